From an optimization exercise on the open Yosys and OpenROAD flow, aimed at small area and a short achievable clock period; shortcuts taken in it are not production practice.
Where RTL was checked, it was by simulation tests only, not by an equivalence proof against the original.
Runs are listed by start time; runs that overlapped did not see each other's results, and the first one shown may already differ from the original design.
The series may have gaps, and a smaller design here may also do less where the tests do not look.
Only the layout flow was run in runs 1 to 5, 7, 9, 11, 13 to 15, 23, 24, 28 to 31, 33 and 34; the RTL was not checked for function there.
Power is estimated from default activity; no workload was simulated.

[flow/run.sh]
#!/bin/bash
# synth_recipe.tcl (not shown) runs the flow's synth.tcl, then flattens the netlist and writes it again
# the make line also repeats each setting of config.mk as NAME=value (left out here)
make -C /OpenROAD-flow-scripts/flow DESIGN_CONFIG=/design/flow/config.mk WORK_HOME=/design/flow/orfs CLKGATE_MAP_FILE= SYNTH_SCRIPT=/design/flow/synth_recipe.tcl finish
[flow/config.mk]
export PLATFORM = sky130hd
export DESIGN_NAME = FIR_Top
export DESIGN_NICKNAME = FIR_Top
export VERILOG_FILES = /design/flow/design.v
export SDC_FILE = /design/flow/constraint.sdc
export NUM_CORES = 4
export LEC_CHECK = 0
export CAP_MARGIN = 20
export CORE_MARGIN = 2
export CORE_UTILIZATION = 40
export SLEW_MARGIN = 20
[flow/constraint.sdc]
create_clock -name core_clock -period 9.5 [get_ports {clk}]
set_input_delay 1.9000 -clock core_clock [delete_from_list [all_inputs] [get_ports {clk}]]
set_output_delay 1.9000 -clock core_clock [all_outputs]
set_load 0.01 [all_outputs]
[flow/design.v]
`timescale 1ns/1ps
module half_adder(input a,b,output sum,carry);
  assign sum = a ^ b;
  assign carry = a & b;
endmodule
`timescale 1ns/1ps
module full_adder( output sum,carry, input a,b,c);
  wire w1, w2, w3;
  half_adder HA1(.a(a), .b(b), .sum(w1), .carry(w2));
  half_adder HA2(.a(w1), .b(c), .sum(sum), .carry(w3));
  or or1(carry, w2, w3);
endmodule
`timescale 1ns/1ps
module RCA_16bit(output cout, output [15:0] sum, input [15:0] a, b);
    wire [14:0] c;
    full_adder F0(.a(a[0]), .b(b[0]), .c(1'b0), .sum(sum[0]), .carry(c[0]));
    full_adder F1(.a(a[1]), .b(b[1]), .c(c[0]), .sum(sum[1]), .carry(c[1]));
    full_adder F2(.a(a[2]), .b(b[2]), .c(c[1]), .sum(sum[2]), .carry(c[2]));
    full_adder F3(.a(a[3]), .b(b[3]), .c(c[2]), .sum(sum[3]), .carry(c[3]));
    full_adder F4(.a(a[4]), .b(b[4]), .c(c[3]), .sum(sum[4]), .carry(c[4]));
    full_adder F5(.a(a[5]), .b(b[5]), .c(c[4]), .sum(sum[5]), .carry(c[5]));
    full_adder F6(.a(a[6]), .b(b[6]), .c(c[5]), .sum(sum[6]), .carry(c[6]));
    full_adder F7(.a(a[7]), .b(b[7]), .c(c[6]), .sum(sum[7]), .carry(c[7]));
    full_adder F8(.a(a[8]), .b(b[8]), .c(c[7]), .sum(sum[8]), .carry(c[8]));
    full_adder F9(.a(a[9]), .b(b[9]), .c(c[8]), .sum(sum[9]), .carry(c[9]));
    full_adder F10(.a(a[10]), .b(b[10]), .c(c[9]), .sum(sum[10]), .carry(c[10]));
    full_adder F11(.a(a[11]), .b(b[11]), .c(c[10]), .sum(sum[11]), .carry(c[11]));
    full_adder F12(.a(a[12]), .b(b[12]), .c(c[11]), .sum(sum[12]), .carry(c[12]));
    full_adder F13(.a(a[13]), .b(b[13]), .c(c[12]), .sum(sum[13]), .carry(c[13]));
    full_adder F14(.a(a[14]), .b(b[14]), .c(c[13]), .sum(sum[14]), .carry(c[14]));
    full_adder F15(.a(a[15]), .b(b[15]), .c(c[14]), .sum(sum[15]), .carry(cout));
endmodule
`timescale 1ns/1ps
module d_ff(input clk,input [15:0]d,output reg [15:0]q);
  always@(posedge clk)
      q<=d;       
endmodule         
`timescale 1ns / 1ps
module Braun_Multiplier(
    input [7:0] a, b,
    output [15:0] p
);
    wire [15:0] sum_0, sum_1, sum_2, sum_3, sum_4, sum_5, sum_6, sum_7;
    wire [7:0] partial_product[7:0];
    genvar i, j;
    generate
        for (i = 0; i < 8; i = i + 1) begin
            for (j = 0; j < 8; j = j + 1) begin
                assign partial_product[i][j] = a[i] & b[j];   
            end
        end
    endgenerate
    assign sum_0 = {8'b0, partial_product[0]};
    assign sum_1 = {partial_product[1], 1'b0} + sum_0;
    assign sum_2 = {partial_product[2], 2'b0} + sum_1;
    assign sum_3 = {partial_product[3], 3'b0} + sum_2;
    assign sum_4 = {partial_product[4], 4'b0} + sum_3;
    assign sum_5 = {partial_product[5], 5'b0} + sum_4;
    assign sum_6 = {partial_product[6], 6'b0} + sum_5;
    assign sum_7 = {partial_product[7], 7'b0} + sum_6;
    assign p = sum_7;
endmodule
`timescale 1ns / 1ps
module FIR_Top(input clk, input [7:0]Xin, H0,H1,H2,output reg [15:0]Yout);
wire [15:0] M0,M1,M2,add_out1,add_out2;
wire [15:0] Q1,Q2;
Braun_Multiplier BM1(.a(Xin), .b(H2), .p(M2));
Braun_Multiplier BM2(.a(Xin), .b(H1), .p(M1));
Braun_Multiplier BM3(.a(Xin), .b(H0), .p(M0));
RCA_16bit RCA1(.sum(add_out1), .a(Q1), .b(M1));
RCA_16bit RCA2(.sum(add_out2), .a(Q2), .b(M0));
d_ff DFF1(.clk(clk), .d(M2), .q(Q1));
d_ff DFF2(.clk(clk), .d(add_out1), .q(Q2));
always@ (posedge clk)
Yout <= add_out2;
endmodule
==> results of run 1 <==
[flip-flops by register name (all words and copies together) (netlist names)]
signal,count
DFF1.q,16
Yout,16
DFF2.q,16
[through the flow]
stage          TNS [ns]  worst slack [ns]
5_1_grt         -0.0147           -0.0147
6_report              0             0.272
3_5_place_dp      -3.16            -0.845
4_1_cts         -0.0299           -0.0299
2_1_floorplan         0            0.0315
3_3_place_gp      -2.52            -0.735
[critical path: stages]
cell           delay (ns)
dlygate4sd2_1        0.29
and2_1               0.18
ha_1                 0.30
o21ai_1              0.13
nor2_1               0.06
o21ai_1              0.20
nor2b_4              0.20
xor2_2               0.16
fa_1                 0.45
fa_1                 0.49
inv_1                0.05
fa_1                 0.47
ha_1                 0.30
ha_1                 0.23
fa_1                 0.48
inv_1                0.06
fa_2                 0.39
fa_2                 0.38
fa_2                 0.37
fa_2                 0.38
fa_2                 0.38
fa_2                 0.37
fa_2                 0.37
fa_1                 0.41
xor2_1               0.16
xnor2_1              0.18
xnor2_1              0.09
[synthesized netlist by cell type]
master / n
a2111oi_4: 2
a211oi_1: 5
a21o_1: 12
a21o_2: 3
a21oi_1: 24
a221o_1: 2
a41o_1: 1
and2_1: 106
and2_2: 1
and3_1: 5
and3_4: 2
clkbuf_1: 16
dfxtp_1: 48
fa_1: 130
ha_1: 104
inv_1: 177
nand2_1: 90
nand3_1: 6
nor2_1: 12
nor2b_1: 4
nor3_1: 6
nor3b_1: 3
o2111ai_1: 1
o211ai_1: 1
o21a_1: 3
o21ai_0: 12
o21ai_1: 2
o21bai_1: 9
xnor2_1: 24
xor2_1: 23
[repair_timing]
item	CTS	global route
hold endpoints to repair	0	0
pin swaps	2	12
endpoints found under the setup margin	4	3
resized for setup	14	29
[per-layer routing]
layer | GRT usage | wire (um) | vias up
met5 | 0 | 0 | -
met4 | 0.0422 | 214 | 0
met3 | 0.0235 | 414 | 11
met2 | 0.302 | 8150 | 64
met1 | 0.221 | 7250 | 2743
li1 | - | - | 2736
[cell type report]
class | count | share of cell area
clock buffer | 7 | 0.0166
tap | 260 | 0.0353
multi-input combinational | 593 | 0.668
timing repair buffer | 106 | 0.103
inverter | 177 | 0.0722
sequential | 48 | 0.104
[cells by family (layout without fill, tap and decap cells)]
family,Yosys count,after routing,synth area share
and+or+nand+nor,235,235,0.157
adders and majority gates,234,234,0.504
buffers and inverters,193,290,0.0935
AOI/OAI and AO/OA,77,77,0.0691
DFF,48,48,0.124
xor gates and xnor gates,47,47,0.0531
[path summary, 6_finish.rpt]
| path | to | slack (ns) | cells after the start |
|---|---|---|---|
| worst min-delay path | Yout[0] | 0.45 | 1 |
| worst min register to register | Yout[0] | 0.45 | 1 |
| worst max-delay path | Yout[15] | 0.27 | 27 |
| worst max register to register | Yout[15] | 2.84 | 19 |
[where the power goes]
part | internal, mW | switching (mW) | total, mW
combinational | 0.775 | 0.857 | 1.63
sequential | 0.333 | 0.0303 | 0.363
clock | 0.111 | 0.0817 | 0.193
==> notes.md, run 1 <==
* Status: timing/DRC/antenna clean
* Critical R2R Launch: DFF2.q[0]
* WHS at 0.449 ns
* Clock transition at the registers of the reported paths at 0.07 ns
* Fill cells at 1803
* Area Overhead vs Synth at 18.8%
* Longest Clk Path Bufs at 2
* Synthesized instance count at 834
* Largest net degree at the start of global routing at 25
* Crit-path max FO at 3
* Max_cap viols at 0
* Final core occ at 0.489
* Worst hold path type: register to register
* Vias in the first global route at 5871
* Worst Path Required at 9.69 ns
* Cells after DPL at 1184
* Most frequent cells in the layout: 177 x inv_1, 114 x fa_1, 102 x and2_1
* Tmin final at 9.23 ns
* Die W at 143 um
* CTS tree: yes
* Hold path startpoint: DFF2.q[0]
* H-Tree Depth at 2
* Yosys warnings at 3
* Worst Setup End Kind: register
* Core Box Area at 0.0188 mm^2
* # rows at 50
* Critical path class: input port to register
* Final WL at 16000 um
* Top-area cell type share of the netlist area at 0.336
* Commonest non-fill, non-tap cell in the layout: inv_1
* Most area-consuming cells after synthesis: fa_1 34%, ha_1 17%, dfxtp_1 12%
* Crit path launch: H0[3]
* I/O Pins at 49
* Worst EP arrival at 9.42 ns
* Unique masters post-synth at 30
* VDD IR max at 105 uV
* Slew Limit Fails at 0
* Syn Area/Cell at 9.29 um^2
* Initial core utilization at 0.412
* Seq. cell area at 961 um^2
* #FFs+latches synth at 48
* Vias after detailed routing at 5554
* Clk_skew at 0.00735 ns
* Worst slew pin tran at 0.372 ns
* Critical path startpoint category: input port
* Gr usage total at 0.171
* Fmax at 108 MHz
* Largest area contributor in the netlist: fa_1
* Placed cell area at 0.00899 mm^2
* Final Cycle Share at 0.971
* Headroom to the max-slew limit at 0.752
* Die H at 143 um
* Hold buffers post-CTS at 0
* First-pass DRT Iterations at 4
* Total congestion overflow at 0
* Global-route wire length before repair at 27700 um
* DR iter-0 viols at 136
* Post-route insts no fill at 1191
* Full die area at 0.0205 mm^2
* Routed WL per cell at 13.5 um
* Ant diodes at 0
* Sequential area share after synthesis at 0.124
* Pwr Total at 2.19 mW
* DRC at 0
* Pwr Density at 238 mW/mm^2
* Nets@finish at 1198
* Clock Sinks at 48
* Vias/cell at 4.66
* Finished Cell Area at 0.00921 mm^2
* Footprint of the multi-input gates at 0.00615 mm^2
* Post-DP HPWL at 13500 um
* Final Hold Viols at 0
* Port Buffers at 48
* Antenna violations before repair at 0
* TritonCTS Buffers at 5
* Layout cells sized above 1 at 0.113
* Worst-Skew Late Latency at 0.30 ns
* Endpoints failing setup at 0
* Netlist area before placement at 0.00775 mm^2
* Post-route ant nets at 0
* Root Driver: clkbuf_16
* Final RePlAce weighted congestion at 0.806
* Post-CTS Setup Repair Bufs at 0
* P_leak at 4.81 nW
==> run 2: changes to the inputs <==
--- a/flow/design.v
+++ b/flow/design.v
@@ -60,17 +60,659 @@
     assign sum_7 = {partial_product[7], 7'b0} + sum_6;
     assign p = sum_7;
 endmodule
-`timescale 1ns / 1ps
-module FIR_Top(input clk, input [7:0]Xin, H0,H1,H2,output reg [15:0]Yout);
-wire [15:0] M0,M1,M2,add_out1,add_out2;
-wire [15:0] Q1,Q2;
-Braun_Multiplier BM1(.a(Xin), .b(H2), .p(M2));
-Braun_Multiplier BM2(.a(Xin), .b(H1), .p(M1));
-Braun_Multiplier BM3(.a(Xin), .b(H0), .p(M0));
-RCA_16bit RCA1(.sum(add_out1), .a(Q1), .b(M1));
-RCA_16bit RCA2(.sum(add_out2), .a(Q2), .b(M0));
-d_ff DFF1(.clk(clk), .d(M2), .q(Q1));
-d_ff DFF2(.clk(clk), .d(add_out1), .q(Q2));
-always@ (posedge clk)
-Yout <= add_out2;
+module FIR_Top(input clk, input [7:0] Xin, H0, H1, H2, output reg [15:0] Yout);
+  reg [15:0] Q1;
+  reg [15:0] Q2;
+  wire p1 = Xin[0] ^ Xin[1];
+  wire g2 = Xin[0] & Xin[1];
+  wire p3 = Xin[1] ^ Xin[2];
+  wire g4 = Xin[1] & Xin[2];
+  wire p5 = Xin[2] ^ Xin[3];
+  wire g6 = Xin[2] & Xin[3];
+  wire p7 = Xin[3] ^ Xin[4];
+  wire g8 = Xin[3] & Xin[4];
+  wire p9 = Xin[4] ^ Xin[5];
+  wire g10 = Xin[4] & Xin[5];
+  wire p11 = Xin[5] ^ Xin[6];
+  wire g12 = Xin[5] & Xin[6];
+  wire p13 = Xin[6] ^ Xin[7];
+  wire g14 = Xin[6] & Xin[7];
+  wire G15 = g2 | (p1 & 1'b0);
+  wire P16 = p1 & Xin[0];
+  wire G17 = g6 | (p5 & g4);
+  wire P18 = p5 & p3;
+  wire G19 = g10 | (p9 & g8);
+  wire P20 = p9 & p7;
+  wire G21 = g14 | (p13 & g12);
+  wire P22 = p13 & p11;
+  wire G23 = 1'b0 | (1'b0 & 1'b0);
+  wire P24 = 1'b0 & Xin[7];
+  wire G25 = g4 | (p3 & G15);
+  wire P26 = p3 & P16;
+  wire G27 = G17 | (P18 & G15);
+  wire P28 = P18 & P16;
+  wire G29 = g12 | (p11 & G19);
+  wire P30 = p11 & P20;
+  wire G31 = G21 | (P22 & G19);
+  wire P32 = P22 & P20;
+  wire G33 = g8 | (p7 & G27);
+  wire P34 = p7 & P28;
+  wire G35 = G19 | (P20 & G27);
+  wire P36 = P20 & P28;
+  wire G37 = G29 | (P30 & G27);
+  wire P38 = P30 & P28;
+  wire G39 = G31 | (P32 & G27);
+  wire P40 = P32 & P28;
+  wire G41 = 1'b0 | (Xin[7] & G39);
+  wire P42 = Xin[7] & P40;
+  wire G43 = G23 | (P24 & G39);
+  wire P44 = P24 & P40;
+  wire y45 = p3 ^ G15;
+  wire y46 = p5 ^ G25;
+  wire y47 = p7 ^ G27;
+  wire y48 = p9 ^ G33;
+  wire y49 = p11 ^ G35;
+  wire y50 = p13 ^ G37;
+  wire y51 = Xin[7] ^ G39;
+  wire y52 = 1'b0 ^ G41;
+  wire [9:0] T0 = {y52, y51, y50, y49, y48, y47, y46, y45, p1, Xin[0]};
+  wire e53 = H2[0] & ~H2[1];
+  wire e54 = ~H2[0] & H2[1];
+  wire e55 = H2[0] & H2[1];
+  wire r56 = (H2[0] & Xin[0]);
+  wire r57 = (e53 & Xin[1]) | (e54 & Xin[0]) | (e55 & T0[1]);
+  wire r58 = (e53 & Xin[2]) | (e54 & Xin[1]) | (e55 & T0[2]);
+  wire r59 = (e53 & Xin[3]) | (e54 & Xin[2]) | (e55 & T0[3]);
+  wire r60 = (e53 & Xin[4]) | (e54 & Xin[3]) | (e55 & T0[4]);
+  wire r61 = (e53 & Xin[5]) | (e54 & Xin[4]) | (e55 & T0[5]);
+  wire r62 = (e53 & Xin[6]) | (e54 & Xin[5]) | (e55 & T0[6]);
+  wire r63 = (e53 & Xin[7]) | (e54 & Xin[6]) | (e55 & T0[7]);
+  wire r64 = (e54 & Xin[7]) | (e55 & T0[8]);
+  wire r65 = (e55 & T0[9]);
+  wire e66 = H2[2] & ~H2[3];
+  wire e67 = ~H2[2] & H2[3];
+  wire e68 = H2[2] & H2[3];
+  wire r69 = (H2[2] & Xin[0]);
+  wire r70 = (e66 & Xin[1]) | (e67 & Xin[0]) | (e68 & T0[1]);
+  wire r71 = (e66 & Xin[2]) | (e67 & Xin[1]) | (e68 & T0[2]);
+  wire r72 = (e66 & Xin[3]) | (e67 & Xin[2]) | (e68 & T0[3]);
+  wire r73 = (e66 & Xin[4]) | (e67 & Xin[3]) | (e68 & T0[4]);
+  wire r74 = (e66 & Xin[5]) | (e67 & Xin[4]) | (e68 & T0[5]);
+  wire r75 = (e66 & Xin[6]) | (e67 & Xin[5]) | (e68 & T0[6]);
+  wire r76 = (e66 & Xin[7]) | (e67 & Xin[6]) | (e68 & T0[7]);
+  wire r77 = (e67 & Xin[7]) | (e68 & T0[8]);
+  wire r78 = (e68 & T0[9]);
+  wire e79 = H2[4] & ~H2[5];
+  wire e80 = ~H2[4] & H2[5];
+  wire e81 = H2[4] & H2[5];
+  wire r82 = (H2[4] & Xin[0]);
+  wire r83 = (e79 & Xin[1]) | (e80 & Xin[0]) | (e81 & T0[1]);
+  wire r84 = (e79 & Xin[2]) | (e80 & Xin[1]) | (e81 & T0[2]);
+  wire r85 = (e79 & Xin[3]) | (e80 & Xin[2]) | (e81 & T0[3]);
+  wire r86 = (e79 & Xin[4]) | (e80 & Xin[3]) | (e81 & T0[4]);
+  wire r87 = (e79 & Xin[5]) | (e80 & Xin[4]) | (e81 & T0[5]);
+  wire r88 = (e79 & Xin[6]) | (e80 & Xin[5]) | (e81 & T0[6]);
+  wire r89 = (e79 & Xin[7]) | (e80 & Xin[6]) | (e81 & T0[7]);
+  wire r90 = (e80 & Xin[7]) | (e81 & T0[8]);
+  wire r91 = (e81 & T0[9]);
+  wire e92 = H2[6] & ~H2[7];
+  wire e93 = ~H2[6] & H2[7];
+  wire e94 = H2[6] & H2[7];
+  wire r95 = (H2[6] & Xin[0]);
+  wire r96 = (e92 & Xin[1]) | (e93 & Xin[0]) | (e94 & T0[1]);
+  wire r97 = (e92 & Xin[2]) | (e93 & Xin[1]) | (e94 & T0[2]);
+  wire r98 = (e92 & Xin[3]) | (e93 & Xin[2]) | (e94 & T0[3]);
+  wire r99 = (e92 & Xin[4]) | (e93 & Xin[3]) | (e94 & T0[4]);
+  wire r100 = (e92 & Xin[5]) | (e93 & Xin[4]) | (e94 & T0[5]);
+  wire r101 = (e92 & Xin[6]) | (e93 & Xin[5]) | (e94 & T0[6]);
+  wire r102 = (e92 & Xin[7]) | (e93 & Xin[6]) | (e94 & T0[7]);
+  wire r103 = (e93 & Xin[7]) | (e94 & T0[8]);
+  wire r104 = (e94 & T0[9]);
+  wire s105 = r82 ^ r60 ^ r71;
+  wire c106 = (r82 & r60) | (r71 & (r82 ^ r60));
+  wire s107 = r61 ^ r72 ^ r83;
+  wire c108 = (r61 & r72) | (r83 & (r61 ^ r72));
+  wire s109 = r95 ^ r62 ^ r73;
+  wire c110 = (r95 & r62) | (r73 & (r95 ^ r62));
+  wire s111 = r84 ^ c108 ^ s109;
+  wire c112 = (r84 & c108) | (s109 & (r84 ^ c108));
+  wire s113 = r63 ^ r74 ^ r85;
+  wire c114 = (r63 & r74) | (r85 & (r63 ^ r74));
+  wire s115 = r96 ^ c110 ^ s113;
+  wire c116 = (r96 & c110) | (s113 & (r96 ^ c110));
+  wire s117 = r64 ^ r75 ^ r86;
+  wire c118 = (r64 & r75) | (r86 & (r64 ^ r75));
+  wire s119 = r97 ^ c114 ^ s117;
+  wire c120 = (r97 & c114) | (s117 & (r97 ^ c114));
+  wire s121 = r65 ^ r76 ^ r87;
+  wire c122 = (r65 & r76) | (r87 & (r65 ^ r76));
+  wire s123 = r98 ^ c118 ^ s121;
+  wire c124 = (r98 & c118) | (s121 & (r98 ^ c118));
+  wire s125 = r77 ^ r88 ^ r99;
+  wire c126 = (r77 & r88) | (r99 & (r77 ^ r88));
+  wire s127 = c122 ^ s125 ^ c124;
+  wire c128 = (c122 & s125) | (c124 & (c122 ^ s125));
+  wire s129 = r78 ^ r89 ^ r100;
+  wire c130 = (r78 & r89) | (r100 & (r78 ^ r89));
+  wire s131 = c126 ^ s129 ^ c128;
+  wire c132 = (c126 & s129) | (c128 & (c126 ^ s129));
+  wire s133 = r90 ^ r101 ^ c130;
+  wire c134 = (r90 & r101) | (c130 & (r90 ^ r101));
+  wire s135 = r91 ^ r102 ^ c134;
+  wire c136 = (r91 & r102) | (c134 & (r91 ^ r102));
+  wire p137 = r58 ^ r69;
+  wire g138 = r58 & r69;
+  wire p139 = r59 ^ r70;
+  wire g140 = r59 & r70;
+  wire p141 = c106 ^ s107;
+  wire g142 = c106 & s107;
+  wire p143 = c112 ^ s115;
+  wire g144 = c112 & s115;
+  wire p145 = c116 ^ s119;
+  wire g146 = c116 & s119;
+  wire p147 = c120 ^ s123;
+  wire g148 = c120 & s123;
+  wire p149 = c132 ^ s133;
+  wire g150 = c132 & s133;
+  wire p151 = r103 ^ c136;
+  wire g152 = r103 & c136;
+  wire G153 = 1'b0 | (r57 & 1'b0);
+  wire P154 = r57 & r56;
+  wire G155 = g140 | (p139 & g138);
+  wire P156 = p139 & p137;
+  wire G157 = g142 | (p141 & 1'b0);
+  wire P158 = p141 & s105;
+  wire G159 = g144 | (p143 & 1'b0);
+  wire P160 = p143 & s111;
+  wire G161 = g148 | (p147 & g146);
+  wire P162 = p147 & p145;
+  wire G163 = 1'b0 | (s131 & 1'b0);
+  wire P164 = s131 & s127;
+  wire G165 = 1'b0 | (s135 & g150);
+  wire P166 = s135 & p149;
+  wire G167 = 1'b0 | (r104 & g152);
+  wire P168 = r104 & p151;
+  wire G169 = g138 | (p137 & G153);
+  wire P170 = p137 & P154;
+  wire G171 = G155 | (P156 & G153);
+  wire P172 = P156 & P154;
+  wire G173 = 1'b0 | (s111 & G157);
+  wire P174 = s111 & P158;
+  wire G175 = G159 | (P160 & G157);
+  wire P176 = P160 & P158;
+  wire G177 = 1'b0 | (s127 & G161);
+  wire P178 = s127 & P162;
+  wire G179 = G163 | (P164 & G161);
+  wire P180 = P164 & P162;
+  wire G181 = g152 | (p151 & G165);
+  wire P182 = p151 & P166;
+  wire G183 = G167 | (P168 & G165);
+  wire P184 = P168 & P166;
+  wire G185 = 1'b0 | (s105 & G171);
+  wire P186 = s105 & P172;
+  wire G187 = G157 | (P158 & G171);
+  wire P188 = P158 & P172;
+  wire G189 = G173 | (P174 & G171);
+  wire P190 = P174 & P172;
+  wire G191 = G175 | (P176 & G171);
+  wire P192 = P176 & P172;
+  wire G193 = g150 | (p149 & G179);
+  wire P194 = p149 & P180;
+  wire G195 = G165 | (P166 & G179);
+  wire P196 = P166 & P180;
+  wire G197 = G181 | (P182 & G179);
+  wire P198 = P182 & P180;
+  wire G199 = G183 | (P184 & G179);
+  wire P200 = P184 & P180;
+  wire G201 = g146 | (p145 & G191);
+  wire P202 = p145 & P192;
+  wire G203 = G161 | (P162 & G191);
+  wire P204 = P162 & P192;
+  wire G205 = G177 | (P178 & G191);
+  wire P206 = P178 & P192;
+  wire G207 = G179 | (P180 & G191);
+  wire P208 = P180 & P192;
+  wire G209 = G193 | (P194 & G191);
+  wire P210 = P194 & P192;
+  wire G211 = G195 | (P196 & G191);
+  wire P212 = P196 & P192;
+  wire G213 = G197 | (P198 & G191);
+  wire P214 = P198 & P192;
+  wire G215 = G199 | (P200 & G191);
+  wire P216 = P200 & P192;
+  wire y217 = p137 ^ G153;
+  wire y218 = p139 ^ G169;
+  wire y219 = s105 ^ G171;
+  wire y220 = p141 ^ G185;
+  wire y221 = s111 ^ G187;
+  wire y222 = p143 ^ G189;
+  wire y223 = p145 ^ G191;
+  wire y224 = p147 ^ G201;
+  wire y225 = s127 ^ G203;
+  wire y226 = s131 ^ G205;
+  wire y227 = p149 ^ G207;
+  wire y228 = s135 ^ G209;
+  wire y229 = p151 ^ G211;
+  wire y230 = r104 ^ G213;
+  wire e231 = H1[0] & ~H1[1];
+  wire e232 = ~H1[0] & H1[1];
+  wire e233 = H1[0] & H1[1];
+  wire r234 = (H1[0] & Xin[0]);
+  wire r235 = (e231 & Xin[1]) | (e232 & Xin[0]) | (e233 & T0[1]);
+  wire r236 = (e231 & Xin[2]) | (e232 & Xin[1]) | (e233 & T0[2]);
+  wire r237 = (e231 & Xin[3]) | (e232 & Xin[2]) | (e233 & T0[3]);
+  wire r238 = (e231 & Xin[4]) | (e232 & Xin[3]) | (e233 & T0[4]);
+  wire r239 = (e231 & Xin[5]) | (e232 & Xin[4]) | (e233 & T0[5]);
+  wire r240 = (e231 & Xin[6]) | (e232 & Xin[5]) | (e233 & T0[6]);
+  wire r241 = (e231 & Xin[7]) | (e232 & Xin[6]) | (e233 & T0[7]);
+  wire r242 = (e232 & Xin[7]) | (e233 & T0[8]);
+  wire r243 = (e233 & T0[9]);
+  wire e244 = H1[2] & ~H1[3];
+  wire e245 = ~H1[2] & H1[3];
+  wire e246 = H1[2] & H1[3];
+  wire r247 = (H1[2] & Xin[0]);
+  wire r248 = (e244 & Xin[1]) | (e245 & Xin[0]) | (e246 & T0[1]);
+  wire r249 = (e244 & Xin[2]) | (e245 & Xin[1]) | (e246 & T0[2]);
+  wire r250 = (e244 & Xin[3]) | (e245 & Xin[2]) | (e246 & T0[3]);
+  wire r251 = (e244 & Xin[4]) | (e245 & Xin[3]) | (e246 & T0[4]);
+  wire r252 = (e244 & Xin[5]) | (e245 & Xin[4]) | (e246 & T0[5]);
+  wire r253 = (e244 & Xin[6]) | (e245 & Xin[5]) | (e246 & T0[6]);
+  wire r254 = (e244 & Xin[7]) | (e245 & Xin[6]) | (e246 & T0[7]);
+  wire r255 = (e245 & Xin[7]) | (e246 & T0[8]);
+  wire r256 = (e246 & T0[9]);
+  wire e257 = H1[4] & ~H1[5];
+  wire e258 = ~H1[4] & H1[5];
+  wire e259 = H1[4] & H1[5];
+  wire r260 = (H1[4] & Xin[0]);
+  wire r261 = (e257 & Xin[1]) | (e258 & Xin[0]) | (e259 & T0[1]);
+  wire r262 = (e257 & Xin[2]) | (e258 & Xin[1]) | (e259 & T0[2]);
+  wire r263 = (e257 & Xin[3]) | (e258 & Xin[2]) | (e259 & T0[3]);
+  wire r264 = (e257 & Xin[4]) | (e258 & Xin[3]) | (e259 & T0[4]);
+  wire r265 = (e257 & Xin[5]) | (e258 & Xin[4]) | (e259 & T0[5]);
+  wire r266 = (e257 & Xin[6]) | (e258 & Xin[5]) | (e259 & T0[6]);
+  wire r267 = (e257 & Xin[7]) | (e258 & Xin[6]) | (e259 & T0[7]);
+  wire r268 = (e258 & Xin[7]) | (e259 & T0[8]);
+  wire r269 = (e259 & T0[9]);
+  wire e270 = H1[6] & ~H1[7];
+  wire e271 = ~H1[6] & H1[7];
+  wire e272 = H1[6] & H1[7];
+  wire r273 = (H1[6] & Xin[0]);
+  wire r274 = (e270 & Xin[1]) | (e271 & Xin[0]) | (e272 & T0[1]);
+  wire r275 = (e270 & Xin[2]) | (e271 & Xin[1]) | (e272 & T0[2]);
+  wire r276 = (e270 & Xin[3]) | (e271 & Xin[2]) | (e272 & T0[3]);
+  wire r277 = (e270 & Xin[4]) | (e271 & Xin[3]) | (e272 & T0[4]);
+  wire r278 = (e270 & Xin[5]) | (e271 & Xin[4]) | (e272 & T0[5]);
+  wire r279 = (e270 & Xin[6]) | (e271 & Xin[5]) | (e272 & T0[6]);
+  wire r280 = (e270 & Xin[7]) | (e271 & Xin[6]) | (e272 & T0[7]);
+  wire r281 = (e271 & Xin[7]) | (e272 & T0[8]);
+  wire r282 = (e272 & T0[9]);
+  wire s283 = Q1[2] ^ r247 ^ r236;
+  wire c284 = (Q1[2] & r247) | (r236 & (Q1[2] ^ r247));
+  wire s285 = Q1[3] ^ r237 ^ r248;
+  wire c286 = (Q1[3] & r237) | (r248 & (Q1[3] ^ r237));
+  wire s287 = Q1[4] ^ r260 ^ r238;
+  wire c288 = (Q1[4] & r260) | (r238 & (Q1[4] ^ r260));
+  wire s289 = r249 ^ c286 ^ s287;
+  wire c290 = (r249 & c286) | (s287 & (r249 ^ c286));
+  wire s291 = Q1[5] ^ r239 ^ r250;
+  wire c292 = (Q1[5] & r239) | (r250 & (Q1[5] ^ r239));
+  wire s293 = r261 ^ c288 ^ s291;
+  wire c294 = (r261 & c288) | (s291 & (r261 ^ c288));
+  wire s295 = Q1[6] ^ r273 ^ r240;
+  wire c296 = (Q1[6] & r273) | (r240 & (Q1[6] ^ r273));
+  wire s297 = r251 ^ r262 ^ c292;
+  wire c298 = (r251 & r262) | (c292 & (r251 ^ r262));
+  wire s299 = s295 ^ c294 ^ s297;
+  wire c300 = (s295 & c294) | (s297 & (s295 ^ c294));
+  wire s301 = Q1[7] ^ r241 ^ r252;
+  wire c302 = (Q1[7] & r241) | (r252 & (Q1[7] ^ r241));
+  wire s303 = r263 ^ r274 ^ c296;
+  wire c304 = (r263 & r274) | (c296 & (r263 ^ r274));
+  wire s305 = s301 ^ c298 ^ s303;
+  wire c306 = (s301 & c298) | (s303 & (s301 ^ c298));
+  wire s307 = Q1[8] ^ r242 ^ r253;
+  wire c308 = (Q1[8] & r242) | (r253 & (Q1[8] ^ r242));
+  wire s309 = r264 ^ r275 ^ c302;
+  wire c310 = (r264 & r275) | (c302 & (r264 ^ r275));
+  wire s311 = s307 ^ c304 ^ s309;
+  wire c312 = (s307 & c304) | (s309 & (s307 ^ c304));
+  wire s313 = Q1[9] ^ r243 ^ r254;
+  wire c314 = (Q1[9] & r243) | (r254 & (Q1[9] ^ r243));
+  wire s315 = r265 ^ r276 ^ c308;
+  wire c316 = (r265 & r276) | (c308 & (r265 ^ r276));
+  wire s317 = s313 ^ c310 ^ s315;
+  wire c318 = (s313 & c310) | (s315 & (s313 ^ c310));
+  wire s319 = Q1[10] ^ r255 ^ r266;
+  wire c320 = (Q1[10] & r255) | (r266 & (Q1[10] ^ r255));
+  wire s321 = r277 ^ c314 ^ s319;
+  wire c322 = (r277 & c314) | (s319 & (r277 ^ c314));
+  wire s323 = c316 ^ s321 ^ c318;
+  wire c324 = (c316 & s321) | (c318 & (c316 ^ s321));
+  wire s325 = Q1[11] ^ r256 ^ r267;
+  wire c326 = (Q1[11] & r256) | (r267 & (Q1[11] ^ r256));
+  wire s327 = r278 ^ c320 ^ s325;
+  wire c328 = (r278 & c320) | (s325 & (r278 ^ c320));
+  wire s329 = c322 ^ s327 ^ c324;
+  wire c330 = (c322 & s327) | (c324 & (c322 ^ s327));
+  wire s331 = Q1[12] ^ r268 ^ r279;
+  wire c332 = (Q1[12] & r268) | (r279 & (Q1[12] ^ r268));
+  wire s333 = c326 ^ s331 ^ c328;
+  wire c334 = (c326 & s331) | (c328 & (c326 ^ s331));
+  wire s335 = Q1[13] ^ r269 ^ r280;
+  wire c336 = (Q1[13] & r269) | (r280 & (Q1[13] ^ r269));
+  wire s337 = c332 ^ s335 ^ c334;
+  wire c338 = (c332 & s335) | (c334 & (c332 ^ s335));
+  wire s339 = Q1[14] ^ r281 ^ c336;
+  wire c340 = (Q1[14] & r281) | (c336 & (Q1[14] ^ r281));
+  wire s341 = Q1[15] ^ r282 ^ c340;
+  wire p342 = r234 ^ Q1[0];
+  wire g343 = r234 & Q1[0];
+  wire p344 = r235 ^ Q1[1];
+  wire g345 = r235 & Q1[1];
+  wire p346 = c284 ^ s285;
+  wire g347 = c284 & s285;
+  wire p348 = c290 ^ s293;
+  wire g349 = c290 & s293;
+  wire p350 = c300 ^ s305;
+  wire g351 = c300 & s305;
+  wire p352 = c306 ^ s311;
+  wire g353 = c306 & s311;
+  wire p354 = c312 ^ s317;
+  wire g355 = c312 & s317;
+  wire p356 = c330 ^ s333;
+  wire g357 = c330 & s333;
+  wire p358 = c338 ^ s339;
+  wire g359 = c338 & s339;
+  wire G360 = g345 | (p344 & g343);
+  wire P361 = p344 & p342;
+  wire G362 = g347 | (p346 & 1'b0);
+  wire P363 = p346 & s283;
+  wire G364 = g349 | (p348 & 1'b0);
+  wire P365 = p348 & s289;
+  wire G366 = g351 | (p350 & 1'b0);
+  wire P367 = p350 & s299;
+  wire G368 = g355 | (p354 & g353);
+  wire P369 = p354 & p352;
+  wire G370 = 1'b0 | (s329 & 1'b0);
+  wire P371 = s329 & s323;
+  wire G372 = 1'b0 | (s337 & g357);
+  wire P373 = s337 & p356;
+  wire G374 = 1'b0 | (s341 & g359);
+  wire P375 = s341 & p358;
+  wire G376 = 1'b0 | (s283 & G360);
+  wire P377 = s283 & P361;
+  wire G378 = G362 | (P363 & G360);
+  wire P379 = P363 & P361;
+  wire G380 = 1'b0 | (s299 & G364);
+  wire P381 = s299 & P365;
+  wire G382 = G366 | (P367 & G364);
+  wire P383 = P367 & P365;
+  wire G384 = 1'b0 | (s323 & G368);
+  wire P385 = s323 & P369;
+  wire G386 = G370 | (P371 & G368);
+  wire P387 = P371 & P369;
+  wire G388 = g359 | (p358 & G372);
+  wire P389 = p358 & P373;
+  wire G390 = G374 | (P375 & G372);
+  wire P391 = P375 & P373;
+  wire G392 = 1'b0 | (s289 & G378);
+  wire P393 = s289 & P379;
+  wire G394 = G364 | (P365 & G378);
+  wire P395 = P365 & P379;
+  wire G396 = G380 | (P381 & G378);
+  wire P397 = P381 & P379;
+  wire G398 = G382 | (P383 & G378);
+  wire P399 = P383 & P379;
+  wire G400 = g357 | (p356 & G386);
+  wire P401 = p356 & P387;
+  wire G402 = G372 | (P373 & G386);
+  wire P403 = P373 & P387;
+  wire G404 = G388 | (P389 & G386);
+  wire P405 = P389 & P387;
+  wire G406 = G390 | (P391 & G386);
+  wire P407 = P391 & P387;
+  wire G408 = g353 | (p352 & G398);
+  wire P409 = p352 & P399;
+  wire G410 = G368 | (P369 & G398);
+  wire P411 = P369 & P399;
+  wire G412 = G384 | (P385 & G398);
+  wire P413 = P385 & P399;
+  wire G414 = G386 | (P387 & G398);
+  wire P415 = P387 & P399;
+  wire G416 = G400 | (P401 & G398);
+  wire P417 = P401 & P399;
+  wire G418 = G402 | (P403 & G398);
+  wire P419 = P403 & P399;
+  wire G420 = G404 | (P405 & G398);
+  wire P421 = P405 & P399;
+  wire G422 = G406 | (P407 & G398);
+  wire P423 = P407 & P399;
+  wire y424 = p344 ^ g343;
+  wire y425 = s283 ^ G360;
+  wire y426 = p346 ^ G376;
+  wire y427 = s289 ^ G378;
+  wire y428 = p348 ^ G392;
+  wire y429 = s299 ^ G394;
+  wire y430 = p350 ^ G396;
+  wire y431 = p352 ^ G398;
+  wire y432 = p354 ^ G408;
+  wire y433 = s323 ^ G410;
+  wire y434 = s329 ^ G412;
+  wire y435 = p356 ^ G414;
+  wire y436 = s337 ^ G416;
+  wire y437 = p358 ^ G418;
+  wire y438 = s341 ^ G420;
+  wire e439 = H0[0] & ~H0[1];
+  wire e440 = ~H0[0] & H0[1];
+  wire e441 = H0[0] & H0[1];
+  wire r442 = (H0[0] & Xin[0]);
+  wire r443 = (e439 & Xin[1]) | (e440 & Xin[0]) | (e441 & T0[1]);
+  wire r444 = (e439 & Xin[2]) | (e440 & Xin[1]) | (e441 & T0[2]);
+  wire r445 = (e439 & Xin[3]) | (e440 & Xin[2]) | (e441 & T0[3]);
+  wire r446 = (e439 & Xin[4]) | (e440 & Xin[3]) | (e441 & T0[4]);
+  wire r447 = (e439 & Xin[5]) | (e440 & Xin[4]) | (e441 & T0[5]);
+  wire r448 = (e439 & Xin[6]) | (e440 & Xin[5]) | (e441 & T0[6]);
+  wire r449 = (e439 & Xin[7]) | (e440 & Xin[6]) | (e441 & T0[7]);
+  wire r450 = (e440 & Xin[7]) | (e441 & T0[8]);
+  wire r451 = (e441 & T0[9]);
+  wire e452 = H0[2] & ~H0[3];
+  wire e453 = ~H0[2] & H0[3];
+  wire e454 = H0[2] & H0[3];
+  wire r455 = (H0[2] & Xin[0]);
+  wire r456 = (e452 & Xin[1]) | (e453 & Xin[0]) | (e454 & T0[1]);
+  wire r457 = (e452 & Xin[2]) | (e453 & Xin[1]) | (e454 & T0[2]);
+  wire r458 = (e452 & Xin[3]) | (e453 & Xin[2]) | (e454 & T0[3]);
+  wire r459 = (e452 & Xin[4]) | (e453 & Xin[3]) | (e454 & T0[4]);
+  wire r460 = (e452 & Xin[5]) | (e453 & Xin[4]) | (e454 & T0[5]);
+  wire r461 = (e452 & Xin[6]) | (e453 & Xin[5]) | (e454 & T0[6]);
+  wire r462 = (e452 & Xin[7]) | (e453 & Xin[6]) | (e454 & T0[7]);
+  wire r463 = (e453 & Xin[7]) | (e454 & T0[8]);
+  wire r464 = (e454 & T0[9]);
+  wire e465 = H0[4] & ~H0[5];
+  wire e466 = ~H0[4] & H0[5];
+  wire e467 = H0[4] & H0[5];
+  wire r468 = (H0[4] & Xin[0]);
+  wire r469 = (e465 & Xin[1]) | (e466 & Xin[0]) | (e467 & T0[1]);
+  wire r470 = (e465 & Xin[2]) | (e466 & Xin[1]) | (e467 & T0[2]);
+  wire r471 = (e465 & Xin[3]) | (e466 & Xin[2]) | (e467 & T0[3]);
+  wire r472 = (e465 & Xin[4]) | (e466 & Xin[3]) | (e467 & T0[4]);
+  wire r473 = (e465 & Xin[5]) | (e466 & Xin[4]) | (e467 & T0[5]);
+  wire r474 = (e465 & Xin[6]) | (e466 & Xin[5]) | (e467 & T0[6]);
+  wire r475 = (e465 & Xin[7]) | (e466 & Xin[6]) | (e467 & T0[7]);
+  wire r476 = (e466 & Xin[7]) | (e467 & T0[8]);
+  wire r477 = (e467 & T0[9]);
+  wire e478 = H0[6] & ~H0[7];
+  wire e479 = ~H0[6] & H0[7];
+  wire e480 = H0[6] & H0[7];
+  wire r481 = (H0[6] & Xin[0]);
+  wire r482 = (e478 & Xin[1]) | (e479 & Xin[0]) | (e480 & T0[1]);
+  wire r483 = (e478 & Xin[2]) | (e479 & Xin[1]) | (e480 & T0[2]);
+  wire r484 = (e478 & Xin[3]) | (e479 & Xin[2]) | (e480 & T0[3]);
+  wire r485 = (e478 & Xin[4]) | (e479 & Xin[3]) | (e480 & T0[4]);
+  wire r486 = (e478 & Xin[5]) | (e479 & Xin[4]) | (e480 & T0[5]);
+  wire r487 = (e478 & Xin[6]) | (e479 & Xin[5]) | (e480 & T0[6]);
+  wire r488 = (e478 & Xin[7]) | (e479 & Xin[6]) | (e480 & T0[7]);
+  wire r489 = (e479 & Xin[7]) | (e480 & T0[8]);
+  wire r490 = (e480 & T0[9]);
+  wire s491 = Q2[2] ^ r455 ^ r444;
+  wire c492 = (Q2[2] & r455) | (r444 & (Q2[2] ^ r455));
+  wire s493 = Q2[3] ^ r445 ^ r456;
+  wire c494 = (Q2[3] & r445) | (r456 & (Q2[3] ^ r445));
+  wire s495 = Q2[4] ^ r468 ^ r446;
+  wire c496 = (Q2[4] & r468) | (r446 & (Q2[4] ^ r468));
+  wire s497 = r457 ^ c494 ^ s495;
+  wire c498 = (r457 & c494) | (s495 & (r457 ^ c494));
+  wire s499 = Q2[5] ^ r447 ^ r458;
+  wire c500 = (Q2[5] & r447) | (r458 & (Q2[5] ^ r447));
+  wire s501 = r469 ^ c496 ^ s499;
+  wire c502 = (r469 & c496) | (s499 & (r469 ^ c496));
+  wire s503 = Q2[6] ^ r481 ^ r448;
+  wire c504 = (Q2[6] & r481) | (r448 & (Q2[6] ^ r481));
+  wire s505 = r459 ^ r470 ^ c500;
+  wire c506 = (r459 & r470) | (c500 & (r459 ^ r470));
+  wire s507 = s503 ^ c502 ^ s505;
+  wire c508 = (s503 & c502) | (s505 & (s503 ^ c502));
+  wire s509 = Q2[7] ^ r449 ^ r460;
+  wire c510 = (Q2[7] & r449) | (r460 & (Q2[7] ^ r449));
+  wire s511 = r471 ^ r482 ^ c504;
+  wire c512 = (r471 & r482) | (c504 & (r471 ^ r482));
+  wire s513 = s509 ^ c506 ^ s511;
+  wire c514 = (s509 & c506) | (s511 & (s509 ^ c506));
+  wire s515 = Q2[8] ^ r450 ^ r461;
+  wire c516 = (Q2[8] & r450) | (r461 & (Q2[8] ^ r450));
+  wire s517 = r472 ^ r483 ^ c510;
+  wire c518 = (r472 & r483) | (c510 & (r472 ^ r483));
+  wire s519 = s515 ^ c512 ^ s517;
+  wire c520 = (s515 & c512) | (s517 & (s515 ^ c512));
+  wire s521 = Q2[9] ^ r451 ^ r462;
+  wire c522 = (Q2[9] & r451) | (r462 & (Q2[9] ^ r451));
+  wire s523 = r473 ^ r484 ^ c516;
+  wire c524 = (r473 & r484) | (c516 & (r473 ^ r484));
+  wire s525 = s521 ^ c518 ^ s523;
+  wire c526 = (s521 & c518) | (s523 & (s521 ^ c518));
+  wire s527 = Q2[10] ^ r463 ^ r474;
+  wire c528 = (Q2[10] & r463) | (r474 & (Q2[10] ^ r463));
+  wire s529 = r485 ^ c522 ^ s527;
+  wire c530 = (r485 & c522) | (s527 & (r485 ^ c522));
+  wire s531 = c524 ^ s529 ^ c526;
+  wire c532 = (c524 & s529) | (c526 & (c524 ^ s529));
+  wire s533 = Q2[11] ^ r464 ^ r475;
+  wire c534 = (Q2[11] & r464) | (r475 & (Q2[11] ^ r464));
+  wire s535 = r486 ^ c528 ^ s533;
+  wire c536 = (r486 & c528) | (s533 & (r486 ^ c528));
+  wire s537 = c530 ^ s535 ^ c532;
+  wire c538 = (c530 & s535) | (c532 & (c530 ^ s535));
+  wire s539 = Q2[12] ^ r476 ^ r487;
+  wire c540 = (Q2[12] & r476) | (r487 & (Q2[12] ^ r476));
+  wire s541 = c534 ^ s539 ^ c536;
+  wire c542 = (c534 & s539) | (c536 & (c534 ^ s539));
+  wire s543 = Q2[13] ^ r477 ^ r488;
+  wire c544 = (Q2[13] & r477) | (r488 & (Q2[13] ^ r477));
+  wire s545 = c540 ^ s543 ^ c542;
+  wire c546 = (c540 & s543) | (c542 & (c540 ^ s543));
+  wire s547 = Q2[14] ^ r489 ^ c544;
+  wire c548 = (Q2[14] & r489) | (c544 & (Q2[14] ^ r489));
+  wire s549 = Q2[15] ^ r490 ^ c548;
+  wire p550 = r442 ^ Q2[0];
+  wire g551 = r442 & Q2[0];
+  wire p552 = r443 ^ Q2[1];
+  wire g553 = r443 & Q2[1];
+  wire p554 = c492 ^ s493;
+  wire g555 = c492 & s493;
+  wire p556 = c498 ^ s501;
+  wire g557 = c498 & s501;
+  wire p558 = c508 ^ s513;
+  wire g559 = c508 & s513;
+  wire p560 = c514 ^ s519;
+  wire g561 = c514 & s519;
+  wire p562 = c520 ^ s525;
+  wire g563 = c520 & s525;
+  wire p564 = c538 ^ s541;
+  wire g565 = c538 & s541;
+  wire p566 = c546 ^ s547;
+  wire g567 = c546 & s547;
+  wire G568 = g553 | (p552 & g551);
+  wire P569 = p552 & p550;
+  wire G570 = g555 | (p554 & 1'b0);
+  wire P571 = p554 & s491;
+  wire G572 = g557 | (p556 & 1'b0);
+  wire P573 = p556 & s497;
+  wire G574 = g559 | (p558 & 1'b0);
+  wire P575 = p558 & s507;
+  wire G576 = g563 | (p562 & g561);
+  wire P577 = p562 & p560;
+  wire G578 = 1'b0 | (s537 & 1'b0);
+  wire P579 = s537 & s531;
+  wire G580 = 1'b0 | (s545 & g565);
+  wire P581 = s545 & p564;
+  wire G582 = 1'b0 | (s549 & g567);
+  wire P583 = s549 & p566;
+  wire G584 = 1'b0 | (s491 & G568);
+  wire P585 = s491 & P569;
+  wire G586 = G570 | (P571 & G568);
+  wire P587 = P571 & P569;
+  wire G588 = 1'b0 | (s507 & G572);
+  wire P589 = s507 & P573;
+  wire G590 = G574 | (P575 & G572);
+  wire P591 = P575 & P573;
+  wire G592 = 1'b0 | (s531 & G576);
+  wire P593 = s531 & P577;
+  wire G594 = G578 | (P579 & G576);
+  wire P595 = P579 & P577;
+  wire G596 = g567 | (p566 & G580);
+  wire P597 = p566 & P581;
+  wire G598 = G582 | (P583 & G580);
+  wire P599 = P583 & P581;
+  wire G600 = 1'b0 | (s497 & G586);
+  wire P601 = s497 & P587;
+  wire G602 = G572 | (P573 & G586);
+  wire P603 = P573 & P587;
+  wire G604 = G588 | (P589 & G586);
+  wire P605 = P589 & P587;
+  wire G606 = G590 | (P591 & G586);
+  wire P607 = P591 & P587;
+  wire G608 = g565 | (p564 & G594);
+  wire P609 = p564 & P595;
+  wire G610 = G580 | (P581 & G594);
+  wire P611 = P581 & P595;
+  wire G612 = G596 | (P597 & G594);
+  wire P613 = P597 & P595;
+  wire G614 = G598 | (P599 & G594);
+  wire P615 = P599 & P595;
+  wire G616 = g561 | (p560 & G606);
+  wire P617 = p560 & P607;
+  wire G618 = G576 | (P577 & G606);
+  wire P619 = P577 & P607;
+  wire G620 = G592 | (P593 & G606);
+  wire P621 = P593 & P607;
+  wire G622 = G594 | (P595 & G606);
+  wire P623 = P595 & P607;
+  wire G624 = G608 | (P609 & G606);
+  wire P625 = P609 & P607;
+  wire G626 = G610 | (P611 & G606);
+  wire P627 = P611 & P607;
+  wire G628 = G612 | (P613 & G606);
+  wire P629 = P613 & P607;
+  wire G630 = G614 | (P615 & G606);
+  wire P631 = P615 & P607;
+  wire y632 = p552 ^ g551;
+  wire y633 = s491 ^ G568;
+  wire y634 = p554 ^ G584;
+  wire y635 = s497 ^ G586;
+  wire y636 = p556 ^ G600;
+  wire y637 = s507 ^ G602;
+  wire y638 = p558 ^ G604;
+  wire y639 = p560 ^ G606;
+  wire y640 = p562 ^ G616;
+  wire y641 = s531 ^ G618;
+  wire y642 = s537 ^ G620;
+  wire y643 = p564 ^ G622;
+  wire y644 = s545 ^ G624;
+  wire y645 = p566 ^ G626;
+  wire y646 = s549 ^ G628;
+  always @(posedge clk) begin
+    Q1 <= {y230, y229, y228, y227, y226, y225, y224, y223, y222, y221, y220, y219, y218, y217, r57, r56};
+    Q2 <= {y438, y437, y436, y435, y434, y433, y432, y431, y430, y429, y428, y427, y426, y425, y424, p342};
+    Yout <= {y646, y645, y644, y643, y642, y641, y640, y639, y638, y637, y636, y635, y634, y633, y632, p550};
+  end
 endmodule
==> run 2 against run 1 <==
Clock skew barely moved; register-to-register slack better by 3.2 ns; worst setup slack gained 1.8 ns.
==> notes.md, run 2 <==
* Placed cell area at 0.00705 mm^2 (was 0.00899 mm^2)
* Top Registers: Q1 (16), Q2 (16), Yout (16) (was DFF1.q (16), DFF2.q (16), Yout (16))
* Area Overhead vs Synth at 11.5% (was 18.8%)
* Post-CTS Setup Repair Bufs at 0 (unchanged)
* Die H at 131 um (was 143 um)
* VDD IR max at 141 uV (was 105 uV)
* Longest Clk Path Bufs at 2 (unchanged)
* Synthesized instance count at 752 (was 834)
* Ant diodes at 0 (unchanged)
* Syn Area/Cell at 8.60 um^2 (was 9.29 um^2)
* Sequential share of power at 0.163 (was 0.166)
* Crit-path max FO at 25 (was 3)
* Port Buffers at 48 (unchanged)
* Post-route ant nets at 0 (unchanged)
* Post-DP HPWL at 12600 um (was 13500 um)
* Netlist area before placement at 0.00647 mm^2 (was 0.00775 mm^2)
* Critical path startpoint category: input port (unchanged)
* # rows at 46 (was 50)
* NetSw at 1.01 mW (was 0.969 mW)
* Int Power at 1.22 mW (about the same)
* Worst Setup End Kind: register (unchanged)
* Ys async rst share at 0 (unchanged)
* Worst EP arrival at 7.64 ns (was 9.42 ns)
* WHS at 0.475 ns (was 0.449 ns)
* DRC at 0 (unchanged)
* Initial core utilization at 0.409 (was 0.412)
* Layout cells sized above 1 at 0.0837 (was 0.113)
* Most frequent cells in the layout: 93 x inv_1, 82 x fa_1, 74 x nand2_1 (was 177 x inv_1, 114 x fa_1, 102 x and2_1)
* Nets@finish at 903 (was 1198)
* Fill cells at 1551 (was 1803)
* Core Box Area at 0.0158 mm^2 (was 0.0188 mm^2)
* Routed WL per cell at 17.3 um (was 13.5 um)
* Top-count cell post-synth: inv_1 (unchanged)
* RSZ-0062 raised after global routing: no
* CTS tree: yes (unchanged)
* First-pass DRT Iterations at 5 (was 4)
* Headroom to the max-slew limit at 0.343 (was 0.752)
* Slew Limit Fails at 0 (unchanged)
* Sw frac at 0.453 (was 0.443)
* H-Tree Depth at 2 (unchanged)
* Top-area cell type share of the netlist area at 0.254 (was 0.336)
* Critical path class: input port to register (unchanged)
* Die W at 131 um (was 143 um)
* Final RePlAce weighted congestion at 0.847 (was 0.806)
* Commonest non-fill, non-tap cell in the layout: inv_1 (unchanged)
* CTS resizes at 0 (was 14)
* #FFs+latches synth at 48 (unchanged)
* Root Driver: clkbuf_16 (unchanged)
* Fmax at 134 MHz (was 108 MHz)
* Antenna violations before repair at 0 (unchanged)
* Most used DFF post-synth: dfxtp_1 (unchanged)
* Gr usage total at 0.197 (was 0.171)
* Worst slew pin tran at 0.978 ns (was 0.372 ns)
* Yosys warnings at 1 (was 3)
* Sum of negative setup slack at 0 ns (unchanged)
* Final Cycle Share at 0.785 (was 0.971)
* Final Hold Viols at 0 (unchanged)
* Clock transition at the registers of the reported paths at 0.07 ns (about the same)
* Largest area contributor in the netlist: fa_1 (unchanged)
* Clock Sinks at 48 (unchanged)
* Commonest cells in the synthesized netlist: 93 x inv_1, 82 x fa_1, 74 x nand2_1 (was 177 x inv_1, 130 x fa_1, 106 x and2_1)
* Comb power frac at 0.744 (was 0.746)
* Pwr Density at 309 mW/mm^2 (was 238 mW/mm^2)
* Tmin final at 7.46 ns (was 9.23 ns)
* TritonCTS Buffers at 5 (unchanged)
* P_leak at 3.21 nW (was 4.81 nW)
* Global-route wire length before repair at 27900 um (was 27700 um)
* Worst hold path type: register to register (unchanged)
* Sequential area share after synthesis at 0.149 (was 0.124)
* DR iter-0 viols at 343 (was 136)
* Worst Path Required at 9.68 ns (was 9.69 ns)
* Max_cap viols at 0 (unchanged)
* Finished Cell Area at 0.00721 mm^2 (was 0.00921 mm^2)
* Full die area at 0.0172 mm^2 (was 0.0205 mm^2)
* Number of synthesized flops with an enable pin at 0 (unchanged)
* Vias after detailed routing at 5441 (was 5554)
* Hold buffers post-CTS at 0 (unchanged)
* Vias in the first global route at 5699 (was 5871)
* Endpoints failing setup at 0 (unchanged)
* Status: timing/DRC/antenna clean (unchanged)
* Total congestion overflow at 0 (unchanged)
* I/O Pins at 49 (unchanged)
* Unique masters post-synth at 47 (was 30)
* Vias/cell at 5.62 (was 4.66)
* Worst-Skew Late Latency at 0.30 ns (about the same)
* Most area-consuming cells after synthesis: fa_1 25%, dfxtp_1 15%, ha_1 7.0% (was fa_1 34%, ha_1 17%, dfxtp_1 12%)
* Clk_skew at 0.00695 ns (was 0.00735 ns)
* Largest net degree at the start of global routing at 28 (was 25)
* Final WL at 16800 um (was 16000 um)
* Clk pwr share at 0.093 (was 0.088)
## run 2: final timing paths
check	from	cells after the start	to	slack [ns]
worst min-delay path	Q2[0]	1	Yout[0]	0.48
worst min register to register	Q2[0]	1	Yout[0]	0.48
worst max-delay path	Xin[0]	19	Q1[14]	2.04
worst max register to register	Q1[6]	10	Q2[14]	6.00
## run 2: kinds of logic after synthesis
logic type / synth area share
and+or+nand+nor: 0.129
AOI/OAI and AO/OA: 0.185
adders and majority gates: 0.323
muxes: 0.0748
buffers and inverters: 0.0919
DFF: 0.149
xor gates and xnor gates: 0.0474
## run 2: area by class of cell
type / instances / area [um^2] / share of cell area
Multi-Input combinational cell: 546 / 4910 / 0.681
Sequential cell: 48 / 961 / 0.133
Clock buffer: 6 / 129 / 0.0179
Timing Repair Buffer: 58 / 556 / 0.0770
Clock inverter: 2 / 35.0 / 0.00486
Tap cell: 216 / 270 / 0.0375
Inverter: 93 / 349 / 0.0484
## run 2: routing by layer
layer  vias to the layer above  part of all wire  wire (um)  track usage
li1                       2523                 -          -            -
met1                      2671              0.41       6950        0.231
met2                       202              0.51       8540        0.365
met3                        45             0.050        841       0.0243
met4                         0             0.028        471       0.0761
met5                         -                 0          0            0
## run 2: power groups by stage
| stage | Combinational (mW) | Sequential, mW | Clock [mW] |
|---|---|---|---|
| finish | 1.66 | 0.363 | 0.206 |
| global route | 1.91 | 0.373 | 0.218 |
| CTS | 1.68 | 0.366 | 0.211 |
| detailed placement | 1.67 | 0.371 | 0 |
| global placement | 1.61 | 0.369 | 0 |
| floorplan | 1.26 | 0.380 | 0 |
## run 2: per-stage QoR
stage                     power [mW]  cells  setup WS (ns)  utilization
after floorplan                 1.64    752           2.98            -
after global placement          1.98    961           1.97        0.445
after detailed placement        2.04    961           1.82        0.445
after CTS                       2.26    969           2.13        0.456
after global routing            2.51    969           1.73        0.456
final                           2.23    969           2.04        0.456
## run 2: worst max-delay path: stages
cell,delay [ns]
clkdlybuf4s50_1,0.45
buf_4,0.30
ha_1,0.25
a21o_1,0.17
a21oi_1,0.09
fa_1,0.38
xnor2_1,0.79
nand2_1,0.09
o21ai_0,0.12
a22oi_1,0.13
fa_1,0.47
fa_1,0.40
fa_1,0.39
fa_1,0.49
nand4bb_1,0.21
a2111o_1,0.42
a21boi_0,0.28
o21ai_0,0.14
xnor2_1,0.14
==> run 3: too many edits to list; what changed since run 2 <==
flow/design.v: 718 -> 853 lines; modules unchanged: 5
  FIR_Top: edited, 656 -> 791 lines, not shown
==> run 3 against run 2 <==
Cell area rose by 8.2%; global-route usage shrank 3.2 points; hold slack got worse by 0.0032 ns; sequential share of layout area is 1.0 points lower; non-clock buffer count fell by 8; cell count increased by 1.7%; clock skew up 0.0019 ns; critical endpoint is now Yout[14].
==> notes.md, run 3 <==
* Die W at 135 um (was 131 um)
* Status: timing/DRC/antenna clean (unchanged)
* Layout cells sized above 1 at 0.0171 (was 0.0837)
* Synth Area in Compound Gates at 0.0368 (was 0.185)
* Netlist area before placement at 0.00690 mm^2 (was 0.00647 mm^2)
* Synth Area in Adders at 0.505 (was 0.323)
* Ys async rst share at 0 (unchanged)
* Commonest non-fill, non-tap cell in the layout: inv_1 (unchanged)
* Hold buffers post-CTS at 0 (unchanged)
* R2r endpoint: Yout[14] (was Q2[14])
* Clock Sinks at 48 (unchanged)
* Port Buffers at 48 (unchanged)
* Worst Setup End Kind: register (unchanged)
* Clk_skew at 0.00888 ns (was 0.00695 ns)
* Number of synthesized flops with an enable pin at 0 (unchanged)
* Total congestion overflow at 0 (unchanged)
* Final WL at 13600 um (was 16800 um)
* Synthesized instance count at 719 (was 752)
* Sequential area share after synthesis at 0.139 (was 0.149)
* Worst Path Required at 9.69 ns (was 9.68 ns)
* Gr usage total at 0.165 (was 0.197)
* Synth Area in XOR/XNOR at 0.0368 (was 0.0474)
* Final core occ at 0.458 (was 0.456)
* Final Cycle Share at 0.780 (was 0.785)
* Worst-Skew Late Latency at 0.29 ns (was 0.30 ns)
* Register-to-Register Path Depth at 14 (was 10)
* DRC at 0 (unchanged)
* I/O Pins at 49 (unchanged)
* Worst EP arrival at 7.60 ns (was 7.64 ns)
* Initial core utilization at 0.405 (was 0.409)
* Most frequent cells in the layout: 162 x inv_1, 154 x fa_1, 116 x and2_1 (was 93 x inv_1, 82 x fa_1, 74 x nand2_1)
* Root Driver: clkbuf_16 (unchanged)
* Full die area at 0.0183 mm^2 (was 0.0172 mm^2)
* Yosys warnings at 1 (unchanged)
* RSZ-0062 raised after global routing: no (unchanged)
* Vias in the first global route at 5255 (was 5699)
* Worst Setup EP: Yout[14] (was Q1[14])
* DR iter-0 viols at 121 (was 343)
* Largest area contributor in the netlist: fa_1 (unchanged)
* Worst slew pin tran at 1.05 ns (was 0.978 ns)
* Antenna violations before repair at 0 (unchanged)
* Crit path launch: Xin[1] (was Xin[0])
* Critical path class: input port to register (unchanged)
* Syn Area/Cell at 9.60 um^2 (was 8.60 um^2)
* Final RePlAce weighted congestion at 0.828 (was 0.847)
* Global-route wire length before repair at 24300 um (was 27900 um)
* Fmax at 135 MHz (was 134 MHz)
* Clock transition at the registers of the reported paths at 0.07 ns (about the same)
* Post-route ant nets at 0 (unchanged)
* First-pass DRT Iterations at 4 (was 5)
* Critical path startpoint category: input port (unchanged)
* Post-CTS Setup Repair Bufs at 0 (unchanged)
* Endpoints failing setup at 0 (unchanged)
* Area share of and/or/nand/nor cells after synthesis at 0.184 (was 0.129)
* Top-count cell post-synth: inv_1 (unchanged)
* Commonest cells in the synthesized netlist: 162 x inv_1, 154 x fa_1, 116 x and2_1 (was 93 x inv_1, 82 x fa_1, 74 x nand2_1)
* Mux share of post-synthesis cell area at 0.00145 (was 0.0748)
* Final Hold Viols at 0 (unchanged)
* H-Tree Depth at 2 (unchanged)
* Worst hold path type: register to register (unchanged)
* Max_cap viols at 0 (unchanged)
* Largest net degree at the start of global routing at 25 (was 28)
* Top-area cell type share of the netlist area at 0.447 (was 0.254)
* Core Box Area at 0.0171 mm^2 (was 0.0158 mm^2)
* Area Overhead vs Synth at 13.1% (was 11.5%)
* Post-DP HPWL at 10900 um (was 12600 um)
* # rows at 48 (was 46)
* Tmin final at 7.41 ns (was 7.46 ns)
* Headroom to the max-slew limit at 0.298 (was 0.343)
* Vias/cell at 4.75 (was 5.62)
* CTS tree: yes (unchanged)
* TritonCTS Buffers at 5 (unchanged)
* Unique masters post-synth at 40 (was 47)
* CTS resizes at 0 (unchanged)
* Critical R2R Launch: Q2[2] (was Q1[6])
* Sum of negative setup slack at 0 ns (unchanged)
* Worst reg2reg setup slack at 4.53 ns (was 6.00 ns)
* Top Registers: Q1 (16), Q2 (16), Yout (16) (unchanged)
* Longest Clk Path Bufs at 2 (unchanged)
* Ant diodes at 0 (unchanged)
* Routed WL per cell at 13.8 um (was 17.3 um)
* #FFs+latches synth at 48 (unchanged)
* Crit-path max FO at 24 (was 25)
* Largest family of logic cells by synthesized area: adder cells (unchanged)
* Most used DFF post-synth: dfxtp_1 (unchanged)
* Die H at 135 um (was 131 um)
* Nets@finish at 979 (was 903)
* Slew Limit Fails at 0 (unchanged)
* Most area-consuming cells after synthesis: fa_1 45%, dfxtp_1 14%, and2_1 11% (was fa_1 25%, dfxtp_1 15%, ha_1 7.0%)
* Vias after detailed routing at 4683 (was 5441)
## run 3: cell types whose count changed after synthesis, moves of 27 or more
cell | previous run | this run
a21oi_1 | 33 | 6
mux2_2 | 35 | 0
a22oi_1 | 44 | 0
fa_1 | 82 | 154
clkbuf_1 | 64 | 16
inv_1 | 93 | 162
and2_1 | 8 | 116
## run 3: area by class of cell
class	count	area [um^2]
clock buffers	5	125
clock inverters	2	60.1
fillers	1662	9250
inverters	162	608
multi-input cells	493	5270
flip-flops and latches	48	961
well taps	225	282
repair buffers	50	495
## run 3: kinds of logic after synthesis
group	count (synthesis)
AOI/OAI and AO/OA	36
xor gates and xnor gates	29
adders and majority gates	186
buffers and inverters	178
DFF	48
muxes	1
and+or+nand+nor	241
## run 3: per-stage QoR
step | hold slack [ns] | area (um^2) | setup WS [ns] | std cells
6_report | 0.472 | 7800 | 2.09 | 985
3_5_place_dp | 0.465 | 7620 | 1.76 | 978
2_1_floorplan | 0.432 | 6900 | 2.92 | 719
4_1_cts | 0.482 | 7800 | 2.07 | 985
3_3_place_gp | 0.448 | 7620 | 1.87 | 978
5_1_grt | 0.508 | 7800 | 1.73 | 985
## run 3: worst min-delay path by stage
stage | startpoint | end | slack [ns] | cells past startpoint
after floorplan | Q1[0] | Q2[0] | 0.43 | 1
after global placement | Q2[0] | Yout[0] | 0.45 | 1
after detailed placement | Q2[0] | Yout[0] | 0.46 | 1
after CTS | Q2[0] | Yout[0] | 0.48 | 1
after global routing | Q2[0] | Yout[0] | 0.51 | 1
final | Q2[0] | Yout[0] | 0.47 | 1
## run 3: worst max-delay path: stages
cell	delay [ns]
clkdlybuf4s50_1	1.04
nand2_1	0.15
fa_1	0.49
fa_1	0.40
fa_1	0.44
fa_1	0.41
fa_1	0.41
fa_1	0.41
fa_1	0.37
inv_1	0.09
fa_1	0.44
nor4bb_1	0.18
a41o_1	0.27
or4b_1	0.46
o311ai_0	0.10
## run 3: layer usage
layer,track usage,vias up,share of wire
met3,0.0195,14,0.027
met4,0.0353,0,0.011
met1,0.195,2407,0.43
li1,-,2195,-
met2,0.320,67,0.53
met5,0,-,0
Power of run 3 is not shown: the default activity estimate is doubtful for this run.
## Run 4: large edit since run 3, in outline
flow/design.v: 853 -> 899 lines; modules unchanged: 5
  FIR_Top: edited, 791 -> 837 lines, not shown
--- a/flow/config.mk
+++ b/flow/config.mk
@@ -8,4 +8,5 @@
 export CAP_MARGIN = 20
 export CORE_MARGIN = 2
 export CORE_UTILIZATION = 40
+export SETUP_SLACK_MARGIN = 3.5
 export SLEW_MARGIN = 20
==> run 4 against run 3 <==
Still clean; critical path depth did not move; via count up 10%; clock skew fell by 0.0049 ns; area after synthesis is 5.0% higher; die area increased by 4.9%; first-iteration DRC count rose by 80%; sequential share of layout area decreased by 0.79 points; worst setup slack improved by 1.6 ns; largest cell class unchanged; highest routed layer unchanged.
==> notes.md, run 4 <==
* Status: timing/DRC/antenna clean (unchanged)
* Headroom to the max-slew limit at 0.670 (was 0.298)
* # rows at 49 (was 48)
* Most used cell, CP: fa_1 (unchanged)
* Crit-path max FO at 8 (was 24)
* Core Box Area at 0.0179 mm^2 (was 0.0171 mm^2)
* Post-DP HPWL at 11600 um (was 10900 um)
* Total congestion overflow at 0 (unchanged)
* Layout cells sized above 1 at 0.0369 (was 0.0171)
* Fmax at 172 MHz (was 135 MHz)
* Initial core utilization at 0.405 (about the same)
* First-pass DRT Iterations at 4 (unchanged)
* Die H at 139 um (was 135 um)
* Sequential area share after synthesis at 0.133 (was 0.139)
* Top-count cell post-synth: inv_1 (unchanged)
* Fill cells at 1778 (was 1662)
* Port Buffers at 48 (unchanged)
* Worst Path Required at 9.70 ns (was 9.69 ns)
* TritonCTS Buffers at 5 (unchanged)
* Largest area contributor in the netlist: fa_1 (unchanged)
* Sum of negative setup slack at 0 ns (unchanged)
* Final RePlAce weighted congestion at 0.800 (was 0.828)
* Slew Limit Fails at 0 (unchanged)
* Hold buffers post-CTS at 0 (unchanged)
* Number of synthesized flops with an enable pin at 0 (unchanged)
* Post-route ant nets at 0 (unchanged)
* Root Driver: clkbuf_16 (unchanged)
* Worst slew pin tran at 0.495 ns (was 1.05 ns)
* Worst-Skew Late Latency at 0.31 ns (was 0.29 ns)
* Critical path startpoint category: input port (unchanged)
* Clk_skew at 0.00400 ns (was 0.00888 ns)
* H-Tree Depth at 2 (unchanged)
* Crit path cell chain: clkdlybuf4s50_1, and2_1, ha_1, inv_1, fa_1, fa_1, fa_1, inv_1, ha_1, nor2_1, nor4b_1, a221oi_2, nor2_1, a31o_1, a22o_1 (was clkdlybuf4s50_1, nand2_1, fa_1, fa_1, fa_1, fa_1, fa_1, fa_1, fa_1, inv_1, fa_1, nor4bb_1, a41o_1, or4b_1, o311ai_0)
* Final Hold Viols at 0 (unchanged)
* Vias after detailed routing at 5166 (was 4683)
* DR iter-0 viols at 218 (was 121)
* Most frequent cells in the layout: 184 x inv_1, 142 x fa_1, 121 x nand2_1 (was 162 x inv_1, 154 x fa_1, 116 x and2_1)
* Worst Setup End Kind: register (unchanged)
* Worst hold path type: register to register (unchanged)
* RSZ-0062 raised after global routing: no (unchanged)
* Antenna violations before repair at 0 (unchanged)
* Footprint of the multi-input gates at 0.00554 mm^2 (was 0.00527 mm^2)
* DRC at 0 (unchanged)
* Final Cycle Share at 0.611 (was 0.780)
* Area Overhead vs Synth at 15.1% (was 13.1%)
* Yosys warnings at 1 (unchanged)
* Worst reg2reg setup slack at 5.54 ns (was 4.53 ns)
* CTS tree: yes (unchanged)
* Critical path class: input port to register (unchanged)
* Longest Clk Path Bufs at 2 (unchanged)
* Vias/cell at 4.83 (was 4.75)
* Commonest non-fill, non-tap cell in the layout: inv_1 (unchanged)
* Die W at 139 um (was 135 um)
* Worst EP arrival at 6.01 ns (was 7.60 ns)
* Netlist area before placement at 0.00725 mm^2 (was 0.00690 mm^2)
* Ant diodes at 0 (unchanged)
* Largest net degree at the start of global routing at 25 (unchanged)
* #FFs+latches synth at 48 (unchanged)
* Most area-consuming cells after synthesis: fa_1 39%, dfxtp_1 13%, ha_1 11% (was fa_1 45%, dfxtp_1 14%, and2_1 11%)
* Gr usage total at 0.169 (was 0.165)
* Vias in the first global route at 5533 (was 5255)
* Clock Sinks at 48 (unchanged)
* I/O Pins at 49 (unchanged)
* Top-area cell type share of the netlist area at 0.392 (was 0.447)
* Final WL at 15300 um (was 13600 um)
* Global-route wire length before repair at 26400 um (was 24300 um)
* Nets@finish at 1082 (was 979)
* Tmin final at 5.81 ns (was 7.41 ns)
* Syn Area/Cell at 9.12 um^2 (was 9.60 um^2)
* Routed WL per cell at 14.3 um (was 13.8 um)
* Ys async rst share at 0 (unchanged)
* Critical-path top delay cell: clkdlybuf4s50_1 (unchanged)
* Seq. cell area at 961 um^2 (unchanged)
* Clock transition at the registers of the reported paths at 0.07 ns (about the same)
* Full die area at 0.0192 mm^2 (was 0.0183 mm^2)
* Commonest cells in the synthesized netlist: 184 x inv_1, 142 x fa_1, 121 x nand2_1 (was 162 x inv_1, 154 x fa_1, 116 x and2_1)
* Synthesized instance count at 795 (was 719)
* Max_cap viols at 0 (unchanged)
* Top Registers: Q1 (16), Q2 (16), Yout (16) (unchanged)
* Unique masters post-synth at 42 (was 40)
* Critical Path Max Stage Delay at 0.55 ns (was 1.04 ns)
* Endpoints failing setup at 0 (unchanged)
* Most used DFF post-synth: dfxtp_1 (unchanged)
## run 4: cell types whose count changed after synthesis, moves of 3 or more
cell | before | now
ha_1 | 32 | 65
clkbuf_1 | 16 | 20
o21bai_1 | 2 | 5
inv_1 | 162 | 184
a21oi_1 | 6 | 25
and2_1 | 116 | 85
a21o_1 | 2 | 7
fa_1 | 154 | 142
a211oi_1 | 4 | 0
nand2_1 | 84 | 121
## run 4: final cells by class
class / instances / area share
clock buffers: 5 / 0.0150
clock inverters: 1 / 0.00360
inverters: 184 / 0.0828
multi-input cells: 543 / 0.664
flip-flops and latches: 48 / 0.115
well taps: 229 / 0.0343
repair buffers: 60 / 0.0855
## run 4: critical path: cells and delay by family
kind | cells | cell delay [ns]
adder cells (fa/ha/maj) | 5 | 1.98
AO/OA/AOI/OAI | 3 | 0.75
AND/OR/NAND/NOR | 4 | 0.70
buffers and inverters | 3 | 0.67
## run 4: what timing repair did
| action | 4_1_cts | 5_1_grt |
|---|---|---|
| cloned | 0 | 4 |
| pin swaps | 2 | 2 |
| resized for setup | 17 | 34 |
| setup endpoints to repair | 22 | 10 |
| endpoints found under the hold margin | 0 | 0 |
| setup buffers | 1 | 2 |
## run 4: layer usage
layer,global-route usage,wire [um],up-vias
li1,-,-,2463
met1,0.231,6850,2598
met2,0.289,7590,95
met3,0.0218,640,10
met4,0.0362,165,0
met5,0,0,-
## run 4: logic make-up (layout without fill, tap and decap cells)
kind of cell,after synthesis,in the layout,share of synthesized area
simple gates,246,246,0.165
fa+ha+maj,207,207,0.504
buf+inv,204,250,0.106
compound gates,62,62,0.0583
flops,48,48,0.133
xor+xnor,28,28,0.0338
## run 4: final timing paths
| kind | startpoint | endpoint | cells after the start |
|---|---|---|---|
| max | H1[1] | Q2[15] | 15 |
| max reg2reg | Q1[8] | Q2[15] | 13 |
| min | Q2[0] | Yout[0] | 1 |
| min reg2reg | Q2[0] | Yout[0] | 1 |
## run 4: stage by stage
stage | utilization | worst slack [ns] | hold slack, ns | instance area, um^2 | cells
floorplan | - | 3.76 | 0.432 | 7250 | 795
global placement | 0.446 | 2.68 | 0.447 | 7980 | 1057
detailed placement | 0.446 | 2.56 | 0.450 | 7980 | 1057
CTS | 0.456 | 3.50 | 0.465 | 8160 | 1064
global route | 0.466 | 3.48 | 0.487 | 8340 | 1070
finish | 0.466 | 3.69 | 0.463 | 8340 | 1070
Power of run 4 is not shown: the default activity estimate is doubtful for this run.
==> run 5: changes to the inputs <==
==> flow/design.v (replaced) <==
`timescale 1ns/1ps
module half_adder(input a,b,output sum,carry);
  assign sum = a ^ b;
  assign carry = a & b;
endmodule
`timescale 1ns/1ps
module full_adder( output sum,carry, input a,b,c);
  wire w1, w2, w3;
  half_adder HA1(.a(a), .b(b), .sum(w1), .carry(w2));
  half_adder HA2(.a(w1), .b(c), .sum(sum), .carry(w3));
  or or1(carry, w2, w3);
endmodule
`timescale 1ns/1ps
module RCA_16bit(output cout, output [15:0] sum, input [15:0] a, b);
    wire [14:0] c;
    full_adder F0(.a(a[0]), .b(b[0]), .c(1'b0), .sum(sum[0]), .carry(c[0]));
    full_adder F1(.a(a[1]), .b(b[1]), .c(c[0]), .sum(sum[1]), .carry(c[1]));
    full_adder F2(.a(a[2]), .b(b[2]), .c(c[1]), .sum(sum[2]), .carry(c[2]));
    full_adder F3(.a(a[3]), .b(b[3]), .c(c[2]), .sum(sum[3]), .carry(c[3]));
    full_adder F4(.a(a[4]), .b(b[4]), .c(c[3]), .sum(sum[4]), .carry(c[4]));
    full_adder F5(.a(a[5]), .b(b[5]), .c(c[4]), .sum(sum[5]), .carry(c[5]));
    full_adder F6(.a(a[6]), .b(b[6]), .c(c[5]), .sum(sum[6]), .carry(c[6]));
    full_adder F7(.a(a[7]), .b(b[7]), .c(c[6]), .sum(sum[7]), .carry(c[7]));
    full_adder F8(.a(a[8]), .b(b[8]), .c(c[7]), .sum(sum[8]), .carry(c[8]));
    full_adder F9(.a(a[9]), .b(b[9]), .c(c[8]), .sum(sum[9]), .carry(c[9]));
    full_adder F10(.a(a[10]), .b(b[10]), .c(c[9]), .sum(sum[10]), .carry(c[10]));
    full_adder F11(.a(a[11]), .b(b[11]), .c(c[10]), .sum(sum[11]), .carry(c[11]));
    full_adder F12(.a(a[12]), .b(b[12]), .c(c[11]), .sum(sum[12]), .carry(c[12]));
    full_adder F13(.a(a[13]), .b(b[13]), .c(c[12]), .sum(sum[13]), .carry(c[13]));
    full_adder F14(.a(a[14]), .b(b[14]), .c(c[13]), .sum(sum[14]), .carry(c[14]));
    full_adder F15(.a(a[15]), .b(b[15]), .c(c[14]), .sum(sum[15]), .carry(cout));
endmodule
`timescale 1ns/1ps
module d_ff(input clk,input [15:0]d,output reg [15:0]q);
  always@(posedge clk)
      q<=d;       
endmodule         
`timescale 1ns / 1ps
module Braun_Multiplier(
    input [7:0] a, b,
    output [15:0] p
);
    wire [15:0] sum_0, sum_1, sum_2, sum_3, sum_4, sum_5, sum_6, sum_7;
    wire [7:0] partial_product[7:0];
    genvar i, j;
    generate
        for (i = 0; i < 8; i = i + 1) begin
            for (j = 0; j < 8; j = j + 1) begin
                assign partial_product[i][j] = a[i] & b[j];   
            end
        end
    endgenerate
    assign sum_0 = {8'b0, partial_product[0]};
    assign sum_1 = {partial_product[1], 1'b0} + sum_0;
    assign sum_2 = {partial_product[2], 2'b0} + sum_1;
    assign sum_3 = {partial_product[3], 3'b0} + sum_2;
    assign sum_4 = {partial_product[4], 4'b0} + sum_3;
    assign sum_5 = {partial_product[5], 5'b0} + sum_4;
    assign sum_6 = {partial_product[6], 6'b0} + sum_5;
    assign sum_7 = {partial_product[7], 7'b0} + sum_6;
    assign p = sum_7;
endmodule
module FIR_Top(input clk, input [7:0] Xin, H0, H1, H2, output reg [15:0] Yout);
  reg [7:0] X1;
  reg [7:0] X2;
  reg [7:0] H11;
  reg [7:0] H21;
  reg [7:0] H22;
  wire a1 = Xin[0] & H0[0];
  wire a2 = Xin[0] & H0[1];
  wire a3 = Xin[0] & H0[2];
  wire a4 = Xin[0] & H0[3];
  wire a5 = Xin[0] & H0[4];
  wire a6 = Xin[0] & H0[5];
  wire a7 = Xin[0] & H0[6];
  wire a8 = Xin[0] & H0[7];
  wire a9 = Xin[1] & H0[0];
  wire a10 = Xin[1] & H0[1];
  wire a11 = Xin[1] & H0[2];
  wire a12 = Xin[1] & H0[3];
  wire a13 = Xin[1] & H0[4];
  wire a14 = Xin[1] & H0[5];
  wire a15 = Xin[1] & H0[6];
  wire a16 = Xin[1] & H0[7];
  wire a17 = Xin[2] & H0[0];
  wire a18 = Xin[2] & H0[1];
  wire a19 = Xin[2] & H0[2];
  wire a20 = Xin[2] & H0[3];
  wire a21 = Xin[2] & H0[4];
  wire a22 = Xin[2] & H0[5];
  wire a23 = Xin[2] & H0[6];
  wire a24 = Xin[2] & H0[7];
  wire a25 = Xin[3] & H0[0];
  wire a26 = Xin[3] & H0[1];
  wire a27 = Xin[3] & H0[2];
  wire a28 = Xin[3] & H0[3];
  wire a29 = Xin[3] & H0[4];
  wire a30 = Xin[3] & H0[5];
  wire a31 = Xin[3] & H0[6];
  wire a32 = Xin[3] & H0[7];
  wire a33 = Xin[4] & H0[0];
  wire a34 = Xin[4] & H0[1];
  wire a35 = Xin[4] & H0[2];
  wire a36 = Xin[4] & H0[3];
  wire a37 = Xin[4] & H0[4];
  wire a38 = Xin[4] & H0[5];
  wire a39 = Xin[4] & H0[6];
  wire a40 = Xin[4] & H0[7];
  wire a41 = Xin[5] & H0[0];
  wire a42 = Xin[5] & H0[1];
  wire a43 = Xin[5] & H0[2];
  wire a44 = Xin[5] & H0[3];
  wire a45 = Xin[5] & H0[4];
  wire a46 = Xin[5] & H0[5];
  wire a47 = Xin[5] & H0[6];
  wire a48 = Xin[5] & H0[7];
  wire a49 = Xin[6] & H0[0];
  wire a50 = Xin[6] & H0[1];
  wire a51 = Xin[6] & H0[2];
  wire a52 = Xin[6] & H0[3];
  wire a53 = Xin[6] & H0[4];
  wire a54 = Xin[6] & H0[5];
  wire a55 = Xin[6] & H0[6];
  wire a56 = Xin[6] & H0[7];
  wire a57 = Xin[7] & H0[0];
  wire a58 = Xin[7] & H0[1];
  wire a59 = Xin[7] & H0[2];
  wire a60 = Xin[7] & H0[3];
  wire a61 = Xin[7] & H0[4];
  wire a62 = Xin[7] & H0[5];
  wire a63 = Xin[7] & H0[6];
  wire a64 = Xin[7] & H0[7];
  wire a65 = X1[0] & H11[0];
  wire a66 = X1[0] & H11[1];
  wire a67 = X1[0] & H11[2];
  wire a68 = X1[0] & H11[3];
  wire a69 = X1[0] & H11[4];
  wire a70 = X1[0] & H11[5];
  wire a71 = X1[0] & H11[6];
  wire a72 = X1[0] & H11[7];
  wire a73 = X1[1] & H11[0];
  wire a74 = X1[1] & H11[1];
  wire a75 = X1[1] & H11[2];
  wire a76 = X1[1] & H11[3];
  wire a77 = X1[1] & H11[4];
  wire a78 = X1[1] & H11[5];
  wire a79 = X1[1] & H11[6];
  wire a80 = X1[1] & H11[7];
  wire a81 = X1[2] & H11[0];
  wire a82 = X1[2] & H11[1];
  wire a83 = X1[2] & H11[2];
  wire a84 = X1[2] & H11[3];
  wire a85 = X1[2] & H11[4];
  wire a86 = X1[2] & H11[5];
  wire a87 = X1[2] & H11[6];
  wire a88 = X1[2] & H11[7];
  wire a89 = X1[3] & H11[0];
  wire a90 = X1[3] & H11[1];
  wire a91 = X1[3] & H11[2];
  wire a92 = X1[3] & H11[3];
  wire a93 = X1[3] & H11[4];
  wire a94 = X1[3] & H11[5];
  wire a95 = X1[3] & H11[6];
  wire a96 = X1[3] & H11[7];
  wire a97 = X1[4] & H11[0];
  wire a98 = X1[4] & H11[1];
  wire a99 = X1[4] & H11[2];
  wire a100 = X1[4] & H11[3];
  wire a101 = X1[4] & H11[4];
  wire a102 = X1[4] & H11[5];
  wire a103 = X1[4] & H11[6];
  wire a104 = X1[4] & H11[7];
  wire a105 = X1[5] & H11[0];
  wire a106 = X1[5] & H11[1];
  wire a107 = X1[5] & H11[2];
  wire a108 = X1[5] & H11[3];
  wire a109 = X1[5] & H11[4];
  wire a110 = X1[5] & H11[5];
  wire a111 = X1[5] & H11[6];
  wire a112 = X1[5] & H11[7];
  wire a113 = X1[6] & H11[0];
  wire a114 = X1[6] & H11[1];
  wire a115 = X1[6] & H11[2];
  wire a116 = X1[6] & H11[3];
  wire a117 = X1[6] & H11[4];
  wire a118 = X1[6] & H11[5];
  wire a119 = X1[6] & H11[6];
  wire a120 = X1[6] & H11[7];
  wire a121 = X1[7] & H11[0];
  wire a122 = X1[7] & H11[1];
  wire a123 = X1[7] & H11[2];
  wire a124 = X1[7] & H11[3];
  wire a125 = X1[7] & H11[4];
  wire a126 = X1[7] & H11[5];
  wire a127 = X1[7] & H11[6];
  wire a128 = X1[7] & H11[7];
  wire a129 = X2[0] & H22[0];
  wire a130 = X2[0] & H22[1];
  wire a131 = X2[0] & H22[2];
  wire a132 = X2[0] & H22[3];
  wire a133 = X2[0] & H22[4];
  wire a134 = X2[0] & H22[5];
  wire a135 = X2[0] & H22[6];
  wire a136 = X2[0] & H22[7];
  wire a137 = X2[1] & H22[0];
  wire a138 = X2[1] & H22[1];
  wire a139 = X2[1] & H22[2];
  wire a140 = X2[1] & H22[3];
  wire a141 = X2[1] & H22[4];
  wire a142 = X2[1] & H22[5];
  wire a143 = X2[1] & H22[6];
  wire a144 = X2[1] & H22[7];
  wire a145 = X2[2] & H22[0];
  wire a146 = X2[2] & H22[1];
  wire a147 = X2[2] & H22[2];
  wire a148 = X2[2] & H22[3];
  wire a149 = X2[2] & H22[4];
  wire a150 = X2[2] & H22[5];
  wire a151 = X2[2] & H22[6];
  wire a152 = X2[2] & H22[7];
  wire a153 = X2[3] & H22[0];
  wire a154 = X2[3] & H22[1];
  wire a155 = X2[3] & H22[2];
  wire a156 = X2[3] & H22[3];
  wire a157 = X2[3] & H22[4];
  wire a158 = X2[3] & H22[5];
  wire a159 = X2[3] & H22[6];
  wire a160 = X2[3] & H22[7];
  wire a161 = X2[4] & H22[0];
  wire a162 = X2[4] & H22[1];
  wire a163 = X2[4] & H22[2];
  wire a164 = X2[4] & H22[3];
  wire a165 = X2[4] & H22[4];
  wire a166 = X2[4] & H22[5];
  wire a167 = X2[4] & H22[6];
  wire a168 = X2[4] & H22[7];
  wire a169 = X2[5] & H22[0];
  wire a170 = X2[5] & H22[1];
  wire a171 = X2[5] & H22[2];
  wire a172 = X2[5] & H22[3];
  wire a173 = X2[5] & H22[4];
  wire a174 = X2[5] & H22[5];
  wire a175 = X2[5] & H22[6];
  wire a176 = X2[5] & H22[7];
  wire a177 = X2[6] & H22[0];
  wire a178 = X2[6] & H22[1];
  wire a179 = X2[6] & H22[2];
  wire a180 = X2[6] & H22[3];
  wire a181 = X2[6] & H22[4];
  wire a182 = X2[6] & H22[5];
  wire a183 = X2[6] & H22[6];
  wire a184 = X2[6] & H22[7];
  wire a185 = X2[7] & H22[0];
  wire a186 = X2[7] & H22[1];
  wire a187 = X2[7] & H22[2];
  wire a188 = X2[7] & H22[3];
  wire a189 = X2[7] & H22[4];
  wire a190 = X2[7] & H22[5];
  wire a191 = X2[7] & H22[6];
  wire a192 = X2[7] & H22[7];
  wire s193 = a71 ^ a78 ^ a85;
  wire c194 = (a71 & a78) | (a85 & (a71 ^ a78));
  wire s195 = a72 ^ a79 ^ a86;
  wire c196 = (a72 & a79) | (a86 & (a72 ^ a79));
  wire s197 = a93 ^ a100 ^ a107;
  wire c198 = (a93 & a100) | (a107 & (a93 ^ a100));
  wire s199 = a114 ^ a121 ^ a136;
  wire c200 = (a114 & a121) | (a136 & (a114 ^ a121));
  wire s201 = a80 ^ a87 ^ a94;
  wire c202 = (a80 & a87) | (a94 & (a80 ^ a87));
  wire s203 = a101 ^ a108 ^ a115;
  wire c204 = (a101 & a108) | (a115 & (a101 ^ a108));
  wire s205 = a122 ^ a144;
  wire c206 = a122 & a144;
  wire s207 = a88 ^ a95 ^ a102;
  wire c208 = (a88 & a95) | (a102 & (a88 ^ a95));
  wire s209 = a69 ^ a76 ^ a83;
  wire c210 = (a69 & a76) | (a83 & (a69 ^ a76));
  wire s211 = a70 ^ a77 ^ a84;
  wire c212 = (a70 & a77) | (a84 & (a70 ^ a77));
  wire s213 = a91 ^ a98 ^ a105;
  wire c214 = (a91 & a98) | (a105 & (a91 ^ a98));
  wire s215 = a134 ^ a141 ^ a148;
  wire c216 = (a134 & a141) | (a148 & (a134 ^ a141));
  wire s217 = a92 ^ a99 ^ a106;
  wire c218 = (a92 & a99) | (a106 & (a92 ^ a99));
  wire s219 = a113 ^ a135 ^ a142;
  wire c220 = (a113 & a135) | (a142 & (a113 ^ a135));
  wire s221 = a149 ^ a156 ^ a163;
  wire c222 = (a149 & a156) | (a163 & (a149 ^ a156));
  wire s223 = a170 ^ a177 ^ s193;
  wire c224 = (a170 & a177) | (s193 & (a170 ^ a177));
  wire s225 = a7 ^ a14;
  wire c226 = a7 & a14;
  wire s227 = a143 ^ a150 ^ a157;
  wire c228 = (a143 & a150) | (a157 & (a143 ^ a150));
  wire s229 = a164 ^ a171 ^ a178;
  wire c230 = (a164 & a171) | (a178 & (a164 ^ a171));
  wire s231 = a185 ^ c194 ^ s195;
  wire c232 = (a185 & c194) | (s195 & (a185 ^ c194));
  wire s233 = s197 ^ s199 ^ a8;
  wire c234 = (s197 & s199) | (a8 & (s197 ^ s199));
  wire s235 = a15 ^ a22 ^ a29;
  wire c236 = (a15 & a22) | (a29 & (a15 ^ a22));
  wire s237 = a36 ^ a43;
  wire c238 = a36 & a43;
  wire s239 = a151 ^ a158 ^ a165;
  wire c240 = (a151 & a158) | (a165 & (a151 ^ a158));
  wire s241 = a172 ^ a179 ^ a186;
  wire c242 = (a172 & a179) | (a186 & (a172 ^ a179));
  wire s243 = s205 ^ c196 ^ c198;
  wire c244 = (s205 & c196) | (c198 & (s205 ^ c196));
  wire s245 = c200 ^ s201 ^ s203;
  wire c246 = (c200 & s201) | (s203 & (c200 ^ s201));
  wire s247 = a16 ^ a23 ^ a30;
  wire c248 = (a16 & a23) | (a30 & (a16 ^ a23));
  wire s249 = a37 ^ a44 ^ a51;
  wire c250 = (a37 & a44) | (a51 & (a37 ^ a44));
  wire s251 = a109 ^ a116 ^ a123;
  wire c252 = (a109 & a116) | (a123 & (a109 ^ a116));
  wire s253 = a152 ^ a159 ^ a166;
  wire c254 = (a152 & a159) | (a166 & (a152 ^ a159));
  wire s255 = a173 ^ a180 ^ a187;
  wire c256 = (a173 & a180) | (a187 & (a173 ^ a180));
  wire s257 = c206 ^ c202 ^ c204;
  wire c258 = (c206 & c202) | (c204 & (c206 ^ c202));
  wire s259 = s207 ^ a24 ^ a31;
  wire c260 = (s207 & a24) | (a31 & (s207 ^ a24));
  wire s261 = a38 ^ a45 ^ a52;
  wire c262 = (a38 & a45) | (a52 & (a38 ^ a45));
  wire s263 = a96 ^ a103 ^ a110;
  wire c264 = (a96 & a103) | (a110 & (a96 ^ a103));
  wire s265 = a117 ^ a124 ^ a160;
  wire c266 = (a117 & a124) | (a160 & (a117 ^ a124));
  wire s267 = a167 ^ a174 ^ a181;
  wire c268 = (a167 & a174) | (a181 & (a167 ^ a174));
  wire s269 = a188 ^ c208 ^ a32;
  wire c270 = (a188 & c208) | (a32 & (a188 ^ c208));
  wire s271 = a39 ^ a46;
  wire c272 = a39 & a46;
  wire s273 = a104 ^ a111 ^ a118;
  wire c274 = (a104 & a111) | (a118 & (a104 ^ a111));
  wire s275 = a125 ^ a168 ^ a175;
  wire c276 = (a125 & a168) | (a175 & (a125 ^ a168));
  wire s277 = a68 ^ a75 ^ a82;
  wire c278 = (a68 & a75) | (a82 & (a68 ^ a75));
  wire s279 = a89 ^ a132;
  wire c280 = a89 & a132;
  wire s281 = a90 ^ a97 ^ a133;
  wire c282 = (a90 & a97) | (a133 & (a90 ^ a97));
  wire s283 = a140 ^ a147 ^ a154;
  wire c284 = (a140 & a147) | (a154 & (a140 ^ a147));
  wire s285 = a161 ^ s209 ^ a5;
  wire c286 = (a161 & s209) | (a5 & (a161 ^ s209));
  wire s287 = a155 ^ a162 ^ a169;
  wire c288 = (a155 & a162) | (a169 & (a155 ^ a162));
  wire s289 = c210 ^ s211 ^ s213;
  wire c290 = (c210 & s211) | (s213 & (c210 ^ s211));
  wire s291 = s215 ^ a6 ^ a13;
  wire c292 = (s215 & a6) | (a13 & (s215 ^ a6));
  wire s293 = a20 ^ a27;
  wire c294 = a20 & a27;
  wire s295 = c212 ^ c214 ^ c216;
  wire c296 = (c212 & c214) | (c216 & (c212 ^ c214));
  wire s297 = s217 ^ s219 ^ s221;
  wire c298 = (s217 & s219) | (s221 & (s217 ^ s219));
  wire s299 = s223 ^ a21 ^ a28;
  wire c300 = (s223 & a21) | (a28 & (s223 ^ a21));
  wire s301 = a35 ^ a42 ^ a49;
  wire c302 = (a35 & a42) | (a49 & (a35 ^ a42));
  wire s303 = c218 ^ c220 ^ c222;
  wire c304 = (c218 & c220) | (c222 & (c218 ^ c220));
  wire s305 = s227 ^ s229 ^ c224;
  wire c306 = (s227 & s229) | (c224 & (s227 ^ s229));
  wire s307 = s231 ^ a50 ^ a57;
  wire c308 = (s231 & a50) | (a57 & (s231 ^ a50));
  wire s309 = c226 ^ s237 ^ s233;
  wire c310 = (c226 & s237) | (s233 & (c226 ^ s237));
  wire s311 = c228 ^ c230 ^ s239;
  wire c312 = (c228 & c230) | (s239 & (c228 ^ c230));
  wire s313 = s241 ^ c232 ^ s243;
  wire c314 = (s241 & c232) | (s243 & (s241 ^ c232));
  wire s315 = s245 ^ a58 ^ c238;
  wire c316 = (s245 & a58) | (c238 & (s245 ^ a58));
  wire s317 = c234 ^ c236 ^ s247;
  wire c318 = (c234 & c236) | (s247 & (c234 ^ c236));
  wire s319 = c240 ^ c242 ^ s251;
  wire c320 = (c240 & c242) | (s251 & (c240 ^ c242));
  wire s321 = s253 ^ s255 ^ c244;
  wire c322 = (s253 & s255) | (c244 & (s253 ^ s255));
  wire s323 = c246 ^ s257 ^ a59;
  wire c324 = (c246 & s257) | (a59 & (c246 ^ s257));
  wire s325 = c248 ^ c250 ^ s259;
  wire c326 = (c248 & c250) | (s259 & (c248 ^ c250));
  wire s327 = c252 ^ c254 ^ c256;
  wire c328 = (c252 & c254) | (c256 & (c252 ^ c254));
  wire s329 = s263 ^ s265 ^ s267;
  wire c330 = (s263 & s265) | (s267 & (s263 ^ s265));
  wire s331 = c258 ^ a53 ^ a60;
  wire c332 = (c258 & a53) | (a60 & (c258 ^ a53));
  wire s333 = s271 ^ c260 ^ c262;
  wire c334 = (s271 & c260) | (c262 & (s271 ^ c260));
  wire s335 = a182 ^ a189 ^ c264;
  wire c336 = (a182 & a189) | (c264 & (a182 ^ a189));
  wire s337 = c266 ^ c268 ^ s273;
  wire c338 = (c266 & c268) | (s273 & (c266 ^ c268));
  wire s339 = s275 ^ a40 ^ a47;
  wire c340 = (s275 & a40) | (a47 & (s275 ^ a40));
  wire s341 = a54 ^ a61 ^ c272;
  wire c342 = (a54 & a61) | (c272 & (a54 ^ a61));
  wire s343 = a112 ^ a119 ^ a126;
  wire c344 = (a112 & a119) | (a126 & (a112 ^ a119));
  wire s345 = a176 ^ a183 ^ a190;
  wire c346 = (a176 & a183) | (a190 & (a176 ^ a183));
  wire s347 = c274 ^ c276 ^ a48;
  wire c348 = (c274 & c276) | (a48 & (c274 ^ c276));
  wire s349 = a67 ^ a74 ^ a81;
  wire c350 = (a67 & a74) | (a81 & (a67 ^ a74));
  wire s351 = a131 ^ a138;
  wire c352 = a131 & a138;
  wire s353 = a139 ^ a146 ^ a153;
  wire c354 = (a139 & a146) | (a153 & (a139 ^ a146));
  wire s355 = s279 ^ s277 ^ a4;
  wire c356 = (s279 & s277) | (a4 & (s279 ^ s277));
  wire s357 = a11 ^ a18;
  wire c358 = a11 & a18;
  wire s359 = c280 ^ c278 ^ s281;
  wire c360 = (c280 & c278) | (s281 & (c280 ^ c278));
  wire s361 = s283 ^ a12 ^ a19;
  wire c362 = (s283 & a12) | (a19 & (s283 ^ a12));
  wire s363 = a26 ^ a33 ^ s285;
  wire c364 = (a26 & a33) | (s285 & (a26 ^ a33));
  wire s365 = c282 ^ c284 ^ s287;
  wire c366 = (c282 & c284) | (s287 & (c282 ^ c284));
  wire s367 = s289 ^ a34 ^ a41;
  wire c368 = (s289 & a34) | (a41 & (s289 ^ a34));
  wire s369 = s293 ^ c286 ^ s291;
  wire c370 = (s293 & c286) | (s291 & (s293 ^ c286));
  wire s371 = c288 ^ c290 ^ s295;
  wire c372 = (c288 & c290) | (s295 & (c288 ^ c290));
  wire s373 = s297 ^ c294 ^ s225;
  wire c374 = (s297 & c294) | (s225 & (s297 ^ c294));
  wire s375 = c292 ^ s299 ^ s301;
  wire c376 = (c292 & s299) | (s301 & (c292 ^ s299));
  wire s377 = c296 ^ c298 ^ s303;
  wire c378 = (c296 & c298) | (s303 & (c296 ^ c298));
  wire s379 = s305 ^ c300 ^ c302;
  wire c380 = (s305 & c300) | (c302 & (s305 ^ c300));
  wire s381 = s307 ^ s235 ^ s309;
  wire c382 = (s307 & s235) | (s309 & (s307 ^ s235));
  wire s383 = c304 ^ s311 ^ c306;
  wire c384 = (c304 & s311) | (c306 & (c304 ^ s311));
  wire s385 = s313 ^ c308 ^ s249;
  wire c386 = (s313 & c308) | (s249 & (s313 ^ c308));
  wire s387 = s315 ^ c310 ^ s317;
  wire c388 = (s315 & c310) | (s317 & (s315 ^ c310));
  wire s389 = c312 ^ s319 ^ c314;
  wire c390 = (c312 & s319) | (c314 & (c312 ^ s319));
  wire s391 = s321 ^ s323 ^ s261;
  wire c392 = (s321 & s323) | (s261 & (s321 ^ s323));
  wire s393 = c316 ^ c318 ^ s325;
  wire c394 = (c316 & c318) | (s325 & (c316 ^ c318));
  wire s395 = c320 ^ s327 ^ s329;
  wire c396 = (c320 & s327) | (s329 & (c320 ^ s327));
  wire s397 = c322 ^ c324 ^ s331;
  wire c398 = (c322 & c324) | (s331 & (c322 ^ c324));
  wire s399 = s269 ^ c326 ^ s333;
  wire c400 = (s269 & c326) | (s333 & (s269 ^ c326));
  wire s401 = c328 ^ c330 ^ s335;
  wire c402 = (c328 & c330) | (s335 & (c328 ^ c330));
  wire s403 = s337 ^ c332 ^ c270;
  wire c404 = (s337 & c332) | (c270 & (s337 ^ c332));
  wire s405 = s339 ^ s341 ^ c334;
  wire c406 = (s339 & s341) | (c334 & (s339 ^ s341));
  wire s407 = s343 ^ s345 ^ c336;
  wire c408 = (s343 & s345) | (c336 & (s343 ^ s345));
  wire s409 = c338 ^ a55 ^ a62;
  wire c410 = (c338 & a55) | (a62 & (c338 ^ a55));
  wire s411 = c340 ^ s347 ^ c342;
  wire c412 = (c340 & s347) | (c342 & (c340 ^ s347));
  wire s413 = a120 ^ a127 ^ a184;
  wire c414 = (a120 & a127) | (a184 & (a120 ^ a127));
  wire s415 = a191 ^ c344 ^ c346;
  wire c416 = (a191 & c344) | (c346 & (a191 ^ c344));
  wire s417 = a56 ^ a63 ^ c348;
  wire c418 = (a56 & a63) | (c348 & (a56 ^ a63));
  wire s419 = a66 ^ a73 ^ a130;
  wire c420 = (a66 & a73) | (a130 & (a66 ^ a73));
  wire s421 = a145 ^ s351 ^ s349;
  wire c422 = (a145 & s351) | (s349 & (a145 ^ s351));
  wire s423 = a3 ^ a10;
  wire c424 = a3 & a10;
  wire s425 = c352 ^ c350 ^ s353;
  wire c426 = (c352 & c350) | (s353 & (c352 ^ c350));
  wire s427 = a25 ^ s357 ^ s355;
  wire c428 = (a25 & s357) | (s355 & (a25 ^ s357));
  wire s429 = c354 ^ s359 ^ c358;
  wire c430 = (c354 & s359) | (c358 & (c354 ^ s359));
  wire s431 = c356 ^ s361 ^ s363;
  wire c432 = (c356 & s361) | (s363 & (c356 ^ s361));
  wire s433 = c360 ^ s365 ^ c362;
  wire c434 = (c360 & s365) | (c362 & (c360 ^ s365));
  wire s435 = s367 ^ c364 ^ s369;
  wire c436 = (s367 & c364) | (s369 & (s367 ^ c364));
  wire s437 = c366 ^ s371 ^ c368;
  wire c438 = (c366 & s371) | (c368 & (c366 ^ s371));
  wire s439 = s373 ^ c370 ^ s375;
  wire c440 = (s373 & c370) | (s375 & (s373 ^ c370));
  wire s441 = c372 ^ s377 ^ c374;
  wire c442 = (c372 & s377) | (c374 & (c372 ^ s377));
  wire s443 = c376 ^ s379 ^ s381;
  wire c444 = (c376 & s379) | (s381 & (c376 ^ s379));
  wire s445 = c378 ^ s383 ^ c380;
  wire c446 = (c378 & s383) | (c380 & (c378 ^ s383));
  wire s447 = s385 ^ c382 ^ s387;
  wire c448 = (s385 & c382) | (s387 & (s385 ^ c382));
  wire s449 = c384 ^ s389 ^ c386;
  wire c450 = (c384 & s389) | (c386 & (c384 ^ s389));
  wire s451 = s391 ^ c388 ^ s393;
  wire c452 = (s391 & c388) | (s393 & (s391 ^ c388));
  wire s453 = s395 ^ c390 ^ c392;
  wire c454 = (s395 & c390) | (c392 & (s395 ^ c390));
  wire s455 = s397 ^ c394 ^ s399;
  wire c456 = (s397 & c394) | (s399 & (s397 ^ c394));
  wire s457 = c396 ^ s401 ^ c398;
  wire c458 = (c396 & s401) | (c398 & (c396 ^ s401));
  wire s459 = s403 ^ c400 ^ s405;
  wire c460 = (s403 & c400) | (s405 & (s403 ^ c400));
  wire s461 = c402 ^ s407 ^ s409;
  wire c462 = (c402 & s407) | (s409 & (c402 ^ s407));
  wire s463 = c404 ^ s411 ^ c406;
  wire c464 = (c404 & s411) | (c406 & (c404 ^ s411));
  wire s465 = s413 ^ s415 ^ c408;
  wire c466 = (s413 & s415) | (c408 & (s413 ^ s415));
  wire s467 = c410 ^ s417 ^ c412;
  wire c468 = (c410 & s417) | (c412 & (c410 ^ s417));
  wire s469 = a128 ^ a192 ^ c414;
  wire c470 = (a128 & a192) | (c414 & (a128 ^ a192));
  wire s471 = c416 ^ a64 ^ c418;
  wire c472 = (c416 & a64) | (c418 & (c416 ^ a64));
  wire s473 = a137 ^ s419;
  wire c474 = a137 & s419;
  wire s475 = c420 ^ s421 ^ a17;
  wire c476 = (c420 & s421) | (a17 & (c420 ^ s421));
  wire s477 = c422 ^ s425 ^ c424;
  wire c478 = (c422 & s425) | (c424 & (c422 ^ s425));
  wire s479 = c426 ^ s429 ^ c428;
  wire c480 = (c426 & s429) | (c428 & (c426 ^ s429));
  wire s481 = c430 ^ s433 ^ c432;
  wire c482 = (c430 & s433) | (c432 & (c430 ^ s433));
  wire s483 = c434 ^ s437 ^ c436;
  wire c484 = (c434 & s437) | (c436 & (c434 ^ s437));
  wire s485 = c438 ^ s441 ^ c440;
  wire c486 = (c438 & s441) | (c440 & (c438 ^ s441));
  wire s487 = c442 ^ s445 ^ c444;
  wire c488 = (c442 & s445) | (c444 & (c442 ^ s445));
  wire s489 = c446 ^ s449 ^ c448;
  wire c490 = (c446 & s449) | (c448 & (c446 ^ s449));
  wire s491 = c450 ^ s453 ^ c452;
  wire c492 = (c450 & s453) | (c452 & (c450 ^ s453));
  wire s493 = c454 ^ s457 ^ c456;
  wire c494 = (c454 & s457) | (c456 & (c454 ^ s457));
  wire s495 = s461 ^ c458 ^ c460;
  wire c496 = (s461 & c458) | (c460 & (s461 ^ c458));
  wire s497 = s465 ^ c462 ^ s467;
  wire c498 = (s465 & c462) | (s467 & (s465 ^ c462));
  wire s499 = s469 ^ c466 ^ s471;
  wire c500 = (s469 & c466) | (s471 & (s469 ^ c466));
  wire s501 = a65 ^ a129;
  wire c502 = a65 & a129;
  wire s503 = s473 ^ a2 ^ a9;
  wire c504 = (s473 & a2) | (a9 & (s473 ^ a2));
  wire s505 = c474 ^ s423 ^ s475;
  wire c506 = (c474 & s423) | (s475 & (c474 ^ s423));
  wire s507 = c476 ^ s477 ^ s427;
  wire c508 = (c476 & s477) | (s427 & (c476 ^ s477));
  wire s509 = c478 ^ s479 ^ s431;
  wire c510 = (c478 & s479) | (s431 & (c478 ^ s479));
  wire s511 = c480 ^ s435 ^ s481;
  wire c512 = (c480 & s435) | (s481 & (c480 ^ s435));
  wire s513 = s439 ^ c482 ^ s483;
  wire c514 = (s439 & c482) | (s483 & (s439 ^ c482));
  wire s515 = c484 ^ s485 ^ s443;
  wire c516 = (c484 & s485) | (s443 & (c484 ^ s485));
  wire s517 = c486 ^ s447 ^ s487;
  wire c518 = (c486 & s447) | (s487 & (c486 ^ s447));
  wire s519 = s451 ^ c488 ^ s489;
  wire c520 = (s451 & c488) | (s489 & (s451 ^ c488));
  wire s521 = s455 ^ c490 ^ s491;
  wire c522 = (s455 & c490) | (s491 & (s455 ^ c490));
  wire s523 = s459 ^ c492 ^ s493;
  wire c524 = (s459 & c492) | (s493 & (s459 ^ c492));
  wire s525 = s463 ^ s495 ^ c494;
  wire c526 = (s463 & s495) | (c494 & (s463 ^ s495));
  wire s527 = c464 ^ s497 ^ c496;
  wire c528 = (c464 & s497) | (c496 & (c464 ^ s497));
  wire s529 = c468 ^ s499 ^ c498;
  wire c530 = (c468 & s499) | (c498 & (c468 ^ s499));
  wire s531 = c470 ^ c472 ^ c500;
  wire p532 = s501 ^ a1;
  wire g533 = s501 & a1;
  wire p534 = c502 ^ s503;
  wire g535 = c502 & s503;
  wire p536 = c504 ^ s505;
  wire g537 = c504 & s505;
  wire p538 = c506 ^ s507;
  wire g539 = c506 & s507;
  wire p540 = c508 ^ s509;
  wire g541 = c508 & s509;
  wire p542 = c510 ^ s511;
  wire g543 = c510 & s511;
  wire p544 = c512 ^ s513;
  wire g545 = c512 & s513;
  wire p546 = c514 ^ s515;
  wire g547 = c514 & s515;
  wire p548 = c516 ^ s517;
  wire g549 = c516 & s517;
  wire p550 = c518 ^ s519;
  wire g551 = c518 & s519;
  wire p552 = c520 ^ s521;
  wire g553 = c520 & s521;
  wire p554 = c522 ^ s523;
  wire g555 = c522 & s523;
  wire p556 = c524 ^ s525;
  wire g557 = c524 & s525;
  wire p558 = c526 ^ s527;
  wire g559 = c526 & s527;
  wire p560 = c528 ^ s529;
  wire g561 = c528 & s529;
  wire p562 = c530 ^ s531;
  wire g563 = c530 & s531;
  wire G564 = g535 | (p534 & g533);
  wire P565 = p534 & p532;
  wire G566 = g539 | (p538 & g537);
  wire P567 = p538 & p536;
  wire G568 = g543 | (p542 & g541);
  wire P569 = p542 & p540;
  wire G570 = g547 | (p546 & g545);
  wire P571 = p546 & p544;
  wire G572 = g551 | (p550 & g549);
  wire P573 = p550 & p548;
  wire G574 = g555 | (p554 & g553);
  wire P575 = p554 & p552;
  wire G576 = g559 | (p558 & g557);
  wire P577 = p558 & p556;
  wire G578 = g563 | (p562 & g561);
  wire P579 = p562 & p560;
  wire G580 = g537 | (p536 & G564);
  wire P581 = p536 & P565;
  wire G582 = G566 | (P567 & G564);
  wire P583 = P567 & P565;
  wire G584 = g545 | (p544 & G568);
  wire P585 = p544 & P569;
  wire G586 = G570 | (P571 & G568);
  wire P587 = P571 & P569;
  wire G588 = g553 | (p552 & G572);
  wire P589 = p552 & P573;
  wire G590 = G574 | (P575 & G572);
  wire P591 = P575 & P573;
  wire G592 = g561 | (p560 & G576);
  wire P593 = p560 & P577;
  wire G594 = G578 | (P579 & G576);
  wire P595 = P579 & P577;
  wire G596 = g541 | (p540 & G582);
  wire P597 = p540 & P583;
  wire G598 = G568 | (P569 & G582);
  wire P599 = P569 & P583;
  wire G600 = G584 | (P585 & G582);
  wire P601 = P585 & P583;
  wire G602 = G586 | (P587 & G582);
  wire P603 = P587 & P583;
  wire G604 = g557 | (p556 & G590);
  wire P605 = p556 & P591;
  wire G606 = G576 | (P577 & G590);
  wire P607 = P577 & P591;
  wire G608 = G592 | (P593 & G590);
  wire P609 = P593 & P591;
  wire G610 = G594 | (P595 & G590);
  wire P611 = P595 & P591;
  wire G612 = g549 | (p548 & G602);
  wire P613 = p548 & P603;
  wire G614 = G572 | (P573 & G602);
  wire P615 = P573 & P603;
  wire G616 = G588 | (P589 & G602);
  wire P617 = P589 & P603;
  wire G618 = G590 | (P591 & G602);
  wire P619 = P591 & P603;
  wire G620 = G604 | (P605 & G602);
  wire P621 = P605 & P603;
  wire G622 = G606 | (P607 & G602);
  wire P623 = P607 & P603;
  wire G624 = G608 | (P609 & G602);
  wire P625 = P609 & P603;
  wire G626 = G610 | (P611 & G602);
  wire P627 = P611 & P603;
  wire y628 = p534 ^ g533;
  wire y629 = p536 ^ G564;
  wire y630 = p538 ^ G580;
  wire y631 = p540 ^ G582;
  wire y632 = p542 ^ G596;
  wire y633 = p544 ^ G598;
  wire y634 = p546 ^ G600;
  wire y635 = p548 ^ G602;
  wire y636 = p550 ^ G612;
  wire y637 = p552 ^ G614;
  wire y638 = p554 ^ G616;
  wire y639 = p556 ^ G618;
  wire y640 = p558 ^ G620;
  wire y641 = p560 ^ G622;
  wire y642 = p562 ^ G624;
  always @(posedge clk) begin
    X1 <= Xin;
    X2 <= X1;
    H11 <= H1;
    H21 <= H2;
    H22 <= H21;
    Yout <= {y642, y641, y640, y639, y638, y637, y636, y635, y634, y633, y632, y631, y630, y629, y628, p532};
  end
endmodule
==> run 5 against run 4 <==
Still clean on timing, DRC and antenna; synthesized cell count down 26%; clock skew rose by 0.0088 ns; sequential share of layout area grew 3.8 points; register-to-register slack got worse by 1.6 ns; critical path type unchanged; largest cell class unchanged.
==> notes.md, run 5 <==
* Status: timing/DRC/antenna clean (unchanged)
* Sequential area share after synthesis at 0.177 (was 0.133)
* Post-route ant nets at 0 (unchanged)
* Worst Path Required at 9.68 ns (was 9.70 ns)
* Worst Setup End Kind: register (unchanged)
* H-Tree Depth at 2 (unchanged)
* Final Hold Viols at 0 (unchanged)
* Vias in the first global route at 4936 (was 5533)
* Number of synthesized flops with an enable pin at 0 (unchanged)
* Endpoints failing setup at 0 (unchanged)
* Syn Area/Cell at 10.7 um^2 (was 9.12 um^2)
* TritonCTS Buffers at 5 (unchanged)
* Worst hold path type: register to register (unchanged)
* First-pass DRT Iterations at 5 (was 4)
* Area Overhead vs Synth at 16.0% (was 15.1%)
* Antenna violations before repair at 0 (unchanged)
* Total congestion overflow at 0 (unchanged)
* # rows at 45 (was 49)
* Die W at 130 um (was 139 um)
* Slew Limit Fails at 0 (unchanged)
* Vias after detailed routing at 4248 (was 5166)
* Final WL at 15100 um (was 15300 um)
* Netlist area before placement at 0.00633 mm^2 (was 0.00725 mm^2)
* Most frequent cells in the layout: 156 x fa_1, 114 x nand2_1, 101 x inv_1 (was 184 x inv_1, 142 x fa_1, 121 x nand2_1)
* Initial core utilization at 0.413 (was 0.405)
* Gr usage total at 0.198 (was 0.169)
* DR iter-0 viols at 179 (was 218)
* Critical path class: input port to register (unchanged)
* Global-route wire length before repair at 25000 um (was 26400 um)
* Ant diodes at 0 (unchanged)
* Yosys warnings at 1 (unchanged)
* RSZ-0062 raised after global routing: yes (was no)
* Final RePlAce weighted congestion at 0.864 (was 0.800)
* Most used DFF post-synth: dfxtp_1 (unchanged)
* Die H at 130 um (was 139 um)
* Largest register FFs at 16
* Worst EP arrival at 6.11 ns (was 6.01 ns)
* Fmax at 169 MHz (was 172 MHz)
* Port Buffers at 48 (unchanged)
* Post-DP HPWL at 12200 um (was 11600 um)
* I/O Pins at 49 (unchanged)
* Hold buffers post-CTS at 0 (unchanged)
* Layout cells sized above 1 at 0.0835 (was 0.0369)
* Clock transition at the registers of the reported paths at 0.09 ns (was 0.07 ns)
* Headroom to the max-slew limit at 0.644 (was 0.670)
* Top-area cell type share of the netlist area at 0.512 (was 0.392)
* Worst-Skew Late Latency at 0.31 ns (about the same)
* DRC at 0 (unchanged)
* Crit-path max FO at 8 (unchanged)
* Unique masters post-synth at 26 (was 42)
* CTS tree: yes (unchanged)
* Tmin final at 5.93 ns (was 5.81 ns)
* Synthesized instance count at 589 (was 795)
* Top reg by flops: Yout
* Worst slew pin tran at 0.530 ns (was 0.495 ns)
* Vias/cell at 4.95 (was 4.83)
* Top-count cell post-synth: fa_1 (was inv_1)
* Longest Clk Path Bufs at 2 (unchanged)
* #FFs+latches synth at 56 (was 48)
* Full die area at 0.0168 mm^2 (was 0.0192 mm^2)
* Largest net degree at the start of global routing at 19 (was 25)
* Ys async rst share at 0 (unchanged)
* Largest area contributor in the netlist: fa_1 (unchanged)
* Routed WL per cell at 17.6 um (was 14.3 um)
* Critical path startpoint category: input port (unchanged)
* Core Box Area at 0.0153 mm^2 (was 0.0179 mm^2)
* Commonest non-fill, non-tap cell in the layout: fa_1 (was inv_1)
* Final Cycle Share at 0.624 (was 0.611)
* Clk_skew at 0.0128 ns (was 0.00400 ns)
* Nets@finish at 866 (was 1082)
* Clock Sinks at 56 (was 48)
* Sum of negative setup slack at 0 ns (unchanged)
* Most area-consuming cells after synthesis: fa_1 51%, dfxtp_1 18%, and2_1 7.7% (was fa_1 39%, dfxtp_1 13%, ha_1 11%)
* Commonest cells in the synthesized netlist: 162 x fa_1, 117 x nand2_1, 101 x inv_1 (was 184 x inv_1, 142 x fa_1, 121 x nand2_1)
* Max_cap viols at 0 (unchanged)
* Root Driver: clkbuf_16 (unchanged)
-- run 5: layer usage --
| layer | track usage | vias up | wire length, um |
|---|---|---|---|
| li1 | - | 1856 | - |
| met1 | 0.246 | 2195 | 5870 |
| met2 | 0.355 | 162 | 7790 |
| met3 | 0.0357 | 35 | 974 |
| met4 | 0.0563 | 0 | 433 |
| met5 | 0 | - | 0 |
-- run 5: cell families after synthesis --
logic type | count (synthesis) | synth area share
adder cells (fa/ha/maj) | 187 | 0.562
buffers and inverters | 102 | 0.0605
XOR/XNOR | 12 | 0.0166
AO/OA/AOI/OAI | 24 | 0.0267
AND/OR/NAND/NOR | 208 | 0.157
flip-flops | 56 | 0.177
-- run 5: layout make-up --
| class | count | area, um^2 |
|---|---|---|
| sequential | 56 | 1120 |
| clock buffer | 5 | 125 |
| fill | 1461 | 7980 |
| clock inverter | 3 | 46.3 |
| multi-input combinational | 431 | 4960 |
| tap | 211 | 264 |
| timing repair buffer | 51 | 444 |
| inverter | 101 | 379 |
-- run 5: final timing paths --
path,depth (start not counted),slack [ns],end,from
worst max-delay path,16,3.57,Yout[15],H0[7]
worst min-delay path,0,0.32,H22[1],H21[1]
worst max register to register,18,3.90,Yout[14],X1[0]
worst min register to register,0,0.32,H22[1],H21[1]
-- run 5: what timing repair did --
action                     in CTS  in global routing
setup endpoints to repair      10                  8
gates resized for setup        74                 35
buffers inserted                1                  2
pin swaps                       3                 16
-- run 5: critical path: stages --
cell and delay (ns):
buf_4 0.15, and2_4 0.17, fa_1 0.50, inv_1 0.05
fa_1 0.52, fa_2 0.47, fa_2 0.35, fa_1 0.48
inv_1 0.05, fa_1 0.56, ha_4 0.24, a21oi_2 0.14
o211ai_1 0.11, buf_4 0.16, a21oi_1 0.14, o311ai_1 0.12
-- run 5: stage by stage --
stage,hold WS [ns],worst slack [ns],instances,utilization,area (um^2)
2_1_floorplan,0.310,3.52,589,-,6330
3_3_place_gp,0.310,2.57,847,0.462,7070
3_5_place_dp,0.316,2.48,847,0.462,7070
4_1_cts,0.327,3.49,856,0.474,7260
5_1_grt,0.334,3.46,858,0.479,7340
6_report,0.323,3.57,858,0.479,7340
Power of run 5 is left out: the tool's default activity adds up to more than one toggle a clock period on the data nets, which glitch-free logic cannot reach.
==> run 6: too many edits to list; what changed since run 5 <==
flow/design.v: 719 -> 1101 lines; modules unchanged: 5
  FIR_Top: edited, 657 -> 1023 lines, not shown
  fir_fa: new, 4 lines, not shown
  fir_nor2: new, 3 lines
  fir_or2: new, 3 lines
  fir_xnor2: new, 3 lines
  fir_xor2: new, 3 lines
==> module fir_nor2 as of run 6 <==
module fir_nor2(input a, b, output y);
  assign y = ~(a | b);
endmodule
==> module fir_or2 as of run 6 <==
module fir_or2(input a, b, output y);
  assign y = a | b;
endmodule
==> module fir_xnor2 as of run 6 <==
module fir_xnor2(input a, b, output y);
  assign y = ~(a ^ b);
endmodule
==> module fir_xor2 as of run 6 <==
module fir_xor2(input a, b, output y);
  assign y = a ^ b;
endmodule
--- a/flow/config.mk
+++ b/flow/config.mk
@@ -10,3 +10,5 @@
 export CORE_UTILIZATION = 40
 export SETUP_SLACK_MARGIN = 3.5
 export SLEW_MARGIN = 20
+export SYNTH_HIERARCHICAL = 1
+export SYNTH_MINIMUM_KEEP_SIZE = 0
==> run 6 against run 5 <==
Fmax grew 3.9%; still clean; utilization shrank 2.4 points; hold slack gained 0.14 ns; sequential share of layout area shrank 1.9 points; highest routed layer unchanged; sequential cell count shrank 8; clock skew shrank 0.0090 ns; routed wire length shrank 15%; worst setup slack gained 0.22 ns; non-clock buffer count shrank 1.
==> notes.md, run 6 <==
* Status: timing/DRC/antenna clean (unchanged)
* H-Tree Depth at 2 (unchanged)
* Critical R2R Launch: Q1[8] (was X1[0])
* Worst slew pin tran at 0.625 ns (was 0.530 ns)
* Most area-consuming cells after synthesis: fa_1 41%, dfxtp_1 15%, nand2_1 12% (was fa_1 51%, dfxtp_1 18%, and2_1 7.7%)
* Hold path startpoint: Q2[0] (was H21[1])
* Synth Area in Adders at 0.405 (was 0.562)
* I/O Pins at 49 (unchanged)
* Final RePlAce weighted congestion at 0.796 (was 0.864)
* Antenna violations before repair at 0 (unchanged)
* PnR worst setup slack at 3.79 ns (was 3.57 ns)
* Vias after detailed routing at 4658 (was 4248)
* Mux share of post-synthesis cell area at 0 (unchanged)
* Die W at 131 um (was 130 um)
* Ant diodes at 0 (unchanged)
* Synth Area in Compound Gates at 0.0696 (was 0.0267)
* Crit path launch: H0[5] (was H0[7])
* Area Overhead vs Synth at 11.4% (was 16.0%)
* Routed WL per cell at 13.7 um (was 17.6 um)
* Vias/cell at 4.96 (was 4.95)
* TritonCTS Buffers at 5 (unchanged)
* Clock Sinks at 48 (was 56)
* Post-route insts no fill at 940 (was 858)
* Max_cap viols at 0 (unchanged)
* Seq. cell area at 961 um^2 (was 0.00112 mm^2)
* Largest area contributor in the netlist: fa_1 (unchanged)
* Full die area at 0.0172 mm^2 (was 0.0168 mm^2)
* Unique masters post-synth at 31 (was 26)
* Critical path class: input port to register (unchanged)
* First-pass DRT Iterations at 4 (was 5)
* Final Cycle Share at 0.601 (was 0.624)
* Netlist area before placement at 0.00647 mm^2 (was 0.00633 mm^2)
* Worst hold path type: register to register (unchanged)
* Vias in the first global route at 4863 (was 4936)
* Top-area cell type share of the netlist area at 0.405 (was 0.512)
* Largest family of logic cells by synthesized area: adder cells (unchanged)
* # rows at 46 (was 45)
* Port Buffers at 48 (unchanged)
* Post-DP HPWL at 10100 um (was 12200 um)
* Post-CTS Setup Repair Bufs at 0 (was 1)
* Worst Path Required at 9.67 ns (was 9.68 ns)
* CTS tree: yes (unchanged)
* Most used DFF post-synth: dfxtp_1 (unchanged)
* Sequential area share after synthesis at 0.149 (was 0.177)
* Total congestion overflow at 0 (unchanged)
* Core Box Area at 0.0158 mm^2 (was 0.0153 mm^2)
* Top-count cell post-synth: nand2_1 (was fa_1)
* WHS at 0.460 ns (was 0.323 ns)
* Clk_skew at 0.00384 ns (was 0.0128 ns)
* Fill cells at 1531 (was 1461)
* Slew Limit Fails at 0 (unchanged)
* Crit-path max FO at 8 (unchanged)
* Cells after DPL at 932 (was 847)
* DR iter-0 viols at 238 (was 179)
* Syn Area/Cell at 9.16 um^2 (was 10.7 um^2)
* Global-route wire length before repair at 23100 um (was 25000 um)
* Synthesized instance count at 706 (was 589)
* Sum of negative setup slack at 0 ns (unchanged)
* Area share of and/or/nand/nor cells after synthesis at 0.198 (was 0.157)
* Footprint of the multi-input gates at 0.00535 mm^2 (was 0.00496 mm^2)
* Commonest non-fill, non-tap cell in the layout: nand2_1 (was fa_1)
* Initial core utilization at 0.409 (was 0.413)
* Top Registers: Q1 (16), Q2 (16), Yout (16)
* Gr usage total at 0.161 (was 0.198)
* Worst-Skew Late Latency at 0.29 ns (was 0.31 ns)
* Ys async rst share at 0 (unchanged)
* Hold buffers post-CTS at 0 (unchanged)
* Final Hold Viols at 0 (unchanged)
* Critical path startpoint category: input port (unchanged)
* Commonest cells in the synthesized netlist: 199 x nand2_1, 131 x fa_1, 61 x xor2_1 (was 162 x fa_1, 117 x nand2_1, 101 x inv_1)
* Number of synthesized flops with an enable pin at 0 (unchanged)
* Worst Setup End Kind: register (unchanged)
* Longest Clk Path Bufs at 2 (unchanged)
* Most frequent cells in the layout: 199 x nand2_1, 131 x fa_1, 61 x xor2_1 (was 156 x fa_1, 114 x nand2_1, 101 x inv_1)
* Yosys warnings at 7 (was 1)
* Headroom to the max-slew limit at 0.583 (was 0.644)
* Fmax at 175 MHz (was 169 MHz)
* Final WL at 12800 um (was 15100 um)
* #FFs+latches synth at 48 (was 56)
* Root Driver: clkbuf_16 (unchanged)
* Nets@finish at 887 (was 866)
* CTS resizes at 9 (was 74)
* Worst EP arrival at 5.88 ns (was 6.11 ns)
* Endpoints failing setup at 0 (unchanged)
* Clock transition at the registers of the reported paths at 0.07 ns (was 0.09 ns)
* Die H at 131 um (was 130 um)
* Pre-CTS WS at 2.90 ns (was 2.48 ns)
* RSZ-0062 raised after global routing: no (was yes)
* Tmin final at 5.71 ns (was 5.93 ns)
* Layout cells sized above 1 at 0.0373 (was 0.0835)
* Post-route ant nets at 0 (unchanged)
* Largest net degree at the start of global routing at 25 (was 19)
* DRC at 0 (unchanged)
* Synth Area in XOR/XNOR at 0.153 (was 0.0166)
==> run 6: per-stage QoR <==
| step | instance area [um^2] | utilization |
|---|---|---|
| 6_report | 7200 | 0.455 |
| 5_1_grt | 7200 | 0.455 |
| 4_1_cts | 7230 | 0.457 |
| 3_5_place_dp | 7080 | 0.448 |
| 3_3_place_gp | 7080 | 0.448 |
| 2_1_floorplan | 6470 | - |
==> run 6: metal layers <==
metal,global-route usage,up-vias,routed length [um]
met3,0.0282,2,744
met5,0,-,0
met4,0.0248,0,35
li1,-,2218,-
met2,0.273,115,6340
met1,0.221,2323,5710
==> run 6: cells by family after synthesis <==
logic type / after synthesis
buf+inv: 42
compound gates: 64
xor+xnor: 113
other cells: 1
fa+ha+maj: 131
simple gates: 307
flops: 48
==> run 6: critical path: stages <==
cell	delay (ns)
clkdlybuf4s50_1	0.68
nand2_1	0.14
fa_1	0.49
fa_1	0.47
fa_1	0.53
fa_1	0.44
xor2_1	0.24
a21oi_1	0.17
o21ai_0	0.11
o31ai_1	0.37
a21oi_1	0.14
xor2_1	0.19
==> run 6: area by class of cell <==
class                           count  share of cell area
Timing Repair Buffer               50              0.0646
Sequential cell                    48               0.133
Multi-Input combinational cell    616               0.743
Clock inverter                      1             0.00104
Inverter                            2             0.00104
Clock buffer                        7              0.0198
Tap cell                          216              0.0375
==> run 6: modules after synthesis (local to each module, per instance) <==
module / copies in the design / cells inside / area (um^2) / flip-flops and latches
FIR_Top: 1 / 395 / 2550 / 48
fir_fa: 131 / 1 / 20.0 / 0
fir_nor2: 44 / 1 / 3.75 / 0
fir_or2: 23 / 1 / 6.26 / 0
fir_xnor2: 52 / 1 / 8.76 / 0
fir_xor2: 61 / 1 / 8.76 / 0
==> run 6: worst paths after layout <==
kind | depth (start not counted) | to | slack, ns
max reg2reg | 10 | Q2[15] | 5.90
max | 12 | Yout[15] | 3.79
min reg2reg | 1 | Yout[0] | 0.46
min | 1 | Yout[0] | 0.46
Power of run 6 is not shown: the default activity estimate is doubtful for this run.
==> run 7: changes to the inputs <==
==> flow/design.v (replaced) <==
`timescale 1ns/1ps
module half_adder(input a,b,output sum,carry);
  assign sum = a ^ b;
  assign carry = a & b;
endmodule
`timescale 1ns/1ps
module full_adder( output sum,carry, input a,b,c);
  wire w1, w2, w3;
  half_adder HA1(.a(a), .b(b), .sum(w1), .carry(w2));
  half_adder HA2(.a(w1), .b(c), .sum(sum), .carry(w3));
  or or1(carry, w2, w3);
endmodule
`timescale 1ns/1ps
module RCA_16bit(output cout, output [15:0] sum, input [15:0] a, b);
    wire [14:0] c;
    full_adder F0(.a(a[0]), .b(b[0]), .c(1'b0), .sum(sum[0]), .carry(c[0]));
    full_adder F1(.a(a[1]), .b(b[1]), .c(c[0]), .sum(sum[1]), .carry(c[1]));
    full_adder F2(.a(a[2]), .b(b[2]), .c(c[1]), .sum(sum[2]), .carry(c[2]));
    full_adder F3(.a(a[3]), .b(b[3]), .c(c[2]), .sum(sum[3]), .carry(c[3]));
    full_adder F4(.a(a[4]), .b(b[4]), .c(c[3]), .sum(sum[4]), .carry(c[4]));
    full_adder F5(.a(a[5]), .b(b[5]), .c(c[4]), .sum(sum[5]), .carry(c[5]));
    full_adder F6(.a(a[6]), .b(b[6]), .c(c[5]), .sum(sum[6]), .carry(c[6]));
    full_adder F7(.a(a[7]), .b(b[7]), .c(c[6]), .sum(sum[7]), .carry(c[7]));
    full_adder F8(.a(a[8]), .b(b[8]), .c(c[7]), .sum(sum[8]), .carry(c[8]));
    full_adder F9(.a(a[9]), .b(b[9]), .c(c[8]), .sum(sum[9]), .carry(c[9]));
    full_adder F10(.a(a[10]), .b(b[10]), .c(c[9]), .sum(sum[10]), .carry(c[10]));
    full_adder F11(.a(a[11]), .b(b[11]), .c(c[10]), .sum(sum[11]), .carry(c[11]));
    full_adder F12(.a(a[12]), .b(b[12]), .c(c[11]), .sum(sum[12]), .carry(c[12]));
    full_adder F13(.a(a[13]), .b(b[13]), .c(c[12]), .sum(sum[13]), .carry(c[13]));
    full_adder F14(.a(a[14]), .b(b[14]), .c(c[13]), .sum(sum[14]), .carry(c[14]));
    full_adder F15(.a(a[15]), .b(b[15]), .c(c[14]), .sum(sum[15]), .carry(cout));
endmodule
`timescale 1ns/1ps
module d_ff(input clk,input [15:0]d,output reg [15:0]q);
  always@(posedge clk)
      q<=d;       
endmodule         
`timescale 1ns / 1ps
module Braun_Multiplier(
    input [7:0] a, b,
    output [15:0] p
);
    wire [15:0] sum_0, sum_1, sum_2, sum_3, sum_4, sum_5, sum_6, sum_7;
    wire [7:0] partial_product[7:0];
    genvar i, j;
    generate
        for (i = 0; i < 8; i = i + 1) begin
            for (j = 0; j < 8; j = j + 1) begin
                assign partial_product[i][j] = a[i] & b[j];   
            end
        end
    endgenerate
    assign sum_0 = {8'b0, partial_product[0]};
    assign sum_1 = {partial_product[1], 1'b0} + sum_0;
    assign sum_2 = {partial_product[2], 2'b0} + sum_1;
    assign sum_3 = {partial_product[3], 3'b0} + sum_2;
    assign sum_4 = {partial_product[4], 4'b0} + sum_3;
    assign sum_5 = {partial_product[5], 5'b0} + sum_4;
    assign sum_6 = {partial_product[6], 6'b0} + sum_5;
    assign sum_7 = {partial_product[7], 7'b0} + sum_6;
    assign p = sum_7;
endmodule
module FIR_Top(input clk, input [7:0] Xin, H0, H1, H2, output reg [15:0] Yout);
  reg [7:0] X1;
  reg [7:0] X2;
  reg [7:0] H11;
  reg [7:0] H21;
  reg [7:0] H22;
  wire a1 = ~(Xin[0] & H0[0]);
  wire a2 = ~(Xin[0] & H0[1]);
  wire a3 = ~(Xin[0] & H0[2]);
  wire a4 = ~(Xin[0] & H0[3]);
  wire a5 = ~(Xin[0] & H0[4]);
  wire a6 = ~(Xin[0] & H0[5]);
  wire a7 = ~(Xin[0] & H0[6]);
  wire a8 = ~(Xin[0] & H0[7]);
  wire a9 = ~(Xin[1] & H0[0]);
  wire a10 = ~(Xin[1] & H0[1]);
  wire a11 = ~(Xin[1] & H0[2]);
  wire a12 = ~(Xin[1] & H0[3]);
  wire a13 = ~(Xin[1] & H0[4]);
  wire a14 = ~(Xin[1] & H0[5]);
  wire a15 = ~(Xin[1] & H0[6]);
  wire a16 = ~(Xin[1] & H0[7]);
  wire a17 = ~(Xin[2] & H0[0]);
  wire a18 = ~(Xin[2] & H0[1]);
  wire a19 = ~(Xin[2] & H0[2]);
  wire a20 = ~(Xin[2] & H0[3]);
  wire a21 = ~(Xin[2] & H0[4]);
  wire a22 = ~(Xin[2] & H0[5]);
  wire a23 = ~(Xin[2] & H0[6]);
  wire a24 = ~(Xin[2] & H0[7]);
  wire a25 = ~(Xin[3] & H0[0]);
  wire a26 = ~(Xin[3] & H0[1]);
  wire a27 = ~(Xin[3] & H0[2]);
  wire a28 = ~(Xin[3] & H0[3]);
  wire a29 = ~(Xin[3] & H0[4]);
  wire a30 = ~(Xin[3] & H0[5]);
  wire a31 = ~(Xin[3] & H0[6]);
  wire a32 = ~(Xin[3] & H0[7]);
  wire a33 = ~(Xin[4] & H0[0]);
  wire a34 = ~(Xin[4] & H0[1]);
  wire a35 = ~(Xin[4] & H0[2]);
  wire a36 = ~(Xin[4] & H0[3]);
  wire a37 = ~(Xin[4] & H0[4]);
  wire a38 = ~(Xin[4] & H0[5]);
  wire a39 = ~(Xin[4] & H0[6]);
  wire a40 = ~(Xin[4] & H0[7]);
  wire a41 = ~(Xin[5] & H0[0]);
  wire a42 = ~(Xin[5] & H0[1]);
  wire a43 = ~(Xin[5] & H0[2]);
  wire a44 = ~(Xin[5] & H0[3]);
  wire a45 = ~(Xin[5] & H0[4]);
  wire a46 = ~(Xin[5] & H0[5]);
  wire a47 = ~(Xin[5] & H0[6]);
  wire a48 = ~(Xin[5] & H0[7]);
  wire a49 = ~(Xin[6] & H0[0]);
  wire a50 = ~(Xin[6] & H0[1]);
  wire a51 = ~(Xin[6] & H0[2]);
  wire a52 = ~(Xin[6] & H0[3]);
  wire a53 = ~(Xin[6] & H0[4]);
  wire a54 = ~(Xin[6] & H0[5]);
  wire a55 = ~(Xin[6] & H0[6]);
  wire a56 = ~(Xin[6] & H0[7]);
  wire a57 = ~(Xin[7] & H0[0]);
  wire a58 = ~(Xin[7] & H0[1]);
  wire a59 = ~(Xin[7] & H0[2]);
  wire a60 = ~(Xin[7] & H0[3]);
  wire a61 = ~(Xin[7] & H0[4]);
  wire a62 = ~(Xin[7] & H0[5]);
  wire a63 = ~(Xin[7] & H0[6]);
  wire a64 = ~(Xin[7] & H0[7]);
  wire a65 = ~(X1[0] & H11[0]);
  wire a66 = ~(X1[0] & H11[1]);
  wire a67 = ~(X1[0] & H11[2]);
  wire a68 = ~(X1[0] & H11[3]);
  wire a69 = ~(X1[0] & H11[4]);
  wire a70 = ~(X1[0] & H11[5]);
  wire a71 = ~(X1[0] & H11[6]);
  wire a72 = ~(X1[0] & H11[7]);
  wire a73 = ~(X1[1] & H11[0]);
  wire a74 = ~(X1[1] & H11[1]);
  wire a75 = ~(X1[1] & H11[2]);
  wire a76 = ~(X1[1] & H11[3]);
  wire a77 = ~(X1[1] & H11[4]);
  wire a78 = ~(X1[1] & H11[5]);
  wire a79 = ~(X1[1] & H11[6]);
  wire a80 = ~(X1[1] & H11[7]);
  wire a81 = ~(X1[2] & H11[0]);
  wire a82 = ~(X1[2] & H11[1]);
  wire a83 = ~(X1[2] & H11[2]);
  wire a84 = ~(X1[2] & H11[3]);
  wire a85 = ~(X1[2] & H11[4]);
  wire a86 = ~(X1[2] & H11[5]);
  wire a87 = ~(X1[2] & H11[6]);
  wire a88 = ~(X1[2] & H11[7]);
  wire a89 = ~(X1[3] & H11[0]);
  wire a90 = ~(X1[3] & H11[1]);
  wire a91 = ~(X1[3] & H11[2]);
  wire a92 = ~(X1[3] & H11[3]);
  wire a93 = ~(X1[3] & H11[4]);
  wire a94 = ~(X1[3] & H11[5]);
  wire a95 = ~(X1[3] & H11[6]);
  wire a96 = ~(X1[3] & H11[7]);
  wire a97 = ~(X1[4] & H11[0]);
  wire a98 = ~(X1[4] & H11[1]);
  wire a99 = ~(X1[4] & H11[2]);
  wire a100 = ~(X1[4] & H11[3]);
  wire a101 = ~(X1[4] & H11[4]);
  wire a102 = ~(X1[4] & H11[5]);
  wire a103 = ~(X1[4] & H11[6]);
  wire a104 = ~(X1[4] & H11[7]);
  wire a105 = ~(X1[5] & H11[0]);
  wire a106 = ~(X1[5] & H11[1]);
  wire a107 = ~(X1[5] & H11[2]);
  wire a108 = ~(X1[5] & H11[3]);
  wire a109 = ~(X1[5] & H11[4]);
  wire a110 = ~(X1[5] & H11[5]);
  wire a111 = ~(X1[5] & H11[6]);
  wire a112 = ~(X1[5] & H11[7]);
  wire a113 = ~(X1[6] & H11[0]);
  wire a114 = ~(X1[6] & H11[1]);
  wire a115 = ~(X1[6] & H11[2]);
  wire a116 = ~(X1[6] & H11[3]);
  wire a117 = ~(X1[6] & H11[4]);
  wire a118 = ~(X1[6] & H11[5]);
  wire a119 = ~(X1[6] & H11[6]);
  wire a120 = ~(X1[6] & H11[7]);
  wire a121 = ~(X1[7] & H11[0]);
  wire a122 = ~(X1[7] & H11[1]);
  wire a123 = ~(X1[7] & H11[2]);
  wire a124 = ~(X1[7] & H11[3]);
  wire a125 = ~(X1[7] & H11[4]);
  wire a126 = ~(X1[7] & H11[5]);
  wire a127 = ~(X1[7] & H11[6]);
  wire a128 = ~(X1[7] & H11[7]);
  wire a129 = ~(X2[0] & H22[0]);
  wire a130 = ~(X2[0] & H22[1]);
  wire a131 = ~(X2[0] & H22[2]);
  wire a132 = ~(X2[0] & H22[3]);
  wire a133 = ~(X2[0] & H22[4]);
  wire a134 = ~(X2[0] & H22[5]);
  wire a135 = ~(X2[0] & H22[6]);
  wire a136 = ~(X2[0] & H22[7]);
  wire a137 = ~(X2[1] & H22[0]);
  wire a138 = ~(X2[1] & H22[1]);
  wire a139 = ~(X2[1] & H22[2]);
  wire a140 = ~(X2[1] & H22[3]);
  wire a141 = ~(X2[1] & H22[4]);
  wire a142 = ~(X2[1] & H22[5]);
  wire a143 = ~(X2[1] & H22[6]);
  wire a144 = ~(X2[1] & H22[7]);
  wire a145 = ~(X2[2] & H22[0]);
  wire a146 = ~(X2[2] & H22[1]);
  wire a147 = ~(X2[2] & H22[2]);
  wire a148 = ~(X2[2] & H22[3]);
  wire a149 = ~(X2[2] & H22[4]);
  wire a150 = ~(X2[2] & H22[5]);
  wire a151 = ~(X2[2] & H22[6]);
  wire a152 = ~(X2[2] & H22[7]);
  wire a153 = ~(X2[3] & H22[0]);
  wire a154 = ~(X2[3] & H22[1]);
  wire a155 = ~(X2[3] & H22[2]);
  wire a156 = ~(X2[3] & H22[3]);
  wire a157 = ~(X2[3] & H22[4]);
  wire a158 = ~(X2[3] & H22[5]);
  wire a159 = ~(X2[3] & H22[6]);
  wire a160 = ~(X2[3] & H22[7]);
  wire a161 = ~(X2[4] & H22[0]);
  wire a162 = ~(X2[4] & H22[1]);
  wire a163 = ~(X2[4] & H22[2]);
  wire a164 = ~(X2[4] & H22[3]);
  wire a165 = ~(X2[4] & H22[4]);
  wire a166 = ~(X2[4] & H22[5]);
  wire a167 = ~(X2[4] & H22[6]);
  wire a168 = ~(X2[4] & H22[7]);
  wire a169 = ~(X2[5] & H22[0]);
  wire a170 = ~(X2[5] & H22[1]);
  wire a171 = ~(X2[5] & H22[2]);
  wire a172 = ~(X2[5] & H22[3]);
  wire a173 = ~(X2[5] & H22[4]);
  wire a174 = ~(X2[5] & H22[5]);
  wire a175 = ~(X2[5] & H22[6]);
  wire a176 = ~(X2[5] & H22[7]);
  wire a177 = ~(X2[6] & H22[0]);
  wire a178 = ~(X2[6] & H22[1]);
  wire a179 = ~(X2[6] & H22[2]);
  wire a180 = ~(X2[6] & H22[3]);
  wire a181 = ~(X2[6] & H22[4]);
  wire a182 = ~(X2[6] & H22[5]);
  wire a183 = ~(X2[6] & H22[6]);
  wire a184 = ~(X2[6] & H22[7]);
  wire a185 = ~(X2[7] & H22[0]);
  wire a186 = ~(X2[7] & H22[1]);
  wire a187 = ~(X2[7] & H22[2]);
  wire a188 = ~(X2[7] & H22[3]);
  wire a189 = ~(X2[7] & H22[4]);
  wire a190 = ~(X2[7] & H22[5]);
  wire a191 = ~(X2[7] & H22[6]);
  wire a192 = ~(X2[7] & H22[7]);
  wire s193, c193;
  fir_fa u193 (.a(a71), .b(a78), .c(a85), .s(s193), .co(c193));
  wire s194, c194;
  fir_fa u194 (.a(a72), .b(a79), .c(a86), .s(s194), .co(c194));
  wire s195, c195;
  fir_fa u195 (.a(a93), .b(a100), .c(a107), .s(s195), .co(c195));
  wire s196, c196;
  fir_fa u196 (.a(a114), .b(a121), .c(a136), .s(s196), .co(c196));
  wire s197, c197;
  fir_fa u197 (.a(a80), .b(a87), .c(a94), .s(s197), .co(c197));
  wire s198, c198;
  fir_fa u198 (.a(a101), .b(a108), .c(a115), .s(s198), .co(c198));
  wire s199;
  fir_xnor2 u199 (.a(a122), .b(a144), .y(s199));
  wire c200;
  fir_or2 u200 (.a(a122), .b(a144), .y(c200));
  wire s201, c201;
  fir_fa u201 (.a(a88), .b(a95), .c(a102), .s(s201), .co(c201));
  wire s202, c202;
  fir_fa u202 (.a(a69), .b(a76), .c(a83), .s(s202), .co(c202));
  wire s203, c203;
  fir_fa u203 (.a(a70), .b(a77), .c(a84), .s(s203), .co(c203));
  wire s204, c204;
  fir_fa u204 (.a(a91), .b(a98), .c(a105), .s(s204), .co(c204));
  wire s205, c205;
  fir_fa u205 (.a(a134), .b(a141), .c(a148), .s(s205), .co(c205));
  wire s206, c206;
  fir_fa u206 (.a(a92), .b(a99), .c(a106), .s(s206), .co(c206));
  wire s207, c207;
  fir_fa u207 (.a(a113), .b(a135), .c(a142), .s(s207), .co(c207));
  wire s208, c208;
  fir_fa u208 (.a(a149), .b(a156), .c(a163), .s(s208), .co(c208));
  wire s209, c209;
  fir_fa u209 (.a(a170), .b(a177), .c(s193), .s(s209), .co(c209));
  wire s210;
  fir_xnor2 u210 (.a(a7), .b(a14), .y(s210));
  wire c211;
  fir_or2 u211 (.a(a7), .b(a14), .y(c211));
  wire s212, c212;
  fir_fa u212 (.a(a143), .b(a150), .c(a157), .s(s212), .co(c212));
  wire s213, c213;
  fir_fa u213 (.a(a164), .b(a171), .c(a178), .s(s213), .co(c213));
  wire s214, c214;
  fir_fa u214 (.a(a185), .b(c193), .c(s194), .s(s214), .co(c214));
  wire s215, c215;
  fir_fa u215 (.a(s195), .b(s196), .c(a8), .s(s215), .co(c215));
  wire s216, c216;
  fir_fa u216 (.a(a15), .b(a22), .c(a29), .s(s216), .co(c216));
  wire s217;
  fir_xnor2 u217 (.a(a36), .b(a43), .y(s217));
  wire c218;
  fir_or2 u218 (.a(a36), .b(a43), .y(c218));
  wire s219, c219;
  fir_fa u219 (.a(a151), .b(a158), .c(a165), .s(s219), .co(c219));
  wire s220, c220;
  fir_fa u220 (.a(a172), .b(a179), .c(a186), .s(s220), .co(c220));
  wire s221, c221;
  fir_fa u221 (.a(s199), .b(c194), .c(c195), .s(s221), .co(c221));
  wire s222, c222;
  fir_fa u222 (.a(c196), .b(s197), .c(s198), .s(s222), .co(c222));
  wire s223, c223;
  fir_fa u223 (.a(a16), .b(a23), .c(a30), .s(s223), .co(c223));
  wire s224, c224;
  fir_fa u224 (.a(a37), .b(a44), .c(a51), .s(s224), .co(c224));
  wire s225, c225;
  fir_fa u225 (.a(a109), .b(a116), .c(a123), .s(s225), .co(c225));
  wire s226, c226;
  fir_fa u226 (.a(a152), .b(a159), .c(a166), .s(s226), .co(c226));
  wire s227, c227;
  fir_fa u227 (.a(a173), .b(a180), .c(a187), .s(s227), .co(c227));
  wire s228, c228;
  fir_fa u228 (.a(c200), .b(c197), .c(c198), .s(s228), .co(c228));
  wire s229, c229;
  fir_fa u229 (.a(s201), .b(a24), .c(a31), .s(s229), .co(c229));
  wire s230, c230;
  fir_fa u230 (.a(a38), .b(a45), .c(a52), .s(s230), .co(c230));
  wire s231, c231;
  fir_fa u231 (.a(a96), .b(a103), .c(a110), .s(s231), .co(c231));
  wire s232, c232;
  fir_fa u232 (.a(a117), .b(a124), .c(a160), .s(s232), .co(c232));
  wire s233, c233;
  fir_fa u233 (.a(a167), .b(a174), .c(a181), .s(s233), .co(c233));
  wire s234, c234;
  fir_fa u234 (.a(a188), .b(c201), .c(a32), .s(s234), .co(c234));
  wire s235;
  fir_xnor2 u235 (.a(a39), .b(a46), .y(s235));
  wire c236;
  fir_or2 u236 (.a(a39), .b(a46), .y(c236));
  wire s237, c237;
  fir_fa u237 (.a(a104), .b(a111), .c(a118), .s(s237), .co(c237));
  wire s238, c238;
  fir_fa u238 (.a(a125), .b(a168), .c(a175), .s(s238), .co(c238));
  wire s239, c239;
  fir_fa u239 (.a(a68), .b(a75), .c(a82), .s(s239), .co(c239));
  wire s240;
  fir_xnor2 u240 (.a(a89), .b(a132), .y(s240));
  wire c241;
  fir_or2 u241 (.a(a89), .b(a132), .y(c241));
  wire s242, c242;
  fir_fa u242 (.a(a90), .b(a97), .c(a133), .s(s242), .co(c242));
  wire s243, c243;
  fir_fa u243 (.a(a140), .b(a147), .c(a154), .s(s243), .co(c243));
  wire s244, c244;
  fir_fa u244 (.a(a161), .b(s202), .c(a5), .s(s244), .co(c244));
  wire s245, c245;
  fir_fa u245 (.a(a155), .b(a162), .c(a169), .s(s245), .co(c245));
  wire s246, c246;
  fir_fa u246 (.a(c202), .b(s203), .c(s204), .s(s246), .co(c246));
  wire s247, c247;
  fir_fa u247 (.a(s205), .b(a6), .c(a13), .s(s247), .co(c247));
  wire s248;
  fir_xnor2 u248 (.a(a20), .b(a27), .y(s248));
  wire c249;
  fir_or2 u249 (.a(a20), .b(a27), .y(c249));
  wire s250, c250;
  fir_fa u250 (.a(c203), .b(c204), .c(c205), .s(s250), .co(c250));
  wire s251, c251;
  fir_fa u251 (.a(s206), .b(s207), .c(s208), .s(s251), .co(c251));
  wire s252, c252;
  fir_fa u252 (.a(s209), .b(a21), .c(a28), .s(s252), .co(c252));
  wire s253, c253;
  fir_fa u253 (.a(a35), .b(a42), .c(a49), .s(s253), .co(c253));
  wire s254, c254;
  fir_fa u254 (.a(c206), .b(c207), .c(c208), .s(s254), .co(c254));
  wire s255, c255;
  fir_fa u255 (.a(s212), .b(s213), .c(c209), .s(s255), .co(c255));
  wire s256, c256;
  fir_fa u256 (.a(s214), .b(a50), .c(a57), .s(s256), .co(c256));
  wire s257, c257;
  fir_fa u257 (.a(c211), .b(s217), .c(s215), .s(s257), .co(c257));
  wire s258, c258;
  fir_fa u258 (.a(c212), .b(c213), .c(s219), .s(s258), .co(c258));
  wire s259, c259;
  fir_fa u259 (.a(s220), .b(c214), .c(s221), .s(s259), .co(c259));
  wire s260, c260;
  fir_fa u260 (.a(s222), .b(a58), .c(c218), .s(s260), .co(c260));
  wire s261, c261;
  fir_fa u261 (.a(c215), .b(c216), .c(s223), .s(s261), .co(c261));
  wire s262, c262;
  fir_fa u262 (.a(c219), .b(c220), .c(s225), .s(s262), .co(c262));
  wire s263, c263;
  fir_fa u263 (.a(s226), .b(s227), .c(c221), .s(s263), .co(c263));
  wire s264, c264;
  fir_fa u264 (.a(c222), .b(s228), .c(a59), .s(s264), .co(c264));
  wire s265, c265;
  fir_fa u265 (.a(c223), .b(c224), .c(s229), .s(s265), .co(c265));
  wire s266, c266;
  fir_fa u266 (.a(c225), .b(c226), .c(c227), .s(s266), .co(c266));
  wire s267, c267;
  fir_fa u267 (.a(s231), .b(s232), .c(s233), .s(s267), .co(c267));
  wire s268, c268;
  fir_fa u268 (.a(c228), .b(a53), .c(a60), .s(s268), .co(c268));
  wire s269, c269;
  fir_fa u269 (.a(s235), .b(c229), .c(c230), .s(s269), .co(c269));
  wire s270, c270;
  fir_fa u270 (.a(a182), .b(a189), .c(c231), .s(s270), .co(c270));
  wire s271, c271;
  fir_fa u271 (.a(c232), .b(c233), .c(s237), .s(s271), .co(c271));
  wire s272, c272;
  fir_fa u272 (.a(s238), .b(a40), .c(a47), .s(s272), .co(c272));
  wire s273, c273;
  fir_fa u273 (.a(a54), .b(a61), .c(c236), .s(s273), .co(c273));
  wire s274, c274;
  fir_fa u274 (.a(a112), .b(a119), .c(a126), .s(s274), .co(c274));
  wire s275, c275;
  fir_fa u275 (.a(a176), .b(a183), .c(a190), .s(s275), .co(c275));
  wire s276, c276;
  fir_fa u276 (.a(c237), .b(c238), .c(a48), .s(s276), .co(c276));
  wire s277, c277;
  fir_fa u277 (.a(a67), .b(a74), .c(a81), .s(s277), .co(c277));
  wire s278;
  fir_xnor2 u278 (.a(a131), .b(a138), .y(s278));
  wire c279;
  fir_or2 u279 (.a(a131), .b(a138), .y(c279));
  wire s280, c280;
  fir_fa u280 (.a(a139), .b(a146), .c(a153), .s(s280), .co(c280));
  wire s281, c281;
  fir_fa u281 (.a(s240), .b(s239), .c(a4), .s(s281), .co(c281));
  wire s282;
  fir_xnor2 u282 (.a(a11), .b(a18), .y(s282));
  wire c283;
  fir_or2 u283 (.a(a11), .b(a18), .y(c283));
  wire s284, c284;
  fir_fa u284 (.a(c241), .b(c239), .c(s242), .s(s284), .co(c284));
  wire s285, c285;
  fir_fa u285 (.a(s243), .b(a12), .c(a19), .s(s285), .co(c285));
  wire s286, c286;
  fir_fa u286 (.a(a26), .b(a33), .c(s244), .s(s286), .co(c286));
  wire s287, c287;
  fir_fa u287 (.a(c242), .b(c243), .c(s245), .s(s287), .co(c287));
  wire s288, c288;
  fir_fa u288 (.a(s246), .b(a34), .c(a41), .s(s288), .co(c288));
  wire s289, c289;
  fir_fa u289 (.a(s248), .b(c244), .c(s247), .s(s289), .co(c289));
  wire s290, c290;
  fir_fa u290 (.a(c245), .b(c246), .c(s250), .s(s290), .co(c290));
  wire s291, c291;
  fir_fa u291 (.a(s251), .b(c249), .c(s210), .s(s291), .co(c291));
  wire s292, c292;
  fir_fa u292 (.a(c247), .b(s252), .c(s253), .s(s292), .co(c292));
  wire s293, c293;
  fir_fa u293 (.a(c250), .b(c251), .c(s254), .s(s293), .co(c293));
  wire s294, c294;
  fir_fa u294 (.a(s255), .b(c252), .c(c253), .s(s294), .co(c294));
  wire s295, c295;
  fir_fa u295 (.a(s256), .b(s216), .c(s257), .s(s295), .co(c295));
  wire s296, c296;
  fir_fa u296 (.a(c254), .b(s258), .c(c255), .s(s296), .co(c296));
  wire s297, c297;
  fir_fa u297 (.a(s259), .b(c256), .c(s224), .s(s297), .co(c297));
  wire s298, c298;
  fir_fa u298 (.a(s260), .b(c257), .c(s261), .s(s298), .co(c298));
  wire s299, c299;
  fir_fa u299 (.a(c258), .b(s262), .c(s263), .s(s299), .co(c299));
  wire s300, c300;
  fir_fa u300 (.a(c259), .b(s264), .c(s230), .s(s300), .co(c300));
  wire s301, c301;
  fir_fa u301 (.a(c260), .b(c261), .c(s265), .s(s301), .co(c301));
  wire s302, c302;
  fir_fa u302 (.a(c262), .b(s266), .c(s267), .s(s302), .co(c302));
  wire s303, c303;
  fir_fa u303 (.a(c263), .b(c264), .c(s268), .s(s303), .co(c303));
  wire s304, c304;
  fir_fa u304 (.a(s234), .b(c265), .c(s269), .s(s304), .co(c304));
  wire s305, c305;
  fir_fa u305 (.a(c266), .b(c267), .c(s270), .s(s305), .co(c305));
  wire s306, c306;
  fir_fa u306 (.a(s271), .b(c268), .c(c234), .s(s306), .co(c306));
  wire s307, c307;
  fir_fa u307 (.a(s272), .b(s273), .c(c269), .s(s307), .co(c307));
  wire s308, c308;
  fir_fa u308 (.a(s274), .b(s275), .c(c270), .s(s308), .co(c308));
  wire s309, c309;
  fir_fa u309 (.a(c271), .b(a55), .c(a62), .s(s309), .co(c309));
  wire s310, c310;
  fir_fa u310 (.a(c272), .b(s276), .c(c273), .s(s310), .co(c310));
  wire s311, c311;
  fir_fa u311 (.a(a120), .b(a127), .c(a184), .s(s311), .co(c311));
  wire s312, c312;
  fir_fa u312 (.a(a191), .b(c274), .c(c275), .s(s312), .co(c312));
  wire s313, c313;
  fir_fa u313 (.a(a56), .b(a63), .c(c276), .s(s313), .co(c313));
  wire s314, c314;
  fir_fa u314 (.a(a66), .b(a73), .c(a130), .s(s314), .co(c314));
  wire s315, c315;
  fir_fa u315 (.a(a145), .b(s278), .c(s277), .s(s315), .co(c315));
  wire s316;
  fir_xnor2 u316 (.a(a3), .b(a10), .y(s316));
  wire c317;
  fir_or2 u317 (.a(a3), .b(a10), .y(c317));
  wire s318, c318;
  fir_fa u318 (.a(c279), .b(c277), .c(s280), .s(s318), .co(c318));
  wire s319, c319;
  fir_fa u319 (.a(a25), .b(s282), .c(s281), .s(s319), .co(c319));
  wire s320, c320;
  fir_fa u320 (.a(c280), .b(s284), .c(c283), .s(s320), .co(c320));
  wire s321, c321;
  fir_fa u321 (.a(c281), .b(s285), .c(s286), .s(s321), .co(c321));
  wire s322, c322;
  fir_fa u322 (.a(c284), .b(s287), .c(c285), .s(s322), .co(c322));
  wire s323, c323;
  fir_fa u323 (.a(s288), .b(c286), .c(s289), .s(s323), .co(c323));
  wire s324, c324;
  fir_fa u324 (.a(c287), .b(s290), .c(c288), .s(s324), .co(c324));
  wire s325, c325;
  fir_fa u325 (.a(s291), .b(c289), .c(s292), .s(s325), .co(c325));
  wire s326, c326;
  fir_fa u326 (.a(c290), .b(s293), .c(c291), .s(s326), .co(c326));
  wire s327, c327;
  fir_fa u327 (.a(c292), .b(s294), .c(s295), .s(s327), .co(c327));
  wire s328, c328;
  fir_fa u328 (.a(c293), .b(s296), .c(c294), .s(s328), .co(c328));
  wire s329, c329;
  fir_fa u329 (.a(s297), .b(c295), .c(s298), .s(s329), .co(c329));
  wire s330, c330;
  fir_fa u330 (.a(c296), .b(s299), .c(c297), .s(s330), .co(c330));
  wire s331, c331;
  fir_fa u331 (.a(s300), .b(c298), .c(s301), .s(s331), .co(c331));
  wire s332, c332;
  fir_fa u332 (.a(s302), .b(c299), .c(c300), .s(s332), .co(c332));
  wire s333, c333;
  fir_fa u333 (.a(s303), .b(c301), .c(s304), .s(s333), .co(c333));
  wire s334, c334;
  fir_fa u334 (.a(c302), .b(s305), .c(c303), .s(s334), .co(c334));
  wire s335, c335;
  fir_fa u335 (.a(s306), .b(c304), .c(s307), .s(s335), .co(c335));
  wire s336, c336;
  fir_fa u336 (.a(s308), .b(c305), .c(s309), .s(s336), .co(c336));
  wire s337, c337;
  fir_fa u337 (.a(c306), .b(s310), .c(c307), .s(s337), .co(c337));
  wire s338, c338;
  fir_fa u338 (.a(s311), .b(s312), .c(c308), .s(s338), .co(c338));
  wire s339, c339;
  fir_fa u339 (.a(c309), .b(s313), .c(c310), .s(s339), .co(c339));
  wire s340, c340;
  fir_fa u340 (.a(a128), .b(a192), .c(c311), .s(s340), .co(c340));
  wire s341, c341;
  fir_fa u341 (.a(c312), .b(a64), .c(c313), .s(s341), .co(c341));
  wire s342;
  fir_xnor2 u342 (.a(a137), .b(s314), .y(s342));
  wire c343;
  fir_or2 u343 (.a(a137), .b(s314), .y(c343));
  wire s344, c344;
  fir_fa u344 (.a(c314), .b(s315), .c(a17), .s(s344), .co(c344));
  wire s345, c345;
  fir_fa u345 (.a(c315), .b(s318), .c(c317), .s(s345), .co(c345));
  wire s346, c346;
  fir_fa u346 (.a(c318), .b(s320), .c(c319), .s(s346), .co(c346));
  wire s347, c347;
  fir_fa u347 (.a(c320), .b(s322), .c(c321), .s(s347), .co(c347));
  wire s348, c348;
  fir_fa u348 (.a(c322), .b(s324), .c(c323), .s(s348), .co(c348));
  wire s349, c349;
  fir_fa u349 (.a(c324), .b(s326), .c(c325), .s(s349), .co(c349));
  wire s350, c350;
  fir_fa u350 (.a(c326), .b(s328), .c(c327), .s(s350), .co(c350));
  wire s351, c351;
  fir_fa u351 (.a(c328), .b(s330), .c(c329), .s(s351), .co(c351));
  wire s352, c352;
  fir_fa u352 (.a(c330), .b(s332), .c(c331), .s(s352), .co(c352));
  wire s353, c353;
  fir_fa u353 (.a(c332), .b(s334), .c(c333), .s(s353), .co(c353));
  wire s354, c354;
  fir_fa u354 (.a(s336), .b(c334), .c(c335), .s(s354), .co(c354));
  wire s355, c355;
  fir_fa u355 (.a(s338), .b(c336), .c(s339), .s(s355), .co(c355));
  wire s356, c356;
  fir_fa u356 (.a(s340), .b(c338), .c(s341), .s(s356), .co(c356));
  wire s357;
  fir_xnor2 u357 (.a(a65), .b(a129), .y(s357));
  wire c358;
  fir_or2 u358 (.a(a65), .b(a129), .y(c358));
  wire s359, c359;
  fir_fa u359 (.a(s342), .b(a2), .c(a9), .s(s359), .co(c359));
  wire s360, c360;
  fir_fa u360 (.a(c343), .b(s316), .c(s344), .s(s360), .co(c360));
  wire s361, c361;
  fir_fa u361 (.a(c344), .b(s345), .c(s319), .s(s361), .co(c361));
  wire s362, c362;
  fir_fa u362 (.a(c345), .b(s346), .c(s321), .s(s362), .co(c362));
  wire s363, c363;
  fir_fa u363 (.a(c346), .b(s323), .c(s347), .s(s363), .co(c363));
  wire s364, c364;
  fir_fa u364 (.a(s325), .b(c347), .c(s348), .s(s364), .co(c364));
  wire s365, c365;
  fir_fa u365 (.a(c348), .b(s349), .c(s327), .s(s365), .co(c365));
  wire s366, c366;
  fir_fa u366 (.a(c349), .b(s329), .c(s350), .s(s366), .co(c366));
  wire s367, c367;
  fir_fa u367 (.a(s331), .b(c350), .c(s351), .s(s367), .co(c367));
  wire s368, c368;
  fir_fa u368 (.a(s333), .b(c351), .c(s352), .s(s368), .co(c368));
  wire s369, c369;
  fir_fa u369 (.a(s335), .b(c352), .c(s353), .s(s369), .co(c369));
  wire s370, c370;
  fir_fa u370 (.a(s337), .b(s354), .c(c353), .s(s370), .co(c370));
  wire s371, c371;
  fir_fa u371 (.a(c337), .b(s355), .c(c354), .s(s371), .co(c371));
  wire s372, c372;
  fir_fa u372 (.a(c339), .b(s356), .c(c355), .s(s372), .co(c372));
  wire s373 = c340 ^ c341 ^ c356;
  wire p374;
  fir_xor2 u374 (.a(s357), .b(a1), .y(p374));
  wire g375;
  fir_nor2 u375 (.a(s357), .b(a1), .y(g375));
  wire p376;
  fir_xor2 u376 (.a(c358), .b(s359), .y(p376));
  wire g377;
  fir_nor2 u377 (.a(c358), .b(s359), .y(g377));
  wire p378;
  fir_xor2 u378 (.a(c359), .b(s360), .y(p378));
  wire g379;
  fir_nor2 u379 (.a(c359), .b(s360), .y(g379));
  wire p380;
  fir_xor2 u380 (.a(c360), .b(s361), .y(p380));
  wire g381;
  fir_nor2 u381 (.a(c360), .b(s361), .y(g381));
  wire p382;
  fir_xor2 u382 (.a(c361), .b(s362), .y(p382));
  wire g383;
  fir_nor2 u383 (.a(c361), .b(s362), .y(g383));
  wire p384;
  fir_xor2 u384 (.a(c362), .b(s363), .y(p384));
  wire g385;
  fir_nor2 u385 (.a(c362), .b(s363), .y(g385));
  wire p386;
  fir_xor2 u386 (.a(c363), .b(s364), .y(p386));
  wire g387;
  fir_nor2 u387 (.a(c363), .b(s364), .y(g387));
  wire p388;
  fir_xor2 u388 (.a(c364), .b(s365), .y(p388));
  wire g389;
  fir_nor2 u389 (.a(c364), .b(s365), .y(g389));
  wire p390;
  fir_xor2 u390 (.a(c365), .b(s366), .y(p390));
  wire g391;
  fir_nor2 u391 (.a(c365), .b(s366), .y(g391));
  wire p392;
  fir_xor2 u392 (.a(c366), .b(s367), .y(p392));
  wire g393;
  fir_nor2 u393 (.a(c366), .b(s367), .y(g393));
  wire p394;
  fir_xor2 u394 (.a(c367), .b(s368), .y(p394));
  wire g395;
  fir_nor2 u395 (.a(c367), .b(s368), .y(g395));
  wire p396;
  fir_xor2 u396 (.a(c368), .b(s369), .y(p396));
  wire g397;
  fir_nor2 u397 (.a(c368), .b(s369), .y(g397));
  wire p398;
  fir_xor2 u398 (.a(c369), .b(s370), .y(p398));
  wire g399;
  fir_nor2 u399 (.a(c369), .b(s370), .y(g399));
  wire p400;
  fir_xor2 u400 (.a(c370), .b(s371), .y(p400));
  wire g401;
  fir_nor2 u401 (.a(c370), .b(s371), .y(g401));
  wire p402;
  fir_xor2 u402 (.a(c371), .b(s372), .y(p402));
  wire g403;
  fir_nor2 u403 (.a(c371), .b(s372), .y(g403));
  wire p404;
  fir_xor2 u404 (.a(c372), .b(s373), .y(p404));
  wire g405;
  fir_nor2 u405 (.a(c372), .b(s373), .y(g405));
  wire G406 = g377 | (p376 & g375);
  wire P407 = p376 & p374;
  wire G408 = g381 | (p380 & g379);
  wire P409 = p380 & p378;
  wire G410 = g385 | (p384 & g383);
  wire P411 = p384 & p382;
  wire G412 = g389 | (p388 & g387);
  wire P413 = p388 & p386;
  wire G414 = g393 | (p392 & g391);
  wire P415 = p392 & p390;
  wire G416 = g397 | (p396 & g395);
  wire P417 = p396 & p394;
  wire G418 = g401 | (p400 & g399);
  wire P419 = p400 & p398;
  wire G420 = g405 | (p404 & g403);
  wire P421 = p404 & p402;
  wire G422 = g379 | (p378 & G406);
  wire P423 = p378 & P407;
  wire G424 = G408 | (P409 & G406);
  wire P425 = P409 & P407;
  wire G426 = g387 | (p386 & G410);
  wire P427 = p386 & P411;
  wire G428 = G412 | (P413 & G410);
  wire P429 = P413 & P411;
  wire G430 = g395 | (p394 & G414);
  wire P431 = p394 & P415;
  wire G432 = G416 | (P417 & G414);
  wire P433 = P417 & P415;
  wire G434 = g403 | (p402 & G418);
  wire P435 = p402 & P419;
  wire G436 = G420 | (P421 & G418);
  wire P437 = P421 & P419;
  wire G438 = g383 | (p382 & G424);
  wire P439 = p382 & P425;
  wire G440 = G410 | (P411 & G424);
  wire P441 = P411 & P425;
  wire G442 = G426 | (P427 & G424);
  wire P443 = P427 & P425;
  wire G444 = G428 | (P429 & G424);
  wire P445 = P429 & P425;
  wire G446 = g399 | (p398 & G432);
  wire P447 = p398 & P433;
  wire G448 = G418 | (P419 & G432);
  wire P449 = P419 & P433;
  wire G450 = G434 | (P435 & G432);
  wire P451 = P435 & P433;
  wire G452 = G436 | (P437 & G432);
  wire P453 = P437 & P433;
  wire G454 = g391 | (p390 & G444);
  wire P455 = p390 & P445;
  wire G456 = G414 | (P415 & G444);
  wire P457 = P415 & P445;
  wire G458 = G430 | (P431 & G444);
  wire P459 = P431 & P445;
  wire G460 = G432 | (P433 & G444);
  wire P461 = P433 & P445;
  wire G462 = G446 | (P447 & G444);
  wire P463 = P447 & P445;
  wire G464 = G448 | (P449 & G444);
  wire P465 = P449 & P445;
  wire G466 = G450 | (P451 & G444);
  wire P467 = P451 & P445;
  wire G468 = G452 | (P453 & G444);
  wire P469 = P453 & P445;
  wire y470 = (p374);
  wire y471;
  fir_xor2 u471 (.a(p376), .b(g375), .y(y471));
  wire y472;
  fir_xor2 u472 (.a(p378), .b(G406), .y(y472));
  wire y473;
  fir_xor2 u473 (.a(p380), .b(G422), .y(y473));
  wire y474;
  fir_xor2 u474 (.a(p382), .b(G424), .y(y474));
  wire y475;
  fir_xor2 u475 (.a(p384), .b(G438), .y(y475));
  wire y476;
  fir_xor2 u476 (.a(p386), .b(G440), .y(y476));
  wire y477;
  fir_xor2 u477 (.a(p388), .b(G442), .y(y477));
  wire y478;
  fir_xor2 u478 (.a(p390), .b(G444), .y(y478));
  wire y479;
  fir_xor2 u479 (.a(p392), .b(G454), .y(y479));
  wire y480;
  fir_xor2 u480 (.a(p394), .b(G456), .y(y480));
  wire y481;
  fir_xor2 u481 (.a(p396), .b(G458), .y(y481));
  wire y482;
  fir_xor2 u482 (.a(p398), .b(G460), .y(y482));
  wire y483;
  fir_xor2 u483 (.a(p400), .b(G462), .y(y483));
  wire y484;
  fir_xor2 u484 (.a(p402), .b(G464), .y(y484));
  wire y485;
  fir_xor2 u485 (.a(p404), .b(G466), .y(y485));
  always @(posedge clk) begin
    X1 <= Xin;
    X2 <= X1;
    H11 <= H1;
    H21 <= H2;
    H22 <= H21;
    Yout <= {y485, y484, y483, y482, y481, y480, y479, y478, y477, y476, y475, y474, y473, y472, y471, y470};
  end
endmodule
module fir_fa(input a, b, c, output s, co);
  assign s = a ^ b ^ c;
  assign co = (a & b) | (a & c) | (b & c);
endmodule
module fir_nor2(input a, b, output y);
  assign y = ~(a | b);
endmodule
module fir_or2(input a, b, output y);
  assign y = a | b;
endmodule
module fir_xnor2(input a, b, output y);
  assign y = ~(a ^ b);
endmodule
module fir_xor2(input a, b, output y);
  assign y = a ^ b;
endmodule
==> run 7 against run 6 <==
Non-clock buffer count decreased by 1; die area decreased by 7.9%; register-to-register slack worse by 2.0 ns; largest cell class unchanged; cell area decreased by 7.9%; highest routed layer unchanged; cell count down 20%; still clean on timing, DRC and antenna; first-iteration DRC count shrank 25%.
==> notes.md, run 7 <==
* Final WL at 13700 um (was 12800 um)
* Placed cell area at 0.00652 mm^2 (was 0.00708 mm^2)
* Synthesized instance count at 560 (was 706)
* # rows at 44 (was 46)
* Root Driver: clkbuf_16 (unchanged)
* Worst slew pin tran at 0.413 ns (was 0.625 ns)
* Vias/cell at 5.14 (was 4.96)
* Most area-consuming cells after synthesis: fa_1 53%, dfxtp_1 19%, nand2_1 12% (was fa_1 41%, dfxtp_1 15%, nand2_1 12%)
* DRC at 0 (unchanged)
* Finished Cell Area at 0.00664 mm^2 (was 0.00720 mm^2)
* Final core occ at 0.457 (was 0.455)
* Die W at 126 um (was 131 um)
* Top reg by flops: Yout
* Netlist area before placement at 0.00594 mm^2 (was 0.00647 mm^2)
* Hold path startpoint: H21[3] (was Q2[0])
* Vias after detailed routing at 3870 (was 4658)
* CTS tree: yes (unchanged)
* Crit-path max FO at 9 (was 8)
* Sequential area share after synthesis at 0.189 (was 0.149)
* Worst EP arrival at 6.08 ns (was 5.88 ns)
* Yosys warnings at 7 (unchanged)
* Worst Setup End Kind: register (unchanged)
* DR iter-0 viols at 178 (was 238)
* Largest area contributor in the netlist: fa_1 (unchanged)
* Syn Area/Cell at 10.6 um^2 (was 9.16 um^2)
* Final Cycle Share at 0.618 (was 0.601)
* Critical path startpoint category: input port (unchanged)
* Largest net degree at the start of global routing at 21 (was 25)
* Commonest non-fill, non-tap cell in the layout: nand2_1 (unchanged)
* Pre-CTS WS at 2.57 ns (was 2.90 ns)
* Worst reg2reg setup slack at 3.88 ns (was 5.90 ns)
* Commonest cells in the synthesized netlist: 196 x nand2_1, 158 x fa_1, 56 x dfxtp_1 (was 199 x nand2_1, 131 x fa_1, 61 x xor2_1)
* Fmax at 170 MHz (was 175 MHz)
* Post-route ant nets at 0 (unchanged)
* Top-area cell type share of the netlist area at 0.532 (was 0.405)
* Worst Path Required at 9.70 ns (was 9.67 ns)
* #FFs+latches synth at 56 (was 48)
* Vias in the first global route at 4553 (was 4863)
* Layout cells sized above 1 at 0.0703 (was 0.0373)
* Hold path depth at 0 (was 1)
* Endpoints failing setup at 0 (unchanged)
* Critical Path Max Stage Delay at 0.62 ns (was 0.68 ns)
* WHS Endpoint: H22[3] (was Yout[0])
* Critical-path top delay cell: fa_2 (was clkdlybuf4s50_1)
* Full die area at 0.0158 mm^2 (was 0.0172 mm^2)
* Top-count cell post-synth: nand2_1 (unchanged)
* Clock transition at the registers of the reported paths at 0.08 ns (was 0.07 ns)
* Number of synthesized flops with an enable pin at 0 (unchanged)
* Status: timing/DRC/antenna clean (unchanged)
* First-pass DRT Iterations at 4 (unchanged)
* RSZ-0062 raised after global routing: yes (was no)
* Total congestion overflow at 0 (unchanged)
* Max_cap viols at 0 (unchanged)
* Initial core utilization at 0.409 (about the same)
* Critical path class: input port to register (unchanged)
* Worst-Skew Late Latency at 0.32 ns (was 0.29 ns)
* Core Box Area at 0.0145 mm^2 (was 0.0158 mm^2)
* Final RePlAce weighted congestion at 0.902 (was 0.796)
* Routed WL per cell at 18.2 um (was 13.7 um)
* Die H at 126 um (was 131 um)
* Clk_skew at 0.00970 ns (was 0.00384 ns)
* TritonCTS Buffers at 5 (unchanged)
* Final Hold Viols at 0 (unchanged)
* Headroom to the max-slew limit at 0.723 (was 0.583)
* Critical R2R Launch: X1[0] (was Q1[8])
* Post-DP HPWL at 11500 um (was 10100 um)
* Ys async rst share at 0 (unchanged)
* Most frequent cells in the layout: 196 x nand2_1, 151 x fa_1, 56 x dfxtp_1 (was 199 x nand2_1, 131 x fa_1, 61 x xor2_1)
* Area Overhead vs Synth at 11.7% (was 11.4%)
* Clock Sinks at 56 (was 48)
* Antenna violations before repair at 0 (unchanged)
* Crit path cell chain: buf_4, nand2_1, fa_2, fa_1, fa_2, fa_2, fa_1, fa_2, nor2_2, a21oi_1, nand2_1, a21oi_2, o221ai_2, o31a_1, xor2_1 (was clkdlybuf4s50_1, nand2_1, fa_1, fa_1, fa_1, fa_1, xor2_1, a21oi_1, o21ai_0, o31ai_1, a21oi_1, xor2_1)
* I/O Pins at 49 (unchanged)
* R2r endpoint: Yout[15] (was Q2[15])
* Nets@finish at 759 (was 887)
* Gr usage total at 0.193 (was 0.161)
* Largest register FFs at 16
* Ant diodes at 0 (unchanged)
* Unique masters post-synth at 22 (was 31)
* Register-to-Register Path Depth at 15 (was 10)
* PnR worst setup slack at 3.63 ns (was 3.79 ns)
* Sum of negative setup slack at 0 ns (unchanged)
* Tmin final at 5.87 ns (was 5.71 ns)
* Port Buffers at 48 (unchanged)
* H-Tree Depth at 2 (unchanged)
* Hold buffers post-CTS at 0 (unchanged)
* Worst hold path type: register to register (unchanged)
* Most used DFF post-synth: dfxtp_1 (unchanged)
* Global-route wire length before repair at 23400 um (was 23100 um)
* Longest Clk Path Bufs at 2 (unchanged)
* Most used cell, CP: fa_2 (was fa_1)
* Slew Limit Fails at 0 (unchanged)
[run 7: changes by cell type after synthesis, sizes merged, moves of 4 or more]
cell and delta:
nand3 -6, a21oi -18, or2 -13, a21o -14
buf -16, dfxtp +8, nor2 -40, fa +27
xnor2 -39, nor2b -4, xor2 -30, clkbuf +24
nor3 -7
[run 7: metrics by stage]
step	hold slack, ns	std cells
final	0.330	753
after CTS	0.332	752
after global placement	0.311	744
after floorplan	0.310	560
after global routing	0.340	753
after detailed placement	0.312	744
[run 7: Yosys stat by module (local to each module, per instance)]
module / times used / cells / flops+latches / area (um^2)
FIR_Top: 1 / 334 / 56 / 2290
fir_fa: 158 / 1 / 0 / 20.0
fir_xnor2: 11 / 1 / 0 / 8.76
fir_xor2: 31 / 1 / 0 / 8.76
fir_or2: 11 / 1 / 0 / 6.26
fir_nor2: 15 / 1 / 0 / 3.75
[run 7: repair_timing]
action | 4_1_cts | 5_1_grt
hold endpoints to repair | 0 | 0
endpoints found under the setup margin | 7 | 6
resized for setup | 61 | 21
setup buffers | 0 | 1
gates cloned | 0 | 0
pin swaps | 2 | 4
[run 7: worst max-delay path by stage]
stage                      start  endpoint  slack [ns]  depth (start not counted)
after floorplan           Xin[1]  Yout[15]        3.48                         15
after CTS                  H0[4]  Yout[15]        3.50                         15
after detailed placement  Xin[1]  Yout[15]        2.57                         15
final                     Xin[1]  Yout[15]        3.63                         15
after global placement    Xin[1]  Yout[15]        2.67                         15
after global routing      Xin[2]  Yout[15]        3.46                         15
[run 7: final cells by class]
type	count	area, um^2
Clock buffer	5	125
Clock inverter	3	33.8
Fill cell	1379	7900
Inverter	2	7.51
Multi-Input combinational cell	454	4690
Sequential cell	56	1120
Tap cell	184	230
Timing Repair Buffer	49	429
[run 7: kinds of logic (layout without fill, tap and decap cells)]
logic type / after synthesis / after routing / share of synthesized area
buffers and inverters: 50 / 59 / 0.0316
xor gates and xnor gates: 44 / 44 / 0.0649
and+or+nand+nor: 230 / 230 / 0.152
AOI/OAI and AO/OA: 22 / 22 / 0.0303
adders and majority gates: 158 / 158 / 0.532
DFF: 56 / 56 / 0.189
[run 7: critical path, delay by kind of cell]
kind	cells	cell delay, ns
buffers and inverters	1	0.17
xor gates and xnor gates	1	0.16
and+or+nand+nor	3	0.27
AOI/OAI and AO/OA	4	0.69
adders and majority gates	6	2.89
[run 7: per-layer routing]
| metal | wire, um | GRT usage | up-vias |
|---|---|---|---|
| met4 | 552 | 0.0847 | 0 |
| met3 | 549 | 0.0289 | 31 |
| met5 | 0 | 0 | - |
| met1 | 5400 | 0.234 | 2025 |
| li1 | - | - | 1683 |
| met2 | 7220 | 0.342 | 131 |
Power of run 7 is not shown: the default activity estimate is doubtful for this run.
==> run 8: changes to the inputs <==
==> flow/design.v: back to that of run 6 <==
--- a/flow/config.mk
+++ b/flow/config.mk
@@ -8,7 +8,7 @@
 export CAP_MARGIN = 20
 export CORE_MARGIN = 2
 export CORE_UTILIZATION = 40
-export SETUP_SLACK_MARGIN = 3.5
+export SETUP_SLACK_MARGIN = 5
 export SLEW_MARGIN = 20
 export SYNTH_HIERARCHICAL = 1
 export SYNTH_MINIMUM_KEEP_SIZE = 0
==> run 8 against run 7 <==
Non-clock buffer count increased by 58; routed wire length grew 14%; die area grew 8.6%; hold slack improved by 0.13 ns; clock-buffer cell count unchanged; fmax grew 19%.
==> notes.md, run 8 <==
* RSZ-0062 raised after global routing: yes (unchanged)
* Worst Path Required at 9.68 ns (was 9.70 ns)
* Clock transition at the registers of the reported paths at 0.07 ns (was 0.08 ns)
* Vias after detailed routing at 5001 (was 3870)
* # rows at 46 (was 44)
* Full die area at 0.0172 mm^2 (was 0.0158 mm^2)
* Core Box Area at 0.0158 mm^2 (was 0.0145 mm^2)
* Vias/cell at 5.02 (was 5.14)
* #FFs+latches synth at 48 (was 56)
* Final RePlAce weighted congestion at 0.799 (was 0.902)
* Post-DP HPWL at 10400 um (was 11500 um)
* Endpoints failing setup at 0 (unchanged)
* TritonCTS Buffers at 5 (unchanged)
* DRC at 0 (unchanged)
* Critical path startpoint category: input port (unchanged)
* Footprint of the multi-input gates at 0.00602 mm^2 (was 0.00469 mm^2)
* Critical path class: input port to register (unchanged)
* Yosys warnings at 7 (unchanged)
* Critical path buffers and inverters at 2 (was 1)
* Initial core utilization at 0.409 (about the same)
* Critical Path Max Stage Delay at 0.52 ns (was 0.62 ns)
* Commonest non-fill, non-tap cell in the layout: nand2_1 (unchanged)
* Longest Clk Path Bufs at 2 (unchanged)
* Global-route wire length before repair at 26700 um (was 23400 um)
* Top Registers: Q1 (16), Q2 (16), Yout (16)
* Ys async rst share at 0 (unchanged)
* Gr usage total at 0.189 (was 0.193)
* Largest area contributor in the netlist: fa_1 (unchanged)
* Unique masters post-synth at 31 (was 22)
* Port Buffers at 48 (unchanged)
* Sum of negative setup slack at 0 ns (unchanged)
* Final Cycle Share at 0.522 (was 0.618)
* Die H at 131 um (was 126 um)
* Status: timing/DRC/antenna clean (unchanged)
* Total congestion overflow at 0 (unchanged)
* I/O Pins at 49 (unchanged)
* DR iter-0 viols at 209 (was 178)
* Number of synthesized flops with an enable pin at 0 (unchanged)
* Largest net degree at the start of global routing at 25 (was 21)
* Syn Area/Cell at 9.16 um^2 (was 10.6 um^2)
* Top-area cell type share of the netlist area at 0.405 (was 0.532)
* Clock Sinks at 48 (was 56)
* Vias in the first global route at 5620 (was 4553)
* Seq. cell area at 961 um^2 (was 0.00112 mm^2)
* Most used DFF post-synth: dfxtp_1 (unchanged)
* Hold buffers post-CTS at 0 (unchanged)
* Commonest cells in the synthesized netlist: 199 x nand2_1, 131 x fa_1, 61 x xor2_1 (was 196 x nand2_1, 158 x fa_1, 56 x dfxtp_1)
* Worst hold path type: register to register (unchanged)
* Area Overhead vs Synth at 34.2% (was 11.7%)
* Ant diodes at 0 (unchanged)
* Worst EP arrival at 5.13 ns (was 6.08 ns)
* Layout cells sized above 1 at 0.307 (was 0.0703)
* Tmin final at 4.96 ns (was 5.87 ns)
* Most area-consuming cells after synthesis: fa_1 41%, dfxtp_1 15%, nand2_1 12% (was fa_1 53%, dfxtp_1 19%, nand2_1 12%)
* Root Driver: clkbuf_16 (unchanged)
* Clk_skew at 0.00989 ns (was 0.00970 ns)
* Final Hold Viols at 0 (unchanged)
* Max_cap viols at 0 (unchanged)
* Sequential area share after synthesis at 0.149 (was 0.189)
* Fmax at 202 MHz (was 170 MHz)
* Post-route ant nets at 0 (unchanged)
* Crit path cell chain: buf_12, buf_12, nand2_4, fa_1, fa_2, fa_1, fa_2, xor2_2, a21oi_2, nor2b_4, or3_4, a21o_1, xnor2_1 (was buf_4, nand2_1, fa_2, fa_1, fa_2, fa_2, fa_1, fa_2, nor2_2, a21oi_1, nand2_1, a21oi_2, o221ai_2, o31a_1, xor2_1)
* First-pass DRT Iterations at 4 (unchanged)
* CTS tree: yes (unchanged)
* Synthesized instance count at 706 (was 560)
* Routed WL per cell at 15.7 um (was 18.2 um)
* Slew Limit Fails at 0 (unchanged)
* Fill cells at 1377 (was 1379)
* Die W at 131 um (was 126 um)
* H-Tree Depth at 2 (unchanged)
* Crit-path max FO at 6 (was 9)
* Antenna violations before repair at 0 (unchanged)
* Netlist area before placement at 0.00647 mm^2 (was 0.00594 mm^2)
* Most frequent cells in the layout: 169 x nand2_1, 90 x fa_1, 49 x xnor2_1 (was 196 x nand2_1, 151 x fa_1, 56 x dfxtp_1)
* Critical-path top delay cell: fa_1 (was fa_2)
* Nets@finish at 944 (was 759)
* Worst-Skew Late Latency at 0.29 ns (was 0.32 ns)
* Final WL at 15600 um (was 13700 um)
* Top Family by Delay on Critical Path: adder cells (unchanged)
* Top-count cell post-synth: nand2_1 (unchanged)
* Worst Setup End Kind: register (unchanged)
[run 8: changes by cell type after synthesis, moves of 7 or more]
cell	previous run	this run
a21oi_1	4	18
nor2_1	16	56
a21o_1	7	22
dfxtp_1	56	48
xnor2_1	13	52
nor3_1	0	7
fa_1	158	131
or2_1	11	24
buf_1	0	16
xor2_1	31	61
clkbuf_1	48	24
[run 8: Yosys stat by module (local to each module, per instance)]
module | flops+latches | cells inside
fir_or2 | 0 | 1
fir_xnor2 | 0 | 1
fir_xor2 | 0 | 1
fir_fa | 0 | 1
FIR_Top | 48 | 395
fir_nor2 | 0 | 1
[run 8: timing repair]
item	4_1_cts	5_1_grt
setup endpoints to repair	38	27
buffers inserted	34	11
resized for setup	250	46
cloned	7	3
pin swaps	79	46
[run 8: worst paths after layout]
kind | end | slack [ns] | cells past startpoint | start
worst max-delay path | Q2[10] | 4.54 | 13 | Xin[1]
worst max register to register | Q2[10] | 6.08 | 10 | Q1[6]
worst min-delay path | Yout[0] | 0.46 | 1 | Q2[0]
worst min register to register | Yout[0] | 0.46 | 1 | Q2[0]
[run 8: metrics by stage]
step | instances | area (um^2) | worst slack [ns] | hold slack, ns | util
2_1_floorplan | 706 | 7190 | 4.44 | 0.428 | -
3_3_place_gp | 934 | 7400 | 3.06 | 0.446 | 0.467
5_1_grt | 997 | 8680 | 4.45 | 0.484 | 0.548
6_report | 997 | 8680 | 4.54 | 0.461 | 0.548
4_1_cts | 983 | 8330 | 4.54 | 0.464 | 0.527
3_5_place_dp | 934 | 7390 | 3.01 | 0.454 | 0.467
[run 8: final cells by class]
| cell class | instances | share of cell area |
|---|---|---|
| clock inverter | 3 | 0.00490 |
| tap | 216 | 0.0311 |
| clock buffer | 5 | 0.0144 |
| inverter | 2 | 0.000865 |
| sequential | 48 | 0.111 |
| multi-input combinational | 616 | 0.693 |
| timing repair buffer | 107 | 0.145 |
[run 8: cell families (layout without fill, tap and decap cells)]
group / after synthesis / after routing / share of synthesized area
buffers and inverters: 42 / 117 / 0.0244
adders and majority gates: 131 / 131 / 0.405
DFF: 48 / 48 / 0.149
and+or+nand+nor: 307 / 307 / 0.198
other: 1 / 1 / 0.000580
xor gates and xnor gates: 113 / 113 / 0.153
AOI/OAI and AO/OA: 64 / 64 / 0.0696
[run 8: per-layer routing]
metal / global-route usage / up-vias / share of wire
met5: 0 / - / 0
met4: 0.0386 / 0 / 0.014
met3: 0.0274 / 16 / 0.035
met2: 0.342 / 95 / 0.52
met1: 0.242 / 2554 / 0.43
li1: - / 2336 / -
Power of run 8 is not shown: the default activity estimate is doubtful for this run.
==> run 9: changes to the inputs <==
==> flow/design.v: back to that of run 7 <==
==> run 9 against run 8 <==
Via count decreased by 21%; non-clock buffer count decreased by 33; clock skew increased by 0.0011 ns; worst setup slack got worse by 0.81 ns; routed wire length decreased by 7.9%; clock-buffer cell count unchanged; area after synthesis decreased by 8.1%; critical path depth increased by 2; hold slack got worse by 0.13 ns; cell area decreased by 17%.
==> notes.md, run 9 <==
* Final Cycle Share at 0.607 (was 0.522)
* Worst reg2reg setup slack at 3.97 ns (was 6.08 ns)
* Worst-Skew Late Latency at 0.31 ns (was 0.29 ns)
* RSZ-0062 raised after global routing: yes (unchanged)
* Final RePlAce weighted congestion at 0.920 (was 0.799)
* Global-route wire length before repair at 23700 um (was 26700 um)
* Antenna violations before repair at 0 (unchanged)
* Endpoints failing setup at 0 (unchanged)
* Routed WL per cell at 18.5 um (was 15.7 um)
* Largest net degree at the start of global routing at 19 (was 25)
* DRC at 0 (unchanged)
* Cells after DPL at 744 (was 934)
* Slew Limit Fails at 0 (unchanged)
* Ant diodes at 0 (unchanged)
* Top-area cell type share of the netlist area at 0.532 (was 0.405)
* Fmax at 173 MHz (was 202 MHz)
* Largest register FFs at 16
* Gr usage total at 0.197 (was 0.189)
* Hold path startpoint: H21[2] (was Q2[0])
* Most used DFF post-synth: dfxtp_1 (unchanged)
* DR iter-0 viols at 190 (was 209)
* Final Hold Viols at 0 (unchanged)
* Final WL at 14400 um (was 15600 um)
* First-pass DRT Iterations at 5 (was 4)
* Most area-consuming cells after synthesis: fa_1 53%, dfxtp_1 19%, nand2_1 12% (was fa_1 41%, dfxtp_1 15%, nand2_1 12%)
* Total congestion overflow at 0 (unchanged)
* Clock Sinks at 56 (was 48)
* Max_cap viols at 0 (unchanged)
* Number of synthesized flops with an enable pin at 0 (unchanged)
* Vias in the first global route at 4589 (was 5620)
* Clock transition at the registers of the reported paths at 0.08 ns (was 0.07 ns)
* Clk_skew at 0.0110 ns (was 0.00989 ns)
* Crit path launch: H0[7] (was Xin[1])
* Die H at 126 um (was 131 um)
* Port Buffers at 48 (unchanged)
* Crit-path max FO at 8 (was 6)
* TritonCTS Buffers at 5 (unchanged)
* Sequential area share after synthesis at 0.189 (was 0.149)
* Worst Setup EP: Yout[15] (was Q2[10])
* Worst Path Required at 9.70 ns (was 9.68 ns)
* Critical path startpoint category: input port (unchanged)
* Tmin final at 5.77 ns (was 4.96 ns)
* Root Driver: clkbuf_16 (unchanged)
* H-Tree Depth at 2 (unchanged)
* R2r endpoint: Yout[11] (was Q2[10])
* Longest Clk Path Bufs at 2 (unchanged)
* Sum of negative setup slack at 0 ns (unchanged)
* Syn Area/Cell at 10.6 um^2 (was 9.16 um^2)
* I/O Pins at 49 (unchanged)
* Critical Path Max Stage Delay at 0.52 ns (about the same)
* Post-route insts no fill at 778 (was 997)
* Synthesized instance count at 560 (was 706)
* Layout cells sized above 1 at 0.172 (was 0.307)
* Worst hold path type: register to register (unchanged)
* Core Box Area at 0.0145 mm^2 (was 0.0158 mm^2)
* Commonest cells in the synthesized netlist: 196 x nand2_1, 158 x fa_1, 56 x dfxtp_1 (was 199 x nand2_1, 131 x fa_1, 61 x xor2_1)
* Unique masters post-synth at 22 (was 31)
* Hold buffers post-CTS at 0 (unchanged)
* Status: timing/DRC/antenna clean (unchanged)
* Worst Setup End Kind: register (unchanged)
* Vias/cell at 5.11 (was 5.02)
* Post-DP HPWL at 11400 um (was 10400 um)
* Headroom to the max-slew limit at 0.695
* Die W at 126 um (was 131 um)
* Top-count cell post-synth: nand2_1 (unchanged)
* Yosys warnings at 7 (unchanged)
* Vias after detailed routing at 3972 (was 5001)
* Worst slew pin tran at 0.457 ns
* Full die area at 0.0158 mm^2 (was 0.0172 mm^2)
* Initial core utilization at 0.409 (about the same)
* Area Overhead vs Synth at 20.6% (was 34.2%)
* # rows at 44 (was 46)
* Final core occ at 0.493 (was 0.548)
* Critical-path top delay cell: fa_1 (unchanged)
* Largest area contributor in the netlist: fa_1 (unchanged)
* Commonest non-fill, non-tap cell in the layout: nand2_1 (unchanged)
* Top reg by flops: Yout
* Critical path class: input port to register (unchanged)
* CTS tree: yes (unchanged)
* Nets@finish at 784 (was 944)
* Netlist area before placement at 0.00594 mm^2 (was 0.00647 mm^2)
* Register-to-Register Path Depth at 17 (was 10)
* Most frequent cells in the layout: 183 x nand2_1, 142 x fa_1, 55 x dfxtp_1 (was 169 x nand2_1, 90 x fa_1, 49 x xnor2_1)
* Ys async rst share at 0 (unchanged)
* Critical R2R Launch: X1[0] (was Q1[6])
* Worst EP arrival at 5.97 ns (was 5.13 ns)
* #FFs+latches synth at 56 (was 48)
* Post-route ant nets at 0 (unchanged)
* Crit path cell chain: buf_12, nand2_4, fa_1, fa_1, fa_1, fa_2, fa_1, fa_1, xor2_2, a21oi_2, nand2_1, a21oi_2, o221ai_2, o31a_1, xor2_1 (was buf_12, buf_12, nand2_4, fa_1, fa_2, fa_1, fa_2, xor2_2, a21oi_2, nor2b_4, or3_4, a21o_1, xnor2_1)
* Most used cell, CP: fa_1
==> run 9: cell types whose count changed after synthesis, sizes merged, moves of 13 or more <==
cell and delta:
nor2 -40, xnor2 -39, xor2 -30, fa +27, clkbuf +24, a21oi -18, buf -16, a21o -14
or2 -13
==> run 9: worst min-delay path by stage <==
stage,end,slack (ns),cells past startpoint
finish,H22[2],0.33,0
global route,H22[5],0.34,0
CTS,H22[2],0.33,0
detailed placement,H22[2],0.31,0
global placement,H22[6],0.31,0
floorplan,H22[0],0.31,0
==> run 9: kinds of logic after synthesis <==
logic type      synth area share
compound gates            0.0303
xor+xnor                  0.0649
flops                      0.189
fa+ha+maj                  0.532
buf+inv                   0.0316
simple gates               0.152
==> run 9: worst max-delay path, delay by kind of cell <==
| kind | cells | cell delay, ns |
|---|---|---|
| adders and majority gates | 6 | 2.74 |
| buffers and inverters | 1 | 0.11 |
| AOI/OAI and AO/OA | 4 | 0.73 |
| xor gates and xnor gates | 2 | 0.36 |
| and+or+nand+nor | 2 | 0.12 |
==> run 9: area by class of cell <==
| type | count | area [um^2] |
|---|---|---|
| multi-input cells | 454 | 4850 |
| repair buffers | 74 | 786 |
| inverters | 2 | 7.51 |
| clock inverters | 3 | 46.3 |
| clock buffers | 5 | 125 |
| well taps | 184 | 230 |
| flip-flops and latches | 56 | 1120 |
| fillers | 1372 | 7370 |
==> run 9: layer usage <==
metal | global-route usage | share of wire | up-vias
met5 | 0 | 0 | -
met4 | 0.106 | 0.047 | 0
met3 | 0.0272 | 0.055 | 33
met2 | 0.351 | 0.54 | 158
met1 | 0.230 | 0.36 | 2051
li1 | - | - | 1730
==> run 9: timing repair <==
| action | CTS | global route |
|---|---|---|
| pin swaps | 29 | 19 |
| resized for setup | 146 | 12 |
| setup endpoints to repair | 13 | 11 |
| hold endpoints to repair | 0 | 0 |
| setup buffers | 17 | 9 |
==> run 9: Yosys stat by module (local to each module, per instance) <==
module	cell area (um^2)	cells	copies in the design	flip-flops and latches
fir_fa	20.0	1	158	0
fir_xor2	8.76	1	31	0
fir_or2	6.26	1	11	0
fir_xnor2	8.76	1	11	0
FIR_Top	2290	334	1	56
fir_nor2	3.75	1	15	0
==> run 9: through the flow <==
stage          setup slack [ns]  area [um^2]  hold slack (ns)
4_1_cts                    3.72         7050            0.329
3_3_place_gp               2.67         6580            0.312
2_1_floorplan              3.50         6160            0.310
5_1_grt                    3.57         7170            0.335
6_report                   3.73         7170            0.329
3_5_place_dp               2.62         6580            0.312
Power of run 9 is left out: the tool's default activity adds up to more than one toggle a clock period on the data nets, which glitch-free logic cannot reach.
==> run 10: changes to the inputs <==
==> flow/design.v: back to that of run 6 <==
--- a/flow/config.mk
+++ b/flow/config.mk
@@ -12,3 +12,4 @@
 export SLEW_MARGIN = 20
 export SYNTH_HIERARCHICAL = 1
 export SYNTH_MINIMUM_KEEP_SIZE = 0
+export TNS_END_PERCENT = 0
==> run 10 against run 9 <==
Critical path depth decreased by 1; critical path type unchanged; hold slack improved by 0.14 ns; register-to-register slack improved by 2.1 ns; synthesized cell count increased by 26%; die area increased by 8.6%; worst setup slack improved by 0.80 ns; still clean on timing, DRC and antenna; global-route usage decreased by 1.6 points.
==> notes.md, run 10 <==
* Final Cycle Share at 0.523 (was 0.607)
* Area Overhead vs Synth at 24.5% (was 20.6%)
* Final WL at 14600 um (was 14400 um)
* Final Hold Viols at 0 (unchanged)
* Die W at 131 um (was 126 um)
* Tmin final at 4.97 ns (was 5.77 ns)
* Gr usage total at 0.181 (was 0.197)
* Commonest non-fill, non-tap cell in the layout: nand2_1 (unchanged)
* Hold path depth at 1 (was 0)
* Most area-consuming cells after synthesis: fa_1 41%, dfxtp_1 15%, nand2_1 12% (was fa_1 53%, dfxtp_1 19%, nand2_1 12%)
* Hold path startpoint: Q2[0] (was H21[2])
* Pre-CTS WS at 2.89 ns (was 2.62 ns)
* WHS Endpoint: Yout[0] (was H22[2])
* #FFs+latches synth at 48 (was 56)
* DRC at 0 (unchanged)
* Synthesized instance count at 706 (was 560)
* Sequential area share after synthesis at 0.149 (was 0.189)
* Worst hold path type: register to register (unchanged)
* Initial core utilization at 0.409 (about the same)
* Root Driver: clkbuf_16 (unchanged)
* Sum of negative setup slack at 0 ns (unchanged)
* Top Registers: Q1 (16), Q2 (16), Yout (16)
* Routed WL per cell at 15.1 um (was 18.5 um)
* Layout cells sized above 1 at 0.206 (was 0.172)
* Nets@finish at 917 (was 784)
* Post-DP HPWL at 10200 um (was 11400 um)
* Worst reg2reg setup slack at 6.09 ns (was 3.97 ns)
* Worst-Skew Late Latency at 0.29 ns (was 0.31 ns)
* Fill cells at 1482 (was 1372)
* Clock transition at the registers of the reported paths at 0.07 ns (was 0.08 ns)
* Syn Area/Cell at 9.16 um^2 (was 10.6 um^2)
* Worst EP arrival at 5.20 ns (was 5.97 ns)
* Register-to-Register Path Depth at 11 (was 17)
* Hold buffers post-CTS at 0 (unchanged)
* H-Tree Depth at 2 (unchanged)
* Slew Limit Fails at 0 (unchanged)
* Antenna violations before repair at 0 (unchanged)
* Crit-path max FO at 12 (was 8)
* Clk_skew at 0.00592 ns (was 0.0110 ns)
* Most used DFF post-synth: dfxtp_1 (unchanged)
* R2r endpoint: Q2[14] (was Yout[11])
* Commonest cells in the synthesized netlist: 199 x nand2_1, 131 x fa_1, 61 x xor2_1 (was 196 x nand2_1, 158 x fa_1, 56 x dfxtp_1)
* Full die area at 0.0172 mm^2 (was 0.0158 mm^2)
* Core Box Area at 0.0158 mm^2 (was 0.0145 mm^2)
* Final RePlAce weighted congestion at 0.823 (was 0.920)
* First-pass DRT Iterations at 5 (unchanged)
* Ys async rst share at 0 (unchanged)
* RSZ-0062 raised after global routing: yes (unchanged)
* PnR worst setup slack at 4.53 ns (was 3.73 ns)
* Worst Setup End Kind: register (unchanged)
* Worst Path Required at 9.73 ns (was 9.70 ns)
* Clock Sinks at 48 (was 56)
* Total congestion overflow at 0 (unchanged)
* Most frequent cells in the layout: 191 x nand2_1, 100 x fa_1, 53 x nor2_1 (was 183 x nand2_1, 142 x fa_1, 55 x dfxtp_1)
* Post-route ant nets at 0 (unchanged)
* I/O Pins at 49 (unchanged)
* CTS tree: yes (unchanged)
* Endpoints failing setup at 0 (unchanged)
* Vias in the first global route at 5331 (was 4589)
* Global-route wire length before repair at 25500 um (was 23700 um)
* Seq. cell area at 961 um^2 (was 0.00112 mm^2)
* Vias/cell at 5.05 (was 5.11)
* Critical path class: input port to register (unchanged)
* Critical path startpoint category: input port (unchanged)
* Port Buffers at 48 (unchanged)
* Netlist area before placement at 0.00647 mm^2 (was 0.00594 mm^2)
* Top-count cell post-synth: nand2_1 (unchanged)
* Largest area contributor in the netlist: fa_1 (unchanged)
* Vias after detailed routing at 4898 (was 3972)
* Number of synthesized flops with an enable pin at 0 (unchanged)
* DR iter-0 viols at 216 (was 190)
* Critical R2R Launch: Q1[8] (was X1[0])
* Largest net degree at the start of global routing at 25 (was 19)
* Die H at 131 um (was 126 um)
* Fmax at 201 MHz (was 173 MHz)
* Unique masters post-synth at 31 (was 22)
* Top-area cell type share of the netlist area at 0.405 (was 0.532)
* Yosys warnings at 7 (unchanged)
* Footprint of the multi-input gates at 0.00571 mm^2 (was 0.00485 mm^2)
* Max_cap viols at 0 (unchanged)
* # rows at 46 (was 44)
* Ant diodes at 0 (unchanged)
* Status: timing/DRC/antenna clean (unchanged)
* TritonCTS Buffers at 5 (unchanged)
* Longest Clk Path Bufs at 2 (unchanged)
run 10: how the worst max path moves through the flow:
stage / startpoint / to / slack (ns) / cells past startpoint
2_1_floorplan: Xin[0] / Yout[10] / 4.42 / 12
3_3_place_gp: Xin[3] / Yout[15] / 3.04 / 12
3_5_place_dp: Xin[2] / Q2[14] / 2.89 / 12
4_1_cts: Xin[6] / Yout[15] / 4.53 / 15
5_1_grt: Xin[7] / Q2[15] / 4.38 / 14
6_report: Xin[7] / Q2[14] / 4.53 / 14
run 10: timing repair:
item / 4_1_cts / 5_1_grt
pin swaps: 34 / 25
buffers inserted: 16 / 4
gates cloned: 6 / 2
gates resized for setup: 212 / 35
endpoints found under the setup margin: 37 / 28
hold endpoints to repair: 0 / 0
run 10: critical path, stage by stage:
cell and delay, ns:
clkdlybuf4s15_2 0.21, buf_12 0.15, nand2_1 0.08, or2_1 0.25, fa_1 0.50, fa_1 0.44, fa_2 0.63, xor2_4 0.21
o21a_1 0.17, nor3_1 0.05, nor2_1 0.18, o31ai_4 0.13, a21oi_2 0.16, xnor2_1 0.12
run 10: stage by stage:
step / hold WS (ns) / cell area (um^2) / util / instances
after global routing: 0.482 / 8050 / 0.509 / 969
final: 0.465 / 8050 / 0.509 / 969
after CTS: 0.473 / 7870 / 0.497 / 963
after floorplan: 0.428 / 6670 / - / 706
after global placement: 0.444 / 7200 / 0.455 / 934
after detailed placement: 0.462 / 7200 / 0.455 / 934
run 10: metal layers:
metal	routed length (um)	vias up	global-route usage	share of wire
met5	0	-	0	0
met4	182	0	0.0344	0.012
met3	693	16	0.0293	0.047
met2	7480	114	0.322	0.51
met1	6240	2496	0.235	0.43
li1	-	2272	-	-
run 10: layout make-up:
class	instances	share of cell area
well taps	216	0.0336
clock buffers	6	0.0160
multi-input cells	616	0.709
repair buffers	80	0.120
flip-flops and latches	48	0.119
inverters	2	0.000933
clock inverters	1	0.000622
run 10: logic make-up after synthesis:
group	after synthesis	share of synthesized area
simple gates	307	0.198
fa+ha+maj	131	0.405
xor+xnor	113	0.153
compound gates	64	0.0696
flops	48	0.149
buf+inv	42	0.0244
other cells	1	0.000580
run 10: Yosys stat by module (local to each module, per instance):
module | times used | cells
FIR_Top | 1 | 395
fir_fa | 131 | 1
fir_nor2 | 44 | 1
fir_or2 | 23 | 1
fir_xnor2 | 52 | 1
fir_xor2 | 61 | 1
Power of run 10 is not shown: the default activity estimate is doubtful for this run.
## Run 11: large edit since run 10, in outline
flow/design.v: 1101 -> 1072 lines; modules unchanged: 10
  FIR_Top: edited, 1023 -> 988 lines, not shown
  fir_ao22i: new, 3 lines
  fir_ao32i: new, 3 lines
==> module fir_ao22i as of run 11 <==
module fir_ao22i(input a0, b0, a1, b1, output y);
  assign y = ~((a0 & b0) | (a1 & b1));
endmodule
==> module fir_ao32i as of run 11 <==
module fir_ao32i(input a0, b0, a1, b1, a2, b2, output y);
  assign y = ~((a0 & b0) | (a1 & b1) | (a2 & b2));
endmodule
==> run 11 against run 10 <==
Die area fell by 14%; critical endpoint is now Yout[14]; non-clock buffer count grew 30; area after synthesis is 14% lower; utilization rose by 4.1 points; critical path depth increased by 4; clock skew shrank 0.0018 ns; synthesized cell count decreased by 19%; routed wire length rose by 22%.
==> notes.md, run 11 <==
* H-Tree Depth at 2 (unchanged)
* Crit-path max FO at 8 (was 12)
* Status: timing/DRC/antenna clean (unchanged)
* Seq. cell area at 961 um^2 (unchanged)
* Worst hold path type: register to register (unchanged)
* Top-count cell post-synth: a222oi_1 (was nand2_1)
* Gr usage total at 0.244 (was 0.181)
* Vias in the first global route at 5625 (was 5331)
* Critical Path Max Stage Delay at 0.76 ns (was 0.63 ns)
* Antenna violations before repair at 0 (unchanged)
* Max_cap viols at 0 (unchanged)
* Full die area at 0.0148 mm^2 (was 0.0172 mm^2)
* Die W at 122 um (was 131 um)
* Largest area contributor in the netlist: fa_1 (unchanged)
* Area Overhead vs Synth at 36.0% (was 24.5%)
* TritonCTS Buffers at 5 (unchanged)
* Most frequent cells in the layout: 84 x a222oi_1, 58 x xor2_1, 53 x nor2_1 (was 191 x nand2_1, 100 x fa_1, 53 x nor2_1)
* Hold buffers post-CTS at 0 (unchanged)
* # rows at 43 (was 46)
* Post-route ant nets at 0 (unchanged)
* Fmax at 159 MHz (was 201 MHz)
* Final core occ at 0.550 (was 0.509)
* Total congestion overflow at 0 (unchanged)
* Longest Clk Path Bufs at 2 (unchanged)
* Final Hold Viols at 0 (unchanged)
* Pre-CTS WS at 1.91 ns (was 2.89 ns)
* DRC at 0 (unchanged)
* PnR worst setup slack at 3.23 ns (was 4.53 ns)
* Commonest non-fill, non-tap cell in the layout: a222oi_1 (was nand2_1)
* Clk_skew at 0.00412 ns (was 0.00592 ns)
* Critical path startpoint category: input port (unchanged)
* Vias/cell at 6.22 (was 5.05)
* Worst Setup End Kind: register (unchanged)
* Met3 Usage GRT at 0.0431 (was 0.0293)
* #FFs+latches synth at 48 (unchanged)
* GR peak layer: met2 (unchanged)
* First-pass DRT Iterations at 9 (was 5)
* Root Driver: clkbuf_16 (unchanged)
* Final WL at 17800 um (was 14600 um)
* Final Cycle Share at 0.660 (was 0.523)
* P_leak at 2.95 nW
* Crit path cell chain: buf_4, buf_12, inv_1, xor2_1, a21o_1, buf_4, buf_4, xor2_1, a222oi_1, fa_1, fa_1, xor2_1, a21oi_1, nand2_1, a31oi_2, o21ai_0, a211o_1, xor2_1 (was clkdlybuf4s15_2, buf_12, nand2_1, or2_1, fa_1, fa_1, fa_2, xor2_4, o21a_1, nor3_1, nor2_1, o31ai_4, a21oi_2, xnor2_1)
* Fill cells at 1224 (was 1482)
* Top Family by Delay on Critical Path: XOR/XNOR gates (was adder cells)
* Cells after DPL at 815 (was 934)
* Core Box Area at 0.0137 mm^2 (was 0.0158 mm^2)
* Endpoints failing setup at 0 (unchanged)
* Worst EP arrival at 6.44 ns (was 5.20 ns)
* Most used cell, CP: xor2_1 (was fa_1)
* Nets@finish at 779 (was 917)
* WHS at 0.462 ns (was 0.465 ns)
* I/O Pins at 49 (unchanged)
* GRT met2 Usage at 0.431 (was 0.322)
* Worst slew pin tran at 0.976 ns
* Largest net degree at the start of global routing at 27 (was 25)
* Syn Area/Cell at 9.68 um^2 (was 9.16 um^2)
* CTS tree: yes (unchanged)
* Footprint of the multi-input gates at 0.00483 mm^2 (was 0.00571 mm^2)
* Pwr Total at 2.58 mW
* Most area-consuming cells after synthesis: fa_1 21%, dfxtp_1 17%, a222oi_1 15% (was fa_1 41%, dfxtp_1 15%, nand2_1 12%)
* Tmin final at 6.27 ns (was 4.97 ns)
* Slew Limit Fails at 0 (unchanged)
* Finished Cell Area at 0.00754 mm^2 (was 0.00805 mm^2)
* RSZ-0062 raised after global routing: yes (unchanged)
* Post-DP HPWL at 11200 um (was 10200 um)
* Worst-Skew Late Latency at 0.29 ns (about the same)
* Critical path buffers and inverters at 5 (was 2)
* Top-area cell type share of the netlist area at 0.206 (was 0.405)
* Netlist area before placement at 0.00555 mm^2 (was 0.00647 mm^2)
* Top Registers: Q1 (16), Q2 (16), Yout (16) (unchanged)
* Global-route wire length before repair at 28500 um (was 25500 um)
* Routed WL per cell at 20.5 um (was 15.1 um)
* DR iter-0 viols at 661 (was 216)
* VDD IR max at 137 uV
* Sum of negative setup slack at 0 ns (unchanged)
* Initial core utilization at 0.404 (was 0.409)
* GR met1 Demand/Resource at 0.292 (was 0.235)
* Ys async rst share at 0 (unchanged)
* Critical-path top delay cell: xor2_1 (was fa_2)
* Sequential area share after synthesis at 0.173 (was 0.149)
* Headroom to the max-slew limit at 0.347
* Pwr Density at 342 mW/mm^2
* Layout cells sized above 1 at 0.194 (was 0.206)
* Yosys warnings at 7 (unchanged)
* Commonest cells in the synthesized netlist: 84 x a222oi_1, 75 x xor2_1, 57 x fa_1, 57 x nor2_1 (was 199 x nand2_1, 131 x fa_1, 61 x xor2_1)
* Port Buffers at 48 (unchanged)
* Clock Sinks at 48 (unchanged)
* Vias after detailed routing at 5414 (was 4898)
* Ant diodes at 0 (unchanged)
* Synthesized instance count at 573 (was 706)
* Critical path class: input port to register (unchanged)
* Placed cell area at 0.00648 mm^2 (was 0.00720 mm^2)
* Worst Path Required at 9.67 ns (was 9.73 ns)
* Die H at 122 um (was 131 um)
* Post-route insts no fill at 870 (was 969)
* Final RePlAce weighted congestion at 0.872 (was 0.823)
* Most used DFF post-synth: dfxtp_1 (unchanged)
* Number of synthesized flops with an enable pin at 0 (unchanged)
* Unique masters post-synth at 39 (was 31)
* Clock transition at the registers of the reported paths at 0.07 ns (about the same)
-- run 11: cell count changes in the layout (fill, tap and decap cells not counted), moves of 12 or more --
cell | before | now
nand2_1 | 191 | 33
a222oi_1 | 0 | 84
fa_1 | 100 | 52
fa_2 | 31 | 5
clkdlybuf4s50_1 | 16 | 40
nor2b_1 | 2 | 24
buf_4 | 23 | 41
a22oi_2 | 0 | 12
and2_1 | 0 | 12
xor2_1 | 46 | 58
-- run 11: cell families (layout without fill, tap and decap cells) --
logic type,after synthesis,after routing,synth area share
AOI/OAI and AO/OA,168,168,0.276
and+or+nand+nor,159,159,0.138
xor gates and xnor gates,123,123,0.194
adders and majority gates,57,57,0.206
DFF,48,48,0.173
buffers and inverters,17,133,0.0115
other,1,2,0.000676
-- run 11: final cells by class --
type / count / area share
timing repair buffer: 110 / 0.170
tap: 180 / 0.0299
sequential: 48 / 0.127
multi-input combinational: 509 / 0.640
clock buffer: 8 / 0.0194
inverter: 15 / 0.0131
-- run 11: power by group --
part / switching [mW] / internal [mW] / leakage (nW) / total (mW)
Sequential: 0.0453 / 0.329 / 0.405 / 0.374
Combinational: 1.05 / 0.977 / 2.47 / 2.02
Clock: 0.0793 / 0.105 / 0.0712 / 0.185
-- run 11: timing repair --
item | in CTS | in global routing
endpoints found under the hold margin | 0 | 0
endpoints found under the setup margin | 38 | 36
resized for setup | 85 | 12
pin swaps | 39 | 22
gates cloned | 7 | 1
setup buffers | 30 | 9
-- run 11: modules after synthesis, one instance, submodules excluded --
module | flip-flops and latches | copies in the design | cell area [um^2]
fir_or2 | 0 | 17 | 6.26
fir_ao32i | 0 | 84 | 10.0
fir_fa | 0 | 57 | 20.0
fir_ao22i | 0 | 12 | 12.5
FIR_Top | 48 | 1 | 2040
fir_xnor2 | 0 | 48 | 8.76
fir_xor2 | 0 | 75 | 8.76
fir_nor2 | 0 | 50 | 3.75
-- run 11: worst paths after layout --
path / end / slack [ns] / cells after the start / startpoint
worst min-delay path: Yout[0] / 0.46 / 1 / Q2[0]
worst max-delay path: Yout[14] / 3.23 / 18 / Xin[3]
worst max register to register: Q2[15] / 6.42 / 9 / Q1[8]
worst min register to register: Yout[0] / 0.46 / 1 / Q2[0]
-- run 11: metal layers --
layer	vias to the layer above	share of wire
li1	2420	-
met1	2611	0.38
met2	324	0.49
met3	59	0.088
met4	0	0.034
met5	-	0
==> run 12: changes to the inputs <==
==> flow/design.v: back to that of run 6 <==
--- a/flow/config.mk
+++ b/flow/config.mk
@@ -7,7 +7,7 @@
 export LEC_CHECK = 0
 export CAP_MARGIN = 20
 export CORE_MARGIN = 2
-export CORE_UTILIZATION = 40
+export CORE_UTILIZATION = 60
 export SETUP_SLACK_MARGIN = 5
 export SLEW_MARGIN = 20
 export SYNTH_HIERARCHICAL = 1
==> run 12 against run 11 <==
Still clean; worst setup slack better by 1.4 ns; clock-buffer cell count down 2; critical path depth down 5.
==> notes.md, run 12 <==
* Die W at 108 um (was 122 um)
* Layout cells sized above 1 at 0.200 (was 0.194)
* Root Driver: clkbuf_8 (was clkbuf_16)
* Slew Limit Fails at 0 (unchanged)
* Antenna violations before repair at 0 (unchanged)
* Commonest non-fill, non-tap cell in the layout: nand2_1 (was a222oi_1)
* Critical-path top delay cell: fa_1 (was xor2_1)
* #FFs+latches synth at 48 (unchanged)
* Fmax at 204 MHz (was 159 MHz)
* Final WL at 14900 um (was 17800 um)
* Core Box Area at 0.0104 mm^2 (was 0.0137 mm^2)
* Gr usage total at 0.283 (was 0.244)
* Sum of negative setup slack at 0 ns (unchanged)
* Longest Clk Path Bufs at 2 (unchanged)
* Largest area contributor in the netlist: fa_1 (unchanged)
* Most used cell, CP: fa_1 (was xor2_1)
* Worst Setup End Kind: register (unchanged)
* Number of synthesized flops with an enable pin at 0 (unchanged)
* Vias after detailed routing at 4993 (was 5414)
* Top-count cell post-synth: nand2_1 (was a222oi_1)
* DR iter-0 viols at 304 (was 661)
* Seq. cell area at 961 um^2 (unchanged)
* Worst EP arrival at 5.11 ns (was 6.44 ns)
* Max_cap viols at 0 (unchanged)
* Most frequent cells in the layout: 188 x nand2_1, 107 x fa_1, 55 x nor2_1 (was 84 x a222oi_1, 58 x xor2_1, 53 x nor2_1)
* Clock Sinks at 48 (unchanged)
* Status: timing/DRC/antenna clean (unchanged)
* Yosys warnings at 7 (unchanged)
* DRC at 0 (unchanged)
* Final RePlAce weighted congestion at 0.846 (was 0.872)
* Area Overhead vs Synth at 22.5% (was 36.0%)
* Nets@finish at 914 (was 779)
* H-Tree Depth at 2 (unchanged)
* I/O Pins at 49 (unchanged)
* Hold buffers post-CTS at 0 (unchanged)
* Critical path class: input port to register (unchanged)
* Initial core utilization at 0.621 (was 0.404)
* Top Registers: Q1 (16), Q2 (16), Yout (16) (unchanged)
* Clk_skew at 0.0120 ns (was 0.00412 ns)
* # rows at 37 (was 43)
* Ant diodes at 0 (unchanged)
* WHS at 0.456 ns (was 0.462 ns)
* Commonest cells in the synthesized netlist: 199 x nand2_1, 131 x fa_1, 61 x xor2_1 (was 84 x a222oi_1, 75 x xor2_1, 57 x fa_1, 57 x nor2_1)
* Critical Path Max Stage Delay at 0.58 ns (was 0.76 ns)
* Full die area at 0.0116 mm^2 (was 0.0148 mm^2)
* Critical path buffers and inverters at 2 (was 5)
* Most area-consuming cells after synthesis: fa_1 41%, dfxtp_1 15%, nand2_1 12% (was fa_1 21%, dfxtp_1 17%, a222oi_1 15%)
* Ys async rst share at 0 (unchanged)
* RSZ-0062 raised after global routing: yes (unchanged)
* Die H at 108 um (was 122 um)
* Sequential area share after synthesis at 0.149 (was 0.173)
* Top-area cell type share of the netlist area at 0.405 (was 0.206)
* Final Cycle Share at 0.517 (was 0.660)
* Vias/cell at 5.63 (was 6.22)
* Footprint of the multi-input gates at 0.00568 mm^2 (was 0.00483 mm^2)
* Routed WL per cell at 16.8 um (was 20.5 um)
* Post-DP HPWL at 9850 um (was 11200 um)
* Port Buffers at 48 (unchanged)
* Largest net degree at the start of global routing at 25 (was 27)
* First-pass DRT Iterations at 5 (was 9)
* Worst-Skew Late Latency at 0.32 ns (was 0.29 ns)
* Unique masters post-synth at 31 (was 39)
* Tmin final at 4.91 ns (was 6.27 ns)
* Worst Path Required at 9.70 ns (was 9.67 ns)
* Total congestion overflow at 0 (unchanged)
* Vias in the first global route at 5378 (was 5625)
* Most used DFF post-synth: dfxtp_1 (unchanged)
* Worst hold path type: register to register (unchanged)
* Crit-path max FO at 12 (was 8)
* Syn Area/Cell at 9.16 um^2 (was 9.68 um^2)
* Critical path startpoint category: input port (unchanged)
* TritonCTS Buffers at 5 (unchanged)
* Synthesized instance count at 706 (was 573)
* CTS tree: yes (unchanged)
* Endpoints failing setup at 0 (unchanged)
* Top Family by Delay on Critical Path: adder cells (was XOR/XNOR gates)
* Fill cells at 741 (was 1224)
* Post-route ant nets at 0 (unchanged)
* Global-route wire length before repair at 25500 um (was 28500 um)
* Final Hold Viols at 0 (unchanged)
* Clock transition at the registers of the reported paths at 0.10 ns (was 0.07 ns)
* Netlist area before placement at 0.00647 mm^2 (was 0.00555 mm^2)
* Crit path cell chain: buf_16, nand2_2, fa_2, fa_1, fa_1, fa_1, xor2_2, a21oi_1, o21ai_2, o31ai_2, buf_4, a21oi_2, xnor2_1 (was buf_4, buf_12, inv_1, xor2_1, a21o_1, buf_4, buf_4, xor2_1, a222oi_1, fa_1, fa_1, xor2_1, a21oi_1, nand2_1, a31oi_2, o21ai_0, a211o_1, xor2_1)
==> run 12: cell types whose count changed in the layout (fill, tap and decap cells not counted), moves of 10 or more <==
cell | previous run | this run
nand2_1 | 33 | 188
a222oi_1 | 84 | 0
fa_1 | 52 | 107
clkdlybuf4s50_1 | 40 | 16
nor2b_1 | 24 | 2
fa_2 | 5 | 24
buf_4 | 41 | 25
a22oi_2 | 12 | 0
and2_1 | 12 | 0
xor2_1 | 58 | 46
a21o_1 | 32 | 22
nand2_2 | 0 | 10
==> run 12: final cells by class <==
cell class / instances / area share
Tap cell: 136 / 0.0215
Sequential cell: 48 / 0.121
Multi-Input combinational cell: 616 / 0.717
Clock buffer: 6 / 0.0104
Inverter: 2 / 0.000948
Clock inverter: 2 / 0.00490
Timing Repair Buffer: 77 / 0.124
==> run 12: logic make-up (layout without fill, tap and decap cells) <==
logic type | Yosys count | after routing | share of synthesized area
compound gates | 64 | 64 | 0.0696
flops | 48 | 48 | 0.149
fa+ha+maj | 131 | 131 | 0.405
other cells | 1 | 1 | 0.000580
simple gates | 307 | 307 | 0.198
buf+inv | 42 | 87 | 0.0244
xor+xnor | 113 | 113 | 0.153
==> run 12: path summary, 6_finish.rpt <==
path / startpoint / endpoint / slack, ns / depth (start not counted)
worst min register to register: Q2[0] / Yout[0] / 0.46 / 1
worst min-delay path: Q2[0] / Yout[0] / 0.46 / 1
worst max register to register: Q1[7] / Q2[14] / 5.99 / 11
worst max-delay path: Xin[1] / Q2[14] / 4.59 / 13
==> run 12: routing by layer <==
metal  global-route usage  up-vias  share of wire
met5                    0        -              0
met4               0.0842        0          0.031
met3               0.0490       40          0.058
met2                0.475      151           0.50
met1                0.379     2530           0.41
li1                     -     2272              -
==> run 12: stage by stage <==
stage	area, um^2	std cells	setup WS, ns	utilization
2_1_floorplan	6670	706	4.42	-
3_3_place_gp	7070	851	3.08	0.679
3_5_place_dp	7070	851	3.04	0.679
4_1_cts	7760	879	4.66	0.745
5_1_grt	7920	887	4.47	0.760
6_report	7920	887	4.59	0.760
==> run 12: per-module statistics from Yosys, one instance, submodules excluded <==
module     cell area (um^2)  times used  cells inside
fir_xnor2              8.76          52             1
fir_nor2               3.75          44             1
fir_fa                 20.0         131             1
fir_xor2               8.76          61             1
FIR_Top                2550           1           395
fir_or2                6.26          23             1
==> run 12: repair_timing <==
item	in CTS	in global routing
pin swaps	47	29
gates resized for setup	240	27
endpoints found under the setup margin	37	26
setup buffers	13	8
gates cloned	7	0
==> run 12: worst reg2reg max path, delay by kind of cell (launching register included) <==
family          cells  cell delay (ns)
compound gates      4             0.61
xor+xnor            2             0.34
fa+ha+maj           4             1.93
buf+inv             1             0.17
flops               1             0.34
Power of run 12 is not shown: the default activity estimate is doubtful for this run.
==> run 13: changes to the inputs <==
==> flow/design.v: back to that of run 7 <==
--- a/flow/config.mk
+++ b/flow/config.mk
@@ -8,7 +8,7 @@
 export CAP_MARGIN = 20
 export CORE_MARGIN = 2
 export CORE_UTILIZATION = 60
-export SETUP_SLACK_MARGIN = 5
+export SETUP_SLACK_MARGIN = 4.0
 export SLEW_MARGIN = 20
 export SYNTH_HIERARCHICAL = 1
 export SYNTH_MINIMUM_KEEP_SIZE = 0
==> run 13 against run 12 <==
Synthesized cell count shrank 21%; utilization shrank 8.3 points; worst setup slack lost 0.91 ns; area after synthesis shrank 8.1%; first-iteration DRC count shrank 38%; non-clock buffer count shrank 24; via count shrank 24%; sequential share of layout area grew 4.9 points.
==> notes.md, run 13 <==
* Sum of negative setup slack at 0 ns (unchanged)
* Vias/cell at 5.41 (was 5.63)
* Endpoints failing setup at 0 (unchanged)
* Root Driver: clkbuf_8 (unchanged)
* Final WL at 12900 um (was 14900 um)
* GRT met2 Usage at 0.486 (was 0.475)
* Initial core utilization at 0.614 (was 0.621)
* Clock transition at the registers of the reported paths at 0.11 ns (was 0.10 ns)
* Worst-Skew Late Latency at 0.33 ns (was 0.32 ns)
* Clk_skew at 0.00874 ns (was 0.0120 ns)
* DRC at 0 (unchanged)
* #FFs+latches synth at 56 (was 48)
* Final Hold Viols at 0 (unchanged)
* Hold path depth at 0 (was 1)
* Final RePlAce weighted congestion at 0.920 (was 0.846)
* Most used DFF post-synth: dfxtp_1 (unchanged)
* Longest Clk Path Bufs at 2 (unchanged)
* Global-route wire length before repair at 22500 um (was 25500 um)
* Top-area cell type share of the netlist area at 0.532 (was 0.405)
* I/O Pins at 49 (unchanged)
* PnR worst setup slack at 3.68 ns (was 4.59 ns)
* H-Tree Depth at 2 (unchanged)
* Vias after detailed routing at 3818 (was 4993)
* Nets@finish at 763 (was 914)
* Ant diodes at 0 (unchanged)
* Synth Area in Adders at 0.532 (was 0.405)
* Mux share of post-synthesis cell area at 0 (unchanged)
* Clock Sinks at 56 (was 48)
* Largest family of logic cells by synthesized area: adder cells (unchanged)
* Post-route ant nets at 0 (unchanged)
* Synth Area in Compound Gates at 0.0303 (was 0.0696)
* GR peak layer: met2 (unchanged)
* Vias in the first global route at 4494 (was 5378)
* Largest net degree at the start of global routing at 20 (was 25)
* Full die area at 0.0107 mm^2 (was 0.0116 mm^2)
* Antenna violations before repair at 0 (unchanged)
* Worst Path Required at 9.73 ns (was 9.70 ns)
* Largest register FFs at 16
* WHS Endpoint: H22[1] (was Yout[0])
* Hold buffers post-CTS at 0 (unchanged)
* CTS tree: yes (unchanged)
* Yosys warnings at 7 (unchanged)
* Met3 Usage GRT at 0.0378 (was 0.0490)
* Final Cycle Share at 0.612 (was 0.517)
* Most frequent cells in the layout: 196 x nand2_1, 151 x fa_1, 56 x dfxtp_1 (was 188 x nand2_1, 107 x fa_1, 55 x nor2_1)
* Hold path startpoint: H21[1] (was Q2[0])
* Register-to-Register Path Depth at 15 (was 11)
* Slew Limit Fails at 0 (unchanged)
* Worst reg2reg setup slack at 4.00 ns (was 5.99 ns)
* Die W at 104 um (was 108 um)
* Tmin final at 5.82 ns (was 4.91 ns)
* Worst Setup End Kind: register (unchanged)
* Core Box Area at 0.00968 mm^2 (was 0.0104 mm^2)
* DR iter-0 viols at 188 (was 304)
* Critical path startpoint category: input port (unchanged)
* Synth Area in XOR/XNOR at 0.0649 (was 0.153)
* Post-DP HPWL at 10700 um (was 9850 um)
* Gr usage total at 0.275 (was 0.283)
* Largest area contributor in the netlist: fa_1 (unchanged)
* Worst EP arrival at 6.04 ns (was 5.11 ns)
* Worst hold path type: register to register (unchanged)
* Routed WL per cell at 18.3 um (was 16.8 um)
* Sequential area share after synthesis at 0.189 (was 0.149)
* TritonCTS Buffers at 5 (unchanged)
* First-pass DRT Iterations at 4 (was 5)
* Top reg by flops: Yout
* Die H at 104 um (was 108 um)
* Headroom to the max-slew limit at 0.714
* Top-count cell post-synth: nand2_1 (unchanged)
* Worst slew pin tran at 0.429 ns
* Critical R2R Launch: X1[0] (was Q1[7])
* Layout cells sized above 1 at 0.0785 (was 0.200)
* Netlist area before placement at 0.00594 mm^2 (was 0.00647 mm^2)
* RSZ-0062 raised after global routing: yes (unchanged)
* Number of synthesized flops with an enable pin at 0 (unchanged)
* GR met1 Demand/Resource at 0.344 (was 0.379)
* Commonest cells in the synthesized netlist: 196 x nand2_1, 158 x fa_1, 56 x dfxtp_1 (was 199 x nand2_1, 131 x fa_1, 61 x xor2_1)
* Crit-path max FO at 8 (was 12)
* Syn Area/Cell at 10.6 um^2 (was 9.16 um^2)
* Fmax at 172 MHz (was 204 MHz)
* Port Buffers at 48 (unchanged)
* Area Overhead vs Synth at 10.5% (was 22.5%)
* Pre-CTS WS at 2.57 ns (was 3.04 ns)
* Fill cells at 733 (was 741)
* Unique masters post-synth at 22 (was 31)
* Synthesized instance count at 560 (was 706)
* # rows at 36 (was 37)
* Total congestion overflow at 0 (unchanged)
* Commonest non-fill, non-tap cell in the layout: nand2_1 (unchanged)
* Seq. cell area at 0.00112 mm^2 (was 961 um^2)
* Most area-consuming cells after synthesis: fa_1 53%, dfxtp_1 19%, nand2_1 12% (was fa_1 41%, dfxtp_1 15%, nand2_1 12%)
* Footprint of the multi-input gates at 0.00470 mm^2 (was 0.00568 mm^2)
* Critical path class: input port to register (unchanged)
* Ys async rst share at 0 (unchanged)
* Max_cap viols at 0 (unchanged)
* Area share of and/or/nand/nor cells after synthesis at 0.152 (was 0.198)
* Status: timing/DRC/antenna clean (unchanged)
* R2r endpoint: Yout[15] (was Q2[14])
-- run 13: per-stage QoR --
stage	instances	hold slack (ns)	instance area (um^2)	util
floorplan	560	0.310	6040	-
global placement	693	0.310	6460	0.667
detailed placement	693	0.313	6460	0.667
CTS	706	0.339	6560	0.677
global route	706	0.343	6560	0.678
finish	706	0.333	6560	0.678
-- run 13: per-module statistics from Yosys (local to each module, per instance) --
module,cell area [um^2],flip-flops and latches,times used,cells inside
FIR_Top,2290,56,1,334
fir_fa,20.0,0,158,1
fir_xnor2,8.76,0,11,1
fir_xor2,8.76,0,31,1
fir_or2,6.26,0,11,1
fir_nor2,3.75,0,15,1
-- run 13: worst max-delay path, stage by stage --
cell and delay (ns):
buf_2 0.19, nand2_1 0.10, fa_2 0.54, fa_1 0.43, fa_2 0.43, fa_2 0.35
fa_1 0.47, fa_2 0.66, nor2_2 0.08, a21oi_1 0.12, nand2_1 0.08, a21oi_2 0.15
o221ai_2 0.14, o31a_1 0.26, xor2_1 0.16
-- run 13: layout make-up --
class	instances	share of cell area
Tap cell	133	0.0254
Sequential cell	56	0.171
Inverter	2	0.00114
Clock inverter	3	0.00400
Clock buffer	5	0.0105
Timing Repair Buffer	53	0.0724
Multi-Input combinational cell	454	0.716
-- run 13: kinds of logic (layout without fill, tap and decap cells) --
logic type | after synthesis | in the layout
AO/OA/AOI/OAI | 22 | 22
AND/OR/NAND/NOR | 230 | 230
XOR/XNOR | 44 | 44
buffers and inverters | 50 | 63
adder cells (fa/ha/maj) | 158 | 158
flip-flops | 56 | 56
-- run 13: timing repair --
action / in CTS / in global routing
pin swaps: 5 / 0
setup buffers: 5 / 0
gates resized for setup: 81 / 1
setup endpoints to repair: 10 / 8
-- run 13: routing by layer --
metal / up-vias / part of all wire / routed length, um
met5: - / 0 / 0
met4: 0 / 0.039 / 507
met3: 35 / 0.059 / 761
met2: 149 / 0.53 / 6890
met1: 1940 / 0.37 / 4750
li1: 1694 / - / -
-- run 13: worst max-delay path by stage --
stage | start | slack [ns] | end
2_1_floorplan | Xin[1] | 3.48 | Yout[15]
3_3_place_gp | Xin[1] | 2.67 | Yout[15]
3_5_place_dp | Xin[0] | 2.57 | Yout[14]
4_1_cts | Xin[0] | 3.68 | Yout[11]
5_1_grt | Xin[2] | 3.54 | Yout[15]
6_report | H0[5] | 3.68 | Yout[15]
Power of run 13 is not shown: the default activity estimate is doubtful for this run.
--- run 14: outline of the changes from run 13 ---
flow/design.v: 805 -> 1044 lines; modules unchanged: 10
  FIR_Top: edited, 727 -> 966 lines, not shown
--- a/flow/config.mk
+++ b/flow/config.mk
@@ -8,7 +8,7 @@
 export CAP_MARGIN = 20
 export CORE_MARGIN = 2
 export CORE_UTILIZATION = 60
-export SETUP_SLACK_MARGIN = 4.0
+export SETUP_SLACK_MARGIN = 4.2
 export SLEW_MARGIN = 20
 export SYNTH_HIERARCHICAL = 1
 export SYNTH_MINIMUM_KEEP_SIZE = 0
==> run 14 against run 13 <==
Still clean on timing, DRC and antenna; global-route usage up 0.096 points; register-to-register slack improved by 1.7 ns; die area increased by 8.6%; clock skew is 0.0047 ns lower; sequential share of layout area is 4.5 points lower; via count up 28%; routed wire length grew 11%; critical path type unchanged.
==> notes.md, run 14 <==
* Clk_skew at 0.00404 ns (was 0.00874 ns)
* Top Registers: Q1 (16), Q2 (16), Yout (16)
* Most used cell, CP: fa_2 (unchanged)
* Area Overhead vs Synth at 17.8% (was 10.5%)
* Gr usage total at 0.276 (was 0.275)
* Largest area contributor in the netlist: fa_1 (unchanged)
* Worst-Skew Late Latency at 0.31 ns (was 0.33 ns)
* First-pass DRT Iterations at 5 (was 4)
* Fmax at 189 MHz (was 172 MHz)
* Final Hold Viols at 0 (unchanged)
* Sequential area share after synthesis at 0.148 (was 0.189)
* Unique masters post-synth at 32 (was 22)
* Ys async rst share at 0 (unchanged)
* Top-count cell post-synth: nand2_1 (unchanged)
* Sum of negative setup slack at 0 ns (unchanged)
* I/O Pins at 49 (unchanged)
* Final WL at 14400 um (was 12900 um)
* Port Buffers at 48 (unchanged)
* Most area-consuming cells after synthesis: fa_1 40%, dfxtp_1 15%, nand2_1 12% (was fa_1 53%, dfxtp_1 19%, nand2_1 12%)
* Total congestion overflow at 0 (unchanged)
* Top-area cell type share of the netlist area at 0.405 (was 0.532)
* TritonCTS Buffers at 5 (unchanged)
* Vias after detailed routing at 4897 (was 3818)
* Tmin final at 5.30 ns (was 5.82 ns)
* Die H at 108 um (was 104 um)
* Post-DP HPWL at 10300 um (was 10700 um)
* Crit path cell chain: buf_4, buf_12, nand2_1, fa_2, fa_2, fa_1, fa_2, xor2_2, and3_1, a221o_1, nor2_1, o21ai_2, a221o_1, xor2_1 (was buf_2, nand2_1, fa_2, fa_1, fa_2, fa_2, fa_1, fa_2, nor2_2, a21oi_1, nand2_1, a21oi_2, o221ai_2, o31a_1, xor2_1)
* Synthesized instance count at 702 (was 560)
* # rows at 37 (was 36)
* Endpoints failing setup at 0 (unchanged)
* Routed WL per cell at 16.3 um (was 18.3 um)
* Commonest cells in the synthesized netlist: 204 x nand2_1, 131 x fa_1, 61 x xor2_1 (was 196 x nand2_1, 158 x fa_1, 56 x dfxtp_1)
* Clock Sinks at 48 (was 56)
* Vias/cell at 5.56 (was 5.41)
* H-Tree Depth at 2 (unchanged)
* Crit-path max FO at 8 (unchanged)
* Initial core utilization at 0.622 (was 0.614)
* #FFs+latches synth at 48 (was 56)
* Commonest non-fill, non-tap cell in the layout: nand2_1 (unchanged)
* CTS tree: yes (unchanged)
* Critical path startpoint category: input port (unchanged)
* DRC at 0 (unchanged)
* Largest net degree at the start of global routing at 25 (was 20)
* Syn Area/Cell at 9.23 um^2 (was 10.6 um^2)
* Critical Path Max Stage Delay at 0.54 ns (was 0.66 ns)
* Die W at 108 um (was 104 um)
* Number of synthesized flops with an enable pin at 0 (unchanged)
* Yosys warnings at 7 (unchanged)
* Nets@finish at 908 (was 763)
* Worst EP arrival at 5.49 ns (was 6.04 ns)
* Most frequent cells in the layout: 196 x nand2_1, 113 x fa_1, 50 x nor2_1, 50 x xnor2_1, 50 x xor2_1 (was 196 x nand2_1, 151 x fa_1, 56 x dfxtp_1)
* RSZ-0062 raised after global routing: yes (unchanged)
* Slew Limit Fails at 0 (unchanged)
* Global-route wire length before repair at 24900 um (was 22500 um)
* DR iter-0 viols at 297 (was 188)
* Full die area at 0.0116 mm^2 (was 0.0107 mm^2)
* Post-route ant nets at 0 (unchanged)
* Max_cap viols at 0 (unchanged)
* Netlist area before placement at 0.00648 mm^2 (was 0.00594 mm^2)
* Antenna violations before repair at 0 (unchanged)
* Layout cells sized above 1 at 0.149 (was 0.0785)
* Ant diodes at 0 (unchanged)
* Final Cycle Share at 0.558 (was 0.612)
* Longest Clk Path Bufs at 2 (unchanged)
* Critical path class: input port to register (unchanged)
* Worst Setup End Kind: register (unchanged)
* Status: timing/DRC/antenna clean (unchanged)
* Most used DFF post-synth: dfxtp_1 (unchanged)
* Hold buffers post-CTS at 0 (unchanged)
* Clock transition at the registers of the reported paths at 0.10 ns (was 0.11 ns)
* Vias in the first global route at 5187 (was 4494)
* Critical-path top delay cell: fa_1 (was fa_2)
* Worst hold path type: register to register (unchanged)
* Final RePlAce weighted congestion at 0.813 (was 0.920)
* Worst Path Required at 9.69 ns (was 9.73 ns)
* Core Box Area at 0.0104 mm^2 (was 0.00968 mm^2)
* Root Driver: clkbuf_8 (unchanged)
[run 14: cell families after synthesis]
group,count (synthesis),share of synthesized area
xor+xnor,113,0.153
other cells,1,0.000579
flops,48,0.148
simple gates,301,0.193
buf+inv,42,0.0243
fa+ha+maj,131,0.405
compound gates,66,0.0759
[run 14: per-layer routing]
metal  up-vias  GRT usage  part of all wire
li1       2261          -                 -
met1      2466      0.390              0.43
met2       155      0.472              0.51
met3        15     0.0327             0.060
met4         0     0.0412            0.0075
met5         -          0                 0
[run 14: final timing paths]
kind,cells past startpoint,slack [ns],to,from
worst max-delay path,14,4.20,Yout[13],Xin[0]
worst min-delay path,1,0.47,Yout[0],Q2[0]
worst max register to register,11,5.71,Yout[13],Q2[8]
worst min register to register,1,0.47,Yout[0],Q2[0]
[run 14: cell type report]
cell class | count | area, um^2
multi-input cells | 612 | 5560
clock buffers | 6 | 72.6
clock inverters | 2 | 16.3
flip-flops and latches | 48 | 961
repair buffers | 75 | 840
inverters | 2 | 7.51
well taps | 136 | 170
fillers | 786 | 2790
[run 14: worst max-delay path, delay by kind of cell]
kind	cells	cell delay [ns]
AOI/OAI and AO/OA	3	0.75
xor gates and xnor gates	2	0.33
adders and majority gates	4	1.83
buffers and inverters	2	0.27
and+or+nand+nor	3	0.41
[run 14: what timing repair did]
item	4_1_cts	5_1_grt
buffers inserted	16	1
hold endpoints to repair	0	0
pin swaps	16	18
setup endpoints to repair	28	11
gates resized for setup	136	40
gates cloned	5	1
[run 14: metrics by stage]
stage           util  hold slack [ns]  area, um^2  setup WS [ns]  cells
2_1_floorplan      -            0.428        6750           4.10    702
3_3_place_gp   0.682            0.452        7110           2.84    850
3_5_place_dp   0.682            0.458        7110           2.72    850
4_1_cts        0.722            0.472        7520           4.19    879
5_1_grt        0.732            0.479        7630           4.08    881
6_report       0.732            0.472        7630           4.20    881
[run 14: modules after synthesis (local to each module, per instance)]
module / cells inside / copies in the design / flip-flops and latches
fir_nor2: 1 / 44 / 0
fir_or2: 1 / 23 / 0
fir_xor2: 1 / 61 / 0
fir_xnor2: 1 / 52 / 0
fir_fa: 1 / 131 / 0
FIR_Top: 391 / 1 / 48
Power of run 14 is not shown: the default activity estimate is doubtful for this run.
--- run 15: outline of the changes from run 14 ---
flow/design.v: 1044 -> 1026 lines; modules unchanged: 10
  FIR_Top: edited, 966 -> 948 lines, shown in part
==> module FIR_Top, changes in run 15, first 38 of 1327 lines <==
@@ -224,8 +224,8 @@
   wire G144 = g119 | (p118 & G143);
   wire G145 = g121 | (p120 & G144);
   wire G146 = g123 | (p122 & G145);
-  wire G147 = g127 | (p126 & g125);
-  wire P148 = p126 & p124;
+  wire G147 = g125 | (p124 & G146);
+  wire G148 = g127 | (p126 & G147);
   wire G149 = g131 | (p130 & g129);
   wire P150 = p130 & p128;
   wire G151 = g135 | (p134 & g133);
@@ -234,733 +234,715 @@
   wire P154 = p138 & p136;
   wire G155 = 1'b0 | (1'b0 & g141);
   wire P156 = 1'b0 & p140;
-  wire G157 = g129 | (p128 & G147);
-  wire P158 = p128 & P148;
-  wire G159 = G149 | (P150 & G147);
-  wire P160 = P150 & P148;
-  wire G161 = g137 | (p136 & G151);
-  wire P162 = p136 & P152;
-  wire G163 = G153 | (P154 & G151);
-  wire P164 = P154 & P152;
-  wire G165 = g133 | (p132 & G159);
-  wire P166 = p132 & P160;
-  wire G167 = G151 | (P152 & G159);
-  wire P168 = P152 & P160;
+  wire G157 = g133 | (p132 & G149);
+  wire P158 = p132 & P150;
+  wire G159 = G151 | (P152 & G149);
+  wire P160 = P152 & P150;
+  wire G161 = g141 | (p140 & G153);
+  wire P162 = p140 & P154;
+  wire G163 = G155 | (P156 & G153);
+  wire P164 = P156 & P154;
+  wire G165 = g137 | (p136 & G159);
+  wire P166 = p136 & P160;
+  wire G167 = G153 | (P154 & G159);
==> run 15 against run 14 <==
Still clean on timing, DRC and antenna; synthesized cell count up 0.14%; utilization is 2.7 points lower; sequential share of layout area grew 0.49 points; first-iteration DRC count fell by 19%; largest cell class unchanged.
==> notes.md, run 15 <==
* Most area-consuming cells after synthesis: fa_1 41%, dfxtp_1 15%, nand2_1 12% (was fa_1 40%, dfxtp_1 15%, nand2_1 12%)
* GRT met2 Usage at 0.439 (was 0.472)
* Die W at 108 um (about the same)
* Worst-Skew Late Latency at 0.32 ns (was 0.31 ns)
* Global-route wire length before repair at 23800 um (was 24900 um)
* Antenna violations before repair at 0 (unchanged)
* Core Box Area at 0.0104 mm^2 (unchanged)
* Largest net degree at the start of global routing at 25 (unchanged)
* Seq. cell area at 961 um^2 (unchanged)
* Slew Limit Fails at 0 (unchanged)
* Synth Area in Adders at 0.405 (about the same)
* #FFs+latches synth at 48 (unchanged)
* Top-count cell post-synth: nand2_1 (unchanged)
* Clock transition at the registers of the reported paths at 0.11 ns (was 0.10 ns)
* GR peak layer: met2 (unchanged)
* Area Overhead vs Synth at 13.5% (was 17.8%)
* Post-route ant nets at 0 (unchanged)
* Synth Area in Compound Gates at 0.0768 (was 0.0759)
* # rows at 37 (unchanged)
* Netlist area before placement at 0.00647 mm^2 (was 0.00648 mm^2)
* Yosys warnings at 7 (unchanged)
* Finished Cell Area at 0.00734 mm^2 (was 0.00763 mm^2)
* Longest Clk Path Bufs at 2 (unchanged)
* Sum of negative setup slack at 0 ns (unchanged)
* Worst Path Required at 9.74 ns (was 9.69 ns)
* Sequential area share after synthesis at 0.149 (was 0.148)
* Largest area contributor in the netlist: fa_1 (unchanged)
* Final Cycle Share at 0.552 (was 0.558)
* Ant diodes at 0 (unchanged)
* Gr usage total at 0.259 (was 0.276)
* Die H at 108 um (about the same)
* First-pass DRT Iterations at 5 (unchanged)
* Clock Sinks at 48 (unchanged)
* Fill cells at 804 (was 786)
* Commonest cells in the synthesized netlist: 201 x nand2_1, 131 x fa_1, 61 x xor2_1 (was 204 x nand2_1, 131 x fa_1, 61 x xor2_1)
* Worst hold path type: register to register (unchanged)
* DR iter-0 viols at 242 (was 297)
* Synth Area in XOR/XNOR at 0.153 (about the same)
* Commonest non-fill, non-tap cell in the layout: nand2_1 (unchanged)
* Met3 Usage GRT at 0.0412 (was 0.0327)
* Critical path startpoint category: input port (unchanged)
* Final Hold Viols at 0 (unchanged)
* Top Registers: Q1 (16), Q2 (16), Yout (16) (unchanged)
* Area share of and/or/nand/nor cells after synthesis at 0.188 (was 0.193)
* Number of synthesized flops with an enable pin at 0 (unchanged)
* Layout cells sized above 1 at 0.0862 (was 0.149)
* Max_cap viols at 0 (unchanged)
* Worst EP arrival at 5.48 ns (was 5.49 ns)
* Post-route insts no fill at 867 (was 881)
* Root Driver: clkbuf_8 (unchanged)
* Mux share of post-synthesis cell area at 0 (unchanged)
* Top-area cell type share of the netlist area at 0.405 (about the same)
* Worst Setup End Kind: register (unchanged)
* Endpoints failing setup at 0 (unchanged)
* Ys async rst share at 0 (unchanged)
* Synthesized instance count at 703 (was 702)
* Fmax at 191 MHz (was 189 MHz)
* Cells after DPL at 850 (unchanged)
* Largest family of logic cells by synthesized area: adder cells (unchanged)
* Tmin final at 5.24 ns (was 5.30 ns)
* Nets@finish at 894 (was 908)
* Full die area at 0.0116 mm^2 (about the same)
* Footprint of the multi-input gates at 0.00542 mm^2 (was 0.00556 mm^2)
* Most used DFF post-synth: dfxtp_1 (unchanged)
* CTS tree: yes (unchanged)
* Most frequent cells in the layout: 201 x nand2_1, 127 x fa_1, 53 x xor2_1 (was 196 x nand2_1, 113 x fa_1, 50 x nor2_1, 50 x xnor2_1, 50 x xor2_1)
* Status: timing/DRC/antenna clean (unchanged)
* Placed cell area at 0.00701 mm^2 (was 0.00711 mm^2)
* TritonCTS Buffers at 5 (unchanged)
* Unique masters post-synth at 30 (was 32)
* I/O Pins at 49 (unchanged)
* Crit-path max FO at 8 (unchanged)
* DRC at 0 (unchanged)
* Routed WL per cell at 15.2 um (was 16.3 um)
* H-Tree Depth at 2 (unchanged)
* Vias/cell at 5.49 (was 5.56)
* Vias in the first global route at 5184 (was 5187)
* Final RePlAce weighted congestion at 0.814 (was 0.813)
* Final core occ at 0.705 (was 0.732)
* Vias after detailed routing at 4763 (was 4897)
* Total congestion overflow at 0 (unchanged)
* Port Buffers at 48 (unchanged)
* Initial core utilization at 0.621 (was 0.622)
* Post-DP HPWL at 9830 um (was 10300 um)
* GR met1 Demand/Resource at 0.353 (was 0.390)
* Clk_skew at 0.0157 ns (was 0.00404 ns)
* Syn Area/Cell at 9.20 um^2 (was 9.23 um^2)
* RSZ-0062 raised after global routing: yes (unchanged)
* Critical path class: input port to register (unchanged)
* Final WL at 13200 um (was 14400 um)
run 15: cell count changes in the layout (fill, tap and decap cells not counted), sizes merged, moves of 5 or more:
cell and delta:
buf -16, inv +6, dlymetal6s2s +5, o21a +5
o21bai +5
run 15: final timing paths:
kind / cells after the start / from / slack (ns) / to
hold reg to reg: 1 / Q2[0] / 0.48 / Yout[0]
setup reg to reg: 11 / Q1[8] / 5.90 / Q2[15]
setup / recovery: 12 / H0[4] / 4.26 / Yout[13]
hold / removal: 1 / Q2[0] / 0.48 / Yout[0]
run 15: Yosys stat by module, one instance, submodules excluded:
module | cell area [um^2] | copies in the design | cells inside
FIR_Top | 2550 | 1 | 392
fir_fa | 20.0 | 131 | 1
fir_nor2 | 3.75 | 44 | 1
fir_or2 | 6.26 | 23 | 1
fir_xnor2 | 8.76 | 52 | 1
fir_xor2 | 8.76 | 61 | 1
run 15: layer usage:
metal	up-vias	part of all wire
li1	2218	-
met1	2383	0.44
met2	142	0.49
met3	20	0.062
met4	0	0.013
met5	-	0
run 15: cell families after synthesis:
logic type | after synthesis
simple gates | 296
fa+ha+maj | 131
xor+xnor | 113
compound gates | 66
buf+inv | 48
flops | 48
other cells | 1
run 15: repair_timing:
action                                  4_1_cts  5_1_grt
hold buffers                                  0        0
cloned                                        3        0
endpoints found under the hold margin         0        0
pin swaps                                     1       10
endpoints found under the setup margin       27       16
resized for setup                            86       48
setup buffers                                 0        6
run 15: worst max-delay path: stages:
cell             delay, ns
clkdlybuf4s15_2       0.30
nand2_1               0.12
fa_1                  0.50
fa_1                  0.42
fa_1                  0.48
fa_1                  0.55
xor2_2                0.20
nand3_1               0.12
o32a_4                0.36
o21ai_2               0.20
o31a_1                0.16
xor2_1                0.15
run 15: through the flow:
| step | hold slack [ns] | setup WS (ns) |
|---|---|---|
| 6_report | 0.480 | 4.26 |
| 3_3_place_gp | 0.448 | 2.98 |
| 2_1_floorplan | 0.428 | 4.19 |
| 5_1_grt | 0.507 | 4.17 |
| 4_1_cts | 0.481 | 4.19 |
| 3_5_place_dp | 0.457 | 2.89 |
run 15: area by class of cell:
cell class,count,area share
Tap cell,136,0.0232
Timing Repair Buffer,60,0.0874
Multi-Input combinational cell,607,0.739
Sequential cell,48,0.131
Clock buffer,5,0.00937
Inverter,8,0.00409
Clock inverter,3,0.00648
Power of run 15 is not shown: the default activity estimate is doubtful for this run.
==> run 16: changes to the inputs <==
==> flow/design.v: back to that of run 6 <==
==> run 16 against run 15 <==
Still clean; non-clock buffer count is 7 lower; sequential share of layout area up 0.24 points; hold slack got worse by 0.0014 ns; routed wire length down 1.9%; die area unchanged; fmax grew 1.4%; via count fell by 1.3%; cell count fell by 0.46%; critical endpoint is now Yout[14].
==> notes.md, run 16 <==
* Full die area at 0.0116 mm^2 (unchanged)
* Ys async rst share at 0 (unchanged)
* Critical path class: input port to register (unchanged)
* Fmax at 193 MHz (was 191 MHz)
* Number of synthesized flops with an enable pin at 0 (unchanged)
* Vias in the first global route at 5013 (was 5184)
* Layout cells sized above 1 at 0.0757 (was 0.0862)
* Port Buffers at 48 (unchanged)
* Clk_skew at 0.00630 ns (was 0.0157 ns)
* Worst Path Required at 9.75 ns (was 9.74 ns)
* Nets@finish at 890 (was 894)
* Antenna violations before repair at 0 (unchanged)
* Unique masters post-synth at 31 (was 30)
* CTS tree: yes (unchanged)
* # rows at 37 (unchanged)
* Commonest non-fill, non-tap cell in the layout: nand2_1 (unchanged)
* Yosys warnings at 7 (unchanged)
* Routed WL per cell at 15.0 um (was 15.2 um)
* Crit-path max FO at 12 (was 8)
* DR iter-0 viols at 262 (was 242)
* Footprint of the multi-input gates at 0.00542 mm^2 (unchanged)
* Vias after detailed routing at 4699 (was 4763)
* Sequential area share after synthesis at 0.149 (unchanged)
* Top Registers: Q1 (16), Q2 (16), Yout (16) (unchanged)
* Worst-Skew Late Latency at 0.31 ns (was 0.32 ns)
* Final Hold Viols at 0 (unchanged)
* Slew Limit Fails at 0 (unchanged)
* I/O Pins at 49 (unchanged)
* Initial core utilization at 0.621 (unchanged)
* DRC at 0 (unchanged)
* Final Cycle Share at 0.544 (was 0.552)
* Gr usage total at 0.254 (was 0.259)
* Top-area cell type share of the netlist area at 0.405 (unchanged)
* Post-route insts no fill at 863 (was 867)
* Pre-CTS WS at 2.92 ns (was 2.89 ns)
* Ant diodes at 0 (unchanged)
* Top-count cell post-synth: nand2_1 (unchanged)
* H-Tree Depth at 2 (unchanged)
* Tmin final at 5.17 ns (was 5.24 ns)
* Final WL at 12900 um (was 13200 um)
* Die H at 108 um (unchanged)
* TritonCTS Buffers at 5 (unchanged)
* PnR worst setup slack at 4.33 ns (was 4.26 ns)
* Largest area contributor in the netlist: fa_1 (unchanged)
* Most frequent cells in the layout: 199 x nand2_1, 131 x fa_1, 56 x nor2_1 (was 201 x nand2_1, 127 x fa_1, 53 x xor2_1)
* Root Driver: clkbuf_8 (unchanged)
* Worst reg2reg setup slack at 5.98 ns (was 5.90 ns)
* Finished Cell Area at 0.00721 mm^2 (was 0.00734 mm^2)
* Most used DFF post-synth: dfxtp_1 (unchanged)
* Core Box Area at 0.0104 mm^2 (unchanged)
* Largest net degree at the start of global routing at 25 (unchanged)
* Synthesized instance count at 706 (was 703)
* Syn Area/Cell at 9.16 um^2 (was 9.20 um^2)
* Seq. cell area at 961 um^2 (unchanged)
* Total congestion overflow at 0 (unchanged)
* Longest Clk Path Bufs at 2 (unchanged)
* RSZ-0062 raised after global routing: yes (unchanged)
* Vias/cell at 5.44 (was 5.49)
* Cells after DPL at 852 (was 850)
* Post-route ant nets at 0 (unchanged)
* #FFs+latches synth at 48 (unchanged)
* Area Overhead vs Synth at 11.5% (was 13.5%)
* Final RePlAce weighted congestion at 0.836 (was 0.814)
* First-pass DRT Iterations at 4 (was 5)
* Post-DP HPWL at 9800 um (was 9830 um)
* Sum of negative setup slack at 0 ns (unchanged)
* Critical path startpoint category: input port (unchanged)
* Global-route wire length before repair at 23400 um (was 23800 um)
* Max_cap viols at 0 (unchanged)
* Netlist area before placement at 0.00647 mm^2 (unchanged)
* Fill cells at 839 (was 804)
* Clock transition at the registers of the reported paths at 0.10 ns (was 0.11 ns)
* Worst Setup End Kind: register (unchanged)
* Die W at 108 um (unchanged)
* Most area-consuming cells after synthesis: fa_1 41%, dfxtp_1 15%, nand2_1 12% (unchanged)
* Endpoints failing setup at 0 (unchanged)
* Placed cell area at 0.00698 mm^2 (was 0.00701 mm^2)
* Worst hold path type: register to register (unchanged)
* Status: timing/DRC/antenna clean (unchanged)
* Worst EP arrival at 5.42 ns (was 5.48 ns)
* Commonest cells in the synthesized netlist: 199 x nand2_1, 131 x fa_1, 61 x xor2_1 (was 201 x nand2_1, 131 x fa_1, 61 x xor2_1)
* Clock Sinks at 48 (unchanged)
==> run 16: changes by cell type after synthesis, moves of 4 or more <==
| cell | delta |
|---|---|
| a21oi_1 | +10 |
| inv_1 | -6 |
| and2_1 | -4 |
| nor2_1 | +5 |
| nand3_1 | +6 |
| o21a_1 | -4 |
| nor3_1 | +4 |
| nor2b_1 | +4 |
==> run 16: what timing repair did <==
item,CTS,global route
resized for setup,80,31
endpoints found under the hold margin,0,0
buffers inserted,0,1
endpoints found under the setup margin,28,17
hold buffers,0,0
pin swaps,3,2
cloned,2,0
==> run 16: stage by stage <==
step	util	hold slack (ns)
floorplan	-	0.428
global placement	0.670	0.446
detailed placement	0.670	0.459
CTS	0.692	0.481
global route	0.692	0.513
finish	0.692	0.478
==> run 16: Yosys stat by module (local to each module, per instance) <==
module | flops+latches | area [um^2] | cells inside
fir_fa | 0 | 20.0 | 1
FIR_Top | 48 | 2550 | 395
fir_or2 | 0 | 6.26 | 1
fir_xor2 | 0 | 8.76 | 1
fir_xnor2 | 0 | 8.76 | 1
fir_nor2 | 0 | 3.75 | 1
==> run 16: kinds of logic (layout without fill, tap and decap cells) <==
logic type      Yosys count  after routing  synth area share
xor+xnor                113            113             0.153
simple gates            307            307             0.198
buf+inv                  42             63            0.0244
flops                    48             48             0.149
compound gates           64             64            0.0696
fa+ha+maj               131            131             0.405
other cells               1              1          0.000580
==> run 16: cell type report <==
class | count | area share
Clock buffer | 5 | 0.00955
Clock inverter | 3 | 0.00590
Inverter | 2 | 0.00104
Multi-Input combinational cell | 616 | 0.752
Sequential cell | 48 | 0.133
Tap cell | 136 | 0.0236
Timing Repair Buffer | 53 | 0.0745
==> run 16: final timing paths <==
check,endpoint,depth (start not counted),from
worst min-delay path,Yout[0],1,Q2[0]
worst max-delay path,Yout[14],14,Xin[6]
worst max register to register,Yout[14],11,Q2[8]
worst min register to register,Yout[0],1,Q2[0]
==> run 16: critical path, cell delays in order <==
cell and delay (ns):
dlygate4sd2_1 0.30, buf_12 0.17, nand2_1 0.07, fa_1 0.46
fa_1 0.39, fa_1 0.45, fa_1 0.52, xor2_1 0.30
o21a_1 0.20, nor3_1 0.05, nor2_1 0.14, o31ai_2 0.11
a21oi_1 0.20, xor2_1 0.14
==> run 16: metal layers <==
layer  track usage  part of all wire  vias to the layer above
met1         0.370              0.45                     2352
met3        0.0327             0.059                        5
li1              -                 -                     2217
met5             0                 0                        -
met4        0.0403            0.0046                        0
met2         0.419              0.49                      125
Power of run 16 is not shown: the default activity estimate is doubtful for this run.
==> run 17: changes to the inputs <==
==> flow/flow/run.sh (new file) <==
#!/bin/bash
# Own flow: the standard layout (standard.sh, unchanged synthesis and steps),
# with the port buffers that global placement inserts made as the smallest
# plain buffer instead of the default; repair then upsizes them where timing needs it.
set -euo pipefail
export BUFFER_PORTS_ARGS="-buffer_cell sky130_fd_sc_hd__buf_1"
bash standard.sh > standard_make.log 2>&1
==> flow/standard.sh (new file) <==
#!/bin/bash
# synth_recipe.tcl (not shown) runs the flow's synth.tcl, then flattens the netlist and writes it again
# the make line also repeats each setting of config.mk as NAME=value (left out here)
make -C /OpenROAD-flow-scripts/flow DESIGN_CONFIG=/design/flow/config.mk WORK_HOME=/design/flow/orfs CLKGATE_MAP_FILE= SYNTH_SCRIPT=/design/flow/synth_recipe.tcl "${@:-finish}"
--- a/flow/config.mk
+++ b/flow/config.mk
@@ -8,7 +8,7 @@
 export CAP_MARGIN = 20
 export CORE_MARGIN = 2
 export CORE_UTILIZATION = 60
-export SETUP_SLACK_MARGIN = 4.2
+export SETUP_SLACK_MARGIN = 4.5
 export SLEW_MARGIN = 20
 export SYNTH_HIERARCHICAL = 1
 export SYNTH_MINIMUM_KEEP_SIZE = 0
removed: flow/run.sh
==> run 17 against run 16 <==
Cell count is 2.2% higher; cell area is 2.8% higher; synthesized cell count stayed put; routed wire length is 9.8% higher; sequential share of layout area is 0.36 points lower; hold slack worse by 0.011 ns; critical path depth is 1 lower; largest cell class unchanged.
==> notes.md, run 17 <==
* Hold buffers post-CTS at 0 (unchanged)
* Full die area at 0.0116 mm^2 (unchanged)
* Die W at 108 um (unchanged)
* Top-area cell type share of the netlist area at 0.405 (unchanged)
* Most area-consuming cells after synthesis: fa_1 41%, dfxtp_1 15%, nand2_1 12% (unchanged)
* Status: timing/DRC/antenna clean (unchanged)
* Final WL at 14200 um (was 12900 um)
* Gr usage total at 0.278 (was 0.254)
* Worst hold path type: register to register (unchanged)
* Placed cell area at 0.00682 mm^2 (was 0.00698 mm^2)
* Clock Sinks at 48 (unchanged)
* Worst Setup End Kind: register (unchanged)
* Area Overhead vs Synth at 14.6% (was 11.5%)
* Final Hold Viols at 0 (unchanged)
* Unique masters post-synth at 31 (unchanged)
* Critical R2R Launch: Q1[7] (was Q2[8])
* TritonCTS Buffers at 5 (unchanged)
* #FFs+latches synth at 48 (unchanged)
* Most used DFF post-synth: dfxtp_1 (unchanged)
* Vias after detailed routing at 4814 (was 4699)
* Total congestion overflow at 0 (unchanged)
* # rows at 37 (unchanged)
* Netlist area before placement at 0.00647 mm^2 (unchanged)
* CTS tree: yes (unchanged)
* Syn Area/Cell at 9.16 um^2 (unchanged)
* Largest area contributor in the netlist: fa_1 (unchanged)
* Fill cells at 832 (was 839)
* Number of synthesized flops with an enable pin at 0 (unchanged)
* Core Box Area at 0.0104 mm^2 (unchanged)
* Worst Path Required at 9.74 ns (was 9.75 ns)
* Commonest cells in the synthesized netlist: 199 x nand2_1, 131 x fa_1, 61 x xor2_1 (unchanged)
* Hold path startpoint: Q2[0] (unchanged)
* Routed WL per cell at 16.1 um (was 15.0 um)
* Vias in the first global route at 5353 (was 5013)
* Sum of negative setup slack at 0 ns (unchanged)
* Yosys warnings at 7 (unchanged)
* Post-route ant nets at 0 (unchanged)
* Worst-Skew Late Latency at 0.32 ns (was 0.31 ns)
* Initial core utilization at 0.621 (unchanged)
* Worst EP arrival at 5.29 ns (was 5.42 ns)
* First-pass DRT Iterations at 5 (was 4)
* Longest Clk Path Bufs at 2 (unchanged)
* Ys async rst share at 0 (unchanged)
* Crit path launch: Xin[2] (was Xin[6])
* Critical path startpoint category: input port (unchanged)
* Endpoints failing setup at 0 (unchanged)
* Antenna violations before repair at 0 (unchanged)
* Top Registers: Q1 (16), Q2 (16), Yout (16) (unchanged)
* Ant diodes at 0 (unchanged)
* Critical path class: input port to register (unchanged)
* Crit-path max FO at 11 (was 12)
* I/O Pins at 49 (unchanged)
* Vias/cell at 5.46 (was 5.44)
* Max_cap viols at 0 (unchanged)
* Commonest non-fill, non-tap cell in the layout: nand2_1 (unchanged)
* H-Tree Depth at 2 (unchanged)
* Post-DP HPWL at 10400 um (was 9800 um)
* Finished Cell Area at 0.00741 mm^2 (was 0.00721 mm^2)
* Sequential area share after synthesis at 0.149 (unchanged)
* DR iter-0 viols at 280 (was 262)
* Root Driver: clkbuf_8 (unchanged)
* Fmax at 198 MHz (was 193 MHz)
* Slew Limit Fails at 0 (unchanged)
* DRC at 0 (unchanged)
* Synthesized instance count at 706 (unchanged)
* Clk_skew at 0.0121 ns (was 0.00630 ns)
* Die H at 108 um (unchanged)
* Final RePlAce weighted congestion at 0.811 (was 0.836)
* Global-route wire length before repair at 25200 um (was 23400 um)
* RSZ-0062 raised after global routing: yes (unchanged)
* Top-count cell post-synth: nand2_1 (unchanged)
* Most frequent cells in the layout: 198 x nand2_1, 109 x fa_1, 54 x nor2_1 (was 199 x nand2_1, 131 x fa_1, 56 x nor2_1)
* Tmin final at 5.04 ns (was 5.17 ns)
* Largest net degree at the start of global routing at 25 (unchanged)
* Nets@finish at 909 (was 890)
* Layout cells sized above 1 at 0.155 (was 0.0757)
* Final Cycle Share at 0.531 (was 0.544)
* Port Buffers at 48 (unchanged)
* Clock transition at the registers of the reported paths at 0.09 ns (was 0.10 ns)
[run 17: cell counts after synthesis]
Identical to the previous run, type by type.
[run 17: modules after synthesis (local to each module, per instance)]
module     flip-flops and latches  cells inside
FIR_Top                        48           395
fir_fa                          0             1
fir_nor2                        0             1
fir_or2                         0             1
fir_xnor2                       0             1
fir_xor2                        0             1
[run 17: per-layer routing]
layer  wire [um]  GRT usage  up-vias
met4         131     0.0522        0
li1            -          -     2256
met1        6270      0.384     2419
met5           0          0        -
met2        7130      0.473      130
met3         673     0.0393        9
[run 17: final cells by class]
| cell class | count | area, um^2 | share of cell area |
|---|---|---|---|
| clock buffer | 5 | 68.8 | 0.00929 |
| clock inverter | 3 | 42.5 | 0.00574 |
| inverter | 2 | 7.51 | 0.00101 |
| multi-input combinational | 616 | 5570 | 0.752 |
| sequential | 48 | 961 | 0.130 |
| tap | 136 | 170 | 0.0230 |
| timing repair buffer | 72 | 587 | 0.0792 |
[run 17: final timing paths]
check / endpoint / slack [ns] / depth (start not counted)
worst min-delay path: Yout[0] / 0.47 / 1
worst max-delay path: Q2[10] / 4.46 / 13
worst max register to register: Q2[10] / 6.07 / 10
worst min register to register: Yout[0] / 0.47 / 1
[run 17: timing repair]
action                                  in CTS  in global routing
setup buffers                                9                  4
cloned                                       4                  0
endpoints found under the setup margin      28                 20
pin swaps                                   15                  7
gates resized for setup                     55                 24
[run 17: metrics by stage]
stage	instances	hold WS, ns	utilization	setup slack, ns
floorplan	706	0.428	-	4.42
global placement	856	0.448	0.654	3.37
detailed placement	857	0.446	0.655	3.29
CTS	878	0.468	0.698	4.48
global route	882	0.490	0.711	4.32
finish	882	0.468	0.711	4.46
[run 17: critical path, stage by stage]
cell     delay, ns
buf_4         0.16
buf_12        0.15
nand2_1       0.09
fa_2          0.49
fa_2          0.36
fa_1          0.53
fa_1          0.46
xor2_2        0.21
nand3_1       0.11
a21oi_2       0.07
or3_4         0.38
a21o_1        0.19
xnor2_1       0.16
[run 17: cell families after synthesis]
| kind of cell | Yosys count | share of synthesized area |
|---|---|---|
| compound gates | 64 | 0.0696 |
| xor+xnor | 113 | 0.153 |
| fa+ha+maj | 131 | 0.405 |
| buf+inv | 42 | 0.0244 |
| flops | 48 | 0.149 |
| other cells | 1 | 0.000580 |
| simple gates | 307 | 0.198 |
Power of run 17 is not shown: the default activity estimate is doubtful for this run.
==> run 18: changes to the inputs <==
--- a/flow/config.mk
+++ b/flow/config.mk
@@ -8,7 +8,7 @@
 export CAP_MARGIN = 20
 export CORE_MARGIN = 2
 export CORE_UTILIZATION = 60
-export SETUP_SLACK_MARGIN = 4.5
+export SETUP_SLACK_MARGIN = 4.8
 export SLEW_MARGIN = 20
 export SYNTH_HIERARCHICAL = 1
 export SYNTH_MINIMUM_KEEP_SIZE = 0
==> run 18 against run 17 <==
Critical path depth is 2 higher; routed wire length rose by 13%; critical endpoint unchanged; cell count is 4.5% higher; clock skew up 0.0028 ns.
==> notes.md, run 18 <==
* Post-route ant nets at 0 (unchanged)
* Netlist area before placement at 0.00647 mm^2 (unchanged)
* Clock transition at the registers of the reported paths at 0.10 ns (was 0.09 ns)
* Most frequent cells in the layout: 182 x nand2_1, 101 x fa_1, 53 x nor2_1 (was 198 x nand2_1, 109 x fa_1, 54 x nor2_1)
* Ant diodes at 0 (unchanged)
* Longest Clk Path Bufs at 2 (unchanged)
* Worst hold path type: register to register (unchanged)
* Layout cells sized above 1 at 0.249 (was 0.155)
* H-Tree Depth at 2 (unchanged)
* Ys async rst share at 0 (unchanged)
* First-pass DRT Iterations at 4 (was 5)
* Worst Path Required at 9.71 ns (was 9.74 ns)
* Global-route wire length before repair at 27100 um (was 25200 um)
* #FFs+latches synth at 48 (unchanged)
* Top-count cell post-synth: nand2_1 (unchanged)
* TritonCTS Buffers at 5 (unchanged)
* Max_cap viols at 0 (unchanged)
* Vias in the first global route at 5675 (was 5353)
* Syn Area/Cell at 9.16 um^2 (unchanged)
* Root Driver: clkbuf_8 (unchanged)
* Critical-path top delay cell: fa_1 (unchanged)
* Vias after detailed routing at 5062 (was 4814)
* Top Family by Delay on Critical Path: adder cells (unchanged)
* Full die area at 0.0116 mm^2 (unchanged)
* Area Overhead vs Synth at 26.4% (was 14.6%)
* Core Box Area at 0.0104 mm^2 (unchanged)
* Worst EP arrival at 5.24 ns (was 5.29 ns)
* Status: timing/DRC/antenna clean (unchanged)
* Final Hold Viols at 0 (unchanged)
* Largest net degree at the start of global routing at 25 (unchanged)
* Final RePlAce weighted congestion at 0.811 (unchanged)
* Clock Sinks at 48 (unchanged)
* Total congestion overflow at 0 (unchanged)
* Final WL at 16100 um (was 14200 um)
* Synthesized instance count at 706 (unchanged)
* Yosys warnings at 7 (unchanged)
* Commonest cells in the synthesized netlist: 199 x nand2_1, 131 x fa_1, 61 x xor2_1 (unchanged)
* Critical path startpoint category: input port (unchanged)
* Final Cycle Share at 0.529 (was 0.531)
* Post-route insts no fill at 922 (was 882)
* DRC at 0 (unchanged)
* Most used cell, CP: fa_1
* I/O Pins at 49 (unchanged)
* RSZ-0062 raised after global routing: yes (unchanged)
* Die H at 108 um (unchanged)
* Tmin final at 5.03 ns (was 5.04 ns)
* Antenna violations before repair at 0 (unchanged)
* Initial core utilization at 0.621 (unchanged)
* Routed WL per cell at 17.5 um (was 16.1 um)
* DR iter-0 viols at 351 (was 280)
* Critical path class: input port to register (unchanged)
* Most area-consuming cells after synthesis: fa_1 41%, dfxtp_1 15%, nand2_1 12% (unchanged)
* Unique masters post-synth at 31 (unchanged)
* # rows at 37 (unchanged)
* Nets@finish at 949 (was 909)
* Slew Limit Fails at 0 (unchanged)
* Most used DFF post-synth: dfxtp_1 (unchanged)
* Port Buffers at 48 (unchanged)
* Gr usage total at 0.303 (was 0.278)
* Worst Setup End Kind: register (unchanged)
* Endpoints failing setup at 0 (unchanged)
* Sequential area share after synthesis at 0.149 (unchanged)
* Largest area contributor in the netlist: fa_1 (unchanged)
* Critical path buffers and inverters at 4 (was 2)
* Hold buffers post-CTS at 0 (unchanged)
* Commonest non-fill, non-tap cell in the layout: nand2_1 (unchanged)
* CTS tree: yes (unchanged)
* Die W at 108 um (unchanged)
* Clk_skew at 0.0149 ns (was 0.0121 ns)
* Vias/cell at 5.49 (was 5.46)
* Sum of negative setup slack at 0 ns (unchanged)
* Top-area cell type share of the netlist area at 0.405 (unchanged)
* Critical Path Max Stage Delay at 0.52 ns (was 0.53 ns)
* Top Registers: Q1 (16), Q2 (16), Yout (16) (unchanged)
* Crit path cell chain: buf_12, buf_12, buf_4, buf_4, nand2_1, fa_1, fa_1, fa_1, xor2_2, and4_4, a21oi_4, a21oi_4, or3_4, a21o_1, xnor2_1 (was buf_4, buf_12, nand2_1, fa_2, fa_2, fa_1, fa_1, xor2_2, nand3_1, a21oi_2, or3_4, a21o_1, xnor2_1)
* Worst reg2reg setup slack at 5.99 ns (was 6.07 ns)
* Number of synthesized flops with an enable pin at 0 (unchanged)
* Worst-Skew Late Latency at 0.33 ns (was 0.32 ns)
* Crit-path max FO at 7 (was 11)
* Cells after DPL at 857 (unchanged)
* Fmax at 199 MHz (was 198 MHz)
* Post-DP HPWL at 10400 um (unchanged)
run 18: cell types whose count changed in the layout (fill, tap and decap cells not counted), sizes merged:
cell,previous run,this run
bufbuf,3,5
clkbuf,9,10
buf,65,102
run 18: Yosys stat by module, one instance, submodules excluded:
module,copies in the design,flops+latches
fir_nor2,44,0
fir_or2,23,0
fir_fa,131,0
fir_xor2,61,0
FIR_Top,1,48
fir_xnor2,52,0
run 18: cell families (layout without fill, tap and decap cells):
logic type	Yosys count	count (layout)	synth area share
AOI/OAI and AO/OA	64	64	0.0696
DFF	48	48	0.149
xor gates and xnor gates	113	113	0.153
adders and majority gates	131	131	0.405
and+or+nand+nor	307	307	0.198
other	1	1	0.000580
buffers and inverters	42	122	0.0244
run 18: path summary, 6_finish.rpt:
kind,endpoint,cells after the start,start
setup / recovery,Q2[10],15,Xin[2]
hold / removal,Yout[0],1,Q2[0]
hold reg to reg,Yout[0],1,Q2[0]
setup reg to reg,Yout[14],11,Q2[8]
run 18: worst register-to-register path, delay by kind of cell (launching register included):
| kind | cells | cell delay, ns |
|---|---|---|
| fa+ha+maj | 4 | 2.05 |
| compound gates | 3 | 0.47 |
| xor+xnor | 2 | 0.35 |
| flops | 1 | 0.34 |
| simple gates | 2 | 0.22 |
run 18: per-stage QoR:
stage          setup slack (ns)  cell area (um^2)  hold slack (ns)   util
2_1_floorplan              4.42              6670            0.428      -
3_3_place_gp               3.37              6810            0.448  0.654
6_report                   4.47              8170            0.468  0.785
4_1_cts                    4.57              7910            0.468  0.759
3_5_place_dp               3.29              6820            0.446  0.655
5_1_grt                    4.37              8170            0.490  0.785
run 18: final cells by class:
class                      instances  area [um^2]
clock inverter                     3         42.5
tap                              136          170
inverter                           2         7.51
sequential                        48          961
clock buffer                       5         68.8
timing repair buffer             112         1140
fill                             696         2240
multi-input combinational        616         5780
run 18: timing repair:
action / in CTS / in global routing
buffers inserted: 33 / 14
resized for setup: 139 / 28
pin swaps: 65 / 35
setup endpoints to repair: 30 / 25
gates cloned: 9 / 1
run 18: per-layer routing:
| metal | track usage | vias up | share of wire |
|---|---|---|---|
| met5 | 0 | - | 0 |
| li1 | - | 2328 | - |
| met1 | 0.401 | 2561 | 0.41 |
| met3 | 0.0418 | 27 | 0.047 |
| met2 | 0.526 | 146 | 0.53 |
| met4 | 0.0778 | 0 | 0.019 |
Power of run 18 is not shown: the default activity estimate is doubtful for this run.
==> run 19: changes to the inputs <==
--- a/flow/config.mk
+++ b/flow/config.mk
@@ -5,10 +5,11 @@
 export SDC_FILE = /design/flow/constraint.sdc
 export NUM_CORES = 4
 export LEC_CHECK = 0
+export ABC_CLOCK_PERIOD_IN_PS = 1500
 export CAP_MARGIN = 20
 export CORE_MARGIN = 2
 export CORE_UTILIZATION = 60
-export SETUP_SLACK_MARGIN = 4.8
+export SETUP_SLACK_MARGIN = 4.2
 export SLEW_MARGIN = 20
 export SYNTH_HIERARCHICAL = 1
 export SYNTH_MINIMUM_KEEP_SIZE = 0
==> run 19 against run 18 <==
Cell area shrank 15%; first-iteration DRC count decreased by 36%; utilization is 12 points lower; sequential cell count unchanged; synthesized cell count unchanged; via count fell by 6.5%; die area is the same; highest routed layer unchanged.
==> notes.md, run 19 <==
* Vias after detailed routing at 4732 (was 5062)
* Antenna violations before repair at 0 (unchanged)
* Critical path startpoint category: input port (unchanged)
* Most area-consuming cells after synthesis: fa_1 41%, dfxtp_1 15%, nand2_1 12% (unchanged)
* Post-DP HPWL at 9880 um (was 10400 um)
* Critical path class: input port to register (unchanged)
* Longest Clk Path Bufs at 2 (unchanged)
* Cells after DPL at 854 (was 857)
* Die H at 108 um (unchanged)
* Clock transition at the registers of the reported paths at 0.09 ns (was 0.10 ns)
* H-Tree Depth at 2 (unchanged)
* Post-route ant nets at 0 (unchanged)
* Layout cells sized above 1 at 0.0729 (was 0.249)
* Status: timing/DRC/antenna clean (unchanged)
* Core Box Area at 0.0104 mm^2 (unchanged)
* Worst Setup End Kind: register (unchanged)
* Netlist area before placement at 0.00647 mm^2 (unchanged)
* Most frequent cells in the layout: 199 x nand2_1, 129 x fa_1, 57 x xor2_1 (was 182 x nand2_1, 101 x fa_1, 53 x nor2_1)
* Fmax at 194 MHz (was 199 MHz)
* Area Overhead vs Synth at 7.64% (was 26.4%)
* Total congestion overflow at 0 (unchanged)
* Final RePlAce weighted congestion at 0.788 (was 0.811)
* Port Buffers at 48 (unchanged)
* Syn Area/Cell at 9.16 um^2 (unchanged)
* Final Cycle Share at 0.542 (was 0.529)
* Sum of negative setup slack at 0 ns (unchanged)
* Largest area contributor in the netlist: fa_1 (unchanged)
* Most used DFF post-synth: dfxtp_1 (unchanged)
* Die W at 108 um (unchanged)
* Root Driver: clkbuf_8 (unchanged)
* Endpoints failing setup at 0 (unchanged)
* Critical path buffers and inverters at 1 (was 4)
* CTS tree: yes (unchanged)
* Vias/cell at 5.48 (was 5.49)
* # rows at 37 (unchanged)
* Unique masters post-synth at 31 (unchanged)
* Initial core utilization at 0.621 (unchanged)
* RSZ-0062 raised after global routing: yes (unchanged)
* Ys async rst share at 0 (unchanged)
* Synthesized instance count at 706 (unchanged)
* I/O Pins at 49 (unchanged)
* Top-area cell type share of the netlist area at 0.405 (unchanged)
* Ant diodes at 0 (unchanged)
* Max_cap viols at 0 (unchanged)
* Most used cell, CP: fa_1 (unchanged)
* Critical-path top delay cell: fa_1 (unchanged)
* Clk_skew at 0.00761 ns (was 0.0149 ns)
* Final WL at 13100 um (was 16100 um)
* DRC at 0 (unchanged)
* Sequential area share after synthesis at 0.149 (unchanged)
* Top-count cell post-synth: nand2_1 (unchanged)
* Top Family by Delay on Critical Path: adder cells (unchanged)
* Gr usage total at 0.255 (was 0.303)
* Worst hold path type: register to register (unchanged)
* Crit path cell chain: buf_4, nand2_1, fa_1, fa_1, fa_1, fa_1, xor2_1, a21oi_1, nor2b_1, or3_4, a21o_1, xnor2_1 (was buf_12, buf_12, buf_4, buf_4, nand2_1, fa_1, fa_1, fa_1, xor2_2, and4_4, a21oi_4, a21oi_4, or3_4, a21o_1, xnor2_1)
* #FFs+latches synth at 48 (unchanged)
* Tmin final at 5.15 ns (was 5.03 ns)
* Vias in the first global route at 5040 (was 5675)
* Clock Sinks at 48 (unchanged)
* Worst EP arrival at 5.38 ns (was 5.24 ns)
* Largest net degree at the start of global routing at 25 (unchanged)
* Commonest non-fill, non-tap cell in the layout: nand2_1 (unchanged)
* Global-route wire length before repair at 23400 um (was 27100 um)
* Nets@finish at 891 (was 949)
* Yosys warnings at 7 (unchanged)
* Worst-Skew Late Latency at 0.32 ns (was 0.33 ns)
* TritonCTS Buffers at 5 (unchanged)
* Worst Path Required at 9.73 ns (was 9.71 ns)
* First-pass DRT Iterations at 5 (was 4)
* Slew Limit Fails at 0 (unchanged)
* Top Registers: Q1 (16), Q2 (16), Yout (16) (unchanged)
* DR iter-0 viols at 223 (was 351)
* Full die area at 0.0116 mm^2 (unchanged)
* Critical Path Max Stage Delay at 0.53 ns (was 0.52 ns)
* Final Hold Viols at 0 (unchanged)
* Post-route insts no fill at 863 (was 922)
* Commonest cells in the synthesized netlist: 199 x nand2_1, 131 x fa_1, 61 x xor2_1 (unchanged)
* Number of synthesized flops with an enable pin at 0 (unchanged)
* Crit-path max FO at 24 (was 7)
* Routed WL per cell at 15.1 um (was 17.5 um)
## run 19: cells by family (layout without fill, tap and decap cells)
group,Yosys count,after routing,share of synthesized area
AO/OA/AOI/OAI,64,64,0.0696
XOR/XNOR,113,113,0.153
adder cells (fa/ha/maj),131,131,0.405
buffers and inverters,42,63,0.0244
flip-flops,48,48,0.149
other,1,1,0.000580
AND/OR/NAND/NOR,307,307,0.198
## run 19: cell type report
cell class                      instances  area, um^2
Multi-Input combinational cell        616        5410
Clock buffer                            6        72.6
Tap cell                              136         170
Clock inverter                          1        5.00
Timing Repair Buffer                   54         335
Sequential cell                        48         961
Inverter                                2        7.51
Fill cell                             891        3450
## run 19: worst paths after layout
| kind | start | end | slack, ns | cells past startpoint |
|---|---|---|---|---|
| worst max-delay path | Xin[0] | Q2[10] | 4.35 | 12 |
| worst min-delay path | Q2[0] | Yout[0] | 0.46 | 1 |
| worst max register to register | Q1[6] | Q2[10] | 6.00 | 10 |
| worst min register to register | Q2[0] | Yout[0] | 0.46 | 1 |
## run 19: repair_timing
| action | 4_1_cts | 5_1_grt |
|---|---|---|
| hold buffers | 0 | 0 |
| setup endpoints to repair | 25 | 16 |
| cloned | 0 | 2 |
| resized for setup | 22 | 36 |
| setup buffers | 0 | 0 |
| pin swaps | 0 | 3 |
## run 19: per-layer routing
| metal | routed length, um | track usage | vias up | share of wire |
|---|---|---|---|---|
| met2 | 6330 | 0.412 | 105 | 0.49 |
| met5 | 0 | 0 | - | 0 |
| met3 | 582 | 0.0375 | 12 | 0.045 |
| met1 | 6030 | 0.367 | 2387 | 0.46 |
| met4 | 110 | 0.0577 | 0 | 0.0084 |
| li1 | - | - | 2228 | - |
## run 19: metrics by stage
step	worst slack [ns]	cell area (um^2)	utilization	hold WS [ns]
2_1_floorplan	4.21	6470	-	0.428
3_3_place_gp	3.31	6700	0.643	0.445
3_5_place_dp	3.14	6700	0.643	0.442
4_1_cts	4.20	6800	0.653	0.455
5_1_grt	4.17	6960	0.668	0.490
6_report	4.35	6960	0.668	0.457
## run 19: per-module statistics from Yosys, one instance, submodules excluded
| module | flops+latches | cells | copies in the design | area (um^2) |
|---|---|---|---|---|
| FIR_Top | 48 | 395 | 1 | 2550 |
| fir_fa | 0 | 1 | 131 | 20.0 |
| fir_nor2 | 0 | 1 | 44 | 3.75 |
| fir_or2 | 0 | 1 | 23 | 6.26 |
| fir_xnor2 | 0 | 1 | 52 | 8.76 |
| fir_xor2 | 0 | 1 | 61 | 8.76 |
Power of run 19 is not shown: the default activity estimate is doubtful for this run.
==> run 20: changes to the inputs <==
--- a/flow/config.mk
+++ b/flow/config.mk
@@ -5,7 +5,7 @@
 export SDC_FILE = /design/flow/constraint.sdc
 export NUM_CORES = 4
 export LEC_CHECK = 0
-export ABC_CLOCK_PERIOD_IN_PS = 1500
+export ABC_CLOCK_PERIOD_IN_PS = 3000
 export CAP_MARGIN = 20
 export CORE_MARGIN = 2
 export CORE_UTILIZATION = 60
==> run 20 against run 19 <==
Routed wire length stayed put; area after synthesis unchanged; sequential share of layout area did not move; first-iteration DRC count unchanged; cell count is the same; hold slack is the same; critical path depth unchanged; global-route usage unchanged; worst setup slack unchanged; critical endpoint unchanged.
==> notes.md, run 20 <==
* #FFs+latches synth at 48 (unchanged)
* Mux share of post-synthesis cell area at 0 (unchanged)
* Synth Area in Adders at 0.405 (unchanged)
* Register-to-Register Path Depth at 10 (unchanged)
* CTS tree: yes (unchanged)
* Antenna violations before repair at 0 (unchanged)
* Hold path depth at 1 (unchanged)
* Final RePlAce weighted congestion at 0.788 (unchanged)
* Final Cycle Share at 0.542 (unchanged)
* Core Box Area at 0.0104 mm^2 (unchanged)
* Post-DP HPWL at 9880 um (unchanged)
* Most area-consuming cells after synthesis: fa_1 41%, dfxtp_1 15%, nand2_1 12% (unchanged)
* Fmax at 194 MHz (unchanged)
* Max_cap viols at 0 (unchanged)
* Post-route ant nets at 0 (unchanged)
* Critical path class: input port to register (unchanged)
* Final WL at 13100 um (unchanged)
* Post-route insts no fill at 863 (unchanged)
* Slew Limit Fails at 0 (unchanged)
* Root Driver: clkbuf_8 (unchanged)
* Syn Area/Cell at 9.16 um^2 (unchanged)
* I/O Pins at 49 (unchanged)
* Gr usage total at 0.255 (unchanged)
* Largest family of logic cells by synthesized area: adder cells (unchanged)
* Worst reg2reg setup slack at 6.00 ns (about the same)
* Critical R2R Launch: Q1[6] (unchanged)
* Cells after DPL at 854 (unchanged)
* Hold path startpoint: Q2[0] (unchanged)
* Yosys warnings at 7 (unchanged)
* Fill cells at 891 (unchanged)
* Vias after detailed routing at 4732 (unchanged)
* Largest area contributor in the netlist: fa_1 (unchanged)
* TritonCTS Buffers at 5 (unchanged)
* Netlist area before placement at 0.00647 mm^2 (unchanged)
* Area share of and/or/nand/nor cells after synthesis at 0.198 (unchanged)
* Most frequent cells in the layout: 199 x nand2_1, 129 x fa_1, 57 x xor2_1 (unchanged)
* Longest Clk Path Bufs at 2 (unchanged)
* Synth Area in Compound Gates at 0.0696 (unchanged)
* Ant diodes at 0 (unchanged)
* Clock transition at the registers of the reported paths at 0.09 ns (about the same)
* Most used DFF post-synth: dfxtp_1 (unchanged)
* Sum of negative setup slack at 0 ns (unchanged)
* Full die area at 0.0116 mm^2 (unchanged)
* Synth Area in XOR/XNOR at 0.153 (unchanged)
* Vias/cell at 5.48 (unchanged)
* Top-count cell post-synth: nand2_1 (unchanged)
* Number of synthesized flops with an enable pin at 0 (unchanged)
* Global-route wire length before repair at 23400 um (unchanged)
* Crit path launch: Xin[0] (unchanged)
* Status: timing/DRC/antenna clean (unchanged)
* Worst Setup End Kind: register (unchanged)
* Largest net degree at the start of global routing at 25 (unchanged)
* First-pass DRT Iterations at 5 (unchanged)
* Unique masters post-synth at 31 (unchanged)
* Vias in the first global route at 5040 (unchanged)
* Total congestion overflow at 0 (unchanged)
* Initial core utilization at 0.621 (unchanged)
* Top-area cell type share of the netlist area at 0.405 (unchanged)
* Critical path startpoint category: input port (unchanged)
* Endpoints failing setup at 0 (unchanged)
* Worst EP arrival at 5.38 ns (about the same)
* Port Buffers at 48 (unchanged)
* Tmin final at 5.15 ns (unchanged)
* Clock Sinks at 48 (unchanged)
* Die H at 108 um (unchanged)
* Final Hold Viols at 0 (unchanged)
* DR iter-0 viols at 223 (unchanged)
* Synthesized instance count at 706 (unchanged)
* Post-CTS Setup Repair Bufs at 0 (unchanged)
* Die W at 108 um (unchanged)
* Crit-path max FO at 24 (unchanged)
* Ys async rst share at 0 (unchanged)
* Commonest cells in the synthesized netlist: 199 x nand2_1, 131 x fa_1, 61 x xor2_1 (unchanged)
* Layout cells sized above 1 at 0.0729 (unchanged)
* Sequential area share after synthesis at 0.149 (unchanged)
* Routed WL per cell at 15.1 um (unchanged)
* RSZ-0062 raised after global routing: yes (unchanged)
* DRC at 0 (unchanged)
* Top Registers: Q1 (16), Q2 (16), Yout (16) (unchanged)
* # rows at 37 (unchanged)
* H-Tree Depth at 2 (unchanged)
* Commonest non-fill, non-tap cell in the layout: nand2_1 (unchanged)
* Worst Path Required at 9.73 ns (about the same)
* Clk_skew at 0.00761 ns (unchanged)
* Worst-Skew Late Latency at 0.32 ns (about the same)
* Worst hold path type: register to register (unchanged)
* Nets@finish at 891 (unchanged)
* Area Overhead vs Synth at 7.64% (unchanged)
* Hold buffers post-CTS at 0 (unchanged)
-- run 20: cell counts in the layout (fill, tap and decap cells not counted) --
No cell type changed its count.
-- run 20: per-layer routing --
layer / track usage / share of wire
met5: 0 / 0
met4: 0.0577 / 0.0084
met3: 0.0375 / 0.045
met2: 0.412 / 0.49
met1: 0.367 / 0.46
-- run 20: what timing repair did --
action,in CTS,in global routing
gates cloned,0,2
setup endpoints to repair,25,16
pin swaps,0,3
endpoints found under the hold margin,0,0
resized for setup,22,36
-- run 20: layout make-up --
type / instances / area (um^2) / area share
clock buffers: 6 / 72.6 / 0.0104
repair buffers: 54 / 335 / 0.0482
multi-input cells: 616 / 5410 / 0.777
well taps: 136 / 170 / 0.0244
clock inverters: 1 / 5.00 / 0.000719
flip-flops and latches: 48 / 961 / 0.138
inverters: 2 / 7.51 / 0.00108
-- run 20: kinds of logic after synthesis --
family | Yosys count
XOR/XNOR | 113
flip-flops | 48
AND/OR/NAND/NOR | 307
adder cells (fa/ha/maj) | 131
other | 1
AO/OA/AOI/OAI | 64
buffers and inverters | 42
-- run 20: worst max-delay path, stage by stage --
cell and delay (ns):
buf_4 0.26, nand2_1 0.12, fa_1 0.49, fa_1 0.40, fa_1 0.45, fa_1 0.53, xor2_1 0.32, a21oi_1 0.12
nor2b_1 0.32, or3_4 0.20, a21o_1 0.12, xnor2_1 0.14
-- run 20: worst paths after layout --
path | end
min | Yout[0]
min reg2reg | Yout[0]
max | Q2[10]
max reg2reg | Q2[10]
-- run 20: Yosys stat by module (local to each module, per instance) --
module	cells inside	times used	cell area (um^2)	flops+latches
fir_or2	1	23	6.26	0
fir_xnor2	1	52	8.76	0
fir_nor2	1	44	3.75	0
fir_fa	1	131	20.0	0
fir_xor2	1	61	8.76	0
FIR_Top	395	1	2550	48
-- run 20: stage by stage --
stage | hold WS [ns] | util | cell area (um^2) | setup WS, ns
3_3_place_gp | 0.445 | 0.643 | 6700 | 3.31
5_1_grt | 0.490 | 0.668 | 6960 | 4.17
6_report | 0.457 | 0.668 | 6960 | 4.35
4_1_cts | 0.455 | 0.653 | 6800 | 4.20
2_1_floorplan | 0.428 | - | 6470 | 4.21
3_5_place_dp | 0.442 | 0.643 | 6700 | 3.14
Power of run 20 is not shown: the default activity estimate is doubtful for this run.
==> run 21: changes to the inputs <==
--- a/flow/config.mk
+++ b/flow/config.mk
@@ -5,11 +5,10 @@
 export SDC_FILE = /design/flow/constraint.sdc
 export NUM_CORES = 4
 export LEC_CHECK = 0
-export ABC_CLOCK_PERIOD_IN_PS = 3000
 export CAP_MARGIN = 20
 export CORE_MARGIN = 2
 export CORE_UTILIZATION = 60
-export SETUP_SLACK_MARGIN = 4.2
+export SETUP_SLACK_MARGIN = 3.8
 export SLEW_MARGIN = 20
 export SYNTH_HIERARCHICAL = 1
 export SYNTH_MINIMUM_KEEP_SIZE = 0
==> run 21 against run 20 <==
Still clean; utilization fell by 1.7 points; worst setup slack lost 0.24 ns; cell area is 2.5% lower; die area did not move; fmax decreased by 4.5%; clock-buffer cell count unchanged; critical endpoint is now Yout[15].
==> notes.md, run 21 <==
* Endpoints failing setup at 0 (unchanged)
* RSZ-0062 raised after global routing: no (was yes)
* Commonest non-fill, non-tap cell in the layout: nand2_1 (unchanged)
* Clock transition at the registers of the reported paths at 0.10 ns (was 0.09 ns)
* First-pass DRT Iterations at 4 (was 5)
* Sum of negative setup slack at 0 ns (unchanged)
* I/O Pins at 49 (unchanged)
* Most frequent cells in the layout: 199 x nand2_1, 131 x fa_1, 61 x xor2_1 (was 199 x nand2_1, 129 x fa_1, 57 x xor2_1)
* Clk_skew at 0.00773 ns (was 0.00761 ns)
* Total congestion overflow at 0 (unchanged)
* Hold path startpoint: Q2[0] (unchanged)
* Vias after detailed routing at 4700 (was 4732)
* Critical path startpoint category: input port (unchanged)
* Slew Limit Fails at 0 (unchanged)
* Antenna violations before repair at 0 (unchanged)
* Footprint of the multi-input gates at 0.00535 mm^2 (was 0.00541 mm^2)
* Nets@finish at 889 (was 891)
* Hold buffers post-CTS at 0 (unchanged)
* Sequential area share after synthesis at 0.149 (unchanged)
* Final WL at 12600 um (was 13100 um)
* Most area-consuming cells after synthesis: fa_1 41%, dfxtp_1 15%, nand2_1 12% (unchanged)
* Clock Sinks at 48 (unchanged)
* CTS tree: yes (unchanged)
* Die W at 108 um (unchanged)
* Register-to-Register Path Depth at 10 (unchanged)
* WHS Endpoint: Yout[0] (unchanged)
* Critical R2R Launch: Q2[8] (was Q1[6])
* Ys async rst share at 0 (unchanged)
* Post-route ant nets at 0 (unchanged)
* Longest Clk Path Bufs at 2 (unchanged)
* Root Driver: clkbuf_8 (unchanged)
* # rows at 37 (unchanged)
* R2r endpoint: Yout[15] (was Q2[10])
* Vias/cell at 5.46 (was 5.48)
* Hold path depth at 1 (unchanged)
* CTS resizes at 8 (was 22)
* Worst slew pin tran at 0.502 ns
* Syn Area/Cell at 9.16 um^2 (unchanged)
* Port Buffers at 48 (unchanged)
* Largest net degree at the start of global routing at 25 (unchanged)
* Worst hold path type: register to register (unchanged)
* Most used DFF post-synth: dfxtp_1 (unchanged)
* Final Hold Viols at 0 (unchanged)
* Placed cell area at 0.00670 mm^2 (unchanged)
* Full die area at 0.0116 mm^2 (unchanged)
* Tmin final at 5.39 ns (was 5.15 ns)
* Vias in the first global route at 4991 (was 5040)
* Headroom to the max-slew limit at 0.665
* Fmax at 185 MHz (was 194 MHz)
* Netlist area before placement at 0.00647 mm^2 (unchanged)
* Core Box Area at 0.0104 mm^2 (unchanged)
* Unique masters post-synth at 31 (unchanged)
* Finished Cell Area at 0.00679 mm^2 (was 0.00696 mm^2)
* Worst-Skew Late Latency at 0.32 ns (about the same)
* Number of synthesized flops with an enable pin at 0 (unchanged)
* Gr usage total at 0.254 (was 0.255)
* Worst reg2reg setup slack at 5.89 ns (was 6.00 ns)
* Worst EP arrival at 5.59 ns (was 5.38 ns)
* Worst Setup End Kind: register (unchanged)
* Initial core utilization at 0.621 (unchanged)
* #FFs+latches synth at 48 (unchanged)
* Final core occ at 0.652 (was 0.668)
* H-Tree Depth at 2 (unchanged)
* Worst Path Required at 9.70 ns (was 9.73 ns)
* Top-count cell post-synth: nand2_1 (unchanged)
* Die H at 108 um (unchanged)
* Top-area cell type share of the netlist area at 0.405 (unchanged)
* Routed WL per cell at 14.6 um (was 15.1 um)
* Max_cap viols at 0 (unchanged)
* Ant diodes at 0 (unchanged)
* Largest area contributor in the netlist: fa_1 (unchanged)
* Post-CTS Setup Repair Bufs at 0 (unchanged)
* Critical path class: input port to register (unchanged)
* Area Overhead vs Synth at 4.95% (was 7.64%)
* TritonCTS Buffers at 5 (unchanged)
* Final RePlAce weighted congestion at 0.788 (unchanged)
* Seq. cell area at 961 um^2 (unchanged)
* Yosys warnings at 7 (unchanged)
* Top Registers: Q1 (16), Q2 (16), Yout (16) (unchanged)
* Layout cells sized above 1 at 0.0359 (was 0.0729)
* Fill cells at 907 (was 891)
* Synthesized instance count at 706 (unchanged)
* DR iter-0 viols at 220 (was 223)
* Post-DP HPWL at 9880 um (unchanged)
* WHS at 0.457 ns (about the same)
* Final Cycle Share at 0.568 (was 0.542)
* Status: timing/DRC/antenna clean (unchanged)
* Crit-path max FO at 24 (unchanged)
* Commonest cells in the synthesized netlist: 199 x nand2_1, 131 x fa_1, 61 x xor2_1 (unchanged)
* DRC at 0 (unchanged)
* Global-route wire length before repair at 23300 um (was 23400 um)
[run 21: cell counts after synthesis]
Identical to the previous run, type by type.
[run 21: cell type report]
cell class	count	share of cell area
multi-input combinational	616	0.788
sequential	48	0.142
clock inverter	1	0.000737
clock buffer	6	0.0107
tap	136	0.0251
inverter	2	0.00111
timing repair buffer	52	0.0328
[run 21: critical path: stages]
cell	delay, ns
buf_2	0.41
nand2_1	0.14
fa_1	0.51
fa_1	0.44
fa_1	0.43
fa_1	0.50
xor2_1	0.24
a21oi_1	0.17
o21ai_0	0.11
o31ai_1	0.41
a21oi_1	0.14
xor2_1	0.19
[run 21: worst max-delay path by stage]
stage | depth (start not counted) | to | from | slack [ns]
after floorplan | 12 | Yout[10] | Xin[0] | 4.21
after CTS | 12 | Yout[15] | Xin[3] | 3.86
final | 12 | Yout[15] | Xin[0] | 4.11
after global routing | 13 | Yout[15] | Xin[4] | 3.82
after global placement | 12 | Yout[14] | Xin[3] | 3.31
after detailed placement | 12 | Yout[15] | Xin[2] | 3.14
[run 21: modules after synthesis, one instance, submodules excluded]
module / flops+latches / times used / cell area (um^2)
fir_or2: 0 / 23 / 6.26
fir_xnor2: 0 / 52 / 8.76
fir_fa: 0 / 131 / 20.0
fir_nor2: 0 / 44 / 3.75
fir_xor2: 0 / 61 / 8.76
FIR_Top: 48 / 1 / 2550
[run 21: logic make-up after synthesis]
group	after synthesis	share of synthesized area
AOI/OAI and AO/OA	64	0.0696
xor gates and xnor gates	113	0.153
adders and majority gates	131	0.405
buffers and inverters	42	0.0244
DFF	48	0.149
other	1	0.000580
and+or+nand+nor	307	0.198
[run 21: layer usage]
layer  global-route usage  up-vias  routed length, um
met5                    0        -                  0
met4               0.0559        0                133
met3               0.0393       14                575
met2                0.408       98               5870
met1                0.366     2357               6020
li1                     -     2231                  -
[run 21: per-stage QoR]
stage          instances  setup WS (ns)
2_1_floorplan        706           4.21
3_3_place_gp         854           3.31
3_5_place_dp         854           3.14
4_1_cts              861           3.86
5_1_grt              861           3.82
6_report             861           4.11
Power of run 21 is not shown: the default activity estimate is doubtful for this run.
==> run 22: changes to the inputs <==
--- a/flow/config.mk
+++ b/flow/config.mk
@@ -8,7 +8,7 @@
 export CAP_MARGIN = 20
 export CORE_MARGIN = 2
 export CORE_UTILIZATION = 60
-export SETUP_SLACK_MARGIN = 3.8
+export SETUP_SLACK_MARGIN = 4.0
 export SLEW_MARGIN = 20
 export SYNTH_HIERARCHICAL = 1
 export SYNTH_MINIMUM_KEEP_SIZE = 0
==> run 22 against run 21 <==
Cell count unchanged; clock skew rose by 0.0020 ns; register-to-register slack better by 0.08 ns; largest cell class unchanged; hold slack about the same; utilization increased by 0.23 points; non-clock buffer count stayed put; via count rose by 0.11%; clock-buffer cell count is the same.
==> notes.md, run 22 <==
* Critical R2R Launch: Q2[8] (unchanged)
* Area Overhead vs Synth at 5.32% (was 4.95%)
* Unique masters post-synth at 31 (unchanged)
* DRC at 0 (unchanged)
* Status: timing/DRC/antenna clean (unchanged)
* Ant diodes at 0 (unchanged)
* Antenna violations before repair at 0 (unchanged)
* Synthesized instance count at 706 (unchanged)
* Final Cycle Share at 0.559 (was 0.568)
* Fmax at 188 MHz (was 185 MHz)
* Register-to-Register Path Depth at 10 (unchanged)
* Root Driver: clkbuf_8 (unchanged)
* Hold path depth at 1 (unchanged)
* Longest Clk Path Bufs at 2 (unchanged)
* Worst reg2reg setup slack at 5.97 ns (was 5.89 ns)
* Clock Sinks at 48 (unchanged)
* Worst Setup End Kind: register (unchanged)
* TritonCTS Buffers at 5 (unchanged)
* Slew Limit Fails at 0 (unchanged)
* Nets@finish at 889 (unchanged)
* Pre-CTS WS at 3.14 ns (unchanged)
* Commonest non-fill, non-tap cell in the layout: nand2_1 (unchanged)
* Final Hold Viols at 0 (unchanged)
* Ys async rst share at 0 (unchanged)
* Placed cell area at 0.00670 mm^2 (unchanged)
* CTS resizes at 16 (was 8)
* Routed WL per cell at 14.7 um (was 14.6 um)
* Final RePlAce weighted congestion at 0.788 (unchanged)
* Worst hold path type: register to register (unchanged)
* Worst-Skew Late Latency at 0.32 ns (about the same)
* Most used DFF post-synth: dfxtp_1 (unchanged)
* Commonest cells in the synthesized netlist: 199 x nand2_1, 131 x fa_1, 61 x xor2_1 (unchanged)
* RSZ-0062 raised after global routing: yes (was no)
* Post-route insts no fill at 861 (unchanged)
* Initial core utilization at 0.621 (unchanged)
* PnR worst setup slack at 4.19 ns (was 4.11 ns)
* Syn Area/Cell at 9.16 um^2 (unchanged)
* Hold path startpoint: Q2[0] (unchanged)
* Post-DP HPWL at 9880 um (unchanged)
* Netlist area before placement at 0.00647 mm^2 (unchanged)
* Yosys warnings at 7 (unchanged)
* DR iter-0 viols at 227 (was 220)
* Critical-path top delay cell: fa_1 (unchanged)
* Critical path startpoint category: input port (unchanged)
* Top-count cell post-synth: nand2_1 (unchanged)
* Crit-path max FO at 24 (unchanged)
* Critical path class: input port to register (unchanged)
* # rows at 37 (unchanged)
* Die H at 108 um (unchanged)
* Post-route ant nets at 0 (unchanged)
* WHS Endpoint: Yout[0] (unchanged)
* Port Buffers at 48 (unchanged)
* Gr usage total at 0.253 (was 0.254)
* Hold buffers post-CTS at 0 (unchanged)
* Worst EP arrival at 5.51 ns (was 5.59 ns)
* Final WL at 12700 um (was 12600 um)
* Most used cell, CP: fa_1 (unchanged)
* Critical path buffers and inverters at 2 (was 1)
* Die W at 108 um (unchanged)
* Largest area contributor in the netlist: fa_1 (unchanged)
* Finished Cell Area at 0.00681 mm^2 (was 0.00679 mm^2)
* #FFs+latches synth at 48 (unchanged)
* Top Registers: Q1 (16), Q2 (16), Yout (16) (unchanged)
* Endpoints failing setup at 0 (unchanged)
* Vias in the first global route at 4989 (was 4991)
* Max_cap viols at 0 (unchanged)
* First-pass DRT Iterations at 4 (unchanged)
* Layout cells sized above 1 at 0.0414 (was 0.0359)
* Clk_skew at 0.00972 ns (was 0.00773 ns)
* Largest net degree at the start of global routing at 25 (unchanged)
* Vias after detailed routing at 4705 (was 4700)
* Most frequent cells in the layout: 199 x nand2_1, 131 x fa_1, 59 x xor2_1 (was 199 x nand2_1, 131 x fa_1, 61 x xor2_1)
* Number of synthesized flops with an enable pin at 0 (unchanged)
* Clock transition at the registers of the reported paths at 0.10 ns (about the same)
* Sequential area share after synthesis at 0.149 (unchanged)
* Worst Path Required at 9.70 ns (about the same)
* Global-route wire length before repair at 23200 um (was 23300 um)
* Top Family by Delay on Critical Path: adder cells (unchanged)
* Total congestion overflow at 0 (unchanged)
* Sum of negative setup slack at 0 ns (unchanged)
* Top-area cell type share of the netlist area at 0.405 (unchanged)
* Full die area at 0.0116 mm^2 (unchanged)
* Most area-consuming cells after synthesis: fa_1 41%, dfxtp_1 15%, nand2_1 12% (unchanged)
* Tmin final at 5.31 ns (was 5.39 ns)
* Critical Path Max Stage Delay at 0.53 ns (was 0.51 ns)
* Core Box Area at 0.0104 mm^2 (unchanged)
* Crit path cell chain: buf_1, buf_4, nand2_1, fa_1, fa_1, fa_1, fa_1, xor2_2, a21oi_1, o21ai_0, o31ai_2, a21oi_1, xor2_1 (was buf_2, nand2_1, fa_1, fa_1, fa_1, fa_1, xor2_1, a21oi_1, o21ai_0, o31ai_1, a21oi_1, xor2_1)
* Cells after DPL at 854 (unchanged)
* CTS tree: yes (unchanged)
* H-Tree Depth at 2 (unchanged)
* R2r endpoint: Yout[15] (unchanged)
* Vias/cell at 5.46 (about the same)
* Post-CTS Setup Repair Bufs at 0 (unchanged)
* I/O Pins at 49 (unchanged)
-- run 22: cell counts after synthesis --
No cell type changed its count.
-- run 22: kinds of logic (layout without fill, tap and decap cells) --
logic type / after synthesis / after routing / share of synthesized area
adders and majority gates: 131 / 131 / 0.405
other: 1 / 1 / 0.000580
AOI/OAI and AO/OA: 64 / 64 / 0.0696
and+or+nand+nor: 307 / 307 / 0.198
buffers and inverters: 42 / 61 / 0.0244
DFF: 48 / 48 / 0.149
xor gates and xnor gates: 113 / 113 / 0.153
-- run 22: per-layer routing --
layer	vias up	GRT usage	routed length, um
met5	-	0	0
met4	0	0.0577	147
met3	15	0.0369	628
met2	102	0.407	5950
met1	2362	0.366	5940
li1	2226	-	-
-- run 22: final cells by class --
cell class	instances	area [um^2]
Multi-Input combinational cell	616	5370
Fill cell	905	3600
Sequential cell	48	961
Timing Repair Buffer	52	226
Tap cell	136	170
Clock buffer	6	72.6
Inverter	2	7.51
Clock inverter	1	5.00
-- run 22: worst max-delay path by stage --
stage	to	from	cells after the start	slack, ns
final	Yout[15]	Xin[4]	13	4.19
after floorplan	Yout[10]	Xin[0]	12	4.21
after global routing	Yout[15]	Xin[4]	13	3.97
after global placement	Yout[14]	Xin[3]	12	3.31
after detailed placement	Yout[15]	Xin[2]	12	3.14
after CTS	Yout[15]	Xin[3]	12	4.01
-- run 22: per-module statistics from Yosys (local to each module, per instance) --
module / cells inside / times used / area [um^2] / flops+latches
fir_xnor2: 1 / 52 / 8.76 / 0
fir_or2: 1 / 23 / 6.26 / 0
fir_xor2: 1 / 61 / 8.76 / 0
FIR_Top: 395 / 1 / 2550 / 48
fir_nor2: 1 / 44 / 3.75 / 0
fir_fa: 1 / 131 / 20.0 / 0
-- run 22: worst reg2reg max path, cell delays in order (launching register included) --
cell and delay [ns]:
dfxtp_1 0.33, fa_1 0.50, fa_1 0.44, fa_1 0.53, fa_1 0.47, xor2_2 0.24
a21oi_1 0.16, o21ai_0 0.13, o31ai_2 0.31, a21oi_1 0.13, xor2_1 0.18
-- run 22: through the flow --
stage	hold slack (ns)	util
after CTS	0.455	0.651
after floorplan	0.428	-
final	0.458	0.654
after detailed placement	0.442	0.643
after global routing	0.490	0.654
after global placement	0.445	0.643
Power of run 22 is not shown: the default activity estimate is doubtful for this run.
## Run 23: large edit since run 22, in outline
flow/design.v: 1101 -> 1065 lines; modules unchanged: 10
  FIR_Top: edited, 1023 -> 987 lines, not shown
--- a/flow/config.mk
+++ b/flow/config.mk
@@ -8,7 +8,7 @@
 export CAP_MARGIN = 20
 export CORE_MARGIN = 2
 export CORE_UTILIZATION = 60
-export SETUP_SLACK_MARGIN = 4.0
+export SETUP_SLACK_MARGIN = 4.2
 export SLEW_MARGIN = 20
 export SYNTH_HIERARCHICAL = 1
 export SYNTH_MINIMUM_KEEP_SIZE = 0
==> run 23 against run 22 <==
Still clean on timing, DRC and antenna; cell area up 2.8%; sequential share of layout area down 0.38 points; non-clock buffer count grew 6; routed wire length rose by 3.5%; fmax is 0.78% higher; clock-buffer cell count is 1 higher; clock skew fell by 0.0029 ns; die area shrank 0.52%; global-route usage up 0.099 points; utilization up 2.1 points; critical path type unchanged; highest routed layer unchanged.
==> notes.md, run 23 <==
* Status: timing/DRC/antenna clean (unchanged)
* First-pass DRT Iterations at 5 (was 4)
* Port Buffers at 48 (unchanged)
* Largest net degree at the start of global routing at 25 (unchanged)
* Number of synthesized flops with an enable pin at 0 (unchanged)
* Worst hold path type: register to register (unchanged)
* Largest area contributor in the netlist: fa_1 (unchanged)
* M1 WL at 5900 um (was 5940 um)
* Global-route wire length before repair at 23300 um (was 23200 um)
* Crit-path max FO at 12 (was 24)
* Hold buffers post-CTS at 0 (unchanged)
* Vias in the first global route at 4984 (was 4989)
* DRC at 0 (unchanged)
* Crit path cell chain: clkbuf_4, buf_12, nand2_1, fa_1, fa_2, fa_1, fa_2, xor2_2, a21o_1, a21oi_2, inv_1, a211o_1, a31o_1, xor2_1 (was buf_1, buf_4, nand2_1, fa_1, fa_1, fa_1, fa_1, xor2_2, a21oi_1, o21ai_0, o31ai_2, a21oi_1, xor2_1)
* Final Cycle Share at 0.554 (was 0.559)
* Ys async rst share at 0 (unchanged)
* Layout cells sized above 1 at 0.0838 (was 0.0414)
* Nets@finish at 891 (was 889)
* Root Driver: clkbuf_8 (unchanged)
* Commonest cells in the synthesized netlist: 198 x nand2_1, 131 x fa_1, 61 x xor2_1 (was 199 x nand2_1, 131 x fa_1, 61 x xor2_1)
* Vias/cell at 5.43 (was 5.46)
* Die H at 108 um (about the same)
* TritonCTS Buffers at 5 (unchanged)
* Critical-path top delay cell: fa_1 (unchanged)
* Worst EP arrival at 5.46 ns (was 5.51 ns)
* Yosys warnings at 7 (unchanged)
* Finished Cell Area at 0.00700 mm^2 (was 0.00681 mm^2)
* Critical Path Max Stage Delay at 0.54 ns (was 0.53 ns)
* Die W at 108 um (about the same)
* Top Registers: Q1 (16), Q2 (16), Yout (16) (unchanged)
* Fmax at 190 MHz (was 188 MHz)
* Gr usage total at 0.254 (was 0.253)
* # rows at 37 (unchanged)
* Top layer in use: met4 (unchanged)
* Worst-Skew Late Latency at 0.31 ns (was 0.32 ns)
* Post-DP HPWL at 9930 um (was 9880 um)
* #FFs+latches synth at 48 (unchanged)
* Critical path startpoint category: input port (unchanged)
* Commonest non-fill, non-tap cell in the layout: nand2_1 (unchanged)
* Routed WL per cell at 15.2 um (was 14.7 um)
* Clk_skew at 0.00681 ns (was 0.00972 ns)
* Antenna violations before repair at 0 (unchanged)
* Tmin final at 5.27 ns (was 5.31 ns)
* Full die area at 0.0116 mm^2 (about the same)
* CTS tree: yes (unchanged)
* Sequential area share after synthesis at 0.149 (about the same)
* I/O Pins at 49 (unchanged)
* Final RePlAce weighted congestion at 0.809 (was 0.788)
* Post-route ant nets at 0 (unchanged)
* Top-count cell post-synth: nand2_1 (unchanged)
* RSZ-0062 raised after global routing: yes (unchanged)
* Final core occ at 0.675 (was 0.654)
* Worst Path Required at 9.69 ns (was 9.70 ns)
* Fill cells at 855 (was 905)
* Final WL at 13100 um (was 12700 um)
* Area Overhead vs Synth at 8.83% (was 5.32%)
* Endpoints failing setup at 0 (unchanged)
* Met3 WL post-DR at 665 um (was 628 um)
* Slew Limit Fails at 0 (unchanged)
* Placed cell area at 0.00668 mm^2 (was 0.00670 mm^2)
* Most frequent cells in the layout: 198 x nand2_1, 127 x fa_1, 57 x xor2_1 (was 199 x nand2_1, 131 x fa_1, 59 x xor2_1)
* Vias after detailed routing at 4695 (was 4705)
* Worst Setup End Kind: register (unchanged)
* Sum of negative setup slack at 0 ns (unchanged)
* Top-area cell type share of the netlist area at 0.408 (was 0.405)
* Max_cap viols at 0 (unchanged)
* Clock transition at the registers of the reported paths at 0.10 ns (about the same)
* Unique masters post-synth at 35 (was 31)
* Total congestion overflow at 0 (unchanged)
* Critical path class: input port to register (unchanged)
* Syn Area/Cell at 9.16 um^2 (about the same)
* H-Tree Depth at 2 (unchanged)
* Ant diodes at 0 (unchanged)
* Final Hold Viols at 0 (unchanged)
* Longest Clk Path Bufs at 2 (unchanged)
* DR iter-0 viols at 279 (was 227)
* Synthesized instance count at 702 (was 706)
* Initial core utilization at 0.620 (was 0.621)
* Netlist area before placement at 0.00643 mm^2 (was 0.00647 mm^2)
* Most used DFF post-synth: dfxtp_1 (unchanged)
* Clock Sinks at 48 (unchanged)
* Core Box Area at 0.0104 mm^2 (about the same)
* Met2 wire len at 6470 um (was 5950 um)
* Most area-consuming cells after synthesis: fa_1 41%, dfxtp_1 15%, nand2_1 12% (unchanged)
-- run 23: cell types whose count changed after synthesis, sizes merged, moves of 3 or more --
cell   delta
a31o      +4
a21oi     -9
nand3     -4
or2       +4
and3      +3
nor2b     -4
nor3      -4
inv       +5
-- run 23: final timing paths --
kind                            startpoint       end  slack, ns  cells past startpoint
worst min register to register       Q2[0]   Yout[0]       0.48                      1
worst min-delay path                 Q2[0]   Yout[0]       0.48                      1
worst max register to register       Q2[7]  Yout[13]       5.83                     11
worst max-delay path                Xin[5]  Yout[13]       4.23                     14
-- run 23: worst max-delay path: cells and delay by family --
kind,cells,cell delay [ns]
compound gates,4,0.87
xor+xnor,2,0.37
fa+ha+maj,4,1.87
buf+inv,3,0.37
simple gates,1,0.08
-- run 23: what timing repair did --
action                                  in CTS  in global routing
gates cloned                                 0                  2
pin swaps                                    0                  7
resized for setup                           43                 29
endpoints found under the setup margin      25                 15
setup buffers                                0                  4
-- run 23: layout make-up --
| type | count | area (um^2) | area share |
|---|---|---|---|
| inverter | 7 | 26.3 | 0.00375 |
| clock inverter | 1 | 7.51 | 0.00107 |
| timing repair buffer | 58 | 405 | 0.0579 |
| clock buffer | 7 | 86.3 | 0.0123 |
| multi-input combinational | 607 | 5340 | 0.763 |
| sequential | 48 | 961 | 0.137 |
| tap | 136 | 170 | 0.0243 |
-- run 23: metal layers --
metal / global-route usage / vias to the layer above
met4: 0.0430 / 0
met1: 0.365 / 2367
met5: 0 / -
met3: 0.0303 / 9
met2: 0.425 / 105
li1: - / 2214
-- run 23: per-module statistics from Yosys (local to each module, per instance) --
module / cells inside / flops+latches / area [um^2] / times used
fir_or2: 1 / 0 / 6.26 / 23
fir_nor2: 1 / 0 / 3.75 / 44
fir_xor2: 1 / 0 / 8.76 / 61
fir_xnor2: 1 / 0 / 8.76 / 52
fir_fa: 1 / 0 / 20.0 / 131
FIR_Top: 391 / 48 / 2510 / 1
-- run 23: cell families (layout without fill, tap and decap cells) --
| logic type | Yosys count | count (layout) | synth area share |
|---|---|---|---|
| AND/OR/NAND/NOR | 300 | 300 | 0.193 |
| adder cells (fa/ha/maj) | 131 | 131 | 0.408 |
| XOR/XNOR | 113 | 113 | 0.154 |
| AO/OA/AOI/OAI | 62 | 62 | 0.0685 |
| flip-flops | 48 | 48 | 0.149 |
| buffers and inverters | 47 | 73 | 0.0274 |
| other | 1 | 1 | 0.000583 |
-- run 23: per-stage QoR --
stage                     std cells  worst slack [ns]  hold slack [ns]
final                           864              4.23            0.480
after global routing            864              4.11            0.508
after CTS                       858              4.20            0.479
after detailed placement        850              3.11            0.465
after global placement          850              3.22            0.443
after floorplan                 702              4.19            0.428
Power of run 23 is not shown: the default activity estimate is doubtful for this run.
--- run 24: outline of the changes from run 23 ---
flow/design.v: 1065 -> 1203 lines; modules unchanged: 10
  FIR_Top: edited, 987 -> 1125 lines, not shown
==> run 24 against run 23 <==
Register-to-register slack hardly changed; first-iteration DRC count is 15% lower; global-route usage is 0.11 points higher; area after synthesis is 0.21% lower; cell area is 1.0% higher; critical path depth stayed put; routed wire length is 0.13% lower.
==> notes.md, run 24 <==
* H-Tree Depth at 2 (unchanged)
* Routed WL per cell at 15.2 um (about the same)
* Commonest cells in the synthesized netlist: 201 x nand2_1, 131 x fa_1, 61 x xor2_1 (was 198 x nand2_1, 131 x fa_1, 61 x xor2_1)
* Top layer in use: met4 (unchanged)
* Fmax at 189 MHz (was 190 MHz)
* Antenna violations before repair at 0 (unchanged)
* Yosys warnings at 7 (unchanged)
* Clock Sinks at 48 (unchanged)
* PnR worst setup slack at 4.21 ns (was 4.23 ns)
* Worst path depth at 14 (unchanged)
* Top-area cell type share of the netlist area at 0.409 (was 0.408)
* Vias/cell at 5.49 (was 5.43)
* Number of synthesized flops with an enable pin at 0 (unchanged)
* Root Driver: clkbuf_8 (unchanged)
* Largest net degree at the start of global routing at 25 (unchanged)
* Final WL at 13100 um (about the same)
* Most area-consuming cells after synthesis: fa_1 41%, dfxtp_1 15%, nand2_1 12% (unchanged)
* Ant diodes at 0 (unchanged)
* Area share of and/or/nand/nor cells after synthesis at 0.189 (was 0.193)
* Vias after detailed routing at 4730 (was 4695)
* RSZ-0062 raised after global routing: yes (unchanged)
* Initial core utilization at 0.619 (was 0.620)
* Syn Area/Cell at 9.17 um^2 (was 9.16 um^2)
* Critical path buffers and inverters at 2 (was 3)
* First-pass DRT Iterations at 5 (unchanged)
* Nets@finish at 888 (was 891)
* Final Hold Viols at 0 (unchanged)
* Crit path cell chain: clkbuf_4, buf_12, nand2_1, fa_1, fa_2, fa_1, fa_2, xor2_2, and3_4, a211o_1, a31oi_1, o21ai_2, a21o_1, xor2_1 (was clkbuf_4, buf_12, nand2_1, fa_1, fa_2, fa_1, fa_2, xor2_2, a21o_1, a21oi_2, inv_1, a211o_1, a31o_1, xor2_1)
* Worst-Skew Late Latency at 0.31 ns (about the same)
* Mux share of post-synthesis cell area at 0 (unchanged)
* Hold buffers post-CTS at 0 (unchanged)
* Worst Setup End Kind: register (unchanged)
* Core Box Area at 0.0104 mm^2 (unchanged)
* Endpoints failing setup at 0 (unchanged)
* Longest Clk Path Bufs at 2 (unchanged)
* Post-route ant nets at 0 (unchanged)
* Slew Limit Fails at 0 (unchanged)
* Area Overhead vs Synth at 10.2% (was 8.83%)
* I/O Pins at 49 (unchanged)
* R2r endpoint: Yout[14] (was Yout[13])
* Commonest non-fill, non-tap cell in the layout: nand2_1 (unchanged)
* Largest family of logic cells by synthesized area: adder cells (unchanged)
* Die H at 107 um (was 108 um)
* Final RePlAce weighted congestion at 0.815 (was 0.809)
* Top Registers: Q1 (16), Q2 (16), Yout (16) (unchanged)
* Ys async rst share at 0 (unchanged)
* Unique masters post-synth at 37 (was 35)
* Finished Cell Area at 0.00707 mm^2 (was 0.00700 mm^2)
* Critical path class: input port to register (unchanged)
* Worst Path Required at 9.69 ns (about the same)
* Final Cycle Share at 0.557 (was 0.554)
* Vias in the first global route at 5044 (was 4984)
* Status: timing/DRC/antenna clean (unchanged)
* Max_cap viols at 0 (unchanged)
* Crit-path max FO at 12 (unchanged)
* M1 WL at 6070 um (was 5900 um)
* Synth Area in XOR/XNOR at 0.154 (about the same)
* Gr usage total at 0.255 (was 0.254)
* Synthesized instance count at 700 (was 702)
* Critical path startpoint category: input port (unchanged)
* CTS tree: yes (unchanged)
* Global-route wire length before repair at 23500 um (was 23300 um)
* Worst reg2reg setup slack at 5.83 ns (about the same)
* WHS at 0.483 ns (was 0.480 ns)
* Netlist area before placement at 0.00642 mm^2 (was 0.00643 mm^2)
* Sequential area share after synthesis at 0.150 (was 0.149)
* Layout cells sized above 1 at 0.0897 (was 0.0838)
* Top Family by Delay on Critical Path: adder cells (unchanged)
* Worst Setup EP: Yout[14] (was Yout[13])
* Largest area contributor in the netlist: fa_1 (unchanged)
* Met2 wire len at 6270 um (was 6470 um)
* Synth Area in Adders at 0.409 (was 0.408)
* Worst hold path type: register to register (unchanged)
* TritonCTS Buffers at 5 (unchanged)
* Total congestion overflow at 0 (unchanged)
* Pre-CTS WS at 3.08 ns (was 3.11 ns)
* Critical-path top delay cell: fa_1 (unchanged)
* Clock transition at the registers of the reported paths at 0.11 ns (was 0.10 ns)
* Critical Path Max Stage Delay at 0.51 ns (was 0.54 ns)
* Most used DFF post-synth: dfxtp_1 (unchanged)
* Placed cell area at 0.00670 mm^2 (was 0.00668 mm^2)
* Crit path launch: Xin[2] (was Xin[5])
* # rows at 37 (unchanged)
* Register-to-Register Path Depth at 11 (unchanged)
* Top-count cell post-synth: nand2_1 (unchanged)
* Worst EP arrival at 5.48 ns (was 5.46 ns)
* Most frequent cells in the layout: 199 x nand2_1, 126 x fa_1, 52 x xnor2_1 (was 198 x nand2_1, 127 x fa_1, 57 x xor2_1)
* Port Buffers at 48 (unchanged)
* Synth Area in Compound Gates at 0.0702 (was 0.0685)
* Die W at 107 um (was 108 um)
* Tmin final at 5.29 ns (was 5.27 ns)
* Clk_skew at 0.0154 ns (was 0.00681 ns)
* Sum of negative setup slack at 0 ns (unchanged)
* DR iter-0 viols at 236 (was 279)
* #FFs+latches synth at 48 (unchanged)
* Met3 WL post-DR at 651 um (was 665 um)
* Post-DP HPWL at 9970 um (was 9930 um)
* Critical R2R Launch: Q2[7] (unchanged)
* Full die area at 0.0115 mm^2 (was 0.0116 mm^2)
* DRC at 0 (unchanged)
run 24: changes by cell type in the layout (fill, tap and decap cells not counted), moves of 3 or more:
cell      before  now
buf_2         13    5
xor2_1        57   51
xor2_2         4   10
buf_1         23   28
clkbuf_2       7   12
nor2_1        54   49
a21o_1        24   27
buf_4          4    1
o21ai_1        3    0
or2_2          5    2
run 24: worst min path at each step:
stage	startpoint	to	cells after the start
global route	Q2[0]	Yout[0]	1
global placement	Q2[0]	Yout[0]	1
CTS	Q2[0]	Yout[0]	1
floorplan	Q2[0]	Yout[0]	1
finish	Q2[0]	Yout[0]	1
detailed placement	Q2[0]	Yout[0]	1
run 24: cell type report:
cell class,count,area [um^2]
multi-input cells,605,5400
flip-flops and latches,48,961
clock buffers,6,82.6
fillers,838,3300
clock inverters,2,38.8
well taps,136,170
inverters,7,26.3
repair buffers,57,395
run 24: logic make-up (layout without fill, tap and decap cells):
group	Yosys count	after routing
simple gates	295	295
fa+ha+maj	131	131
xor+xnor	113	113
compound gates	65	65
flops	48	48
buf+inv	47	72
other cells	1	1
run 24: per-stage QoR:
stage / utilization / cells
finish: 0.682 / 861
CTS: 0.666 / 859
detailed placement: 0.646 / 850
global placement: 0.646 / 850
global route: 0.682 / 861
floorplan: - / 700
run 24: timing repair:
item | in CTS | in global routing
pin swaps | 1 | 6
gates cloned | 1 | 1
buffers inserted | 0 | 1
setup endpoints to repair | 24 | 16
gates resized for setup | 25 | 37
run 24: Yosys stat by module (local to each module, per instance):
module | area (um^2) | times used | flops+latches | cells
fir_nor2 | 3.75 | 44 | 0 | 1
fir_xor2 | 8.76 | 61 | 0 | 1
fir_xnor2 | 8.76 | 52 | 0 | 1
fir_or2 | 6.26 | 23 | 0 | 1
FIR_Top | 2500 | 1 | 48 | 389
fir_fa | 20.0 | 131 | 0 | 1
run 24: metal layers:
metal	up-vias	GRT usage
li1	2220	-
met1	2370	0.366
met2	131	0.426
met3	9	0.0327
met4	0	0.0430
met5	-	0
run 24: worst reg2reg max path, cell delays in order, from the launching register on:
cell and delay (ns):
dfxtp_1 0.34, fa_2 0.39, fa_1 0.46, fa_1 0.53
fa_2 0.46, xor2_2 0.19, and3_4 0.20, a211o_1 0.27
a31oi_1 0.21, o21ai_2 0.13, a21o_1 0.20, xor2_1 0.15
Power of run 24 is not shown: the default activity estimate is doubtful for this run.
==> run 25: changes to the inputs <==
==> flow/design.v: back to that of run 6 <==
==> flow/flow/run.sh (replaced) <==
#!/bin/bash
# Own flow: the standard layout (standard.sh: unchanged synthesis and steps) with
#  - the port buffers that global placement inserts made as the smallest plain buffer
#    (repair upsizes them where timing needs it), and
#  - ORFS's power-recovery pass after global routing (RECOVER_POWER), which downsizes
#    gates on paths that keep positive slack.
set -euo pipefail
export BUFFER_PORTS_ARGS="-buffer_cell sky130_fd_sc_hd__buf_1"
export RECOVER_POWER=100
bash standard.sh > standard_make.log 2>&1
==> run 25 against run 24 <==
Still clean; utilization down 2.1 points; die area up 0.73%; worst setup slack worse by 0.69 ns; non-clock buffer count down 3; synthesized cell count up 0.86%; global-route usage about the same; hold slack worse by 0.025 ns; clock skew down 0.0070 ns; sequential share of layout area up 0.37 points; via count down 0.47%; routed wire length down 0.21%; highest routed layer unchanged.
==> notes.md, run 25 <==
* Die H at 108 um (was 107 um)
* Critical path startpoint category: input port (unchanged)
* Worst slew pin tran at 1.21 ns
* RSZ-0062 raised after global routing: yes (unchanged)
* Port Buffers at 48 (unchanged)
* Crit-path max FO at 24 (was 12)
* Tmin final at 5.98 ns (was 5.29 ns)
* Headroom to the max-slew limit at 0.190
* Most frequent cells in the layout: 199 x nand2_1, 130 x fa_1, 59 x xor2_1 (was 199 x nand2_1, 126 x fa_1, 52 x xnor2_1)
* Final Hold Viols at 0 (unchanged)
* Max_cap viols at 0 (unchanged)
* Commonest cells in the synthesized netlist: 199 x nand2_1, 131 x fa_1, 61 x xor2_1 (was 201 x nand2_1, 131 x fa_1, 61 x xor2_1)
* CTS tree: yes (unchanged)
* Ant diodes at 0 (unchanged)
* Post-CTS Setup Repair Bufs at 0 (unchanged)
* Clk_skew at 0.00842 ns (was 0.0154 ns)
* GRT met2 Usage at 0.412 (was 0.426)
* Sequential area share after synthesis at 0.149 (was 0.150)
* Worst-Skew Late Latency at 0.32 ns (was 0.31 ns)
* H-Tree Depth at 2 (unchanged)
* Root Driver: clkbuf_8 (unchanged)
* Critical path class: input port to register (unchanged)
* Worst EP arrival at 6.18 ns (was 5.48 ns)
* Routed WL per cell at 15.1 um (was 15.2 um)
* Total congestion overflow at 0 (unchanged)
* Clock Sinks at 48 (unchanged)
* Hold path depth at 1 (unchanged)
* Number of synthesized flops with an enable pin at 0 (unchanged)
* #FFs+latches synth at 48 (unchanged)
* Fmax at 167 MHz (was 189 MHz)
* GR met1 Demand/Resource at 0.367 (was 0.366)
* Nets@finish at 891 (was 888)
* Vias after detailed routing at 4708 (was 4730)
* Post-DP HPWL at 9880 um (was 9970 um)
* Top-area cell type share of the netlist area at 0.405 (was 0.409)
* Final RePlAce weighted congestion at 0.788 (was 0.815)
* Vias in the first global route at 5040 (was 5044)
* Core Box Area at 0.0104 mm^2 (about the same)
* Area Overhead vs Synth at 6.50% (was 10.2%)
* Met3 Usage GRT at 0.0375 (was 0.0327)
* Longest Clk Path Bufs at 2 (unchanged)
* Clock transition at the registers of the reported paths at 0.09 ns (was 0.11 ns)
* Final WL at 13100 um (about the same)
* Global-route wire length before repair at 23400 um (was 23500 um)
* R2r endpoint: Yout[15] (was Yout[14])
* Vias/cell at 5.46 (was 5.49)
* Post-route ant nets at 0 (unchanged)
* Netlist area before placement at 0.00647 mm^2 (was 0.00642 mm^2)
* Endpoints failing setup at 0 (unchanged)
* Top Registers: Q1 (16), Q2 (16), Yout (16) (unchanged)
* Initial core utilization at 0.621 (was 0.619)
* Commonest non-fill, non-tap cell in the layout: nand2_1 (unchanged)
* Gr usage total at 0.255 (about the same)
* Top-count cell post-synth: nand2_1 (unchanged)
* Unique masters post-synth at 31 (was 37)
* Hold path startpoint: Q2[0] (unchanged)
* I/O Pins at 49 (unchanged)
* Synthesized instance count at 706 (was 700)
* Worst hold path type: register to register (unchanged)
* TritonCTS Buffers at 5 (unchanged)
* Final Cycle Share at 0.629 (was 0.557)
* # rows at 37 (unchanged)
* PnR worst setup slack at 3.52 ns (was 4.21 ns)
* Worst Setup End Kind: register (unchanged)
* Ys async rst share at 0 (unchanged)
* Largest area contributor in the netlist: fa_1 (unchanged)
* Status: timing/DRC/antenna clean (unchanged)
* Largest net degree at the start of global routing at 25 (unchanged)
* Register-to-Register Path Depth at 10 (was 11)
* First-pass DRT Iterations at 5 (unchanged)
* Antenna violations before repair at 0 (unchanged)
* Most used DFF post-synth: dfxtp_1 (unchanged)
* Sum of negative setup slack at 0 ns (unchanged)
* Pre-CTS WS at 3.14 ns (was 3.08 ns)
* Full die area at 0.0116 mm^2 (was 0.0115 mm^2)
* DR iter-0 viols at 221 (was 236)
* Syn Area/Cell at 9.16 um^2 (was 9.17 um^2)
* DRC at 0 (unchanged)
* Yosys warnings at 7 (unchanged)
* WHS Endpoint: Yout[0] (unchanged)
* Die W at 108 um (was 107 um)
* Critical R2R Launch: Q2[7] (unchanged)
* Fill cells at 903 (was 838)
* Worst Path Required at 9.71 ns (was 9.69 ns)
* Worst reg2reg setup slack at 5.89 ns (was 5.83 ns)
* Most area-consuming cells after synthesis: fa_1 41%, dfxtp_1 15%, nand2_1 12% (unchanged)
* Slew Limit Fails at 0 (unchanged)
* GR peak layer: met2 (unchanged)
* Layout cells sized above 1 at 0.0578 (was 0.0897)
## run 25: layer usage
metal  routed length, um  up-vias
li1                    -     2231
met2                6380       92
met3                 637       10
met4                 105        0
met1                5950     2375
met5                   0        -
## run 25: worst max path at each step
stage / from / end / slack, ns / cells after the start
2_1_floorplan: Xin[0] / Yout[10] / 4.21 / 12
3_3_place_gp: Xin[3] / Yout[14] / 3.31 / 12
3_5_place_dp: Xin[2] / Yout[15] / 3.14 / 12
4_1_cts: Xin[4] / Yout[15] / 4.20 / 13
5_1_grt: Xin[0] / Yout[15] / 3.26 / 12
6_report: Xin[0] / Q1[15] / 3.52 / 12
## run 25: stage by stage
step	hold slack, ns	instance area [um^2]	util	std cells
after floorplan	0.428	6470	-	706
after global placement	0.445	6700	0.643	854
after detailed placement	0.442	6700	0.643	854
after CTS	0.455	6800	0.653	861
after global routing	0.490	6890	0.661	863
final	0.457	6890	0.661	863
## run 25: critical path: stages
cell	delay, ns
clkbuf_1	0.87
nand2_1	0.20
fa_1	0.60
fa_1	0.43
fa_1	0.55
xor2_1	0.29
nand3_1	0.13
nor3_1	0.32
o2111ai_1	0.19
o21ai_0	0.40
a31o_2	0.22
xnor2_1	0.07
## run 25: cell type report
cell class	count	area, um^2	share of cell area
multi-input cells	616	5340	0.775
clock buffers	6	72.6	0.0105
repair buffers	54	332	0.0481
clock inverters	1	5.00	0.000727
flip-flops and latches	48	961	0.140
inverters	2	7.51	0.00109
well taps	136	170	0.0247
## run 25: per-module statistics from Yosys, one instance, submodules excluded
| module | cells inside | flip-flops and latches |
|---|---|---|
| fir_xor2 | 1 | 0 |
| FIR_Top | 395 | 48 |
| fir_or2 | 1 | 0 |
| fir_xnor2 | 1 | 0 |
| fir_nor2 | 1 | 0 |
| fir_fa | 1 | 0 |
## run 25: logic make-up after synthesis
kind of cell / after synthesis / synth area share
AO/OA/AOI/OAI: 64 / 0.0696
XOR/XNOR: 113 / 0.153
adder cells (fa/ha/maj): 131 / 0.405
buffers and inverters: 42 / 0.0244
flip-flops: 48 / 0.149
AND/OR/NAND/NOR: 307 / 0.198
other: 1 / 0.000580
## run 25: repair_timing
| action | in CTS | in global routing |
|---|---|---|
| gates cloned | 0 | 2 |
| resized for setup | 22 | 36 |
| hold buffers | 0 | 0 |
| setup endpoints to repair | 25 | 16 |
| pin swaps | 0 | 3 |
Power of run 25 is not shown: the default activity estimate is doubtful for this run.
==> run 26: changes to the inputs <==
==> flow/flow/run.sh (replaced) <==
#!/bin/bash
# Own flow: the standard layout (standard.sh, unchanged synthesis and steps),
# with the port buffers that global placement inserts made as the smallest
# plain buffer instead of the default; repair then upsizes them where timing needs it.
set -euo pipefail
export BUFFER_PORTS_ARGS="-buffer_cell sky130_fd_sc_hd__buf_1"
bash standard.sh > standard_make.log 2>&1
--- a/flow/config.mk
+++ b/flow/config.mk
@@ -7,7 +7,7 @@
 export LEC_CHECK = 0
 export CAP_MARGIN = 20
 export CORE_MARGIN = 2
-export CORE_UTILIZATION = 60
+export CORE_UTILIZATION = 75
 export SETUP_SLACK_MARGIN = 4.2
 export SLEW_MARGIN = 20
 export SYNTH_HIERARCHICAL = 1
==> run 26 against run 25 <==
Non-clock buffer count did not move; register-to-register slack improved by 0.02 ns; utilization rose by 18 points; global-route usage rose by 5.4 points; highest routed layer unchanged.
==> notes.md, run 26 <==
* Ant diodes at 0 (unchanged)
* Seq. cell area at 961 um^2 (unchanged)
* Layout cells sized above 1 at 0.0879 (was 0.0578)
* Port Buffers at 48 (unchanged)
* Critical path class: input port to register (unchanged)
* Worst Setup End Kind: register (unchanged)
* Sum of negative setup slack at 0 ns (unchanged)
* Fmax at 192 MHz (was 167 MHz)
* PnR worst setup slack at 4.30 ns (was 3.52 ns)
* Total congestion overflow at 0 (unchanged)
* H-Tree Depth at 2 (unchanged)
* #FFs+latches synth at 48 (unchanged)
* Worst hold path type: register to register (unchanged)
* Initial core utilization at 0.779 (was 0.621)
* Antenna violations before repair at 0 (unchanged)
* Netlist area before placement at 0.00647 mm^2 (unchanged)
* Crit-path max FO at 24 (unchanged)
* Vias in the first global route at 5238 (was 5040)
* Synthesized instance count at 706 (unchanged)
* Footprint of the multi-input gates at 0.00545 mm^2 (was 0.00534 mm^2)
* Most frequent cells in the layout: 199 x nand2_1, 130 x fa_1, 56 x nor2_1 (was 199 x nand2_1, 130 x fa_1, 59 x xor2_1)
* Vias/cell at 5.83 (was 5.46)
* Final core occ at 0.838 (was 0.661)
* Longest Clk Path Bufs at 2 (unchanged)
* Die H at 96.9 um (was 108 um)
* Routed WL per cell at 16.2 um (was 15.1 um)
* Clock transition at the registers of the reported paths at 0.10 ns (was 0.09 ns)
* Most area-consuming cells after synthesis: fa_1 41%, dfxtp_1 15%, nand2_1 12% (unchanged)
* Most used DFF post-synth: dfxtp_1 (unchanged)
* Largest area contributor in the netlist: fa_1 (unchanged)
* Top Registers: Q1 (16), Q2 (16), Yout (16) (unchanged)
* Sequential area share after synthesis at 0.149 (unchanged)
* Post-DP HPWL at 10100 um (was 9880 um)
* Most used cell, CP: fa_1 (unchanged)
* Worst-Skew Late Latency at 0.31 ns (was 0.32 ns)
* Clock Sinks at 48 (unchanged)
* Number of synthesized flops with an enable pin at 0 (unchanged)
* Top-count cell post-synth: nand2_1 (unchanged)
* Ys async rst share at 0 (unchanged)
* Unique masters post-synth at 31 (unchanged)
* Clk_skew at 0.0109 ns (was 0.00842 ns)
* DRC at 0 (unchanged)
* CTS tree: yes (unchanged)
* Final RePlAce weighted congestion at 0.843 (was 0.788)
* Nets@finish at 891 (unchanged)
* Slew Limit Fails at 0 (unchanged)
* Global-route wire length before repair at 23700 um (was 23400 um)
* Critical Path Max Stage Delay at 0.51 ns (was 0.87 ns)
* Area Overhead vs Synth at 7.49% (was 6.50%)
* Core Box Area at 0.00830 mm^2 (was 0.0104 mm^2)
* Worst reg2reg setup slack at 5.91 ns (was 5.89 ns)
* Top-area cell type share of the netlist area at 0.405 (unchanged)
* Pre-CTS WS at 3.08 ns (was 3.14 ns)
* TritonCTS Buffers at 5 (unchanged)
* Commonest non-fill, non-tap cell in the layout: nand2_1 (unchanged)
* RSZ-0062 raised after global routing: yes (unchanged)
* First-pass DRT Iterations at 5 (unchanged)
* Worst Path Required at 9.70 ns (was 9.71 ns)
* Critical path startpoint category: input port (unchanged)
* Hold buffers post-CTS at 0 (unchanged)
* Worst EP arrival at 5.40 ns (was 6.18 ns)
* Final Hold Viols at 0 (unchanged)
* Tmin final at 5.20 ns (was 5.98 ns)
* Post-route ant nets at 0 (unchanged)
* Root Driver: clkbuf_8 (unchanged)
* Commonest cells in the synthesized netlist: 199 x nand2_1, 131 x fa_1, 61 x xor2_1 (unchanged)
* Final Cycle Share at 0.547 (was 0.629)
* Max_cap viols at 0 (unchanged)
* Die W at 96.9 um (was 108 um)
* Vias after detailed routing at 4856 (was 4708)
* Full die area at 0.00938 mm^2 (was 0.0116 mm^2)
* Yosys warnings at 7 (unchanged)
* Syn Area/Cell at 9.16 um^2 (unchanged)
* Critical-path top delay cell: fa_1 (was clkbuf_1)
* Gr usage total at 0.309 (was 0.255)
* # rows at 33 (was 37)
* Fill cells at 533 (was 903)
* I/O Pins at 49 (unchanged)
* Endpoints failing setup at 0 (unchanged)
* Crit path cell chain: buf_1, buf_12, nand2_1, fa_1, fa_1, fa_1, fa_1, xor2_2, a21oi_1, nor2b_2, or3_4, a21o_1, xor2_1 (was clkbuf_1, nand2_1, fa_1, fa_1, fa_1, xor2_1, nand3_1, nor3_1, o2111ai_1, o21ai_0, a31o_2, xnor2_1)
* Status: timing/DRC/antenna clean (unchanged)
* Largest net degree at the start of global routing at 25 (unchanged)
* DR iter-0 viols at 261 (was 221)
* Final WL at 13500 um (was 13100 um)
[run 26: cell counts after synthesis]
Identical to the previous run, type by type.
[run 26: metrics by stage]
step	cell area [um^2]	std cells	hold slack, ns
floorplan	6470	706	0.428
global placement	6660	823	0.444
detailed placement	6660	823	0.449
CTS	6780	831	0.470
global route	6950	833	0.486
finish	6950	833	0.468
[run 26: logic make-up (layout without fill, tap and decap cells)]
logic type,count (synthesis),in the layout,synth area share
AO/OA/AOI/OAI,64,64,0.0696
XOR/XNOR,113,113,0.153
adder cells (fa/ha/maj),131,131,0.405
buffers and inverters,42,64,0.0244
flip-flops,48,48,0.149
other,1,1,0.000580
AND/OR/NAND/NOR,307,307,0.198
[run 26: routing by layer]
layer  global-route usage  up-vias  routed length, um
li1                     -     2219                  -
met1                0.423     2403               5380
met2                0.514      198               6970
met3               0.0441       36                879
met4                0.102        0                302
met5                    0        -                  0
[run 26: final cells by class]
cell class / instances / share of cell area
flip-flops and latches: 48 / 0.138
well taps: 105 / 0.0189
multi-input cells: 616 / 0.784
inverters: 2 / 0.00108
clock inverters: 2 / 0.00216
repair buffers: 54 / 0.0437
clock buffers: 6 / 0.0119
[run 26: critical path, delay by kind of cell]
kind	cells	cell delay, ns
AO/OA/AOI/OAI	2	0.39
XOR/XNOR	2	0.38
adder cells (fa/ha/maj)	4	1.88
buffers and inverters	2	0.32
AND/OR/NAND/NOR	3	0.52
[run 26: per-module statistics from Yosys, one instance, submodules excluded]
module | area, um^2 | times used | cells inside
fir_or2 | 6.26 | 23 | 1
fir_fa | 20.0 | 131 | 1
fir_nor2 | 3.75 | 44 | 1
fir_xnor2 | 8.76 | 52 | 1
fir_xor2 | 8.76 | 61 | 1
FIR_Top | 2550 | 1 | 395
[run 26: worst paths after layout]
kind,start,endpoint,cells after the start
min,Q2[0],Yout[0],1
max reg2reg,Q2[8],Yout[15],12
max,Xin[0],Yout[10],13
min reg2reg,Q2[0],Yout[0],1
[run 26: what timing repair did]
item,CTS,global route
resized for setup,21,45
pin swaps,0,2
buffers inserted,0,2
endpoints found under the setup margin,26,17
cloned,0,0
Power of run 26 is not shown: the default activity estimate is doubtful for this run.
==> run 27: changes to the inputs <==
--- a/flow/config.mk
+++ b/flow/config.mk
@@ -7,7 +7,7 @@
 export LEC_CHECK = 0
 export CAP_MARGIN = 20
 export CORE_MARGIN = 2
-export CORE_UTILIZATION = 75
+export CORE_UTILIZATION = 60
 export SETUP_SLACK_MARGIN = 4.2
 export SLEW_MARGIN = 20
 export SYNTH_HIERARCHICAL = 1
==> run 27 against run 26 <==
Still clean; register-to-register slack improved by 0.09 ns; clock skew shrank 0.0032 ns; utilization fell by 17 points; synthesized cell count unchanged; cell count grew 3.6%; critical path depth decreased by 1; cell area increased by 0.14%; die area increased by 24%; worst setup slack better by 0.051 ns.
==> notes.md, run 27 <==
* Status: timing/DRC/antenna clean (unchanged)
* Number of synthesized flops with an enable pin at 0 (unchanged)
* Post-DP HPWL at 9880 um (was 10100 um)
* Vias in the first global route at 5040 (was 5238)
* I/O Pins at 49 (unchanged)
* Unique masters post-synth at 31 (unchanged)
* Root Driver: clkbuf_8 (unchanged)
* CTS tree: yes (unchanged)
* Critical-path top delay cell: fa_1 (unchanged)
* Critical path buffers and inverters at 1 (was 2)
* Full die area at 0.0116 mm^2 (was 0.00938 mm^2)
* Post-route ant nets at 0 (unchanged)
* Hold buffers post-CTS at 0 (unchanged)
* Worst EP arrival at 5.38 ns (was 5.40 ns)
* Tmin final at 5.15 ns (was 5.20 ns)
* Layout cells sized above 1 at 0.0729 (was 0.0879)
* Most area-consuming cells after synthesis: fa_1 41%, dfxtp_1 15%, nand2_1 12% (unchanged)
* Fmax at 194 MHz (was 192 MHz)
* Clock Sinks at 48 (unchanged)
* Sequential area share after synthesis at 0.149 (unchanged)
* Ant diodes at 0 (unchanged)
* Crit-path max FO at 24 (unchanged)
* First-pass DRT Iterations at 5 (unchanged)
* RSZ-0062 raised after global routing: yes (unchanged)
* Ys async rst share at 0 (unchanged)
* Worst Path Required at 9.73 ns (was 9.70 ns)
* Placed cell area at 0.00670 mm^2 (was 0.00666 mm^2)
* Top Family by Delay on Critical Path: adder cells (unchanged)
* Worst-Skew Late Latency at 0.32 ns (was 0.31 ns)
* Longest Clk Path Bufs at 2 (unchanged)
* Clk_skew at 0.00761 ns (was 0.0109 ns)
* Synthesized instance count at 706 (unchanged)
* Endpoints failing setup at 0 (unchanged)
* Global-route wire length before repair at 23400 um (was 23700 um)
* Final WL at 13100 um (was 13500 um)
* Top-count cell post-synth: nand2_1 (unchanged)
* Die H at 108 um (was 96.9 um)
* Port Buffers at 48 (unchanged)
* Core Box Area at 0.0104 mm^2 (was 0.00830 mm^2)
* Top-area cell type share of the netlist area at 0.405 (unchanged)
* Crit path cell chain: buf_4, nand2_1, fa_1, fa_1, fa_1, fa_1, xor2_1, a21oi_1, nor2b_1, or3_4, a21o_1, xnor2_1 (was buf_1, buf_12, nand2_1, fa_1, fa_1, fa_1, fa_1, xor2_2, a21oi_1, nor2b_2, or3_4, a21o_1, xor2_1)
* Final Cycle Share at 0.542 (was 0.547)
* Worst hold path type: register to register (unchanged)
* Sum of negative setup slack at 0 ns (unchanged)
* H-Tree Depth at 2 (unchanged)
* Max_cap viols at 0 (unchanged)
* Final Hold Viols at 0 (unchanged)
* Die W at 108 um (was 96.9 um)
* Finished Cell Area at 0.00696 mm^2 (was 0.00695 mm^2)
* Clock transition at the registers of the reported paths at 0.09 ns (was 0.10 ns)
* DR iter-0 viols at 223 (was 261)
* Vias/cell at 5.48 (was 5.83)
* Syn Area/Cell at 9.16 um^2 (unchanged)
* TritonCTS Buffers at 5 (unchanged)
* Area Overhead vs Synth at 7.64% (was 7.49%)
* Yosys warnings at 7 (unchanged)
* Largest net degree at the start of global routing at 25 (unchanged)
* Most frequent cells in the layout: 199 x nand2_1, 129 x fa_1, 57 x xor2_1 (was 199 x nand2_1, 130 x fa_1, 56 x nor2_1)
* Initial core utilization at 0.621 (was 0.779)
* Antenna violations before repair at 0 (unchanged)
* #FFs+latches synth at 48 (unchanged)
* Worst Setup End Kind: register (unchanged)
* DRC at 0 (unchanged)
* Most used cell, CP: fa_1 (unchanged)
* Slew Limit Fails at 0 (unchanged)
* Gr usage total at 0.255 (was 0.309)
* Routed WL per cell at 15.1 um (was 16.2 um)
* Final RePlAce weighted congestion at 0.788 (was 0.843)
* Critical path class: input port to register (unchanged)
* Top Registers: Q1 (16), Q2 (16), Yout (16) (unchanged)
* Netlist area before placement at 0.00647 mm^2 (unchanged)
* Largest area contributor in the netlist: fa_1 (unchanged)
* Total congestion overflow at 0 (unchanged)
* Critical path startpoint category: input port (unchanged)
* Most used DFF post-synth: dfxtp_1 (unchanged)
* Nets@finish at 891 (unchanged)
* Commonest cells in the synthesized netlist: 199 x nand2_1, 131 x fa_1, 61 x xor2_1 (unchanged)
* Commonest non-fill, non-tap cell in the layout: nand2_1 (unchanged)
* Critical Path Max Stage Delay at 0.53 ns (was 0.51 ns)
* # rows at 37 (was 33)
* Vias after detailed routing at 4732 (was 4856)
## run 27: cell counts after synthesis
No cell type changed its count.
## run 27: worst paths after layout
| check | slack, ns | cells past startpoint | to | startpoint |
|---|---|---|---|---|
| worst max-delay path | 4.35 | 12 | Q2[10] | Xin[0] |
| worst min-delay path | 0.46 | 1 | Yout[0] | Q2[0] |
| worst min register to register | 0.46 | 1 | Yout[0] | Q2[0] |
| worst max register to register | 6.00 | 10 | Q2[10] | Q1[6] |
## run 27: per-module statistics from Yosys, one instance, submodules excluded
module / cells / flops+latches
fir_xnor2: 1 / 0
FIR_Top: 395 / 48
fir_fa: 1 / 0
fir_or2: 1 / 0
fir_xor2: 1 / 0
fir_nor2: 1 / 0
## run 27: cells by family (layout without fill, tap and decap cells)
logic type,count (synthesis),in the layout,synth area share
xor gates and xnor gates,113,113,0.153
DFF,48,48,0.149
buffers and inverters,42,63,0.0244
other,1,1,0.000580
and+or+nand+nor,307,307,0.198
adders and majority gates,131,131,0.405
AOI/OAI and AO/OA,64,64,0.0696
## run 27: what timing repair did
item | 4_1_cts | 5_1_grt
endpoints found under the setup margin | 25 | 16
gates resized for setup | 22 | 36
gates cloned | 0 | 2
pin swaps | 0 | 3
setup buffers | 0 | 0
## run 27: routing by layer
metal,routed length [um],part of all wire,up-vias,global-route usage
met5,0,0,-,0
met4,110,0.0084,0,0.0577
met3,582,0.045,12,0.0375
met2,6330,0.49,105,0.412
met1,6030,0.46,2387,0.367
li1,-,-,2228,-
## run 27: through the flow
step,utilization,hold slack (ns),instances,setup WS (ns)
after global routing,0.668,0.490,863,4.17
final,0.668,0.457,863,4.35
after detailed placement,0.643,0.442,854,3.14
after global placement,0.643,0.445,854,3.31
after floorplan,-,0.428,706,4.21
after CTS,0.653,0.455,861,4.20
## run 27: area by class of cell
class | count | area, um^2
clock buffer | 6 | 72.6
clock inverter | 1 | 5.00
fill | 891 | 3450
inverter | 2 | 7.51
multi-input combinational | 616 | 5410
sequential | 48 | 961
tap | 136 | 170
timing repair buffer | 54 | 335
Power of run 27 is not shown: the default activity estimate is doubtful for this run.
## Run 28: large edit since run 27, in outline
flow/design.v: 1101 -> 955 lines; modules unchanged: 10
  FIR_Top: edited, 1023 -> 877 lines, not shown
==> run 28 against run 27 <==
Cell count down 9.2%; global-route usage up 0.61 points; clock skew down 0.0012 ns; area after synthesis down 5.0%; utilization up 1.1 points; clock-buffer cell count unchanged; fmax down 7.6%; critical path type unchanged; critical endpoint is now Q2[11]; highest routed layer unchanged.
==> notes.md, run 28 <==
* Status: timing/DRC/antenna clean (unchanged)
* #FFs+latches synth at 48 (unchanged)
* Hold buffers post-CTS at 0 (unchanged)
* Initial core utilization at 0.623 (was 0.621)
* Largest family of logic cells by synthesized area: adder cells (unchanged)
* Total congestion overflow at 0 (unchanged)
* TritonCTS Buffers at 5 (unchanged)
* Clock transition at the registers of the reported paths at 0.09 ns (about the same)
* Placed cell area at 0.00637 mm^2 (was 0.00670 mm^2)
* Root Driver: clkbuf_8 (unchanged)
* Slew Limit Fails at 0 (unchanged)
* Top-area cell type share of the netlist area at 0.469 (was 0.405)
* Area Overhead vs Synth at 9.04% (was 7.64%)
* Post-DP HPWL at 10100 um (was 9880 um)
* Commonest non-fill, non-tap cell in the layout: nand2_1 (unchanged)
* Vias in the first global route at 4726 (was 5040)
* Worst slew pin tran at 0.449 ns
* RSZ-0062 raised after global routing: yes (unchanged)
* Full die area at 0.0111 mm^2 (was 0.0116 mm^2)
* Mux share of post-synthesis cell area at 0 (unchanged)
* Final Cycle Share at 0.586 (was 0.542)
* Vias/cell at 5.49 (was 5.48)
* CTS tree: yes (unchanged)
* Hold path depth at 1 (unchanged)
* Endpoints failing setup at 0 (unchanged)
* Synth Area in Adders at 0.469 (was 0.405)
* Netlist area before placement at 0.00614 mm^2 (was 0.00647 mm^2)
* H-Tree Depth at 2 (unchanged)
* DR iter-0 viols at 206 (was 223)
* Sum of negative setup slack at 0 ns (unchanged)
* Sequential area share after synthesis at 0.156 (was 0.149)
* Final core occ at 0.679 (was 0.668)
* Register-to-Register Path Depth at 14 (was 10)
* Critical R2R Launch: X1[1] (was Q1[6])
* Ant diodes at 0 (unchanged)
* Headroom to the max-slew limit at 0.701
* Number of synthesized flops with an enable pin at 0 (unchanged)
* PnR worst setup slack at 3.93 ns (was 4.35 ns)
* Hold path startpoint: Q2[0] (unchanged)
* Unique masters post-synth at 30 (was 31)
* DRC at 0 (unchanged)
* Post-route ant nets at 0 (unchanged)
* WHS Endpoint: Yout[0] (unchanged)
* Synthesized instance count at 632 (was 706)
* Nets@finish at 828 (was 891)
* Final WL at 12900 um (was 13100 um)
* Pre-CTS WS at 3.03 ns (was 3.14 ns)
* Fmax at 180 MHz (was 194 MHz)
* Top Registers: Q2 (16), Yout (16) (was Q1 (16), Q2 (16), Yout (16))
* Worst-Skew Late Latency at 0.32 ns (about the same)
* Crit-path max FO at 5 (was 24)
* Clk_skew at 0.00646 ns (was 0.00761 ns)
* Worst hold path type: register to register (unchanged)
* Top-count cell post-synth: nand2_1 (unchanged)
* Global-route wire length before repair at 22600 um (was 23400 um)
* Vias after detailed routing at 4305 (was 4732)
* Ys async rst share at 0 (unchanged)
* Critical path class: input port to register (unchanged)
* Critical path startpoint category: input port (unchanged)
* Core Box Area at 0.00986 mm^2 (was 0.0104 mm^2)
* Port Buffers at 48 (unchanged)
* Synth Area in Compound Gates at 0.0562 (was 0.0696)
* Most area-consuming cells after synthesis: fa_1 47%, dfxtp_1 16%, nand2_1 12% (was fa_1 41%, dfxtp_1 15%, nand2_1 12%)
* Antenna violations before repair at 0 (unchanged)
* I/O Pins at 49 (unchanged)
* Final RePlAce weighted congestion at 0.841 (was 0.788)
* Largest net degree at the start of global routing at 18 (was 25)
* Clock Sinks at 48 (unchanged)
* Syn Area/Cell at 9.72 um^2 (was 9.16 um^2)
* Most frequent cells in the layout: 197 x nand2_1, 137 x fa_1, 48 x dfxtp_1 (was 199 x nand2_1, 129 x fa_1, 57 x xor2_1)
* Worst EP arrival at 5.77 ns (was 5.38 ns)
* Tmin final at 5.57 ns (was 5.15 ns)
* Max_cap viols at 0 (unchanged)
* Yosys warnings at 7 (unchanged)
* Synth Area in XOR/XNOR at 0.113 (was 0.153)
* Longest Clk Path Bufs at 2 (unchanged)
* Gr usage total at 0.261 (was 0.255)
* Most used DFF post-synth: dfxtp_1 (unchanged)
* Area share of and/or/nand/nor cells after synthesis at 0.173 (was 0.198)
* Die W at 105 um (was 108 um)
* Worst Setup End Kind: register (unchanged)
* Layout cells sized above 1 at 0.0876 (was 0.0729)
* Worst Path Required at 9.70 ns (was 9.73 ns)
* Commonest cells in the synthesized netlist: 199 x nand2_1, 144 x fa_1, 48 x dfxtp_1 (was 199 x nand2_1, 131 x fa_1, 61 x xor2_1)
* # rows at 36 (was 37)
* Finished Cell Area at 0.00670 mm^2 (was 0.00696 mm^2)
* R2r endpoint: Q2[15] (was Q2[10])
* Final Hold Viols at 0 (unchanged)
* Largest area contributor in the netlist: fa_1 (unchanged)
* First-pass DRT Iterations at 5 (unchanged)
* Routed WL per cell at 16.4 um (was 15.1 um)
* Die H at 105 um (was 108 um)
* Worst reg2reg setup slack at 4.48 ns (was 6.00 ns)
run 28: changes by cell type in the layout (fill, tap and decap cells not counted), moves of 5 or more:
cell      previous run  this run
nor2_1              56        30
xnor2_1             52        32
clkbuf_2            16         0
xor2_1              57        41
a21oi_1             18         6
buf_4                2        13
buf_1               28        37
a21o_1              22        14
fa_1               129       137
nor3_1               6         0
or2_1               24        18
fa_2                 2         7
run 28: cell families (layout without fill, tap and decap cells):
group	after synthesis	count (layout)
AO/OA/AOI/OAI	45	45
XOR/XNOR	79	79
adder cells (fa/ha/maj)	144	144
buffers and inverters	53	72
flip-flops	48	48
AND/OR/NAND/NOR	263	263
run 28: worst max-delay path, cell delays in order:
cell      delay [ns]
buf_1           0.09
buf_6           0.13
nand2_1         0.08
fa_1            0.53
fa_1            0.44
fa_2            0.35
fa_1            0.50
fa_1            0.46
xor2_2          0.20
a21oi_2         0.16
o21ai_2         0.09
a22oi_4         0.23
buf_4           0.17
nand2b_4        0.06
o31a_1          0.25
xnor2_1         0.13
run 28: Yosys stat by module (local to each module, per instance):
module	copies in the design	cells inside
FIR_Top	1	362
fir_fa	144	1
fir_xnor2	32	1
fir_xor2	47	1
fir_or2	17	1
fir_nor2	30	1
run 28: how the worst max path moves through the flow:
| stage | start | end | depth (start not counted) | slack, ns |
|---|---|---|---|---|
| after floorplan | Xin[0] | Q2[15] | 14 | 3.84 |
| after global placement | Xin[0] | Q2[15] | 14 | 3.18 |
| after detailed placement | Xin[2] | Q2[14] | 14 | 3.03 |
| after CTS | Xin[1] | Q2[15] | 15 | 4.01 |
| after global routing | Xin[5] | Q2[15] | 16 | 3.79 |
| final | Xin[1] | Q2[11] | 16 | 3.93 |
run 28: repair_timing:
action,in CTS,in global routing
gates resized for setup,41,16
buffers inserted,8,1
pin swaps,9,9
setup endpoints to repair,15,14
run 28: per-layer routing:
metal  up-vias  track usage  wire [um]
li1       1952            -          -
met3        19       0.0337        539
met4         0       0.0524        240
met1      2223        0.354       5390
met5         -            0          0
met2       111        0.455       6700
run 28: stage by stage:
stage                     hold WS (ns)  std cells
final                            0.464        784
after detailed placement         0.451        768
after CTS                        0.466        783
after global placement           0.446        768
after floorplan                  0.428        632
after global routing             0.487        784
run 28: final cells by class:
class / instances / area (um^2)
clock buffer: 6 / 82.6
clock inverter: 1 / 8.76
fill: 791 / 3160
inverter: 5 / 18.8
multi-input combinational: 531 / 5110
sequential: 48 / 961
tap: 133 / 166
timing repair buffer: 60 / 352
Power of run 28 is not shown: the default activity estimate is doubtful for this run.
--- run 29: outline of the changes from run 28 ---
flow/design.v: 955 -> 1012 lines; modules unchanged: 10
  FIR_Top: edited, 877 -> 934 lines, not shown
==> run 29 against run 28 <==
Sequential cell count unchanged; highest routed layer unchanged; non-clock buffer count rose by 2; sequential share of layout area decreased by 0.47 points; critical path depth is 3 lower.
==> notes.md, run 29 <==
* Root Driver: clkbuf_8 (unchanged)
* Ys async rst share at 0 (unchanged)
* Worst-Skew Late Latency at 0.30 ns (was 0.32 ns)
* Final RePlAce weighted congestion at 0.806 (was 0.841)
* Longest Clk Path Bufs at 2 (unchanged)
* Die W at 106 um (was 105 um)
* Vias after detailed routing at 4610 (was 4305)
* Fmax at 192 MHz (was 180 MHz)
* Top Registers: Q1 (16), Q2 (16), Yout (16) (was Q2 (16), Yout (16))
* Sum of negative setup slack at 0 ns (unchanged)
* Full die area at 0.0113 mm^2 (was 0.0111 mm^2)
* Most frequent cells in the layout: 201 x nand2_1, 138 x fa_1, 50 x xnor2_1 (was 197 x nand2_1, 137 x fa_1, 48 x dfxtp_1)
* Top-area cell type share of the netlist area at 0.442 (was 0.469)
* Most area-consuming cells after synthesis: fa_1 44%, dfxtp_1 15%, nand2_1 12% (was fa_1 47%, dfxtp_1 16%, nand2_1 12%)
* Unique masters post-synth at 22 (was 30)
* Vias in the first global route at 4958 (was 4726)
* Status: timing/DRC/antenna clean (unchanged)
* Worst hold path type: register to register (unchanged)
* Yosys warnings at 7 (unchanged)
* Clock Sinks at 48 (unchanged)
* Worst Path Required at 9.69 ns (was 9.70 ns)
* Critical path class: input port to register (unchanged)
* Core Box Area at 0.0103 mm^2 (was 0.00986 mm^2)
* Number of synthesized flops with an enable pin at 0 (unchanged)
* Largest net degree at the start of global routing at 25 (was 18)
* Antenna violations before repair at 0 (unchanged)
* Final Cycle Share at 0.548 (was 0.586)
* #FFs+latches synth at 48 (unchanged)
* CTS tree: yes (unchanged)
* Slew Limit Fails at 0 (unchanged)
* Final WL at 13300 um (was 12900 um)
* Routed WL per cell at 15.9 um (was 16.4 um)
* Critical path startpoint category: input port (unchanged)
* Crit path launch: Xin[0] (was Xin[1])
* Placed cell area at 0.00656 mm^2 (was 0.00637 mm^2)
* Tmin final at 5.21 ns (was 5.57 ns)
* Clock transition at the registers of the reported paths at 0.08 ns (was 0.09 ns)
* Port Buffers at 48 (unchanged)
* Commonest cells in the synthesized netlist: 201 x nand2_1, 139 x fa_1, 50 x xnor2_1 (was 199 x nand2_1, 144 x fa_1, 48 x dfxtp_1)
* Critical path buffers and inverters at 2 (was 3)
* Top-count cell post-synth: nand2_1 (unchanged)
* Ant diodes at 0 (unchanged)
* Initial core utilization at 0.613 (was 0.623)
* Critical-path top delay cell: fa_1 (unchanged)
* Register-to-Register Path Depth at 10 (was 14)
* # rows at 37 (was 36)
* DR iter-0 viols at 235 (was 206)
* Final Hold Viols at 0 (unchanged)
* Finished Cell Area at 0.00693 mm^2 (was 0.00670 mm^2)
* Gr usage total at 0.253 (was 0.261)
* Area Overhead vs Synth at 9.95% (was 9.04%)
* Nets@finish at 874 (was 828)
* Max_cap viols at 0 (unchanged)
* Most used cell, CP: fa_1 (unchanged)
* Post-route ant nets at 0 (unchanged)
* Netlist area before placement at 0.00630 mm^2 (was 0.00614 mm^2)
* Most used DFF post-synth: dfxtp_1 (unchanged)
* R2r endpoint: Yout[13] (was Q2[15])
* Hold buffers post-CTS at 0 (unchanged)
* Critical R2R Launch: Q2[9] (was X1[1])
* Worst Setup End Kind: register (unchanged)
* Worst EP arrival at 5.40 ns (was 5.77 ns)
* H-Tree Depth at 2 (unchanged)
* Syn Area/Cell at 9.36 um^2 (was 9.72 um^2)
* Top Family by Delay on Critical Path: adder cells (unchanged)
* Die H at 106 um (was 105 um)
* Worst path depth at 13 (was 16)
* Crit-path max FO at 24 (was 5)
* Largest area contributor in the netlist: fa_1 (unchanged)
* Global-route wire length before repair at 22600 um (about the same)
* Clk_skew at 0.0104 ns (was 0.00646 ns)
* RSZ-0062 raised after global routing: yes (unchanged)
* Crit path cell chain: buf_1, buf_8, nand2_1, fa_1, fa_1, fa_1, fa_1, xor2_2, nand4_1, a21oi_1, o2111ai_1, a21oi_1, xnor2_1 (was buf_1, buf_6, nand2_1, fa_1, fa_1, fa_2, fa_1, fa_1, xor2_2, a21oi_2, o21ai_2, a22oi_4, buf_4, nand2b_4, o31a_1, xnor2_1)
* Total congestion overflow at 0 (unchanged)
* Worst Setup EP: Q1[15] (was Q2[11])
* Vias/cell at 5.50 (was 5.49)
* Synthesized instance count at 673 (was 632)
* Critical Path Max Stage Delay at 0.57 ns (was 0.53 ns)
* Post-DP HPWL at 10000 um (was 10100 um)
* Sequential area share after synthesis at 0.152 (was 0.156)
* Final core occ at 0.674 (was 0.679)
* Commonest non-fill, non-tap cell in the layout: nand2_1 (unchanged)
* Layout cells sized above 1 at 0.0869 (was 0.0876)
* Worst reg2reg setup slack at 5.98 ns (was 4.48 ns)
* First-pass DRT Iterations at 5 (unchanged)
* Endpoints failing setup at 0 (unchanged)
* I/O Pins at 49 (unchanged)
* TritonCTS Buffers at 5 (unchanged)
* DRC at 0 (unchanged)
run 29: cells by family after synthesis:
| kind of cell | after synthesis | share of synthesized area |
|---|---|---|
| fa+ha+maj | 139 | 0.442 |
| simple gates | 293 | 0.193 |
| xor+xnor | 97 | 0.135 |
| other cells | 1 | 0.000595 |
| compound gates | 48 | 0.0500 |
| buf+inv | 47 | 0.0280 |
| flops | 48 | 0.152 |
run 29: timing repair:
action / 4_1_cts / 5_1_grt
setup endpoints to repair: 21 / 13
setup buffers: 0 / 4
resized for setup: 16 / 42
cloned: 0 / 3
pin swaps: 0 / 13
run 29: worst min path at each step:
| stage | startpoint | end | slack (ns) | depth (start not counted) |
|---|---|---|---|---|
| floorplan | Q1[0] | Q2[0] | 0.42 | 1 |
| global placement | Q1[0] | Q2[0] | 0.43 | 1 |
| detailed placement | Q1[0] | Q2[0] | 0.44 | 1 |
| CTS | Q1[0] | Q2[0] | 0.46 | 1 |
| global route | Q1[0] | Q2[0] | 0.47 | 1 |
| finish | Q1[0] | Q2[0] | 0.45 | 1 |
run 29: Yosys stat by module (local to each module, per instance):
module	cells	cell area, um^2	flops+latches
FIR_Top	378	2380	48
fir_xnor2	1	8.76	0
fir_fa	1	20.0	0
fir_nor2	1	3.75	0
fir_xor2	1	8.76	0
fir_or2	1	6.26	0
run 29: routing by layer:
metal	share of wire	wire [um]	track usage
met5	0	0	0
met4	0.017	232	0.0603
met3	0.053	709	0.0313
met2	0.51	6770	0.434
met1	0.42	5570	0.347
run 29: metrics by stage:
| step | cells | hold slack [ns] | worst slack [ns] |
|---|---|---|---|
| final | 838 | 0.453 | 4.29 |
| after global routing | 838 | 0.474 | 4.15 |
| after CTS | 831 | 0.459 | 4.19 |
| after detailed placement | 824 | 0.444 | 3.05 |
| after global placement | 823 | 0.430 | 3.18 |
| after floorplan | 673 | 0.418 | 4.22 |
run 29: area by class of cell:
type	instances	area, um^2
Clock buffer	6	72.6
Inverter	7	26.3
Multi-Input combinational cell	578	5260
Tap cell	136	170
Sequential cell	48	961
Fill cell	888	3350
Clock inverter	1	5.00
Timing Repair Buffer	62	438
Power of run 29 is not shown: the default activity estimate is doubtful for this run.
==> run 30: too many edits to list; what changed since run 29 <==
flow/design.v: 1012 -> 989 lines; modules unchanged: 10
  FIR_Top: edited, 934 -> 911 lines, not shown
==> run 30 against run 29 <==
Via count is 5.5% lower; synthesized cell count is 3.4% lower; largest cell class unchanged; still clean; first-iteration DRC count decreased by 18%; cell count fell by 2.9%.
==> notes.md, run 30 <==
* Largest net degree at the start of global routing at 25 (unchanged)
* DRC at 0 (unchanged)
* Core Box Area at 0.0102 mm^2 (was 0.0103 mm^2)
* TritonCTS Buffers at 5 (unchanged)
* Hold buffers post-CTS at 0 (unchanged)
* WHS Endpoint: Q2[0] (unchanged)
* Clock transition at the registers of the reported paths at 0.09 ns (was 0.08 ns)
* Yosys warnings at 7 (unchanged)
* # rows at 37 (unchanged)
* Fmax at 192 MHz (about the same)
* Hold path startpoint: Q1[0] (unchanged)
* Routed WL per cell at 14.9 um (was 15.9 um)
* Initial core utilization at 0.611 (was 0.613)
* Final RePlAce weighted congestion at 0.792 (was 0.806)
* Unique masters post-synth at 22 (unchanged)
* Max_cap viols at 0 (unchanged)
* Nets@finish at 853 (was 874)
* Ys async rst share at 0 (unchanged)
* Vias/cell at 5.35 (was 5.50)
* Commonest cells in the synthesized netlist: 198 x nand2_1, 142 x fa_1, 48 x dfxtp_1, 48 x xnor2_1, 43 x xor2_1 (was 201 x nand2_1, 139 x fa_1, 50 x xnor2_1)
* Worst Setup End Kind: register (unchanged)
* Clock Sinks at 48 (unchanged)
* Slew Limit Fails at 0 (unchanged)
* Vias in the first global route at 4835 (was 4958)
* I/O Pins at 49 (unchanged)
* Full die area at 0.0112 mm^2 (was 0.0113 mm^2)
* Antenna violations before repair at 0 (unchanged)
* Status: timing/DRC/antenna clean (unchanged)
* Ant diodes at 0 (unchanged)
* GR met1 Demand/Resource at 0.324 (was 0.347)
* GRT met2 Usage at 0.427 (was 0.434)
* RSZ-0062 raised after global routing: yes (unchanged)
* Sum of negative setup slack at 0 ns (unchanged)
* Critical R2R Launch: Q2[6] (was Q2[9])
* Met3 Usage GRT at 0.0421 (was 0.0313)
* Clk_skew at 0.0107 ns (was 0.0104 ns)
* Final Cycle Share at 0.549 (was 0.548)
* Final WL at 12100 um (was 13300 um)
* Worst EP arrival at 5.42 ns (was 5.40 ns)
* Critical path startpoint category: input port (unchanged)
* Most area-consuming cells after synthesis: fa_1 46%, dfxtp_1 15%, nand2_1 12% (was fa_1 44%, dfxtp_1 15%, nand2_1 12%)
* Root Driver: clkbuf_8 (unchanged)
* Syn Area/Cell at 9.58 um^2 (was 9.36 um^2)
* Worst reg2reg setup slack at 5.92 ns (was 5.98 ns)
* Number of synthesized flops with an enable pin at 0 (unchanged)
* DR iter-0 viols at 192 (was 235)
* Hold path depth at 1 (unchanged)
* Post-route ant nets at 0 (unchanged)
* Largest area contributor in the netlist: fa_1 (unchanged)
* Critical path class: input port to register (unchanged)
* First-pass DRT Iterations at 4 (was 5)
* Final Hold Viols at 0 (unchanged)
* Layout cells sized above 1 at 0.0649 (was 0.0869)
* Endpoints failing setup at 0 (unchanged)
* Global-route wire length before repair at 21900 um (was 22600 um)
* Vias after detailed routing at 4356 (was 4610)
* H-Tree Depth at 2 (unchanged)
* Synthesized instance count at 650 (was 673)
* R2r endpoint: Yout[11] (was Yout[13])
* Most frequent cells in the layout: 198 x nand2_1, 141 x fa_1, 48 x dfxtp_1, 48 x xnor2_1, 36 x xor2_1 (was 201 x nand2_1, 138 x fa_1, 50 x xnor2_1)
* Tmin final at 5.22 ns (was 5.21 ns)
* Crit-path max FO at 12 (was 24)
* Worst Path Required at 9.70 ns (was 9.69 ns)
* Top-count cell post-synth: nand2_1 (unchanged)
* GR peak layer: met2 (unchanged)
* Longest Clk Path Bufs at 2 (unchanged)
* #FFs+latches synth at 48 (unchanged)
* Post-DP HPWL at 9450 um (was 10000 um)
* Gr usage total at 0.246 (was 0.253)
* Worst-Skew Late Latency at 0.31 ns (was 0.30 ns)
* CTS tree: yes (unchanged)
* Top Registers: Q1 (16), Q2 (16), Yout (16) (unchanged)
* Register-to-Register Path Depth at 10 (unchanged)
* Worst hold path type: register to register (unchanged)
* Top-area cell type share of the netlist area at 0.457 (was 0.442)
* Total congestion overflow at 0 (unchanged)
* Die H at 106 um (about the same)
* Commonest non-fill, non-tap cell in the layout: nand2_1 (unchanged)
* Die W at 106 um (about the same)
* Netlist area before placement at 0.00622 mm^2 (was 0.00630 mm^2)
* Port Buffers at 48 (unchanged)
* Area Overhead vs Synth at 8.72% (was 9.95%)
* Sequential area share after synthesis at 0.154 (was 0.152)
* Most used DFF post-synth: dfxtp_1 (unchanged)
==> run 30: worst max path at each step <==
stage          slack (ns)       end    from
2_1_floorplan        4.20  Yout[15]   H0[6]
3_3_place_gp         3.76  Yout[15]  Xin[0]
3_5_place_dp         3.63  Yout[14]  Xin[0]
4_1_cts              4.23  Yout[11]  Xin[1]
5_1_grt              4.18  Yout[14]  Xin[2]
6_report             4.28  Yout[11]  Xin[1]
==> run 30: area by class of cell <==
type / count / area [um^2]
tap: 136 / 170
inverter: 20 / 75.1
clock inverter: 1 / 5.00
sequential: 48 / 961
fill: 847 / 3420
clock buffer: 6 / 72.6
timing repair buffer: 61 / 375
multi-input combinational: 542 / 5110
==> run 30: per-layer routing <==
layer | wire length, um | vias up
met5 | 0 | -
met4 | 126 | 0
met3 | 647 | 10
met2 | 6260 | 103
met1 | 5100 | 2224
li1 | - | 2019
==> run 30: per-module statistics from Yosys (local to each module, per instance) <==
module / cells inside / times used / area (um^2)
fir_xnor2: 1 / 48 / 8.76
fir_fa: 1 / 142 / 20.0
FIR_Top: 361 / 1 / 2310
fir_or2: 1 / 26 / 6.26
fir_nor2: 1 / 30 / 3.75
fir_xor2: 1 / 43 / 8.76
==> run 30: kinds of logic after synthesis <==
logic type | synth area share
other | 0.000602
AO/OA/AOI/OAI | 0.0551
flip-flops | 0.154
buffers and inverters | 0.0362
AND/OR/NAND/NOR | 0.169
XOR/XNOR | 0.128
adder cells (fa/ha/maj) | 0.457
==> run 30: what timing repair did <==
action                                  4_1_cts  5_1_grt
resized for setup                             7       31
buffers inserted                              0        3
pin swaps                                     0        6
endpoints found under the setup margin        4       15
cloned                                        0        2
==> run 30: worst max-delay path, stage by stage <==
cell      delay (ns)
clkbuf_4        0.16
buf_12          0.14
nand2_1         0.08
fa_1            0.50
fa_2            0.37
fa_1            0.55
fa_1            0.45
xor2_1          0.21
a21o_1          0.19
a31o_2          0.25
a21o_1          0.22
a31o_1          0.23
xor2_1          0.15
==> run 30: through the flow <==
stage | std cells | setup WS, ns | cell area (um^2) | util | hold slack, ns
2_1_floorplan | 650 | 4.20 | 6230 | - | 0.418
3_3_place_gp | 802 | 3.76 | 6480 | 0.637 | 0.425
3_5_place_dp | 802 | 3.63 | 6480 | 0.637 | 0.437
4_1_cts | 809 | 4.23 | 6600 | 0.648 | 0.450
5_1_grt | 814 | 4.18 | 6770 | 0.664 | 0.474
6_report | 814 | 4.28 | 6770 | 0.664 | 0.443
Power of run 30 is not shown: the default activity estimate is doubtful for this run.
==> run 31: changes to the inputs <==
--- a/flow/config.mk
+++ b/flow/config.mk
@@ -8,7 +8,7 @@
 export CAP_MARGIN = 20
 export CORE_MARGIN = 2
 export CORE_UTILIZATION = 60
-export SETUP_SLACK_MARGIN = 4.2
+export SETUP_SLACK_MARGIN = 4.4
 export SLEW_MARGIN = 20
 export SYNTH_HIERARCHICAL = 1
 export SYNTH_MINIMUM_KEEP_SIZE = 0
==> run 31 against run 30 <==
Synthesized cell count stayed put; sequential cell count unchanged; critical path depth is the same; utilization is 4.9 points higher; critical path type unchanged.
==> notes.md, run 31 <==
* Netlist area before placement at 0.00622 mm^2 (unchanged)
* Antenna violations before repair at 0 (unchanged)
* PnR worst setup slack at 4.45 ns (was 4.28 ns)
* Total congestion overflow at 0 (unchanged)
* Worst Path Required at 9.70 ns (about the same)
* Largest net degree at the start of global routing at 25 (unchanged)
* Clock transition at the registers of the reported paths at 0.09 ns (about the same)
* Gr usage total at 0.258 (was 0.246)
* Post-DP HPWL at 9570 um (was 9450 um)
* Critical path startpoint category: input port (unchanged)
* Commonest non-fill, non-tap cell in the layout: nand2_1 (unchanged)
* Worst EP arrival at 5.25 ns (was 5.42 ns)
* Routed WL per cell at 16.9 um (was 14.9 um)
* Vias in the first global route at 4827 (was 4835)
* Final Cycle Share at 0.532 (was 0.549)
* Worst-Skew Late Latency at 0.31 ns (about the same)
* Nets@finish at 868 (was 853)
* Clock Sinks at 48 (unchanged)
* Vias/cell at 5.47 (was 5.35)
* H-Tree Depth at 2 (unchanged)
* DRC at 0 (unchanged)
* Worst hold path type: register to register (unchanged)
* Most used DFF post-synth: dfxtp_1 (unchanged)
* Port Buffers at 48 (unchanged)
* Post-route ant nets at 0 (unchanged)
* Placed cell area at 0.00654 mm^2 (was 0.00648 mm^2)
* Most frequent cells in the layout: 194 x nand2_1, 130 x fa_1, 48 x dfxtp_1 (was 198 x nand2_1, 141 x fa_1, 48 x dfxtp_1, 48 x xnor2_1, 36 x xor2_1)
* Seq. cell area at 961 um^2 (unchanged)
* I/O Pins at 49 (unchanged)
* Full die area at 0.0112 mm^2 (unchanged)
* Top-area cell type share of the netlist area at 0.457 (unchanged)
* Footprint of the multi-input gates at 0.00529 mm^2 (was 0.00511 mm^2)
* Top Registers: Q1 (16), Q2 (16), Yout (16) (unchanged)
* Slew Limit Fails at 0 (unchanged)
* Unique masters post-synth at 22 (unchanged)
* Layout cells sized above 1 at 0.147 (was 0.0649)
* Ant diodes at 0 (unchanged)
* Most area-consuming cells after synthesis: fa_1 46%, dfxtp_1 15%, nand2_1 12% (unchanged)
* Yosys warnings at 7 (unchanged)
* Longest Clk Path Bufs at 2 (unchanged)
* Root Driver: clkbuf_8 (unchanged)
* Max_cap viols at 0 (unchanged)
* Sum of negative setup slack at 0 ns (unchanged)
* Die H at 106 um (unchanged)
* Final WL at 14000 um (was 12100 um)
* Clk_skew at 0.00315 ns (was 0.0107 ns)
* Area Overhead vs Synth at 16.7% (was 8.72%)
* CTS tree: yes (unchanged)
* Number of synthesized flops with an enable pin at 0 (unchanged)
* Endpoints failing setup at 0 (unchanged)
* Fmax at 198 MHz (was 192 MHz)
* Vias after detailed routing at 4532 (was 4356)
* Core Box Area at 0.0102 mm^2 (unchanged)
* Largest area contributor in the netlist: fa_1 (unchanged)
* RSZ-0062 raised after global routing: yes (unchanged)
* WHS at 0.449 ns (was 0.443 ns)
* Ys async rst share at 0 (unchanged)
* # rows at 37 (unchanged)
* Top-count cell post-synth: nand2_1 (unchanged)
* DR iter-0 viols at 170 (was 192)
* Status: timing/DRC/antenna clean (unchanged)
* Initial core utilization at 0.611 (unchanged)
* Critical path class: input port to register (unchanged)
* Syn Area/Cell at 9.58 um^2 (unchanged)
* Sequential area share after synthesis at 0.154 (unchanged)
* #FFs+latches synth at 48 (unchanged)
* Pre-CTS WS at 3.86 ns (was 3.63 ns)
* Global-route wire length before repair at 22600 um (was 21900 um)
* Final RePlAce weighted congestion at 0.796 (was 0.792)
* Fill cells at 831 (was 847)
* Crit-path max FO at 8 (was 12)
* Final Hold Viols at 0 (unchanged)
* Commonest cells in the synthesized netlist: 198 x nand2_1, 142 x fa_1, 48 x dfxtp_1, 48 x xnor2_1, 43 x xor2_1 (unchanged)
* Synthesized instance count at 650 (unchanged)
* Tmin final at 5.05 ns (was 5.22 ns)
* Worst Setup End Kind: register (unchanged)
* Finished Cell Area at 0.00727 mm^2 (was 0.00677 mm^2)
* First-pass DRT Iterations at 4 (unchanged)
* Die W at 106 um (unchanged)
* TritonCTS Buffers at 5 (unchanged)
## run 31: cell counts after synthesis
No cell type changed its count.
## run 31: worst max-delay path, stage by stage
cell     delay, ns
buf_4         0.12
buf_12        0.13
nand2_4       0.04
fa_1          0.47
fa_2          0.40
fa_1          0.54
fa_2          0.48
xor2_2        0.19
a21o_1        0.18
a31o_4        0.23
a21o_1        0.22
a31o_1        0.22
xnor2_1       0.12
## run 31: worst paths after layout
kind	start	to	slack, ns	cells past startpoint
max	Xin[0]	Q2[11]	4.45	13
min	Q1[0]	Q2[0]	0.45	1
max reg2reg	Q1[6]	Q2[11]	5.96	10
min reg2reg	Q1[0]	Q2[0]	0.45	1
## run 31: timing repair
item	CTS	global route
pin swaps	1	37
hold buffers	0	0
gates cloned	2	6
endpoints found under the setup margin	15	17
gates resized for setup	25	78
setup buffers	0	12
## run 31: cells by family (layout without fill, tap and decap cells)
kind of cell | count (synthesis) | count (layout) | synth area share
compound gates | 48 | 48 | 0.0551
flops | 48 | 48 | 0.154
buf+inv | 60 | 103 | 0.0362
other cells | 1 | 1 | 0.000602
xor+xnor | 91 | 91 | 0.128
simple gates | 260 | 260 | 0.169
fa+ha+maj | 142 | 142 | 0.457
## run 31: Yosys stat by module, one instance, submodules excluded
| module | cell area (um^2) | cells inside | flops+latches |
|---|---|---|---|
| FIR_Top | 2310 | 361 | 48 |
| fir_fa | 20.0 | 1 | 0 |
| fir_nor2 | 3.75 | 1 | 0 |
| fir_or2 | 6.26 | 1 | 0 |
| fir_xnor2 | 8.76 | 1 | 0 |
| fir_xor2 | 8.76 | 1 | 0 |
## run 31: cell type report
class,instances,share of cell area
clock buffer,6,0.00999
multi-input combinational,542,0.728
sequential,48,0.132
inverter,20,0.0103
tap,136,0.0234
clock inverter,1,0.000689
timing repair buffer,76,0.0956
## run 31: per-stage QoR
| stage | instances | utilization |
|---|---|---|
| after floorplan | 650 | - |
| after global placement | 802 | 0.642 |
| after detailed placement | 802 | 0.642 |
| after CTS | 811 | 0.664 |
| after global routing | 829 | 0.714 |
| final | 829 | 0.714 |
## run 31: metal layers
metal,part of all wire,GRT usage
met5,0,0
met4,0.024,0.0714
met3,0.060,0.0377
met2,0.52,0.453
met1,0.40,0.335
Power of run 31 is not shown: the default activity estimate is doubtful for this run.
--- run 32: outline of the changes from run 31 ---
flow/design.v: 989 -> 960 lines; modules unchanged: 10
  FIR_Top: edited, 911 -> 882 lines, not shown
--- a/flow/config.mk
+++ b/flow/config.mk
@@ -8,7 +8,7 @@
 export CAP_MARGIN = 20
 export CORE_MARGIN = 2
 export CORE_UTILIZATION = 60
-export SETUP_SLACK_MARGIN = 4.4
+export SETUP_SLACK_MARGIN = 4.2
 export SLEW_MARGIN = 20
 export SYNTH_HIERARCHICAL = 1
 export SYNTH_MINIMUM_KEEP_SIZE = 0
==> run 32 against run 31 <==
Still clean on timing, DRC and antenna; routed wire length fell by 11%; first-iteration DRC count up 36%; largest cell class unchanged; cell area fell by 6.8%; clock-buffer cell count stayed put; global-route usage down 1.4 points; worst setup slack worse by 0.096 ns; synthesized cell count rose by 1.5%; sequential share of layout area is 0.96 points higher; cell count shrank 0.97%; non-clock buffer count shrank 19.
==> notes.md, run 32 <==
* Status: timing/DRC/antenna clean (unchanged)
* Yosys warnings at 7 (unchanged)
* Endpoints failing setup at 0 (unchanged)
* Worst-Skew Late Latency at 0.30 ns (was 0.31 ns)
* Longest Clk Path Bufs at 2 (unchanged)
* Worst hold path type: register to register (unchanged)
* Total congestion overflow at 0 (unchanged)
* Routed WL per cell at 15.1 um (was 16.9 um)
* Vias/cell at 5.40 (was 5.47)
* Worst reg2reg setup slack at 6.03 ns (was 5.96 ns)
* Pre-CTS WS at 3.88 ns (was 3.86 ns)
* Vias in the first global route at 4672 (was 4827)
* DRC at 0 (unchanged)
* Top Registers: Q1 (16), Q2 (16), Yout (16) (unchanged)
* Final WL at 12400 um (was 14000 um)
* Global-route wire length before repair at 21900 um (was 22600 um)
* Core Box Area at 0.0103 mm^2 (was 0.0102 mm^2)
* Port Buffers at 48 (unchanged)
* Layout cells sized above 1 at 0.0730 (was 0.147)
* PnR worst setup slack at 4.35 ns (was 4.45 ns)
* Most area-consuming cells after synthesis: fa_1 46%, dfxtp_1 15%, nand2_1 12% (unchanged)
* Sum of negative setup slack at 0 ns (unchanged)
* Synthesized instance count at 660 (was 650)
* Netlist area before placement at 0.00630 mm^2 (was 0.00622 mm^2)
* Hold path depth at 1 (unchanged)
* Commonest non-fill, non-tap cell in the layout: nand2_1 (unchanged)
* Max_cap viols at 0 (unchanged)
* Nets@finish at 862 (was 868)
* #FFs+latches synth at 48 (unchanged)
* Ys async rst share at 0 (unchanged)
* Antenna violations before repair at 0 (unchanged)
* CTS tree: yes (unchanged)
* WHS at 0.438 ns (was 0.449 ns)
* Clock Sinks at 48 (unchanged)
* Full die area at 0.0113 mm^2 (was 0.0112 mm^2)
* Unique masters post-synth at 24 (was 22)
* Final Hold Viols at 0 (unchanged)
* Vias after detailed routing at 4431 (was 4532)
* Initial core utilization at 0.613 (was 0.611)
* DR iter-0 viols at 232 (was 170)
* Fill cells at 908 (was 831)
* Worst Path Required at 9.73 ns (was 9.70 ns)
* Placed cell area at 0.00653 mm^2 (was 0.00654 mm^2)
* Crit-path max FO at 8 (unchanged)
* Die W at 106 um (about the same)
* R2r endpoint: Q2[11] (unchanged)
* WHS Endpoint: Q2[0] (unchanged)
* Final RePlAce weighted congestion at 0.814 (was 0.796)
* Clock transition at the registers of the reported paths at 0.09 ns (about the same)
* Critical R2R Launch: Q1[2] (was Q1[6])
* I/O Pins at 49 (unchanged)
* Largest area contributor in the netlist: fa_1 (unchanged)
* First-pass DRT Iterations at 5 (was 4)
* Largest net degree at the start of global routing at 25 (unchanged)
* Clk_skew at 0.00839 ns (was 0.00315 ns)
* Post-DP HPWL at 9610 um (was 9570 um)
* Tmin final at 5.15 ns (was 5.05 ns)
* TritonCTS Buffers at 5 (unchanged)
* H-Tree Depth at 2 (unchanged)
* Fmax at 194 MHz (was 198 MHz)
* Most frequent cells in the layout: 198 x nand2_1, 143 x fa_1, 48 x dfxtp_1 (was 194 x nand2_1, 130 x fa_1, 48 x dfxtp_1)
* Syn Area/Cell at 9.54 um^2 (was 9.58 um^2)
* Gr usage total at 0.244 (was 0.258)
* Register-to-Register Path Depth at 11 (was 10)
* RSZ-0062 raised after global routing: yes (unchanged)
* Commonest cells in the synthesized netlist: 198 x nand2_1, 145 x fa_1, 48 x dfxtp_1 (was 198 x nand2_1, 142 x fa_1, 48 x dfxtp_1, 48 x xnor2_1, 43 x xor2_1)
* Slew Limit Fails at 0 (unchanged)
* Die H at 106 um (about the same)
* Sequential area share after synthesis at 0.153 (was 0.154)
* Root Driver: clkbuf_8 (unchanged)
* Top-count cell post-synth: nand2_1 (unchanged)
* Post-route ant nets at 0 (unchanged)
* Worst Setup End Kind: register (unchanged)
* Final Cycle Share at 0.542 (was 0.532)
* Worst EP arrival at 5.38 ns (was 5.25 ns)
* Hold buffers post-CTS at 0 (unchanged)
* Critical path class: input port to register (unchanged)
* Number of synthesized flops with an enable pin at 0 (unchanged)
* Area Overhead vs Synth at 7.57% (was 16.7%)
* # rows at 37 (unchanged)
* Ant diodes at 0 (unchanged)
* Top-area cell type share of the netlist area at 0.461 (was 0.457)
* Most used DFF post-synth: dfxtp_1 (unchanged)
* Critical path startpoint category: input port (unchanged)
* Finished Cell Area at 0.00678 mm^2 (was 0.00727 mm^2)
* Hold path startpoint: Q1[0] (unchanged)
[run 32: changes by cell type in the layout (fill, tap and decap cells not counted), sizes merged, moves of 8 or more]
| cell | delta |
|---|---|
| buf | -9 |
| a21oi | +9 |
| or2 | +9 |
| clkbuf | -8 |
| a21o | -12 |
| inv | -11 |
| nor2 | +9 |
[run 32: critical path: stages]
cell and delay (ns):
buf_1 0.32, nand2_1 0.14, or2_1 0.27, fa_1 0.38
fa_1 0.41, fa_1 0.40, fa_1 0.38, fa_1 0.41
nor2b_2 0.14, o211a_1 0.24, o21ai_2 0.10, a21oi_2 0.17
xnor2_1 0.12
[run 32: area by class of cell]
| cell class | count | area (um^2) | share of cell area |
|---|---|---|---|
| clock buffer | 6 | 72.6 | 0.0107 |
| tap | 136 | 170 | 0.0251 |
| sequential | 48 | 961 | 0.142 |
| clock inverter | 2 | 35.0 | 0.00517 |
| inverter | 9 | 33.8 | 0.00499 |
| multi-input combinational | 563 | 5190 | 0.765 |
| timing repair buffer | 57 | 317 | 0.0467 |
[run 32: worst max-delay path by stage]
stage                     startpoint       end  slack, ns  cells past startpoint
final                          H1[0]    Q2[11]       4.35                     13
after global routing          Xin[1]  Yout[11]       4.16                     13
after CTS                      H0[2]  Yout[11]       4.21                     13
after detailed placement      Xin[0]  Yout[11]       3.88                     14
after global placement        Xin[3]  Yout[15]       3.46                     12
after floorplan                H0[2]  Yout[12]       4.35                     13
[run 32: metal layers]
metal	vias to the layer above	GRT usage	wire (um)
met1	2281	0.342	5500
met3	9	0.0288	509
met4	0	0.0362	113
met5	-	0	0
met2	94	0.422	6270
li1	2047	-	-
[run 32: repair_timing]
item / CTS / global route
pin swaps: 0 / 5
cloned: 0 / 1
buffers inserted: 0 / 1
resized for setup: 1 / 32
setup endpoints to repair: 3 / 15
[run 32: cells by family (layout without fill, tap and decap cells)]
kind of cell / count (synthesis) / in the layout / synth area share
and+or+nand+nor: 290 / 290 / 0.193
other: 1 / 1 / 0.000595
DFF: 48 / 48 / 0.153
xor gates and xnor gates: 85 / 85 / 0.118
AOI/OAI and AO/OA: 42 / 42 / 0.0429
adders and majority gates: 145 / 145 / 0.461
buffers and inverters: 49 / 74 / 0.0322
[run 32: per-stage QoR]
step            util  cells
2_1_floorplan      -    660
4_1_cts        0.647    819
6_report       0.659    821
3_5_place_dp   0.636    811
3_3_place_gp   0.636    811
5_1_grt        0.659    821
[run 32: Yosys stat by module (local to each module, per instance)]
module / flip-flops and latches / copies in the design / cell area, um^2
fir_xor2: 0 / 39 / 8.76
fir_or2: 0 / 26 / 6.26
fir_fa: 0 / 145 / 20.0
fir_nor2: 0 / 27 / 3.75
fir_xnor2: 0 / 46 / 8.76
FIR_Top: 48 / 1 / 2390
Power of run 32 is not shown: the default activity estimate is doubtful for this run.
--- run 33: outline of the changes from run 32 ---
flow/design.v: 960 -> 937 lines; modules unchanged: 10
  FIR_Top: edited, 882 -> 859 lines, not shown
==> run 33 against run 32 <==
Global-route usage up 0.68 points; largest cell class unchanged; first-iteration DRC count rose by 2.2%; sequential share of layout area decreased by 0.53 points; critical path type unchanged; register-to-register slack worse by 0.15 ns; clock skew grew 0.0072 ns; synthesized cell count fell by 2.1%; highest routed layer unchanged; worst setup slack worse by 0.055 ns; hold slack better by 0.040 ns; fmax fell by 1.1%; critical path depth is 1 higher; die area is 0.92% lower; critical endpoint is now Yout[14].
==> notes.md, run 33 <==
* Critical path startpoint category: input port (unchanged)
* Vias in the first global route at 4885 (was 4672)
* Initial core utilization at 0.610 (was 0.613)
* Ant diodes at 0 (unchanged)
* # rows at 37 (unchanged)
* Worst Path Required at 9.75 ns (was 9.73 ns)
* TritonCTS Buffers at 5 (unchanged)
* Die H at 106 um (about the same)
* Worst-Skew Late Latency at 0.32 ns (was 0.30 ns)
* M1 WL at 5380 um (was 5500 um)
* Gr usage total at 0.251 (was 0.244)
* Tmin final at 5.20 ns (was 5.15 ns)
* Vias after detailed routing at 4506 (was 4431)
* Most used cell, CP: fa_2 (was fa_1)
* Met3 WL post-DR at 893 um (was 509 um)
* Area Overhead vs Synth at 12.8% (was 7.57%)
* Yosys warnings at 7 (unchanged)
* Antenna violations before repair at 0 (unchanged)
* Critical-path top delay cell: fa_1 (unchanged)
* Nets@finish at 861 (was 862)
* CTS tree: yes (unchanged)
* Clk_skew at 0.0156 ns (was 0.00839 ns)
* Critical path class: input port to register (unchanged)
* Commonest cells in the synthesized netlist: 201 x nand2_1, 148 x fa_1, 48 x dfxtp_1 (was 198 x nand2_1, 145 x fa_1, 48 x dfxtp_1)
* Met2 wire len at 6950 um (was 6270 um)
* Final WL at 13500 um (was 12400 um)
* Top-count cell post-synth: nand2_1 (unchanged)
* Status: timing/DRC/antenna clean (unchanged)
* Top layer in use: met4 (unchanged)
* Worst hold path type: register to register (unchanged)
* Endpoints failing setup at 0 (unchanged)
* Most area-consuming cells after synthesis: fa_1 47%, dfxtp_1 15%, nand2_1 12% (was fa_1 46%, dfxtp_1 15%, nand2_1 12%)
* Layout cells sized above 1 at 0.113 (was 0.0730)
* Longest Clk Path Bufs at 2 (unchanged)
* Final RePlAce weighted congestion at 0.849 (was 0.814)
* Largest area contributor in the netlist: fa_1 (unchanged)
* Worst EP arrival at 5.46 ns (was 5.38 ns)
* Crit-path max FO at 6 (was 8)
* Unique masters post-synth at 24 (unchanged)
* RSZ-0062 raised after global routing: yes (unchanged)
* H-Tree Depth at 2 (unchanged)
* Clock Sinks at 48 (unchanged)
* Core Box Area at 0.0102 mm^2 (was 0.0103 mm^2)
* I/O Pins at 49 (unchanged)
* Die W at 106 um (about the same)
* Full die area at 0.0112 mm^2 (was 0.0113 mm^2)
* Largest net degree at the start of global routing at 25 (unchanged)
* Crit path cell chain: buf_4, buf_12, nand2_1, fa_1, fa_1, fa_2, fa_2, fa_2, fa_2, inv_2, a21o_1, a41oi_4, o21ai_2, xor2_1 (was buf_1, nand2_1, or2_1, fa_1, fa_1, fa_1, fa_1, fa_1, nor2b_2, o211a_1, o21ai_2, a21oi_2, xnor2_1)
* Most used DFF post-synth: dfxtp_1 (unchanged)
* Post-DP HPWL at 9660 um (was 9610 um)
* Total congestion overflow at 0 (unchanged)
* Fill cells at 830 (was 908)
* Slew Limit Fails at 0 (unchanged)
* Final Cycle Share at 0.548 (was 0.542)
* Final Hold Viols at 0 (unchanged)
* Netlist area before placement at 0.00624 mm^2 (was 0.00630 mm^2)
* Commonest non-fill, non-tap cell in the layout: nand2_1 (unchanged)
* Clock transition at the registers of the reported paths at 0.10 ns (was 0.09 ns)
* Hold buffers post-CTS at 0 (unchanged)
* Vias/cell at 5.52 (was 5.40)
* Routed WL per cell at 16.5 um (was 15.1 um)
* Fmax at 192 MHz (was 194 MHz)
* Syn Area/Cell at 9.66 um^2 (was 9.54 um^2)
* Top-area cell type share of the netlist area at 0.475 (was 0.461)
* Number of synthesized flops with an enable pin at 0 (unchanged)
* Port Buffers at 48 (unchanged)
* DRC at 0 (unchanged)
* Post-route ant nets at 0 (unchanged)
* Critical Path Max Stage Delay at 0.57 ns (was 0.41 ns)
* Sequential area share after synthesis at 0.154 (was 0.153)
* Hold path depth at 1 (unchanged)
* Most frequent cells in the layout: 199 x nand2_1, 136 x fa_1, 48 x dfxtp_1 (was 198 x nand2_1, 143 x fa_1, 48 x dfxtp_1)
* Synthesized instance count at 646 (was 660)
* Max_cap viols at 0 (unchanged)
* Worst Setup End Kind: register (unchanged)
* First-pass DRT Iterations at 5 (unchanged)
* Root Driver: clkbuf_8 (unchanged)
* Top Registers: Q1 (16), Q2 (16), Yout (16) (unchanged)
* DR iter-0 viols at 237 (was 232)
* Ys async rst share at 0 (unchanged)
* Sum of negative setup slack at 0 ns (unchanged)
* Register-to-Register Path Depth at 12 (was 11)
* Global-route wire length before repair at 22500 um (was 21900 um)
* #FFs+latches synth at 48 (unchanged)
-- run 33: what timing repair did --
action / in CTS / in global routing
setup buffers: 1 / 3
gates resized for setup: 8 / 44
gates cloned: 0 / 7
setup endpoints to repair: 9 / 18
pin swaps: 1 / 12
-- run 33: logic make-up (layout without fill, tap and decap cells) --
group / after synthesis / in the layout / synth area share
buffers and inverters: 50 / 85 / 0.0301
AOI/OAI and AO/OA: 36 / 36 / 0.0433
other: 1 / 1 / 0.000601
and+or+nand+nor: 284 / 284 / 0.186
adders and majority gates: 148 / 148 / 0.475
xor gates and xnor gates: 79 / 79 / 0.111
DFF: 48 / 48 / 0.154
-- run 33: layout make-up --
type / instances / area (um^2) / share of cell area
Multi-Input combinational cell: 548 / 5220 / 0.742
Timing Repair Buffer: 67 / 524 / 0.0745
Tap cell: 136 / 170 / 0.0242
Sequential cell: 48 / 961 / 0.137
Clock buffer: 6 / 82.6 / 0.0117
Inverter: 10 / 37.5 / 0.00533
Clock inverter: 2 / 38.8 / 0.00551
-- run 33: worst paths after layout --
kind / startpoint / endpoint / slack [ns]
worst min register to register: Q1[0] / Q2[0] / 0.48
worst min-delay path: Q1[0] / Q2[0] / 0.48
worst max-delay path: Xin[1] / Yout[14] / 4.30
worst max register to register: Q1[2] / Q2[15] / 5.88
-- run 33: critical path: cells and delay by family --
family	cells	cell delay, ns
xor gates and xnor gates	1	0.15
buffers and inverters	3	0.34
and+or+nand+nor	1	0.08
AOI/OAI and AO/OA	3	0.60
adders and majority gates	6	2.39
-- run 33: metal layers --
| layer | GRT usage | up-vias |
|---|---|---|
| met4 | 0.0489 | 0 |
| met3 | 0.0325 | 23 |
| met2 | 0.436 | 132 |
| met1 | 0.344 | 2325 |
| li1 | - | 2026 |
| met5 | 0 | - |
-- run 33: Yosys stat by module, one instance, submodules excluded --
module | cell area, um^2 | copies in the design
fir_nor2 | 3.75 | 24
fir_or2 | 6.26 | 26
fir_xnor2 | 8.76 | 44
fir_xor2 | 8.76 | 35
fir_fa | 20.0 | 148
FIR_Top | 2330 | 1
-- run 33: metrics by stage --
step,util,hold slack [ns],area [um^2],worst slack (ns),std cells
6_report,0.688,0.479,7040,4.30,817
5_1_grt,0.688,0.483,7040,4.15,817
4_1_cts,0.657,0.476,6720,4.19,807
3_5_place_dp,0.641,0.463,6560,3.72,798
3_3_place_gp,0.641,0.460,6560,3.81,798
2_1_floorplan,-,0.418,6320,4.20,646
Power of run 33 is not shown: the default activity estimate is doubtful for this run.
--- run 34: outline of the changes from run 33 ---
flow/design.v: 937 -> 975 lines; modules unchanged: 10
  FIR_Top: edited, 859 -> 897 lines, not shown
==> run 34 against run 33 <==
Register-to-register slack better by 0.10 ns; cell count down 0.37%; worst setup slack better by 0.026 ns; sequential share of layout area up 0.45 points; critical path type unchanged; largest cell class unchanged.
==> notes.md, run 34 <==
* Status: timing/DRC/antenna clean (unchanged)
* Top-count cell post-synth: nand2_1 (unchanged)
* Unique masters post-synth at 23 (was 24)
* Register-to-Register Path Depth at 11 (was 12)
* Seq. cell area at 961 um^2 (unchanged)
* Global-route wire length before repair at 22000 um (was 22500 um)
* Ant diodes at 0 (unchanged)
* Die W at 106 um (about the same)
* Nets@finish at 855 (was 861)
* CTS tree: yes (unchanged)
* Endpoints failing setup at 0 (unchanged)
* Yosys warnings at 7 (unchanged)
* Vias after detailed routing at 4378 (was 4506)
* Hold buffers post-CTS at 0 (unchanged)
* Worst Setup End Kind: register (unchanged)
* Area share of and/or/nand/nor cells after synthesis at 0.181 (was 0.186)
* Layout cells sized above 1 at 0.0782 (was 0.113)
* Synth Area in XOR/XNOR at 0.118 (was 0.111)
* Slew Limit Fails at 0 (unchanged)
* Sum of negative setup slack at 0 ns (unchanged)
* Placed cell area at 0.00655 mm^2 (was 0.00656 mm^2)
* Full die area at 0.0113 mm^2 (was 0.0112 mm^2)
* I/O Pins at 49 (unchanged)
* DR iter-0 viols at 217 (was 237)
* Worst hold path type: register to register (unchanged)
* Fill cells at 888 (was 830)
* H-Tree Depth at 2 (unchanged)
* Commonest non-fill, non-tap cell in the layout: nand2_1 (unchanged)
* Worst reg2reg setup slack at 5.98 ns (was 5.88 ns)
* Routed WL per cell at 15.0 um (was 16.5 um)
* Crit-path max FO at 12 (was 6)
* Worst-Skew Late Latency at 0.31 ns (was 0.32 ns)
* Sequential area share after synthesis at 0.153 (was 0.154)
* Most frequent cells in the layout: 204 x nand2_1, 143 x fa_1, 48 x dfxtp_1 (was 199 x nand2_1, 136 x fa_1, 48 x dfxtp_1)
* Hold path startpoint: Q1[0] (unchanged)
* Vias/cell at 5.38 (was 5.52)
* # rows at 37 (unchanged)
* Mux share of post-synthesis cell area at 0 (unchanged)
* Gr usage total at 0.245 (was 0.251)
* RSZ-0062 raised after global routing: yes (unchanged)
* Top-area cell type share of the netlist area at 0.462 (was 0.475)
* Tmin final at 5.18 ns (was 5.20 ns)
* Headroom to the max-slew limit at 0.667
* Initial core utilization at 0.615 (was 0.610)
* Synth Area in Compound Gates at 0.0525 (was 0.0433)
* Fmax at 193 MHz (was 192 MHz)
* Post-route ant nets at 0 (unchanged)
* GR met1 Demand/Resource at 0.336 (was 0.344)
* Clock Sinks at 48 (unchanged)
* Finished Cell Area at 0.00681 mm^2 (was 0.00704 mm^2)
* Most used DFF post-synth: dfxtp_1 (unchanged)
* Final RePlAce weighted congestion at 0.846 (was 0.849)
* Worst slew pin tran at 0.498 ns
* WHS Endpoint: Q2[0] (unchanged)
* Synth Area in Adders at 0.462 (was 0.475)
* Core Box Area at 0.0102 mm^2 (unchanged)
* Footprint of the multi-input gates at 0.00521 mm^2 (was 0.00522 mm^2)
* Total congestion overflow at 0 (unchanged)
* Longest Clk Path Bufs at 2 (unchanged)
* Die H at 106 um (about the same)
* GRT met2 Usage at 0.421 (was 0.436)
* Ys async rst share at 0 (unchanged)
* GR peak layer: met2 (unchanged)
* Root Driver: clkbuf_8 (unchanged)
* First-pass DRT Iterations at 4 (was 5)
* Final core occ at 0.666 (was 0.688)
* Worst EP arrival at 5.43 ns (was 5.46 ns)
* Largest net degree at the start of global routing at 25 (unchanged)
* Clk_skew at 0.00898 ns (was 0.0156 ns)
* Post-DP HPWL at 9470 um (was 9660 um)
* Worst Path Required at 9.75 ns (about the same)
* Clock transition at the registers of the reported paths at 0.10 ns (about the same)
* Final Cycle Share at 0.545 (was 0.548)
* Antenna violations before repair at 0 (unchanged)
* Max_cap viols at 0 (unchanged)
* Commonest cells in the synthesized netlist: 204 x nand2_1, 145 x fa_1, 48 x dfxtp_1 (was 201 x nand2_1, 148 x fa_1, 48 x dfxtp_1)
* Synthesized instance count at 651 (was 646)
* DRC at 0 (unchanged)
* #FFs+latches synth at 48 (unchanged)
* R2r endpoint: Yout[14] (was Q2[15])
* Syn Area/Cell at 9.66 um^2 (about the same)
* Vias in the first global route at 4709 (was 4885)
* Critical R2R Launch: Q2[2] (was Q1[2])
* Final WL at 12200 um (was 13500 um)
* Pre-CTS WS at 3.89 ns (was 3.72 ns)
* Port Buffers at 48 (unchanged)
* PnR worst setup slack at 4.32 ns (was 4.30 ns)
* Top Registers: Q1 (16), Q2 (16), Yout (16) (unchanged)
* Hold path depth at 1 (unchanged)
* Netlist area before placement at 0.00629 mm^2 (was 0.00624 mm^2)
* Critical path class: input port to register (unchanged)
* Number of synthesized flops with an enable pin at 0 (unchanged)
* Critical path startpoint category: input port (unchanged)
* Area Overhead vs Synth at 8.36% (was 12.8%)
* Final Hold Viols at 0 (unchanged)
* TritonCTS Buffers at 5 (unchanged)
* Most area-consuming cells after synthesis: fa_1 46%, dfxtp_1 15%, nand2_1 12% (was fa_1 47%, dfxtp_1 15%, nand2_1 12%)
* Largest area contributor in the netlist: fa_1 (unchanged)
* Met3 Usage GRT at 0.0349 (was 0.0325)
* Largest family of logic cells by synthesized area: adder cells (unchanged)
-- run 34: cell count changes in the layout (fill, tap and decap cells not counted), sizes merged, moves of 5 or more --
cell | previous run | this run
nor2 | 39 | 27
clkbuf | 25 | 18
a21oi | 9 | 15
nand2 | 201 | 207
nor3 | 6 | 0
inv | 10 | 15
-- run 34: worst max-delay path, stage by stage --
cell	delay [ns]
clkbuf_2	0.16
buf_12	0.16
nand2_1	0.08
xnor2_1	0.17
fa_1	0.46
fa_1	0.44
fa_1	0.40
fa_1	0.38
fa_1	0.38
nand3b_1	0.18
nand2_2	0.13
a41oi_4	0.19
o21bai_1	0.22
xor2_1	0.15
-- run 34: layout make-up --
| cell class | instances | area share |
|---|---|---|
| multi-input combinational | 548 | 0.764 |
| sequential | 48 | 0.141 |
| timing repair buffer | 59 | 0.0476 |
| tap | 136 | 0.0250 |
| clock buffer | 7 | 0.0127 |
| inverter | 15 | 0.00826 |
| clock inverter | 1 | 0.00110 |
-- run 34: cell families (layout without fill, tap and decap cells) --
| group | count (synthesis) | in the layout |
|---|---|---|
| other | 1 | 1 |
| AO/OA/AOI/OAI | 42 | 42 |
| buffers and inverters | 55 | 82 |
| XOR/XNOR | 85 | 85 |
| flip-flops | 48 | 48 |
| adder cells (fa/ha/maj) | 145 | 145 |
| AND/OR/NAND/NOR | 275 | 275 |
-- run 34: Yosys stat by module (local to each module, per instance) --
module | flip-flops and latches | cells | cell area [um^2] | copies in the design
fir_fa | 0 | 1 | 20.0 | 145
fir_nor2 | 0 | 1 | 3.75 | 27
fir_xnor2 | 0 | 1 | 8.76 | 46
fir_or2 | 0 | 1 | 6.26 | 26
FIR_Top | 48 | 368 | 2380 | 1
fir_xor2 | 0 | 1 | 8.76 | 39
-- run 34: worst max path at each step --
stage | slack (ns) | startpoint | cells after the start | to
after floorplan | 4.25 | Xin[0] | 13 | Q2[14]
after global placement | 4.00 | Xin[0] | 14 | Yout[15]
after detailed placement | 3.89 | Xin[3] | 13 | Q2[15]
after CTS | 4.23 | Xin[0] | 14 | Q2[13]
after global routing | 4.17 | Xin[1] | 13 | Yout[14]
final | 4.32 | Xin[0] | 14 | Yout[14]
-- run 34: metal layers --
layer,vias up,share of wire
met5,-,0
met4,0,0.0080
met3,12,0.048
met2,100,0.51
met1,2244,0.44
li1,2022,-
-- run 34: timing repair --
action / in CTS / in global routing
hold endpoints to repair: 0 / 0
setup endpoints to repair: 0 / 16
gates resized for setup: 0 / 32
buffers inserted: 0 / 2
-- run 34: metrics by stage --
stage / instances / hold slack [ns]
after floorplan: 651 / 0.418
after global placement: 803 / 0.439
after detailed placement: 803 / 0.446
after CTS: 811 / 0.461
after global routing: 814 / 0.465
final: 814 / 0.471
Power of run 34 is not shown: the default activity estimate is doubtful for this run.
==> run 35: changes to the inputs <==
==> flow/design.v: back to that of run 32 <==
==> flow/flow/run.sh (replaced) <==
#!/bin/bash
# Own flow: the standard layout (standard.sh: unchanged synthesis and steps) with
#  - the port buffers that global placement inserts made as the smallest plain buffer
#    (repair upsizes them where timing needs it), and
#  - timing repair limited to resizing and pin swaps (no buffer insertion or cloning).
set -euo pipefail
export BUFFER_PORTS_ARGS="-buffer_cell sky130_fd_sc_hd__buf_1"
export SETUP_MOVE_SEQUENCE="unbuffer,sizeup,swap"
bash standard.sh > standard_make.log 2>&1
==> run 35 against run 34 <==
Area after synthesis rose by 0.18%; first-iteration DRC count up 17%; still clean; die area rose by 0.17%; highest routed layer unchanged.
==> notes.md, run 35 <==
* Vias after detailed routing at 4396 (was 4378)
* Total congestion overflow at 0 (unchanged)
* Top-area cell type share of the netlist area at 0.461 (was 0.462)
* Register-to-Register Path Depth at 11 (unchanged)
* Hold buffers post-CTS at 0 (unchanged)
* Port Buffers at 48 (unchanged)
* Area share of and/or/nand/nor cells after synthesis at 0.193 (was 0.181)
* Clk_skew at 0.00876 ns (was 0.00898 ns)
* Critical path class: input port to register (unchanged)
* Critical R2R Launch: Q2[2] (unchanged)
* DRC at 0 (unchanged)
* Area Overhead vs Synth at 7.13% (was 8.36%)
* First-pass DRT Iterations at 4 (unchanged)
* # rows at 37 (unchanged)
* Root Driver: clkbuf_8 (unchanged)
* Ys async rst share at 0 (unchanged)
* Crit-path max FO at 24 (was 12)
* Mux share of post-synthesis cell area at 0 (unchanged)
* Clock Sinks at 48 (unchanged)
* Largest family of logic cells by synthesized area: adder cells (unchanged)
* Longest Clk Path Bufs at 2 (unchanged)
* Post-DP HPWL at 9610 um (was 9470 um)
* Worst Path Required at 9.73 ns (was 9.75 ns)
* Sequential area share after synthesis at 0.153 (about the same)
* TritonCTS Buffers at 5 (unchanged)
* Ant diodes at 0 (unchanged)
* R2r endpoint: Yout[12] (was Yout[14])
* Fmax at 194 MHz (was 193 MHz)
* Status: timing/DRC/antenna clean (unchanged)
* Number of synthesized flops with an enable pin at 0 (unchanged)
* Unique masters post-synth at 24 (was 23)
* Commonest non-fill, non-tap cell in the layout: nand2_1 (unchanged)
* Most used cell, CP: fa_1 (unchanged)
* Core Box Area at 0.0103 mm^2 (was 0.0102 mm^2)
* Critical Path Max Stage Delay at 0.46 ns (about the same)
* Most frequent cells in the layout: 197 x nand2_1, 143 x fa_1, 48 x dfxtp_1 (was 204 x nand2_1, 143 x fa_1, 48 x dfxtp_1)
* Final Cycle Share at 0.542 (was 0.545)
* Tmin final at 5.15 ns (was 5.18 ns)
* Endpoints failing setup at 0 (unchanged)
* Synthesized instance count at 660 (was 651)
* Critical-path top delay cell: fa_1 (unchanged)
* I/O Pins at 49 (unchanged)
* Crit path cell chain: buf_1, buf_12, nand2_2, xnor2_2, fa_1, fa_1, fa_1, fa_1, fa_2, nor2b_2, o211a_1, o21ai_2, a21oi_1, xor2_1 (was clkbuf_2, buf_12, nand2_1, xnor2_1, fa_1, fa_1, fa_1, fa_1, fa_1, nand3b_1, nand2_2, a41oi_4, o21bai_1, xor2_1)
* Global-route wire length before repair at 21900 um (was 22000 um)
* Synth Area in Compound Gates at 0.0429 (was 0.0525)
* Vias/cell at 5.37 (was 5.38)
* Gr usage total at 0.244 (was 0.245)
* Netlist area before placement at 0.00630 mm^2 (was 0.00629 mm^2)
* Max_cap viols at 0 (unchanged)
* Hold path startpoint: Q1[0] (unchanged)
* WHS Endpoint: Q2[0] (unchanged)
* Most area-consuming cells after synthesis: fa_1 46%, dfxtp_1 15%, nand2_1 12% (unchanged)
* Die H at 106 um (about the same)
* Synth Area in Adders at 0.461 (was 0.462)
* Worst Setup End Kind: register (unchanged)
* H-Tree Depth at 2 (unchanged)
* Antenna violations before repair at 0 (unchanged)
* Most used DFF post-synth: dfxtp_1 (unchanged)
* Top Registers: Q1 (16), Q2 (16), Yout (16) (unchanged)
* Layout cells sized above 1 at 0.0644 (was 0.0782)
* Worst reg2reg setup slack at 6.00 ns (was 5.98 ns)
* Critical path buffers and inverters at 2 (unchanged)
* Worst hold path type: register to register (unchanged)
* Vias in the first global route at 4672 (was 4709)
* Final WL at 12100 um (was 12200 um)
* Largest net degree at the start of global routing at 25 (unchanged)
* Nets@finish at 860 (was 855)
* Synth Area in XOR/XNOR at 0.118 (about the same)
* Routed WL per cell at 14.8 um (was 15.0 um)
* Clock transition at the registers of the reported paths at 0.09 ns (was 0.10 ns)
* Top Family by Delay on Critical Path: adder cells (unchanged)
* Post-route ant nets at 0 (unchanged)
* Top-count cell post-synth: nand2_1 (unchanged)
* Syn Area/Cell at 9.54 um^2 (was 9.66 um^2)
* Yosys warnings at 7 (unchanged)
* Final RePlAce weighted congestion at 0.814 (was 0.846)
* Worst EP arrival at 5.38 ns (was 5.43 ns)
* Finished Cell Area at 0.00675 mm^2 (was 0.00681 mm^2)
* DR iter-0 viols at 253 (was 217)
* Full die area at 0.0113 mm^2 (about the same)
* Placed cell area at 0.00653 mm^2 (was 0.00655 mm^2)
* Commonest cells in the synthesized netlist: 198 x nand2_1, 145 x fa_1, 48 x dfxtp_1 (was 204 x nand2_1, 145 x fa_1, 48 x dfxtp_1)
* Hold path depth at 1 (unchanged)
* Slew Limit Fails at 0 (unchanged)
* Worst-Skew Late Latency at 0.30 ns (was 0.31 ns)
* Final Hold Viols at 0 (unchanged)
* Largest area contributor in the netlist: fa_1 (unchanged)
* #FFs+latches synth at 48 (unchanged)
* RSZ-0062 raised after global routing: yes (unchanged)
* Sum of negative setup slack at 0 ns (unchanged)
* Die W at 106 um (about the same)
* Initial core utilization at 0.613 (was 0.615)
* Critical path startpoint category: input port (unchanged)
* CTS tree: yes (unchanged)
## run 35: cell types whose count changed after synthesis, sizes merged, moves of 6 or more
cell and change:
clkbuf -15, nand3 -6, nor3 +6, nor2 +12, nand2 -9, buf +15, inv -6, or2 +9
## run 35: area by class of cell
type	instances	area, um^2
timing repair buffer	55	287
clock inverter	2	35.0
inverter	9	33.8
tap	136	170
fill	909	3530
multi-input combinational	563	5190
sequential	48	961
clock buffer	6	72.6
## run 35: worst max path at each step
stage / from / to / slack (ns) / cells past startpoint
3_5_place_dp: Xin[0] / Yout[11] / 3.88 / 14
5_1_grt: H0[4] / Yout[15] / 4.15 / 12
6_report: Xin[0] / Yout[12] / 4.35 / 14
2_1_floorplan: H0[2] / Yout[12] / 4.35 / 13
4_1_cts: H0[2] / Yout[11] / 4.21 / 13
3_3_place_gp: Xin[3] / Yout[15] / 3.46 / 12
## run 35: metal layers
metal / part of all wire / global-route usage / wire length [um]
met2: 0.51 / 0.422 / 6240
met5: 0 / 0 / 0
met3: 0.053 / 0.0288 / 643
met4: 0.0059 / 0.0362 / 72
met1: 0.43 / 0.342 / 5170
## run 35: what timing repair did
action                     CTS  global route
setup endpoints to repair    3            15
gates cloned                 0             0
resized for setup            1            30
buffers inserted             0             0
pin swaps                    0             3
## run 35: logic make-up (layout without fill, tap and decap cells)
kind of cell	Yosys count	after routing
compound gates	42	42
xor+xnor	85	85
fa+ha+maj	145	145
buf+inv	49	72
flops	48	48
other cells	1	1
simple gates	290	290
## run 35: metrics by stage
step,instances,setup slack [ns],hold slack (ns),util
finish,819,4.35,0.438,0.657
global route,819,4.15,0.474,0.657
CTS,819,4.21,0.441,0.647
detailed placement,811,3.88,0.428,0.636
global placement,811,3.46,0.431,0.636
floorplan,660,4.35,0.418,-
## run 35: Yosys stat by module (local to each module, per instance)
module	flip-flops and latches	cells	copies in the design
fir_xnor2	0	1	46
fir_nor2	0	1	27
FIR_Top	48	377	1
fir_xor2	0	1	39
fir_fa	0	1	145
fir_or2	0	1	26
Power of run 35 is not shown: the default activity estimate is doubtful for this run.
==> run 36: changes to the inputs <==
==> flow/flow/run.sh (replaced) <==
#!/bin/bash
# Own flow: the standard layout (standard.sh, unchanged synthesis and steps),
# with the port buffers that global placement inserts made as the smallest
# plain buffer instead of the default; repair then upsizes them where timing needs it.
set -euo pipefail
export BUFFER_PORTS_ARGS="-buffer_cell sky130_fd_sc_hd__buf_1"
bash standard.sh > standard_make.log 2>&1
--- a/flow/config.mk
+++ b/flow/config.mk
@@ -8,6 +8,7 @@
 export CAP_MARGIN = 20
 export CORE_MARGIN = 2
 export CORE_UTILIZATION = 60
+export PLACE_DENSITY = 0.9
 export SETUP_SLACK_MARGIN = 4.2
 export SLEW_MARGIN = 20
 export SYNTH_HIERARCHICAL = 1
==> run 36 against run 35 <==
Largest cell class unchanged; area after synthesis unchanged; routed wire length increased by 7.7%; still clean; synthesized cell count unchanged; global-route usage increased by 1.3 points.
==> notes.md, run 36 <==
* Status: timing/DRC/antenna clean (unchanged)
* Synthesized instance count at 660 (unchanged)
* H-Tree Depth at 2 (unchanged)
* Hold buffers post-CTS at 0 (unchanged)
* Final Hold Viols at 0 (unchanged)
* Fill cells at 811 (was 909)
* Largest net degree at the start of global routing at 25 (unchanged)
* Number of synthesized flops with an enable pin at 0 (unchanged)
* Seq. cell area at 961 um^2 (unchanged)
* Port Buffers at 48 (unchanged)
* Worst hold path type: register to register (unchanged)
* #FFs+latches synth at 48 (unchanged)
* Clock Sinks at 48 (unchanged)
* Most area-consuming cells after synthesis: fa_1 46%, dfxtp_1 15%, nand2_1 12% (unchanged)
* Top Registers: Q1 (16), Q2 (16), Yout (16) (unchanged)
* # rows at 37 (unchanged)
* Final Cycle Share at 0.543 (was 0.542)
* Clock transition at the registers of the reported paths at 0.10 ns (was 0.09 ns)
* Ys async rst share at 0 (unchanged)
* Unique masters post-synth at 24 (unchanged)
* Core Box Area at 0.0103 mm^2 (unchanged)
* Worst Setup End Kind: register (unchanged)
* Syn Area/Cell at 9.54 um^2 (unchanged)
* Commonest non-fill, non-tap cell in the layout: nand2_1 (unchanged)
* Global-route wire length before repair at 23100 um (was 21900 um)
* Largest area contributor in the netlist: fa_1 (unchanged)
* WHS at 0.457 ns (was 0.438 ns)
* Most frequent cells in the layout: 198 x nand2_1, 145 x fa_1, 48 x dfxtp_1 (was 197 x nand2_1, 143 x fa_1, 48 x dfxtp_1)
* Longest Clk Path Bufs at 2 (unchanged)
* First-pass DRT Iterations at 4 (unchanged)
* Final core occ at 0.653 (was 0.657)
* Vias/cell at 5.60 (was 5.37)
* Clk_skew at 0.00814 ns (was 0.00876 ns)
* Sequential area share after synthesis at 0.153 (unchanged)
* Worst-Skew Late Latency at 0.31 ns (was 0.30 ns)
* Most used DFF post-synth: dfxtp_1 (unchanged)
* Antenna violations before repair at 0 (unchanged)
* I/O Pins at 49 (unchanged)
* Crit-path max FO at 15 (was 24)
* Vias after detailed routing at 4573 (was 4396)
* DR iter-0 viols at 278 (was 253)
* Die H at 106 um (unchanged)
* Worst Path Required at 9.73 ns (about the same)
* Initial core utilization at 0.613 (unchanged)
* Vias in the first global route at 5153 (was 4672)
* Gr usage total at 0.257 (was 0.244)
* Post-route ant nets at 0 (unchanged)
* Total congestion overflow at 0 (unchanged)
* Tmin final at 5.16 ns (was 5.15 ns)
* Area Overhead vs Synth at 6.48% (was 7.13%)
* Footprint of the multi-input gates at 0.00517 mm^2 (was 0.00519 mm^2)
* Critical path startpoint category: input port (unchanged)
* Slew Limit Fails at 0 (unchanged)
* Root Driver: clkbuf_8 (unchanged)
* Sum of negative setup slack at 0 ns (unchanged)
* Ant diodes at 0 (unchanged)
* Commonest cells in the synthesized netlist: 198 x nand2_1, 145 x fa_1, 48 x dfxtp_1 (unchanged)
* CTS tree: yes (unchanged)
* Fmax at 194 MHz (about the same)
* Top-area cell type share of the netlist area at 0.461 (unchanged)
* Routed WL per cell at 16.0 um (was 14.8 um)
* Top-count cell post-synth: nand2_1 (unchanged)
* Netlist area before placement at 0.00630 mm^2 (unchanged)
* Full die area at 0.0113 mm^2 (unchanged)
* Yosys warnings at 7 (unchanged)
* Final RePlAce weighted congestion at 0.818 (was 0.814)
* Worst EP arrival at 5.39 ns (was 5.38 ns)
* RSZ-0062 raised after global routing: yes (unchanged)
* DRC at 0 (unchanged)
* TritonCTS Buffers at 5 (unchanged)
* Final WL at 13100 um (was 12100 um)
* Nets@finish at 858 (was 860)
* Post-DP HPWL at 10200 um (was 9610 um)
* Endpoints failing setup at 0 (unchanged)
* Critical path class: input port to register (unchanged)
* Layout cells sized above 1 at 0.0573 (was 0.0644)
* Die W at 106 um (unchanged)
* Max_cap viols at 0 (unchanged)
==> run 36: kinds of logic after synthesis <==
logic type,count (synthesis),share of synthesized area
DFF,48,0.153
xor gates and xnor gates,85,0.118
buffers and inverters,49,0.0322
AOI/OAI and AO/OA,42,0.0429
and+or+nand+nor,290,0.193
other,1,0.000595
adders and majority gates,145,0.461
==> run 36: layer usage <==
layer,track usage,up-vias,share of wire
li1,-,2028,-
met1,0.311,2330,0.38
met2,0.465,181,0.53
met3,0.0386,34,0.061
met4,0.100,0,0.028
met5,0,-,0
==> run 36: layout make-up <==
| class | instances | share of cell area |
|---|---|---|
| clock buffers | 5 | 0.0103 |
| repair buffers | 53 | 0.0390 |
| flip-flops and latches | 48 | 0.143 |
| inverters | 9 | 0.00504 |
| well taps | 136 | 0.0254 |
| clock inverters | 3 | 0.00634 |
| multi-input cells | 563 | 0.771 |
==> run 36: worst max-delay path, cell delays in order <==
cell and delay [ns]:
buf_2 0.23, buf_6 0.22, nand2_1 0.08, fa_1 0.47
fa_1 0.40, fa_1 0.49, fa_1 0.54, xor2_1 0.32
o211a_1 0.30, o21ai_2 0.10, a21oi_1 0.18, xnor2_1 0.15
==> run 36: modules after synthesis, one instance, submodules excluded <==
module	cell area, um^2	flops+latches	cells inside
FIR_Top	2390	48	377
fir_fa	20.0	0	1
fir_nor2	3.75	0	1
fir_or2	6.26	0	1
fir_xnor2	8.76	0	1
fir_xor2	8.76	0	1
==> run 36: worst paths after layout <==
kind	cells past startpoint	end	slack, ns	start
setup reg to reg	11	Yout[11]	5.94	Q2[2]
hold / removal	1	Q2[0]	0.46	Q1[0]
setup / recovery	12	Q2[12]	4.34	Xin[4]
hold reg to reg	1	Q2[0]	0.46	Q1[0]
==> run 36: timing repair <==
| action | CTS | global route |
|---|---|---|
| setup endpoints to repair | 25 | 18 |
| pin swaps | 0 | 2 |
| gates resized for setup | 18 | 22 |
| hold endpoints to repair | 0 | 0 |
| buffers inserted | 0 | 1 |
==> run 36: metrics by stage <==
step	worst slack [ns]	area [um^2]	cells
after floorplan	4.35	6300	660
after global placement	3.52	6500	807
after detailed placement	3.26	6510	808
after CTS	4.18	6630	816
after global routing	4.16	6710	817
final	4.34	6710	817
Power of run 36 is not shown: the default activity estimate is doubtful for this run.
==> run 37: changes to the inputs <==
==> flow/flow/run.sh (replaced) <==
#!/bin/bash
# Own flow: the standard layout (standard.sh: unchanged synthesis and steps) with
#  - the port buffers that global placement inserts made as the smallest plain buffer
#    (repair upsizes them where timing needs it), and
#  - timing repair limited to resizing and pin swaps (no buffer insertion or cloning).
set -euo pipefail
export BUFFER_PORTS_ARGS="-buffer_cell sky130_fd_sc_hd__buf_1"
export SETUP_MOVE_SEQUENCE="unbuffer,sizeup,swap"
bash standard.sh > standard_make.log 2>&1
--- a/flow/config.mk
+++ b/flow/config.mk
@@ -8,7 +8,7 @@
 export CAP_MARGIN = 20
 export CORE_MARGIN = 2
 export CORE_UTILIZATION = 60
-export PLACE_DENSITY = 0.9
+export PLACE_DENSITY = 0.8
 export SETUP_SLACK_MARGIN = 4.2
 export SLEW_MARGIN = 20
 export SYNTH_HIERARCHICAL = 1
==> run 37 against run 36 <==
Still clean; hold slack better by 0.0017 ns; routed wire length shrank 4.6%; synthesized cell count did not move; non-clock buffer count shrank 1; clock skew is 0.0018 ns higher; critical path depth grew 1; cell count decreased by 0.12%; register-to-register slack gained 0.09 ns; fmax rose by 0.10%; via count shrank 2.4%; utilization is 0.55 points lower.
==> notes.md, run 37 <==
* Status: timing/DRC/antenna clean (unchanged)
* Port Buffers at 48 (unchanged)
* Worst Path Required at 9.74 ns (was 9.73 ns)
* Unique masters post-synth at 24 (unchanged)
* Commonest cells in the synthesized netlist: 198 x nand2_1, 145 x fa_1, 48 x dfxtp_1 (unchanged)
* Vias after detailed routing at 4461 (was 4573)
* Final Cycle Share at 0.543 (about the same)
* Vias in the first global route at 4937 (was 5153)
* Tmin final at 5.16 ns (about the same)
* Layout cells sized above 1 at 0.0500 (was 0.0573)
* Final RePlAce weighted congestion at 0.816 (was 0.818)
* First-pass DRT Iterations at 5 (was 4)
* Full die area at 0.0113 mm^2 (unchanged)
* Critical Path Max Stage Delay at 0.57 ns (was 0.54 ns)
* Ant diodes at 0 (unchanged)
* Top Registers: Q1 (16), Q2 (16), Yout (16) (unchanged)
* RSZ-0062 raised after global routing: yes (unchanged)
* Sequential area share after synthesis at 0.153 (unchanged)
* TritonCTS Buffers at 5 (unchanged)
* Nets@finish at 857 (was 858)
* Final core occ at 0.647 (was 0.653)
* Critical path buffers and inverters at 2 (unchanged)
* Worst path depth at 13 (was 12)
* Die H at 106 um (unchanged)
* Hold path depth at 1 (unchanged)
* H-Tree Depth at 2 (unchanged)
* Post-route ant nets at 0 (unchanged)
* Core Box Area at 0.0103 mm^2 (unchanged)
* Commonest non-fill, non-tap cell in the layout: nand2_1 (unchanged)
* Root Driver: clkbuf_8 (unchanged)
* Top-area cell type share of the netlist area at 0.461 (unchanged)
* Initial core utilization at 0.613 (unchanged)
* Total congestion overflow at 0 (unchanged)
* Die W at 106 um (unchanged)
* Yosys warnings at 7 (unchanged)
* Fmax at 194 MHz (about the same)
* Clk_skew at 0.00993 ns (was 0.00814 ns)
* Clock Sinks at 48 (unchanged)
* Critical path startpoint category: input port (unchanged)
* Worst EP arrival at 5.39 ns (about the same)
* Vias/cell at 5.47 (was 5.60)
* Area Overhead vs Synth at 5.58% (was 6.48%)
* Slew Limit Fails at 0 (unchanged)
* Max_cap viols at 0 (unchanged)
* Top-count cell post-synth: nand2_1 (unchanged)
* Worst-Skew Late Latency at 0.30 ns (was 0.31 ns)
* Most used cell, CP: fa_1 (unchanged)
* #FFs+latches synth at 48 (unchanged)
* Syn Area/Cell at 9.54 um^2 (unchanged)
* Ys async rst share at 0 (unchanged)
* CTS tree: yes (unchanged)
* Register-to-Register Path Depth at 11 (unchanged)
* Antenna violations before repair at 0 (unchanged)
* Clock transition at the registers of the reported paths at 0.09 ns (was 0.10 ns)
* Post-DP HPWL at 10000 um (was 10200 um)
* Endpoints failing setup at 0 (unchanged)
* Critical path class: input port to register (unchanged)
* Most area-consuming cells after synthesis: fa_1 46%, dfxtp_1 15%, nand2_1 12% (unchanged)
* Crit path cell chain: buf_1, buf_8, nand2_1, fa_1, fa_1, fa_1, fa_1, fa_1, nor2b_1, o211a_1, o21ai_2, a21oi_1, xor2_1 (was buf_2, buf_6, nand2_1, fa_1, fa_1, fa_1, fa_1, xor2_1, o211a_1, o21ai_2, a21oi_1, xnor2_1)
* Final Hold Viols at 0 (unchanged)
* Most used DFF post-synth: dfxtp_1 (unchanged)
* Number of synthesized flops with an enable pin at 0 (unchanged)
* DRC at 0 (unchanged)
* # rows at 37 (unchanged)
* Netlist area before placement at 0.00630 mm^2 (unchanged)
* Longest Clk Path Bufs at 2 (unchanged)
* Routed WL per cell at 15.3 um (was 16.0 um)
* Critical-path top delay cell: fa_1 (unchanged)
* Most frequent cells in the layout: 198 x nand2_1, 145 x fa_1, 48 x dfxtp_1 (unchanged)
* Largest area contributor in the netlist: fa_1 (unchanged)
* Worst Setup End Kind: register (unchanged)
* Final WL at 12500 um (was 13100 um)
* Synthesized instance count at 660 (unchanged)
* Gr usage total at 0.249 (was 0.257)
* DR iter-0 viols at 274 (was 278)
* Global-route wire length before repair at 22400 um (was 23100 um)
* WHS at 0.458 ns (was 0.457 ns)
* Crit-path max FO at 24 (was 15)
* Top Family by Delay on Critical Path: adder cells (unchanged)
* Worst hold path type: register to register (unchanged)
* Sum of negative setup slack at 0 ns (unchanged)
* Largest net degree at the start of global routing at 25 (unchanged)
* Worst reg2reg setup slack at 6.03 ns (was 5.94 ns)
* Hold buffers post-CTS at 0 (unchanged)
* I/O Pins at 49 (unchanged)
[run 37: cell count changes in the layout (fill, tap and decap cells not counted), sizes merged]
cell,delta
clkbuf,+5
buf,-4
bufinv,-1
clkinv,-1
[run 37: Yosys stat by module, one instance, submodules excluded]
module	cells	area [um^2]	times used
fir_nor2	1	3.75	27
fir_or2	1	6.26	26
fir_xor2	1	8.76	39
FIR_Top	377	2390	1
fir_fa	1	20.0	145
fir_xnor2	1	8.76	46
[run 37: layout make-up]
cell class | count | area [um^2]
multi-input cells | 563 | 5140
well taps | 136 | 170
inverters | 9 | 33.8
clock buffers | 7 | 86.3
repair buffers | 52 | 246
fillers | 838 | 3630
flip-flops and latches | 48 | 961
clock inverters | 1 | 7.51
[run 37: worst paths after layout]
kind	startpoint	endpoint
min reg2reg	Q1[0]	Q2[0]
min	Q1[0]	Q2[0]
max	Xin[1]	Yout[11]
max reg2reg	Q2[2]	Yout[11]
[run 37: logic make-up after synthesis]
kind of cell | after synthesis | share of synthesized area
fa+ha+maj | 145 | 0.461
xor+xnor | 85 | 0.118
compound gates | 42 | 0.0429
other cells | 1 | 0.000595
buf+inv | 49 | 0.0322
flops | 48 | 0.153
simple gates | 290 | 0.193
[run 37: per-layer routing]
layer | vias to the layer above | track usage | routed length (um)
li1 | 2028 | - | -
met5 | - | 0 | 0
met3 | 19 | 0.0368 | 704
met1 | 2257 | 0.316 | 4930
met2 | 157 | 0.449 | 6630
met4 | 0 | 0.0631 | 195
[run 37: worst register-to-register path: cells and delay by family (launching register included)]
family                   cells  cell delay (ns)
AND/OR/NAND/NOR              1             0.16
flip-flops                   1             0.34
XOR/XNOR                     2             0.31
AO/OA/AOI/OAI                3             0.53
adder cells (fa/ha/maj)      5             2.06
[run 37: what timing repair did]
| action | 4_1_cts | 5_1_grt |
|---|---|---|
| pin swaps | 0 | 0 |
| setup endpoints to repair | 25 | 16 |
| buffers inserted | 0 | 0 |
| gates resized for setup | 13 | 17 |
[run 37: stage by stage]
stage | instance area, um^2 | worst slack (ns) | cells
finish | 6650 | 4.34 | 816
global route | 6650 | 4.18 | 816
CTS | 6610 | 4.19 | 816
detailed placement | 6510 | 3.29 | 808
global placement | 6510 | 3.48 | 808
floorplan | 6300 | 4.35 | 660
Power of run 37 is not shown: the default activity estimate is doubtful for this run.
==> run 38: changes to the inputs <==
==> flow/flow/run.sh (replaced) <==
#!/bin/bash
# Own flow: the standard layout (standard.sh, unchanged synthesis and steps),
# with the port buffers that global placement inserts made as the smallest
# plain buffer instead of the default; repair then upsizes them where timing needs it.
set -euo pipefail
export BUFFER_PORTS_ARGS="-buffer_cell sky130_fd_sc_hd__buf_1"
bash standard.sh > standard_make.log 2>&1
==> run 38 against run 37 <==
Non-clock buffer count stayed put; cell count stayed put; synthesized cell count stayed put; clock skew stayed put; cell area stayed put; critical path depth stayed put; sequential share of layout area stayed put; area after synthesis stayed put; register-to-register slack hardly changed; routed wire length stayed put; die area stayed put; critical path type unchanged; critical endpoint unchanged; largest cell class unchanged.
==> notes.md, run 38 <==
* Status: timing/DRC/antenna clean (unchanged)
* Root Driver: clkbuf_8 (unchanged)
* Top-count cell post-synth: nand2_1 (unchanged)
* Max_cap viols at 0 (unchanged)
* Most used DFF post-synth: dfxtp_1 (unchanged)
* WHS Endpoint: Q2[0] (unchanged)
* Vias in the first global route at 4937 (unchanged)
* Hold path depth at 1 (unchanged)
* Netlist area before placement at 0.00630 mm^2 (unchanged)
* H-Tree Depth at 2 (unchanged)
* Ys async rst share at 0 (unchanged)
* Synthesized instance count at 660 (unchanged)
* Hold buffers post-CTS at 0 (unchanged)
* CTS tree: yes (unchanged)
* Vias/cell at 5.47 (unchanged)
* Worst Path Required at 9.74 ns (about the same)
* Syn Area/Cell at 9.54 um^2 (unchanged)
* Yosys warnings at 7 (unchanged)
* Antenna violations before repair at 0 (unchanged)
* TritonCTS Buffers at 5 (unchanged)
* Most frequent cells in the layout: 198 x nand2_1, 145 x fa_1, 48 x dfxtp_1 (unchanged)
* Nets@finish at 857 (unchanged)
* Commonest non-fill, non-tap cell in the layout: nand2_1 (unchanged)
* Final Cycle Share at 0.543 (unchanged)
* Area Overhead vs Synth at 5.58% (unchanged)
* First-pass DRT Iterations at 5 (unchanged)
* Critical path startpoint category: input port (unchanged)
* Clock transition at the registers of the reported paths at 0.09 ns (about the same)
* Layout cells sized above 1 at 0.0500 (unchanged)
* Global-route wire length before repair at 22400 um (unchanged)
* Hold path startpoint: Q1[0] (unchanged)
* Top Registers: Q1 (16), Q2 (16), Yout (16) (unchanged)
* Most area-consuming cells after synthesis: fa_1 46%, dfxtp_1 15%, nand2_1 12% (unchanged)
* Vias after detailed routing at 4461 (unchanged)
* Fill cells at 838 (unchanged)
* Final Hold Viols at 0 (unchanged)
* Worst hold path type: register to register (unchanged)
* Core Box Area at 0.0103 mm^2 (unchanged)
* Critical path class: input port to register (unchanged)
* Mux share of post-synthesis cell area at 0 (unchanged)
* Synth Area in Adders at 0.461 (unchanged)
* RSZ-0062 raised after global routing: yes (unchanged)
* Worst Setup End Kind: register (unchanged)
* Total congestion overflow at 0 (unchanged)
* Tmin final at 5.16 ns (unchanged)
* I/O Pins at 49 (unchanged)
* Final WL at 12500 um (unchanged)
* Crit-path max FO at 24 (unchanged)
* Die W at 106 um (unchanged)
* Ant diodes at 0 (unchanged)
* Longest Clk Path Bufs at 2 (unchanged)
* Area share of and/or/nand/nor cells after synthesis at 0.193 (unchanged)
* Top-area cell type share of the netlist area at 0.461 (unchanged)
* Largest family of logic cells by synthesized area: adder cells (unchanged)
* R2r endpoint: Yout[11] (unchanged)
* Sum of negative setup slack at 0 ns (unchanged)
* Commonest cells in the synthesized netlist: 198 x nand2_1, 145 x fa_1, 48 x dfxtp_1 (unchanged)
* Fmax at 194 MHz (unchanged)
* Post-CTS Setup Repair Bufs at 0 (unchanged)
* Port Buffers at 48 (unchanged)
* Gr usage total at 0.249 (unchanged)
* Clk_skew at 0.00993 ns (unchanged)
* Initial core utilization at 0.613 (unchanged)
* Worst-Skew Late Latency at 0.30 ns (about the same)
* Register-to-Register Path Depth at 11 (unchanged)
* Worst EP arrival at 5.39 ns (about the same)
* Unique masters post-synth at 24 (unchanged)
* Clock Sinks at 48 (unchanged)
* Post-route ant nets at 0 (unchanged)
* Number of synthesized flops with an enable pin at 0 (unchanged)
* Largest net degree at the start of global routing at 25 (unchanged)
* # rows at 37 (unchanged)
* Crit path launch: Xin[1] (unchanged)
* Routed WL per cell at 15.3 um (unchanged)
* Endpoints failing setup at 0 (unchanged)
* Synth Area in XOR/XNOR at 0.118 (unchanged)
* Worst reg2reg setup slack at 6.03 ns (about the same)
* Sequential area share after synthesis at 0.153 (unchanged)
* Final RePlAce weighted congestion at 0.816 (unchanged)
* DR iter-0 viols at 274 (unchanged)
* Slew Limit Fails at 0 (unchanged)
* Synth Area in Compound Gates at 0.0429 (unchanged)
* Full die area at 0.0113 mm^2 (unchanged)
* #FFs+latches synth at 48 (unchanged)
* Largest area contributor in the netlist: fa_1 (unchanged)
* Die H at 106 um (unchanged)
* DRC at 0 (unchanged)
* Post-DP HPWL at 10000 um (unchanged)
* Critical R2R Launch: Q2[2] (unchanged)
run 38: repair_timing:
item,CTS,global route
endpoints found under the hold margin,0,0
resized for setup,13,17
setup endpoints to repair,25,16
pin swaps,0,0
run 38: layer usage:
metal,global-route usage,share of wire,vias up
met5,0,0,-
met4,0.0631,0.016,0
met3,0.0368,0.057,19
met2,0.449,0.53,157
met1,0.316,0.40,2257
li1,-,-,2028
run 38: area by class of cell:
cell class	instances	area, um^2	share of cell area
Clock inverter	1	7.51	0.00113
Clock buffer	7	86.3	0.0130
Inverter	9	33.8	0.00508
Tap cell	136	170	0.0256
Sequential cell	48	961	0.144
Multi-Input combinational cell	563	5140	0.774
Timing Repair Buffer	52	246	0.0371
run 38: worst max path at each step:
stage | to | cells after the start
global route | Yout[14] | 13
finish | Yout[11] | 13
CTS | Q2[11] | 12
global placement | Yout[12] | 13
floorplan | Yout[12] | 13
detailed placement | Yout[11] | 13
run 38: metrics by stage:
| stage | instances | hold WS, ns | setup WS [ns] | util | cell area [um^2] |
|---|---|---|---|---|---|
| floorplan | 660 | 0.418 | 4.35 | - | 6300 |
| global placement | 808 | 0.430 | 3.48 | 0.633 | 6510 |
| detailed placement | 808 | 0.451 | 3.29 | 0.634 | 6510 |
| CTS | 816 | 0.466 | 4.19 | 0.643 | 6610 |
| global route | 816 | 0.479 | 4.18 | 0.647 | 6650 |
| finish | 816 | 0.458 | 4.34 | 0.647 | 6650 |
run 38: worst max-delay path, stage by stage:
cell	delay [ns]
buf_1	0.10
buf_8	0.21
nand2_1	0.10
fa_1	0.57
fa_1	0.44
fa_1	0.42
fa_1	0.40
fa_1	0.40
nor2b_1	0.16
o211a_1	0.25
o21ai_2	0.09
a21oi_1	0.19
xor2_1	0.14
run 38: Yosys stat by module, one instance, submodules excluded:
module / times used / cells
FIR_Top: 1 / 377
fir_fa: 145 / 1
fir_nor2: 27 / 1
fir_or2: 26 / 1
fir_xnor2: 46 / 1
fir_xor2: 39 / 1
run 38: logic make-up (layout without fill, tap and decap cells):
kind of cell / after synthesis / count (layout)
xor+xnor: 85 / 85
buf+inv: 49 / 69
compound gates: 42 / 42
other cells: 1 / 1
fa+ha+maj: 145 / 145
flops: 48 / 48
simple gates: 290 / 290
Power of run 38 is not shown: the default activity estimate is doubtful for this run.
==> run 39: changes to the inputs <==
--- a/flow/config.mk
+++ b/flow/config.mk
@@ -9,7 +9,7 @@
 export CORE_MARGIN = 2
 export CORE_UTILIZATION = 60
 export PLACE_DENSITY = 0.8
-export SETUP_SLACK_MARGIN = 4.2
+export SETUP_SLACK_MARGIN = 4.35
 export SLEW_MARGIN = 20
 export SYNTH_HIERARCHICAL = 1
 export SYNTH_MINIMUM_KEEP_SIZE = 0
==> run 39 against run 38 <==
Utilization is 1.2 points higher; sequential cell count stayed put; area after synthesis stayed put; die area stayed put; non-clock buffer count is 2 higher; routed wire length is 3.9% higher; global-route usage hardly changed; sequential share of layout area is 0.26 points lower; critical path type unchanged; synthesized cell count stayed put; worst setup slack better by 0.068 ns; register-to-register slack better by 0.05 ns; hold slack worse by 0.00056 ns; still clean.
==> notes.md, run 39 <==
* Status: timing/DRC/antenna clean (unchanged)
* Worst reg2reg setup slack at 6.08 ns (was 6.03 ns)
* Critical R2R Launch: Q1[2] (was Q2[2])
* Layout cells sized above 1 at 0.0865 (was 0.0500)
* Initial core utilization at 0.613 (unchanged)
* Top-count cell post-synth: nand2_1 (unchanged)
* WHS Endpoint: Q2[0] (unchanged)
* Commonest non-fill, non-tap cell in the layout: nand2_1 (unchanged)
* Commonest cells in the synthesized netlist: 198 x nand2_1, 145 x fa_1, 48 x dfxtp_1 (unchanged)
* Hold path depth at 1 (unchanged)
* Routed WL per cell at 15.8 um (was 15.3 um)
* Endpoints failing setup at 0 (unchanged)
* Critical path class: input port to register (unchanged)
* Nets@finish at 859 (was 857)
* Worst Setup End Kind: register (unchanged)
* Vias/cell at 5.50 (was 5.47)
* # rows at 37 (unchanged)
* Top Registers: Q1 (16), Q2 (16), Yout (16) (unchanged)
* Crit-path max FO at 12 (was 24)
* I/O Pins at 49 (unchanged)
* Full die area at 0.0113 mm^2 (unchanged)
* First-pass DRT Iterations at 5 (unchanged)
* Largest area contributor in the netlist: fa_1 (unchanged)
* Pre-CTS WS at 3.29 ns (unchanged)
* PnR worst setup slack at 4.41 ns (was 4.34 ns)
* Final Hold Viols at 0 (unchanged)
* TritonCTS Buffers at 5 (unchanged)
* Root Driver: clkbuf_8 (unchanged)
* Sum of negative setup slack at 0 ns (unchanged)
* Synthesized instance count at 660 (unchanged)
* H-Tree Depth at 2 (unchanged)
* Port Buffers at 48 (unchanged)
* Die H at 106 um (unchanged)
* Core Box Area at 0.0103 mm^2 (unchanged)
* Final Cycle Share at 0.535 (was 0.543)
* Worst EP arrival at 5.28 ns (was 5.39 ns)
* Clock Sinks at 48 (unchanged)
* Vias in the first global route at 4958 (was 4937)
* Tmin final at 5.09 ns (was 5.16 ns)
* Syn Area/Cell at 9.54 um^2 (unchanged)
* Most used DFF post-synth: dfxtp_1 (unchanged)
* Worst Path Required at 9.70 ns (was 9.74 ns)
* Seq. cell area at 961 um^2 (unchanged)
* Register-to-Register Path Depth at 11 (unchanged)
* DRC at 0 (unchanged)
* WHS at 0.458 ns (about the same)
* Footprint of the multi-input gates at 0.00521 mm^2 (was 0.00514 mm^2)
* Worst-Skew Late Latency at 0.31 ns (was 0.30 ns)
* Hold path startpoint: Q1[0] (unchanged)
* DR iter-0 viols at 275 (was 274)
* Final core occ at 0.659 (was 0.647)
* Yosys warnings at 7 (unchanged)
* Largest net degree at the start of global routing at 25 (unchanged)
* CTS tree: yes (unchanged)
* Antenna violations before repair at 0 (unchanged)
* R2r endpoint: Q2[11] (was Yout[11])
* Clk_skew at 0.00977 ns (was 0.00993 ns)
* Final WL at 12900 um (was 12500 um)
* Unique masters post-synth at 24 (unchanged)
* Longest Clk Path Bufs at 2 (unchanged)
* Global-route wire length before repair at 22500 um (was 22400 um)
* Die W at 106 um (unchanged)
* Post-DP HPWL at 10000 um (unchanged)
* Slew Limit Fails at 0 (unchanged)
* RSZ-0062 raised after global routing: yes (unchanged)
* #FFs+latches synth at 48 (unchanged)
* Area Overhead vs Synth at 7.51% (was 5.58%)
* Ys async rst share at 0 (unchanged)
* Worst hold path type: register to register (unchanged)
* Critical path startpoint category: input port (unchanged)
* Fmax at 197 MHz (was 194 MHz)
* Clock transition at the registers of the reported paths at 0.09 ns (about the same)
* Most area-consuming cells after synthesis: fa_1 46%, dfxtp_1 15%, nand2_1 12% (unchanged)
* Final RePlAce weighted congestion at 0.816 (unchanged)
* Number of synthesized flops with an enable pin at 0 (unchanged)
* Gr usage total at 0.249 (about the same)
* Ant diodes at 0 (unchanged)
* Netlist area before placement at 0.00630 mm^2 (unchanged)
* Fill cells at 826 (was 838)
* Sequential area share after synthesis at 0.153 (unchanged)
* Vias after detailed routing at 4500 (was 4461)
* Max_cap viols at 0 (unchanged)
* Top-area cell type share of the netlist area at 0.461 (unchanged)
* Post-route ant nets at 0 (unchanged)
* Hold buffers post-CTS at 0 (unchanged)
* Total congestion overflow at 0 (unchanged)
* Most frequent cells in the layout: 198 x nand2_1, 143 x fa_1, 48 x dfxtp_1 (was 198 x nand2_1, 145 x fa_1, 48 x dfxtp_1)
## run 39: cell counts after synthesis
No cell type changed its count.
## run 39: cell families after synthesis
family,Yosys count,synth area share
flops,48,0.153
other cells,1,0.000595
compound gates,42,0.0429
xor+xnor,85,0.118
simple gates,290,0.193
buf+inv,49,0.0322
fa+ha+maj,145,0.461
## run 39: worst max-delay path, stage by stage
cell and delay (ns):
buf_2 0.16, buf_12 0.16, nand2_1 0.10, fa_1 0.59, fa_1 0.45, fa_1 0.42
fa_1 0.38, fa_1 0.41, nor2b_2 0.16, o211a_4 0.20, o21ai_2 0.08, a21oi_1 0.19
xnor2_1 0.09
## run 39: worst max-delay path by stage
stage / endpoint / slack (ns) / startpoint / cells past startpoint
final: Q2[11] / 4.41 / Xin[1] / 13
after global routing: Q1[14] / 4.28 / H2[6] / 12
after CTS: Q2[11] / 4.33 / Xin[1] / 13
after detailed placement: Yout[11] / 3.29 / Xin[0] / 13
after global placement: Yout[12] / 3.48 / Xin[0] / 13
after floorplan: Yout[12] / 4.35 / H0[2] / 13
## run 39: final cells by class
type	instances	share of cell area
Clock buffer	7	0.0127
Clock inverter	1	0.00111
Inverter	9	0.00499
Multi-Input combinational cell	563	0.770
Sequential cell	48	0.142
Tap cell	136	0.0251
Timing Repair Buffer	54	0.0443
## run 39: what timing repair did
item,4_1_cts,5_1_grt
gates resized for setup,22,33
pin swaps,0,2
endpoints found under the hold margin,0,0
gates cloned,0,1
endpoints found under the setup margin,29,19
setup buffers,0,1
## run 39: metrics by stage
| stage | instance area [um^2] | cells |
|---|---|---|
| after floorplan | 6300 | 660 |
| after global placement | 6510 | 808 |
| after detailed placement | 6510 | 808 |
| after CTS | 6640 | 816 |
| after global routing | 6770 | 818 |
| final | 6770 | 818 |
## run 39: per-layer routing
layer	share of wire	GRT usage
met3	0.054	0.0374
met4	0.019	0.0631
met2	0.53	0.450
met1	0.40	0.316
met5	0	0
## run 39: per-module statistics from Yosys, one instance, submodules excluded
module	flip-flops and latches	cell area [um^2]	times used
FIR_Top	48	2390	1
fir_fa	0	20.0	145
fir_xnor2	0	8.76	46
fir_xor2	0	8.76	39
fir_or2	0	6.26	26
fir_nor2	0	3.75	27
Power of run 39 is not shown: the default activity estimate is doubtful for this run.
==> run 40: changes to the inputs <==
--- a/flow/config.mk
+++ b/flow/config.mk
@@ -8,8 +8,8 @@
 export CAP_MARGIN = 20
 export CORE_MARGIN = 2
 export CORE_UTILIZATION = 60
-export PLACE_DENSITY = 0.8
-export SETUP_SLACK_MARGIN = 4.35
+export PLACE_DENSITY = 0.7
+export SETUP_SLACK_MARGIN = 4.2
 export SLEW_MARGIN = 20
 export SYNTH_HIERARCHICAL = 1
 export SYNTH_MINIMUM_KEEP_SIZE = 0
==> run 40 against run 39 <==
Cell area decreased by 1.7%; synthesized cell count unchanged; utilization decreased by 1.1 points; critical path depth unchanged; first-iteration DRC count decreased by 24%; area after synthesis unchanged; routed wire length decreased by 6.6%; sequential cell count unchanged; non-clock buffer count decreased by 1; clock-buffer cell count decreased by 1; largest cell class unchanged.
==> notes.md, run 40 <==
* Status: timing/DRC/antenna clean (unchanged)
* Hold path startpoint: Q1[0] (unchanged)
* Worst EP arrival at 5.49 ns (was 5.28 ns)
* Ant diodes at 0 (unchanged)
* #FFs+latches synth at 48 (unchanged)
* CTS tree: yes (unchanged)
* WHS Endpoint: Q2[0] (unchanged)
* Netlist area before placement at 0.00630 mm^2 (unchanged)
* Die W at 106 um (unchanged)
* GRT met2 Usage at 0.436 (was 0.450)
* Largest area contributor in the netlist: fa_1 (unchanged)
* H-Tree Depth at 2 (unchanged)
* Fmax at 191 MHz (was 197 MHz)
* Most used DFF post-synth: dfxtp_1 (unchanged)
* Antenna violations before repair at 0 (unchanged)
* Max_cap viols at 0 (unchanged)
* GR met1 Demand/Resource at 0.333 (was 0.316)
* Crit-path max FO at 24 (was 12)
* I/O Pins at 49 (unchanged)
* # rows at 37 (unchanged)
* Top-area cell type share of the netlist area at 0.461 (unchanged)
* Top-count cell post-synth: nand2_1 (unchanged)
* Global-route wire length before repair at 22500 um (about the same)
* DRC at 0 (unchanged)
* Final RePlAce weighted congestion at 0.826 (was 0.816)
* Critical R2R Launch: Q1[2] (unchanged)
* Tmin final at 5.25 ns (was 5.09 ns)
* Total congestion overflow at 0 (unchanged)
* Most used cell, CP: fa_1 (unchanged)
* Critical path buffers and inverters at 2 (unchanged)
* Clock transition at the registers of the reported paths at 0.10 ns (was 0.09 ns)
* Worst hold path type: register to register (unchanged)
* Clock Sinks at 48 (unchanged)
* Clk_skew at 0.0124 ns (was 0.00977 ns)
* Vias in the first global route at 5020 (was 4958)
* Yosys warnings at 7 (unchanged)
* Top Family by Delay on Critical Path: adder cells (unchanged)
* Die H at 106 um (unchanged)
* Sum of negative setup slack at 0 ns (unchanged)
* Gr usage total at 0.248 (was 0.249)
* Critical Path Max Stage Delay at 0.55 ns (was 0.59 ns)
* Longest Clk Path Bufs at 2 (unchanged)
* Final WL at 12100 um (was 12900 um)
* Sequential area share after synthesis at 0.153 (unchanged)
* Post-DP HPWL at 9680 um (was 10000 um)
* Worst-Skew Late Latency at 0.32 ns (was 0.31 ns)
* Crit path cell chain: buf_1, buf_4, nand2_1, fa_1, fa_1, fa_1, fa_1, fa_1, nor2b_1, o211a_1, o21ai_2, a21boi_1, xnor2_1 (was buf_2, buf_12, nand2_1, fa_1, fa_1, fa_1, fa_1, fa_1, nor2b_2, o211a_4, o21ai_2, a21oi_1, xnor2_1)
* Critical path class: input port to register (unchanged)
* Syn Area/Cell at 9.54 um^2 (unchanged)
* Vias/cell at 5.37 (was 5.50)
* Critical path startpoint category: input port (unchanged)
* Vias after detailed routing at 4389 (was 4500)
* Synthesized instance count at 660 (unchanged)
* Root Driver: clkbuf_8 (unchanged)
* Largest net degree at the start of global routing at 25 (unchanged)
* Most area-consuming cells after synthesis: fa_1 46%, dfxtp_1 15%, nand2_1 12% (unchanged)
* Area Overhead vs Synth at 5.64% (was 7.51%)
* Nets@finish at 858 (was 859)
* RSZ-0062 raised after global routing: yes (unchanged)
* Final Hold Viols at 0 (unchanged)
* Endpoints failing setup at 0 (unchanged)
* First-pass DRT Iterations at 4 (was 5)
* Post-route ant nets at 0 (unchanged)
* Core Box Area at 0.0103 mm^2 (unchanged)
* GR peak layer: met2 (unchanged)
* Commonest non-fill, non-tap cell in the layout: nand2_1 (unchanged)
* Slew Limit Fails at 0 (unchanged)
* Most frequent cells in the layout: 198 x nand2_1, 145 x fa_1, 48 x dfxtp_1 (was 198 x nand2_1, 143 x fa_1, 48 x dfxtp_1)
* R2r endpoint: Q2[14] (was Q2[11])
* Initial core utilization at 0.613 (unchanged)
* DR iter-0 viols at 208 (was 275)
* Ys async rst share at 0 (unchanged)
* Worst Path Required at 9.74 ns (was 9.70 ns)
* Worst Setup End Kind: register (unchanged)
* Top Registers: Q1 (16), Q2 (16), Yout (16) (unchanged)
* Critical-path top delay cell: fa_1 (unchanged)
* Routed WL per cell at 14.8 um (was 15.8 um)
* Final Cycle Share at 0.552 (was 0.535)
* Layout cells sized above 1 at 0.0426 (was 0.0865)
* Commonest cells in the synthesized netlist: 198 x nand2_1, 145 x fa_1, 48 x dfxtp_1 (unchanged)
* Post-CTS Setup Repair Bufs at 0 (unchanged)
* Worst reg2reg setup slack at 5.94 ns (was 6.08 ns)
* TritonCTS Buffers at 5 (unchanged)
* Unique masters post-synth at 24 (unchanged)
* Full die area at 0.0113 mm^2 (unchanged)
* Hold path depth at 1 (unchanged)
* Register-to-Register Path Depth at 11 (unchanged)
* Number of synthesized flops with an enable pin at 0 (unchanged)
* Port Buffers at 48 (unchanged)
* Met3 Usage GRT at 0.0307 (was 0.0374)
[run 40: how the worst max path moves through the flow]
stage                 from  endpoint  slack, ns  depth (start not counted)
floorplan            H0[2]  Yout[12]       4.35                         13
detailed placement  Xin[0]    Q2[14]       3.30                         13
global placement    Xin[0]  Yout[12]       3.46                         13
finish              Xin[2]    Q2[14]       4.25                         13
global route        Xin[2]    Q2[14]       4.11                         13
CTS                 Xin[3]  Yout[15]       4.22                         12
[run 40: layout make-up]
type                            instances  area (um^2)
Fill cell                             857         3620
Clock buffer                            6         82.6
Clock inverter                          2         15.0
Timing Repair Buffer                   53          234
Sequential cell                        48          961
Multi-Input combinational cell        563         5160
Inverter                                9         33.8
Tap cell                              136          170
[run 40: kinds of logic (layout without fill, tap and decap cells)]
kind of cell	after synthesis	after routing	share of synthesized area
xor gates and xnor gates	85	85	0.118
adders and majority gates	145	145	0.461
AOI/OAI and AO/OA	42	42	0.0429
DFF	48	48	0.153
and+or+nand+nor	290	290	0.193
buffers and inverters	49	70	0.0322
other	1	1	0.000595
[run 40: per-layer routing]
layer  part of all wire  up-vias  wire [um]
met5                  0        -          0
met4             0.0095        0        115
met3              0.049       12        589
met1               0.43     2241       5170
li1                   -     2031          -
met2               0.51      105       6220
[run 40: per-module statistics from Yosys, one instance, submodules excluded]
module | cells inside | cell area [um^2] | flops+latches
FIR_Top | 377 | 2390 | 48
fir_fa | 1 | 20.0 | 0
fir_nor2 | 1 | 3.75 | 0
fir_or2 | 1 | 6.26 | 0
fir_xnor2 | 1 | 8.76 | 0
fir_xor2 | 1 | 8.76 | 0
[run 40: stage by stage]
step	cell area [um^2]	utilization	setup WS, ns	hold slack (ns)	cells
after global placement	6520	0.634	3.46	0.434	809
after floorplan	6300	-	4.35	0.418	660
after global routing	6650	0.647	4.11	0.465	817
final	6650	0.647	4.25	0.445	817
after CTS	6630	0.645	4.22	0.449	817
after detailed placement	6520	0.634	3.30	0.434	809
[run 40: what timing repair did]
item	in CTS	in global routing
endpoints found under the hold margin	0	0
gates cloned	0	0
setup endpoints to repair	25	13
resized for setup	11	5
hold buffers	0	0
Power of run 40 is not shown: the default activity estimate is doubtful for this run.
==> run 41: changes to the inputs <==
--- a/flow/config.mk
+++ b/flow/config.mk
@@ -8,9 +8,9 @@
 export CAP_MARGIN = 20
 export CORE_MARGIN = 2
 export CORE_UTILIZATION = 60
-export PLACE_DENSITY = 0.7
+export PLACE_DENSITY = 0.8
 export SETUP_SLACK_MARGIN = 4.2
 export SLEW_MARGIN = 20
 export SYNTH_HIERARCHICAL = 1
 export SYNTH_MINIMUM_KEEP_SIZE = 0
-export TNS_END_PERCENT = 0
+export TNS_END_PERCENT = 5
==> run 41 against run 40 <==
Worst setup slack better by 0.090 ns; critical endpoint is now Yout[11]; fmax is 1.8% higher; sequential share of layout area hardly changed; sequential cell count stayed put; still clean on timing, DRC and antenna; non-clock buffer count is 1 lower; clock-buffer cell count is 1 higher; first-iteration DRC count is 32% higher; hold slack better by 0.013 ns; synthesized cell count stayed put; area after synthesis stayed put.
==> notes.md, run 41 <==
* WHS Endpoint: Q2[0] (unchanged)
* Endpoints failing setup at 0 (unchanged)
* First-pass DRT Iterations at 5 (was 4)
* Sum of negative setup slack at 0 ns (unchanged)
* Clk_skew at 0.00993 ns (was 0.0124 ns)
* Critical path buffers and inverters at 2 (unchanged)
* Nets@finish at 857 (was 858)
* Status: timing/DRC/antenna clean (unchanged)
* Critical path class: input port to register (unchanged)
* Unique masters post-synth at 24 (unchanged)
* CTS resizes at 13 (was 11)
* RSZ-0062 raised after global routing: yes (unchanged)
* Number of synthesized flops with an enable pin at 0 (unchanged)
* Hold path startpoint: Q1[0] (unchanged)
* Top Family by Delay on Critical Path: adder cells (unchanged)
* Yosys warnings at 7 (unchanged)
* Syn Area/Cell at 9.54 um^2 (unchanged)
* Longest Clk Path Bufs at 2 (unchanged)
* Vias/cell at 5.47 (was 5.37)
* Most used DFF post-synth: dfxtp_1 (unchanged)
* Critical path startpoint category: input port (unchanged)
* CTS tree: yes (unchanged)
* Initial core utilization at 0.613 (unchanged)
* Sequential area share after synthesis at 0.153 (unchanged)
* Critical Path Max Stage Delay at 0.57 ns (was 0.55 ns)
* Largest net degree at the start of global routing at 25 (unchanged)
* Largest area contributor in the netlist: fa_1 (unchanged)
* Clock Sinks at 48 (unchanged)
* Hold buffers post-CTS at 0 (unchanged)
* Finished Cell Area at 0.00665 mm^2 (about the same)
* Full die area at 0.0113 mm^2 (unchanged)
* Post-CTS Setup Repair Bufs at 0 (unchanged)
* Vias after detailed routing at 4461 (was 4389)
* Root Driver: clkbuf_8 (unchanged)
* R2r endpoint: Yout[11] (was Q2[14])
* Max_cap viols at 0 (unchanged)
* Worst hold path type: register to register (unchanged)
* Gr usage total at 0.249 (was 0.248)
* Commonest non-fill, non-tap cell in the layout: nand2_1 (unchanged)
* Placed cell area at 0.00651 mm^2 (was 0.00652 mm^2)
* Final Hold Viols at 0 (unchanged)
* Layout cells sized above 1 at 0.0500 (was 0.0426)
* Worst Setup End Kind: register (unchanged)
* TritonCTS Buffers at 5 (unchanged)
* Top Registers: Q1 (16), Q2 (16), Yout (16) (unchanged)
* Most area-consuming cells after synthesis: fa_1 46%, dfxtp_1 15%, nand2_1 12% (unchanged)
* Synthesized instance count at 660 (unchanged)
* Worst EP arrival at 5.39 ns (was 5.49 ns)
* Antenna violations before repair at 0 (unchanged)
* DRC at 0 (unchanged)
* Worst Path Required at 9.74 ns (about the same)
* Commonest cells in the synthesized netlist: 198 x nand2_1, 145 x fa_1, 48 x dfxtp_1 (unchanged)
* Port Buffers at 48 (unchanged)
* Most used cell, CP: fa_1 (unchanged)
* Critical-path top delay cell: fa_1 (unchanged)
* # rows at 37 (unchanged)
* Post-route ant nets at 0 (unchanged)
* I/O Pins at 49 (unchanged)
* Final WL at 12500 um (was 12100 um)
* Most frequent cells in the layout: 198 x nand2_1, 145 x fa_1, 48 x dfxtp_1 (unchanged)
* DR iter-0 viols at 274 (was 208)
* Register-to-Register Path Depth at 11 (unchanged)
* H-Tree Depth at 2 (unchanged)
* Final RePlAce weighted congestion at 0.816 (was 0.826)
* Post-DP HPWL at 10000 um (was 9680 um)
* Critical R2R Launch: Q2[2] (was Q1[2])
* Total congestion overflow at 0 (unchanged)
* Slew Limit Fails at 0 (unchanged)
* Die H at 106 um (unchanged)
* Clock transition at the registers of the reported paths at 0.09 ns (was 0.10 ns)
* Vias in the first global route at 4937 (was 5020)
* Crit-path max FO at 24 (unchanged)
* Worst-Skew Late Latency at 0.30 ns (was 0.32 ns)
* Ys async rst share at 0 (unchanged)
* Area Overhead vs Synth at 5.58% (was 5.64%)
* Top-count cell post-synth: nand2_1 (unchanged)
* Netlist area before placement at 0.00630 mm^2 (unchanged)
* Crit path cell chain: buf_1, buf_8, nand2_1, fa_1, fa_1, fa_1, fa_1, fa_1, nor2b_1, o211a_1, o21ai_2, a21oi_1, xor2_1 (was buf_1, buf_4, nand2_1, fa_1, fa_1, fa_1, fa_1, fa_1, nor2b_1, o211a_1, o21ai_2, a21boi_1, xnor2_1)
* Die W at 106 um (unchanged)
* Fmax at 194 MHz (was 191 MHz)
* Top-area cell type share of the netlist area at 0.461 (unchanged)
* Routed WL per cell at 15.3 um (was 14.8 um)
* Final Cycle Share at 0.543 (was 0.552)
* Global-route wire length before repair at 22400 um (was 22500 um)
* #FFs+latches synth at 48 (unchanged)
* Hold path depth at 1 (unchanged)
* Worst reg2reg setup slack at 6.03 ns (was 5.94 ns)
* Ant diodes at 0 (unchanged)
* Tmin final at 5.16 ns (was 5.25 ns)
* Core Box Area at 0.0103 mm^2 (unchanged)
run 41: cell counts after synthesis:
No cell type changed its count.
run 41: worst max-delay path by stage:
stage	from	cells past startpoint	to	slack, ns
2_1_floorplan	H0[2]	13	Yout[12]	4.35
3_3_place_gp	Xin[0]	13	Yout[12]	3.48
3_5_place_dp	Xin[0]	13	Yout[11]	3.29
4_1_cts	Xin[2]	12	Q2[11]	4.19
5_1_grt	Xin[5]	13	Yout[14]	4.18
6_report	Xin[1]	13	Yout[11]	4.34
run 41: logic make-up (layout without fill, tap and decap cells):
logic type | Yosys count | in the layout | share of synthesized area
compound gates | 42 | 42 | 0.0429
xor+xnor | 85 | 85 | 0.118
fa+ha+maj | 145 | 145 | 0.461
buf+inv | 49 | 69 | 0.0322
flops | 48 | 48 | 0.153
other cells | 1 | 1 | 0.000595
simple gates | 290 | 290 | 0.193
run 41: per-module statistics from Yosys (local to each module, per instance):
module	copies in the design	cells inside	cell area, um^2
FIR_Top	1	377	2390
fir_or2	26	1	6.26
fir_fa	145	1	20.0
fir_xnor2	46	1	8.76
fir_nor2	27	1	3.75
fir_xor2	39	1	8.76
run 41: final cells by class:
cell class                      count  area (um^2)
Clock buffer                        7         86.3
Clock inverter                      1         7.51
Fill cell                         838         3630
Inverter                            9         33.8
Multi-Input combinational cell    563         5140
Sequential cell                    48          961
Tap cell                          136          170
Timing Repair Buffer               52          246
run 41: per-layer routing:
metal | vias up | track usage | part of all wire
met1 | 2257 | 0.316 | 0.40
met2 | 157 | 0.449 | 0.53
met5 | - | 0 | 0
met4 | 0 | 0.0631 | 0.016
li1 | 2028 | - | -
met3 | 19 | 0.0368 | 0.057
run 41: through the flow:
| stage | setup WS [ns] | instances | hold WS, ns | utilization |
|---|---|---|---|---|
| floorplan | 4.35 | 660 | 0.418 | - |
| global placement | 3.48 | 808 | 0.430 | 0.633 |
| detailed placement | 3.29 | 808 | 0.451 | 0.634 |
| CTS | 4.19 | 816 | 0.466 | 0.643 |
| global route | 4.18 | 816 | 0.479 | 0.647 |
| finish | 4.34 | 816 | 0.458 | 0.647 |
Power of run 41 is not shown: the default activity estimate is doubtful for this run.

-- static timing again, ports no longer ideal --
The results above use ideal ports. As a check the final layouts listed here were re-extracted and re-timed, cells and wires unchanged. Step 1 assumes that a clkbuf_16 drives the clock port and a buf_2 every other input. Step 2, shift: input delay + t, output delay - t, t = (earliest + latest rising clock arrival at the registers) / 2. This alone moves slack from input paths to output paths. Three values: ideal, step 1, step 2; two values: the first two.
run | shift t [ns] | setup slack, ns | hold WS [ns]
run 1 | 0.339 | 0.272 / 0.292 / -0.047 | 0.449 / 0.449 / 0.449
run 2 | 0.331 | 2.041 / 2.055 / 1.724 | 0.475 / 0.475 / 0.475
run 3 | 0.331 | 2.091 / 2.110 / 1.780 | 0.472 / 0.472 / 0.472
run 4 | 0.345 | 3.691 / 3.710 / 3.365 | 0.463 / 0.463 / 0.463
run 5 | 0.350 | 3.572 / 3.589 / 3.240 | 0.323 / 0.323 / 0.323
run 6 | 0.326 | 3.795 / 3.810 / 3.484 | 0.460 / 0.460 / 0.460
run 7 | 0.351 | 3.626 / 3.640 / 3.289 | 0.330 / 0.330 / 0.330
run 8 | 0.327 | 4.544 / 4.492 / 4.165 | 0.461 / 0.461 / 0.461
run 9 | 0.346 | 3.733 / 3.711 / 3.365 | 0.329 / 0.329 / 0.329
run 10 | 0.330 | 4.530 / 4.465 / 4.135 | 0.465 / 0.465 / 0.465
run 11 | 0.329 | 3.226 / 3.239 / 2.911 | 0.462 / 0.462 / 0.462
run 12 | 0.345 | 4.590 / 4.469 / 4.124 | 0.456 / 0.456 / 0.456
run 13 | 0.359 | 3.683 / 3.694 / 3.334 | 0.333 / 0.333 / 0.333
run 14 | 0.343 | 4.200 / 4.182 / 3.839 | 0.472 / 0.472 / 0.472
run 15 | 0.343 | 4.259 / 4.265 / 3.922 | 0.480 / 0.480 / 0.480
run 16 | 0.341 | 4.332 / 4.341 / 4.001 | 0.478 / 0.478 / 0.478
run 17 | 0.348 | 4.457 / 4.461 / 4.113 | 0.468 / 0.468 / 0.468
run 18 | 0.353 | 4.471 / 4.458 / 4.105 | 0.468 / 0.468 / 0.468
run 19 | 0.346 | 4.351 / 4.363 / 4.017 | 0.457 / 0.457 / 0.457
run 20 | 0.346 | 4.351 / 4.363 / 4.017 | 0.457 / 0.457 / 0.457
run 21 | 0.348 | 4.107 / 4.120 / 3.772 | 0.457 / 0.457 / 0.457
run 22 | 0.349 | 4.192 / 4.201 / 3.852 | 0.457 / 0.457 / 0.457
run 23 | 0.334 | 4.233 / 4.230 / 3.896 | 0.480 / 0.480 / 0.480
run 24 | 0.339 | 4.213 / 4.225 / 3.886 | 0.483 / 0.483 / 0.483
run 25 | 0.350 | 3.524 / 3.530 / 3.180 | 0.457 / 0.457 / 0.457
run 26 | 0.340 | 4.300 / 4.307 / 3.967 | 0.468 / 0.468 / 0.468
run 27 | 0.346 | 4.351 / 4.363 / 4.017 | 0.457 / 0.457 / 0.457
run 28 | 0.347 | 3.930 / 3.934 / 3.587 | 0.464 / 0.464 / 0.464
run 29 | 0.335 | 4.290 / 4.299 / 3.964 | 0.453 / 0.453 / 0.453
run 30 | 0.338 | 4.280 / 4.291 / 3.954 | 0.443 / 0.443 / 0.443
run 31 | 0.343 | 4.448 / 4.423 / 4.080 | 0.449 / 0.449 / 0.449
run 32 | 0.330 | 4.352 / 4.356 / 4.026 | 0.438 / 0.438 / 0.438
run 33 | 0.343 | 4.297 / 4.305 / 3.962 | 0.479 / 0.479 / 0.479
run 34 | 0.342 | 4.323 / 4.333 / 3.992 | 0.471 / 0.471 / 0.471
run 35 | 0.330 | 4.353 / 4.365 / 4.036 | 0.438 / 0.438 / 0.438
run 36 | 0.340 | 4.340 / 4.326 / 3.986 | 0.457 / 0.457 / 0.457
run 37 | 0.331 | 4.345 / 4.355 / 4.024 | 0.458 / 0.458 / 0.458
run 38 | 0.331 | 4.345 / 4.355 / 4.024 | 0.458 / 0.458 / 0.458
run 39 | 0.334 | 4.413 / 4.423 / 4.089 | 0.458 / 0.458 / 0.458
run 40 | 0.344 | 4.254 / 4.265 / 3.921 | 0.445 / 0.445 / 0.445
run 41 | 0.331 | 4.345 / 4.355 / 4.024 | 0.458 / 0.458 / 0.458
With both steps, setup timing fails in run 1, where it was met with ideal ports. The setup slack of run 12, which loses most, moves by -0.121 ns with the drivers and by -0.466 ns with both steps.
